This design comes from an exercise in tuning for small area on the open sky130 flow, not from production work.
Where RTL was checked, it was by simulation tests only, not by an equivalence proof against the original.
The runs stand in the order in which they began. Some may have run side by side, so a run need not build on the results above it, and the first need not be the original design.
Some runs may be left out. An edit can pass the tests and still lose a function that they never use.
No functional check of the RTL was part of runs 3 to 13, 16, 33, 36 and 37.
The clock cells of runs 11 to 38 come from the design's own scripts or RTL, not from TritonCTS.
The flow treats the clock pin as an ideal source. Dropping or thinning the clock tree relies on that and would not hold on a real chip.
Power is estimated from default activity; no workload was simulated.

--- flow/config.mk ---
export PLATFORM = sky130hd
export DESIGN_NAME = us_sensor
export DESIGN_NICKNAME = us_sensor
export VERILOG_FILES = /design/flow/design.v
export SDC_FILE = /design/flow/constraint.sdc
export NUM_CORES = 4
export LEC_CHECK = 0
export CAP_MARGIN = 20
export CORE_MARGIN = 2
export CORE_UTILIZATION = 40
export PLACE_DENSITY = 0.6
export SLEW_MARGIN = 20
--- flow/constraint.sdc ---
create_clock -name core_clock -period 30.0 [get_ports {clk}]
set_input_delay 6.0000 -clock core_clock [delete_from_list [all_inputs] [get_ports {clk}]]
set_output_delay 6.0000 -clock core_clock [all_outputs]
set_load 0.01 [all_outputs]
--- flow/design.v ---
`timescale 1ns / 1ps
module sev_seg(clk,rst,dist_in,en,seg
    );
input [9:0] dist_in;
input clk,rst;
output reg [7:0] seg;
output reg [2:0] en;
reg nclk;
reg [1:0] segno; 
reg [31:0] count;
reg [3:0] cas;
reg [3:0] a,b,c; 
reg [3:0] cas_n;
reg [7:0] seg_n;
reg [2:0] en_n;
reg [1:0] segno_n;
	always @(posedge clk) begin
		if(rst) begin
			count<=0;
			nclk<=0;
		end
		else if(count+1==50000) begin
			nclk<=~nclk;
			count<=0;
		end	
		else
			count<=count+1;
	end
	always @* begin
		c=dist_in/100;
		b=(dist_in%100)/10;
		a=dist_in%10;
	end
	always @* begin
		cas_n=cas;
		en_n=en;
		seg_n=seg;
		case(segno)
			0: begin
				en_n=3'b110;
				cas_n=c;
				end
			1: begin
				en_n=3'b101;
				cas_n=b;
				end
			2: begin
				en_n=3'b011;
				cas_n=a;
				end	
			default: ;
		endcase
			case(cas_n)
				0: seg_n=8'hC0;
				1: seg_n=8'hF9;
				2: seg_n=8'hA8;
				3: seg_n=8'hB0;
				4: seg_n=8'h99;
				5: seg_n=8'h92;
				6: seg_n=8'h82;
				7: seg_n=8'hF8;
				8: seg_n=8'h80;
				9: seg_n=8'h90;
				default: ;
			endcase	
		segno_n=segno+1;	
		if(segno_n==3)
			segno_n=0;
	end
	always @(posedge clk) begin
		if(rst) begin
			seg<=8'h80;
			en<=0;
			segno<=0;
			cas<=0;
		end
		else if(count+1==50000 && nclk==0) begin	 
			seg<=seg_n;
			en<=en_n;
			cas<=cas_n;
			segno<=segno_n;
		end
	end
endmodule
`timescale 1ns / 1ps
module us_sensor(echo,trigger,ss,en,clk,rst);
input clk,echo,rst;
output reg trigger;
output [7:0] ss;
output [2:0] en;
reg [9:0] distance;	
reg [31:0] t_2c, t_3c, t_c, count;	
wire [31:0] on_count = 1002;
wire [31:0] off_count = 10000000;
sev_seg m1(clk,rst,distance,en,ss);
always @(posedge clk) begin
	if(rst) begin
		trigger<=1;
		count<=0;
	end
	else if(trigger==1) begin
		if(count+1==on_count) begin
			count<=0;
			trigger<=0;
	   end
	   else
			count<=count+1;
	end	
	else begin
		if(count+1==off_count) begin
			count<=0;
			trigger<=1;
	   end
	   else
			count<=count+1;
	end	
end
	always @*
		distance=(t_3c*34)/200000;
always @(posedge clk) begin
		if(rst) begin
			t_c<=0;
			t_2c<=0;
			t_3c<=0;
		end
		else if(echo==0) begin
			t_3c<=t_2c+1;					 
			t_c<=0;							 
		end	
		else if(echo==1)	begin
			t_c<=t_c+1;						 
			t_2c<=t_c+1;					 
		end
end		
endmodule		
--- flow/run.sh ---
#!/bin/bash
# synth_recipe.tcl (not shown) runs the flow's synth.tcl, then flattens the netlist and writes it again
# the make line also repeats each setting of config.mk as NAME=value (left out here)
make -C /OpenROAD-flow-scripts/flow DESIGN_CONFIG=/design/flow/config.mk WORK_HOME=/design/flow/orfs CLKGATE_MAP_FILE= SYNTH_SCRIPT=/design/flow/synth_recipe.tcl finish
==> impl_results.md, run 1 <==
* Worst R2R Setup Slack at approximately 3200 ps
* Via/cell ratio at between 6 and 7
* Hold Buf Count CTS at 0
* Initial antenna violation count at 0
* Initial DRC Count at about 2.2k
* Post-synth top area cell: dfxtp_1
* Cells after Synth at around 3.0k
* WS Path Type: reg2reg
* Count of filler cells inserted in the layout at 5578
* Clk_skew at roughly 16 ps
* First-pass GRT wire length at around 110000 um
* Yosys top cell area share at between 10% and 20%
* Startpoint types: register
* Vias in the first global route at 21.2k
* Diode count at 0
* IO Count at 15
* RSZ-0062 raised after global routing: no
* Status: complete, no violations
* Mapped Area at approximately 0.022 sq mm
* Final hold violation count at 0
* Hpwl dp at just over 50000 um
* Ratio of cells with drive above 1 in the final layout at 8.36%
* Register area share after synthesis at between 15 and 20%
* F_max at approximately 0.037 GHz
* Async set or reset register ratio after synthesis at 0%
* Area Overhead vs Synth at 5.33%
* IO Port Bufs at 12
* Post-CTS sizing at 0
* Gr ovfl total at 0
* Max Fanout on Critical Path at 35
* Post-Syn Nets at 3066
* Clock Sinks at 174
* CP peak stage delay at between 800 and 900 ps
* H-tree lvl count at 4
* Top post-synthesis cells by area: dfxtp_1 (16%), nor2_1 (6.6%), xnor2_1 (5.2%), nand2_1 (4.9%), a21oi_1 (4.3%)
* Post-synth EDFFs at 0
* Slew @ Worst Pin at between 1000 and 1500 ps
* Drt pass-1 iters at 6
* CTS Root Cell: clkbuf_16
* Hold Crit Class: reg2reg
* Worst Path Arrival at 27110 ps
* Rel. slew slack at 24.4%
* Die width at ~240 um
* Largest net degree at the start of global routing at between 40 and 50
* Global Route Usage Sum at 22.9%
* Total number of vias at between 20k and 25k
* Final period util at roughly 90%
* Syn avg cell area at 7.29 sq um
* Synth warn at 2
* Seq cells post-synth at 174
* Postcts setup bufs at 0
* Drt drc at 0
* Avg WL per Cell at 18.5 um
* TritonCTS buffer count at 17
* Crit path capture type: register
* Unique masters post-synth at about 150
* Max Slew Vio Count at 0
* Max cap viols at 0
* Post-Route WL at 66700 um
* Crit-path most repeated cell: a21o_1
* Clk buf depth at 2
* CTS tree: done
* Core area at between 0.05 and 0.06 sq mm
* Row count at 85
* Die Y at about 240 um
* Final ANT Viol Nets at 0
* Post-route setup TNS at 0 ps
* Slowest stage cell, crit path: a21boi_1
* Worst path required time at slightly above 30000 ps
* Worst-path clk slew at 80 ps
* Fin area at around 0.023 sq mm
* Nets at between 2k and 3k
* Final setup fails at 0
* Post-DP Area at about 0.022 sq mm
* Fin crit period at between 20000 and 30000 ps
* Global placement routability congestion at slightly below 1
* Skew-Pair Late Insertion Delay at between 400 and 500 ps
* Top_reg_cell synth: dfxtp_1
* Initial core utilization at 40.5%
* Die ar. at ~0.056 sq mm
-- path summary, 6_finish.rpt --
check,from,end,cells past startpoint
hold reg to reg,count[0],count[0],1
setup reg to reg,t_3c[1],m1.seg[0],78
hold / removal,count[0],count[0],1
setup / recovery,t_3c[1],m1.seg[0],78
-- worst max-delay path: cells and delay by family, from the launching register on --
kind / cells / cell delay (ps)
flip-flops: 1 / 340
adder cells (fa/ha/maj): 3 / 960
XOR/XNOR: 1 / 460
AO/OA/AOI/OAI: 43 / 14840
multiplexers: 7 / 2760
buffers and inverters: 4 / 1200
AND/OR/NAND/NOR: 20 / 6100
-- flip-flops by register name, indices dropped and copies added (netlist names) --
name,flops
count,32
m1.cas,4
m1.count,32
m1.en,3
m1.nclk,1
m1.seg,6
m1.segno,2
t_2c,31
t_3c,31
t_c,31
trigger,1
-- cells by family (layout without fill, tap and decap cells) --
group	count (synthesis)	count (layout)	synth area share, %
XOR/XNOR	233	233	9.45
AO/OA/AOI/OAI	972	972	34.1
other	2	2	0.0344
flip-flops	174	174	16.0
AND/OR/NAND/NOR	1275	1275	28.8
buffers and inverters	188	113	3.77
adder cells (fa/ha/maj)	83	83	4.64
multiplexers	66	66	3.19
-- final cells by class --
class                   instances  area, sq um  area share [%]
well taps                     696          871            3.79
repair buffers                 32          285            1.24
clock buffers                  17          425            1.85
clock inverters                15          204           0.887
inverters                      49          184           0.800
multi-input cells            2631        17500            76.3
flip-flops and latches        174         3480            15.2
-- synth_stat cells, types with 47 or more instances --
cell	number
nor2_1	384
nand2_1	285
a21oi_1	188
dfxtp_1	174
nand3_1	145
xnor2_1	129
o21ai_0	122
xor2_1	101
nor3_1	91
clkbuf_1	79
ha_1	69
a21o_1	64
nand4_1	54
and2_1	47
-- layout by cell type, fill, tap and decap left out, types with 25 or more instances in the layout --
cell type / count
o21a_1: 33
and2_1: 47
a21oi_1: 187
ha_1: 69
o211ai_1: 44
nand4_1: 54
nor3_1: 91
nor2_1: 383
a21o_1: 64
o22ai_1: 25
and3_1: 41
o31ai_1: 26
inv_1: 44
or3_1: 38
mux2i_1: 45
o21ai_1: 38
a211oi_1: 46
xor2_1: 100
dfxtp_1: 174
nand3_1: 145
a31oi_1: 39
nand2_1: 284
xnor2_1: 129
o21ai_0: 122
-- routing by layer --
metal / part of all wire, % / vias up / track usage, %
met1: 45 / 10900 / 30.5
met4: 2.4 / 0 / 7.17
met2: 46 / 846 / 38.5
li1: - / 11100 / -
met3: 5.9 / 126 / 2.51
met5: 0 / - / 0
-- metrics by stage --
stage | hold slack (ps) | setup slack [ps] | cells | utilization [%]
2_1_floorplan | 426 | 9090 | 2993 | -
3_3_place_gp | 458 | 3940 | 3581 | 41.4
3_5_place_dp | 466 | 3310 | 3581 | 41.4
4_1_cts | 486 | 3220 | 3613 | 42.6
5_1_grt | 507 | 1230 | 3614 | 42.6
6_report | 479 | 3230 | 3614 | 42.6
Power of run 1 is not shown: the default activity estimate is doubtful for this run.
==> inputs of run 2 (changes only) <==
==> flow/design.v (replaced) <==
module us_sensor(echo,trigger,ss,en,clk,rst);
input clk,echo,rst;
output reg trigger;
output [7:0] ss;
output [2:0] en;
localparam [23:0] TRG_A   = 24'h1a325c;
localparam [23:0] TRG_X   = 24'h27bfba;
localparam [23:0] TRG_POL = 24'haaaaaa;
reg  [23:0] trg_q;
wire [23:0] trg_s   = trg_q ^ TRG_POL;
wire        trg_end = (trg_s == TRG_X);
wire        trg_ld  = rst | trg_end;
wire [23:0] trg_v   = {TRG_A[23:1], ~rst & trigger};
wire [23:0] trg_n   = trg_ld ? trg_v
                    : {trg_s[22:0], ~(trg_s[23] ^ trg_s[22] ^ trg_s[21] ^ trg_s[16])};
always @(posedge clk) begin
	trg_q   <= trg_n ^ TRG_POL;
	trigger <= rst | (trigger ^ trg_end);
end
localparam [16:0] DSP_B   = 17'h16d96;
localparam [16:0] DSP_X   = 17'h150e9;
localparam [16:0] DSP_POL = 17'h0aaaa;
reg  [16:0] dsp_q;
wire [16:0] dsp_s   = dsp_q ^ DSP_POL;
wire        tick    = (dsp_s == DSP_X);
wire [16:0] dsp_n   = (rst | tick) ? {DSP_B[16:1], rst}
                    : {dsp_s[15:0], ~(dsp_s[16] ^ dsp_s[13])};
always @(posedge clk)
	dsp_q <= dsp_n ^ DSP_POL;
localparam [12:0] GAP_X   = 13'h058f;
localparam [12:0] GAP_POL = 13'h0aaa;
reg  [12:0] gap_q;
reg  [4:0]  ph;               
reg         ph_long;          
wire [12:0] gap_s   = gap_q ^ GAP_POL;
wire        gap_end = (gap_s == GAP_X);
wire        gap_ld  = rst | ~echo | gap_end;
wire [12:0] gap_n   = gap_ld ? {12'd0, ~(ph_long & echo & ~rst)}
                    : {gap_s[11:0], ~(gap_s[12] ^ gap_s[3] ^ gap_s[2] ^ gap_s[0])};
always @* begin
	case (ph)
		5'd1, 5'd4, 5'd7, 5'd10, 5'd13, 5'd16: ph_long = 1'b1;
		default: ph_long = 1'b0;
	endcase
end
always @(posedge clk) begin
	gap_q <= gap_n ^ GAP_POL;
	if (rst | ~echo)
		ph <= 5'd0;
	else if (gap_end)
		ph <= (ph == 5'd17) ? 5'd1 : ph + 5'd1;
end
reg  [3:0] r0, r1, r2;
reg  [3:0] r0_n, r1_n, r2_n;
always @* begin
	r0_n = r0; r1_n = r1; r2_n = r2;
	if (rst) begin
		r0_n = 0; r1_n = 0; r2_n = 0;
	end else if (echo) begin
		if (gap_end) begin
			if (r0 == 4'd9) begin
				r0_n = 0;
				if (r1 == 4'd9) begin
					r1_n = 0;
					r2_n = r2 + 4'd1;
				end else
					r1_n = r1 + 4'd1;
			end else
				r0_n = r0 + 4'd1;
		end else if (ph == 5'd0) begin
			r0_n = 0; r1_n = 0; r2_n = 0;
		end
	end
end
reg [3:0] d0, d1, d2;
always @(posedge clk) begin
	r0 <= r0_n; r1 <= r1_n; r2 <= r2_n;
	if (rst | ~echo) begin
		d0 <= r0_n; d1 <= r1_n; d2 <= r2_n;
	end
end
reg  [1:0] pos;
reg  [3:0] dig;
wire [1:0] pos_n = (pos == 2'd3) ? 2'd1 : pos + 2'd1;
always @(posedge clk) begin
	if (rst) begin
		pos <= 0;
		dig <= 4'd8;
	end else if (tick) begin
		pos <= pos_n;
		case (pos_n)
			2'd1: if (d2 != 4'd10) dig <= d2;
			2'd2: dig <= d1;
			default: dig <= d0;
		endcase
	end
end
assign en = {pos[1] ^ pos[0], pos[0], pos[1]};
reg [6:0] seg;
always @* begin
	case (dig)
		4'd0: seg = 7'h40;
		4'd1: seg = 7'h79;
		4'd2: seg = 7'h28;
		4'd3: seg = 7'h30;
		4'd4: seg = 7'h19;
		4'd5: seg = 7'h12;
		4'd6: seg = 7'h02;
		4'd7: seg = 7'h78;
		4'd8: seg = 7'h00;
		default: seg = 7'h10;
	endcase
end
assign ss = {1'b1, seg};
endmodule
==> run 2 against run 1 <==
  * Critical path depth is 74 lower
  * Wire length is 90% lower
  * Fmax grew to 3.4 times the previous value
  * Utilization is 3.0 points higher
  * Highest routed layer unchanged
==> impl_results.md, run 2 <==
* Cells after Synth at 381
* IO Count at 15
* GR Util met3 at between 3 and 4%
* Grt met2 use at 22.2%
* Top delay family on crit path: buffers and inverters
* Nets at 410
* Max Slew Vio Count at 0
* Post-synth EDFFs at 12
* Most numerous cell in the Yosys netlist: dfxtp_1
* Seq cells post-synth at 96
* Mapped Area at 0.00381 sq mm
* Skew-Pair Late Insertion Delay at about 350 ps
* CP startpoint: pos[1]
* M1 GR Usage at approximately 17%
* CTS Root Cell: clkbuf_8
* Hold Buf Count CTS at 0
* Post-Syn Nets at ~400
* F_max at approximately 0.13 GHz
* Final ANT Viol Nets at 0
* Initial DRC Count at around 120
* Buffer and inverter count on the worst path at 3
* Synth warn at 1
* Post-DP Area at between 0.004 and 0.005 sq mm
* Leak at between 1.5 and 2 nW
* Gr ovfl total at 0
* Worst-path clk slew at approximately 90 ps
* Hold Crit Class: reg2reg
* Top Usage Layer GRT: met2
* Post-Route WL at between 6000 and 7000 um
* Hpwl dp at 4600 um
* Peak VDD IR at roughly 39 uV
* Max Fanout on Critical Path at 8
* Startpoint types: register
* RR Startpoint: pos[1]
* Global Route Usage Sum at ~14%
* Slowest stage cell, crit path: clkdlybuf4s50_1
* Largest regs: trg_q: 24 flops, dsp_q: 17 flops, gap_q: 13 flops
* Ratio of cells with drive above 1 in the final layout at under 10%
* Drt pass-1 iters at 4
* Yosys top cell area share at roughly 44%
* Top_reg_cell synth: dfxtp_1
* Core area at between 0.009 and 0.01 sq mm
* Final hold violation count at 0
* Fin crit period at between 7000 and 8000 ps
* Post-synth top area cell: dfxtp_1
* Max FFs per register at 24
* Clock Sinks at between 90 and 100
* Final setup fails at 0
* Critical path depth at 4
* Max cap viols at 0
* CP peak stage delay at between 500 and 600 ps
* CP cell instances: inv_1 > ha_1 > inv_1 > clkdlybuf4s50_1
* Area Overhead vs Synth at 10.7%
* Die Y at 102 um
* Status: complete, no violations
* Worst path required time at approximately 24000 ps
* Die ar. at roughly 0.010 sq mm
* Slew @ Worst Pin at about 770 ps
* Clk_skew at about 8.4 ps
* Unique masters post-synth at between 50 and 60
* Hold Crit Start: gap_q[4]
* Post-CTS sizing at 0
* Via/cell ratio at roughly 5
* PwrDens at 54.3 mW/mm^2
* Largest Register: trg_q
* Initial antenna violation count at 0
* Fin area at around 0.0042 sq mm
* Initial core utilization at approximately 41%
* Vias in the first global route at about 2.6k
* Count of filler cells inserted in the layout at 883
* Drt drc at 0
* Largest net degree at the start of global routing at 32
* Die width at 102 um
* TritonCTS buffer count at 9
* Avg WL per Cell at ~13 um
* Register area share after synthesis at 53.6%
* Post-route setup TNS at 0 ps
* Hold depth at 1
* IO Port Bufs at 12
* Async set or reset register ratio after synthesis at 0%
* R2R depth at 10
* Global placement routability congestion at approximately 0.76
* Crit path capture type: primary output
* Most common cell after layout, fill and taps aside: dfxtp_1
* Commonest non-fill, non-tap cells in the layout: dfxtp_1 (84), nor2_1 (52), nand2_1 (40)
* First-pass GRT wire length at ~11000 um
* Row count at 35
* Commonest cells post-synth: dfxtp_1 (84), nor2_1 (52), nand2_1 (40)
* Postcts setup bufs at 0
* Tot Pwr at approximately 230 uW
* Total number of vias at 2622
* DP Cell Count at between 500 and 600
* Worst Path Arrival at around 1800 ps
* Diode count at 0
* Final period util at a little over a quarter
* CTS tree: done
* Clk buf depth at 2
* WS Path Type: reg2out
* Rel. slew slack at between 40% and 50%
* Crit-path most repeated cell: inv_1
* RSZ-0062 raised after global routing: no
* Fin cells at ~520
* Top post-synthesis cells by area: dfxtp_1 (44%), edfxtp_1 (9.5%), ha_1 (5.6%), nor2_1 (5.1%), nand2_1 (3.9%)
* H-tree lvl count at 3
* Syn avg cell area at 9.99 sq um
run 2: cell types whose count changed in the layout (fill, tap and decap cells not counted), moves of 52 or more:
cell,delta
a21o_1,-61
a21oi_1,-176
xor2_1,-97
nor2_1,-331
nand2_1,-244
ha_1,-52
xnor2_1,-123
dfxtp_1,-90
o21ai_0,-112
nor3_1,-86
nand3_1,-134
run 2: through the flow:
| step | util (%) | hold WS, ps | worst slack (ps) |
|---|---|---|---|
| after floorplan | - | 353 | 22830 |
| after global placement | 43.4 | 363 | 22000 |
| after detailed placement | 43.4 | 366 | 21870 |
| after CTS | 45.6 | 388 | 22160 |
| after global routing | 45.6 | 407 | 22000 |
| final | 45.6 | 385 | 22190 |
run 2: layout make-up:
class	count	area, sq um	area share (%)
clock buffer	9	124	2.94
clock inverter	7	77.6	1.84
inverter	19	71.3	1.69
multi-input combinational	250	1600	38.1
sequential	96	2040	48.4
tap	129	161	3.83
timing repair buffer	14	135	3.21
run 2: worst paths after layout:
| path | to | slack, ps |
|---|---|---|
| max | en[2] | 22190 |
| min | gap_q[5] | 380 |
| max reg2reg | seg[3] | 27500 |
| min reg2reg | gap_q[5] | 380 |
run 2: kinds of logic (layout without fill, tap and decap cells):
family,after synthesis,in the layout,share of synthesized area (%)
other,2,2,0.197
xor gates and xnor gates,9,9,2.07
buffers and inverters,35,49,4.21
adders and majority gates,17,17,5.59
muxes,10,10,2.73
DFF,96,96,53.6
AOI/OAI and AO/OA,60,60,11.1
and+or+nand+nor,152,152,20.4
run 2: per-layer routing:
layer | part of all wire [%] | vias to the layer above
met3 | 2.8 | 17
met1 | 48 | 1231
met5 | 0 | -
li1 | - | 1338
met4 | 3.3 | 0
met2 | 46 | 36
run 2: power breakdown:
part	internal (mW)	total, mW	switching, mW	leakage [nW]
Clock	0.0396	0.0847	0.0451	0.102
Combinational	0.00275	0.00730	0.00456	0.639
Sequential	0.134	0.137	0.00232	0.820
Total	0.177	0.229	0.0519	1.56
==> inputs of run 3 (changes only) <==
--- a/flow/design.v
+++ b/flow/design.v
@@ -39,8 +39,4 @@
                     : {gap_s[11:0], ~(gap_s[12] ^ gap_s[3] ^ gap_s[2] ^ gap_s[0])};
-always @* begin
-	case (ph)
-		5'd1, 5'd4, 5'd7, 5'd10, 5'd13, 5'd16: ph_long = 1'b1;
-		default: ph_long = 1'b0;
-	endcase
-end
+always @*
+	ph_long = (ph == 5'd1) | (ph == 5'd4) | (ph == 5'd7) | (ph == 5'd10) | (ph == 5'd13) | (ph == 5'd16);
 always @(posedge clk) begin
@@ -54,2 +50,7 @@
 reg  [3:0] r0_n, r1_n, r2_n;
+function [3:0] bcd_inc(input [3:0] b);
+	bcd_inc = {b[3] ? ~b[0] : &b[2:0], b[2] ^ (b[1] & b[0]), (b[1] ^ b[0]) & ~b[3], ~b[0]};
+endfunction
+wire r0_9 = r0[3] & r0[0];
+wire r1_9 = r1[3] & r1[0];
 always @* begin
@@ -60,11 +61,5 @@
 		if (gap_end) begin
-			if (r0 == 4'd9) begin
-				r0_n = 0;
-				if (r1 == 4'd9) begin
-					r1_n = 0;
-					r2_n = r2 + 4'd1;
-				end else
-					r1_n = r1 + 4'd1;
-			end else
-				r0_n = r0 + 4'd1;
+			r0_n = bcd_inc(r0);
+			if (r0_9) r1_n = bcd_inc(r1);
+			if (r0_9 & r1_9) r2_n = {r2[3] | (r2[2] & r2[1] & r2[0]), r2[2] ^ (r2[1] & r2[0]), r2[1] ^ r2[0], ~r2[0]};
 		end else if (ph == 5'd0) begin
@@ -83,3 +78,3 @@
 reg  [3:0] dig;
-wire [1:0] pos_n = (pos == 2'd3) ? 2'd1 : pos + 2'd1;
+wire [1:0] pos_n = {pos[1] ^ pos[0], ~pos[0] | pos[1]};    
 always @(posedge clk) begin
@@ -91,3 +86,3 @@
 		case (pos_n)
-			2'd1: if (d2 != 4'd10) dig <= d2;
+			2'd1: if (!(d2[3] & d2[1])) dig <= d2;    
 			2'd2: dig <= d1;
@@ -98,17 +93,10 @@
 assign en = {pos[1] ^ pos[0], pos[0], pos[1]};
-reg [6:0] seg;
-always @* begin
-	case (dig)
-		4'd0: seg = 7'h40;
-		4'd1: seg = 7'h79;
-		4'd2: seg = 7'h28;
-		4'd3: seg = 7'h30;
-		4'd4: seg = 7'h19;
-		4'd5: seg = 7'h12;
-		4'd6: seg = 7'h02;
-		4'd7: seg = 7'h78;
-		4'd8: seg = 7'h00;
-		default: seg = 7'h10;
-	endcase
-end
+wire [6:0] seg;
+assign seg[0] = (dig == 4'd1) | (dig == 4'd4) | (dig == 4'd10) | (dig == 4'd12) | (dig == 4'd14);
+assign seg[1] = (dig == 4'd5) | (dig == 4'd6);
+assign seg[2] = 1'b0;
+assign seg[3] = (dig == 4'd1) | (dig == 4'd2) | (dig == 4'd4) | (dig == 4'd7) | (dig == 4'd12) | (dig == 4'd13) | (dig == 4'd14) | (dig == 4'd15);
+assign seg[4] = (dig == 4'd1) | (dig == 4'd3) | (dig == 4'd4) | (dig == 4'd5) | (dig == 4'd7) | (dig == 4'd9) | (dig == 4'd10) | (dig == 4'd11);
+assign seg[5] = (dig == 4'd1) | (dig == 4'd2) | (dig == 4'd3) | (dig == 4'd7);
+assign seg[6] = (dig == 4'd0) | (dig == 4'd1) | (dig == 4'd7);
 assign ss = {1'b1, seg};
==> run 3 against run 2 <==
  * Still clean on timing, DRC and antenna
  * Sequential power fell by 6%
  * Synthesized cell count is 13% lower
  * Die area down 11%
  * Final cell count is 14% lower
  * Fmax is 8.0% lower
  * Utilization grew 0.13 points
  * Area after synthesis fell by 12%
  * Combinational power down 7.7%
  * Largest cell class unchanged
  * Largest power group unchanged
==> impl_results.md, run 3 <==
* Hold path endpoint: dsp_q[2]
* Max Slew Vio Count at 0
* Hold Crit Start: dsp_q[1]
* Peak VDD IR at between 30 and 40 uV
* Post-DP Area at roughly 0.0035 sq mm
* Final hold violation count at 0
* Comb pwr share at under 10%
* Global placement routability congestion at 0.781
* Mapped Area at ~0.0034 sq mm
* Post-route setup TNS at 0 ps
* Die width at approximately 96 um
* Via/cell ratio at between 5 and 6
* Die Y at 95.7 um
* Commonest non-fill, non-tap cells in the layout: dfxtp_1 (78), nor2_1 (44), nand2_1 (42)
* IO Count at 15
* Max Fanout on Critical Path at 23
* Worst Path Arrival at approximately 8700 ps
* Max FFs per register at 24
* CTS Root Cell: clkbuf_8
* Sequential Power Share at 58.7%
* Fin crit period at 8490 ps
* Drt pass-1 iters at 4
* Setup ws final at between 20000 and 25000 ps
* Avg WL per Cell at approximately 13 um
* Sw frac at between 20% and 30%
* Async set or reset register ratio after synthesis at 0%
* Post-Route WL at around 6000 um
* Switch Pwr at 52.7 uW
* Reg-to-reg endpoint: d0[3]
* Final ANT Viol Nets at 0
* Total number of vias at around 2.3k
* Drt drc at 0
* Fin area at between 0.003 and 0.004 sq mm
* Clock share of power at 38.2%
* Largest regs: trg_q: 24 flops, dsp_q: 17 flops, gap_q: 13 flops
* IO Port Bufs at 12
* Hold depth at 1
* Fin cells at 450
* Final period util at 28.3%
* Cells after Synth at approximately 330
* F_max at between 0.1 and 0.15 GHz
* WS Path Type: in2reg
* Syn avg cell area at slightly above 10 sq um
* Worst path required time at between 30000 and 40000 ps
* Clock Sinks at 90
* Initial DRC Count at between 100 and 150
* Area Overhead vs Synth at 11.3%
* Most numerous cell in the Yosys netlist: dfxtp_1
* Count of filler cells inserted in the layout at about 770
* TritonCTS buffer count at 9
* Die ar. at 0.00915 sq mm
* Hold Crit Class: reg2reg
* Nets at 355
* Setup WS pre-CTS at 21120 ps
* R2R depth at 5
* Diode count at 0
* Tot Pwr at between 200 and 250 uW
* Max cap viols at 0
* Row count at 33
* Largest Register: trg_q
* Design internal power at approximately 170 uW
* Post-Syn Nets at 348
* Yosys top cell area share at 46.5%
* RR Startpoint: gap_q[7]
* Top_reg_cell synth: dfxtp_1
* First-pass GRT wire length at ~9900 um
* Startpoint types: input pin
* Clk buf depth at 2
* Leak at 1.47 nW
* CTS tree: done
* Hpwl dp at about 4000 um
* DP Cell Count at ~430
* Clk_skew at roughly 10 ps
* Ratio of cells with drive above 1 in the final layout at 8.41%
* Final setup fails at 0
* Worst R2R Setup Slack at around 28000 ps
* Crit path capture type: register
* Status: complete, no violations
* Hold Buf Count CTS at 0
* Unique masters post-synth at between 40 and 50
* Top post-synthesis cells by area: dfxtp_1 (46%), edfxtp_1 (11%), nor2_1 (4.9%), nand2_1 (4.7%), ha_1 (4.5%)
* PwrDens at around 59 mW/mm^2
* Post-CTS sizing at 0
* Gr ovfl total at 0
* Vias in the first global route at around 2.2k
* Register area share after synthesis at a little under three fifths
* Seq cells post-synth at 90
* Post-synth EDFFs at 12
* Skew-Pair Late Insertion Delay at 360 ps
* Slew @ Worst Pin at roughly 940 ps
* Worst-path clk slew at ~100 ps
* Most common cell after layout, fill and taps aside: dfxtp_1
* Core area at approximately 0.0082 sq mm
* Commonest cells post-synth: dfxtp_1 (78), nor2_1 (44), nand2_1 (42)
* H-tree lvl count at 3
* Global Route Usage Sum at around 14%
* Post-synth top area cell: dfxtp_1
* Rel. slew slack at 36.9%
* Synth warn at 1
* Largest net degree at the start of global routing at 24
* Postcts setup bufs at 0
* RSZ-0062 raised after global routing: no
* Initial antenna violation count at 0
* Initial core utilization at 41.1%
## run 3: critical path: stages
cell and delay, ps:
clkdlybuf4s50_1 890, nor2b_1 490, inv_1 460, nor2_2 370, a22oi_1 110, a311oi_1 320
## run 3: final cells by class
type | instances | area (sq um) | area share (%)
Sequential cell | 90 | 1920 | 51.4
Multi-Input combinational cell | 218 | 1320 | 35.4
Clock buffer | 10 | 149 | 3.98
Tap cell | 105 | 131 | 3.51
Timing Repair Buffer | 12 | 120 | 3.21
Clock inverter | 6 | 60.1 | 1.61
Inverter | 9 | 33.8 | 0.903
## run 3: cell families after synthesis
kind of cell,count (synthesis),synth area share (%)
compound gates,42,8.38
xor+xnor,10,2.61
fa+ha+maj,12,4.47
buf+inv,25,3.42
flops,90,57.2
mux,7,2.12
other cells,2,0.223
simple gates,145,21.6
## run 3: worst max path at each step
stage          slack (ps)  cells past startpoint  startpoint    end
2_1_floorplan       22810                      3        echo  d0[0]
3_3_place_gp        21200                      6         rst  d1[1]
3_5_place_dp        21120                      6         rst  d1[1]
4_1_cts             21490                      6         rst  d1[1]
5_1_grt             21190                      6         rst  d1[1]
6_report            21510                      6         rst  d1[1]
## run 3: per-stage QoR
stage	utilization, %	hold slack, ps
after detailed placement	43.2	367
final	45.7	385
after global placement	43.2	363
after CTS	45.7	389
after floorplan	-	353
after global routing	45.7	400
## run 3: power by group through the flow
| stage | Combinational [mW] | Sequential [mW] | Clock (mW) |
|---|---|---|---|
| floorplan | 0.00526 | 0.131 | 0 |
| global placement | 0.00680 | 0.132 | 0 |
| detailed placement | 0.00688 | 0.132 | 0 |
| CTS | 0.00689 | 0.129 | 0.0877 |
| global route | 0.00779 | 0.129 | 0.0922 |
| finish | 0.00674 | 0.129 | 0.0837 |
## run 3: routing by layer
layer | part of all wire [%] | track usage, %
met5 | 0 | 0
met4 | 2.5 | 7.98
met3 | 2.9 | 3.79
met2 | 47 | 22.7
met1 | 48 | 18.0
==> inputs of run 4 (changes only) <==
--- a/flow/config.mk
+++ b/flow/config.mk
@@ -7,2 +7,3 @@
 export LEC_CHECK = 0
+export ABC_AREA = 1
 export CAP_MARGIN = 20
==> run 4 against run 3 <==
  * Sequential share of layout area shrank 3.2 points
  * Critical path depth shrank 1
  * Clock-buffer cell count fell by 1
  * Utilization about the same
  * Clock skew rose by 2.6 ps
  * Register-to-register slack gained 220 ps
  * Largest cell class unchanged
  * Synthesized cell count rose by 32%
  * First-iteration DRC count is 40% lower
  * Sequential power about the same
  * Global-route usage decreased by 0.21 points
==> impl_results.md, run 4 <==
* Status: complete, no violations
* Fin cells at 566
* Fin area at 0.00399 sq mm
* CP peak stage delay at about 550 ps
* CTS Root Cell: clkbuf_8
* Clock share of power at approximately 37%
* Design internal power at 162 uW
* Cells after Synth at ~440
* Most numerous cell in the Yosys netlist: nand2_1
* CP cell instances: inv_1 > nor2_1 > o21ai_0 > xor2_1 > clkdlybuf4s50_1
* TritonCTS buffer count at 9
* R2R depth at 9
* Vias in the first global route at 2506
* IO Count at 15
* Postcts setup bufs at 0
* Final setup fails at 0
* Worst Path Arrival at about 1900 ps
* Critical path depth at 5
* Hold Buf Count CTS at 0
* Post-Syn Nets at between 400 and 500
* Switch Pwr at between 50 and 60 uW
* Multi-input gate area at between 0.001 and 0.0015 sq mm
* Slowest stage cell, crit path: clkdlybuf4s50_1
* IO Port Bufs at 12
* Top post-synthesis cells by area: dfxtp_1 (43%), nand2_1 (12%), edfxtp_1 (10%), nor2_1 (7.5%), inv_1 (4.3%)
* Leak at approximately 1.7 nW
* Most common cell after layout, fill and taps aside: nand2_1
* Die ar. at 0.00980 sq mm
* Post-DP Area at ~0.0038 sq mm
* Global placement routability congestion at 0.820
* Largest net degree at the start of global routing at 19
* F_max at between 0.1 and 0.15 GHz
* Worst-path clk slew at 110 ps
* Total number of vias at 2649
* Core area at 0.00872 sq mm
* FF+latch area at a little under 0.002 sq mm
* Hold slack at about 380 ps
* Post-synth top area cell: dfxtp_1
* Max FFs per register at 24
* Sequential Power Share at about three fifths
* Initial DRC Count at 76
* Max cap viols at 0
* Seq cells post-synth at 90
* Final ANT Viol Nets at 0
* Syn avg cell area at approximately 8.2 sq um
* Commonest cells post-synth: nand2_1 (115), dfxtp_1 (78), nor2_1 (72)
* Clock Sinks at 90
* Die width at 99.0 um
* Via/cell ratio at ~4.7
* Yosys top cell area share at between 40% and 50%
* Largest regs: trg_q: 24 flops, dsp_q: 17 flops, gap_q: 13 flops
* Hold depth at 1
* Top_reg_cell synth: dfxtp_1
* Top delay family on crit path: buffers and inverters
* Die Y at between 90 and 100 um
* Slew @ Worst Pin at roughly 670 ps
* Setup ws final at between 20000 and 25000 ps
* First-pass GRT wire length at 11200 um
* Gr ovfl total at 0
* Initial antenna violation count at 0
* Largest Register: trg_q
* Peak VDD IR at between 15 and 20 uV
* Register area share after synthesis at a little over half
* Drt drc at 0
* Drt pass-1 iters at 4
* Startpoint types: register
* Fin crit period at between 7000 and 8000 ps
* Max Fanout on Critical Path at 5
* Diode count at 0
* Clk buf depth at 2
* Avg WL per Cell at 11.1 um
* Final core occ at 45.7%
* Post-route setup TNS at 0 ps
* Synth warn at 1
* Comb pwr share at between 3 and 4%
* RSZ-0062 raised after global routing: no
* Clk_skew at roughly 13 ps
* Unique masters post-synth at 32
* Setup WS pre-CTS at around 22000 ps
* Row count at 34
* Final period util at a little over a quarter
* Ratio of cells with drive above 1 in the final layout at ~6.8%
* Skew-Pair Late Insertion Delay at about 360 ps
* Max Slew Vio Count at 0
* CTS tree: done
* Sw frac at between 20% and 30%
* Crit path capture type: primary output
* Commonest non-fill, non-tap cells in the layout: nand2_1 (115), dfxtp_1 (78), nor2_1 (72)
* WS Path Type: reg2out
* PwrDens at about 54 mW/mm^2
* DP Cell Count at 550
* Worst path required time at 24000 ps
* Hold Crit Class: reg2reg
* Rel. slew slack at between 50% and 60%
* Global Route Usage Sum at around 14%
* Initial core utilization at between 40 and 50%
* Final hold violation count at 0
* Buffer and inverter count on the worst path at 2
* Post-synth EDFFs at 12
* Area Overhead vs Synth at 10.4%
* Post-CTS sizing at 0
* Post-Route WL at 6290 um
* Hpwl dp at roughly 4600 um
* Count of filler cells inserted in the layout at a little under 900
* Async set or reset register ratio after synthesis at 0%
* Nets at between 400 and 500
* H-tree lvl count at 3
* Tot Pwr at approximately 220 uW
* Mapped Area at between 0.003 and 0.004 sq mm
[run 4: logic make-up (layout without fill, tap and decap cells)]
kind of cell               after synthesis  count (layout)  synth area share (%)
DFF                                     90              90                  53.2
adders and majority gates               12              12                  4.16
and+or+nand+nor                        235             235                  27.8
AOI/OAI and AO/OA                       37              37                  5.68
other                                    2               2                 0.208
buffers and inverters                   56              73                  6.76
xor gates and xnor gates                 9               9                  2.18
[run 4: path summary, 6_finish.rpt]
kind / start / to / slack, ps
worst max-delay path: dig[1] / ss[3] / 22150
worst min-delay path: trg_q[3] / trg_q[4] / 380
worst max register to register: ph[0] / d0[3] / 28280
worst min register to register: trg_q[3] / trg_q[4] / 380
[run 4: metal layers]
metal	wire, um	global-route usage (%)	vias up	part of all wire [%]
met5	0	0	-	0
met4	109	7.38	0	1.7
met3	174	2.98	9	2.8
met2	2830	21.8	35	45
met1	3180	19.0	1196	51
li1	-	-	1409	-
[run 4: worst register-to-register path: cells and delay by family, from the launching register on]
family                     cells  cell delay, ps
DFF                            1             360
adders and majority gates      1             170
AOI/OAI and AO/OA              1              90
and+or+nand+nor                5             630
buffers and inverters          2             190
[run 4: power groups by stage]
stage	Clock (mW)	Combinational [mW]	Sequential, mW
2_1_floorplan	0	0.00667	0.131
3_3_place_gp	0	0.00771	0.132
3_5_place_dp	0	0.00794	0.132
4_1_cts	0.0817	0.00801	0.129
5_1_grt	0.0873	0.00912	0.130
6_report	0.0793	0.00785	0.129
[run 4: layout make-up]
| cell class | count | area share [%] |
|---|---|---|
| clock buffers | 9 | 3.11 |
| well taps | 108 | 3.39 |
| multi-input cells | 295 | 36.3 |
| repair buffers | 12 | 3.01 |
| flip-flops and latches | 90 | 48.2 |
| inverters | 45 | 4.24 |
| clock inverters | 7 | 1.79 |
==> inputs of run 5 (changes only) <==
==> flow/flow/run.sh (new file) <==
#!/bin/bash
# Layout flow: the standard flow (standard.sh) with
#  - port buffers made of buf_1,
#  - every combinational cell that synthesis upsized replaced, after the
#    floorplan, by the smallest cell of the same function.
# Each tool's output goes to the ORFS logs and to standard.log here.
set -e
here=$(pwd)
export BUFFER_PORTS_ARGS="-buffer_cell sky130_fd_sc_hd__buf_1"
export POST_FLOORPLAN_TCL=$here/flow/downsize.tcl
bash standard.sh finish "$@" > standard.log 2>&1
==> flow/flow/downsize.tcl (new file) <==
# Replace each combinational cell that synthesis upsized with the smallest
# cell of the same function; the later repair steps fix any slew or load
# violation this makes.
set n 0
foreach inst [get_cells *] {
  set ref [get_property $inst ref_name]
  if {![regexp {^sky130_fd_sc_hd__([a-z0-9]+)_([0-9]+)$} $ref -> base size]} { continue }
  if {[string match "df*" $base] || [string match "edf*" $base] || [string match "sdf*" $base]} { continue }
  if {$base eq "conb" || [string match "tap*" $base] || [string match "fill*" $base] || [string match "decap*" $base]} { continue }
  set best ""
  set best_area 1e9
  foreach lc [get_lib_cells sky130_fd_sc_hd__${base}_*] {
    set lname [get_property $lc name]
    if {![regexp "^sky130_fd_sc_hd__${base}_\[0-9\]+\$" $lname]} { continue }
    set a [get_property $lc area]
    if {$a < $best_area} { set best_area $a; set best $lname }
  }
  if {$best ne "" && $best ne $ref} {
    replace_cell $inst $best
    incr n
  }
}
puts "downsize: replaced $n cells"
==> flow/standard.sh (new file) <==
#!/bin/bash
# synth_recipe.tcl (not shown) runs the flow's synth.tcl, then flattens the netlist and writes it again
# the make line also repeats each setting of config.mk as NAME=value (left out here)
make -C /OpenROAD-flow-scripts/flow DESIGN_CONFIG=/design/flow/config.mk WORK_HOME=/design/flow/orfs CLKGATE_MAP_FILE= SYNTH_SCRIPT=/design/flow/synth_recipe.tcl "${@:-finish}"
--- a/flow/config.mk
+++ b/flow/config.mk
@@ -7,3 +7,2 @@
 export LEC_CHECK = 0
-export ABC_AREA = 1
 export CAP_MARGIN = 20
removed: flow/run.sh
==> run 5 against run 4 <==
  * Still clean on timing, DRC and antenna
  * Combinational power is 17% lower
  * Clock power is 2% higher
  * Hold slack worse by 9.6 ps
  * Utilization is 1.4 points lower
  * Die area is 6.7% lower
  * Register-to-register slack worse by 490 ps
  * Area after synthesis is 6.9% lower
  * Global-route usage is 0.26 points lower
  * Non-clock buffer count is 1 higher
  * Highest routed layer unchanged
==> impl_results.md, run 5 <==
* Final core occ at 44.3%
* Final setup fails at 0
* Setup WS pre-CTS at 21890 ps
* Worst-path clk slew at roughly 90 ps
* Worst Path Arrival at 7900 ps
* Syn avg cell area at between 10 and 15 sq um
* Largest net degree at the start of global routing at 24
* Commonest non-fill, non-tap cells in the layout: dfxtp_1 (78), nor2_1 (45), nand2_1 (42)
* Initial DRC Count at 67
* FF+latch area at between 0.0015 and 0.002 sq mm
* Final period util at between 20 and 30%
* RSZ-0062 raised after global routing: no
* Total number of vias at 2247
* Slew @ Worst Pin at about 800 ps
* IO Count at 15
* TritonCTS buffer count at 9
* First-pass GRT wire length at approximately 9800 um
* Die width at between 90 and 100 um
* Commonest cells post-synth: dfxtp_1 (78), nor2_1 (44), nand2_1 (42)
* Max Fanout on Critical Path at 23
* Cells after Synth at approximately 330
* Mapped Area at ~0.0034 sq mm
* Count of filler cells inserted in the layout at between 800 and 900
* Clk buf depth at 2
* Vias in the first global route at ~2.1k
* Hold Crit Start: trg_q[10]
* Area Overhead vs Synth at 7.86%
* F_max at 0.129 GHz
* Diode count at 0
* Fin crit period at slightly below 8000 ps
* Hold Crit Class: reg2reg
* Drt drc at 0
* Drt pass-1 iters at 4
* Max Slew Vio Count at 0
* Post-synth EDFFs at 12
* Top Usage Layer GRT: met2
* Startpoint types: input pin
* Post-route setup TNS at 0 ps
* Post-CTS sizing at 0
* Post-DP Area at around 0.0034 sq mm
* Top_reg_cell synth: dfxtp_1
* Post-synth top area cell: dfxtp_1
* Crit path capture type: register
* Grt met2 use at 21.0%
* Skew-Pair Late Insertion Delay at around 350 ps
* WS Path Type: in2reg
* Global placement routability congestion at between 0.7 and 0.8
* Max cap viols at 0
* Hold path endpoint: trg_q[11]
* Unique masters post-synth at slightly below 50
* Most numerous cell in the Yosys netlist: dfxtp_1
* Initial core utilization at just over 40%
* Synth warn at 1
* H-tree lvl count at 3
* Top post-synthesis cells by area: dfxtp_1 (46%), edfxtp_1 (11%), nor2_1 (4.9%), nand2_1 (4.7%), ha_1 (4.5%)
* Gr ovfl total at 0
* Postcts setup bufs at 0
* Register area share after synthesis at a little under three fifths
* Yosys top cell area share at a little under half
* Clk_skew at 9.55 ps
* Fin area at about 0.0036 sq mm
* PwrDens at about 60 mW/mm^2
* Hold slack at between 300 and 400 ps
* Via/cell ratio at roughly 5.0
* IO Port Bufs at 12
* Leak at about 1.4 nW
* Core area at between 0.008 and 0.009 sq mm
* CTS Root Cell: clkbuf_8
* Ratio of cells with drive above 1 in the final layout at under 10%
* Setup ws final at 22240 ps
* Hold depth at 1
* Hpwl dp at just under 4000 um
* DP Cell Count at about 440
* Post-Route WL at around 5700 um
* Largest Register: trg_q
* Largest regs: trg_q: 24 flops, dsp_q: 17 flops, gap_q: 13 flops
* CTS tree: done
* Reg-to-reg endpoint: d1[1]
* Seq cells post-synth at 90
* Post-Syn Nets at 348
* RR Startpoint: gap_q[7]
* Hold Buf Count CTS at 0
* GR Util met3 at 3.64%
* Final ANT Viol Nets at 0
* Status: complete, no violations
* Fin cells at approximately 450
* Final hold violation count at 0
* Avg WL per Cell at around 13 um
* Die Y at between 90 and 100 um
* Tot Pwr at 216 uW
* R2R depth at 5
* Multi-input gate area at about 0.0013 sq mm
* Rel. slew slack at 46.9%
* Peak VDD IR at 25.8 uV
* Most common cell after layout, fill and taps aside: dfxtp_1
* Worst R2R Setup Slack at ~28000 ps
* Max FFs per register at 24
* Initial antenna violation count at 0
* Global Route Usage Sum at 14.0%
* M1 GR Usage at a little under a fifth
* Worst path required time at roughly 30000 ps
* Row count at 33
* Clock Sinks at 90
* Async set or reset register ratio after synthesis at 0%
* Nets at between 300 and 400
* Die ar. at 0.00915 sq mm
==> run 5: power breakdown <==
part	total, mW	switching (mW)	leakage, nW	internal, mW
logic	0.00653	0.00417	0.529	0.00236
clock network	0.0811	0.0426	0.107	0.0384
registers	0.129	0.00236	0.772	0.126
==> run 5: metal layers <==
metal / vias to the layer above / wire length, um
li1: 1153 / -
met1: 1051 / 2920
met2: 32 / 2440
met3: 11 / 189
met4: 0 / 116
met5: - / 0
==> run 5: logic make-up after synthesis <==
kind of cell	share of synthesized area [%]
buffers and inverters	3.42
XOR/XNOR	2.61
adder cells (fa/ha/maj)	4.47
flip-flops	57.2
multiplexers	2.12
AO/OA/AOI/OAI	8.38
other	0.223
AND/OR/NAND/NOR	21.6
==> run 5: worst max-delay path by stage <==
stage | start | to
after global routing | echo | d1[1]
after floorplan | echo | d0[0]
final | echo | d1[1]
after detailed placement | rst | d1[1]
after global placement | rst | d1[1]
after CTS | rst | d1[1]
==> run 5: final cells by class <==
type                    instances  share of cell area [%]
clock inverters                 5                    1.07
flip-flops and latches         90                    53.0
repair buffers                 13                    1.45
inverters                       9                   0.932
well taps                     105                    3.62
multi-input cells             218                    35.4
clock buffers                  11                    4.49
==> run 5: worst max-delay path, cell delays in order <==
cell      delay (ps)
buf_1            240
nor2b_1          310
inv_1            410
nor2_1           460
a22oi_1          120
a311oi_1         340
==> inputs of run 6 (changes only) <==
--- a/flow/config.mk
+++ b/flow/config.mk
@@ -10,2 +10,5 @@
 export CORE_UTILIZATION = 40
+export CTS_BUF_LIST = sky130_fd_sc_hd__clkbuf_8
+export CTS_CLUSTER_DIAMETER = 100
+export CTS_CLUSTER_SIZE = 30
 export PLACE_DENSITY = 0.6
==> run 6 against run 5 <==
  * Clock skew unchanged
  * Non-clock buffer count unchanged
  * Highest routed layer unchanged
  * Sequential cell count unchanged
  * Area after synthesis stayed put
  * Setup slack improved by 1.1 ps
  * Largest cell class unchanged
==> impl_results.md, run 6 <==
* Status: complete, no violations
* Top layer in use: met4
* TritonCTS buffer count at 9
* First-pass GRT wire length at ~10000 um
* Ratio of cells with drive above 1 in the final layout at under 10%
* RR Startpoint: gap_q[7]
* Max FFs per register at 24
* Worst path required time at between 30000 and 40000 ps
* Largest regs: trg_q: 24 flops, dsp_q: 17 flops, gap_q: 13 flops
* Largest net degree at the start of global routing at 24
* Slew @ Worst Pin at between 700 and 800 ps
* Hold Buf Count CTS at 0
* Seq cells post-synth at 90
* Yosys top cell area share at roughly 46%
* Slowest stage cell, crit path: nor2_1
* Core area at 0.00818 sq mm
* Count of filler cells inserted in the layout at 808
* Drt pass-1 iters at 4
* CP startpoint: echo
* Area Overhead vs Synth at 8.00%
* CTS Root Cell: clkbuf_8
* F_max at between 0.1 and 0.15 GHz
* Leak at ~1.4 nW
* WS Path Type: in2reg
* Cells after Synth at 333
* Max cap viols at 0
* Hpwl dp at ~4000 um
* Initial antenna violation count at 0
* Commonest non-fill, non-tap cells in the layout: dfxtp_1 (78), nor2_1 (45), nand2_1 (42)
* Fin area at roughly 0.0036 sq mm
* PwrDens at approximately 60 mW/mm^2
* Post-DP Area at 0.00342 sq mm
* Most numerous cell in the Yosys netlist: dfxtp_1
* Die ar. at between 0.009 and 0.01 sq mm
* Post-Syn Nets at roughly 350
* H-tree lvl count at 3
* Largest Register: trg_q
* Drt drc at 0
* CTS tree: done
* Post-synth EDFFs at 12
* Unique masters post-synth at 49
* Clock Sinks at 90
* Post-Route WL at between 5000 and 6000 um
* Hold slack at 373 ps
* Final core occ at about 44%
* Most common cell after layout, fill and taps aside: dfxtp_1
* Final ANT Viol Nets at 0
* Top_reg_cell synth: dfxtp_1
* Post-CTS sizing at 0
* Max Fanout on Critical Path at 23
* Met3 routed WL at ~190 um
* Gr ovfl total at 0
* Syn avg cell area at a little over 10 sq um
* Diode count at 0
* Post-route setup TNS at 0 ps
* Hold Crit Start: trg_q[10]
* Final hold violation count at 0
* Async set or reset register ratio after synthesis at 0%
* Commonest cells post-synth: dfxtp_1 (78), nor2_1 (44), nand2_1 (42)
* Tot Pwr at 220 uW
* RSZ-0062 raised after global routing: no
* Die width at approximately 96 um
* Post-synth top area cell: dfxtp_1
* Hold Crit Class: reg2reg
* Fin crit period at approximately 7800 ps
* Postcts setup bufs at 0
* Skew-Pair Late Insertion Delay at 350 ps
* Metal-1 WL at between 2000 and 3000 um
* Clk_skew at roughly 9.6 ps
* Avg WL per Cell at around 13 um
* Crit path capture type: register
* Peak VDD IR at 30.7 uV
* IO Port Bufs at 12
* CP peak stage delay at around 460 ps
* Rel. slew slack at 46.9%
* Startpoint types: input pin
* Worst-path clk slew at about 90 ps
* Final setup fails at 0
* Mapped Area at about 0.0034 sq mm
* Max Slew Vio Count at 0
* Vias in the first global route at 2133
* Nets at 356
* Global Route Usage Sum at between 10% and 20%
* Total number of vias at 2247
* Top post-synthesis cells by area: dfxtp_1 (46%), edfxtp_1 (11%), nor2_1 (4.9%), nand2_1 (4.7%), ha_1 (4.5%)
* Row count at 33
* CP cell instances: buf_1 > nor2b_1 > inv_1 > nor2_1 > a22oi_1 > a311oi_1
* Via/cell ratio at 4.98
* Initial core utilization at a little over 40%
* Die Y at between 90 and 100 um
* Worst Path Arrival at ~8000 ps
* Met2 wire length at 2430 um
* Register area share after synthesis at between 50% and 60%
* Final period util at 25.9%
* Global placement routability congestion at 0.769
* Clk buf depth at 2
* Synth warn at 1
* Initial DRC Count at 68
* IO Count at 15
==> run 6: logic make-up (layout without fill, tap and decap cells) <==
kind of cell / count (synthesis) / count (layout) / share of synthesized area, %
other: 2 / 2 / 0.223
buffers and inverters: 25 / 38 / 3.42
flip-flops: 90 / 90 / 57.2
AO/OA/AOI/OAI: 42 / 42 / 8.38
adder cells (fa/ha/maj): 12 / 12 / 4.47
XOR/XNOR: 10 / 10 / 2.61
AND/OR/NAND/NOR: 145 / 145 / 21.6
multiplexers: 7 / 7 / 2.12
==> run 6: layer usage <==
layer,vias to the layer above,GRT usage [%]
met1,1051,18.2
li1,1153,-
met2,32,21.0
met5,-,0
met3,11,3.64
met4,0,7.62
==> run 6: metrics by stage <==
step / worst slack (ps) / std cells
floorplan: 22810 / 333
global placement: 21930 / 435
detailed placement: 21890 / 435
CTS: 22220 / 451
global route: 21950 / 451
finish: 22240 / 451
==> run 6: worst max-delay path, delay by kind of cell <==
kind	cells	cell delay (ps)
AO/OA/AOI/OAI	2	460
AND/OR/NAND/NOR	2	770
buffers and inverters	2	650
==> run 6: power breakdown <==
part	switching [mW]	internal, mW
registers	0.00236	0.126
logic	0.00417	0.00236
clock network	0.0425	0.0418
==> run 6: worst paths after layout <==
| path | endpoint | slack [ps] | cells past startpoint |
|---|---|---|---|
| max reg2reg | d1[1] | 27790 | 5 |
| min reg2reg | trg_q[11] | 370 | 1 |
| max | d1[1] | 22240 | 6 |
| min | trg_q[11] | 370 | 1 |
==> run 6: area by class of cell <==
cell class / count / area [sq um] / share of cell area (%)
Clock buffer: 10 / 138 / 3.79
Clock inverter: 6 / 68.8 / 1.90
Inverter: 9 / 33.8 / 0.931
Multi-Input combinational cell: 218 / 1280 / 35.4
Sequential cell: 90 / 1920 / 52.9
Tap cell: 105 / 131 / 3.62
Timing Repair Buffer: 13 / 52.6 / 1.45
==> inputs of run 7 (changes only) <==
--- a/flow/config.mk
+++ b/flow/config.mk
@@ -10,3 +10,3 @@
 export CORE_UTILIZATION = 40
-export CTS_BUF_LIST = sky130_fd_sc_hd__clkbuf_8
+export CTS_BUF_LIST = sky130_fd_sc_hd__clkbuf_16
 export CTS_CLUSTER_DIAMETER = 100
==> run 7 against run 6 <==
  * Synthesized cell count stayed put
  * Clock power is 29% higher
  * Hold slack worse by 1.2 ps
  * Sequential power hardly changed
  * Wire length is 1.2% higher
  * Setup slack worse by 8.8 ps
  * Power is 11% higher
  * Sequential cell count stayed put
  * Final cell count stayed put
==> impl_results.md, run 7 <==
* PwrDens at roughly 66 mW/mm^2
* Comb pwr share at around 2.7%
* Final setup fails at 0
* Initial DRC Count at 94
* Worst path required time at between 30000 and 40000 ps
* CTS Root Cell: clkbuf_16
* Top Usage Layer GRT: met2
* Post-synth top area cell: dfxtp_1
* Gr ovfl total at 0
* Synth warn at 1
* Hold Crit Class: reg2reg
* Area Overhead vs Synth at 10.6%
* Slew @ Worst Pin at between 700 and 800 ps
* Startpoint types: input pin
* Top post-synthesis cells by area: dfxtp_1 (46%), edfxtp_1 (11%), nor2_1 (4.9%), nand2_1 (4.7%), ha_1 (4.5%)
* Max cap viols at 0
* CTS tree: done
* Die width at 95.7 um
* Most numerous cell in the Yosys netlist: dfxtp_1
* Max Slew Vio Count at 0
* Post-route setup TNS at 0 ps
* M1 GR Usage at between 10% and 20%
* Final ANT Viol Nets at 0
* Post-CTS sizing at 0
* Diode count at 0
* Status: complete, no violations
* Slowest stage cell, crit path: nor2_1
* CP startpoint: echo
* Initial antenna violation count at 0
* Sw frac at 21.9%
* Via/cell ratio at roughly 5
* Row count at 33
* Setup ws final at 22240 ps
* Peak VDD IR at 33.4 uV
* Clock Sinks at 90
* Total number of vias at approximately 2.2k
* Largest Register: trg_q
* Switch Pwr at around 53 uW
* CP peak stage delay at 450 ps
* H-tree lvl count at 3
* Clock share of power at between 40% and 50%
* Largest regs: trg_q: 24 flops, dsp_q: 17 flops, gap_q: 13 flops
* Hold Buf Count CTS at 0
* Global Route Usage Sum at between 10 and 15%
* Die ar. at approximately 0.009 sq mm
* RSZ-0062 raised after global routing: no
* Crit path capture type: register
* Postcts setup bufs at 0
* GR Util met3 at under 10%
* Worst-path clk slew at roughly 70 ps
* Post-Syn Nets at 348
* Post-Route WL at approximately 5700 um
* Fin crit period at approximately 7800 ps
* R2R depth at 5
* Clk buf depth at 2
* Setup WS pre-CTS at 21890 ps
* IO Port Bufs at 12
* Commonest cells post-synth: dfxtp_1 (78), nor2_1 (44), nand2_1 (42)
* Drt pass-1 iters at 4
* Post-synth EDFFs at 12
* Fin cells at 451
* Vias in the first global route at approximately 2.1k
* Rel. slew slack at between 40% and 50%
* Design internal power at 191 uW
* IO Count at 15
* Mapped Area at between 0.003 and 0.004 sq mm
* Async set or reset register ratio after synthesis at 0%
* Initial core utilization at 41.1%
* Most common cell after layout, fill and taps aside: dfxtp_1
* Global placement routability congestion at around 0.77
* Unique masters post-synth at 49
* Register area share after synthesis at a little under three fifths
* Skew-Pair Late Insertion Delay at ~340 ps
* F_max at about 0.13 GHz
* Avg WL per Cell at roughly 13 um
* Clk_skew at ~6.1 ps
* Cells after Synth at approximately 330
* First-pass GRT wire length at roughly 9800 um
* Leak at between 1 and 1.5 nW
* RR Startpoint: gap_q[7]
* Commonest non-fill, non-tap cells in the layout: dfxtp_1 (78), nor2_1 (45), nand2_1 (42)
* Tot Pwr at between 200 and 250 uW
* Syn avg cell area at approximately 10 sq um
* Ratio of cells with drive above 1 in the final layout at between 4 and 5%
* WS Path Type: in2reg
* TritonCTS buffer count at 9
* DP Cell Count at roughly 440
* Final core occ at 45.5%
* Worst Path Arrival at ~7900 ps
* Grt met2 use at approximately a fifth
* Sequential Power Share at a little over half
* Drt drc at 0
* Core area at between 0.008 and 0.009 sq mm
* Reg-to-reg endpoint: d1[1]
* Seq cells post-synth at 90
* Max FFs per register at 24
* Top_reg_cell synth: dfxtp_1
* Largest net degree at the start of global routing at 24
* Die Y at about 96 um
* Yosys top cell area share at roughly 46%
* Final hold violation count at 0
* Nets at between 300 and 400
* Max Fanout on Critical Path at 23
* CP cell instances: buf_1 > nor2b_1 > inv_1 > nor2_1 > a22oi_1 > a311oi_1
* Hpwl dp at slightly below 4000 um
* CP endpoint: d1[1]
* Worst R2R Setup Slack at roughly 28000 ps
* Final period util at between 20% and 30%
run 7: cell counts after synthesis:
No cell type changed its count.
run 7: cells by family (layout without fill, tap and decap cells):
logic type | Yosys count | in the layout | share of synthesized area, %
other cells | 2 | 2 | 0.223
flops | 90 | 90 | 57.2
mux | 7 | 7 | 2.12
simple gates | 145 | 145 | 21.6
fa+ha+maj | 12 | 12 | 4.47
compound gates | 42 | 42 | 8.38
buf+inv | 25 | 38 | 3.42
xor+xnor | 10 | 10 | 2.61
run 7: final cells by class:
cell class              count  area, sq um
flip-flops and latches     90         1920
multi-input cells         218         1280
clock inverters             6         42.5
repair buffers             13         52.6
fillers                   801         4460
clock buffers              10          250
well taps                 105          131
inverters                   9         33.8
run 7: worst min-delay path by stage:
stage	startpoint	depth (start not counted)	endpoint
2_1_floorplan	dsp_q[1]	1	dsp_q[2]
6_report	trg_q[10]	1	trg_q[11]
3_3_place_gp	gap_q[8]	1	gap_q[9]
4_1_cts	trg_q[10]	1	trg_q[11]
3_5_place_dp	gap_q[10]	1	gap_q[11]
5_1_grt	dsp_q[9]	1	dsp_q[10]
run 7: worst max-delay path: cells and delay by family:
kind / cells / cell delay (ps)
and+or+nand+nor: 2 / 760
AOI/OAI and AO/OA: 2 / 470
buffers and inverters: 2 / 660
run 7: through the flow:
stage | area, sq um | hold WS (ps)
6_report | 3720 | 372
2_1_floorplan | 3360 | 353
5_1_grt | 3720 | 386
4_1_cts | 3720 | 372
3_3_place_gp | 3420 | 358
3_5_place_dp | 3420 | 364
run 7: power groups by stage:
stage	registers (mW)	logic [mW]	clock network, mW
detailed placement	0.132	0.00661	0
global placement	0.132	0.00652	0
floorplan	0.131	0.00526	0
global route	0.129	0.00753	0.116
CTS	0.129	0.00670	0.112
finish	0.129	0.00658	0.109
run 7: layer usage:
| metal | wire length [um] | vias up |
|---|---|---|
| met5 | 0 | - |
| met4 | 145 | 0 |
| met3 | 168 | 12 |
| met2 | 2450 | 32 |
| met1 | 2960 | 1046 |
| li1 | - | 1159 |
==> inputs of run 8 (changes only) <==
--- a/flow/flow/run.sh
+++ b/flow/flow/run.sh
@@ -9,2 +9,3 @@
 export BUFFER_PORTS_ARGS="-buffer_cell sky130_fd_sc_hd__buf_1"
+export CTS_ARGS="-sink_clustering_enable -repair_clock_nets -buf_list sky130_fd_sc_hd__clkbuf_16 -sink_clustering_size 90 -sink_clustering_max_diameter 500 -sink_clustering_levels 0"
 export POST_FLOORPLAN_TCL=$here/flow/downsize.tcl
--- a/flow/config.mk
+++ b/flow/config.mk
@@ -10,5 +10,2 @@
 export CORE_UTILIZATION = 40
-export CTS_BUF_LIST = sky130_fd_sc_hd__clkbuf_16
-export CTS_CLUSTER_DIAMETER = 100
-export CTS_CLUSTER_SIZE = 30
 export PLACE_DENSITY = 0.6
==> run 8 against run 7 <==
  * First-iteration DRC count is the same
  * Utilization stayed put
  * Design area unchanged
  * Clock-buffer cell count unchanged
  * Hold slack did not move
  * Non-clock buffer count is the same
  * Wire length stayed put
  * Sequential cell count stayed put
  * Final cell count did not move
  * Fmax stayed put
  * Power stayed put
==> impl_results.md, run 8 <==
* Final setup fails at 0
* Syn avg cell area at 10.1 sq um
* Peak VDD IR at roughly 33 uV
* Gr ovfl total at 0
* Die Y at approximately 96 um
* CTS tree: done
* Largest family of logic cells by synthesized area: simple AND/OR/NAND/NOR gates
* Vias in the first global route at approximately 2.1k
* Post-Syn Nets at 348
* Tot Pwr at about 240 uW
* Global Route Usage Sum at approximately 14%
* CP endpoint: d1[1]
* Worst R2R Setup Slack at ~28000 ps
* Fin area at between 0.003 and 0.004 sq mm
* Hold Buf Count CTS at 0
* RSZ-0062 raised after global routing: no
* Largest regs: trg_q: 24 flops, dsp_q: 17 flops, gap_q: 13 flops
* F_max at between 0.1 and 0.15 GHz
* Hold depth at 1
* Slowest stage cell, crit path: nor2_1
* Drt drc at 0
* Worst-path clk slew at approximately 70 ps
* CP peak stage delay at 450 ps
* Post-synth EDFFs at 12
* Final period util at 25.9%
* DP Cell Count at approximately 440
* Synth warn at 1
* Mux contribution to synthesized area at 2.12%
* Leak at roughly 1.4 nW
* Seq cells post-synth at 90
* PwrDens at about 66 mW/mm^2
* Yosys top cell area share at a little under half
* Final ANT Viol Nets at 0
* H-tree lvl count at 3
* Most numerous cell in the Yosys netlist: dfxtp_1
* Compound-Gate Fraction of Synth Area at between 8 and 9%
* Global placement routability congestion at just under 0.8
* Count of filler cells inserted in the layout at between 800 and 900
* Buffer and inverter count on the worst path at 2
* Async set or reset register ratio after synthesis at 0%
* Max FFs per register at 24
* Max cap viols at 0
* Row count at 33
* Commonest cells post-synth: dfxtp_1 (78), nor2_1 (44), nand2_1 (42)
* Startpoint types: input pin
* R2R depth at 5
* Top_reg_cell synth: dfxtp_1
* Die width at between 90 and 100 um
* Largest net degree at the start of global routing at 24
* Initial antenna violation count at 0
* RR Startpoint: gap_q[7]
* Largest Register: trg_q
* Drt pass-1 iters at 4
* Skew-Pair Late Insertion Delay at approximately 340 ps
* Initial core utilization at about two fifths
* Hold Crit Start: trg_q[10]
* IO Count at 15
* Postcts setup bufs at 0
* Post-route setup TNS at 0 ps
* Clock Sinks at 90
* Top post-synthesis cells by area: dfxtp_1 (46%), edfxtp_1 (11%), nor2_1 (4.9%), nand2_1 (4.7%), ha_1 (4.5%)
* Worst Path Arrival at 7890 ps
* Rel. slew slack at between 40% and 50%
* Xor/xnor cell area share of the yosys netlist at under 10%
* CP startpoint: echo
* Die ar. at roughly 0.0092 sq mm
* Status: complete, no violations
* Register area share after synthesis at between 50% and 60%
* Crit path capture type: register
* Mapped Area at about 0.0034 sq mm
* Fin crit period at slightly below 8000 ps
* CTS Root Cell: clkbuf_16
* Via/cell ratio at 4.99
* Nets at around 360
* Cells after Synth at about 330
* Critical path depth at 6
* Most common cell after layout, fill and taps aside: dfxtp_1
* First-pass GRT wire length at approximately 9800 um
* Setup ws final at between 20000 and 25000 ps
* Post-DP Area at ~0.0034 sq mm
* WS Path Type: in2reg
* Clk buf depth at 2
* Ratio of cells with drive above 1 in the final layout at between 4 and 5%
* Max Slew Vio Count at 0
* Hpwl dp at a little under 4000 um
* Core area at 0.00818 sq mm
* Commonest non-fill, non-tap cells in the layout: dfxtp_1 (78), nor2_1 (45), nand2_1 (42)
* Slew @ Worst Pin at approximately 790 ps
* Post-Route WL at 5730 um
* TritonCTS buffer count at 9
* Final core occ at about 45%
* Unique masters post-synth at between 40 and 50
* Post-CTS sizing at 0
* Hold Crit Class: reg2reg
* Fin cells at ~450
* Synth Area in Adders at under 10%
* Top delay family on crit path: simple AND/OR/NAND/NOR gates
* Worst path required time at 30130 ps
* Area Overhead vs Synth at 10.6%
* Setup WS pre-CTS at about 22000 ps
* Post-synth top area cell: dfxtp_1
* Hold slack at roughly 370 ps
* Initial DRC Count at 94
* Total number of vias at between 2k and 2.5k
* Clk_skew at between 6 and 7 ps
* IO Port Bufs at 12
* Post-Synth Simple-Gate Area at 21.6%
* CP cell instances: buf_1 > nor2b_1 > inv_1 > nor2_1 > a22oi_1 > a311oi_1
* Max Fanout on Critical Path at 23
* Reg-to-reg endpoint: d1[1]
* Avg WL per Cell at 12.7 um
* Final hold violation count at 0
* Diode count at 0
## run 8: layout make-up
type                    instances  area [sq um]  area share, %
clock buffers                  10           250           6.73
inverters                       9          33.8          0.909
clock inverters                 6          42.5           1.14
repair buffers                 13          52.6           1.41
flip-flops and latches         90          1920           51.7
well taps                     105           131           3.54
multi-input cells             218          1280           34.5
## run 8: cells by family after synthesis
kind of cell | Yosys count
AND/OR/NAND/NOR | 145
flip-flops | 90
AO/OA/AOI/OAI | 42
buffers and inverters | 25
adder cells (fa/ha/maj) | 12
XOR/XNOR | 10
multiplexers | 7
other | 2
## run 8: power by group
group          switching, mW  leakage (nW)  total, mW  internal [mW]
Clock                 0.0468         0.147      0.109         0.0618
Combinational        0.00422         0.529    0.00658        0.00236
Sequential           0.00234         0.772      0.129          0.127
## run 8: metal layers
metal  up-vias  GRT usage (%)  share of wire [%]  wire (um)
li1       1159              -                  -          -
met1      1046           18.1                 52       2960
met2        32           21.2                 43       2450
met3        12           4.58                2.9        168
met4         0           7.38                2.5        145
met5         -              0                  0          0
## run 8: worst min-delay path by stage
| stage | to | slack (ps) |
|---|---|---|
| 6_report | trg_q[11] | 370 |
| 5_1_grt | dsp_q[10] | 390 |
| 4_1_cts | trg_q[11] | 370 |
| 3_5_place_dp | gap_q[11] | 360 |
| 3_3_place_gp | gap_q[9] | 360 |
| 2_1_floorplan | dsp_q[2] | 350 |
==> inputs of run 9 (changes only) <==
--- a/flow/flow/run.sh
+++ b/flow/flow/run.sh
@@ -9,3 +9,3 @@
 export BUFFER_PORTS_ARGS="-buffer_cell sky130_fd_sc_hd__buf_1"
-export CTS_ARGS="-sink_clustering_enable -repair_clock_nets -buf_list sky130_fd_sc_hd__clkbuf_16 -sink_clustering_size 90 -sink_clustering_max_diameter 500 -sink_clustering_levels 0"
+export CTS_ARGS="-repair_clock_nets -buf_list sky130_fd_sc_hd__clkbuf_16 -root_buf sky130_fd_sc_hd__clkbuf_16"
 export POST_FLOORPLAN_TCL=$here/flow/downsize.tcl
==> run 9 against run 8 <==
  * Global-route usage unchanged
  * First-iteration DRC count stayed put
  * Critical endpoint unchanged
  * Hold slack is the same
  * Die area stayed put
  * Non-clock buffer count did not move
  * Utilization is the same
==> impl_results.md, run 9 <==
* Status: complete, no violations
* Most numerous cell in the Yosys netlist: dfxtp_1
* Row count at 33
* Top delay family on crit path: simple AND/OR/NAND/NOR gates
* PwrDens at around 66 mW/mm^2
* Vias in the first global route at around 2.1k
* Drt drc at 0
* Mux contribution to synthesized area at about 2.1%
* Hpwl dp at between 3000 and 4000 um
* Max FFs per register at 24
* Synth Area in Adders at approximately 4.5%
* Ratio of cells with drive above 1 in the final layout at around 4.6%
* Hold Buf Count CTS at 0
* Top_reg_cell synth: dfxtp_1
* Leak at roughly 1.4 nW
* Setup ws final at ~22000 ps
* WS Path Type: in2reg
* IO Count at 15
* Gr ovfl total at 0
* Switch Pwr at roughly 53 uW
* Clk_skew at 6.08 ps
* Die Y at approximately 96 um
* F_max at roughly 0.13 GHz
* Post-CTS sizing at 0
* Hold depth at 1
* Global placement routability congestion at 0.769
* Register area share after synthesis at 57.2%
* Worst Path Arrival at a little under 8000 ps
* First-pass GRT wire length at 9840 um
* Crit path capture type: register
* Final setup fails at 0
* Slew @ Worst Pin at 791 ps
* Commonest non-fill, non-tap cells in the layout: dfxtp_1 (78), nor2_1 (45), nand2_1 (42)
* Yosys top cell area share at between 40% and 50%
* Rel. slew slack at 47.2%
* Largest Register: trg_q
* Post-synth EDFFs at 12
* Worst-path clk slew at ~70 ps
* Initial DRC Count at 94
* Reg-to-reg endpoint: d1[1]
* Max Fanout on Critical Path at 23
* Clk buf depth at 2
* Post-Synth Simple-Gate Area at a little over a fifth
* IO Port Bufs at 12
* Post-Syn Nets at ~350
* Drt pass-1 iters at 4
* TritonCTS buffer count at 9
* Startpoint types: input pin
* R2R depth at 5
* Fin crit period at 7760 ps
* Setup WS pre-CTS at between 20000 and 25000 ps
* Post-Route WL at between 5000 and 6000 um
* Clock share of power at roughly 45%
* CTS Root Cell: clkbuf_16
* Via/cell ratio at ~5.0
* Core area at between 0.008 and 0.009 sq mm
* H-tree lvl count at 3
* Top post-synthesis cells by area: dfxtp_1 (46%), edfxtp_1 (11%), nor2_1 (4.9%), nand2_1 (4.7%), ha_1 (4.5%)
* Largest regs: trg_q: 24 flops, dsp_q: 17 flops, gap_q: 13 flops
* Slowest stage cell, crit path: nor2_1
* CTS tree: done
* Skew-Pair Late Insertion Delay at 340 ps
* Post-synth top area cell: dfxtp_1
* Buffer and inverter count on the worst path at 2
* Global Route Usage Sum at 14.2%
* CP peak stage delay at roughly 450 ps
* Max Slew Vio Count at 0
* Postcts setup bufs at 0
* Tot Pwr at ~240 uW
* Total number of vias at 2249
* Final period util at around 26%
* Final ANT Viol Nets at 0
* Compound-Gate Fraction of Synth Area at around 8.4%
* Diode count at 0
* Nets at between 300 and 400
* Area Overhead vs Synth at 10.6%
* Worst R2R Setup Slack at about 28000 ps
* Most common cell after layout, fill and taps aside: dfxtp_1
* Hold Crit Class: reg2reg
* Seq cells post-synth at 90
* Commonest cells post-synth: dfxtp_1 (78), nor2_1 (44), nand2_1 (42)
* Syn avg cell area at a little over 10 sq um
* Synth warn at 1
* Mapped Area at between 0.003 and 0.004 sq mm
* Sw frac at 21.9%
* Peak VDD IR at ~33 uV
* Sequential Power Share at 52.8%
* Cells after Synth at ~330
* CP cell instances: buf_1 > nor2b_1 > inv_1 > nor2_1 > a22oi_1 > a311oi_1
* Worst path required time at about 30000 ps
* Design internal power at about 190 uW
* Initial antenna violation count at 0
* Unique masters post-synth at just under 50
* Avg WL per Cell at 12.7 um
* Die width at around 96 um
* Die ar. at slightly above 0.009 sq mm
* RSZ-0062 raised after global routing: no
* Initial core utilization at 41.1%
* Hold path endpoint: trg_q[11]
* Max cap viols at 0
* Hold Crit Start: trg_q[10]
* Clock Sinks at 90
* Comb pwr share at around 2.7%
* Largest family of logic cells by synthesized area: simple AND/OR/NAND/NOR gates
* RR Startpoint: gap_q[7]
* Xor/xnor cell area share of the yosys netlist at roughly 2.6%
* Largest net degree at the start of global routing at 24
* Post-route setup TNS at 0 ps
* Final hold violation count at 0
* Async set or reset register ratio after synthesis at 0%
[run 9: area by class of cell]
| class | instances | area, sq um |
|---|---|---|
| clock buffer | 10 | 250 |
| clock inverter | 6 | 42.5 |
| fill | 801 | 4460 |
| inverter | 9 | 33.8 |
| multi-input combinational | 218 | 1280 |
| sequential | 90 | 1920 |
| tap | 105 | 131 |
| timing repair buffer | 13 | 52.6 |
[run 9: layer usage]
layer / wire length, um / share of wire, % / global-route usage [%] / up-vias
met5: 0 / 0 / 0 / -
met4: 145 / 2.5 / 7.38 / 0
met3: 168 / 2.9 / 4.58 / 12
met1: 2960 / 52 / 18.1 / 1046
met2: 2450 / 43 / 21.2 / 32
li1: - / - / - / 1159
[run 9: worst max-delay path by stage]
stage	startpoint	to	cells after the start
final	echo	d1[1]	6
after global routing	echo	d1[1]	6
after CTS	rst	d1[1]	7
after detailed placement	rst	d1[1]	7
after global placement	rst	d1[1]	7
after floorplan	echo	d0[0]	3
[run 9: power groups by stage]
stage                     clock network [mW]  logic (mW)  registers [mW]
after floorplan                            0     0.00526           0.131
after global placement                     0     0.00652           0.132
after detailed placement                   0     0.00661           0.132
after CTS                              0.112     0.00670           0.129
after global routing                   0.116     0.00753           0.129
final                                  0.109     0.00658           0.129
[run 9: cell families (layout without fill, tap and decap cells)]
kind of cell	after synthesis	after routing
mux	7	7
fa+ha+maj	12	12
flops	90	90
compound gates	42	42
buf+inv	25	38
xor+xnor	10	10
other cells	2	2
simple gates	145	145
[run 9: stage by stage]
step	hold slack (ps)	util [%]	area [sq um]	instances
after floorplan	353	-	3360	333
after global placement	358	41.9	3420	435
after detailed placement	364	41.9	3420	435
after CTS	372	45.5	3720	451
after global routing	386	45.5	3720	451
final	372	45.5	3720	451
==> inputs of run 10 (changes only) <==
--- a/flow/flow/run.sh
+++ b/flow/flow/run.sh
@@ -9,3 +9,3 @@
 export BUFFER_PORTS_ARGS="-buffer_cell sky130_fd_sc_hd__buf_1"
-export CTS_ARGS="-repair_clock_nets -buf_list sky130_fd_sc_hd__clkbuf_16 -root_buf sky130_fd_sc_hd__clkbuf_16"
+export CTS_ARGS="-sink_clustering_enable -repair_clock_nets -buf_list sky130_fd_sc_hd__clkbuf_8 -sink_clustering_size 45 -sink_clustering_max_diameter 500 -sink_buffer_max_cap_derate 1.0"
 export POST_FLOORPLAN_TCL=$here/flow/downsize.tcl
==> run 10 against run 9 <==
  * Still clean on timing, DRC and antenna
  * Critical path depth did not move
  * Power fell by 10%
  * Sequential power barely moved
  * Final cell count did not move
  * First-iteration DRC count fell by 28%
  * Hold slack improved by 1.2 ps
  * Fmax rose by 0.11%
  * Via count barely moved
  * Highest routed layer unchanged
==> impl_results.md, run 10 <==
* Status: complete, no violations
* Die Y at 95.7 um
* Mapped Area at 0.00336 sq mm
* Hpwl dp at between 3000 and 4000 um
* Post-CTS sizing at 0
* Most numerous cell in the Yosys netlist: dfxtp_1
* Initial DRC Count at 68
* Post-Route WL at 5660 um
* Worst R2R Setup Slack at between 20000 and 30000 ps
* Nets at approximately 360
* Commonest non-fill, non-tap cells in the layout: dfxtp_1 (78), nor2_1 (45), nand2_1 (42)
* RR Startpoint: gap_q[7]
* Drt pass-1 iters at 4
* IO Count at 15
* Register area share after synthesis at between 50 and 60%
* Unique masters post-synth at 49
* Reg-to-reg endpoint: d1[1]
* Post-synth EDFFs at 12
* WS Path Type: in2reg
* Largest regs: trg_q: 24 flops, dsp_q: 17 flops, gap_q: 13 flops
* Clock Sinks at 90
* Max cap viols at 0
* Fin area at 0.00363 sq mm
* Global Route Usage Sum at 14.0%
* Largest Register: trg_q
* IO Port Bufs at 12
* Cells after Synth at around 330
* Worst-path clk slew at approximately 90 ps
* Synth warn at 1
* CP startpoint: echo
* Crit path capture type: register
* CTS tree: done
* Final hold violation count at 0
* Max FFs per register at 24
* Most common cell after layout, fill and taps aside: dfxtp_1
* Rel. slew slack at between 40% and 50%
* Initial antenna violation count at 0
* First-pass GRT wire length at 9780 um
* TritonCTS buffer count at 9
* Post-route setup TNS at 0 ps
* Seq cells post-synth at 90
* Skew-Pair Late Insertion Delay at 350 ps
* Vias in the first global route at 2133
* PwrDens at slightly above 60 mW/mm^2
* Largest net degree at the start of global routing at 24
* CP endpoint: d1[1]
* Diode count at 0
* Postcts setup bufs at 0
* Clk_skew at 9.55 ps
* Top_reg_cell synth: dfxtp_1
* Fin crit period at between 7000 and 8000 ps
* Core area at roughly 0.0082 sq mm
* H-tree lvl count at 3
* Global placement routability congestion at between 0.7 and 0.8
* Hold Crit Class: reg2reg
* Async set or reset register ratio after synthesis at 0%
* Leak at roughly 1.4 nW
* Area Overhead vs Synth at 8.00%
* Total number of vias at around 2.2k
* Slew @ Worst Pin at ~800 ps
* Final ANT Viol Nets at 0
* Avg WL per Cell at between 10 and 15 um
* Final core occ at between 40% and 50%
* Post-synth top area cell: dfxtp_1
* Startpoint types: input pin
* Drt drc at 0
* Ratio of cells with drive above 1 in the final layout at under 10%
* Initial core utilization at between 40% and 50%
* Fin cells at roughly 450
* Count of filler cells inserted in the layout at just over 800
* Top post-synthesis cells by area: dfxtp_1 (46%), edfxtp_1 (11%), nor2_1 (4.9%), nand2_1 (4.7%), ha_1 (4.5%)
* Die width at 95.7 um
* Max Slew Vio Count at 0
* Final setup fails at 0
* Row count at 33
* Final period util at roughly a quarter
* Peak VDD IR at about 31 uV
* Die ar. at slightly above 0.009 sq mm
* Post-DP Area at 0.00342 sq mm
* DP Cell Count at 435
* RSZ-0062 raised after global routing: no
* Hold Buf Count CTS at 0
* Via/cell ratio at 4.98
* F_max at roughly 0.13 GHz
* Tot Pwr at about 220 uW
* Yosys top cell area share at between 40% and 50%
* Commonest cells post-synth: dfxtp_1 (78), nor2_1 (44), nand2_1 (42)
* Worst Path Arrival at roughly 7900 ps
* CTS Root Cell: clkbuf_8
* Worst path required time at 30140 ps
* R2R depth at 5
* Syn avg cell area at between 10 and 15 sq um
* Clk buf depth at 2
* Gr ovfl total at 0
* Post-Syn Nets at 348
* Max Fanout on Critical Path at 23
[run 10: how the worst min path moves through the flow]
stage               from         to  slack, ps  cells after the start
2_1_floorplan   dsp_q[1]   dsp_q[2]        350                      1
3_3_place_gp    gap_q[8]   gap_q[9]        360                      1
3_5_place_dp   gap_q[10]  gap_q[11]        360                      1
4_1_cts        trg_q[10]  trg_q[11]        370                      1
5_1_grt        trg_q[14]  trg_q[15]        390                      1
6_report       trg_q[10]  trg_q[11]        370                      1
[run 10: final cells by class]
type / instances / area (sq um) / area share [%]
Tap cell: 105 / 131 / 3.62
Clock inverter: 6 / 68.8 / 1.90
Sequential cell: 90 / 1920 / 52.9
Clock buffer: 10 / 138 / 3.79
Timing Repair Buffer: 13 / 52.6 / 1.45
Inverter: 9 / 33.8 / 0.931
Multi-Input combinational cell: 218 / 1280 / 35.4
[run 10: cells by family (layout without fill, tap and decap cells)]
group	Yosys count	in the layout	share of synthesized area [%]
mux	7	7	2.12
other cells	2	2	0.223
compound gates	42	42	8.38
xor+xnor	10	10	2.61
simple gates	145	145	21.6
flops	90	90	57.2
fa+ha+maj	12	12	4.47
buf+inv	25	38	3.42
[run 10: through the flow]
step | hold slack [ps] | worst slack [ps]
final | 373 | 22240
after global routing | 391 | 21950
after CTS | 373 | 22220
after detailed placement | 364 | 21890
after global placement | 358 | 21930
after floorplan | 353 | 22810
[run 10: metal layers]
| metal | up-vias | track usage, % | share of wire (%) | wire length, um |
|---|---|---|---|---|
| met3 | 11 | 3.64 | 3.4 | 190 |
| met4 | 0 | 7.62 | 2.1 | 116 |
| met1 | 1051 | 18.2 | 52 | 2920 |
| met2 | 32 | 21.0 | 43 | 2430 |
| li1 | 1153 | - | - | - |
| met5 | - | 0 | 0 | 0 |
[run 10: worst max-delay path, cell delays in order]
cell and delay [ps]:
buf_1 240, nor2b_1 310, inv_1 410, nor2_1 460
a22oi_1 120, a311oi_1 340
[run 10: where the power goes]
group | total (mW) | internal, mW | switching, mW
combinational | 0.00653 | 0.00236 | 0.00417
clock | 0.0843 | 0.0418 | 0.0425
sequential | 0.129 | 0.126 | 0.00236
total | 0.220 | 0.171 | 0.0491
==> inputs of run 11 (changes only) <==
--- a/flow/flow/run.sh
+++ b/flow/flow/run.sh
@@ -9,4 +9,7 @@
 export BUFFER_PORTS_ARGS="-buffer_cell sky130_fd_sc_hd__buf_1"
-export CTS_ARGS="-sink_clustering_enable -repair_clock_nets -buf_list sky130_fd_sc_hd__clkbuf_8 -sink_clustering_size 45 -sink_clustering_max_diameter 500 -sink_buffer_max_cap_derate 1.0"
 export POST_FLOORPLAN_TCL=$here/flow/downsize.tcl
+export POST_CTS_TCL=$here/flow/clocktree.tcl
+export CLOCK_LEAF_BUF=sky130_fd_sc_hd__clkbuf_16
+export CLOCK_LEAVES=4
+export CLOCK_ROOT_BUF=
 bash standard.sh finish "$@" > standard.log 2>&1
==> flow/flow/clocktree.tcl (new file) <==
# Replace the clock tree that CTS built with CLOCK_LEAVES buffers of type
# CLOCK_LEAF_BUF, one per cluster of nearby registers (k-means on the
# register positions), each placed at its cluster's centre and fed straight
# from the clock port, or from one CLOCK_ROOT_BUF if CLOCK_ROOT_BUF is set.
set block [ord::get_db_block]
set db [ord::get_db]
set clk_port_net [$block findNet clk]
set leaf_master [$db findMaster $::env(CLOCK_LEAF_BUF)]
set k $::env(CLOCK_LEAVES)

# remove the CTS buffers and their nets
set cts_nets {}
foreach inst [$block getInsts] {
  set mname [[$inst getMaster] getName]
  if {[string match "sky130_fd_sc_hd__clkbuf_*" $mname] && [string match "clkbuf_*" [$inst getName]]} {
    set on [[$inst findITerm X] getNet]
    if {$on ne "NULL"} { lappend cts_nets $on }
    odb::dbInst_destroy $inst
  }
}
foreach n $cts_nets {
  if {[$n getName] ne "clk"} { odb::dbNet_destroy $n }
}

# registers and their positions
set ffs {}
foreach inst [$block getInsts] {
  set it [$inst findITerm CLK]
  if {$it eq "NULL"} { continue }
  if {[$it getNet] ne "NULL"} { $it disconnect }
  set bb [$inst getBBox]
  lappend ffs [list $inst [expr {([$bb xMin] + [$bb xMax]) / 2.0}] [expr {([$bb yMin] + [$bb yMax]) / 2.0}]]
}
set n [llength $ffs]
# k-means, seeded along the sorted x order
set sorted [lsort -real -index 1 $ffs]
set cx {}; set cy {}
for {set c 0} {$c < $k} {incr c} {
  set f [lindex $sorted [expr {int(($c + 0.5) * $n / $k)}]]
  lappend cx [lindex $f 1]; lappend cy [lindex $f 2]
}
for {set iter 0} {$iter < 50} {incr iter} {
  set assign {}
  foreach f $ffs {
    set best 0; set bd 1e30
    for {set c 0} {$c < $k} {incr c} {
      set d [expr {abs([lindex $f 1] - [lindex $cx $c]) + abs([lindex $f 2] - [lindex $cy $c])}]
      if {$d < $bd} { set bd $d; set best $c }
    }
    lappend assign $best
  }
  set nx {}; set ny {}
  for {set c 0} {$c < $k} {incr c} {
    set sx 0; set sy 0; set m 0
    foreach f $ffs a $assign {
      if {$a == $c} { set sx [expr {$sx + [lindex $f 1]}]; set sy [expr {$sy + [lindex $f 2]}]; incr m }
    }
    if {$m > 0} { lappend nx [expr {$sx / $m}]; lappend ny [expr {$sy / $m}] } else { lappend nx [lindex $cx $c]; lappend ny [lindex $cy $c] }
  }
  set cx $nx; set cy $ny
}

set src_net $clk_port_net
if {[info exists ::env(CLOCK_ROOT_BUF)] && $::env(CLOCK_ROOT_BUF) ne ""} {
  set root [odb::dbInst_create $block [$db findMaster $::env(CLOCK_ROOT_BUF)] clkroot_buf]
  set src_net [odb::dbNet_create $block clkroot_net]
  $src_net setSigType CLOCK
  [$root findITerm A] connect $clk_port_net
  [$root findITerm X] connect $src_net
  set sx 0; set sy 0
  foreach x $cx y $cy { set sx [expr {$sx + $x}]; set sy [expr {$sy + $y}] }
  $root setLocation [expr {int($sx / $k)}] [expr {int($sy / $k)}]
  $root setPlacementStatus PLACED
}
for {set c 0} {$c < $k} {incr c} {
  set b [odb::dbInst_create $block $leaf_master clkleaf_buf_$c]
  set net [odb::dbNet_create $block clkleaf_net_$c]
  $net setSigType CLOCK
  [$b findITerm A] connect $src_net
  [$b findITerm X] connect $net
  set m 0
  foreach f $ffs a $assign {
    if {$a == $c} { [[lindex $f 0] findITerm CLK] connect $net; incr m }
  }
  $b setLocation [expr {int([lindex $cx $c])}] [expr {int([lindex $cy $c])}]
  $b setPlacementStatus PLACED
  puts "clocktree: leaf $c drives $m registers"
}
detailed_placement
check_placement -verbose
estimate_parasitics -placement
report_checks -path_delay min_max -format full_clock_expanded
report_check_types -max_slew -max_capacitance -violators
==> run 11 against run 10 <==
  * Still clean on timing, DRC and antenna
  * Clock skew up 6.5 ps
  * Synthesized cell count unchanged
  * Power down 14%
  * Sequential power about the same
  * Design area down 0.79%
  * Wire length down 0.16%
  * Clock power down 37%
  * Hold slack better by 11 ps
  * First-iteration DRC count up 79%
  * Sequential cell count unchanged
  * Critical endpoint unchanged
  * Largest power group unchanged
==> impl_results.md, run 11 <==
* IO Count at 15
* F_max at approximately 0.13 GHz
* Tot Pwr at about 190 uW
* Worst-path clk slew at 90 ps
* Initial antenna violation count at 0
* Post-route setup TNS at 0 ps
* Syn avg cell area at 10.1 sq um
* Global Route Usage Sum at between 10% and 20%
* Final hold violation count at 0
* Comb pwr share at 3.8%
* DP Cell Count at between 400 and 500
* Rel. slew slack at between 40% and 50%
* Async set or reset register ratio after synthesis at 0%
* Seq cells post-synth at 90
* Unique masters post-synth at 49
* Sw frac at about a fifth
* Fin cells at approximately 450
* Most common cell after layout, fill and taps aside: dfxtp_1
* Mapped Area at 0.00336 sq mm
* Met2 wire length at around 2500 um
* Yosys top cell area share at around 46%
* Largest Register: trg_q
* Core area at 0.00818 sq mm
* Hold slack at around 380 ps
* Clock share of power at 28.2%
* Post-Route WL at about 5600 um
* Register area share after synthesis at between 50% and 60%
* Ratio of cells with drive above 1 in the final layout at under 10%
* RSZ-0062 raised after global routing: no
* Area Overhead vs Synth at 7.15%
* Final setup fails at 0
* Crit path capture type: register
* Switch Pwr at between 30 and 40 uW
* Vias in the first global route at 2084
* Final period util at 26.5%
* Commonest non-fill, non-tap cells in the layout: dfxtp_1 (78), nor2_1 (45), nand2_1 (42)
* Initial core utilization at 41.1%
* Die width at between 90 and 100 um
* Slew @ Worst Pin at around 790 ps
* Max Fanout on Critical Path at 23
* Largest net degree at the start of global routing at 29
* Via/cell ratio at 4.95
* Die Y at ~96 um
* Total number of vias at about 2.2k
* Skew-Pair Late Insertion Delay at 160 ps
* Nets at 351
* Top layer in use: met4
* Final ANT Viol Nets at 0
* Hold depth at 1
* Post-synth top area cell: dfxtp_1
* Clk_skew at ~16 ps
* R2R depth at 7
* WS Path Type: in2reg
* Leak at 1.39 nW
* Hpwl dp at a little under 4000 um
* Diode count at 0
* Top post-synthesis cells by area: dfxtp_1 (46%), edfxtp_1 (11%), nor2_1 (4.9%), nand2_1 (4.7%), ha_1 (4.5%)
* Setup ws final at around 22000 ps
* Sequential Power Share at between 60% and 70%
* Max Slew Vio Count at 0
* Global placement routability congestion at about 0.77
* Avg WL per Cell at around 13 um
* IO Port Bufs at 12
* Metal-1 WL at around 2900 um
* Worst path required time at between 20000 and 30000 ps
* Row count at 33
* Drt drc at 0
* Post-synth EDFFs at 12
* Max cap viols at 0
* Largest regs: trg_q: 24 flops, dsp_q: 17 flops, gap_q: 13 flops
* Gr ovfl total at 0
* Most numerous cell in the Yosys netlist: dfxtp_1
* Initial DRC Count at between 100 and 150
* Startpoint types: input pin
* Commonest cells post-synth: dfxtp_1 (78), nor2_1 (44), nand2_1 (42)
* Fin crit period at between 7000 and 8000 ps
* Synth warn at 1
* PwrDens at roughly 53 mW/mm^2
* Cells after Synth at around 330
* Max FFs per register at 24
* Die ar. at around 0.009 sq mm
* Setup WS pre-CTS at between 20000 and 25000 ps
* Worst Path Arrival at between 7000 and 8000 ps
* Hold Crit Class: reg2reg
* Peak VDD IR at 41.3 uV
* First-pass GRT wire length at about 9700 um
* Drt pass-1 iters at 4
* Met3 routed WL at 166 um
* Post-Syn Nets at between 300 and 400
* Clock Sinks at 90
* Status: complete, no violations
* Design internal power at between 150 and 200 uW
* Top_reg_cell synth: dfxtp_1
run 11: metrics by stage:
step | utilization [%] | cell area, sq um
finish | 44.0 | 3600
global route | 44.0 | 3600
detailed placement | 41.9 | 3420
global placement | 41.9 | 3420
floorplan | - | 3360
run 11: logic make-up (layout without fill, tap and decap cells):
family	after synthesis	count (layout)	synth area share, %
compound gates	42	42	8.38
fa+ha+maj	12	12	4.47
flops	90	90	57.2
simple gates	145	145	21.6
xor+xnor	10	10	2.61
buf+inv	25	33	3.42
mux	7	7	2.12
other cells	2	2	0.223
run 11: path summary, 6_finish.rpt:
path | start | slack [ps] | endpoint
max | rst | 22060 | d1[1]
min | dsp_q[1] | 380 | dsp_q[2]
max reg2reg | trg_q[22] | 27800 | trg_q[3]
min reg2reg | dsp_q[1] | 380 | dsp_q[2]
run 11: routing by layer:
| layer | up-vias | track usage (%) |
|---|---|---|
| met5 | - | 0 |
| met4 | 0 | 4.88 |
| met3 | 8 | 2.69 |
| met2 | 30 | 21.4 |
| met1 | 1033 | 17.9 |
| li1 | 1137 | - |
run 11: area by class of cell:
type                       count  area [sq um]
timing repair inverter         5          38.8
timing repair buffer          15          91.3
fill                         799          4570
inverter                       9          33.8
sequential                    90          1920
buffer                         4           100
multi-input combinational    218          1280
tap                          105           131
run 11: power by group through the flow:
| stage | Clock [mW] | Combinational, mW | Sequential, mW |
|---|---|---|---|
| detailed placement | 0 | 0.00661 | 0.132 |
| global placement | 0 | 0.00652 | 0.132 |
| floorplan | 0 | 0.00526 | 0.131 |
| global route | 0.0587 | 0.00814 | 0.129 |
| finish | 0.0533 | 0.00715 | 0.129 |
run 11: critical path, stage by stage:
cell and delay, ps:
buf_1 70, buf_4 210, nor2b_1 270, inv_1 410, nor2_1 460, a22oi_1 120
a311oi_1 340
==> inputs of run 12 (changes only) <==
--- a/flow/flow/run.sh
+++ b/flow/flow/run.sh
@@ -11,5 +11,5 @@
 export POST_CTS_TCL=$here/flow/clocktree.tcl
-export CLOCK_LEAF_BUF=sky130_fd_sc_hd__clkbuf_16
-export CLOCK_LEAVES=4
-export CLOCK_ROOT_BUF=
+export CLOCK_LEAF_BUF=sky130_fd_sc_hd__clkbuf_8
+export CLOCK_LEAVES=5
+export CLOCK_ROOT_BUF=sky130_fd_sc_hd__clkbuf_4
 bash standard.sh finish "$@" > standard.log 2>&1
==> run 12 against run 11 <==
  * Fmax is 3.5% higher
  * Register-to-register slack better by 30 ps
  * Still clean
  * Synthesized cell count stayed put
==> impl_results.md, run 12 <==
* Nets at ~350
* Most common cell after layout, fill and taps aside: dfxtp_1
* Core area at between 0.008 and 0.009 sq mm
* Post-DP Area at between 0.003 and 0.004 sq mm
* Sw frac at a little over a fifth
* Max cap viols at 0
* Comb pwr share at under 10%
* Cells after Synth at approximately 330
* Post-Synth Simple-Gate Area at a little over a fifth
* Fin area at about 0.0036 sq mm
* Final period util at 25.6%
* Async set or reset register ratio after synthesis at 0%
* Initial antenna violation count at 0
* IO Port Bufs at 12
* Global Route Usage Sum at 13.0%
* Hpwl dp at just under 4000 um
* Row count at 33
* Post-route setup TNS at 0 ps
* Final hold violation count at 0
* Avg WL per Cell at 12.4 um
* WS Path Type: in2reg
* RSZ-0062 raised after global routing: no
* Drt drc at 0
* Gr ovfl total at 0
* Die Y at 95.7 um
* Worst path required time at between 30000 and 40000 ps
* Die ar. at 0.00915 sq mm
* Design internal power at around 150 uW
* Slew @ Worst Pin at about 800 ps
* Buffer and inverter count on the worst path at 3
* Sequential Power Share at between 60% and 70%
* Commonest cells post-synth: dfxtp_1 (78), nor2_1 (44), nand2_1 (42)
* Initial DRC Count at between 80 and 90
* Worst-path clk slew at roughly 120 ps
* Status: complete, no violations
* Startpoint types: input pin
* Clk_skew at 26.3 ps
* CP startpoint: rst
* Clock Sinks at 90
* CP cell instances: buf_1 > buf_4 > nor2b_1 > inv_1 > nor2_1 > a22oi_1 > a311oi_1
* Diode count at 0
* Synth Area in Adders at approximately 4.5%
* Top post-synthesis cells by area: dfxtp_1 (46%), edfxtp_1 (11%), nor2_1 (4.9%), nand2_1 (4.7%), ha_1 (4.5%)
* Largest Register: trg_q
* Area Overhead vs Synth at 6.44%
* Ratio of cells with drive above 1 in the final layout at around 4.1%
* Clock share of power at a little over a quarter
* Compound-Gate Fraction of Synth Area at under 10%
* Final setup fails at 0
* Synth warn at 1
* F_max at approximately 0.13 GHz
* Largest family of logic cells by synthesized area: simple AND/OR/NAND/NOR gates
* Yosys top cell area share at a little under half
* Post-synth top area cell: dfxtp_1
* Peak VDD IR at ~28 uV
* Commonest non-fill, non-tap cells in the layout: dfxtp_1 (78), nor2_1 (45), nand2_1 (42)
* Post-synth EDFFs at 12
* Mapped Area at ~0.0034 sq mm
* Top_reg_cell synth: dfxtp_1
* Global placement routability congestion at ~0.77
* Initial core utilization at between 40% and 50%
* Max Slew Vio Count at 0
* Most numerous cell in the Yosys netlist: dfxtp_1
* Via/cell ratio at slightly below 5
* Largest regs: trg_q: 24 flops, dsp_q: 17 flops, gap_q: 13 flops
* Final ANT Viol Nets at 0
* Max Fanout on Critical Path at 23
* Post-Route WL at 5570 um
* Slowest stage cell, crit path: nor2_1
* Xor/xnor cell area share of the yosys netlist at 2.61%
* Mux contribution to synthesized area at under 10%
* IO Count at 15
* Drt pass-1 iters at 4
* Die width at approximately 96 um
* Unique masters post-synth at between 40 and 50
* RR Startpoint: gap_q[7]
* Register area share after synthesis at a little under three fifths
* Post-Syn Nets at 348
* Worst Path Arrival at about 7900 ps
* Seq cells post-synth at 90
* CP peak stage delay at 450 ps
* Switch Pwr at between 30 and 40 uW
* Top delay family on crit path: simple AND/OR/NAND/NOR gates
* Count of filler cells inserted in the layout at 811
* Hold Crit Class: reg2reg
* Leak at about 1.4 nW
* First-pass GRT wire length at 9620 um
* Rel. slew slack at between 40% and 50%
* Fin crit period at roughly 7700 ps
* Skew-Pair Late Insertion Delay at between 300 and 400 ps
* Crit path capture type: register
* Syn avg cell area at slightly above 10 sq um
* Vias in the first global route at about 2.1k
* Largest net degree at the start of global routing at 24
* Hold Crit Start: dsp_q[1]
* Total number of vias at approximately 2.2k
* Max FFs per register at 24
* PwrDens at slightly above 50 mW/mm^2
run 12: layer usage:
layer  part of all wire [%]  vias up  track usage (%)  routed length [um]
met3                    3.7        7             2.45                 205
met1                     51     1029             18.0                2850
met4                   0.95        0             3.10                  53
met2                     44       28             21.0                2460
met5                      0        -                0                   0
li1                       -     1142                -                   -
run 12: cells by family (layout without fill, tap and decap cells):
kind of cell | count (synthesis) | after routing
AND/OR/NAND/NOR | 145 | 145
flip-flops | 90 | 90
AO/OA/AOI/OAI | 42 | 42
buffers and inverters | 25 | 35
adder cells (fa/ha/maj) | 12 | 12
XOR/XNOR | 10 | 10
multiplexers | 7 | 7
other | 2 | 2
run 12: layout make-up:
class                   instances  area (sq um)  share of cell area [%]
well taps                     105           131                    3.67
repair inverters                5          38.8                    1.08
flip-flops and latches         90          1920                    53.7
repair buffers                 15          91.3                    2.55
multi-input cells             218          1280                    35.9
inverters                       9          33.8                   0.944
plain buffers                   6          76.3                    2.13
run 12: power by group through the flow:
stage          Combinational [mW]  Sequential (mW)  Clock (mW)
2_1_floorplan             0.00526            0.131           0
3_3_place_gp              0.00652            0.132           0
3_5_place_dp              0.00661            0.132           0
5_1_grt                   0.00813            0.129      0.0554
6_report                  0.00715            0.129      0.0486
run 12: path summary, 6_finish.rpt:
path	to	slack, ps	cells after the start
worst max-delay path	d1[1]	22330	7
worst min-delay path	dsp_q[2]	380	1
worst max register to register	d1[1]	27830	5
worst min register to register	dsp_q[2]	380	1
run 12: through the flow:
step	power (mW)	cells	util, %	setup WS, ps	hold WS (ps)
floorplan	0.136	333	-	22810	353
detailed placement	0.138	435	41.9	21890	364
finish	0.185	448	43.8	22330	380
global route	0.193	448	43.8	22010	393
global placement	0.138	435	41.9	21930	358
==> inputs of run 13 (changes only) <==
--- a/flow/flow/run.sh
+++ b/flow/flow/run.sh
@@ -12,4 +12,4 @@
 export CLOCK_LEAF_BUF=sky130_fd_sc_hd__clkbuf_8
-export CLOCK_LEAVES=5
-export CLOCK_ROOT_BUF=sky130_fd_sc_hd__clkbuf_4
+export CLOCK_LEAVES=6
+export CLOCK_ROOT_BUF=sky130_fd_sc_hd__clkbuf_2
 bash standard.sh finish "$@" > standard.log 2>&1
==> run 13 against run 12 <==
  * Still clean
  * Design area rose by 0.31%
  * Register-to-register slack got worse by 30 ps
  * Via count rose by 0.27%
  * Largest cell class unchanged
  * Sequential power barely moved
  * Global-route usage did not move
  * Wire length fell by 0.32%
  * Power rose by 1.3%
  * Combinational power fell by 0.6%
  * Clock skew rose by 3.4 ps
  * Synthesized cell count did not move
  * Clock power rose by 5.1%
  * Highest routed layer unchanged
==> impl_results.md, run 13 <==
* Vias in the first global route at between 2k and 2.5k
* RR Startpoint: gap_q[7]
* Clock Sinks at 90
* Status: complete, no violations
* Fin crit period at ~7600 ps
* Row count at 33
* Count of filler cells inserted in the layout at 806
* Hold Crit Class: reg2reg
* Mapped Area at between 0.003 and 0.004 sq mm
* Peak VDD IR at 27.2 uV
* Nets at 354
* Ratio of cells with drive above 1 in the final layout at 4.36%
* Core area at approximately 0.008 sq mm
* Hold path endpoint: dsp_q[9]
* Drt drc at 0
* Most common cell after layout, fill and taps aside: dfxtp_1
* Leak at about 1.4 nW
* Die ar. at just over 0.009 sq mm
* Reg-to-reg endpoint: d1[1]
* Via/cell ratio at 4.93
* Slew @ Worst Pin at approximately 800 ps
* Startpoint types: input pin
* Crit path capture type: register
* Async set or reset register ratio after synthesis at 0%
* Clk_skew at 29.7 ps
* Avg WL per Cell at 12.4 um
* Max Fanout on Critical Path at 23
* Worst-path clk slew at roughly 80 ps
* Worst Path Arrival at roughly 8000 ps
* IO Port Bufs at 12
* Rel. slew slack at a little under half
* Fin cells at approximately 450
* Total number of vias at ~2.2k
* Max cap viols at 0
* Syn avg cell area at slightly above 10 sq um
* Post-route setup TNS at 0 ps
* R2R depth at 5
* Commonest cells post-synth: dfxtp_1 (78), nor2_1 (44), nand2_1 (42)
* Hpwl dp at between 3000 and 4000 um
* Largest Register: trg_q
* Diode count at 0
* First-pass GRT wire length at about 9600 um
* Largest regs: trg_q: 24 flops, dsp_q: 17 flops, gap_q: 13 flops
* Final hold violation count at 0
* Hold Crit Start: dsp_q[8]
* Synth warn at 1
* Skew-Pair Late Insertion Delay at 490 ps
* Final ANT Viol Nets at 0
* Final core occ at between 40% and 50%
* Global Route Usage Sum at a little over an eighth
* Final period util at 25.3%
* Max FFs per register at 24
* Die width at approximately 96 um
* WS Path Type: in2reg
* RSZ-0062 raised after global routing: no
* IO Count at 15
* Most numerous cell in the Yosys netlist: dfxtp_1
* Commonest non-fill, non-tap cells in the layout: dfxtp_1 (78), nor2_1 (45), nand2_1 (42)
* Post-synth EDFFs at 12
* Top post-synthesis cells by area: dfxtp_1 (46%), edfxtp_1 (11%), nor2_1 (4.9%), nand2_1 (4.7%), ha_1 (4.5%)
* Initial DRC Count at approximately 110
* Area Overhead vs Synth at 6.78%
* Drt pass-1 iters at 4
* Worst R2R Setup Slack at ~28000 ps
* Worst path required time at approximately 30000 ps
* Yosys top cell area share at around 46%
* Final setup fails at 0
* Initial antenna violation count at 0
* Max Slew Vio Count at 0
* Hold depth at 1
* Post-Route WL at roughly 5500 um
* Register area share after synthesis at a little under three fifths
* Post-synth top area cell: dfxtp_1
* F_max at roughly 0.13 GHz
* Initial core utilization at between 40% and 50%
* Gr ovfl total at 0
* PwrDens at around 52 mW/mm^2
* DP Cell Count at between 400 and 500
* Die Y at approximately 96 um
* Largest net degree at the start of global routing at 24
* Seq cells post-synth at 90
* Tot Pwr at around 190 uW
* Top_reg_cell synth: dfxtp_1
* Global placement routability congestion at roughly 0.77
* Cells after Synth at ~330
* Unique masters post-synth at 49
* Post-Syn Nets at between 300 and 400
-- run 13: worst max-delay path by stage --
stage | from | endpoint | slack, ps | cells past startpoint
2_1_floorplan | echo | d0[0] | 22810 | 3
3_3_place_gp | rst | d1[1] | 21930 | 7
3_5_place_dp | rst | d1[1] | 21890 | 7
5_1_grt | echo | d1[1] | 22110 | 6
6_report | echo | d1[1] | 22400 | 6
-- run 13: through the flow --
| step | setup slack [ps] | cell area (sq um) | hold slack (ps) |
|---|---|---|---|
| after global routing | 22110 | 3590 | 392 |
| after global placement | 21930 | 3420 | 358 |
| after floorplan | 22810 | 3360 | 353 |
| after detailed placement | 21890 | 3420 | 364 |
| final | 22400 | 3590 | 385 |
-- run 13: final cells by class --
type,instances,area [sq um],share of cell area (%)
repair inverters,5,38.8,1.08
flip-flops and latches,90,1920,53.6
plain buffers,7,87.6,2.44
multi-input cells,218,1280,35.8
well taps,105,131,3.66
inverters,9,33.8,0.941
repair buffers,15,91.3,2.55
-- run 13: power breakdown --
part           switching, mW  internal, mW  leakage (nW)  total [mW]
registers            0.00233         0.126         0.772       0.129
clock network         0.0326        0.0185        0.0473      0.0511
logic                0.00414       0.00297         0.571     0.00711
-- run 13: worst max-delay path: stages --
cell	delay [ps]
buf_1	240
nor2b_1	310
inv_1	410
nor2_1	450
a22oi_1	120
a311oi_1	340
-- run 13: cells by family after synthesis --
group / synth area share (%)
compound gates: 8.38
xor+xnor: 2.61
fa+ha+maj: 4.47
buf+inv: 3.42
flops: 57.2
mux: 2.12
other cells: 0.223
simple gates: 21.6
-- run 13: per-layer routing --
metal	GRT usage, %	vias up	part of all wire (%)
met1	17.8	1030	50
met5	0	-	0
met3	2.85	9	4.2
met4	3.33	0	1.6
met2	20.8	30	44
li1	-	1143	-
==> inputs of run 14 (changes only) <==
--- a/flow/design.v
+++ b/flow/design.v
@@ -32,4 +32,11 @@
 reg  [12:0] gap_q;
-reg  [4:0]  ph;               
-reg         ph_long;          
+reg  [4:0]  ph;
+wire        ph_long = ~ph[0] & ~ph[1];    
+wire        ph_first = ph[0] & ph[1];     
+wire [4:0]  ph_adv;
+assign ph_adv[0] = ~ph[0] & ~ph[1];
+assign ph_adv[1] = (ph[0] & ~ph[1] & ~ph[4]) | (ph[0] & ~ph[2]);
+assign ph_adv[2] = (~ph[1] & ph[2] & ~ph[4]) | (~ph[0] & ph[2] & ph[4]) | (ph[1] & ~ph[2]);
+assign ph_adv[3] = (~ph[2] & ph[3]) | (~ph[0] & ph[1] & ph[2] & ~ph[3]) | (~ph[1] & ph[3]);
+assign ph_adv[4] = (ph[1] & ph[2] & ph[3]) | (~ph[0] & ph[4]) | (~ph[2] & ph[4]);
 wire [12:0] gap_s   = gap_q ^ GAP_POL;
@@ -39,4 +46,2 @@
                     : {gap_s[11:0], ~(gap_s[12] ^ gap_s[3] ^ gap_s[2] ^ gap_s[0])};
-always @*
-	ph_long = (ph == 5'd1) | (ph == 5'd4) | (ph == 5'd7) | (ph == 5'd10) | (ph == 5'd13) | (ph == 5'd16);
 always @(posedge clk) begin
@@ -44,5 +49,5 @@
 	if (rst | ~echo)
-		ph <= 5'd0;
+		ph <= 5'd7;
 	else if (gap_end)
-		ph <= (ph == 5'd17) ? 5'd1 : ph + 5'd1;
+		ph <= ph_adv;
 end
@@ -64,3 +69,3 @@
 			if (r0_9 & r1_9) r2_n = {r2[3] | (r2[2] & r2[1] & r2[0]), r2[2] ^ (r2[1] & r2[0]), r2[1] ^ r2[0], ~r2[0]};
-		end else if (ph == 5'd0) begin
+		end else if (ph_first) begin
 			r0_n = 0; r1_n = 0; r2_n = 0;
==> flow/flow/run.sh (replaced) <==
#!/bin/bash
# Layout flow: the standard flow (standard.sh) with three changes:
#  - port buffers are buf_1 (BUFFER_PORTS_ARGS),
#  - after the floorplan, every combinational cell that synthesis upsized is
#    replaced by the smallest cell of the same function (downsize.tcl); the
#    later repair steps fix any slew or load violation this makes,
#  - after CTS, the clock tree is rebuilt as one root buffer feeding one
#    leaf buffer per cluster of nearby registers (clocktree.tcl).
# Each tool's full output is in the ORFS logs under orfs/logs and in
# standard.log here.
set -e
here=$(pwd)
export BUFFER_PORTS_ARGS="-buffer_cell sky130_fd_sc_hd__buf_1"
export POST_FLOORPLAN_TCL=$here/flow/downsize.tcl
export POST_CTS_TCL=$here/flow/clocktree.tcl
export CLOCK_LEAF_BUF=${CLOCK_LEAF_BUF:-sky130_fd_sc_hd__clkbuf_8}
export CLOCK_LEAVES=${CLOCK_LEAVES:-5}
export CLOCK_ROOT_BUF=${CLOCK_ROOT_BUF-sky130_fd_sc_hd__clkbuf_4}
bash standard.sh finish "$@" > standard.log 2>&1
==> run 14 against run 13 <==
  * Still clean
  * Clock skew is 9.5 ps higher
  * Synthesized cell count is 1.5% higher
  * Register-to-register slack hardly changed
  * Critical path depth is 2 lower
  * Sequential cell count stayed put
  * Final cell count is 0.89% higher
  * Area after synthesis is 0.52% higher
  * Die area is 0.50% higher
  * Largest cell class unchanged
  * Highest routed layer unchanged
==> impl_results.md, run 14 <==
* Clk_skew at 39.2 ps
* Die Y at between 90 and 100 um
* PwrDens at 51.6 mW/mm^2
* RR Startpoint: gap_q[3]
* Initial antenna violation count at 0
* F_max at ~0.13 GHz
* First-pass GRT wire length at 10200 um
* Syn avg cell area at about 10 sq um
* CP peak stage delay at 400 ps
* Leak at 1.30 nW
* Post-Syn Nets at between 300 and 400
* CP startpoint: pos[1]
* Mapped Area at roughly 0.0034 sq mm
* Rel. slew slack at about 30%
* Register area share after synthesis at 56.9%
* Avg WL per Cell at about 13 um
* Tot Pwr at approximately 190 uW
* WS Path Type: reg2out
* Sequential Power Share at about 69%
* Worst Path Arrival at between 1000 and 1500 ps
* Largest regs: trg_q: 24 flops, dsp_q: 17 flops, gap_q: 13 flops
* Synth warn at 1
* IO Port Bufs at 12
* Total number of vias at approximately 2.3k
* Largest net degree at the start of global routing at 29
* Startpoint types: register
* Post-synth top area cell: dfxtp_1
* Nets at around 350
* Unique masters post-synth at 52
* Cells after Synth at about 340
* Die ar. at between 0.009 and 0.01 sq mm
* Count of filler cells inserted in the layout at 802
* Largest Register: trg_q
* Critical path depth at 4
* Comb pwr share at under 10%
* Vias in the first global route at between 2k and 2.5k
* Top post-synthesis cells by area: dfxtp_1 (46%), edfxtp_1 (11%), nand2_1 (4.6%), nor2_1 (3.6%), ha_1 (3.0%)
* Crit-path most repeated cell: inv_1
* CP cell instances: inv_1 > ha_1 > inv_1 > buf_1
* Clock Sinks at 90
* Most numerous cell in the Yosys netlist: dfxtp_1
* R2R depth at 4
* Sw frac at between 20% and 30%
* Worst path required time at ~24000 ps
* Ratio of cells with drive above 1 in the final layout at 3.74%
* Initial DRC Count at roughly 140
* Row count at 33
* Commonest non-fill, non-tap cells in the layout: dfxtp_1 (78), nand2_1 (41), nor2_1 (32)
* Switch Pwr at a little under 40 uW
* Async set or reset register ratio after synthesis at 0%
* Hold depth at 1
* Max Slew Vio Count at 0
* Skew-Pair Late Insertion Delay at 410 ps
* Setup ws final at 22530 ps
* Final hold violation count at 0
* Post-Route WL at 5850 um
* Hold slack at between 300 and 400 ps
* Reg-to-reg endpoint: d1[3]
* Initial core utilization at 41.1%
* Worst-path clk slew at approximately 120 ps
* Slew @ Worst Pin at about 1000 ps
* Hold Crit Class: reg2reg
* Seq cells post-synth at 90
* Hpwl dp at between 4000 and 5000 um
* Design internal power at ~150 uW
* Final period util at 24.9%
* Fin crit period at between 7000 and 8000 ps
* Peak VDD IR at 25.2 uV
* Max Fanout on Critical Path at 7
* Most common cell after layout, fill and taps aside: dfxtp_1
* Gr ovfl total at 0
* Via/cell ratio at just over 5
* RSZ-0062 raised after global routing: no
* Yosys top cell area share at between 40 and 50%
* Status: complete, no violations
* Max cap viols at 0
* Multi-input gate area at between 0.001 and 0.0015 sq mm
* Final ANT Viol Nets at 0
* Global Route Usage Sum at 13.7%
* Buffer and inverter count on the worst path at 3
* Setup WS pre-CTS at about 22000 ps
* Post-synth EDFFs at 12
* Commonest cells post-synth: dfxtp_1 (78), nand2_1 (41), nor2_1 (32)
* Worst R2R Setup Slack at 27790 ps
* Max FFs per register at 24
* IO Count at 15
* Core area at 0.00822 sq mm
* Global placement routability congestion at roughly 0.76
* Clock share of power at roughly 27%
* Top delay family on crit path: flip-flops
* Slowest stage cell, crit path: dfxtp_1
* Die width at 95.9 um
* Diode count at 0
* Drt drc at 0
* Post-route setup TNS at 0 ps
* Crit path capture type: primary output
* Final setup fails at 0
* Area Overhead vs Synth at 6.59%
* CP endpoint: en[2]
* Drt pass-1 iters at 4
* Top_reg_cell synth: dfxtp_1
* FF+latch area at 0.00192 sq mm
## run 14: layer usage
| layer | share of wire (%) | global-route usage [%] | vias to the layer above |
|---|---|---|---|
| met3 | 4.8 | 2.58 | 7 |
| met5 | 0 | 0 | - |
| met2 | 45 | 22.1 | 45 |
| met1 | 50 | 19.4 | 1080 |
| met4 | 0.99 | 2.50 | 0 |
| li1 | - | - | 1198 |
## run 14: area by class of cell
cell class                 instances  share of cell area [%]
timing repair buffer              18                    2.64
tap                              105                    3.65
inverter                           6                   0.625
multi-input combinational        225                    37.0
sequential                        90                    53.4
buffer                             6                    2.12
timing repair inverter             3                   0.625
## run 14: worst min path at each step
stage                     slack (ps)         to       from
after floorplan                  350  trg_q[20]  trg_q[19]
after global placement           360  trg_q[11]  trg_q[10]
after detailed placement         360   gap_q[5]   gap_q[4]
after global routing             400   dsp_q[5]   dsp_q[4]
final                            380   dsp_q[5]   dsp_q[4]
## run 14: worst reg2reg max path, stage by stage (launching register included)
cell       delay, ps
dfxtp_1          340
nand4bb_1        300
or4_1            820
or3_1            450
a21oi_1          180
## run 14: stage by stage
step | util [%] | instance area [sq um] | cells
global route | 43.8 | 3600 | 453
detailed placement | 42.2 | 3470 | 440
finish | 43.8 | 3600 | 453
global placement | 42.2 | 3470 | 440
floorplan | - | 3380 | 338
## run 14: cell families (layout without fill, tap and decap cells)
logic type	after synthesis	after routing	synth area share (%)
multiplexers	4	4	1.22
adder cells (fa/ha/maj)	8	8	2.96
AND/OR/NAND/NOR	152	152	24.4
AO/OA/AOI/OAI	50	50	9.04
buffers and inverters	23	33	2.96
other	2	2	0.222
flip-flops	90	90	56.9
XOR/XNOR	9	9	2.33
## run 14: power groups by stage
stage | clock (mW) | sequential, mW | combinational, mW
final | 0.0498 | 0.129 | 0.00700
after global routing | 0.0570 | 0.129 | 0.00816
after detailed placement | 0 | 0.132 | 0.00670
after global placement | 0 | 0.132 | 0.00653
after floorplan | 0 | 0.131 | 0.00551
==> inputs of run 15 (changes only) <==
--- a/flow/flow/run.sh
+++ b/flow/flow/run.sh
@@ -1,3 +1,5 @@
 #!/bin/bash
-# Layout flow: the standard flow (standard.sh) with three changes:
+# Layout flow: the standard flow (standard.sh) with these changes:
+#  - synthesis is the standard flow's (synth_recipe.tcl and ORFS synth.tcl) with only
+#    ABC's mapping script replaced by an area-oriented one (abc_area.script),
 #  - port buffers are buf_1 (BUFFER_PORTS_ARGS),
@@ -12,2 +14,9 @@
 here=$(pwd)
+sed "s#^  log_cmd abc {\*}\$abc_args#  set abc_args [lreplace \$abc_args 1 1 $here/flow/abc_area.script]\n&#" \
+  $FLOW_HOME/scripts/synth.tcl > $here/synth_abc.tcl
+grep -q "flow/abc_area.script" $here/synth_abc.tcl
+sed "s#source \$::env(SCRIPTS_DIR)/synth.tcl#source $here/synth_abc.tcl#" synth_recipe.tcl > $here/my_synth.tcl
+grep -q "synth_abc.tcl" $here/my_synth.tcl
+sed "s#SYNTH_SCRIPT=[^ ]*#SYNTH_SCRIPT=$here/my_synth.tcl#" standard.sh > $here/my_standard.sh
+grep -q "my_synth.tcl" $here/my_standard.sh
 export BUFFER_PORTS_ARGS="-buffer_cell sky130_fd_sc_hd__buf_1"
@@ -18,2 +27,2 @@
 export CLOCK_ROOT_BUF=${CLOCK_ROOT_BUF-sky130_fd_sc_hd__clkbuf_4}
-bash standard.sh finish "$@" > standard.log 2>&1
+bash $here/my_standard.sh finish "$@" > standard.log 2>&1
==> flow/flow/abc_area.script (new file) <==
strash
dc2
dch -f
map -a
topo
strash
&get -n
&dch -f
&nf -R 1000
&put
topo
==> run 15 against run 14 <==
  * Hold slack got worse by 36 ps
  * Global-route usage decreased by 0.92 points
  * Design area decreased by 5.0%
  * Critical path type is now in2reg
  * Critical endpoint is now gap_q[0]
  * Largest cell class unchanged
  * Highest routed layer unchanged
==> impl_results.md, run 15 <==
* Fin crit period at 7700 ps
* Slew @ Worst Pin at 898 ps
* Area Overhead vs Synth at 10.5%
* Startpoint types: input pin
* Async set or reset register ratio after synthesis at 0%
* Sequential Power Share at between 70 and 80%
* Drt drc at 0
* Commonest non-fill, non-tap cells in the layout: dfxtp_1 (78), nor2_1 (48), nand2_1 (41)
* Skew-Pair Late Insertion Delay at ~380 ps
* IO Port Bufs at 12
* Hpwl dp at 3560 um
* Ratio of cells with drive above 1 in the final layout at 4.24%
* Sw frac at between 20% and 30%
* Final setup fails at 0
* Worst-path clk slew at approximately 130 ps
* PwrDens at 53.9 mW/mm^2
* Post-synth EDFFs at 12
* Unique masters post-synth at 33
* F_max at about 0.13 GHz
* R2R depth at 8
* Rel. slew slack at approximately two fifths
* Most common cell after layout, fill and taps aside: dfxtp_1
* Post-DP Area at 0.00325 sq mm
* Top Usage Layer GRT: met2
* GR Util met3 at between 2 and 3%
* Syn avg cell area at ~10 sq um
* M1 GR Usage at 17.1%
* Yosys top cell area share at 50.4%
* Clock share of power at 25.9%
* Initial antenna violation count at 0
* Total number of vias at about 2.1k
* Max cap viols at 0
* Tot Pwr at around 180 uW
* Count of filler cells inserted in the layout at ~750
* Via/cell ratio at 4.86
* Leak at roughly 1.3 nW
* Hold depth at 1
* Initial DRC Count at between 100 and 150
* Status: complete, no violations
* Hold Crit Class: reg2reg
* Design internal power at approximately 150 uW
* Nets at roughly 340
* CP peak stage delay at 600 ps
* First-pass GRT wire length at slightly above 9000 um
* Gr ovfl total at 0
* Post-Route WL at about 5100 um
* Core area at between 0.007 and 0.008 sq mm
* Initial core utilization at 40.7%
* Largest regs: trg_q: 24 flops, dsp_q: 17 flops, gap_q: 13 flops
* Avg WL per Cell at around 12 um
* Die ar. at 0.00846 sq mm
* Seq cells post-synth at 90
* Post-route setup TNS at 0 ps
* Grt met2 use at between 20% and 30%
* Max Fanout on Critical Path at 27
* Fin cells at ~430
* Vias in the first global route at 2028
* CP cell instances: buf_1 > buf_4 > nor2b_1 > clkinv_1 > nor2_1 > a22oi_1
* Final ANT Viol Nets at 0
* Worst path required time at 30230 ps
* Row count at 32
* Fin area at 0.00342 sq mm
* Comb pwr share at approximately 4%
* Post-Syn Nets at about 320
* Mapped Area at roughly 0.0031 sq mm
* Final hold violation count at 0
* DP Cell Count at roughly 420
* Max Slew Vio Count at 0
* Commonest cells post-synth: dfxtp_1 (78), nor2_1 (48), nand2_1 (41)
* Global Route Usage Sum at about an eighth
* Final period util at approximately a quarter
* Cells after Synth at between 300 and 400
* Post-synth top area cell: dfxtp_1
* WS Path Type: in2reg
* Largest Register: trg_q
* Top post-synthesis cells by area: dfxtp_1 (50%), edfxtp_1 (12%), nor2_1 (5.8%), nand2_1 (5.0%), ha_1 (3.2%)
* RSZ-0062 raised after global routing: no
* Clock Sinks at 90
* Drt pass-1 iters at 4
* Clk_skew at roughly 36 ps
* Max FFs per register at 24
* IO Count at 15
* Peak VDD IR at ~34 uV
* Most numerous cell in the Yosys netlist: dfxtp_1
* Switch Pwr at approximately 38 uW
* Largest net degree at the start of global routing at 28
* Diode count at 0
* Global placement routability congestion at approximately 0.77
* Die Y at between 90 and 100 um
* Synth warn at 1
* Die width at a little over 90 um
* Crit path capture type: register
* Worst Path Arrival at 7940 ps
* Hold slack at 343 ps
* Register area share after synthesis at 62.1%
* Slowest stage cell, crit path: clkinv_1
* Top_reg_cell synth: dfxtp_1
==> run 15: critical path, delay by kind of cell <==
| kind | cells | cell delay (ps) |
|---|---|---|
| buffers and inverters | 3 | 880 |
| and+or+nand+nor | 2 | 910 |
| AOI/OAI and AO/OA | 1 | 120 |
==> run 15: layer usage <==
metal,routed length [um],share of wire [%]
met5,0,0
met4,47,0.92
met3,197,3.9
met2,2290,45
met1,2560,50
==> run 15: kinds of logic (layout without fill, tap and decap cells) <==
group	after synthesis	after routing	synth area share, %
fa+ha+maj	8	8	3.23
buf+inv	10	33	1.58
compound gates	49	49	9.74
flops	90	90	62.1
other cells	2	2	0.243
simple gates	142	142	21.5
xor+xnor	6	6	1.70
==> run 15: final cells by class <==
| type | count | area (sq um) | area share [%] |
|---|---|---|---|
| Inverter | 7 | 26.3 | 0.768 |
| Tap cell | 102 | 128 | 3.73 |
| Timing Repair inverter | 6 | 65.1 | 1.90 |
| Multi-Input combinational cell | 207 | 1130 | 32.9 |
| Buffer | 6 | 76.3 | 2.23 |
| Timing Repair Buffer | 14 | 77.6 | 2.27 |
| Sequential cell | 90 | 1920 | 56.2 |
==> run 15: per-stage QoR <==
stage	setup WS, ps	util, %
5_1_grt	22150	45.0
6_report	22300	45.0
3_5_place_dp	21910	42.8
2_1_floorplan	22700	-
3_3_place_gp	21980	42.8
==> run 15: path summary, 6_finish.rpt <==
check	start	end	slack (ps)
setup / recovery	rst	gap_q[0]	22300
hold / removal	trg_q[14]	trg_q[15]	340
setup reg to reg	gap_q[0]	d1[2]	27180
hold reg to reg	trg_q[14]	trg_q[15]	340
==> run 15: power by group through the flow <==
stage | clock network, mW | logic (mW) | registers [mW]
finish | 0.0478 | 0.00737 | 0.129
global route | 0.0550 | 0.00844 | 0.130
detailed placement | 0 | 0.00683 | 0.132
global placement | 0 | 0.00668 | 0.132
floorplan | 0 | 0.00511 | 0.131
==> inputs of run 16 (changes only) <==
--- a/flow/design.v
+++ b/flow/design.v
@@ -32,11 +32,4 @@
 reg  [12:0] gap_q;
-reg  [4:0]  ph;
-wire        ph_long = ~ph[0] & ~ph[1];    
-wire        ph_first = ph[0] & ph[1];     
-wire [4:0]  ph_adv;
-assign ph_adv[0] = ~ph[0] & ~ph[1];
-assign ph_adv[1] = (ph[0] & ~ph[1] & ~ph[4]) | (ph[0] & ~ph[2]);
-assign ph_adv[2] = (~ph[1] & ph[2] & ~ph[4]) | (~ph[0] & ph[2] & ph[4]) | (ph[1] & ~ph[2]);
-assign ph_adv[3] = (~ph[2] & ph[3]) | (~ph[0] & ph[1] & ph[2] & ~ph[3]) | (~ph[1] & ph[3]);
-assign ph_adv[4] = (ph[1] & ph[2] & ph[3]) | (~ph[0] & ph[4]) | (~ph[2] & ph[4]);
+reg  [4:0]  ph;               
+reg         ph_long;          
 wire [12:0] gap_s   = gap_q ^ GAP_POL;
@@ -46,2 +39,4 @@
                     : {gap_s[11:0], ~(gap_s[12] ^ gap_s[3] ^ gap_s[2] ^ gap_s[0])};
+always @*
+	ph_long = (ph == 5'd1) | (ph == 5'd4) | (ph == 5'd7) | (ph == 5'd10) | (ph == 5'd13) | (ph == 5'd16);
 always @(posedge clk) begin
@@ -49,5 +44,5 @@
 	if (rst | ~echo)
-		ph <= 5'd7;
+		ph <= 5'd0;
 	else if (gap_end)
-		ph <= ph_adv;
+		ph <= (ph == 5'd17) ? 5'd1 : ph + 5'd1;
 end
@@ -69,3 +64,3 @@
 			if (r0_9 & r1_9) r2_n = {r2[3] | (r2[2] & r2[1] & r2[0]), r2[2] ^ (r2[1] & r2[0]), r2[1] ^ r2[0], ~r2[0]};
-		end else if (ph_first) begin
+		end else if (ph == 5'd0) begin
 			r0_n = 0; r1_n = 0; r2_n = 0;
==> run 16 against run 15 <==
  * Largest power group unchanged
  * Sequential power about the same
  * Via count up 1.9%
  * Clock power up 4%
  * Synthesized cell count up 3.6%
  * Design area up 1.9%
  * Hold slack better by 48 ps
  * Area after synthesis up 2.1%
  * Power up 0.84%
  * Setup slack better by 150 ps
  * Utilization up 0.38 points
  * Highest routed layer unchanged
  * Critical path depth down 2
  * Still clean
==> impl_results.md, run 16 <==
* Total number of vias at 2139
* Syn avg cell area at slightly below 10 sq um
* Yosys top cell area share at between 40% and 50%
* Via/cell ratio at around 4.8
* Initial antenna violation count at 0
* Commonest cells post-synth: dfxtp_1 (78), nor2_1 (52), nand2_1 (44)
* Sequential Power Share at a little under 70%
* Gr ovfl total at 0
* Final hold violation count at 0
* Initial core utilization at 41.1%
* Switch Pwr at approximately 39 uW
* Hold slack at 391 ps
* Initial DRC Count at ~120
* F_max at 0.132 GHz
* Rel. slew slack at a little over two fifths
* IO Count at 15
* Cells after Synth at ~320
* Register area share after synthesis at between 60% and 70%
* Post-synth EDFFs at 12
* Clk_skew at 35.2 ps
* Die width at 92.9 um
* IO Port Bufs at 12
* Largest net degree at the start of global routing at 25
* Die ar. at about 0.0086 sq mm
* Mapped Area at between 0.003 and 0.004 sq mm
* Seq cells post-synth at 90
* FF+latch area at 0.00192 sq mm
* Worst path required time at approximately 24000 ps
* Skew-Pair Late Insertion Delay at around 400 ps
* Fin crit period at around 7600 ps
* Hpwl dp at 3800 um
* Final setup fails at 0
* Count of filler cells inserted in the layout at 744
* Comb pwr share at 3.9%
* Clock share of power at between 20% and 30%
* First-pass GRT wire length at around 9000 um
* Row count at 32
* Post-route setup TNS at 0 ps
* Max Fanout on Critical Path at 7
* Max Slew Vio Count at 0
* Ratio of cells with drive above 1 in the final layout at ~4.4%
* Worst-path clk slew at 110 ps
* Post-Syn Nets at about 330
* Core area at ~0.0077 sq mm
* Async set or reset register ratio after synthesis at 0%
* Vias in the first global route at 1938
* Slew @ Worst Pin at about 840 ps
* Top post-synthesis cells by area: dfxtp_1 (49%), edfxtp_1 (11%), nor2_1 (6.2%), nand2_1 (5.2%), ha_1 (4.8%)
* Final period util at about a quarter
* Sw frac at between 20% and 30%
* PwrDens at between 50 and 60 mW/mm^2
* Startpoint types: register
* Area Overhead vs Synth at 10.3%
* Diode count at 0
* Largest regs: trg_q: 24 flops, dsp_q: 17 flops, gap_q: 13 flops
* Most common cell after layout, fill and taps aside: dfxtp_1
* Max FFs per register at 24
* Drt pass-1 iters at 4
* Drt drc at 0
* Synth warn at 1
* Unique masters post-synth at 36
* Worst Path Arrival at roughly 1600 ps
* Multi-input gate area at 0.00117 sq mm
* WS Path Type: reg2out
* Top_reg_cell synth: dfxtp_1
* Post-synth top area cell: dfxtp_1
* Fin cells at around 440
* Setup ws final at between 20000 and 25000 ps
* Global placement routability congestion at 0.775
* Commonest non-fill, non-tap cells in the layout: dfxtp_1 (78), nor2_1 (52), nand2_1 (44)
* Post-Route WL at around 5300 um
* RSZ-0062 raised after global routing: no
* Max cap viols at 0
* Crit path capture type: primary output
* Largest Register: trg_q
* Most numerous cell in the Yosys netlist: dfxtp_1
* Die Y at a little over 90 um
* Hold Crit Class: reg2reg
* Final ANT Viol Nets at 0
* Design internal power at 146 uW
* Peak VDD IR at 21.3 uV
* Status: complete, no violations
* Leak at 1.32 nW
* Clock Sinks at 90
* Global Route Usage Sum at between 10% and 20%
* Setup WS pre-CTS at around 22000 ps
* Avg WL per Cell at 12.0 um
* Final core occ at between 40% and 50%
* Nets at 352
* DP Cell Count at between 400 and 500
[run 16: changes by cell type after synthesis, sizes merged, moves of 4 or more]
| cell | change |
|---|---|
| a31oi | -4 |
| clkinv | +4 |
| ha | +4 |
| nor2 | +4 |
| nor2b | -4 |
| xor2 | +4 |
[run 16: metrics by stage]
stage               area, sq um  power (mW)
global placement           3330       0.138
detailed placement         3330       0.138
floorplan                  3160       0.136
global route               3490       0.194
finish                     3490       0.186
[run 16: worst paths after layout]
path	start	endpoint	slack [ps]	cells past startpoint
worst min-delay path	trg_q[22]	trg_q[23]	390	1
worst max register to register	dsp_q[3]	dig[3]	27590	9
worst min register to register	trg_q[22]	trg_q[23]	390	1
worst max-delay path	pos[1]	en[2]	22440	4
[run 16: final cells by class]
cell class                 instances  share of cell area, %
tap                              102                   3.66
multi-input combinational        214                   33.7
buffer                             6                   2.19
timing repair inverter             7                   2.40
inverter                          11                   1.18
sequential                        90                   55.1
timing repair buffer              14                   1.72
[run 16: logic make-up after synthesis]
family,share of synthesized area (%)
other,0.238
AND/OR/NAND/NOR,19.8
buffers and inverters,2.02
flip-flops,60.8
XOR/XNOR,2.49
adder cells (fa/ha/maj),4.75
AO/OA/AOI/OAI,9.94
[run 16: power groups by stage]
| stage | Clock (mW) | Combinational [mW] | Sequential, mW |
|---|---|---|---|
| after floorplan | 0 | 0.00494 | 0.131 |
| after detailed placement | 0 | 0.00666 | 0.132 |
| after global placement | 0 | 0.00643 | 0.132 |
| final | 0.0496 | 0.00722 | 0.129 |
| after global routing | 0.0559 | 0.00832 | 0.130 |
[run 16: layer usage]
metal  track usage, %  share of wire, %  vias to the layer above
met4             3.68               1.9                        0
met3             2.60               3.9                        9
met1             17.1                49                      972
met2             20.8                45                       30
li1                 -                 -                     1128
met5                0                 0                        -
[run 16: worst max-delay path, cell delays in order (launching register included)]
cell and delay, ps:
dfxtp_1 420, clkinv_1 100, ha_1 410, clkinv_1 100, buf_1 130
==> inputs of run 17 (changes only) <==
--- a/flow/design.v
+++ b/flow/design.v
@@ -32,4 +32,11 @@
 reg  [12:0] gap_q;
-reg  [4:0]  ph;               
-reg         ph_long;          
+reg  [4:0]  ph;
+wire        ph_long = ~ph[0] & ~ph[1];    
+wire        ph_first = ph[0] & ph[1];     
+wire [4:0]  ph_adv;
+assign ph_adv[0] = ~ph[0] & ~ph[1];
+assign ph_adv[1] = (ph[0] & ~ph[1] & ~ph[4]) | (ph[0] & ~ph[2]);
+assign ph_adv[2] = (~ph[1] & ph[2] & ~ph[4]) | (~ph[0] & ph[2] & ph[4]) | (ph[1] & ~ph[2]);
+assign ph_adv[3] = (~ph[2] & ph[3]) | (~ph[0] & ph[1] & ph[2] & ~ph[3]) | (~ph[1] & ph[3]);
+assign ph_adv[4] = (ph[1] & ph[2] & ph[3]) | (~ph[0] & ph[4]) | (~ph[2] & ph[4]);
 wire [12:0] gap_s   = gap_q ^ GAP_POL;
@@ -39,4 +46,2 @@
                     : {gap_s[11:0], ~(gap_s[12] ^ gap_s[3] ^ gap_s[2] ^ gap_s[0])};
-always @*
-	ph_long = (ph == 5'd1) | (ph == 5'd4) | (ph == 5'd7) | (ph == 5'd10) | (ph == 5'd13) | (ph == 5'd16);
 always @(posedge clk) begin
@@ -44,5 +49,5 @@
 	if (rst | ~echo)
-		ph <= 5'd0;
+		ph <= 5'd7;
 	else if (gap_end)
-		ph <= (ph == 5'd17) ? 5'd1 : ph + 5'd1;
+		ph <= ph_adv;
 end
@@ -64,3 +69,3 @@
 			if (r0_9 & r1_9) r2_n = {r2[3] | (r2[2] & r2[1] & r2[0]), r2[2] ^ (r2[1] & r2[0]), r2[1] ^ r2[0], ~r2[0]};
-		end else if (ph == 5'd0) begin
+		end else if (ph_first) begin
 			r0_n = 0; r1_n = 0; r2_n = 0;
--- a/flow/flow/clocktree.tcl
+++ b/flow/flow/clocktree.tcl
@@ -10,3 +10,3 @@
 
-# remove the CTS buffers and their nets
+# remove the CTS buffers, their nets and the dummy loads CTS added
 set cts_nets {}
@@ -14,2 +14,6 @@
   set mname [[$inst getMaster] getName]
+  if {[string match "clkload*" [$inst getName]]} {
+    odb::dbInst_destroy $inst
+    continue
+  }
   if {[string match "sky130_fd_sc_hd__clkbuf_*" $mname] && [string match "clkbuf_*" [$inst getName]]} {
==> run 17 against run 16 <==
  * Die area down 1.9%
  * Sequential power about the same
  * Utilization decreased by 1.6 points
  * Design area is 4.5% lower
  * Register-to-register slack lost 410 ps
  * Critical endpoint is now gap_q[0]
  * Clock power is 4% lower
==> impl_results.md, run 17 <==
* Status: complete, no violations
* Final setup fails at 0
* Avg WL per Cell at about 12 um
* Initial core utilization at 40.7%
* RR Startpoint: gap_q[0]
* Die width at roughly 92 um
* Slowest stage cell, crit path: clkinv_1
* Rel. slew slack at 40.0%
* Skew-Pair Late Insertion Delay at 380 ps
* Crit path capture type: register
* Register area share after synthesis at between 60% and 70%
* Yosys top cell area share at approximately half
* Setup WS pre-CTS at 21910 ps
* Final ANT Viol Nets at 0
* Setup ws final at around 22000 ps
* Top_reg_cell synth: dfxtp_1
* Final hold violation count at 0
* IO Port Bufs at 12
* IO Count at 15
* Initial DRC Count at approximately 150
* Slew @ Worst Pin at between 800 and 900 ps
* Clock Sinks at 90
* WS Path Type: in2reg
* Drt pass-1 iters at 4
* Max Slew Vio Count at 0
* Commonest non-fill, non-tap cells in the layout: dfxtp_1 (78), nor2_1 (48), nand2_1 (41)
* Hold Crit Start: trg_q[14]
* Post-route setup TNS at 0 ps
* RSZ-0062 raised after global routing: no
* Area Overhead vs Synth at 7.56%
* PwrDens at 55.1 mW/mm^2
* F_max at ~0.13 GHz
* Hold path endpoint: trg_q[15]
* Top layer in use: met4
* Mapped Area at 0.00310 sq mm
* Leak at roughly 1.2 nW
* Reg-to-reg endpoint: d1[2]
* Top post-synthesis cells by area: dfxtp_1 (50%), edfxtp_1 (12%), nor2_1 (5.8%), nand2_1 (5.0%), ha_1 (3.2%)
* Syn avg cell area at just over 10 sq um
* Worst Path Arrival at a little under 8000 ps
* Hold depth at 1
* Max FFs per register at 24
* Max Fanout on Critical Path at 27
* Metal-1 WL at around 2600 um
* Row count at 32
* Worst-path clk slew at approximately 130 ps
* Post-Syn Nets at 318
* Largest regs: trg_q: 24 flops, dsp_q: 17 flops, gap_q: 13 flops
* Die Y at roughly 90 um
* Met2 wire length at approximately 2300 um
* Worst R2R Setup Slack at approximately 27000 ps
* CP peak stage delay at around 600 ps
* Vias in the first global route at a little over 2k
* Clk_skew at about 36 ps
* Synth warn at 1
* Commonest cells post-synth: dfxtp_1 (78), nor2_1 (48), nand2_1 (41)
* Post-synth top area cell: dfxtp_1
* Largest Register: trg_q
* Post-synth EDFFs at 12
* Initial antenna violation count at 0
* Most common cell after layout, fill and taps aside: dfxtp_1
* Met3 routed WL at between 150 and 200 um
* Fin crit period at a little under 8000 ps
* Total number of vias at about 2.1k
* Drt drc at 0
* First-pass GRT wire length at 9070 um
* Most numerous cell in the Yosys netlist: dfxtp_1
* Startpoint types: input pin
* Ratio of cells with drive above 1 in the final layout at under 10%
* Diode count at 0
* Final period util at about a quarter
* R2R depth at 8
* Max cap viols at 0
* Peak VDD IR at between 30 and 40 uV
* CP cell instances: buf_1 > buf_4 > nor2b_1 > clkinv_1 > nor2_1 > a22oi_1
* Largest net degree at the start of global routing at 28
* Global placement routability congestion at 0.766
* Core area at between 0.007 and 0.008 sq mm
* Async set or reset register ratio after synthesis at 0%
* Gr ovfl total at 0
* Post-Route WL at between 5000 and 6000 um
* Cells after Synth at 307
* Hpwl dp at 3560 um
* Die ar. at ~0.0085 sq mm
* Seq cells post-synth at 90
* Worst path required time at slightly above 30000 ps
* Global Route Usage Sum at around an eighth
* Hold Crit Class: reg2reg
* Via/cell ratio at slightly below 5
* Nets at ~340
* Unique masters post-synth at 33
==> run 17: cell types whose count changed after synthesis, moves of 4 or more <==
cell      before  now
a31oi_1        1    5
clkinv_1      11    7
ha_1          12    8
nor2_1        52   48
nor2b_1        1    5
xor2_1         4    0
==> run 17: stage by stage <==
step / power, mW / util [%] / area (sq um) / instances / hold WS [ps]
final: 0.184 / 43.8 / 3330 / 425 / 343
after global routing: 0.193 / 43.8 / 3330 / 425 / 342
after detailed placement: 0.139 / 42.8 / 3250 / 419 / 366
after global placement: 0.139 / 42.8 / 3250 / 419 / 361
after floorplan: 0.136 / - / 3100 / 307 / 353
==> run 17: cell families after synthesis <==
| logic type | synth area share (%) |
|---|---|
| AND/OR/NAND/NOR | 21.5 |
| flip-flops | 62.1 |
| AO/OA/AOI/OAI | 9.74 |
| buffers and inverters | 1.58 |
| adder cells (fa/ha/maj) | 3.23 |
| XOR/XNOR | 1.70 |
| other | 0.243 |
==> run 17: layout make-up <==
cell class | count | area (sq um)
Buffer | 6 | 76.3
Fill cell | 762 | 4280
Inverter | 7 | 26.3
Multi-Input combinational cell | 207 | 1130
Sequential cell | 90 | 1920
Tap cell | 102 | 128
Timing Repair Buffer | 13 | 52.6
==> run 17: worst max path at each step <==
stage,start,to,slack (ps),depth (start not counted)
6_report,rst,gap_q[0],22300,6
2_1_floorplan,echo,gap_q[0],22700,4
3_5_place_dp,rst,gap_q[0],21910,6
5_1_grt,rst,gap_q[0],22150,6
3_3_place_gp,rst,gap_q[0],21980,6
==> run 17: where the power goes <==
part	total, mW	internal (mW)	switching (mW)	leakage, nW
registers	0.129	0.127	0.00245	0.772
clock network	0.0478	0.0167	0.0311	0.0406
logic	0.00677	0.00261	0.00416	0.422
total	0.184	0.146	0.0377	1.23
==> run 17: critical path, delay by kind of cell <==
kind	cells	cell delay (ps)
simple gates	2	910
buf+inv	3	880
compound gates	1	120
==> run 17: layer usage <==
layer / track usage, % / vias up
met5: 0 / -
met1: 17.1 / 963
met3: 2.63 / 4
met2: 21.6 / 26
met4: 2.74 / 0
li1: - / 1103
==> inputs of run 18 (changes only) <==
--- a/flow/flow/run.sh
+++ b/flow/flow/run.sh
@@ -25,3 +25,3 @@
 export CLOCK_LEAF_BUF=${CLOCK_LEAF_BUF:-sky130_fd_sc_hd__clkbuf_8}
-export CLOCK_LEAVES=${CLOCK_LEAVES:-5}
+export CLOCK_LEAVES=${CLOCK_LEAVES:-6}
 export CLOCK_ROOT_BUF=${CLOCK_ROOT_BUF-sky130_fd_sc_hd__clkbuf_4}
==> run 18 against run 17 <==
  * Synthesized cell count unchanged
  * Sequential cell count did not move
  * Critical path depth did not move
  * Die area stayed put
  * Global-route usage grew 0.16 points
  * Via count is 0.76% higher
  * Combinational power about the same
  * Area after synthesis is the same
  * Sequential power is essentially flat
  * Critical path type unchanged
==> impl_results.md, run 18 <==
* Final hold violation count at 0
* Most common cell after layout, fill and taps aside: dfxtp_1
* Post-Synth Simple-Gate Area at a little over a fifth
* Cells after Synth at 307
* Die Y at about 90 um
* Post-route setup TNS at 0 ps
* Post-synth EDFFs at 12
* Compound-Gate Fraction of Synth Area at just under 10%
* Skew-Pair Late Insertion Delay at 410 ps
* Initial DRC Count at 117
* Final ANT Viol Nets at 0
* Largest net degree at the start of global routing at 28
* Total number of vias at 2112
* IO Count at 15
* Nets at 337
* Drt pass-1 iters at 4
* Die width at 92.0 um
* Xor/xnor cell area share of the yosys netlist at under 10%
* Die ar. at around 0.0085 sq mm
* Area Overhead vs Synth at 8.00%
* Worst-path clk slew at about 100 ps
* Synth warn at 1
* Post-Syn Nets at 318
* Max FFs per register at 24
* Row count at 32
* Status: complete, no violations
* Clock Sinks at 90
* Ratio of cells with drive above 1 in the final layout at roughly 2.5%
* Diode count at 0
* Startpoint types: input pin
* Max cap viols at 0
* Vias in the first global route at 2031
* Initial antenna violation count at 0
* Max Fanout on Critical Path at 27
* F_max at approximately 0.13 GHz
* Commonest cells post-synth: dfxtp_1 (78), nor2_1 (48), nand2_1 (41)
* Leak at approximately 1.2 nW
* Final period util at about a quarter
* Register area share after synthesis at between 60% and 70%
* Async set or reset register ratio after synthesis at 0%
* Max Slew Vio Count at 0
* Fin crit period at 7660 ps
* Core area at between 0.007 and 0.008 sq mm
* Top post-synthesis cells by area: dfxtp_1 (50%), edfxtp_1 (12%), nor2_1 (5.8%), nand2_1 (5.0%), ha_1 (3.2%)
* Largest Register: trg_q
* Final setup fails at 0
* Top_reg_cell synth: dfxtp_1
* Hold Crit Class: reg2reg
* Rel. slew slack at 40.2%
* Global Route Usage Sum at 13.0%
* Worst Path Arrival at between 7000 and 8000 ps
* Largest family of logic cells by synthesized area: simple AND/OR/NAND/NOR gates
* Clk_skew at ~9.9 ps
* WS Path Type: in2reg
* First-pass GRT wire length at ~9100 um
* Mux contribution to synthesized area at 0%
* Most numerous cell in the Yosys netlist: dfxtp_1
* Gr ovfl total at 0
* Initial core utilization at 40.7%
* Hpwl dp at approximately 3600 um
* Largest regs: trg_q: 24 flops, dsp_q: 17 flops, gap_q: 13 flops
* Seq cells post-synth at 90
* IO Port Bufs at 12
* Slew @ Worst Pin at roughly 890 ps
* Yosys top cell area share at around half
* Avg WL per Cell at around 12 um
* Peak VDD IR at 27.8 uV
* RSZ-0062 raised after global routing: no
* Synth Area in Adders at under 10%
* Commonest non-fill, non-tap cells in the layout: dfxtp_1 (78), nor2_1 (48), nand2_1 (41)
* Post-Route WL at around 5200 um
* Via/cell ratio at between 4 and 5
* Global placement routability congestion at roughly 0.77
* Crit path capture type: register
* Unique masters post-synth at 33
* Syn avg cell area at 10.1 sq um
* Mapped Area at ~0.0031 sq mm
* Post-synth top area cell: dfxtp_1
* Hold slack at ~380 ps
* PwrDens at approximately 57 mW/mm^2
* Worst path required time at slightly above 30000 ps
* Drt drc at 0
[run 18: cell counts after synthesis]
Identical to the previous run, type by type.
[run 18: per-stage QoR]
stage / utilization, % / setup WS [ps] / power (mW) / cell area, sq um / instances
floorplan: - / 22700 / 0.136 / 3100 / 307
global placement: 42.8 / 21980 / 0.139 / 3250 / 419
detailed placement: 42.8 / 21910 / 0.139 / 3250 / 419
global route: 44.0 / 22180 / 0.197 / 3340 / 426
finish: 44.0 / 22340 / 0.189 / 3340 / 426
[run 18: area by class of cell]
type                            instances  area (sq um)
Sequential cell                        90          1920
Timing Repair Buffer                   13          52.6
Multi-Input combinational cell        207          1130
Inverter                                7          26.3
Fill cell                             756          4260
Buffer                                  7          90.1
Tap cell                              102           128
[run 18: cells by family after synthesis]
logic type | Yosys count
buffers and inverters | 10
XOR/XNOR | 6
AO/OA/AOI/OAI | 49
AND/OR/NAND/NOR | 142
other | 2
flip-flops | 90
adder cells (fa/ha/maj) | 8
[run 18: final timing paths]
check / slack [ps] / startpoint / depth (start not counted) / endpoint
setup reg to reg: 27210 / gap_q[0] / 8 / d1[2]
hold / removal: 380 / trg_q[0] / 1 / trg_q[1]
hold reg to reg: 380 / trg_q[0] / 1 / trg_q[1]
setup / recovery: 22340 / rst / 6 / gap_q[0]
[run 18: power breakdown]
| group | leakage (nW) | switching [mW] | total, mW | internal [mW] |
|---|---|---|---|---|
| clock | 0.0477 | 0.0338 | 0.0533 | 0.0195 |
| combinational | 0.422 | 0.00415 | 0.00676 | 0.00261 |
| sequential | 0.772 | 0.00246 | 0.129 | 0.127 |
| total | 1.24 | 0.0404 | 0.189 | 0.149 |
[run 18: layer usage]
layer	up-vias	global-route usage [%]	routed length [um]
li1	1108	-	-
met1	965	17.8	2670
met2	33	20.8	2210
met3	6	2.63	198
met4	0	3.98	91
met5	-	0	0
[run 18: worst max-delay path, stage by stage]
cell      delay [ps]
buf_1             70
buf_4            210
nor2b_1          390
clkinv_1         610
nor2_1           520
a22oi_1          120
==> inputs of run 19 (changes only) <==
--- a/flow/flow/run.sh
+++ b/flow/flow/run.sh
@@ -25,3 +25,3 @@
 export CLOCK_LEAF_BUF=${CLOCK_LEAF_BUF:-sky130_fd_sc_hd__clkbuf_8}
-export CLOCK_LEAVES=${CLOCK_LEAVES:-6}
+export CLOCK_LEAVES=${CLOCK_LEAVES:-5}
 export CLOCK_ROOT_BUF=${CLOCK_ROOT_BUF-sky130_fd_sc_hd__clkbuf_4}
--- a/flow/flow/clocktree.tcl
+++ b/flow/flow/clocktree.tcl
@@ -1,4 +1,4 @@
 # Replace the clock tree that CTS built with CLOCK_LEAVES buffers of type
-# CLOCK_LEAF_BUF, one per cluster of nearby registers (k-means on the
-# register positions), each placed at its cluster's centre and fed straight
+# CLOCK_LEAF_BUF, one per cluster of nearby registers (k-means with equal
+# cluster sizes on the register positions), each placed at its cluster's centre and fed straight
 # from the clock port, or from one CLOCK_ROOT_BUF if CLOCK_ROOT_BUF is set.
@@ -45,11 +45,21 @@
 }
-for {set iter 0} {$iter < 50} {incr iter} {
-  set assign {}
-  foreach f $ffs {
-    set best 0; set bd 1e30
+# capacity-limited k-means: each cluster takes at most ceil(n/k) registers,
+# given out in order of increasing distance
+set cap [expr {($n + $k - 1) / $k}]
+for {set iter 0} {$iter < 30} {incr iter} {
+  set pairs {}
+  for {set i 0} {$i < $n} {incr i} {
+    set f [lindex $ffs $i]
     for {set c 0} {$c < $k} {incr c} {
-      set d [expr {abs([lindex $f 1] - [lindex $cx $c]) + abs([lindex $f 2] - [lindex $cy $c])}]
-      if {$d < $bd} { set bd $d; set best $c }
+      lappend pairs [list [expr {abs([lindex $f 1] - [lindex $cx $c]) + abs([lindex $f 2] - [lindex $cy $c])}] $i $c]
     }
-    lappend assign $best
+  }
+  set pairs [lsort -real -index 0 $pairs]
+  set assign [lrepeat $n -1]
+  set cnt [lrepeat $k 0]
+  foreach p $pairs {
+    lassign $p d i c
+    if {[lindex $assign $i] >= 0 || [lindex $cnt $c] >= $cap} { continue }
+    lset assign $i $c
+    lset cnt $c [expr {[lindex $cnt $c] + 1}]
   }
==> run 19 against run 18 <==
  * Critical endpoint unchanged
  * Still clean
  * Design area down 0.41%
  * Area after synthesis did not move
  * Setup slack better by 7.9 ps
  * Synthesized cell count unchanged
  * Sequential share of layout area increased by 0.24 points
==> impl_results.md, run 19 <==
* Status: complete, no violations
* Hpwl dp at about 3600 um
* Unique masters post-synth at 33
* Post-Syn Nets at roughly 320
* Top Usage Layer GRT: met2
* Fin crit period at 7650 ps
* Die ar. at ~0.0085 sq mm
* Max Slew Vio Count at 0
* Grt met2 use at 20.8%
* Max FFs per register at 24
* Crit path capture type: register
* Seq cells post-synth at 90
* Post-Synth Simple-Gate Area at between 20% and 30%
* Via/cell ratio at just under 5
* Setup WS pre-CTS at ~22000 ps
* Synth Area in Adders at 3.23%
* Die width at about 92 um
* Max cap viols at 0
* WS Path Type: in2reg
* Ratio of cells with drive above 1 in the final layout at under 10%
* Setup ws final at roughly 22000 ps
* Post-synth EDFFs at 12
* Initial core utilization at between 40% and 50%
* Worst R2R Setup Slack at roughly 27000 ps
* Area Overhead vs Synth at 7.56%
* Core area at between 0.007 and 0.008 sq mm
* PwrDens at about 56 mW/mm^2
* Initial DRC Count at between 100 and 150
* Die Y at about 90 um
* Largest Register: trg_q
* Mapped Area at around 0.0031 sq mm
* Peak VDD IR at between 20 and 30 uV
* Post-synth top area cell: dfxtp_1
* Most common cell after layout, fill and taps aside: dfxtp_1
* IO Port Bufs at 12
* Leak at 1.23 nW
* Compound-Gate Fraction of Synth Area at 9.74%
* Gr ovfl total at 0
* GR Util met3 at between 2 and 3%
* Diode count at 0
* Post-route setup TNS at 0 ps
* Most numerous cell in the Yosys netlist: dfxtp_1
* Initial antenna violation count at 0
* F_max at 0.131 GHz
* Worst path required time at about 30000 ps
* Startpoint types: input pin
* Commonest non-fill, non-tap cells in the layout: dfxtp_1 (78), nor2_1 (48), nand2_1 (41)
* Final core occ at a little over two fifths
* Drt pass-1 iters at 4
* Post-Route WL at around 5000 um
* IO Count at 15
* Register area share after synthesis at between 60 and 70%
* Synth warn at 1
* Max Fanout on Critical Path at 27
* Final period util at between 20% and 30%
* Worst Path Arrival at ~7900 ps
* Syn avg cell area at between 10 and 15 sq um
* Drt drc at 0
* Yosys top cell area share at 50.4%
* Largest family of logic cells by synthesized area: simple AND/OR/NAND/NOR gates
* M1 GR Usage at roughly 18%
* Global Route Usage Sum at 12.9%
* Final ANT Viol Nets at 0
* Final setup fails at 0
* Fin area at 0.00333 sq mm
* Row count at 32
* Top_reg_cell synth: dfxtp_1
* Largest regs: trg_q: 24 flops, dsp_q: 17 flops, gap_q: 13 flops
* Nets at 336
* RSZ-0062 raised after global routing: no
* Top post-synthesis cells by area: dfxtp_1 (50%), edfxtp_1 (12%), nor2_1 (5.8%), nand2_1 (5.0%), ha_1 (3.2%)
* Total number of vias at about 2.1k
* Xor/xnor cell area share of the yosys netlist at about 1.7%
* Mux contribution to synthesized area at 0%
* Async set or reset register ratio after synthesis at 0%
* Final hold violation count at 0
* Clk_skew at ~9.5 ps
* First-pass GRT wire length at between 9000 and 10000 um
* Fin cells at ~430
* Largest net degree at the start of global routing at 28
* Clock Sinks at 90
* DP Cell Count at between 400 and 500
* Slew @ Worst Pin at approximately 900 ps
* Cells after Synth at roughly 300
* Global placement routability congestion at around 0.77
* Vias in the first global route at approximately 2.0k
* Skew-Pair Late Insertion Delay at around 390 ps
* Rel. slew slack at between 40 and 50%
* Commonest cells post-synth: dfxtp_1 (78), nor2_1 (48), nand2_1 (41)
* Hold Crit Class: reg2reg
* Avg WL per Cell at about 12 um
* Worst-path clk slew at 100 ps
* Post-DP Area at roughly 0.0033 sq mm
## run 19: cell counts after synthesis
Identical to the previous run, type by type.
## run 19: critical path, stage by stage
cell	delay, ps
buf_1	70
buf_4	210
nor2b_1	390
clkinv_1	600
nor2_1	510
a22oi_1	120
## run 19: layout make-up
class                   count  area [sq um]
fillers                   761          4280
repair buffers             13          52.6
well taps                 102           128
multi-input cells         207          1130
flip-flops and latches     90          1920
plain buffers               6          76.3
inverters                   7          26.3
## run 19: logic make-up after synthesis
family,count (synthesis)
compound gates,49
xor+xnor,6
fa+ha+maj,8
buf+inv,10
flops,90
other cells,2
simple gates,142
## run 19: power breakdown
part | internal [mW] | leakage [nW] | switching [mW]
registers | 0.127 | 0.772 | 0.00245
logic | 0.00261 | 0.422 | 0.00416
clock network | 0.0167 | 0.0406 | 0.0327
## run 19: routing by layer
layer  wire, um  part of all wire, %
met4         86                  1.7
met1       2650                   51
met3        169                  3.3
met2       2250                   44
met5          0                    0
## run 19: final timing paths
kind | start | end | depth (start not counted)
worst max-delay path | rst | gap_q[0] | 6
worst min register to register | dsp_q[1] | dsp_q[2] | 1
worst max register to register | gap_q[0] | d1[2] | 8
worst min-delay path | dsp_q[1] | dsp_q[2] | 1
## run 19: stage by stage
stage	total power, mW	hold WS, ps
finish	0.185	384
global route	0.194	400
detailed placement	0.139	366
global placement	0.139	361
floorplan	0.136	353
==> inputs of run 20 (changes only) <==
--- a/flow/flow/run.sh
+++ b/flow/flow/run.sh
@@ -26,3 +26,3 @@
 export CLOCK_LEAVES=${CLOCK_LEAVES:-5}
-export CLOCK_ROOT_BUF=${CLOCK_ROOT_BUF-sky130_fd_sc_hd__clkbuf_4}
+export CLOCK_ROOT_BUF=${CLOCK_ROOT_BUF-sky130_fd_sc_hd__clkbuf_2}
 bash $here/my_standard.sh finish "$@" > standard.log 2>&1
==> run 20 against run 19 <==
  * Synthesized cell count unchanged
  * Utilization about the same
  * Clock skew about the same
  * First-iteration DRC count unchanged
  * Die area unchanged
  * Power decreased by 0.52%
  * Sequential share of layout area about the same
  * Hold slack about the same
  * Combinational power about the same
  * Area after synthesis unchanged
  * Design area about the same
  * Setup slack improved by 60 ps
  * Largest cell class unchanged
==> impl_results.md, run 20 <==
* Status: complete, no violations
* Diode count at 0
* Largest regs: trg_q: 24 flops, dsp_q: 17 flops, gap_q: 13 flops
* Async set or reset register ratio after synthesis at 0%
* Post-Route WL at 5160 um
* Initial core utilization at around two fifths
* Yosys top cell area share at between 50% and 60%
* Post-synth EDFFs at 12
* Initial antenna violation count at 0
* Max Slew Vio Count at 0
* Post-synth top area cell: dfxtp_1
* Via/cell ratio at about 4.9
* Largest net degree at the start of global routing at 28
* Commonest cells post-synth: dfxtp_1 (78), nor2_1 (48), nand2_1 (41)
* Max Fanout on Critical Path at 27
* Nets at approximately 340
* Syn avg cell area at between 10 and 15 sq um
* Fin crit period at 7590 ps
* Register area share after synthesis at between 60% and 70%
* IO Port Bufs at 12
* Initial DRC Count at about 120
* Final period util at 25.3%
* Unique masters post-synth at 33
* Rel. slew slack at 40.0%
* Die Y at between 90 and 100 um
* Final hold violation count at 0
* Slew @ Worst Pin at about 900 ps
* Die width at 92.0 um
* RSZ-0062 raised after global routing: no
* Worst Path Arrival at 7910 ps
* Clock Sinks at 90
* Setup ws final at between 20000 and 25000 ps
* Max FFs per register at 24
* Worst-path clk slew at approximately 100 ps
* Leak at 1.23 nW
* Worst path required time at slightly above 30000 ps
* Setup WS pre-CTS at ~22000 ps
* Core area at ~0.0076 sq mm
* WS Path Type: in2reg
* Global placement routability congestion at 0.766
* Top delay family on crit path: simple AND/OR/NAND/NOR gates
* Top post-synthesis cells by area: dfxtp_1 (50%), edfxtp_1 (12%), nor2_1 (5.8%), nand2_1 (5.0%), ha_1 (3.2%)
* Gr ovfl total at 0
* Hold Crit Class: reg2reg
* Buffer and inverter count on the worst path at 3
* CP cell instances: buf_1 > buf_4 > nor2b_1 > clkinv_1 > nor2_1 > a22oi_1
* Final core occ at a little over two fifths
* IO Count at 15
* CP peak stage delay at ~600 ps
* Final ANT Viol Nets at 0
* Seq cells post-synth at 90
* F_max at roughly 0.13 GHz
* Tot Pwr at 184 uW
* Post-route setup TNS at 0 ps
* Drt pass-1 iters at 4
* Vias in the first global route at about 2.0k
* First-pass GRT wire length at between 9000 and 10000 um
* Hpwl dp at about 3600 um
* Crit path capture type: register
* Drt drc at 0
* Avg WL per Cell at roughly 12 um
* Cells after Synth at about 300
* Total number of vias at around 2.1k
* Max cap viols at 0
* Skew-Pair Late Insertion Delay at ~450 ps
* Largest Register: trg_q
* Slowest stage cell, crit path: clkinv_1
* Area Overhead vs Synth at 7.47%
* Most numerous cell in the Yosys netlist: dfxtp_1
* Synth warn at 1
* Peak VDD IR at approximately 29 uV
* PwrDens at 55.4 mW/mm^2
* M1 GR Usage at approximately 18%
* Clk_skew at approximately 9.6 ps
* GR Util met3 at 2.63%
* Top Usage Layer GRT: met2
* Grt met2 use at between 20% and 30%
* Final setup fails at 0
* Fin cells at about 430
* Top_reg_cell synth: dfxtp_1
* DP Cell Count at roughly 420
* Row count at 32
* Startpoint types: input pin
* Most common cell after layout, fill and taps aside: dfxtp_1
* Global Route Usage Sum at 12.9%
* Ratio of cells with drive above 1 in the final layout at 2.17%
* Post-Syn Nets at between 300 and 400
* Commonest non-fill, non-tap cells in the layout: dfxtp_1 (78), nor2_1 (48), nand2_1 (41)
* Mapped Area at just over 0.003 sq mm
* Die ar. at roughly 0.0085 sq mm
[run 20: cell counts after synthesis]
No cell type changed its count.
[run 20: final timing paths]
path	startpoint	endpoint	slack (ps)	cells past startpoint
min reg2reg	dsp_q[1]	dsp_q[2]	380	1
max	rst	gap_q[0]	22410	6
max reg2reg	gap_q[0]	d1[2]	27190	8
min	dsp_q[1]	dsp_q[2]	380	1
[run 20: cell type report]
| cell class | instances | area (sq um) |
|---|---|---|
| fill | 762 | 4280 |
| sequential | 90 | 1920 |
| multi-input combinational | 207 | 1130 |
| tap | 102 | 128 |
| buffer | 6 | 73.8 |
| timing repair buffer | 13 | 52.6 |
| inverter | 7 | 26.3 |
[run 20: worst reg2reg max path, cell delays in order (launching register included)]
cell	delay (ps)
dfxtp_1	390
nor4bb_1	400
and4b_1	490
and2_0	510
a31oi_1	270
nor2_1	240
nor2_1	80
nand2_1	70
o21ai_0	100
[run 20: routing by layer]
layer | part of all wire (%) | wire length [um]
met1 | 51 | 2640
met2 | 44 | 2260
met3 | 3.4 | 178
met4 | 1.7 | 86
met5 | 0 | 0
[run 20: metrics by stage]
| stage | hold WS, ps | area (sq um) |
|---|---|---|
| 3_5_place_dp | 366 | 3250 |
| 3_3_place_gp | 361 | 3250 |
| 6_report | 385 | 3330 |
| 5_1_grt | 400 | 3330 |
| 2_1_floorplan | 353 | 3100 |
[run 20: cells by family (layout without fill, tap and decap cells)]
| family | after synthesis | count (layout) | synth area share, % |
|---|---|---|---|
| compound gates | 49 | 49 | 9.74 |
| flops | 90 | 90 | 62.1 |
| buf+inv | 10 | 26 | 1.58 |
| simple gates | 142 | 142 | 21.5 |
| xor+xnor | 6 | 6 | 1.70 |
| fa+ha+maj | 8 | 8 | 3.23 |
| other cells | 2 | 2 | 0.243 |
[run 20: report_power, final]
group          switching (mW)  total, mW  leakage [nW]  internal (mW)
clock                  0.0327     0.0485        0.0401         0.0158
combinational         0.00417    0.00678         0.422        0.00261
sequential            0.00245      0.129         0.772          0.127
total                  0.0393      0.184          1.23          0.145
==> inputs of run 21 (changes only) <==
--- a/flow/flow/run.sh
+++ b/flow/flow/run.sh
@@ -26,3 +26,3 @@
 export CLOCK_LEAVES=${CLOCK_LEAVES:-5}
-export CLOCK_ROOT_BUF=${CLOCK_ROOT_BUF-sky130_fd_sc_hd__clkbuf_2}
+export CLOCK_ROOT_BUF=${CLOCK_ROOT_BUF-sky130_fd_sc_hd__clkbuf_1}
 bash $here/my_standard.sh finish "$@" > standard.log 2>&1
==> run 21 against run 20 <==
  * Still clean on timing, DRC and antenna
  * Setup slack worse by 180 ps
  * Design area about the same
  * Clock skew about the same
  * Hold slack better by 1.1 ps
  * Area after synthesis unchanged
  * Critical endpoint is now en[2]
  * Highest routed layer unchanged
==> impl_results.md, run 21 <==
* Nets at between 300 and 400
* Initial antenna violation count at 0
* Final ANT Viol Nets at 0
* Final setup fails at 0
* Most numerous cell in the Yosys netlist: dfxtp_1
* Async set or reset register ratio after synthesis at 0%
* Switch Pwr at approximately 39 uW
* Core area at 0.00761 sq mm
* Via/cell ratio at between 4 and 5
* Avg WL per Cell at 12.2 um
* Startpoint types: register
* Yosys top cell area share at 50.4%
* Row count at 32
* CP cell instances: clkinv_1 > ha_1 > clkinv_1 > buf_1
* Area Overhead vs Synth at 7.43%
* Design internal power at ~140 uW
* Sw frac at between 20% and 30%
* Buffer and inverter count on the worst path at 3
* Post-route setup TNS at 0 ps
* Vias in the first global route at between 2k and 2.5k
* Max cap viols at 0
* Largest regs: trg_q: 24 flops, dsp_q: 17 flops, gap_q: 13 flops
* Comb pwr share at under 10%
* Syn avg cell area at 10.1 sq um
* Initial DRC Count at roughly 120
* Slew @ Worst Pin at roughly 900 ps
* Skew-Pair Late Insertion Delay at 670 ps
* Final core occ at 43.7%
* Max Slew Vio Count at 0
* RSZ-0062 raised after global routing: no
* Worst path required time at around 24000 ps
* Post-Syn Nets at 318
* Cells after Synth at 307
* IO Count at 15
* Clock Sinks at 90
* Status: complete, no violations
* Drt drc at 0
* Commonest cells post-synth: dfxtp_1 (78), nor2_1 (48), nand2_1 (41)
* Max Fanout on Critical Path at 6
* Post-synth top area cell: dfxtp_1
* Crit-path most repeated cell: clkinv_1
* Fin crit period at 7780 ps
* Final hold violation count at 0
* Seq cells post-synth at 90
* Clk_skew at approximately 10 ps
* Worst-path clk slew at 110 ps
* Synth warn at 1
* Most common cell after layout, fill and taps aside: dfxtp_1
* Mapped Area at about 0.0031 sq mm
* Post-Route WL at ~5200 um
* Peak VDD IR at between 20 and 30 uV
* Largest Register: trg_q
* Sequential Power Share at ~70%
* First-pass GRT wire length at approximately 9100 um
* Final period util at approximately 26%
* WS Path Type: reg2out
* Crit path capture type: primary output
* Initial core utilization at about two fifths
* Drt pass-1 iters at 4
* Rel. slew slack at about 40%
* Gr ovfl total at 0
* Worst Path Arrival at 1780 ps
* Ratio of cells with drive above 1 in the final layout at 1.86%
* Total number of vias at roughly 2.1k
* Register area share after synthesis at approximately 62%
* Hpwl dp at about 3600 um
* Die width at ~90 um
* Global Route Usage Sum at ~13%
* IO Port Bufs at 12
* F_max at between 0.1 and 0.15 GHz
* Leak at 1.23 nW
* Top post-synthesis cells by area: dfxtp_1 (50%), edfxtp_1 (12%), nor2_1 (5.8%), nand2_1 (5.0%), ha_1 (3.2%)
* Hold slack at between 300 and 400 ps
* Unique masters post-synth at 33
* Largest net degree at the start of global routing at 28
* Commonest non-fill, non-tap cells in the layout: dfxtp_1 (78), nor2_1 (48), nand2_1 (41)
* Top_reg_cell synth: dfxtp_1
* Top delay family on crit path: adder cells
* Post-synth EDFFs at 12
* Diode count at 0
* Die ar. at roughly 0.0085 sq mm
* Max FFs per register at 24
* Die Y at 92.0 um
* PwrDens at 55.3 mW/mm^2
* Hold Crit Class: reg2reg
* Global placement routability congestion at between 0.7 and 0.8
* Clock share of power at between 20% and 30%
* CP peak stage delay at between 300 and 400 ps
* Slowest stage cell, crit path: ha_1
[run 21: cell counts after synthesis]
No cell type changed its count.
[run 21: metrics by stage]
| stage | total power, mW | setup slack, ps | instances | cell area [sq um] |
|---|---|---|---|---|
| 3_5_place_dp | 0.139 | 21910 | 419 | 3250 |
| 3_3_place_gp | 0.139 | 21980 | 419 | 3250 |
| 2_1_floorplan | 0.136 | 22700 | 307 | 3100 |
| 5_1_grt | 0.192 | 22020 | 425 | 3330 |
| 6_report | 0.184 | 22220 | 425 | 3330 |
[run 21: worst paths after layout]
path	startpoint	endpoint	slack, ps	cells past startpoint
worst max-delay path	pos[1]	en[2]	22220	4
worst max register to register	gap_q[0]	d1[2]	27190	8
worst min-delay path	dsp_q[1]	dsp_q[2]	390	1
worst min register to register	dsp_q[1]	dsp_q[2]	390	1
[run 21: layer usage]
metal	global-route usage [%]	part of all wire (%)	up-vias
met2	20.8	44	27
met1	17.7	51	965
met4	3.73	1.7	0
met5	0	0	-
li1	-	-	1104
met3	2.63	3.4	6
[run 21: area by class of cell]
type                       count  area, sq um
timing repair buffer          13         52.6
buffer                         6         72.6
sequential                    90         1920
tap                          102          128
inverter                       7         26.3
fill                         763         4280
multi-input combinational    207         1130
[run 21: logic make-up after synthesis]
family          after synthesis  synth area share (%)
simple gates                142                  21.5
flops                        90                  62.1
compound gates               49                  9.74
buf+inv                      10                  1.58
fa+ha+maj                     8                  3.23
xor+xnor                      6                  1.70
other cells                   2                 0.243
[run 21: power by group through the flow]
stage	Sequential, mW	Combinational [mW]	Clock (mW)
3_5_place_dp	0.132	0.00683	0
2_1_floorplan	0.131	0.00511	0
3_3_place_gp	0.132	0.00668	0
6_report	0.129	0.00678	0.0481
5_1_grt	0.130	0.00785	0.0546
==> inputs of run 22 (changes only) <==
--- a/flow/design.v
+++ b/flow/design.v
@@ -5,4 +5,4 @@
 output [2:0] en;
-localparam [23:0] TRG_A   = 24'h1a325c;
-localparam [23:0] TRG_X   = 24'h27bfba;
+localparam [23:0] TRG_A   = 24'h566bcb;
+localparam [23:0] TRG_X   = 24'hea8a91;
 localparam [23:0] TRG_POL = 24'haaaaaa;
@@ -12,5 +12,5 @@
 wire        trg_ld  = rst | trg_end;
-wire [23:0] trg_v   = {TRG_A[23:1], ~rst & trigger};
+wire [23:0] trg_v   = {TRG_A[23:1], rst | ~trigger};
 wire [23:0] trg_n   = trg_ld ? trg_v
-                    : {trg_s[22:0], ~(trg_s[23] ^ trg_s[22] ^ trg_s[21] ^ trg_s[16])};
+                    : {trg_s[22:0], ~(trg_s[23] ^ trg_s[4])};
 always @(posedge clk) begin
@@ -29,3 +29,3 @@
 	dsp_q <= dsp_n ^ DSP_POL;
-localparam [12:0] GAP_X   = 13'h058f;
+localparam [12:0] GAP_X   = 13'h15fb;
 localparam [12:0] GAP_POL = 13'h0aaa;
@@ -45,3 +45,3 @@
 wire [12:0] gap_n   = gap_ld ? {12'd0, ~(ph_long & echo & ~rst)}
-                    : {gap_s[11:0], ~(gap_s[12] ^ gap_s[3] ^ gap_s[2] ^ gap_s[0])};
+                    : {gap_s[11:0], ~(gap_s[12] ^ gap_s[2])};
 always @(posedge clk) begin
@@ -54,22 +54,12 @@
 reg  [3:0] r0, r1, r2;
-reg  [3:0] r0_n, r1_n, r2_n;
-function [3:0] bcd_inc(input [3:0] b);
-	bcd_inc = {b[3] ? ~b[0] : &b[2:0], b[2] ^ (b[1] & b[0]), (b[1] ^ b[0]) & ~b[3], ~b[0]};
-endfunction
-wire r0_9 = r0[3] & r0[0];
-wire r1_9 = r1[3] & r1[0];
-always @* begin
-	r0_n = r0; r1_n = r1; r2_n = r2;
-	if (rst) begin
-		r0_n = 0; r1_n = 0; r2_n = 0;
-	end else if (echo) begin
-		if (gap_end) begin
-			r0_n = bcd_inc(r0);
-			if (r0_9) r1_n = bcd_inc(r1);
-			if (r0_9 & r1_9) r2_n = {r2[3] | (r2[2] & r2[1] & r2[0]), r2[2] ^ (r2[1] & r2[0]), r2[1] ^ r2[0], ~r2[0]};
-		end else if (ph_first) begin
-			r0_n = 0; r1_n = 0; r2_n = 0;
-		end
-	end
-end
+wire r_clr = rst | (echo & ph_first & ~gap_end);
+wire r_inc = echo & gap_end;
+wire [3:0] t0 = {r_inc & r0[0] & (r0[3] | (r0[2] & r0[1])), r_inc & r0[0] & r0[1], r_inc & r0[0] & ~r0[3], r_inc};
+wire       c0 = r_inc & r0[0] & r0[3];
+wire [3:0] t1 = {c0 & r1[0] & (r1[3] | (r1[2] & r1[1])), c0 & r1[0] & r1[1], c0 & r1[0] & ~r1[3], c0};
+wire       c1 = c0 & r1[0] & r1[3];
+wire [3:0] t2 = {c1 & r2[0] & r2[1] & r2[2], c1 & r2[0] & r2[1], c1 & r2[0], c1};
+wire [3:0] r0_n = (r0 ^ t0) & {4{~r_clr}};
+wire [3:0] r1_n = (r1 ^ t1) & {4{~r_clr}};
+wire [3:0] r2_n = (r2 ^ t2) & {4{~r_clr}};
 reg [3:0] d0, d1, d2;
--- a/flow/flow/run.sh
+++ b/flow/flow/run.sh
@@ -26,3 +26,3 @@
 export CLOCK_LEAVES=${CLOCK_LEAVES:-5}
-export CLOCK_ROOT_BUF=${CLOCK_ROOT_BUF-sky130_fd_sc_hd__clkbuf_1}
+export CLOCK_ROOT_BUF=${CLOCK_ROOT_BUF-sky130_fd_sc_hd__clkbuf_2}
 bash $here/my_standard.sh finish "$@" > standard.log 2>&1
==> run 22 against run 21 <==
  * Still clean on timing, DRC and antenna
  * Utilization is 0.79 points higher
  * First-iteration DRC count is 56% lower
  * Via count is 10% lower
  * Setup slack better by 160 ps
  * Wire length is 13% lower
  * Clock skew is 3.4 ps higher
  * Global-route usage is 1.3 points lower
  * Clock power hardly changed
  * Final cell count is 5.9% lower
  * Synthesized cell count is 7.5% lower
  * Critical path type is now in2reg
  * Highest routed layer unchanged
==> impl_results.md, run 22 <==
* Status: complete, no violations
* Initial DRC Count at 51
* Total number of vias at between 1.5k and 2k
* CP cell instances: buf_1 > and2_0 > ha_1 > and2_0 > ha_1 > and2_0 > ha_1 > ha_1 > ha_1 > xnor2_1 > nor2_1
* IO Port Bufs at 12
* Count of filler cells inserted in the layout at a little over 700
* Rel. slew slack at between 20 and 30%
* Drt drc at 0
* Commonest non-fill, non-tap cells in the layout: dfxtp_1 (78), nor2_1 (46), nand2_1 (39)
* First-pass GRT wire length at 8040 um
* Cells after Synth at about 280
* Commonest cells post-synth: dfxtp_1 (78), nor2_1 (46), nand2_1 (39)
* Crit path capture type: register
* Unique masters post-synth at 32
* Top_reg_cell synth: dfxtp_1
* Diode count at 0
* Vias in the first global route at ~1.8k
* Clk_skew at 13.3 ps
* Ratio of cells with drive above 1 in the final layout at 2.66%
* Synth warn at 1
* Initial antenna violation count at 0
* Row count at 31
* CP peak stage delay at 220 ps
* Gr ovfl total at 0
* Final hold violation count at 0
* Hold Crit Class: reg2reg
* Final period util at between 20 and 30%
* Async set or reset register ratio after synthesis at 0%
* IO Count at 15
* Initial core utilization at 41.3%
* Die width at between 90 and 100 um
* Max Slew Vio Count at 0
* Startpoint types: input pin
* Most numerous cell in the Yosys netlist: dfxtp_1
* Worst path required time at between 30000 and 40000 ps
* Worst Path Arrival at slightly below 8000 ps
* RSZ-0062 raised after global routing: no
* Via/cell ratio at ~4.7
* Drt pass-1 iters at 4
* Global placement routability congestion at between 0.7 and 0.8
* Post-synth top area cell: dfxtp_1
* WS Path Type: in2reg
* Max cap viols at 0
* Top post-synthesis cells by area: dfxtp_1 (52%), edfxtp_1 (12%), nor2_1 (5.8%), nand2_1 (4.9%), ha_1 (2.9%)
* Skew-Pair Late Insertion Delay at 450 ps
* Die Y at 90.3 um
* Clock Sinks at 90
* Avg WL per Cell at 11.3 um
* Crit-path most repeated cell: ha_1
* Core area at just over 0.007 sq mm
* Largest regs: trg_q: 24 flops, dsp_q: 17 flops, gap_q: 13 flops
* Yosys top cell area share at between 50 and 60%
* Area Overhead vs Synth at 7.90%
* Syn avg cell area at between 10 and 15 sq um
* Peak VDD IR at 24.9 uV
* Worst-path clk slew at between 100 and 150 ps
* Leak at about 1.2 nW
* Mapped Area at about 0.003 sq mm
* Register area share after synthesis at 64.6%
* Global Route Usage Sum at 11.6%
* Slowest stage cell, crit path: ha_1
* Post-Syn Nets at around 290
* Max Fanout on Critical Path at 4
* Die ar. at between 0.008 and 0.009 sq mm
* Seq cells post-synth at 90
* F_max at around 0.13 GHz
* Post-synth EDFFs at 12
* Nets at 313
* Most common cell after layout, fill and taps aside: dfxtp_1
* Final setup fails at 0
* Post-route setup TNS at 0 ps
* Largest Register: trg_q
* Fin crit period at 7610 ps
* Slew @ Worst Pin at 1060 ps
* Tot Pwr at 182 uW
* PwrDens at 56.7 mW/mm^2
* Final ANT Viol Nets at 0
* Largest net degree at the start of global routing at 19
* Post-Route WL at between 4000 and 5000 um
* Max FFs per register at 24
* Hpwl dp at around 3200 um
## run 22: cell families after synthesis
logic type,share of synthesized area (%)
compound gates,7.19
fa+ha+maj,2.94
other cells,0.252
buf+inv,1.51
flops,64.6
simple gates,21.8
xor+xnor,1.77
## run 22: final timing paths
path	from	to	slack, ps	cells past startpoint
worst max-delay path	echo	d2[3]	22390	11
worst min-delay path	trg_q[5]	trg_q[6]	380	1
worst max register to register	gap_q[10]	d2[2]	27080	14
worst min register to register	trg_q[5]	trg_q[6]	380	1
## run 22: area by class of cell
class | instances | area (sq um) | area share (%)
sequential | 90 | 1920 | 59.8
tap | 99 | 124 | 3.86
inverter | 6 | 22.5 | 0.701
buffer | 6 | 73.8 | 2.30
timing repair buffer | 14 | 60.1 | 1.87
multi-input combinational | 185 | 1010 | 31.4
## run 22: routing by layer
metal | part of all wire, % | wire length (um) | global-route usage [%] | vias up
met5 | 0 | 0 | 0 | -
met4 | 1.9 | 86 | 3.08 | 0
met3 | 3.7 | 165 | 2.42 | 9
met2 | 43 | 1950 | 18.2 | 26
met1 | 51 | 2310 | 16.3 | 859
li1 | - | - | - | 998
## run 22: stage by stage
step           area, sq um  instances  worst slack, ps  hold WS (ps)  util (%)
2_1_floorplan         2980        284            22160           353         -
3_3_place_gp          3140        394            21960           361      43.5
3_5_place_dp          3140        394            21920           366      43.5
5_1_grt               3210        400            22250           390      44.5
6_report              3210        400            22390           379      44.5
## run 22: critical path, delay by kind of cell
kind,cells,cell delay (ps)
XOR/XNOR,1,160
adder cells (fa/ha/maj),5,980
buffers and inverters,1,100
AND/OR/NAND/NOR,4,570
## run 22: where the power goes
part / switching [mW] / internal, mW / leakage (nW)
clock: 0.0323 / 0.0158 / 0.0401
sequential: 0.00227 / 0.126 / 0.772
combinational: 0.00341 / 0.00192 / 0.411
total: 0.0380 / 0.144 / 1.22
==> inputs of run 23 (changes only) <==
--- a/flow/design.v
+++ b/flow/design.v
@@ -6,3 +6,5 @@
 localparam [23:0] TRG_A   = 24'h566bcb;
+localparam [23:0] TRG_B   = 24'h566bca;
 localparam [23:0] TRG_X   = 24'hea8a91;
+localparam [23:0] TRG_M   = ~24'h000520;
 localparam [23:0] TRG_POL = 24'haaaaaa;
@@ -10,5 +12,5 @@
 wire [23:0] trg_s   = trg_q ^ TRG_POL;
-wire        trg_end = (trg_s == TRG_X);
+wire        trg_end = ((trg_s & TRG_M) == (TRG_X & TRG_M));
 wire        trg_ld  = rst | trg_end;
-wire [23:0] trg_v   = {TRG_A[23:1], rst | ~trigger};
+wire [23:0] trg_v   = (rst | ~trigger) ? TRG_A : TRG_B;
 wire [23:0] trg_n   = trg_ld ? trg_v
@@ -19,4 +21,6 @@
 end
-localparam [16:0] DSP_B   = 17'h16d96;
-localparam [16:0] DSP_X   = 17'h150e9;
+localparam [16:0] DSP_A   = 17'h197ff;
+localparam [16:0] DSP_B   = 17'h196ff;
+localparam [16:0] DSP_X   = 17'h0e914;
+localparam [16:0] DSP_M   = ~17'h06000;
 localparam [16:0] DSP_POL = 17'h0aaaa;
@@ -24,4 +28,4 @@
 wire [16:0] dsp_s   = dsp_q ^ DSP_POL;
-wire        tick    = (dsp_s == DSP_X);
-wire [16:0] dsp_n   = (rst | tick) ? {DSP_B[16:1], rst}
+wire        tick    = ((dsp_s & DSP_M) == (DSP_X & DSP_M));
+wire [16:0] dsp_n   = (rst | tick) ? (rst ? DSP_A : DSP_B)
                     : {dsp_s[15:0], ~(dsp_s[16] ^ dsp_s[13])};
@@ -30,2 +34,3 @@
 localparam [12:0] GAP_X   = 13'h15fb;
+localparam [12:0] GAP_M   = ~13'h0101;    
 localparam [12:0] GAP_POL = 13'h0aaa;
@@ -42,3 +47,3 @@
 wire [12:0] gap_s   = gap_q ^ GAP_POL;
-wire        gap_end = (gap_s == GAP_X);
+wire        gap_end = ((gap_s & GAP_M) == (GAP_X & GAP_M));
 wire        gap_ld  = rst | ~echo | gap_end;
==> run 23 against run 22 <==
  * Still clean on timing, DRC and antenna
  * Sequential power barely moved
  * Clock skew rose by 4.4 ps
  * Critical path depth did not move
  * Clock power rose by 1%
  * Critical endpoint unchanged
  * Largest power group unchanged
==> impl_results.md, run 23 <==
* Status: complete, no violations
* Hold slack at 373 ps
* Diode count at 0
* Hpwl dp at 3100 um
* Nets at 311
* Final core occ at ~44%
* Max Slew Vio Count at 0
* Most numerous cell in the Yosys netlist: dfxtp_1
* Syn avg cell area at between 10 and 15 sq um
* Largest Register: trg_q
* Post-Syn Nets at approximately 290
* RSZ-0062 raised after global routing: no
* Core area at between 0.007 and 0.008 sq mm
* Row count at 31
* Gr ovfl total at 0
* Vias in the first global route at around 1.9k
* IO Port Bufs at 12
* Worst path required time at a little over 30000 ps
* Top post-synthesis cells by area: dfxtp_1 (53%), edfxtp_1 (12%), nor2_1 (6.2%), nand2_1 (4.8%), ha_1 (3.0%)
* Die Y at around 90 um
* Post-Route WL at around 4600 um
* Max Fanout on Critical Path at 4
* Most common cell after layout, fill and taps aside: dfxtp_1
* Unique masters post-synth at 35
* Final ANT Viol Nets at 0
* Die ar. at approximately 0.008 sq mm
* Leak at around 1.2 nW
* Fin crit period at between 7000 and 8000 ps
* Sequential Power Share at between 70% and 80%
* Post-route setup TNS at 0 ps
* Yosys top cell area share at around 53%
* Mapped Area at 0.00295 sq mm
* Post-synth top area cell: dfxtp_1
* First-pass GRT wire length at between 8000 and 9000 um
* Multi-input gate area at 983 sq um
* Synth warn at 1
* Die width at roughly 90 um
* Register area share after synthesis at between 60% and 70%
* Total number of vias at 1894
* Max FFs per register at 24
* Startpoint types: input pin
* Slew @ Worst Pin at ~750 ps
* FF+latch area at ~0.0019 sq mm
* Initial core utilization at 40.9%
* Largest net degree at the start of global routing at 19
* Top_reg_cell synth: dfxtp_1
* Hold Crit Class: reg2reg
* Seq cells post-synth at 90
* Sw frac at 21.0%
* Final setup fails at 0
* Final hold violation count at 0
* Via/cell ratio at approximately 4.8
* Async set or reset register ratio after synthesis at 0%
* Global placement routability congestion at 0.757
* IO Count at 15
* Worst Path Arrival at 7860 ps
* Tot Pwr at ~180 uW
* Drt drc at 0
* Rel. slew slack at between 40% and 50%
* Max cap viols at 0
* Design internal power at around 140 uW
* Area Overhead vs Synth at 7.45%
* Initial antenna violation count at 0
* Drt pass-1 iters at 4
* Initial DRC Count at 68
* Count of filler cells inserted in the layout at a little over 700
* Clock Sinks at 90
* Global Route Usage Sum at 11.8%
* PwrDens at between 50 and 60 mW/mm^2
* Cells after Synth at 284
* Commonest cells post-synth: dfxtp_1 (78), nor2_1 (49), nand2_1 (38)
* Clk_skew at about 18 ps
* Comb pwr share at 2.7%
* Skew-Pair Late Insertion Delay at approximately 450 ps
* Switch Pwr at about 38 uW
* F_max at 0.130 GHz
* Ratio of cells with drive above 1 in the final layout at approximately 2%
* Peak VDD IR at 32.6 uV
* Final period util at 25.6%
* Avg WL per Cell at about 11 um
* Worst-path clk slew at around 100 ps
* WS Path Type: in2reg
* Commonest non-fill, non-tap cells in the layout: dfxtp_1 (78), nor2_1 (49), nand2_1 (38)
* Post-synth EDFFs at 12
* Crit path capture type: register
* Clock share of power at 26.9%
* Largest regs: trg_q: 24 flops, dsp_q: 17 flops, gap_q: 13 flops
==> run 23: cell types whose count changed after synthesis, sizes merged, moves of 2 or more <==
cell / change
a21oi: +6
and2: -2
nand2b: -2
nand4b: -3
nor2: +3
nor2b: -3
nor3: +2
o22ai: +2
==> run 23: power groups by stage <==
stage / Clock (mW) / Combinational [mW] / Sequential [mW]
final: 0.0488 / 0.00492 / 0.128
after global routing: 0.0560 / 0.00572 / 0.128
after detailed placement: 0 / 0.00504 / 0.131
after global placement: 0 / 0.00490 / 0.131
after floorplan: 0 / 0.00384 / 0.130
==> run 23: final cells by class <==
class / instances / area share (%)
buffer: 6 / 2.33
inverter: 7 / 0.828
multi-input combinational: 184 / 31.0
sequential: 90 / 60.5
tap: 99 / 3.90
timing repair buffer: 12 / 1.42
==> run 23: kinds of logic after synthesis <==
family | after synthesis | share of synthesized area (%)
adder cells (fa/ha/maj) | 7 | 2.96
AO/OA/AOI/OAI | 41 | 8.47
flip-flops | 90 | 65.1
XOR/XNOR | 7 | 2.08
other | 2 | 0.254
buffers and inverters | 10 | 1.65
AND/OR/NAND/NOR | 127 | 19.5
==> run 23: routing by layer <==
layer	routed length [um]	track usage, %	share of wire (%)	vias up
li1	-	-	-	994
met1	2350	15.6	51	867
met2	2010	20.1	44	25
met3	162	2.26	3.5	8
met4	60	3.08	1.3	0
met5	0	0	0	-
==> run 23: stage by stage <==
| stage | instance area (sq um) | std cells | setup slack, ps |
|---|---|---|---|
| 2_1_floorplan | 2950 | 284 | 22150 |
| 3_3_place_gp | 3100 | 392 | 21940 |
| 3_5_place_dp | 3100 | 392 | 21860 |
| 5_1_grt | 3170 | 398 | 22200 |
| 6_report | 3170 | 398 | 22330 |
==> run 23: worst max-delay path: stages <==
cell,delay [ps]
buf_1,120
and4_1,170
ha_1,210
and2_0,180
ha_1,220
and2_0,160
ha_1,180
ha_1,180
ha_1,190
xnor2_1,170
nor2_1,80
==> run 23: path summary, 6_finish.rpt <==
kind	startpoint	end	slack (ps)	depth (start not counted)
worst min register to register	trg_q[5]	trg_q[6]	370	1
worst max-delay path	echo	d2[3]	22330	11
worst max register to register	gap_q[2]	d2[3]	27290	11
worst min-delay path	trg_q[5]	trg_q[6]	370	1
==> inputs of run 24 (changes only) <==
--- a/flow/flow/downsize.tcl
+++ b/flow/flow/downsize.tcl
@@ -23 +23,23 @@
 puts "downsize: replaced $n cells"
+
+# One conb_1 cell has both a HI and a LO output: when one tie cell drives
+# only a constant 1 and another only a constant 0, let the first drive both.
+set block [ord::get_db_block]
+set hi_only {}
+set lo_only {}
+foreach inst [$block getInsts] {
+  if {[[$inst getMaster] getName] ne "sky130_fd_sc_hd__conb_1"} { continue }
+  set hn [[$inst findITerm HI] getNet]
+  set ln [[$inst findITerm LO] getNet]
+  if {$hn ne "NULL" && $ln eq "NULL"} { lappend hi_only $inst }
+  if {$hn eq "NULL" && $ln ne "NULL"} { lappend lo_only $inst }
+}
+while {[llength $hi_only] > 0 && [llength $lo_only] > 0} {
+  set h [lindex $hi_only 0]; set hi_only [lrange $hi_only 1 end]
+  set l [lindex $lo_only 0]; set lo_only [lrange $lo_only 1 end]
+  set net [[$l findITerm LO] getNet]
+  [$l findITerm LO] disconnect
+  odb::dbInst_destroy $l
+  [$h findITerm LO] connect $net
+  puts "tie cells: [$h getName] now drives [$net getName] too"
+}
--- a/flow/config.mk
+++ b/flow/config.mk
@@ -7,3 +7,3 @@
 export LEC_CHECK = 0
-export CAP_MARGIN = 20
+export CAP_MARGIN = 0
 export CORE_MARGIN = 2
@@ -11,2 +11,2 @@
 export PLACE_DENSITY = 0.6
-export SLEW_MARGIN = 20
+export SLEW_MARGIN = 0
==> run 24 against run 23 <==
  * Still clean
  * Utilization decreased by 0.052 points
  * Sequential share of layout area grew 0.072 points
  * Sequential power hardly changed
  * Design area down 0.12%
  * Critical endpoint unchanged
  * Largest power group unchanged
==> impl_results.md, run 24 <==
* Status: complete, no violations
* Async set or reset register ratio after synthesis at 0%
* RSZ-0062 raised after global routing: no
* Peak VDD IR at roughly 34 uV
* R2R depth at 10
* Seq cells post-synth at 90
* Sw frac at between 20% and 30%
* Final ANT Viol Nets at 0
* Setup ws final at about 22000 ps
* Design internal power at about 140 uW
* Gr ovfl total at 0
* F_max at roughly 0.13 GHz
* Drt drc at 0
* RR Startpoint: gap_q[2]
* Largest net degree at the start of global routing at 19
* Top_reg_cell synth: dfxtp_1
* Area Overhead vs Synth at 7.33%
* Hpwl dp at between 3000 and 4000 um
* Core area at roughly 0.007 sq mm
* Crit path capture type: register
* Global placement routability congestion at roughly 0.75
* Final period util at approximately a quarter
* Die Y at about 90 um
* Post-route setup TNS at 0 ps
* IO Count at 15
* Leak at approximately 1.2 nW
* Clock Sinks at 90
* Hold depth at 1
* Clock share of power at between 20% and 30%
* Worst path required time at ~30000 ps
* Hold Crit Start: gap_q[8]
* Initial antenna violation count at 0
* Ratio of cells with drive above 1 in the final layout at slightly above 2%
* Post-Route WL at 4480 um
* Commonest cells post-synth: dfxtp_1 (78), nor2_1 (49), nand2_1 (38)
* Mapped Area at 0.00295 sq mm
* Max Slew Vio Count at 0
* Commonest non-fill, non-tap cells in the layout: dfxtp_1 (78), nor2_1 (49), nand2_1 (38)
* Slew @ Worst Pin at ~760 ps
* Yosys top cell area share at between 50 and 60%
* Worst Path Arrival at between 7000 and 8000 ps
* Max Fanout on Critical Path at 4
* Final setup fails at 0
* Final core occ at between 40% and 50%
* Rel. slew slack at between 40% and 50%
* Worst-path clk slew at approximately 100 ps
* Unique masters post-synth at 35
* Final hold violation count at 0
* Drt pass-1 iters at 4
* Sequential Power Share at ~70%
* Via/cell ratio at between 4 and 5
* Global Route Usage Sum at 11.5%
* First-pass GRT wire length at between 7000 and 8000 um
* Worst R2R Setup Slack at 27280 ps
* Max FFs per register at 24
* Register area share after synthesis at about two thirds
* Vias in the first global route at 1813
* Syn avg cell area at about 10 sq um
* Diode count at 0
* Most numerous cell in the Yosys netlist: dfxtp_1
* Skew-Pair Late Insertion Delay at approximately 450 ps
* Max cap viols at 0
* Die width at ~90 um
* Clk_skew at just under 9 ps
* Row count at 31
* Hold path endpoint: gap_q[9]
* Startpoint types: input pin
* Comb pwr share at 2.7%
* Post-synth EDFFs at 12
* Most common cell after layout, fill and taps aside: dfxtp_1
* Initial DRC Count at about 80
* Hold slack at about 370 ps
* Cells after Synth at approximately 280
* WS Path Type: in2reg
* Largest Register: trg_q
* Top post-synthesis cells by area: dfxtp_1 (53%), edfxtp_1 (12%), nor2_1 (6.2%), nand2_1 (4.8%), ha_1 (3.0%)
* Avg WL per Cell at ~11 um
* Post-Syn Nets at 294
* PwrDens at 57.3 mW/mm^2
* Hold Crit Class: reg2reg
* Total number of vias at roughly 1.9k
* Largest regs: trg_q: 24 flops, dsp_q: 17 flops, gap_q: 13 flops
* Switch Pwr at 38.3 uW
* Die ar. at roughly 0.008 sq mm
* Reg-to-reg endpoint: d2[2]
* Post-synth top area cell: dfxtp_1
* Synth warn at 1
* Setup WS pre-CTS at approximately 22000 ps
* Fin crit period at between 7000 and 8000 ps
* IO Port Bufs at 12
* Initial core utilization at about two fifths
* Nets at approximately 310
-- run 24: power by group through the flow --
| stage | Combinational, mW | Clock, mW | Sequential [mW] |
|---|---|---|---|
| 6_report | 0.00487 | 0.0490 | 0.128 |
| 5_1_grt | 0.00577 | 0.0555 | 0.128 |
| 3_5_place_dp | 0.00507 | 0 | 0.131 |
| 3_3_place_gp | 0.00492 | 0 | 0.131 |
| 2_1_floorplan | 0.00384 | 0 | 0.130 |
-- run 24: logic make-up (layout without fill, tap and decap cells) --
| family | Yosys count | count (layout) | share of synthesized area (%) |
|---|---|---|---|
| AND/OR/NAND/NOR | 127 | 127 | 19.5 |
| flip-flops | 90 | 90 | 65.1 |
| AO/OA/AOI/OAI | 41 | 41 | 8.47 |
| buffers and inverters | 10 | 25 | 1.65 |
| adder cells (fa/ha/maj) | 7 | 7 | 2.96 |
| XOR/XNOR | 7 | 7 | 2.08 |
| other | 2 | 1 | 0.254 |
-- run 24: worst max-delay path by stage --
stage | start | endpoint | slack, ps | cells after the start
floorplan | echo | d2[2] | 22150 | 9
global route | rst | gap_q[0] | 22220 | 5
global placement | echo | d2[3] | 21940 | 11
detailed placement | rst | gap_q[0] | 21890 | 5
finish | echo | d2[3] | 22400 | 11
-- run 24: layout make-up --
cell class	count	area, sq um
buffer	6	73.8
fill	734	4040
inverter	7	26.3
multi-input combinational	183	980
sequential	90	1920
tap	99	124
timing repair buffer	12	45.0
-- run 24: metal layers --
layer  global-route usage (%)  share of wire (%)  wire length [um]  up-vias
met5                        0                  0                 0        -
met4                     3.33                1.5                65        0
met3                     2.18                4.0               180        5
met2                     18.6                 42              1900       27
met1                     15.9                 52              2340      869
li1                         -                  -                 -      990
-- run 24: stage by stage --
step | cells | instance area (sq um) | power (mW)
finish | 397 | 3170 | 0.182
global route | 397 | 3170 | 0.190
detailed placement | 391 | 3100 | 0.136
global placement | 391 | 3100 | 0.135
floorplan | 284 | 2950 | 0.134
-- run 24: worst max-delay path: stages --
cell and delay (ps):
buf_1 110, and4_1 160, ha_1 210, and2_0 180, ha_1 220, and2_0 160, ha_1 180, ha_1 170
ha_1 180, xnor2_1 150, nor2_1 70
==> inputs of run 25 (changes only) <==
--- a/flow/config.mk
+++ b/flow/config.mk
@@ -7,3 +7,3 @@
 export LEC_CHECK = 0
-export CAP_MARGIN = 0
+export CAP_MARGIN = 10
 export CORE_MARGIN = 2
@@ -11,2 +11,2 @@
 export PLACE_DENSITY = 0.6
-export SLEW_MARGIN = 0
+export SLEW_MARGIN = 10
==> run 25 against run 24 <==
  * Still clean on timing, DRC and antenna
  * Register-to-register slack about the same
  * Setup slack stayed put
  * Wire length unchanged
  * Power unchanged
  * Final cell count did not move
  * Critical path type unchanged
==> impl_results.md, run 25 <==
* Worst R2R Setup Slack at around 27000 ps
* Reg-to-reg endpoint: d2[2]
* Seq cells post-synth at 90
* Design internal power at 143 uW
* Global placement routability congestion at between 0.7 and 0.8
* First-pass GRT wire length at approximately 8000 um
* Nets at a little over 300
* Hold Crit Class: reg2reg
* Post-Synth Simple-Gate Area at between 10% and 20%
* Final period util at 25.3%
* Post-route setup TNS at 0 ps
* Via/cell ratio at 4.76
* Worst Path Arrival at 7800 ps
* Hpwl dp at about 3100 um
* Row count at 31
* Clk_skew at ~9 ps
* Hold path endpoint: gap_q[9]
* Post-Syn Nets at slightly below 300
* Synth Area in Adders at 2.96%
* Total number of vias at around 1.9k
* PwrDens at between 50 and 60 mW/mm^2
* Top_reg_cell synth: dfxtp_1
* Comb pwr share at under 10%
* Max FFs per register at 24
* Largest Register: trg_q
* Hold depth at 1
* IO Count at 15
* Clock share of power at 27.0%
* RR Startpoint: gap_q[2]
* Sequential Power Share at around 70%
* Initial antenna violation count at 0
* Post-synth EDFFs at 12
* Max cap viols at 0
* Mux contribution to synthesized area at 0%
* Final core occ at a little over two fifths
* Worst-path clk slew at roughly 100 ps
* Initial DRC Count at 81
* Syn avg cell area at about 10 sq um
* Core area at slightly above 0.007 sq mm
* Synth warn at 1
* WS Path Type: in2reg
* Ratio of cells with drive above 1 in the final layout at about 2.0%
* Max Fanout on Critical Path at 4
* F_max at 0.132 GHz
* Yosys top cell area share at a little over half
* IO Port Bufs at 12
* Slew @ Worst Pin at about 760 ps
* Largest regs: trg_q: 24 flops, dsp_q: 17 flops, gap_q: 13 flops
* Crit path capture type: register
* Final setup fails at 0
* Peak VDD IR at ~34 uV
* Clock Sinks at 90
* Unique masters post-synth at 35
* Vias in the first global route at 1813
* Diode count at 0
* Largest family of logic cells by synthesized area: simple AND/OR/NAND/NOR gates
* Commonest cells post-synth: dfxtp_1 (78), nor2_1 (49), nand2_1 (38)
* Post-synth top area cell: dfxtp_1
* Commonest non-fill, non-tap cells in the layout: dfxtp_1 (78), nor2_1 (49), nand2_1 (38)
* Drt drc at 0
* Async set or reset register ratio after synthesis at 0%
* Sw frac at between 20% and 30%
* Status: complete, no violations
* Drt pass-1 iters at 4
* Gr ovfl total at 0
* Die width at roughly 90 um
* Initial core utilization at 40.9%
* Register area share after synthesis at between 60% and 70%
* Tot Pwr at between 150 and 200 uW
* Global Route Usage Sum at between 10% and 20%
* Xor/xnor cell area share of the yosys netlist at roughly 2.1%
* Count of filler cells inserted in the layout at 734
* Leak at 1.17 nW
* Mapped Area at just under 0.003 sq mm
* Hold Crit Start: gap_q[8]
* Largest net degree at the start of global routing at 19
* Final hold violation count at 0
* Startpoint types: input pin
* Post-Route WL at approximately 4500 um
* Avg WL per Cell at 11.3 um
* RSZ-0062 raised after global routing: no
* Top post-synthesis cells by area: dfxtp_1 (53%), edfxtp_1 (12%), nor2_1 (6.2%), nand2_1 (4.8%), ha_1 (3.0%)
* Switch Pwr at between 30 and 40 uW
* Worst path required time at ~30000 ps
* Most numerous cell in the Yosys netlist: dfxtp_1
* Skew-Pair Late Insertion Delay at 450 ps
* Max Slew Vio Count at 0
* Die ar. at roughly 0.0081 sq mm
* Area Overhead vs Synth at 7.33%
* Fin crit period at around 7600 ps
* Rel. slew slack at 49.3%
* Fin cells at 397
* Die Y at roughly 90 um
* Compound-Gate Fraction of Synth Area at roughly 8.5%
* Final ANT Viol Nets at 0
* DP Cell Count at slightly below 400
* R2R depth at 10
* Cells after Synth at 284
* Most common cell after layout, fill and taps aside: dfxtp_1
==> run 25: kinds of logic (layout without fill, tap and decap cells) <==
group | count (synthesis) | in the layout
compound gates | 41 | 41
xor+xnor | 7 | 7
fa+ha+maj | 7 | 7
buf+inv | 10 | 25
flops | 90 | 90
other cells | 2 | 1
simple gates | 127 | 127
==> run 25: per-stage QoR <==
stage	worst slack, ps	area [sq um]	hold slack (ps)
floorplan	22150	2950	343
global placement	21940	3100	346
detailed placement	21890	3100	352
global route	22220	3170	397
finish	22400	3170	374
==> run 25: worst max path at each step <==
stage                     start  endpoint  slack (ps)  cells past startpoint
after floorplan            echo     d2[2]       22150                      9
after global placement     echo     d2[3]       21940                     11
after detailed placement    rst  gap_q[0]       21890                      5
after global routing        rst  gap_q[0]       22220                      5
final                      echo     d2[3]       22400                     11
==> run 25: cell type report <==
| class | count | area, sq um | share of cell area, % |
|---|---|---|---|
| Sequential cell | 90 | 1920 | 60.6 |
| Multi-Input combinational cell | 183 | 980 | 30.9 |
| Tap cell | 99 | 124 | 3.91 |
| Buffer | 6 | 73.8 | 2.33 |
| Timing Repair Buffer | 12 | 45.0 | 1.42 |
| Inverter | 7 | 26.3 | 0.829 |
==> run 25: critical path: stages <==
cell and delay (ps):
buf_1 110, and4_1 160, ha_1 210, and2_0 180, ha_1 220, and2_0 160, ha_1 180, ha_1 170
ha_1 180, xnor2_1 150, nor2_1 70
==> run 25: per-layer routing <==
layer	global-route usage (%)	vias up	wire [um]
met5	0	-	0
li1	-	990	-
met3	2.18	5	180
met4	3.33	0	65
met1	15.9	869	2340
met2	18.6	27	1900
==> run 25: power groups by stage <==
stage               logic, mW  registers [mW]  clock network, mW
floorplan             0.00384           0.130                  0
global placement      0.00492           0.131                  0
detailed placement    0.00507           0.131                  0
global route          0.00577           0.128             0.0555
finish                0.00487           0.128             0.0490
==> inputs of run 26 (changes only) <==
--- a/flow/flow/run.sh
+++ b/flow/flow/run.sh
@@ -25,4 +25,4 @@
 export CLOCK_LEAF_BUF=${CLOCK_LEAF_BUF:-sky130_fd_sc_hd__clkbuf_8}
-export CLOCK_LEAVES=${CLOCK_LEAVES:-5}
-export CLOCK_ROOT_BUF=${CLOCK_ROOT_BUF-sky130_fd_sc_hd__clkbuf_2}
+export CLOCK_LEAVES=${CLOCK_LEAVES:-4}
+export CLOCK_ROOT_BUF=${CLOCK_ROOT_BUF-}
 bash $here/my_standard.sh finish "$@" > standard.log 2>&1
--- a/flow/config.mk
+++ b/flow/config.mk
@@ -7,6 +7,6 @@
 export LEC_CHECK = 0
-export CAP_MARGIN = 10
+export CAP_MARGIN = 0
 export CORE_MARGIN = 2
-export CORE_UTILIZATION = 40
-export PLACE_DENSITY = 0.6
-export SLEW_MARGIN = 10
+export CORE_UTILIZATION = 60
+export PLACE_DENSITY = 0.9
+export SLEW_MARGIN = 0
==> run 26 against run 25 <==
  * Still clean on timing, DRC and antenna
  * Combinational power increased by 4.7%
  * Synthesized cell count did not move
  * Register-to-register slack got worse by 40 ps
  * Utilization is 22 points higher
  * Setup slack got worse by 330 ps
  * Fmax decreased by 4.2%
  * Hold slack better by 3.0 ps
  * Global-route usage up 7.5 points
  * First-iteration DRC count rose by 12%
  * Largest cell class unchanged
==> impl_results.md, run 26 <==
* Status: complete, no violations
* CP startpoint: echo
* WS Path Type: in2reg
* Rel. slew slack at between 40 and 50%
* Gr ovfl total at 0
* Global placement routability congestion at a little over 0.8
* Largest regs: trg_q: 24 flops, dsp_q: 17 flops, gap_q: 13 flops
* Compound-Gate Fraction of Synth Area at 8.47%
* Synth Area in Adders at a little under 3%
* Hpwl dp at approximately 3400 um
* Startpoint types: input pin
* Area Overhead vs Synth at 5.34%
* Reg-to-reg endpoint: d2[2]
* Post-synth EDFFs at 12
* RSZ-0062 raised after global routing: no
* Post-Route WL at approximately 4900 um
* Initial DRC Count at 91
* Worst-path clk slew at around 120 ps
* Final ANT Viol Nets at 0
* Register area share after synthesis at approximately two thirds
* R2R depth at 10
* F_max at roughly 0.13 GHz
* Post-Syn Nets at roughly 300
* Die ar. at about 0.0055 sq mm
* IO Port Bufs at 12
* First-pass GRT wire length at 8040 um
* Peak VDD IR at between 30 and 40 uV
* Max FFs per register at 24
* Final period util at about a quarter
* Avg WL per Cell at roughly 13 um
* Most common cell after layout, fill and taps aside: dfxtp_1
* Largest net degree at the start of global routing at 24
* Largest Register: trg_q
* Worst Path Arrival at 7870 ps
* Vias in the first global route at roughly 1.8k
* Most numerous cell in the Yosys netlist: dfxtp_1
* Skew-Pair Late Insertion Delay at 180 ps
* Clk_skew at 4.69 ps
* IO Count at 15
* Tot Pwr at ~170 uW
* Global Route Usage Sum at a little under a fifth
* Initial core utilization at 62.5%
* Xor/xnor cell area share of the yosys netlist at just over 2%
* Hold Crit Start: gap_q[0]
* Diode count at 0
* Fin cells at approximately 360
* Mapped Area at 0.00295 sq mm
* Slew @ Worst Pin at around 770 ps
* Leak at ~1.2 nW
* Commonest cells post-synth: dfxtp_1 (78), nor2_1 (49), nand2_1 (38)
* RR Startpoint: gap_q[2]
* Via/cell ratio at 5.29
* Cells after Synth at between 200 and 300
* Commonest non-fill, non-tap cells in the layout: dfxtp_1 (78), nor2_1 (49), nand2_1 (38)
* PwrDens at about 56 mW/mm^2
* Largest family of logic cells by synthesized area: simple AND/OR/NAND/NOR gates
* Die Y at about 74 um
* Final hold violation count at 0
* Max cap viols at 0
* Post-synth top area cell: dfxtp_1
* CP endpoint: d2[2]
* Worst path required time at 29940 ps
* Synth warn at 1
* Nets at 309
* Post-Synth Simple-Gate Area at approximately a fifth
* Count of filler cells inserted in the layout at roughly 350
* Crit path capture type: register
* Final core occ at roughly two thirds
* Mux contribution to synthesized area at 0%
* Seq cells post-synth at 90
* Unique masters post-synth at 35
* Top post-synthesis cells by area: dfxtp_1 (53%), edfxtp_1 (12%), nor2_1 (6.2%), nand2_1 (4.8%), ha_1 (3.0%)
* Max Slew Vio Count at 0
* Async set or reset register ratio after synthesis at 0%
* Max Fanout on Critical Path at 4
* Core area at about 0.0047 sq mm
* DP Cell Count at between 300 and 400
* Die width at around 74 um
* Row count at 25
* Ratio of cells with drive above 1 in the final layout at around 1.4%
* Clock Sinks at 90
* Drt drc at 0
* Worst R2R Setup Slack at roughly 27000 ps
* Final setup fails at 0
* Syn avg cell area at ~10 sq um
* Hold Crit Class: reg2reg
* Initial antenna violation count at 0
* Total number of vias at approximately 1.9k
* Yosys top cell area share at about 53%
* Fin crit period at 7930 ps
* Top_reg_cell synth: dfxtp_1
* Drt pass-1 iters at 4
* Post-route setup TNS at 0 ps
==> run 26: cell types whose count changed in the layout (fill, tap and decap cells not counted), sizes merged <==
| cell | before | now |
|---|---|---|
| clkbuf | 6 | 4 |
==> run 26: metal layers <==
layer,global-route usage (%),share of wire (%),vias up
met3,3.39,2.6,5
met1,24.4,48,900
met4,7.88,1.2,0
li1,-,-,986
met5,0,0,-
met2,32.0,49,29
==> run 26: worst min-delay path by stage <==
stage	to	slack, ps	depth (start not counted)
3_3_place_gp	trg_q[6]	350	1
6_report	gap_q[1]	380	1
5_1_grt	gap_q[1]	400	1
2_1_floorplan	gap_q[1]	340	1
3_5_place_dp	gap_q[1]	350	1
==> run 26: cell type report <==
cell class | count | area (sq um) | share of cell area [%]
repair buffers | 12 | 45.0 | 1.45
inverters | 7 | 26.3 | 0.844
well taps | 67 | 83.8 | 2.69
flip-flops and latches | 90 | 1920 | 61.8
multi-input cells | 183 | 980 | 31.5
plain buffers | 4 | 55.1 | 1.77
==> run 26: per-stage QoR <==
stage / setup WS, ps / cell area, sq um / hold WS, ps
floorplan: 22150 / 2950 / 343
global placement: 21950 / 3060 / 346
detailed placement: 21880 / 3060 / 350
global route: 21960 / 3110 / 399
finish: 22070 / 3110 / 377
==> run 26: report_power, final <==
group	internal, mW	switching [mW]	total [mW]
registers	0.126	0.00200	0.128
logic	0.00167	0.00343	0.00510
clock network	0.0126	0.0281	0.0406
==> run 26: kinds of logic (layout without fill, tap and decap cells) <==
logic type,count (synthesis),count (layout)
AO/OA/AOI/OAI,41,41
XOR/XNOR,7,7
adder cells (fa/ha/maj),7,7
buffers and inverters,10,23
flip-flops,90,90
other,2,1
AND/OR/NAND/NOR,127,127
==> run 26: critical path, stage by stage <==
cell and delay (ps):
buf_1 110, and4_1 160, ha_1 210, and2_0 190
ha_1 230, and2_0 180, ha_1 190, ha_1 170
ha_1 260, and2_0 150
==> inputs of run 27 (changes only) <==
--- a/flow/flow/run.sh
+++ b/flow/flow/run.sh
@@ -25,4 +25,4 @@
 export CLOCK_LEAF_BUF=${CLOCK_LEAF_BUF:-sky130_fd_sc_hd__clkbuf_8}
-export CLOCK_LEAVES=${CLOCK_LEAVES:-4}
-export CLOCK_ROOT_BUF=${CLOCK_ROOT_BUF-}
+export CLOCK_LEAVES=${CLOCK_LEAVES:-5}
+export CLOCK_ROOT_BUF=${CLOCK_ROOT_BUF-sky130_fd_sc_hd__clkbuf_2}
 bash $here/my_standard.sh finish "$@" > standard.log 2>&1
--- a/flow/config.mk
+++ b/flow/config.mk
@@ -7,6 +7,6 @@
 export LEC_CHECK = 0
-export CAP_MARGIN = 0
+export CAP_MARGIN = 20
 export CORE_MARGIN = 2
-export CORE_UTILIZATION = 60
-export PLACE_DENSITY = 0.9
-export SLEW_MARGIN = 0
+export CORE_UTILIZATION = 40
+export PLACE_DENSITY = 0.6
+export SLEW_MARGIN = 20
==> run 27 against run 26 <==
  * Still clean on timing, DRC and antenna
  * Wire length down 7.9%
  * Sequential power about the same
  * Die area up 47%
  * Clock power up 21%
  * Global-route usage down 7.5 points
  * Critical path type unchanged
  * Largest cell class unchanged
==> impl_results.md, run 27 <==
* Rel. slew slack at between 40% and 50%
* Post-route setup TNS at 0 ps
* Initial DRC Count at about 80
* GR Util met3 at ~2.2%
* RSZ-0062 raised after global routing: no
* Drt pass-1 iters at 4
* Final ANT Viol Nets at 0
* Unique masters post-synth at 35
* Peak VDD IR at roughly 34 uV
* Max Slew Vio Count at 0
* Final setup fails at 0
* Largest regs: trg_q: 24 flops, dsp_q: 17 flops, gap_q: 13 flops
* Clk_skew at just under 9 ps
* Hpwl dp at around 3100 um
* Initial core utilization at between 40% and 50%
* Syn avg cell area at around 10 sq um
* Max FFs per register at 24
* Ratio of cells with drive above 1 in the final layout at just over 2%
* Area Overhead vs Synth at 7.33%
* Clock Sinks at 90
* Worst-path clk slew at 100 ps
* Total number of vias at ~1.9k
* Leak at 1.17 nW
* Status: complete, no violations
* Mux contribution to synthesized area at 0%
* Post-Route WL at roughly 4500 um
* Final core occ at between 40% and 50%
* Yosys top cell area share at between 50 and 60%
* Die width at roughly 90 um
* Gr ovfl total at 0
* Global placement routability congestion at roughly 0.75
* Most common cell after layout, fill and taps aside: dfxtp_1
* Top post-synthesis cells by area: dfxtp_1 (53%), edfxtp_1 (12%), nor2_1 (6.2%), nand2_1 (4.8%), ha_1 (3.0%)
* WS Path Type: in2reg
* Core area at 0.00721 sq mm
* Multi-input gate area at 980 sq um
* IO Count at 15
* Avg WL per Cell at 11.3 um
* Slew @ Worst Pin at around 760 ps
* Seq cells post-synth at 90
* Die ar. at 0.00809 sq mm
* Most numerous cell in the Yosys netlist: dfxtp_1
* M1 GR Usage at between 10% and 20%
* Fin crit period at 7600 ps
* Top_reg_cell synth: dfxtp_1
* Worst Path Arrival at just under 8000 ps
* Diode count at 0
* Hold Crit Class: reg2reg
* Vias in the first global route at approximately 1.8k
* Largest Register: trg_q
* IO Port Bufs at 12
* PwrDens at 57.3 mW/mm^2
* FF+latch area at 0.00192 sq mm
* Row count at 31
* Hold slack at 374 ps
* Post-Synth Simple-Gate Area at between 15 and 20%
* Via/cell ratio at roughly 4.8
* First-pass GRT wire length at 7870 um
* Xor/xnor cell area share of the yosys netlist at 2.08%
* Synth Area in Adders at slightly below 3%
* Largest net degree at the start of global routing at 19
* Synth warn at 1
* Max cap viols at 0
* Crit path capture type: register
* Final period util at 25.3%
* Startpoint types: input pin
* Worst path required time at between 30000 and 40000 ps
* F_max at about 0.13 GHz
* Grt met2 use at around a fifth
* Top Usage Layer GRT: met2
* Mapped Area at between 0.002 and 0.003 sq mm
* Final hold violation count at 0
* Commonest non-fill, non-tap cells in the layout: dfxtp_1 (78), nor2_1 (49), nand2_1 (38)
* Largest family of logic cells by synthesized area: simple AND/OR/NAND/NOR gates
* Compound-Gate Fraction of Synth Area at approximately 8.5%
* Register area share after synthesis at about two thirds
* Cells after Synth at roughly 280
* Async set or reset register ratio after synthesis at 0%
* Die Y at between 80 and 90 um
* Commonest cells post-synth: dfxtp_1 (78), nor2_1 (49), nand2_1 (38)
* Post-synth top area cell: dfxtp_1
* Post-synth EDFFs at 12
* Global Route Usage Sum at between 10% and 20%
* Max Fanout on Critical Path at 4
* Skew-Pair Late Insertion Delay at 450 ps
* Initial antenna violation count at 0
* Count of filler cells inserted in the layout at roughly 730
* Post-Syn Nets at ~290
* Nets at approximately 310
* Drt drc at 0
[run 27: changes by cell type in the layout (fill, tap and decap cells not counted), sizes merged]
cell    delta
clkbuf     +2
[run 27: logic make-up (layout without fill, tap and decap cells)]
kind of cell               Yosys count  count (layout)
and+or+nand+nor                    127             127
xor gates and xnor gates             7               7
AOI/OAI and AO/OA                   41              41
other                                2               1
DFF                                 90              90
buffers and inverters               10              25
adders and majority gates            7               7
[run 27: routing by layer]
metal  wire length, um  up-vias
li1                  -      990
met1              2340      869
met2              1900       27
met3               180        5
met4                65        0
met5                 0        -
[run 27: worst max-delay path, cell delays in order]
cell	delay, ps
buf_1	110
and4_1	160
ha_1	210
and2_0	180
ha_1	220
and2_0	160
ha_1	180
ha_1	170
ha_1	180
xnor2_1	150
nor2_1	70
[run 27: power breakdown]
group	internal, mW	switching (mW)	total, mW
sequential	0.126	0.00191	0.128
clock	0.0158	0.0332	0.0490
combinational	0.00167	0.00320	0.00487
[run 27: worst paths after layout]
| check | slack, ps | start | cells after the start | to |
|---|---|---|---|---|
| max reg2reg | 27280 | gap_q[2] | 10 | d2[2] |
| min reg2reg | 370 | gap_q[8] | 1 | gap_q[9] |
| max | 22400 | echo | 11 | d2[3] |
| min | 370 | gap_q[8] | 1 | gap_q[9] |
[run 27: cell type report]
cell class	instances	share of cell area, %
sequential	90	60.6
buffer	6	2.33
inverter	7	0.829
tap	99	3.91
multi-input combinational	183	30.9
timing repair buffer	12	1.42
[run 27: through the flow]
stage               instances  worst slack, ps  power (mW)  instance area [sq um]
detailed placement        391            21890       0.136                   3100
finish                    397            22400       0.182                   3170
global placement          391            21940       0.135                   3100
global route              397            22220       0.190                   3170
floorplan                 284            22150       0.134                   2950
==> inputs of run 28 (changes only) <==
--- a/flow/design.v
+++ b/flow/design.v
@@ -61,10 +61,10 @@
 wire r_inc = echo & gap_end;
-wire [3:0] t0 = {r_inc & r0[0] & (r0[3] | (r0[2] & r0[1])), r_inc & r0[0] & r0[1], r_inc & r0[0] & ~r0[3], r_inc};
-wire       c0 = r_inc & r0[0] & r0[3];
-wire [3:0] t1 = {c0 & r1[0] & (r1[3] | (r1[2] & r1[1])), c0 & r1[0] & r1[1], c0 & r1[0] & ~r1[3], c0};
-wire       c1 = c0 & r1[0] & r1[3];
-wire [3:0] t2 = {c1 & r2[0] & r2[1] & r2[2], c1 & r2[0] & r2[1], c1 & r2[0], c1};
-wire [3:0] r0_n = (r0 ^ t0) & {4{~r_clr}};
-wire [3:0] r1_n = (r1 ^ t1) & {4{~r_clr}};
-wire [3:0] r2_n = (r2 ^ t2) & {4{~r_clr}};
+wire f0 = (~r0[0] & ~r0[1] & r0[3]) | (r0[0] & ~r0[3]);    
+wire f1 = (~r1[0] & ~r1[1] & r1[3]) | (r1[0] & ~r1[3]);
+wire f2 = (~r2[1] & r2[2] & r2[3]) | (r2[0] & ~r2[3]);
+wire c0 = r_inc & ~r0[0] & ~r0[2] & r0[3];                
+wire c1 = c0 & ~r1[0] & ~r1[2] & r1[3];                   
+wire [3:0] r0_n = r_clr ? 4'b0001 : r_inc ? {r0[2:0], f0} : r0;
+wire [3:0] r1_n = r_clr ? 4'b0001 : c0 ? {r1[2:0], f1} : r1;
+wire [3:0] r2_n = r_clr ? 4'b0001 : c1 ? {r2[2:0], f2} : r2;
 reg [3:0] d0, d1, d2;
@@ -82,3 +82,3 @@
 		pos <= 0;
-		dig <= 4'd8;
+		dig <= 4'b0100;    
 	end else if (tick) begin
@@ -86,3 +86,3 @@
 		case (pos_n)
-			2'd1: if (!(d2[3] & d2[1])) dig <= d2;    
+			2'd1: if (d2 != 4'b0000) dig <= d2;    
 			2'd2: dig <= d1;
@@ -94,9 +94,9 @@
 wire [6:0] seg;
-assign seg[0] = (dig == 4'd1) | (dig == 4'd4) | (dig == 4'd10) | (dig == 4'd12) | (dig == 4'd14);
-assign seg[1] = (dig == 4'd5) | (dig == 4'd6);
+assign seg[0] = (dig[0] & dig[1] & ~dig[2]) | (~dig[0] & dig[1] & dig[3]);
+assign seg[1] = (~dig[1] & dig[2] & dig[3]) | (dig[0] & ~dig[2] & dig[3]);
 assign seg[2] = 1'b0;
-assign seg[3] = (dig == 4'd1) | (dig == 4'd2) | (dig == 4'd4) | (dig == 4'd7) | (dig == 4'd12) | (dig == 4'd13) | (dig == 4'd14) | (dig == 4'd15);
-assign seg[4] = (dig == 4'd1) | (dig == 4'd3) | (dig == 4'd4) | (dig == 4'd5) | (dig == 4'd7) | (dig == 4'd9) | (dig == 4'd10) | (dig == 4'd11);
-assign seg[5] = (dig == 4'd1) | (dig == 4'd2) | (dig == 4'd3) | (dig == 4'd7);
-assign seg[6] = (dig == 4'd0) | (dig == 4'd1) | (dig == 4'd7);
+assign seg[3] = (~dig[0] & dig[1]) | (dig[1] & ~dig[3]);
+assign seg[4] = (dig[1] & ~dig[2]) | (dig[1] & dig[3]) | (~dig[0] & dig[3]);
+assign seg[5] = (dig[1] & ~dig[2]) | (dig[0] & dig[2]);
+assign seg[6] = ~dig[2] & ~dig[3];
 assign ss = {1'b1, seg};
--- a/flow/config.mk
+++ b/flow/config.mk
@@ -7,3 +7,3 @@
 export LEC_CHECK = 0
-export CAP_MARGIN = 20
+export CAP_MARGIN = 10
 export CORE_MARGIN = 2
@@ -11,2 +11,2 @@
 export PLACE_DENSITY = 0.6
-export SLEW_MARGIN = 20
+export SLEW_MARGIN = 10
==> run 28 against run 27 <==
  * Synthesized cell count is 2.5% higher
  * Utilization hardly changed
  * Critical path depth is 7 lower
  * Clock skew is 2.2 ps higher
  * Area after synthesis is 1.1% lower
  * Design area is 0.55% lower
  * Via count is 2.5% higher
  * Critical path type is now reg2out
  * Largest power group unchanged
  * Critical endpoint is now en[2]
  * Global-route usage is 0.77 points higher
  * Clock power is 1% higher
==> impl_results.md, run 28 <==
* Diode count at 0
* Final hold violation count at 0
* Crit-path most repeated cell: clkinv_1
* CP peak stage delay at between 400 and 500 ps
* Drt drc at 0
* Worst-path clk slew at ~110 ps
* Final ANT Viol Nets at 0
* Area Overhead vs Synth at 7.92%
* Register area share after synthesis at between 60% and 70%
* Status: complete, no violations
* Most numerous cell in the Yosys netlist: dfxtp_1
* Max Fanout on Critical Path at 6
* Clock share of power at between 20 and 30%
* Die width at 89.5 um
* Design internal power at ~140 uW
* Initial core utilization at just over 40%
* Largest net degree at the start of global routing at 19
* Largest family of logic cells by synthesized area: simple AND/OR/NAND/NOR gates
* Fin crit period at 7580 ps
* Most common cell after layout, fill and taps aside: dfxtp_1
* DP Cell Count at 400
* Hold Crit Class: reg2reg
* Core area at approximately 0.007 sq mm
* Post-synth EDFFs at 12
* Post-Synth Simple-Gate Area at a little over a fifth
* PwrDens at 57.7 mW/mm^2
* Hold slack at around 370 ps
* Post-synth top area cell: dfxtp_1
* Post-Syn Nets at 296
* Final period util at approximately a quarter
* Ratio of cells with drive above 1 in the final layout at 2.61%
* Max cap viols at 0
* Synth warn at 1
* Peak VDD IR at about 23 uV
* First-pass GRT wire length at a little under 8000 um
* Nets at 315
* Async set or reset register ratio after synthesis at 0%
* Compound-Gate Fraction of Synth Area at 8.31%
* CP cell instances: clkinv_1 > ha_1 > clkinv_1 > buf_1
* Top delay family on crit path: flip-flops
* Commonest non-fill, non-tap cells in the layout: dfxtp_1 (78), nor2_1 (52), nand2_1 (46)
* Fin cells at a little over 400
* Mux contribution to synthesized area at 0.685%
* Met3 routed WL at 121 um
* Rel. slew slack at 54.7%
* Top post-synthesis cells by area: dfxtp_1 (53%), edfxtp_1 (12%), nor2_1 (6.7%), nand2_1 (5.9%), a21oi_1 (2.4%)
* Worst path required time at approximately 24000 ps
* Mapped Area at between 0.002 and 0.003 sq mm
* F_max at ~0.13 GHz
* Met2 wire length at around 2000 um
* Global Route Usage Sum at 12.3%
* Startpoint types: register
* Clock Sinks at 90
* Final setup fails at 0
* Leak at roughly 1.1 nW
* Global placement routability congestion at roughly 0.81
* Top_reg_cell synth: dfxtp_1
* Vias in the first global route at ~1.7k
* Sw frac at about a fifth
* Largest regs: trg_q: 24 flops, dsp_q: 17 flops, gap_q: 13 flops
* Largest Register: trg_q
* Gr ovfl total at 0
* Max Slew Vio Count at 0
* Comb pwr share at approximately 2.7%
* Unique masters post-synth at 33
* Metal-1 WL at about 2400 um
* Crit path capture type: primary output
* Post-Route WL at 4750 um
* Synth Area in Adders at 0.857%
* Yosys top cell area share at a little over half
* Clk_skew at 11.1 ps
* Xor/xnor cell area share of the yosys netlist at 0.899%
* RSZ-0062 raised after global routing: no
* Worst Path Arrival at between 1500 and 2000 ps
* Row count at 31
* Max FFs per register at 24
* Initial DRC Count at 48
* Slowest stage cell, crit path: dfxtp_1
* Die Y at roughly 90 um
* Avg WL per Cell at 11.7 um
* Sequential Power Share at a little over two thirds
* Skew-Pair Late Insertion Delay at 460 ps
* Drt pass-1 iters at 4
* Syn avg cell area at ~10 sq um
* WS Path Type: reg2out
* Hpwl dp at ~3300 um
* Initial antenna violation count at 0
* Commonest cells post-synth: dfxtp_1 (78), nor2_1 (52), nand2_1 (46)
* Cells after Synth at roughly 290
* Slew @ Worst Pin at roughly 680 ps
* Total number of vias at just under 2k
* Via/cell ratio at 4.77
* Seq cells post-synth at 90
* Die ar. at between 0.008 and 0.009 sq mm
* Buffer and inverter count on the worst path at 3
* Switch Pwr at just under 40 uW
* Tot Pwr at 182 uW
* IO Port Bufs at 12
* IO Count at 15
* Post-route setup TNS at 0 ps
* Top layer in use: met4
* Final core occ at around 44%
==> run 28: cell count changes after synthesis, sizes merged, moves of 2 or more <==
| cell | change |
|---|---|
| nand2 | +8 |
| and2 | -7 |
| nand3 | +6 |
| ha | -5 |
| o21ai | +4 |
| and3 | -3 |
| nor2 | +3 |
| xor2 | -3 |
| mux2i | +2 |
==> run 28: cells by family (layout without fill, tap and decap cells) <==
family	count (synthesis)	after routing
and+or+nand+nor	140	140
DFF	90	90
AOI/OAI and AO/OA	41	41
buffers and inverters	11	28
xor gates and xnor gates	3	3
adders and majority gates	2	2
other	2	1
muxes	2	2
==> run 28: worst paths after layout <==
kind,from,to,slack (ps),cells after the start
worst max-delay path,pos[1],en[2],22420,4
worst min-delay path,trg_q[5],trg_q[6],370,1
worst max register to register,gap_q[2],d2[2],27200,10
worst min register to register,trg_q[5],trg_q[6],370,1
==> run 28: per-layer routing <==
layer  up-vias  track usage, %
met2        24            19.3
met4         0            4.34
met1       886            17.1
li1       1019               -
met5         -               0
met3         9            2.12
==> run 28: cell type report <==
cell class,count,area [sq um]
well taps,99,124
inverters,8,30.0
repair buffers,14,60.1
flip-flops and latches,90,1920
multi-input cells,189,943
plain buffers,6,73.8
fillers,696,4020
==> run 28: stage by stage <==
step / cell area, sq um / setup slack, ps
after detailed placement: 3080 / 22050
after global routing: 3150 / 22230
final: 3150 / 22420
after floorplan: 2920 / 22480
after global placement: 3080 / 22110
==> run 28: power by group through the flow <==
| stage | logic [mW] | clock network [mW] | registers, mW |
|---|---|---|---|
| detailed placement | 0.00497 | 0 | 0.130 |
| global placement | 0.00489 | 0 | 0.130 |
| finish | 0.00490 | 0.0496 | 0.127 |
| floorplan | 0.00370 | 0 | 0.130 |
| global route | 0.00572 | 0.0554 | 0.128 |
==> inputs of run 29 (changes only) <==
--- a/flow/config.mk
+++ b/flow/config.mk
@@ -7,6 +7,7 @@
 export LEC_CHECK = 0
-export CAP_MARGIN = 10
+export CAP_MARGIN = 20
 export CORE_MARGIN = 2
 export CORE_UTILIZATION = 40
+export GPL_TIMING_DRIVEN = 0
 export PLACE_DENSITY = 0.6
-export SLEW_MARGIN = 10
+export SLEW_MARGIN = 20
==> run 29 against run 28 <==
  * Register-to-register slack got worse by 430 ps
  * Hold slack got worse by 9.6 ps
  * Via count rose by 0.46%
  * Wire length fell by 1.1%
  * Power fell by 0.20%
  * Still clean on timing, DRC and antenna
  * Highest routed layer unchanged
  * Final cell count rose by 0.49%
  * Critical path type unchanged
  * Largest cell class unchanged
  * Critical endpoint unchanged
  * Setup slack got worse by 85 ps
  * Global-route usage rose by 0.34 points
  * Utilization rose by 0.10 points
  * Sequential cell count did not move
  * Die area did not move
  * Synthesized cell count did not move
==> impl_results.md, run 29 <==
* Unique masters post-synth at 33
* Slowest stage cell, crit path: dfxtp_1
* Max Fanout on Critical Path at 6
* Core area at between 0.007 and 0.008 sq mm
* Syn avg cell area at around 10 sq um
* Via/cell ratio at between 4 and 5
* Rel. slew slack at 49.4%
* Initial DRC Count at 144
* PwrDens at 57.4 mW/mm^2
* Skew-Pair Late Insertion Delay at 460 ps
* Top post-synthesis cells by area: dfxtp_1 (53%), edfxtp_1 (12%), nor2_1 (6.7%), nand2_1 (5.9%), a21oi_1 (2.4%)
* CP cell instances: clkinv_1 > ha_1 > clkinv_1 > buf_1 > buf_1
* F_max at 0.130 GHz
* Commonest non-fill, non-tap cells in the layout: dfxtp_1 (78), nor2_1 (52), nand2_1 (46)
* Worst path required time at 24000 ps
* Largest regs: trg_q: 24 flops, dsp_q: 17 flops, gap_q: 13 flops
* Nets at between 300 and 400
* Largest Register: trg_q
* Post-synth EDFFs at 12
* Total number of vias at 1947
* Area Overhead vs Synth at 8.18%
* Max Slew Vio Count at 0
* Final ANT Viol Nets at 0
* Clk_skew at 19.2 ps
* Worst-path clk slew at roughly 120 ps
* Die width at roughly 90 um
* Peak VDD IR at about 19 uV
* Cells after Synth at roughly 290
* Initial antenna violation count at 0
* Mapped Area at around 0.0029 sq mm
* Initial core utilization at between 40% and 50%
* Final setup fails at 0
* Fin area at roughly 0.0032 sq mm
* Tot Pwr at around 180 uW
* Seq cells post-synth at 90
* IO Port Bufs at 12
* Yosys top cell area share at between 50% and 60%
* Post-route setup TNS at 0 ps
* First-pass GRT wire length at just over 8000 um
* Final period util at between 20% and 30%
* Die ar. at roughly 0.0080 sq mm
* Drt pass-1 iters at 4
* Buffer and inverter count on the worst path at 4
* Global Route Usage Sum at roughly 13%
* Row count at 31
* Fin crit period at approximately 7700 ps
* Max FFs per register at 24
* Max cap viols at 0
* Startpoint types: register
* Leak at 1.14 nW
* Top delay family on crit path: buffers and inverters
* Post-Route WL at approximately 4700 um
* RSZ-0062 raised after global routing: no
* Commonest cells post-synth: dfxtp_1 (78), nor2_1 (52), nand2_1 (46)
* Register area share after synthesis at about two thirds
* Top_reg_cell synth: dfxtp_1
* Clock Sinks at 90
* Avg WL per Cell at roughly 12 um
* IO Count at 15
* CP peak stage delay at approximately 410 ps
* Diode count at 0
* Global placement routability congestion at approximately 0.77
* Async set or reset register ratio after synthesis at 0%
* Most numerous cell in the Yosys netlist: dfxtp_1
* Vias in the first global route at 1844
* Worst Path Arrival at 1670 ps
* Drt drc at 0
* Crit path capture type: primary output
* Largest net degree at the start of global routing at 19
* Status: complete, no violations
* WS Path Type: reg2out
* Die Y at about 90 um
* Gr ovfl total at 0
* Ratio of cells with drive above 1 in the final layout at under 10%
* Post-synth top area cell: dfxtp_1
* Post-Syn Nets at about 300
* Slew @ Worst Pin at roughly 760 ps
* Synth warn at 1
* Final hold violation count at 0
* Hold Crit Class: reg2reg
* Most common cell after layout, fill and taps aside: dfxtp_1
* Post-DP Area at 0.00309 sq mm
* Hpwl dp at ~3300 um
run 29: kinds of logic after synthesis:
group           Yosys count  share of synthesized area, %
compound gates           41                          8.31
xor+xnor                  3                         0.900
fa+ha+maj                 2                         0.856
buf+inv                  11                          1.80
flops                    90                          65.8
mux                       2                         0.685
other cells               2                         0.257
simple gates            140                          21.4
run 29: per-stage QoR:
| stage | std cells | hold slack, ps | utilization [%] | setup slack (ps) |
|---|---|---|---|---|
| after global placement | 401 | 345 | 42.9 | 21860 |
| after global routing | 408 | 393 | 44.0 | 22080 |
| after detailed placement | 402 | 355 | 43.0 | 21870 |
| after floorplan | 291 | 343 | - | 22480 |
| final | 408 | 361 | 44.0 | 22330 |
run 29: worst paths after layout:
path                            startpoint  endpoint  slack (ps)  cells past startpoint
worst min-delay path              gap_q[8]  gap_q[9]         360                      1
worst min register to register    gap_q[8]  gap_q[9]         360                      1
worst max-delay path                pos[1]     en[2]       22330                      5
worst max register to register    gap_q[2]     d2[3]       26770                     10
run 29: final cells by class:
cell class / count / area [sq um]
buffer: 9 / 85.1
fill: 700 / 4020
inverter: 8 / 30.0
multi-input combinational: 189 / 950
sequential: 90 / 1920
tap: 99 / 124
timing repair buffer: 13 / 50.0
run 29: power breakdown:
part | switching, mW | leakage [nW] | internal [mW] | total (mW)
Sequential | 0.00174 | 0.759 | 0.126 | 0.127
Combinational | 0.00320 | 0.345 | 0.00169 | 0.00489
Clock | 0.0335 | 0.0401 | 0.0158 | 0.0493
Total | 0.0384 | 1.14 | 0.143 | 0.181
run 29: routing by layer:
layer	GRT usage [%]	wire [um]	vias to the layer above
met2	20.7	2050	27
met3	2.12	131	9
li1	-	-	1029
met1	16.9	2400	882
met5	0	0	-
met4	4.48	117	0
==> inputs of run 30 (changes only) <==
--- a/flow/config.mk
+++ b/flow/config.mk
@@ -10,3 +10,2 @@
 export CORE_UTILIZATION = 40
-export GPL_TIMING_DRIVEN = 0
 export PLACE_DENSITY = 0.6
==> run 30 against run 29 <==
  * Design area fell by 0.24%
  * Wire length increased by 1.1%
  * First-iteration DRC count fell by 67%
  * Fmax up 1.1%
  * Register-to-register slack improved by 430 ps
  * Sequential share of layout area is 0.14 points higher
  * Largest cell class unchanged
  * Largest power group unchanged
==> impl_results.md, run 30 <==
* Initial antenna violation count at 0
* Worst R2R Setup Slack at approximately 27000 ps
* Final hold violation count at 0
* Clock Sinks at 90
* Most common cell after layout, fill and taps aside: dfxtp_1
* Via/cell ratio at 4.77
* Setup WS pre-CTS at between 20000 and 25000 ps
* Syn avg cell area at approximately 10 sq um
* Total number of vias at approximately 1.9k
* Drt drc at 0
* Top post-synthesis cells by area: dfxtp_1 (53%), edfxtp_1 (12%), nor2_1 (6.7%), nand2_1 (5.9%), a21oi_1 (2.4%)
* Setup ws final at between 20000 and 25000 ps
* Startpoint types: register
* Area Overhead vs Synth at 7.92%
* Largest net degree at the start of global routing at 19
* Max Fanout on Critical Path at 6
* Commonest non-fill, non-tap cells in the layout: dfxtp_1 (78), nor2_1 (52), nand2_1 (46)
* Fin area at 0.00315 sq mm
* Worst-path clk slew at 110 ps
* Hold depth at 1
* Tot Pwr at 182 uW
* Synth warn at 1
* Slew @ Worst Pin at 678 ps
* IO Port Bufs at 12
* Unique masters post-synth at 33
* Register area share after synthesis at around 66%
* Post-Syn Nets at between 200 and 300
* Avg WL per Cell at around 12 um
* F_max at roughly 0.13 GHz
* Cells after Synth at 291
* RR Startpoint: gap_q[2]
* Hpwl dp at roughly 3300 um
* Die width at a little under 90 um
* Nets at 315
* Most numerous cell in the Yosys netlist: dfxtp_1
* Max cap viols at 0
* Top delay family on crit path: flip-flops
* Post-DP Area at 0.00308 sq mm
* Max Slew Vio Count at 0
* Post-Route WL at roughly 4700 um
* IO Count at 15
* Max FFs per register at 24
* Global Route Usage Sum at 12.3%
* Die Y at approximately 89 um
* Hold path endpoint: trg_q[6]
* Async set or reset register ratio after synthesis at 0%
* Worst path required time at between 20000 and 25000 ps
* DP Cell Count at 400
* Hold slack at around 370 ps
* Global placement routability congestion at between 0.8 and 0.9
* Ratio of cells with drive above 1 in the final layout at approximately 2.6%
* Reg-to-reg endpoint: d2[2]
* Commonest cells post-synth: dfxtp_1 (78), nor2_1 (52), nand2_1 (46)
* Mapped Area at 0.00292 sq mm
* Yosys top cell area share at between 50 and 60%
* Gr ovfl total at 0
* Core area at ~0.0072 sq mm
* Leak at approximately 1.1 nW
* Worst Path Arrival at 1580 ps
* Die ar. at between 0.008 and 0.009 sq mm
* Largest Register: trg_q
* Clk_skew at 11.1 ps
* Row count at 31
* Initial DRC Count at 48
* PwrDens at 57.7 mW/mm^2
* Crit path capture type: primary output
* Top_reg_cell synth: dfxtp_1
* Peak VDD IR at 22.8 uV
* CP peak stage delay at a little over 400 ps
* Final core occ at a little over two fifths
* Initial core utilization at 40.7%
* Seq cells post-synth at 90
* Final setup fails at 0
* Skew-Pair Late Insertion Delay at between 400 and 500 ps
* Fin crit period at ~7600 ps
* Post-route setup TNS at 0 ps
* RSZ-0062 raised after global routing: no
* Buffer and inverter count on the worst path at 3
* Fin cells at just over 400
* R2R depth at 10
* Diode count at 0
* CP cell instances: clkinv_1 > ha_1 > clkinv_1 > buf_1
* Post-synth top area cell: dfxtp_1
* Vias in the first global route at between 1.5k and 2k
* Slowest stage cell, crit path: dfxtp_1
* Status: complete, no violations
* Largest regs: trg_q: 24 flops, dsp_q: 17 flops, gap_q: 13 flops
* Final period util at 25.3%
* Rel. slew slack at 54.7%
* Hold Crit Start: trg_q[5]
* WS Path Type: reg2out
* First-pass GRT wire length at roughly 7800 um
* Final ANT Viol Nets at 0
* Drt pass-1 iters at 4
* Crit-path most repeated cell: clkinv_1
* Hold Crit Class: reg2reg
* Post-synth EDFFs at 12
[run 30: cells by family after synthesis]
logic type	share of synthesized area [%]
buf+inv	1.80
flops	65.8
other cells	0.257
xor+xnor	0.900
simple gates	21.4
compound gates	8.31
fa+ha+maj	0.856
mux	0.685
[run 30: cell type report]
class                   count  area [sq um]
plain buffers               6          73.8
multi-input cells         189           943
well taps                  99           124
repair buffers             14          60.1
inverters                   8          30.0
fillers                   696          4020
flip-flops and latches     90          1920
[run 30: where the power goes]
| group | internal [mW] | switching [mW] | leakage (nW) | total, mW |
|---|---|---|---|---|
| Sequential | 0.126 | 0.00183 | 0.759 | 0.127 |
| Combinational | 0.00172 | 0.00318 | 0.346 | 0.00490 |
| Clock | 0.0158 | 0.0338 | 0.0401 | 0.0496 |
[run 30: worst max path at each step]
stage,endpoint,slack [ps],from,cells after the start
5_1_grt,d2[3],22230,echo,7
6_report,en[2],22420,pos[1],4
3_5_place_dp,d2[2],22050,echo,7
3_3_place_gp,d2[2],22110,echo,7
2_1_floorplan,d2[2],22480,echo,6
[run 30: metal layers]
| metal | vias up | share of wire, % | wire (um) | track usage [%] |
|---|---|---|---|---|
| met2 | 24 | 43 | 2060 | 19.3 |
| met3 | 9 | 2.5 | 121 | 2.12 |
| li1 | 1019 | - | - | - |
| met1 | 886 | 51 | 2440 | 17.1 |
| met5 | - | 0 | 0 | 0 |
| met4 | 0 | 2.7 | 127 | 4.34 |
==> inputs of run 31 (changes only) <==
--- a/flow/flow/run.sh
+++ b/flow/flow/run.sh
@@ -25,4 +25,5 @@
 export CLOCK_LEAF_BUF=${CLOCK_LEAF_BUF:-sky130_fd_sc_hd__clkbuf_8}
-export CLOCK_LEAVES=${CLOCK_LEAVES:-5}
-export CLOCK_ROOT_BUF=${CLOCK_ROOT_BUF-sky130_fd_sc_hd__clkbuf_2}
+export CLOCK_LEAVES=${CLOCK_LEAVES:-4}
+export CLOCK_ROOT_BUF=${CLOCK_ROOT_BUF-sky130_fd_sc_hd__clkbuf_8}
+export CLOCK_ROOT_DIRECT=14
 bash $here/my_standard.sh finish "$@" > standard.log 2>&1
--- a/flow/flow/clocktree.tcl
+++ b/flow/flow/clocktree.tcl
@@ -36,2 +36,20 @@
   lappend ffs [list $inst [expr {([$bb xMin] + [$bb xMax]) / 2.0}] [expr {([$bb yMin] + [$bb yMax]) / 2.0}]]
+}
+# CLOCK_ROOT_DIRECT registers nearest the registers' centre are driven by
+# the root buffer itself
+set direct {}
+if {[info exists ::env(CLOCK_ROOT_DIRECT)] && $::env(CLOCK_ROOT_DIRECT) > 0} {
+  set mx 0; set my 0
+  foreach f $ffs { set mx [expr {$mx + [lindex $f 1]}]; set my [expr {$my + [lindex $f 2]}] }
+  set mx [expr {$mx / [llength $ffs]}]; set my [expr {$my / [llength $ffs]}]
+  set byd {}
+  foreach f $ffs { lappend byd [list [expr {abs([lindex $f 1] - $mx) + abs([lindex $f 2] - $my)}] $f] }
+  set byd [lsort -real -index 0 $byd]
+  set rest {}
+  set i 0
+  foreach e $byd {
+    if {$i < $::env(CLOCK_ROOT_DIRECT)} { lappend direct [lindex $e 1] } else { lappend rest [lindex $e 1] }
+    incr i
+  }
+  set ffs $rest
 }
@@ -87,2 +105,4 @@
   $root setPlacementStatus PLACED
+  foreach f $direct { [[lindex $f 0] findITerm CLK] connect $src_net }
+  puts "clocktree: root drives [llength $direct] registers"
 }
==> run 31 against run 30 <==
  * Still clean
  * Register-to-register slack gained 50 ps
  * Via count decreased by 2.0%
  * Final cell count fell by 0.25%
  * Power down 1.2%
  * Sequential power is essentially flat
  * Largest power group unchanged
==> impl_results.md, run 31 <==
* Via/cell ratio at ~4.7
* Worst-path clk slew at approximately 120 ps
* Mapped Area at about 0.0029 sq mm
* Unique masters post-synth at 33
* Worst Path Arrival at ~7800 ps
* Post-synth top area cell: dfxtp_1
* Largest net degree at the start of global routing at 20
* Slowest stage cell, crit path: nor3_1
* Vias in the first global route at approximately 1.7k
* Sw frac at between 20% and 30%
* Startpoint types: input pin
* Yosys top cell area share at between 50% and 60%
* Leak at between 1 and 1.5 nW
* Clock share of power at 26.4%
* Avg WL per Cell at ~12 um
* Total number of vias at about 1.9k
* Seq cells post-synth at 90
* Multi-input gate area at ~940 sq um
* Initial antenna violation count at 0
* Most numerous cell in the Yosys netlist: dfxtp_1
* Row count at 31
* Worst path required time at slightly above 30000 ps
* Sequential Power Share at 70.9%
* Fin cells at 405
* Hpwl dp at 3320 um
* Clock Sinks at 90
* Drt drc at 0
* Diode count at 0
* Cells after Synth at about 290
* Global placement routability congestion at slightly above 0.8
* Largest Register: trg_q
* F_max at around 0.13 GHz
* Clk_skew at approximately 220 ps
* Switch Pwr at roughly 37 uW
* Top post-synthesis cells by area: dfxtp_1 (53%), edfxtp_1 (12%), nor2_1 (6.7%), nand2_1 (5.9%), a21oi_1 (2.4%)
* IO Port Bufs at 12
* First-pass GRT wire length at 7730 um
* Commonest cells post-synth: dfxtp_1 (78), nor2_1 (52), nand2_1 (46)
* Drt pass-1 iters at 6
* Max Slew Vio Count at 0
* Final setup fails at 0
* Setup WS pre-CTS at roughly 22000 ps
* Skew-Pair Late Insertion Delay at 390 ps
* Fin crit period at approximately 7600 ps
* Largest regs: trg_q: 24 flops, dsp_q: 17 flops, gap_q: 13 flops
* Max cap viols at 0
* Final ANT Viol Nets at 0
* FF+latch area at slightly below 0.002 sq mm
* RSZ-0062 raised after global routing: no
* Final hold violation count at 0
* Max Fanout on Critical Path at 7
* PwrDens at 57.1 mW/mm^2
* CP peak stage delay at 490 ps
* IO Count at 15
* Die ar. at approximately 0.0080 sq mm
* Rel. slew slack at between 50% and 60%
* Synth warn at 1
* Register area share after synthesis at between 60% and 70%
* Global Route Usage Sum at 12.2%
* Gr ovfl total at 0
* Buffer and inverter count on the worst path at 1
* Post-route setup TNS at 0 ps
* Count of filler cells inserted in the layout at between 700 and 800
* Crit-path most repeated cell: nor3_1
* Syn avg cell area at around 10 sq um
* Core area at between 0.007 and 0.008 sq mm
* Area Overhead vs Synth at 7.75%
* DP Cell Count at 400
* Ratio of cells with drive above 1 in the final layout at between 2 and 2.5%
* Final core occ at around 44%
* Initial core utilization at between 40% and 50%
* Crit path capture type: register
* Nets at ~310
* Post-synth EDFFs at 12
* Post-Route WL at roughly 4700 um
* Most common cell after layout, fill and taps aside: dfxtp_1
* Status: complete, no violations
* Slew @ Worst Pin at 693 ps
* Tot Pwr at between 150 and 200 uW
* WS Path Type: in2reg
* Setup ws final at approximately 22000 ps
* Design internal power at ~140 uW
* Die width at just under 90 um
* Initial DRC Count at 50
* Commonest non-fill, non-tap cells in the layout: dfxtp_1 (78), nor2_1 (52), nand2_1 (46)
* Peak VDD IR at roughly 19 uV
* Post-Syn Nets at 296
* Async set or reset register ratio after synthesis at 0%
* Die Y at approximately 89 um
* Top_reg_cell synth: dfxtp_1
* Hold Crit Class: reg2reg
* Top delay family on crit path: simple AND/OR/NAND/NOR gates
* Final period util at about a quarter
* CP cell instances: buf_1 > nand3_1 > nor3_1 > nand2_1 > nor3_1 > nor2_1 > nor3_1
* Comb pwr share at about 2.7%
* Max FFs per register at 24
==> run 31: cell counts after synthesis <==
Identical to the previous run, type by type.
==> run 31: metal layers <==
metal  routed length, um  GRT usage [%]  vias up
met5                   0              0        -
met4                  48           2.85        0
met3                  64           1.66        2
met2                2040           20.1       12
met1                2520           17.2      870
li1                    -              -     1015
==> run 31: worst paths after layout <==
kind             start        end  slack, ps  cells after the start
max               echo      d2[1]      22450                      7
min          dsp_q[14]  dsp_q[15]        170                      1
max reg2reg   gap_q[6]      d2[1]      27250                     10
min reg2reg  dsp_q[14]  dsp_q[15]        170                      1
==> run 31: logic make-up after synthesis <==
group / share of synthesized area [%]
AOI/OAI and AO/OA: 8.31
xor gates and xnor gates: 0.900
adders and majority gates: 0.856
buffers and inverters: 1.80
DFF: 65.8
muxes: 0.685
other: 0.257
and+or+nand+nor: 21.4
==> run 31: cell type report <==
cell class	count	area share (%)
Buffer	5	2.19
Inverter	8	0.954
Multi-Input combinational cell	189	30.0
Sequential cell	90	61.0
Tap cell	99	3.93
Timing Repair Buffer	14	1.91
==> run 31: stage by stage <==
| step | hold slack, ps | area [sq um] |
|---|---|---|
| floorplan | 343 | 2920 |
| global placement | 344 | 3080 |
| detailed placement | 347 | 3080 |
| global route | 172 | 3150 |
| finish | 174 | 3150 |
==> run 31: power by group through the flow <==
stage | Clock (mW) | Sequential, mW | Combinational (mW)
after floorplan | 0 | 0.130 | 0.00370
after global placement | 0 | 0.130 | 0.00489
after detailed placement | 0 | 0.130 | 0.00497
after global routing | 0.0536 | 0.128 | 0.00570
final | 0.0474 | 0.127 | 0.00489
==> run 31: worst reg2reg max path, cell delays in order, from the launching register on <==
cell and delay [ps]:
dfxtp_1 350, and4b_1 190, nand4b_1 120, nor4_1 190
buf_4 220, nand3_1 130, nor3_1 490, nand2_1 190
nor3_1 370, nor2_1 80, nor3_1 240
==> inputs of run 32 (changes only) <==
--- a/flow/flow/run.sh
+++ b/flow/flow/run.sh
@@ -25,5 +25,5 @@
 export CLOCK_LEAF_BUF=${CLOCK_LEAF_BUF:-sky130_fd_sc_hd__clkbuf_8}
-export CLOCK_LEAVES=${CLOCK_LEAVES:-4}
-export CLOCK_ROOT_BUF=${CLOCK_ROOT_BUF-sky130_fd_sc_hd__clkbuf_8}
-export CLOCK_ROOT_DIRECT=14
+export CLOCK_LEAVES=${CLOCK_LEAVES:-5}
+export CLOCK_ROOT_BUF=${CLOCK_ROOT_BUF-sky130_fd_sc_hd__clkbuf_2}
+export CLOCK_ROOT_DIRECT=0
 bash $here/my_standard.sh finish "$@" > standard.log 2>&1
==> run 32 against run 31 <==
  * Sequential power is essentially flat
  * Clock power increased by 4.6%
  * Utilization grew 0.070 points
  * Still clean on timing, DRC and antenna
  * Final cell count rose by 0.25%
  * Sequential share of layout area fell by 0.097 points
  * Synthesized cell count unchanged
==> impl_results.md, run 32 <==
* Ratio of cells with drive above 1 in the final layout at ~2.6%
* Setup WS pre-CTS at 22050 ps
* Max cap viols at 0
* Final setup fails at 0
* Core area at between 0.007 and 0.008 sq mm
* Metal-1 WL at 2440 um
* IO Port Bufs at 12
* Register area share after synthesis at approximately two thirds
* Count of filler cells inserted in the layout at about 700
* Fin crit period at 7580 ps
* Leak at around 1.1 nW
* Async set or reset register ratio after synthesis at 0%
* Max Fanout on Critical Path at 6
* Top post-synthesis cells by area: dfxtp_1 (53%), edfxtp_1 (12%), nor2_1 (6.7%), nand2_1 (5.9%), a21oi_1 (2.4%)
* Hold Crit Class: reg2reg
* Final core occ at between 40% and 50%
* CP peak stage delay at 410 ps
* WS Path Type: reg2out
* Gr ovfl total at 0
* Cells after Synth at 291
* Max Slew Vio Count at 0
* Global Route Usage Sum at 12.3%
* CP cell instances: clkinv_1 > ha_1 > clkinv_1 > buf_1
* Mapped Area at approximately 0.0029 sq mm
* Unique masters post-synth at 33
* PwrDens at slightly below 60 mW/mm^2
* Diode count at 0
* Vias in the first global route at 1747
* Yosys top cell area share at 53.4%
* RR Startpoint: gap_q[2]
* IO Count at 15
* Avg WL per Cell at between 10 and 15 um
* Drt drc at 0
* Hold Crit Start: trg_q[5]
* Skew-Pair Late Insertion Delay at roughly 460 ps
* Seq cells post-synth at 90
* CP startpoint: pos[1]
* Commonest non-fill, non-tap cells in the layout: dfxtp_1 (78), nor2_1 (52), nand2_1 (46)
* Initial antenna violation count at 0
* Worst R2R Setup Slack at 27200 ps
* Hpwl dp at around 3300 um
* Met2 wire length at about 2100 um
* Commonest cells post-synth: dfxtp_1 (78), nor2_1 (52), nand2_1 (46)
* Met3 routed WL at ~120 um
* Peak VDD IR at around 23 uV
* Row count at 31
* R2R depth at 10
* Area Overhead vs Synth at 7.92%
* Total number of vias at between 1.5k and 2k
* Max FFs per register at 24
* Slew @ Worst Pin at between 600 and 700 ps
* Top_reg_cell synth: dfxtp_1
* Worst path required time at around 24000 ps
* Startpoint types: register
* Initial core utilization at around 41%
* Largest net degree at the start of global routing at 19
* Final period util at between 20% and 30%
* Post-Route WL at ~4700 um
* Most common cell after layout, fill and taps aside: dfxtp_1
* Post-synth EDFFs at 12
* RSZ-0062 raised after global routing: no
* Post-synth top area cell: dfxtp_1
* Top layer in use: met4
* Worst-path clk slew at between 100 and 150 ps
* Hold path endpoint: trg_q[6]
* Drt pass-1 iters at 4
* First-pass GRT wire length at between 7000 and 8000 um
* Largest regs: trg_q: 24 flops, dsp_q: 17 flops, gap_q: 13 flops
* Crit-path most repeated cell: clkinv_1
* Crit path capture type: primary output
* F_max at around 0.13 GHz
* Rel. slew slack at between 50% and 60%
* Global placement routability congestion at about 0.81
* Largest Register: trg_q
* Reg-to-reg endpoint: d2[2]
* Post-Syn Nets at between 200 and 300
* Slowest stage cell, crit path: dfxtp_1
* Die ar. at approximately 0.008 sq mm
* Initial DRC Count at 48
* Syn avg cell area at 10.0 sq um
* Synth warn at 1
* Hold depth at 1
* Final hold violation count at 0
* Nets at about 320
* Final ANT Viol Nets at 0
* Setup ws final at between 20000 and 25000 ps
* Clock Sinks at 90
* Die Y at 89.5 um
* Post-route setup TNS at 0 ps
* Status: complete, no violations
* Worst Path Arrival at between 1500 and 2000 ps
* Clk_skew at between 10 and 15 ps
* Die width at around 90 um
* Most numerous cell in the Yosys netlist: dfxtp_1
* Via/cell ratio at between 4 and 5
## run 32: cells by family (layout without fill, tap and decap cells)
logic type,count (synthesis),after routing,share of synthesized area [%]
AOI/OAI and AO/OA,41,41,8.31
muxes,2,2,0.685
buffers and inverters,11,28,1.80
DFF,90,90,65.8
adders and majority gates,2,2,0.856
other,2,1,0.257
xor gates and xnor gates,3,3,0.900
and+or+nand+nor,140,140,21.4
## run 32: worst max-delay path by stage
stage / slack, ps / cells after the start / end
2_1_floorplan: 22480 / 6 / d2[2]
3_3_place_gp: 22110 / 7 / d2[2]
3_5_place_dp: 22050 / 7 / d2[2]
5_1_grt: 22230 / 7 / d2[3]
6_report: 22420 / 4 / en[2]
## run 32: metrics by stage
stage / hold WS [ps] / instances / total power, mW / instance area [sq um]
2_1_floorplan: 343 / 291 / 0.133 / 2920
3_3_place_gp: 344 / 400 / 0.135 / 3080
3_5_place_dp: 347 / 400 / 0.135 / 3080
5_1_grt: 390 / 406 / 0.189 / 3150
6_report: 371 / 406 / 0.182 / 3150
## run 32: area by class of cell
class	instances	area [sq um]	share of cell area [%]
Inverter	8	30.0	0.952
Sequential cell	90	1920	61.0
Multi-Input combinational cell	189	943	29.9
Timing Repair Buffer	14	60.1	1.90
Buffer	6	73.8	2.34
Tap cell	99	124	3.93
## run 32: metal layers
metal  track usage [%]  vias up
met5                 0        -
met4              4.34        0
met3              2.12        9
met2              19.3       24
met1              17.1      886
li1                  -     1019
## run 32: where the power goes
| part | switching [mW] | total [mW] | internal, mW |
|---|---|---|---|
| Sequential | 0.00183 | 0.127 | 0.126 |
| Clock | 0.0338 | 0.0496 | 0.0158 |
| Combinational | 0.00318 | 0.00490 | 0.00172 |
| Total | 0.0388 | 0.182 | 0.143 |
## run 32: critical path: cells and delay by family (launching register included)
kind / cells / cell delay, ps
adders and majority gates: 1 / 380
buffers and inverters: 3 / 330
DFF: 1 / 410
==> inputs of run 33 (changes only) <==
--- a/flow/design.v
+++ b/flow/design.v
@@ -76,19 +76,21 @@
 end
-reg  [1:0] pos;
+reg  [2:0] enr;
 reg  [3:0] dig;
-wire [1:0] pos_n = {pos[1] ^ pos[0], ~pos[0] | pos[1]};    
+wire       en_rst = ~enr[2] & ~enr[1];           
+wire [2:0] en_n   = {enr[1] | en_rst, enr[0] | en_rst, enr[2]};
 always @(posedge clk) begin
 	if (rst) begin
-		pos <= 0;
+		enr <= 3'b000;
 		dig <= 4'b0100;    
 	end else if (tick) begin
-		pos <= pos_n;
-		case (pos_n)
-			2'd1: if (d2 != 4'b0000) dig <= d2;    
-			2'd2: dig <= d1;
-			default: dig <= d0;
-		endcase
+		enr <= en_n;
+		if (~enr[2]) begin                         
+			if (d2 != 4'b0000) dig <= d2;          
+		end else if (enr[1])                       
+			dig <= d1;
+		else                                       
+			dig <= d0;
 	end
 end
-assign en = {pos[1] ^ pos[0], pos[0], pos[1]};
+assign en = enr;
 wire [6:0] seg;
--- a/flow/flow/run.sh
+++ b/flow/flow/run.sh
@@ -27,3 +27,2 @@
 export CLOCK_ROOT_BUF=${CLOCK_ROOT_BUF-sky130_fd_sc_hd__clkbuf_2}
-export CLOCK_ROOT_DIRECT=0
 bash $here/my_standard.sh finish "$@" > standard.log 2>&1
--- a/flow/flow/clocktree.tcl
+++ b/flow/flow/clocktree.tcl
@@ -36,20 +36,2 @@
   lappend ffs [list $inst [expr {([$bb xMin] + [$bb xMax]) / 2.0}] [expr {([$bb yMin] + [$bb yMax]) / 2.0}]]
-}
-# CLOCK_ROOT_DIRECT registers nearest the registers' centre are driven by
-# the root buffer itself
-set direct {}
-if {[info exists ::env(CLOCK_ROOT_DIRECT)] && $::env(CLOCK_ROOT_DIRECT) > 0} {
-  set mx 0; set my 0
-  foreach f $ffs { set mx [expr {$mx + [lindex $f 1]}]; set my [expr {$my + [lindex $f 2]}] }
-  set mx [expr {$mx / [llength $ffs]}]; set my [expr {$my / [llength $ffs]}]
-  set byd {}
-  foreach f $ffs { lappend byd [list [expr {abs([lindex $f 1] - $mx) + abs([lindex $f 2] - $my)}] $f] }
-  set byd [lsort -real -index 0 $byd]
-  set rest {}
-  set i 0
-  foreach e $byd {
-    if {$i < $::env(CLOCK_ROOT_DIRECT)} { lappend direct [lindex $e 1] } else { lappend rest [lindex $e 1] }
-    incr i
-  }
-  set ffs $rest
 }
@@ -105,4 +87,2 @@
   $root setPlacementStatus PLACED
-  foreach f $direct { [[lindex $f 0] findITerm CLK] connect $src_net }
-  puts "clocktree: root drives [llength $direct] registers"
 }
==> run 33 against run 32 <==
  * Die area increased by 1.6%
  * Register-to-register slack improved by 300 ps
  * Final cell count increased by 0.74%
  * Critical path type is now in2reg
  * Largest power group unchanged
  * Highest routed layer unchanged
==> impl_results.md, run 33 <==
* Switch Pwr at between 30 and 40 uW
* Max Slew Vio Count at 0
* Worst path required time at just over 30000 ps
* Final hold violation count at 0
* Hold path endpoint: gap_q[9]
* Nets at about 320
* Post-synth top area cell: dfxtp_1
* Fin area at between 0.003 and 0.004 sq mm
* Total number of vias at approximately 2.0k
* First-pass GRT wire length at 8160 um
* IO Port Bufs at 12
* Slew @ Worst Pin at between 600 and 700 ps
* Comb pwr share at about 2.6%
* Max cap viols at 0
* Hold depth at 1
* Peak VDD IR at 29.9 uV
* Fin crit period at approximately 7400 ps
* Drt drc at 0
* Row count at 31
* Vias in the first global route at around 1.9k
* Diode count at 0
* Die width at 90.2 um
* Reg-to-reg endpoint: d2[1]
* Global Route Usage Sum at between 10% and 20%
* Final setup fails at 0
* Area Overhead vs Synth at 7.28%
* Avg WL per Cell at 11.1 um
* Register area share after synthesis at 65.3%
* Worst R2R Setup Slack at 27500 ps
* Post-Route WL at ~4600 um
* Hold slack at ~380 ps
* Sequential Power Share at 70.9%
* R2R depth at 9
* PwrDens at 56.9 mW/mm^2
* WS Path Type: in2reg
* Via/cell ratio at between 4 and 5
* Most common cell after layout, fill and taps aside: dfxtp_1
* F_max at roughly 0.14 GHz
* Largest Register: trg_q
* Mapped Area at just under 0.003 sq mm
* Final ANT Viol Nets at 0
* Yosys top cell area share at ~53%
* Ratio of cells with drive above 1 in the final layout at under 10%
* Startpoint types: input pin
* Sw frac at about a fifth
* Seq cells post-synth at around 90
* Post-route setup TNS at 0 ps
* Async set or reset register ratio after synthesis at 0%
* Cells after Synth at about 300
* Hpwl dp at about 3200 um
* Skew-Pair Late Insertion Delay at 470 ps
* Unique masters post-synth at 35
* Leak at 1.15 nW
* Max Fanout on Critical Path at 17
* RSZ-0062 raised after global routing: no
* Worst Path Arrival at 7750 ps
* Hold Crit Start: gap_q[8]
* Initial antenna violation count at 0
* Crit path capture type: register
* RR Startpoint: gap_q[6]
* Largest regs: trg_q: 24 flops, dsp_q: 17 flops, gap_q: 13 flops
* Core area at ~0.0072 sq mm
* Syn avg cell area at approximately 10 sq um
* IO Count at 15
* Design internal power at ~140 uW
* Post-DP Area at around 0.0031 sq mm
* Max FFs per register at 24
* Most numerous cell in the Yosys netlist: dfxtp_1
* Global placement routability congestion at 0.812
* Initial DRC Count at between 70 and 80
* Commonest cells post-synth: dfxtp_1 (79), nor2_1 (53), nand2_1 (51)
* Final period util at roughly a quarter
* Gr ovfl total at 0
* Rel. slew slack at about 53%
* Count of filler cells inserted in the layout at 734
* Synth warn at 1
* Commonest non-fill, non-tap cells in the layout: dfxtp_1 (79), nor2_1 (53), nand2_1 (51)
* Largest net degree at the start of global routing at 20
* Clock share of power at about a quarter
* Die Y at ~90 um
* Die ar. at between 0.008 and 0.009 sq mm
* Worst-path clk slew at about 110 ps
* Final core occ at between 40 and 50%
* Post-synth EDFFs at 12
* Post-Syn Nets at about 300
* Top_reg_cell synth: dfxtp_1
* Top post-synthesis cells by area: dfxtp_1 (53%), edfxtp_1 (12%), nor2_1 (6.7%), nand2_1 (6.4%), a21oi_1 (2.4%)
* Clock Sinks at between 90 and 100
* Hold Crit Class: reg2reg
* Clk_skew at around 14 ps
* Drt pass-1 iters at 4
* Initial core utilization at a little over 40%
* Status: complete, no violations
==> run 33: changes by cell type in the layout (fill, tap and decap cells not counted), moves of 3 or more <==
cell,previous run,this run
a22oi_1,5,1
mux2i_1,2,6
a211oi_1,5,1
clkinv_1,8,5
nand2_1,46,51
nor3_1,9,13
nand3_1,8,5
==> run 33: logic make-up (layout without fill, tap and decap cells) <==
family	after synthesis	in the layout	share of synthesized area, %
other	2	1	0.253
and+or+nand+nor	150	150	23.0
buffers and inverters	8	23	1.39
muxes	8	8	2.78
DFF	91	91	65.3
AOI/OAI and AO/OA	34	34	6.32
xor gates and xnor gates	3	3	0.884
==> run 33: area by class of cell <==
type / count / area (sq um) / share of cell area [%]
timing repair buffer: 12 / 45.0 / 1.41
tap: 99 / 124 / 3.89
inverter: 5 / 18.8 / 0.589
buffer: 6 / 73.8 / 2.32
multi-input combinational: 196 / 985 / 30.9
sequential: 91 / 1940 / 60.9
==> run 33: per-stage QoR <==
| stage | total power, mW | cells | setup slack (ps) |
|---|---|---|---|
| 3_5_place_dp | 0.136 | 403 | 22080 |
| 6_report | 0.181 | 409 | 22620 |
| 3_3_place_gp | 0.136 | 403 | 22200 |
| 5_1_grt | 0.189 | 409 | 22390 |
| 2_1_floorplan | 0.135 | 296 | 22800 |
==> run 33: layer usage <==
layer	wire length [um]	global-route usage [%]	vias to the layer above	share of wire (%)
li1	-	-	1033	-
met1	2310	16.3	924	51
met2	2010	18.4	12	44
met3	114	2.35	7	2.5
met4	110	3.85	0	2.4
met5	0	0	-	0
==> run 33: worst max-delay path by stage <==
stage               from  endpoint  slack (ps)  cells after the start
global route         rst  gap_q[5]       22390                      5
detailed placement   rst  gap_q[1]       22080                      5
global placement     rst  gap_q[1]       22200                      5
finish               rst  gap_q[1]       22620                      5
floorplan           echo     d2[1]       22800                      6
==> run 33: power by group through the flow <==
stage          Combinational, mW  Clock, mW  Sequential (mW)
5_1_grt                  0.00560     0.0547            0.129
6_report                 0.00476     0.0481            0.129
3_5_place_dp             0.00492          0            0.131
2_1_floorplan            0.00371          0            0.131
3_3_place_gp             0.00477          0            0.131
==> run 33: worst max-delay path, cell delays in order <==
cell and delay (ps):
buf_1 290, nor2b_1 390, clkinv_1 500, nor2_1 460
nand2_1 100
==> inputs of run 34 (changes only) <==
--- a/flow/design.v
+++ b/flow/design.v
@@ -76,21 +76,19 @@
 end
-reg  [2:0] enr;
+reg  [1:0] pos;
 reg  [3:0] dig;
-wire       en_rst = ~enr[2] & ~enr[1];           
-wire [2:0] en_n   = {enr[1] | en_rst, enr[0] | en_rst, enr[2]};
+wire [1:0] pos_n = {pos[1] ^ pos[0], ~pos[0] | pos[1]};    
 always @(posedge clk) begin
 	if (rst) begin
-		enr <= 3'b000;
+		pos <= 0;
 		dig <= 4'b0100;    
 	end else if (tick) begin
-		enr <= en_n;
-		if (~enr[2]) begin                         
-			if (d2 != 4'b0000) dig <= d2;          
-		end else if (enr[1])                       
-			dig <= d1;
-		else                                       
-			dig <= d0;
+		pos <= pos_n;
+		case (pos_n)
+			2'd1: if (d2 != 4'b0000) dig <= d2;    
+			2'd2: dig <= d1;
+			default: dig <= d0;
+		endcase
 	end
 end
-assign en = enr;
+assign en = {pos[1] ^ pos[0], pos[0], pos[1]};
 wire [6:0] seg;
==> flow/flow/abc_area.script (replaced) <==
strash
dc2
dch -f
map -a
topo
strash
&get -n
&deepsyn -T 10
&dch -f
&nf -R 1000
&put
topo
==> run 34 against run 33 <==
  * Still clean
  * Sequential share of layout area grew 1.2 points
  * Power shrank 0.68%
  * Sequential cell count shrank 1
  * Die area shrank 2.9%
  * Design area shrank 3.0%
  * Area after synthesis shrank 3.1%
  * Critical endpoint is now en[2]
==> impl_results.md, run 34 <==
* Status: complete, no violations
* Mux contribution to synthesized area at 0.348%
* Startpoint types: register
* Post-Synth Simple-Gate Area at between 10% and 20%
* First-pass GRT wire length at roughly 7700 um
* CP cell instances: clkinv_1 > ha_1 > clkinv_1 > buf_1
* Crit path capture type: primary output
* Final ANT Viol Nets at 0
* Slowest stage cell, crit path: dfxtp_1
* Largest Register: trg_q
* Max cap viols at 0
* Leak at about 1.2 nW
* Most common cell after layout, fill and taps aside: dfxtp_1
* Drt drc at 0
* Final setup fails at 0
* RSZ-0062 raised after global routing: no
* Rel. slew slack at a little over half
* Largest net degree at the start of global routing at 19
* Gr ovfl total at 0
* Post-synth top area cell: dfxtp_1
* Core area at roughly 0.007 sq mm
* Post-synth EDFFs at 12
* Nets at about 290
* Max Fanout on Critical Path at 3
* Max FFs per register at 24
* Die ar. at slightly below 0.008 sq mm
* Diode count at 0
* DP Cell Count at 375
* Largest family of logic cells by synthesized area: simple AND/OR/NAND/NOR gates
* Clock Sinks at 90
* Yosys top cell area share at 54.2%
* Seq cells post-synth at 90
* Most numerous cell in the Yosys netlist: dfxtp_1
* Unique masters post-synth at 36
* Synth warn at 1
* Avg WL per Cell at 11.7 um
* CP peak stage delay at 390 ps
* Async set or reset register ratio after synthesis at 0%
* Initial DRC Count at 77
* Global Route Usage Sum at between 10% and 20%
* Total number of vias at roughly 1.8k
* Clk_skew at roughly 4 ps
* F_max at ~0.13 GHz
* Worst-path clk slew at about 100 ps
* Drt pass-1 iters at 4
* Syn avg cell area at roughly 11 sq um
* Commonest cells post-synth: dfxtp_1 (78), nand2_1 (45), nor2_1 (40)
* Vias in the first global route at between 1.5k and 2k
* Worst Path Arrival at roughly 1500 ps
* Final hold violation count at 0
* Worst path required time at 24000 ps
* IO Count at 15
* Global placement routability congestion at 0.747
* Register area share after synthesis at between 60 and 70%
* Top post-synthesis cells by area: dfxtp_1 (54%), edfxtp_1 (13%), nand2_1 (5.9%), nor2_1 (5.2%), a22o_1 (3.6%)
* Initial antenna violation count at 0
* Commonest non-fill, non-tap cells in the layout: dfxtp_1 (78), nand2_1 (45), nor2_1 (40)
* Hold Crit Class: reg2reg
* Slew @ Worst Pin at approximately 710 ps
* IO Port Bufs at 12
* Crit-path most repeated cell: clkinv_1
* Largest regs: trg_q: 24 flops, dsp_q: 17 flops, gap_q: 13 flops
* Final period util at 25.0%
* Row count at 30
* Compound-Gate Fraction of Synth Area at 9.51%
* Post-Syn Nets at approximately 280
* Xor/xnor cell area share of the yosys netlist at 0.912%
* Initial core utilization at 41.9%
* Cells after Synth at 271
* Via/cell ratio at between 4 and 5
* Post-route setup TNS at 0 ps
* Post-Route WL at 4450 um
* Fin crit period at 7500 ps
* Synth Area in Adders at less than 1%
* PwrDens at a little under 60 mW/mm^2
* Area Overhead vs Synth at 7.39%
* Die Y at around 89 um
* Top_reg_cell synth: dfxtp_1
* Hpwl dp at between 3000 and 4000 um
* Max Slew Vio Count at 0
* Fin cells at about 380
* WS Path Type: reg2out
* Peak VDD IR at 26.2 uV
* Mapped Area at about 0.0029 sq mm
* Skew-Pair Late Insertion Delay at about 440 ps
* Die width at 88.9 um
* Ratio of cells with drive above 1 in the final layout at 2.11%
-- run 34: cell count changes in the layout (fill, tap and decap cells not counted), moves of 5 or more --
cell / change
nor2_1: -13
a22o_1: +12
mux2i_1: -5
a21oi_1: -6
nor3_1: -6
o21ai_0: -8
nand2_1: -6
-- run 34: worst paths after layout --
path / startpoint / endpoint / slack [ps] / cells after the start
setup reg to reg: gap_q[2] / d2[3] / 27400 / 9
hold reg to reg: trg_q[5] / trg_q[6] / 380 / 1
hold / removal: trg_q[5] / trg_q[6] / 380 / 1
setup / recovery: pos[1] / en[2] / 22500 / 4
-- run 34: worst max-delay path: cells and delay by family (launching register included) --
family                     cells  cell delay [ps]
adders and majority gates      1              330
buffers and inverters          3              350
DFF                            1              390
-- run 34: kinds of logic (layout without fill, tap and decap cells) --
logic type | Yosys count | after routing
AND/OR/NAND/NOR | 123 | 123
adder cells (fa/ha/maj) | 2 | 2
XOR/XNOR | 3 | 3
multiplexers | 1 | 1
buffers and inverters | 11 | 26
other | 2 | 1
AO/OA/AOI/OAI | 39 | 39
flip-flops | 90 | 90
-- run 34: cell type report --
type	count	area, sq um
Inverter	8	30.0
Buffer	6	73.8
Multi-Input combinational cell	169	902
Sequential cell	90	1920
Timing Repair Buffer	12	45.0
Fill cell	670	3780
Tap cell	96	120
-- run 34: where the power goes --
group	switching [mW]	internal, mW
combinational	0.00315	0.00161
sequential	0.00182	0.126
clock	0.0322	0.0158
-- run 34: metal layers --
metal | routed length (um) | GRT usage, %
met5 | 0 | 0
met4 | 59 | 2.75
met3 | 141 | 3.17
met2 | 2010 | 19.8
met1 | 2240 | 16.5
-- run 34: per-stage QoR --
step,setup slack (ps),hold WS [ps],total power [mW],util [%],instance area (sq um)
finish,22500,375,0.180,45.0,3090
global placement,22110,345,0.135,44.0,3020
floorplan,22760,343,0.133,-,2880
detailed placement,22020,350,0.135,44.0,3020
global route,22290,395,0.189,45.0,3090
==> inputs of run 35 (changes only) <==
--- a/flow/design.v
+++ b/flow/design.v
@@ -61,10 +61,10 @@
 wire r_inc = echo & gap_end;
-wire f0 = (~r0[0] & ~r0[1] & r0[3]) | (r0[0] & ~r0[3]);    
-wire f1 = (~r1[0] & ~r1[1] & r1[3]) | (r1[0] & ~r1[3]);
-wire f2 = (~r2[1] & r2[2] & r2[3]) | (r2[0] & ~r2[3]);
-wire c0 = r_inc & ~r0[0] & ~r0[2] & r0[3];                
-wire c1 = c0 & ~r1[0] & ~r1[2] & r1[3];                   
-wire [3:0] r0_n = r_clr ? 4'b0001 : r_inc ? {r0[2:0], f0} : r0;
-wire [3:0] r1_n = r_clr ? 4'b0001 : c0 ? {r1[2:0], f1} : r1;
-wire [3:0] r2_n = r_clr ? 4'b0001 : c1 ? {r2[2:0], f2} : r2;
+wire f0 = (r0[0] & ~r0[1]) | (~r0[0] & ~r0[3]) | (r0[0] & r0[3]);
+wire f1 = (r1[0] & ~r1[1]) | (~r1[0] & ~r1[3]) | (r1[0] & r1[3]);
+wire f2 = (r2[2] & ~r2[3]) | (r2[0] & r2[3]) | (~r2[1] & ~r2[3]);
+wire c0 = r_inc & ((r0[0] & r0[2] & ~r0[3]));
+wire c1 = c0 & ((r1[0] & r1[2] & ~r1[3]));
+wire [3:0] r0_n = r_clr ? 4'd14 : r_inc ? {r0[2:0], f0} : r0;
+wire [3:0] r1_n = r_clr ? 4'd14 : c0 ? {r1[2:0], f1} : r1;
+wire [3:0] r2_n = r_clr ? 4'd14 : c1 ? {r2[2:0], f2} : r2;
 reg [3:0] d0, d1, d2;
@@ -82,3 +82,3 @@
 		pos <= 0;
-		dig <= 4'b0100;    
+		dig <= 4'd11;    
 	end else if (tick) begin
@@ -86,3 +86,3 @@
 		case (pos_n)
-			2'd1: if (d2 != 4'b0000) dig <= d2;    
+			2'd1: if (!((d2[0] & d2[1] & d2[2] & d2[3]))) dig <= d2;    
 			2'd2: dig <= d1;
@@ -94,9 +94,9 @@
 wire [6:0] seg;
-assign seg[0] = (dig[0] & dig[1] & ~dig[2]) | (~dig[0] & dig[1] & dig[3]);
-assign seg[1] = (~dig[1] & dig[2] & dig[3]) | (dig[0] & ~dig[2] & dig[3]);
+assign seg[0] = (~dig[0] & ~dig[1] & dig[2]) | (dig[0] & ~dig[1] & ~dig[2]);
+assign seg[1] = (~dig[0] & dig[1] & ~dig[3]) | (dig[1] & ~dig[2] & ~dig[3]);
 assign seg[2] = 1'b0;
-assign seg[3] = (~dig[0] & dig[1]) | (dig[1] & ~dig[3]);
-assign seg[4] = (dig[1] & ~dig[2]) | (dig[1] & dig[3]) | (~dig[0] & dig[3]);
-assign seg[5] = (dig[1] & ~dig[2]) | (dig[0] & dig[2]);
-assign seg[6] = ~dig[2] & ~dig[3];
+assign seg[3] = (dig[0] & ~dig[1]) | (~dig[1] & dig[3]);
+assign seg[4] = (dig[0] & dig[2]) | (~dig[1] & dig[2]) | (~dig[2] & ~dig[3]);
+assign seg[5] = (~dig[0] & ~dig[1]) | (~dig[1] & dig[2]);
+assign seg[6] = (dig[2] & dig[3]);
 assign ss = {1'b1, seg};
==> run 35 against run 34 <==
  * Still clean on timing, DRC and antenna
  * Sequential power about the same
  * Wire length up 1.6%
  * Sequential share of layout area up 0.23 points
  * Die area down 0.37%
  * Combinational power about the same
  * Register-to-register slack better by 30 ps
  * Critical endpoint is now gap_q[7]
  * Largest cell class unchanged
==> impl_results.md, run 35 <==
* Worst path required time at around 30000 ps
* Die Y at between 80 and 90 um
* Status: complete, no violations
* Die ar. at just under 0.008 sq mm
* Buffer and inverter count on the worst path at 2
* Setup ws final at around 22000 ps
* Global Route Usage Sum at 12.2%
* Initial core utilization at 41.8%
* Core area at between 0.006 and 0.007 sq mm
* Fin crit period at about 7600 ps
* Seq cells post-synth at 90
* Top_reg_cell synth: dfxtp_1
* Avg WL per Cell at between 10 and 15 um
* Max cap viols at 0
* Max FFs per register at 24
* Die width at 88.7 um
* Yosys top cell area share at 54.4%
* Startpoint types: input pin
* FF+latch area at around 0.0019 sq mm
* Largest regs: trg_q: 24 flops, dsp_q: 17 flops, gap_q: 13 flops
* Most numerous cell in the Yosys netlist: dfxtp_1
* DP Cell Count at 375
* Syn avg cell area at about 11 sq um
* Row count at 30
* IO Count at 15
* Nets at 293
* Initial DRC Count at 80
* Critical path depth at 5
* IO Port Bufs at 12
* Rel. slew slack at between 50% and 60%
* Max Fanout on Critical Path at 17
* CP cell instances: buf_1 > nor2b_1 > clkinv_1 > nor2_1 > nand2_1
* Final hold violation count at 0
* Post-Syn Nets at about 280
* Ratio of cells with drive above 1 in the final layout at 2.11%
* Fin area at 0.00308 sq mm
* Async set or reset register ratio after synthesis at 0%
* R2R depth at 12
* Count of filler cells inserted in the layout at between 600 and 700
* PwrDens at 58.4 mW/mm^2
* Post-Route WL at roughly 4500 um
* Post-synth top area cell: dfxtp_1
* Mapped Area at 0.00287 sq mm
* Hold Crit Class: reg2reg
* Synth warn at 1
* First-pass GRT wire length at around 7700 um
* Cells after Synth at 271
* Drt drc at 0
* WS Path Type: in2reg
* Initial antenna violation count at 0
* Peak VDD IR at 19.3 uV
* Post-synth EDFFs at 12
* Area Overhead vs Synth at 7.41%
* Worst Path Arrival at around 7900 ps
* Post-DP Area at around 0.003 sq mm
* Setup WS pre-CTS at 21980 ps
* Hpwl dp at about 3200 um
* Register area share after synthesis at roughly two thirds
* Clock Sinks at 90
* Slew @ Worst Pin at about 730 ps
* Largest net degree at the start of global routing at 19
* Max Slew Vio Count at 0
* Fin cells at 381
* Commonest non-fill, non-tap cells in the layout: dfxtp_1 (78), nor2_1 (46), nand2_1 (38)
* Final period util at 25.2%
* Post-route setup TNS at 0 ps
* Top delay family on crit path: simple AND/OR/NAND/NOR gates
* Total number of vias at between 1.5k and 2k
* Slowest stage cell, crit path: clkinv_1
* Final setup fails at 0
* Unique masters post-synth at 34
* Largest Register: trg_q
* Drt pass-1 iters at 4
* Vias in the first global route at between 1.5k and 2k
* Multi-input gate area at about 900 sq um
* Commonest cells post-synth: dfxtp_1 (78), nor2_1 (46), nand2_1 (38)
* Final ANT Viol Nets at 0
* Diode count at 0
* Most common cell after layout, fill and taps aside: dfxtp_1
* Top post-synthesis cells by area: dfxtp_1 (54%), edfxtp_1 (13%), nor2_1 (6.0%), nand2_1 (5.0%), o22a_1 (2.7%)
* Worst-path clk slew at 100 ps
* Crit path capture type: register
* Hold depth at 1
* CP peak stage delay at about 550 ps
* Via/cell ratio at roughly 4.8
* Global placement routability congestion at about 0.77
* Clk_skew at a little under 10 ps
* RSZ-0062 raised after global routing: no
* Leak at between 1 and 1.5 nW
* Skew-Pair Late Insertion Delay at ~450 ps
* F_max at roughly 0.13 GHz
* Gr ovfl total at 0
[run 35: cell count changes in the layout (fill, tap and decap cells not counted), sizes merged, moves of 2 or more]
cell and change:
nor2 +6, nand3 +3, nor3 -3, o21ai +2
a31oi +3, nand2 -7, a22o -11, o22a +9
[run 35: cells by family (layout without fill, tap and decap cells)]
kind of cell | count (synthesis) | in the layout | synth area share (%)
AO/OA/AOI/OAI | 39 | 39 | 9.12
XOR/XNOR | 4 | 4 | 1.22
adder cells (fa/ha/maj) | 2 | 2 | 0.872
buffers and inverters | 11 | 26 | 1.83
flip-flops | 90 | 90 | 67.0
other | 2 | 1 | 0.262
AND/OR/NAND/NOR | 123 | 123 | 19.7
[run 35: worst reg2reg max path, cell delays in order (launching register included)]
cell and delay [ps]:
dfxtp_1 340, nand4b_1 160, nor3_1 120, and4b_1 430
nand2_1 120, nor2_1 200, nand3_1 150, nor2_1 140
and2_0 200, nand2_1 100, nor2_1 90, o21ai_0 80
a21oi_1 260
[run 35: final cells by class]
class	instances	area share, %
multi-input cells	169	28.9
repair buffers	12	1.46
plain buffers	6	2.40
well taps	96	3.90
flip-flops and latches	90	62.4
inverters	8	0.974
[run 35: worst paths after layout]
path	start	end	slack [ps]
worst min-delay path	gap_q[8]	gap_q[9]	370
worst min register to register	gap_q[8]	gap_q[9]	370
worst max register to register	gap_q[2]	d2[0]	27430
worst max-delay path	rst	gap_q[7]	22440
[run 35: routing by layer]
metal | part of all wire [%] | track usage [%]
met1 | 50 | 16.2
met2 | 44 | 19.9
met5 | 0 | 0
met3 | 4.5 | 3.17
met4 | 2.0 | 3.31
[run 35: per-stage QoR]
stage	power, mW	hold slack [ps]	util [%]
final	0.180	374	44.9
after global routing	0.188	391	44.9
after detailed placement	0.134	353	43.8
after global placement	0.134	353	43.8
after floorplan	0.133	343	-
[run 35: where the power goes]
group	switching (mW)	internal, mW
logic	0.00317	0.00158
registers	0.00158	0.125
clock network	0.0328	0.0158
total	0.0375	0.142
==> inputs of run 36 (changes only) <==
--- a/flow/design.v
+++ b/flow/design.v
@@ -61,10 +61,10 @@
 wire r_inc = echo & gap_end;
-wire f0 = (r0[0] & ~r0[1]) | (~r0[0] & ~r0[3]) | (r0[0] & r0[3]);
-wire f1 = (r1[0] & ~r1[1]) | (~r1[0] & ~r1[3]) | (r1[0] & r1[3]);
-wire f2 = (r2[2] & ~r2[3]) | (r2[0] & r2[3]) | (~r2[1] & ~r2[3]);
-wire c0 = r_inc & ((r0[0] & r0[2] & ~r0[3]));
-wire c1 = c0 & ((r1[0] & r1[2] & ~r1[3]));
-wire [3:0] r0_n = r_clr ? 4'd14 : r_inc ? {r0[2:0], f0} : r0;
-wire [3:0] r1_n = r_clr ? 4'd14 : c0 ? {r1[2:0], f1} : r1;
-wire [3:0] r2_n = r_clr ? 4'd14 : c1 ? {r2[2:0], f2} : r2;
+wire f0 = (~r0[0] & ~r0[1] & r0[3]) | (r0[0] & ~r0[3]);    
+wire f1 = (~r1[0] & ~r1[1] & r1[3]) | (r1[0] & ~r1[3]);
+wire f2 = (~r2[1] & r2[2] & r2[3]) | (r2[0] & ~r2[3]);
+wire c0 = r_inc & ~r0[0] & ~r0[2] & r0[3];                
+wire c1 = c0 & ~r1[0] & ~r1[2] & r1[3];                   
+wire [3:0] r0_n = r_clr ? 4'b0001 : r_inc ? {r0[2:0], f0} : r0;
+wire [3:0] r1_n = r_clr ? 4'b0001 : c0 ? {r1[2:0], f1} : r1;
+wire [3:0] r2_n = r_clr ? 4'b0001 : c1 ? {r2[2:0], f2} : r2;
 reg [3:0] d0, d1, d2;
@@ -78,3 +78,8 @@
 reg  [3:0] dig;
-wire [1:0] pos_n = {pos[1] ^ pos[0], ~pos[0] | pos[1]};    
+wire       next_h = ~(pos[1] ^ pos[0]);               
+wire       ld_h = tick & next_h & (d2 != 4'b0000);
+wire       ld_t = tick & ~pos[1] & pos[0];
+wire       ld_o = tick & pos[1] & ~pos[0];
+wire       hold = ~(ld_h | ld_t | ld_o);
+wire [3:0] dig_n = ({4{ld_h}} & d2) | ({4{ld_t}} & d1) | ({4{ld_o}} & d0) | ({4{hold}} & dig);
 always @(posedge clk) begin
@@ -82,10 +87,7 @@
 		pos <= 0;
-		dig <= 4'd11;    
-	end else if (tick) begin
-		pos <= pos_n;
-		case (pos_n)
-			2'd1: if (!((d2[0] & d2[1] & d2[2] & d2[3]))) dig <= d2;    
-			2'd2: dig <= d1;
-			default: dig <= d0;
-		endcase
+		dig <= 4'b0100;    
+	end else begin
+		if (tick)
+			pos <= {pos[1] ^ pos[0], ~pos[0] | pos[1]};    
+		dig <= dig_n;
 	end
@@ -94,9 +96,9 @@
 wire [6:0] seg;
-assign seg[0] = (~dig[0] & ~dig[1] & dig[2]) | (dig[0] & ~dig[1] & ~dig[2]);
-assign seg[1] = (~dig[0] & dig[1] & ~dig[3]) | (dig[1] & ~dig[2] & ~dig[3]);
+assign seg[0] = (dig[0] & dig[1] & ~dig[2]) | (~dig[0] & dig[1] & dig[3]);
+assign seg[1] = (~dig[1] & dig[2] & dig[3]) | (dig[0] & ~dig[2] & dig[3]);
 assign seg[2] = 1'b0;
-assign seg[3] = (dig[0] & ~dig[1]) | (~dig[1] & dig[3]);
-assign seg[4] = (dig[0] & dig[2]) | (~dig[1] & dig[2]) | (~dig[2] & ~dig[3]);
-assign seg[5] = (~dig[0] & ~dig[1]) | (~dig[1] & dig[2]);
-assign seg[6] = (dig[2] & dig[3]);
+assign seg[3] = (~dig[0] & dig[1]) | (dig[1] & ~dig[3]);
+assign seg[4] = (dig[1] & ~dig[2]) | (dig[1] & dig[3]) | (~dig[0] & dig[3]);
+assign seg[5] = (dig[1] & ~dig[2]) | (dig[0] & dig[2]);
+assign seg[6] = ~dig[2] & ~dig[3];
 assign ss = {1'b1, seg};
--- a/flow/flow/clocktree.tcl
+++ b/flow/flow/clocktree.tcl
@@ -36,2 +36,20 @@
   lappend ffs [list $inst [expr {([$bb xMin] + [$bb xMax]) / 2.0}] [expr {([$bb yMin] + [$bb yMax]) / 2.0}]]
+}
+# CLOCK_ROOT_DIRECT registers nearest the registers' centre are driven by
+# the root buffer itself
+set direct {}
+if {[info exists ::env(CLOCK_ROOT_DIRECT)] && $::env(CLOCK_ROOT_DIRECT) > 0} {
+  set mx 0; set my 0
+  foreach f $ffs { set mx [expr {$mx + [lindex $f 1]}]; set my [expr {$my + [lindex $f 2]}] }
+  set mx [expr {$mx / [llength $ffs]}]; set my [expr {$my / [llength $ffs]}]
+  set byd {}
+  foreach f $ffs { lappend byd [list [expr {abs([lindex $f 1] - $mx) + abs([lindex $f 2] - $my)}] $f] }
+  set byd [lsort -real -index 0 $byd]
+  set rest {}
+  set i 0
+  foreach e $byd {
+    if {$i < $::env(CLOCK_ROOT_DIRECT)} { lappend direct [lindex $e 1] } else { lappend rest [lindex $e 1] }
+    incr i
+  }
+  set ffs $rest
 }
@@ -87,2 +105,4 @@
   $root setPlacementStatus PLACED
+  foreach f $direct { [[lindex $f 0] findITerm CLK] connect $src_net }
+  puts "clocktree: root drives [llength $direct] registers"
 }
@@ -105,2 +125,30 @@
 estimate_parasitics -placement
+
+# a leaf whose registers see a clock slew over CLOCK_SLEW_TARGET (ns, with
+# placement parasitics; routing adds some) gets the next larger buffer
+set target [expr {[info exists ::env(CLOCK_SLEW_TARGET)] ? $::env(CLOCK_SLEW_TARGET) : 0.105}]
+set bigger [dict create sky130_fd_sc_hd__clkbuf_2 sky130_fd_sc_hd__clkbuf_4 \
+  sky130_fd_sc_hd__clkbuf_4 sky130_fd_sc_hd__clkbuf_8 sky130_fd_sc_hd__clkbuf_8 sky130_fd_sc_hd__clkbuf_16]
+for {set pass 0} {$pass < 3} {incr pass} {
+  set changed 0
+  for {set c 0} {$c < $k} {incr c} {
+    set worst 0
+    foreach it [[$block findNet clkleaf_net_$c] getITerms] {
+      if {[[$it getMTerm] getName] ne "CLK"} { continue }
+      set pin [get_pins "[[$it getInst] getName]/CLK"]
+      set sl [get_property $pin slew_max]
+      if {$sl > $worst} { set worst $sl }
+    }
+    set inst [$block findInst clkleaf_buf_$c]
+    set m [[$inst getMaster] getName]
+    puts "clocktree: leaf $c ($m) worst register clock slew $worst ns"
+    if {$worst > $target && [dict exists $bigger $m]} {
+      replace_cell [get_cells clkleaf_buf_$c] [dict get $bigger $m]
+      set changed 1
+    }
+  }
+  if {!$changed} { break }
+  detailed_placement
+  estimate_parasitics -placement
+}
 report_checks -path_delay min_max -format full_clock_expanded
==> run 36 against run 35 <==
  * Sequential cell count unchanged
  * Register-to-register slack worse by 620 ps
  * Clock power up 28%
  * Hold slack worse by 8.6 ps
  * Largest cell class unchanged
  * Area after synthesis up 0.26%
  * Via count up 3.2%
  * Utilization up 0.87 points
  * Sequential power about the same
  * Highest routed layer unchanged
==> impl_results.md, run 36 <==
* IO Port Bufs at 12
* Yosys top cell area share at a little over half
* Total number of vias at around 1.9k
* Row count at 30
* Top post-synthesis cells by area: dfxtp_1 (54%), edfxtp_1 (13%), nand2_1 (5.7%), nor2_1 (5.5%), a21oi_1 (2.6%)
* Largest regs: trg_q: 24 flops, dsp_q: 17 flops, gap_q: 13 flops
* Worst R2R Setup Slack at about 27000 ps
* Via/cell ratio at between 4 and 5
* Slowest stage cell, crit path: ha_1
* Seq cells post-synth at 90
* Most common cell after layout, fill and taps aside: dfxtp_1
* Top_reg_cell synth: dfxtp_1
* DP Cell Count at 380
* Syn avg cell area at ~10 sq um
* Most numerous cell in the Yosys netlist: dfxtp_1
* Post-route setup TNS at 0 ps
* Status: complete, no violations
* Count of filler cells inserted in the layout at roughly 650
* Synth warn at 1
* Peak VDD IR at roughly 31 uV
* Fin cells at 386
* Unique masters post-synth at 39
* Max FFs per register at 24
* Worst Path Arrival at about 1700 ps
* Hold depth at 1
* RR Startpoint: gap_q[2]
* RSZ-0062 raised after global routing: no
* CP cell instances: clkinv_1 > ha_1 > clkinv_1 > buf_1
* Cells after Synth at between 200 and 300
* Leak at ~1.1 nW
* Final ANT Viol Nets at 0
* Mapped Area at 0.00288 sq mm
* Largest net degree at the start of global routing at 21
* Hpwl dp at roughly 3100 um
* Drt drc at 0
* Post-DP Area at just over 0.003 sq mm
* Diode count at 0
* First-pass GRT wire length at roughly 8100 um
* Die width at ~89 um
* Post-synth EDFFs at 12
* Final setup fails at 0
* Area Overhead vs Synth at 9.22%
* WS Path Type: reg2out
* Gr ovfl total at 0
* Register area share after synthesis at between 60% and 70%
* Top delay family on crit path: adder cells
* Worst-path clk slew at ~100 ps
* Hold Crit Start: gap_q[0]
* Nets at approximately 300
* Die Y at just under 90 um
* Post-synth top area cell: dfxtp_1
* Die ar. at between 0.007 and 0.008 sq mm
* Initial core utilization at around two fifths
* Buffer and inverter count on the worst path at 3
* Reg-to-reg endpoint: d2[1]
* Hold Crit Class: reg2reg
* Clk_skew at 19.2 ps
* Max Slew Vio Count at 0
* R2R depth at 7
* Fin area at ~0.0031 sq mm
* Drt pass-1 iters at 4
* Max cap viols at 0
* Core area at 0.00687 sq mm
* Tot Pwr at between 150 and 200 uW
* Multi-input gate area at ~900 sq um
* Crit-path most repeated cell: clkinv_1
* F_max at approximately 0.13 GHz
* CP peak stage delay at roughly 440 ps
* Hold slack at about 370 ps
* Hold path endpoint: gap_q[1]
* Commonest cells post-synth: dfxtp_1 (78), nand2_1 (44), nor2_1 (42)
* Final period util at between 20% and 30%
* FF+latch area at slightly below 0.002 sq mm
* Worst path required time at 24000 ps
* Async set or reset register ratio after synthesis at 0%
* Commonest non-fill, non-tap cells in the layout: dfxtp_1 (78), nand2_1 (44), nor2_1 (42)
* Initial DRC Count at 119
* Max Fanout on Critical Path at 8
* Largest Register: trg_q
* Post-Syn Nets at ~280
* Initial antenna violation count at 0
* Avg WL per Cell at between 10 and 15 um
* Vias in the first global route at around 1.8k
* Global placement routability congestion at roughly 0.74
* Ratio of cells with drive above 1 in the final layout at under 10%
* Clock Sinks at 90
* Startpoint types: register
* Global Route Usage Sum at between 10% and 20%
* Rel. slew slack at 37.3%
* Slew @ Worst Pin at 933 ps
* PwrDens at between 60 and 70 mW/mm^2
* IO Count at 15
* Skew-Pair Late Insertion Delay at 520 ps
* Fin crit period at 7660 ps
* Final hold violation count at 0
* Crit path capture type: primary output
* Post-Route WL at ~4500 um
-- run 36: cell count changes after synthesis, moves of 2 or more --
cell	delta
a21oi_1	+7
nor2_1	-4
a31oi_1	-5
a211o_1	+2
a22oi_1	-2
nand4b_1	+2
nand2_1	+6
nor4_1	+2
nor2b_1	-2
a22o_1	+6
and2_0	-2
o21ai_0	+5
o22a_1	-9
nand3_1	-4
-- run 36: worst register-to-register path: cells and delay by family (launching register included) --
| family | cells | cell delay, ps |
|---|---|---|
| DFF | 1 | 340 |
| and+or+nand+nor | 6 | 2360 |
| AOI/OAI and AO/OA | 1 | 300 |
-- run 36: metrics by stage --
stage / utilization, % / setup WS, ps
after floorplan: - / 22830
after global placement: 44.0 / 22250
after detailed placement: 44.0 / 22170
after global routing: 45.7 / 22140
final: 45.7 / 22340
-- run 36: area by class of cell --
cell class	count	area share [%]
Sequential cell	90	61.2
Multi-Input combinational cell	175	29.0
Tap cell	96	3.82
Buffer	6	3.78
Timing Repair Buffer	12	1.43
Inverter	7	0.836
-- run 36: worst max path at each step --
stage	start	end	slack, ps	depth (start not counted)
global route	pos[1]	en[2]	22140	4
finish	pos[1]	en[2]	22340	4
detailed placement	rst	ph[0]	22170	4
floorplan	echo	d2[1]	22830	5
global placement	rst	ph[0]	22250	4
-- run 36: metal layers --
layer | share of wire [%] | track usage [%] | vias up | wire length (um)
li1 | - | - | 984 | -
met1 | 51 | 16.9 | 868 | 2320
met2 | 42 | 20.5 | 20 | 1920
met3 | 3.9 | 2.89 | 9 | 176
met4 | 2.6 | 4.96 | 0 | 116
met5 | 0 | 0 | - | 0
-- run 36: logic make-up (layout without fill, tap and decap cells) --
| family | after synthesis | in the layout | share of synthesized area, % |
|---|---|---|---|
| compound gates | 47 | 47 | 10.4 |
| other cells | 2 | 1 | 0.261 |
| buf+inv | 9 | 25 | 1.44 |
| simple gates | 124 | 124 | 20.1 |
| flops | 90 | 90 | 66.8 |
| xor+xnor | 2 | 2 | 0.609 |
| fa+ha+maj | 1 | 1 | 0.435 |
-- run 36: power by group --
part / total (mW) / switching [mW] / internal, mW
sequential: 0.128 / 0.00200 / 0.126
combinational: 0.00531 / 0.00344 / 0.00186
clock: 0.0622 / 0.0352 / 0.0270
total: 0.195 / 0.0406 / 0.154
==> inputs of run 37 (changes only) <==
--- a/flow/flow/clocktree.tcl
+++ b/flow/flow/clocktree.tcl
@@ -128,3 +128,3 @@
 # placement parasitics; routing adds some) gets the next larger buffer
-set target [expr {[info exists ::env(CLOCK_SLEW_TARGET)] ? $::env(CLOCK_SLEW_TARGET) : 0.105}]
+set target [expr {[info exists ::env(CLOCK_SLEW_TARGET)] ? $::env(CLOCK_SLEW_TARGET) : 0.115}]
 set bigger [dict create sky130_fd_sc_hd__clkbuf_2 sky130_fd_sc_hd__clkbuf_4 \
==> run 37 against run 36 <==
  * Still clean on timing, DRC and antenna
  * Combinational power about the same
  * Power decreased by 5.0%
  * Final cell count is the same
  * Utilization is 0.49 points lower
  * Critical path depth unchanged
  * Setup slack improved by 59 ps
  * Synthesized cell count did not move
  * Die area stayed put
  * First-iteration DRC count rose by 0.84%
  * Hold slack improved by 6.5 ps
  * Via count up 0.16%
  * Critical endpoint unchanged
  * Largest cell class unchanged
==> impl_results.md, run 37 <==
* Post-Route WL at roughly 4600 um
* Final period util at between 20 and 30%
* Count of filler cells inserted in the layout at ~660
* Via/cell ratio at around 4.9
* Largest net degree at the start of global routing at 21
* IO Count at 15
* Hold depth at 1
* Synth warn at 1
* Multi-input gate area at roughly 900 sq um
* Slew @ Worst Pin at between 900 and 1000 ps
* Compound-Gate Fraction of Synth Area at between 10% and 20%
* Vias in the first global route at 1809
* Hpwl dp at just over 3000 um
* Initial core utilization at about two fifths
* First-pass GRT wire length at between 8000 and 9000 um
* Post-Syn Nets at ~280
* Commonest non-fill, non-tap cells in the layout: dfxtp_1 (78), nand2_1 (44), nor2_1 (42)
* Area Overhead vs Synth at 8.05%
* Tot Pwr at around 190 uW
* Clock Sinks at 90
* Worst path required time at 24000 ps
* Mapped Area at ~0.0029 sq mm
* Rel. slew slack at a little under two fifths
* Async set or reset register ratio after synthesis at 0%
* Max FFs per register at 24
* IO Port Bufs at 12
* Post-synth EDFFs at 12
* WS Path Type: reg2out
* Leak at 1.13 nW
* Crit path capture type: primary output
* Final setup fails at 0
* Post-route setup TNS at 0 ps
* Worst-path clk slew at 100 ps
* Diode count at 0
* Clk_skew at 13.3 ps
* Top_reg_cell synth: dfxtp_1
* Hold Crit Class: reg2reg
* Most numerous cell in the Yosys netlist: dfxtp_1
* RSZ-0062 raised after global routing: no
* Final ANT Viol Nets at 0
* Die width at just under 90 um
* Total number of vias at between 1.5k and 2k
* Yosys top cell area share at 54.3%
* Top post-synthesis cells by area: dfxtp_1 (54%), edfxtp_1 (13%), nand2_1 (5.7%), nor2_1 (5.5%), a21oi_1 (2.6%)
* Register area share after synthesis at between 60% and 70%
* Fin crit period at around 7600 ps
* Cells after Synth at ~280
* Final hold violation count at 0
* Initial DRC Count at between 100 and 150
* Hold slack at ~370 ps
* Global Route Usage Sum at between 10% and 20%
* Peak VDD IR at roughly 28 uV
* F_max at between 0.1 and 0.15 GHz
* Largest regs: trg_q: 24 flops, dsp_q: 17 flops, gap_q: 13 flops
* Most common cell after layout, fill and taps aside: dfxtp_1
* Max Slew Vio Count at 0
* Commonest cells post-synth: dfxtp_1 (78), nand2_1 (44), nor2_1 (42)
* DP Cell Count at 380
* Max Fanout on Critical Path at 8
* Syn avg cell area at 10.5 sq um
* Die ar. at 0.00789 sq mm
* Max cap viols at 0
* Mux contribution to synthesized area at 0%
* Post-Synth Simple-Gate Area at 20.1%
* Unique masters post-synth at 39
* Avg WL per Cell at around 12 um
* Post-synth top area cell: dfxtp_1
* Global placement routability congestion at 0.735
* Seq cells post-synth at 90
* Initial antenna violation count at 0
* Die Y at slightly below 90 um
* Drt pass-1 iters at 4
* Startpoint types: register
* Fin cells at approximately 390
* Gr ovfl total at 0
* Xor/xnor cell area share of the yosys netlist at less than 1%
* Largest family of logic cells by synthesized area: simple AND/OR/NAND/NOR gates
* Core area at just under 0.007 sq mm
* Skew-Pair Late Insertion Delay at ~470 ps
* Ratio of cells with drive above 1 in the final layout at 2.07%
* Largest Register: trg_q
* FF+latch area at 0.00192 sq mm
* Nets at around 300
* Row count at 30
* Worst Path Arrival at ~1600 ps
* PwrDens at about 60 mW/mm^2
* R2R depth at 7
* Synth Area in Adders at less than 1%
* Status: complete, no violations
* Drt drc at 0
==> run 37: cell types whose count changed in the layout (fill, tap and decap cells not counted) <==
cell and change:
clkbuf_16 -3, clkbuf_8 +3
==> run 37: path summary, 6_finish.rpt <==
kind	from	end	slack [ps]
worst max-delay path	pos[1]	en[2]	22400
worst min-delay path	gap_q[0]	gap_q[1]	370
worst min register to register	gap_q[0]	gap_q[1]	370
worst max register to register	gap_q[2]	d2[1]	26810
==> run 37: worst max-delay path, stage by stage, from the launching register on <==
cell and delay [ps]:
dfxtp_1 370, clkinv_1 110, ha_1 440, clkinv_1 90, buf_1 130
==> run 37: final cells by class <==
cell class / count / area share [%]
repair buffers: 12 / 1.45
flip-flops and latches: 90 / 61.8
well taps: 96 / 3.86
inverters: 7 / 0.845
multi-input cells: 175 / 29.3
plain buffers: 6 / 2.74
==> run 37: logic make-up after synthesis <==
group	after synthesis
and+or+nand+nor	124
xor gates and xnor gates	2
DFF	90
adders and majority gates	1
other	2
buffers and inverters	9
AOI/OAI and AO/OA	47
==> run 37: metrics by stage <==
stage,instance area [sq um],setup slack [ps],util [%]
5_1_grt,3110,22200,45.2
6_report,3110,22400,45.2
3_5_place_dp,3020,22170,44.0
2_1_floorplan,2880,22830,-
3_3_place_gp,3020,22250,44.0
==> run 37: metal layers <==
layer | wire, um | vias to the layer above | GRT usage [%]
met5 | 0 | - | 0
met4 | 116 | 0 | 4.96
met3 | 186 | 10 | 2.89
met2 | 1910 | 22 | 20.5
met1 | 2340 | 869 | 16.9
li1 | - | 983 | -
==> run 37: where the power goes <==
| part | switching [mW] | internal [mW] | total [mW] |
|---|---|---|---|
| clock network | 0.0338 | 0.0186 | 0.0524 |
| registers | 0.00200 | 0.126 | 0.128 |
| logic | 0.00345 | 0.00186 | 0.00532 |
| total | 0.0393 | 0.146 | 0.185 |
==> inputs of run 38 (changes only) <==
==> flow/design.v: back to that of run 35 <==
==> run 38 against run 37 <==
  * Synthesized cell count is 1.5% lower
  * Global-route usage is 0.58 points lower
  * Design area is 0.48% lower
  * Register-to-register slack better by 620 ps
  * Combinational power is 11% lower
  * Area after synthesis is 0.26% lower
==> impl_results.md, run 38 <==
* RR Startpoint: gap_q[2]
* Core area at around 0.0069 sq mm
* DP Cell Count at around 380
* Post-synth EDFFs at 12
* Largest net degree at the start of global routing at 19
* Hold depth at 1
* Initial DRC Count at 80
* Mapped Area at 0.00287 sq mm
* Initial core utilization at between 40% and 50%
* Final period util at between 20% and 30%
* Rel. slew slack at between 50% and 60%
* Max Fanout on Critical Path at 17
* Via/cell ratio at ~4.8
* Ratio of cells with drive above 1 in the final layout at 2.11%
* First-pass GRT wire length at about 7700 um
* Slew @ Worst Pin at between 700 and 800 ps
* Worst path required time at 30350 ps
* Post-route setup TNS at 0 ps
* Post-Syn Nets at between 200 and 300
* Hold Crit Start: gap_q[0]
* Largest regs: trg_q: 24 flops, dsp_q: 17 flops, gap_q: 13 flops
* Register area share after synthesis at 67.0%
* R2R depth at 12
* Hpwl dp at around 3200 um
* Post-DP Area at 0.00301 sq mm
* Hold path endpoint: gap_q[1]
* Die width at 88.7 um
* Startpoint types: input pin
* Most numerous cell in the Yosys netlist: dfxtp_1
* Commonest cells post-synth: dfxtp_1 (78), nor2_1 (46), nand2_1 (38)
* Setup ws final at around 22000 ps
* Initial antenna violation count at 0
* Gr ovfl total at 0
* Row count at 30
* Leak at roughly 1.1 nW
* Most common cell after layout, fill and taps aside: dfxtp_1
* Drt drc at 0
* Unique masters post-synth at 34
* Die ar. at 0.00787 sq mm
* Fin area at ~0.0031 sq mm
* Avg WL per Cell at ~12 um
* Post-Route WL at ~4500 um
* RSZ-0062 raised after global routing: no
* Synth warn at 1
* Vias in the first global route at about 1.8k
* IO Port Bufs at 12
* Max FFs per register at 24
* Largest Register: trg_q
* PwrDens at 59.2 mW/mm^2
* Max Slew Vio Count at 0
* Top post-synthesis cells by area: dfxtp_1 (54%), edfxtp_1 (13%), nor2_1 (6.0%), nand2_1 (5.0%), o22a_1 (2.7%)
* Max cap viols at 0
* Final hold violation count at 0
* IO Count at 15
* Worst Path Arrival at roughly 8000 ps
* Worst R2R Setup Slack at 27430 ps
* Total number of vias at between 1.5k and 2k
* Setup WS pre-CTS at 21980 ps
* Final ANT Viol Nets at 0
* Fin crit period at roughly 7500 ps
* Global placement routability congestion at just under 0.8
* Top_reg_cell synth: dfxtp_1
* Cells after Synth at 271
* Worst-path clk slew at 100 ps
* Seq cells post-synth at 90
* Diode count at 0
* Multi-input gate area at ~890 sq um
* Syn avg cell area at between 10 and 15 sq um
* Reg-to-reg endpoint: d2[0]
* Commonest non-fill, non-tap cells in the layout: dfxtp_1 (78), nor2_1 (46), nand2_1 (38)
* Die Y at about 89 um
* Area Overhead vs Synth at 7.81%
* F_max at ~0.13 GHz
* FF+latch area at between 0.0015 and 0.002 sq mm
* Count of filler cells inserted in the layout at roughly 660
* Hold Crit Class: reg2reg
* Post-synth top area cell: dfxtp_1
* Nets at just under 300
* WS Path Type: in2reg
* Status: complete, no violations
* Hold slack at 355 ps
* Fin cells at about 380
* Final setup fails at 0
* Drt pass-1 iters at 4
* Yosys top cell area share at a little over half
* Skew-Pair Late Insertion Delay at 470 ps
* Crit path capture type: register
* Async set or reset register ratio after synthesis at 0%
* Clock Sinks at 90
* Clk_skew at between 20 and 25 ps
* Peak VDD IR at roughly 22 uV
* Global Route Usage Sum at about an eighth
## run 38: cell count changes after synthesis, sizes merged, moves of 4 or more
| cell | before | now |
|---|---|---|
| a21oi | 15 | 8 |
| a22o | 7 | 1 |
| a31oi | 0 | 5 |
| nand2 | 44 | 38 |
| nand3 | 2 | 6 |
| nor2 | 42 | 46 |
| o21ai | 13 | 8 |
| o22a | 0 | 9 |
## run 38: worst max-delay path by stage
stage / start / end / slack, ps / cells past startpoint
finish: rst / gap_q[7] / 22470 / 5
global route: rst / gap_q[7] / 22230 / 5
detailed placement: rst / gap_q[7] / 21980 / 5
global placement: rst / gap_q[9] / 22100 / 5
floorplan: echo / gap_q[11] / 22760 / 4
## run 38: cell type report
type	instances	area share [%]
Tap cell	96	3.88
Inverter	8	0.971
Timing Repair Buffer	12	1.46
Sequential cell	90	62.1
Buffer	6	2.75
Multi-Input combinational cell	169	28.8
## run 38: metal layers
layer / vias up / share of wire, % / global-route usage [%]
met5: - / 0 / 0
met4: 0 / 2.1 / 3.31
met3: 11 / 4.5 / 3.17
met2: 34 / 44 / 19.9
met1: 826 / 49 / 16.2
li1: 953 / - / -
## run 38: through the flow
step | power (mW) | util (%)
2_1_floorplan | 0.133 | -
3_3_place_gp | 0.134 | 43.8
3_5_place_dp | 0.134 | 43.8
5_1_grt | 0.191 | 45.0
6_report | 0.183 | 45.0
## run 38: critical path, stage by stage
cell	delay (ps)
buf_1	300
nor2b_1	410
clkinv_1	550
nor2_1	510
nand2_1	110
## run 38: report_power, final
| part | switching (mW) | internal, mW | leakage [nW] | total, mW |
|---|---|---|---|---|
| combinational | 0.00317 | 0.00158 | 0.315 | 0.00474 |
| clock | 0.0332 | 0.0186 | 0.0452 | 0.0518 |
| sequential | 0.00158 | 0.125 | 0.738 | 0.127 |
## run 38: cells by family (layout without fill, tap and decap cells)
| kind of cell | Yosys count | in the layout | share of synthesized area [%] |
|---|---|---|---|
| flops | 90 | 90 | 67.0 |
| fa+ha+maj | 2 | 2 | 0.872 |
| simple gates | 123 | 123 | 19.7 |
| buf+inv | 11 | 26 | 1.83 |
| compound gates | 39 | 39 | 9.12 |
| other cells | 2 | 1 | 0.262 |
| xor+xnor | 4 | 4 | 1.22 |

[what the ideal ports hide]
Ports are ideal in the flow. The routed layouts listed here were re-timed in OpenROAD.
Step 1: set_driving_cell puts a clkbuf_16 on clk and a buf_2 on each other input, an assumption about the parent block.
Step 2 also shifts input and output timing later by t, the mid clock arrival at the registers, as if the neighbouring blocks saw the same clock.
a / b / c = ideal ports / drivers / drivers and shift; a / b = the first two.
| run | t, ns | setup WS [ns] | hold slack, ns |
|---|---|---|---|
| run 1 | 0.506 | 3.233 / 3.233 / 3.233 | 0.479 / 0.479 / 0.479 |
| run 2 | 0.383 | 22.189 / 22.157 / 21.851 | 0.385 / 0.385 / 0.385 |
| run 3 | 0.388 | 21.514 / 21.522 / 21.134 | 0.385 / 0.385 / 0.385 |
| run 4 | 0.388 | 22.155 / 22.124 / 21.941 | 0.383 / 0.383 / 0.383 |
| run 5 | 0.379 | 22.244 / 22.254 / 21.875 | 0.373 / 0.373 / 0.373 |
| run 6 | 0.379 | 22.245 / 22.255 / 21.876 | 0.373 / 0.373 / 0.373 |
| run 7 | 0.373 | 22.236 / 22.251 / 21.878 | 0.372 / 0.372 / 0.372 |
| run 8 | 0.373 | 22.236 / 22.251 / 21.878 | 0.372 / 0.372 / 0.372 |
| run 9 | 0.373 | 22.236 / 22.251 / 21.878 | 0.372 / 0.372 / 0.372 |
| run 10 | 0.379 | 22.245 / 22.255 / 21.876 | 0.373 / 0.373 / 0.373 |
| run 11 | 0.226 | 22.059 / 22.114 / 21.887 | 0.384 / 0.384 / 0.384 |
| run 12 | 0.411 | 22.325 / 22.334 / 21.923 | 0.380 / 0.380 / 0.380 |
| run 13 | 0.506 | 22.397 / 22.403 / 21.897 | 0.385 / 0.385 / 0.385 |
| run 14 | 0.418 | 22.530 / 22.503 / 22.164 | 0.378 / 0.378 / 0.378 |
| run 15 | 0.392 | 22.295 / 22.303 / 21.911 | 0.343 / 0.343 / 0.343 |
| run 16 | 0.413 | 22.442 / 22.414 / 22.319 | 0.391 / 0.391 / 0.391 |
| run 17 | 0.393 | 22.304 / 22.312 / 21.919 | 0.343 / 0.343 / 0.343 |
| run 18 | 0.431 | 22.341 / 22.349 / 21.918 | 0.379 / 0.379 / 0.379 |
| run 19 | 0.418 | 22.349 / 22.357 / 21.939 | 0.384 / 0.384 / 0.384 |
| run 20 | 0.479 | 22.409 / 22.408 / 21.938 | 0.385 / 0.385 / 0.385 |
| run 21 | 0.692 | 22.224 / 22.193 / 21.939 | 0.386 / 0.386 / 0.386 |
| run 22 | 0.469 | 22.387 / 22.394 / 21.926 | 0.379 / 0.379 / 0.379 |
| run 23 | 0.464 | 22.331 / 22.340 / 21.876 | 0.373 / 0.373 / 0.373 |
| run 24 | 0.474 | 22.404 / 22.393 / 21.935 | 0.374 / 0.374 / 0.374 |
| run 25 | 0.474 | 22.404 / 22.393 / 21.935 | 0.374 / 0.374 / 0.374 |
| run 26 | 0.227 | 22.071 / 22.105 / 21.878 | 0.377 / 0.377 / 0.377 |
| run 27 | 0.474 | 22.404 / 22.393 / 21.935 | 0.374 / 0.374 / 0.374 |
| run 28 | 0.482 | 22.417 / 22.390 / 22.053 | 0.371 / 0.371 / 0.371 |
| run 29 | 0.477 | 22.332 / 22.304 / 21.921 | 0.361 / 0.361 / 0.361 |
| run 30 | 0.482 | 22.417 / 22.390 / 22.053 | 0.371 / 0.371 / 0.371 |
| run 31 | 0.314 | 22.446 / 22.450 / 22.137 | 0.174 / 0.174 / 0.174 |
| run 32 | 0.482 | 22.417 / 22.390 / 22.053 | 0.371 / 0.371 / 0.371 |
| run 33 | 0.488 | 22.615 / 22.623 / 22.134 | 0.379 / 0.379 / 0.379 |
| run 34 | 0.461 | 22.498 / 22.472 / 22.105 | 0.375 / 0.375 / 0.375 |
| run 35 | 0.473 | 22.442 / 22.448 / 21.975 | 0.374 / 0.374 / 0.374 |
| run 36 | 0.540 | 22.339 / 22.311 / 22.219 | 0.366 / 0.366 / 0.366 |
| run 37 | 0.487 | 22.397 / 22.370 / 22.225 | 0.372 / 0.372 / 0.372 |
| run 38 | 0.485 | 22.471 / 22.476 / 21.991 | 0.355 / 0.355 / 0.355 |
After both steps every run listed still meets setup and hold. For run 13, which loses most, drivers alone change the setup slack by +0.006 ns; drivers and shift together by -0.500 ns.
